Context: an optimization exercise on an open-source flow, tuned for small area, a short achievable clock period and few clock cycles per item. The choices shown serve that exercise and are no tape-out recipe. At most, simulation tests tie the RTL to the original design; equivalence was not proved. Order is by start time. A run may have started before the one above it ended, and the first run may already hold edits. Some runs may be left out. An edit can pass the tests and still lose a function that they never use. For runs 2 to 10, 12, 22 to 24, 29 to 31, 35 and 44, only the layout was checked, not whether the RTL still works.

==> design.v <==
`timescale 1ns / 1ps
module ASCON_SBOX(input [63:0]Xark0,Xark1,Xark2,Xark3,Xark4,
output [63:0] Xsb0,Xsb1,Xsb2,Xsb3,Xsb4
 );
wire [63:0] Xa0,Xa1,Xa2,Xa3,Xa4,Xb0,Xb1,Xb2,Xb3,Xb4,Xc0,Xc1,Xc2,Xc3,Xc4;
assign Xa0 = Xark0 ^ Xark4;
assign Xa1 = Xark1;
assign Xa2 = Xark2 ^ Xark1;
assign Xa3 = Xark3;
assign Xa4 = Xark4 ^ Xark3;
assign Xb0 = ~Xa0 & Xa1;
assign Xb1 = ~Xa1 & Xa2;
assign Xb2 = ~Xa2 & Xa3;
assign Xb3 = ~Xa3 & Xa4;
assign Xb4 = ~Xa4 & Xa0;
assign Xc0 = Xa0 ^ Xb1;
assign Xc1 = Xa1 ^ Xb2;
assign Xc2 = Xa2 ^ Xb3;
assign Xc3 = Xa3 ^ Xb4;
assign Xc4 = Xa4 ^ Xb0; 
assign Xsb0 = Xc0 ^ Xc4;
assign Xsb1 = Xc1 ^ Xc0;
assign Xsb2 = ~ Xc2;
assign Xsb3 = Xc3 ^ Xc2;
assign Xsb4 = Xc4;
endmodule
`timescale 1ns / 1ps
module ASCON_ROUND_FUNCTION(input [63:0] Xi0,Xi1,Xi2,Xi3,Xi4, input [7:0] Roundconstant, output [63:0] Xo0,Xo1,Xo2,Xo3,Xo4 );
wire [63:0] Xark0,Xark1,Xark2,Xark3,Xark4,Xsb0,Xsb1,Xsb2,Xsb3,Xsb4;
assign Xark0 = Xi0;
assign Xark1 = Xi1;
assign Xark2 = Xi2 ^ {56'b0,Roundconstant};
assign Xark3 = Xi3;
assign Xark4 = Xi4;
ASCON_SBOX  asconsbox1(
Xark0,Xark1,Xark2,Xark3,Xark4,
Xsb0,Xsb1,Xsb2,Xsb3,Xsb4
            );
assign Xo0 = Xsb0 ^  { Xsb0[18:0],Xsb0[63:19] } ^ { Xsb0[27:0],Xsb0[63:28] };
assign Xo1 = Xsb1 ^  { Xsb1[60:0],Xsb1[63:61] } ^ { Xsb1[38:0],Xsb1[63:39] };
assign Xo2 = Xsb2 ^  { Xsb2[ 0:0],Xsb2[63: 1] } ^ { Xsb2[ 5:0],Xsb2[63: 6] };
assign Xo3 = Xsb3 ^  { Xsb3[ 9:0],Xsb3[63:10] } ^ { Xsb3[16:0],Xsb3[63:17] };
assign Xo4 = Xsb4 ^  { Xsb4[ 6:0],Xsb4[63: 7] } ^ { Xsb4[40:0],Xsb4[63:41] };
endmodule
`timescale 1ns / 1ps
module ASCON_ROUND_CONSTANT (
input clk,rst,ce,intial,inc,
input [3:0] constti,
output [7:0] constt
);
reg  [3:0] consttd;
reg [3:0] consttq;
always @(*) begin
case ({intial,inc})
2'b00: consttd = consttq ;
2'b01: consttd = consttq +1;
2'b10: consttd = constti;
2'b11: consttd = constti;
endcase
end
always @(posedge clk , posedge rst) begin
if (rst)
consttq <= 4'b0000;
else if (ce)
consttq <= consttd;
end
assign constt = {~consttq,consttq};
endmodule
`timescale 1ns / 1ps
module ASCON_DATAPATH(
   input clk,rst,ce,intial,inc,
   input [3:0]  constti,
   input[63:0] Xi0,Xi1,Xi2,Xi3,Xi4,
    output [63:0]Xo0,Xo1,Xo2,Xo3,Xo4
    );
    wire [7:0] constt;
    reg [63:0] Xreg0,Xreg1,Xreg2,Xreg3,Xreg4;
    ASCON_ROUND_CONSTANT asconRC1(
        .clk(clk),.rst(rst),.ce(ce),.intial(intial),.inc(inc),
        .constti(constti),
        .constt(constt)
    );
    ASCON_ROUND_FUNCTION asconRF1(
        Xreg0,Xreg1,Xreg2,Xreg3,Xreg4, 
        constt, 
        Xo0,Xo1,Xo2,Xo3,Xo4 
    );
    always @ (posedge clk , posedge rst) begin
    if (rst) begin
    Xreg0 <= 0;
    Xreg1 <= 0;
    Xreg2 <= 0;
    Xreg3 <= 0;
    Xreg4 <= 0; 
    end
    else if (ce) begin
    Xreg0 <= Xi0;
    Xreg1 <= Xi1;
    Xreg2 <= Xi2;
    Xreg3 <= Xi3;
    Xreg4 <= Xi4;
    end
    end
endmodule
`timescale 1ns / 1ps
module ASCONpadding(input [63:0]Ti,input [3:0]Tlen, output reg [63:0]To, output paddone );
always@(*) begin
case (Tlen)
4'd0: begin
To={1'b1,63'b0};
end
4'd1:begin
To={Ti[63:56],1'b1,55'b0};
end
4'd2:begin
To={Ti[63:48],1'b1,47'b0};
end
4'd3:begin
To={Ti[63:40],1'b1,39'b0};
end
4'd4:begin
To={Ti[63:32],1'b1,31'b0};
end
4'd5:begin
To={Ti[63:24],1'b1,23'b0};
end
4'd6:begin
To={Ti[63:16],1'b1,15'b0};
end
4'd7:begin
To={Ti[63:8],1'b1,7'b0};
end
4'd8: begin
To={Ti[63:0]};
end
default:begin
To={Ti[63:0]};
end
endcase
end
assign paddone = !Tlen[3];
endmodule
`timescale 1ns / 1ps
module ASCON_CONTROLER(
input              clk,rst,ce,start,startAD,startT,enc,
input      [127:0] key,nonce,
input        [3:0] PTlen,ADlen,
input       [63:0] ADblock,PTblock,
output     [127:0] T,
output      [63:0] CTblock,
output reg         CTv,
output reg         Tv,
output reg         read,
output             cons,isidle,
output reg        intial,inc,
output reg  [3:0] consti,
output reg [63:0] Xi0,Xi1,Xi2,Xi3,Xi4,
input      [63:0] Xo0,Xo1,Xo2,Xo3,Xo4
);
     reg  [5:0] cstate;
    reg [5:0] nstate;
    reg [63:0]datablock;
    reg [3:0]datalen;
    reg [127:0] keyreg;
    wire [63:0]pado,pado2;
    wire padv,padv2;
    reg lastassoq;
    wire startCT;
    wire startPT;
    parameter idle =              6'b000000,
              intialize1  =       6'b000001,
              intialize2  =       6'b000010,
              intialize3  =       6'b000011,
              intialize4  =       6'b000100,
              intialize5  =       6'b000101,
              intialize6 =        6'b000110,
              intialize7  =       6'b000111,
              intialize8  =       6'b001000,
              intialize9  =       6'b001001,
              intialize10 =       6'b001010,
              intialize11 =       6'b001011,
              intialize12 =       6'b001100, 
              Associateddata1  =  6'b001101,
              Associateddata2  =  6'b001110,
              Associateddata3  =  6'b001111,
              Associateddata4  =  6'b010000,
              Associateddata5  =  6'b010001,
              Associateddata6  =  6'b010010,
              Plaintext1  =       6'b010011,
              Plaintext2  =       6'b010100,
              Plaintext3  =       6'b010101,
              Plaintext4  =       6'b010110,
              Plaintext5  =       6'b010111,
              Plaintext6  =       6'b011000, 
              ciphertext1  =      6'b011001,
              ciphertext2  =      6'b011010,
              ciphertext3  =      6'b011011,
              ciphertext4  =      6'b011100,
              ciphertext5  =      6'b011101,
              ciphertext6  =      6'b011110,
              Finlization1  =     6'b011111, 
              Finlization2  =     6'b100000, 
              Finlization3  =     6'b100001, 
              Finlization4  =     6'b100010, 
              Finlization5  =     6'b100011, 
              Finlization6  =     6'b100100, 
              Finlization7  =     6'b100101, 
              Finlization8  =     6'b100110, 
              Finlization9  =     6'b100111, 
              Finlization10 =     6'b101000,
              Finlization11 =     6'b101001, 
              Finlization12 =     6'b101010, 
              intializereg =      6'b101011;
    always@(*) 
    begin
    case (cstate)
    6'b000000:begin
        intial = 0; inc = 0;
        consti = 4'b0000;
        Xi0 = 64'b0;
        Xi1 = 64'b0;
        Xi2 = 64'b0;
        Xi3 = 64'b0;
        Xi4 = 64'b0;
        CTv = 0;
        Tv = 0;
        read = 0;
        datablock = 64'b0;
        datalen = 0;
        if (start)
            nstate = intializereg;
        else
            nstate = idle;
    end
    6'b101011:begin
        intial = 1; inc = 0;
        consti = 4'b0000;
        Xi0 = 64'h80400c0600000000;
        Xi1 = key[127:64];
        Xi2 = key[63:0];
        Xi3 = nonce[127:64];
        Xi4 = nonce[63:0];
        CTv = 0;
        Tv = 0;
        read = 0;
        if (startAD) begin
            datablock = ADblock;
            datalen = ADlen;
        end
        else begin
            datablock = PTblock;
            datalen = PTlen;
        end
        nstate = intialize1;
    end
    6'b000001:begin
        intial = 0; inc = 1;
        consti = 4'b0000;
        Xi0 = Xo0;
        Xi1 = Xo1;
        Xi2 = Xo2;
        Xi3 = Xo3;
        Xi4 = Xo4;
        CTv = 0;
        Tv = 0;
        read = 0;
        if (startAD) begin
             datablock = ADblock;
             datalen = ADlen;
        end
        else begin
            datablock = PTblock;
            datalen = PTlen;
        end
        nstate = intialize2;
    end
    6'b000010:begin
        intial = 0; inc = 1;
        consti = 4'b0000;
        Xi0 = Xo0;
        Xi1 = Xo1;
        Xi2 = Xo2;
        Xi3 = Xo3;
        Xi4 = Xo4;
        CTv = 0;
        Tv = 0;
        read = 0;
        if (startAD) begin
             datablock = ADblock;
             datalen = ADlen;
        end
        else begin
             datablock = PTblock;
             datalen = PTlen;
        end
        nstate = intialize3;
    end
    6'b000011:begin
        intial = 0; inc = 1;
        consti = 4'b0000;
        Xi0 = Xo0;
        Xi1 = Xo1;
        Xi2 = Xo2;
        Xi3 = Xo3;
        Xi4 = Xo4;
        CTv = 0;
        Tv = 0;
        read = 0;
        if (startAD) begin
             datablock = ADblock;
             datalen = ADlen;
        end
        else begin
             datablock = PTblock;
             datalen = PTlen;
        end
        nstate = intialize4;
    end
    6'b000100:begin
        intial = 0; inc = 1;
        consti = 4'b0000;
        Xi0 = Xo0;
        Xi1 = Xo1;
        Xi2 = Xo2;
        Xi3 = Xo3;
        Xi4 = Xo4;
        CTv = 0;
        Tv = 0;
        read = 0;
        if (startAD) begin
             datablock = ADblock;
             datalen = ADlen;
        end
        else begin
             datablock = PTblock;
             datalen = PTlen;
        end
        nstate = intialize5;
    end
     6'b000101:begin
         intial = 0; inc = 1;
         consti = 4'b0000;
         Xi0 = Xo0;
         Xi1 = Xo1;
         Xi2 = Xo2;
         Xi3 = Xo3;
         Xi4 = Xo4;
         CTv = 0;
         Tv = 0;
         read = 0;
         if (startAD) begin
             datablock = ADblock;
             datalen = ADlen;
         end
         else begin
             datablock = PTblock;
             datalen = PTlen;
         end
         nstate = intialize6;
    end
    6'b000110:begin
        intial = 0; inc = 1;
        consti = 4'b0000;
        Xi0 = Xo0;
        Xi1 = Xo1;
        Xi2 = Xo2;
        Xi3 = Xo3;
        Xi4 = Xo4;
        CTv = 0;
        Tv = 0;
        read = 0;
        if (startAD) begin
             datablock = ADblock;
             datalen = ADlen;
        end
        else begin
             datablock = PTblock;
             datalen = PTlen;
        end
        nstate = intialize7;
    end
    6'b000111:begin
        intial = 0; inc = 1;
        consti = 4'b0000;
        Xi0 = Xo0;
        Xi1 = Xo1;
        Xi2 = Xo2;
        Xi3 = Xo3;
        Xi4 = Xo4;
        CTv = 0;
        Tv = 0;
        read = 0;
        if (startAD) begin
             datablock = ADblock;
             datalen = ADlen;
        end
        else begin
             datablock = PTblock;
             datalen = PTlen;
        end
        nstate = intialize8;
    end
    6'b001000:begin
        intial = 0; inc = 1;
        consti = 4'b0000;
        Xi0 = Xo0;
        Xi1 = Xo1;
        Xi2 = Xo2;
        Xi3 = Xo3;
        Xi4 = Xo4;
        CTv = 0;
        Tv = 0;
        read = 0;
        if (startAD) begin
             datablock = ADblock;
             datalen = ADlen;
        end
        else begin
             datablock = PTblock;
             datalen = PTlen;
        end
        nstate = intialize9;
    end
    6'b001001:begin
        intial = 0; inc = 1;
        consti = 4'b0000;
        Xi0 = Xo0;
        Xi1 = Xo1;
        Xi2 = Xo2;
        Xi3 = Xo3;
        Xi4 = Xo4;
        CTv = 0;
        Tv = 0;
        read = 0;
        if (startAD) begin
             datablock = ADblock;
             datalen = ADlen;
        end
        else begin
             datablock = PTblock;
             datalen = PTlen;
        end
        nstate = intialize10;
    end
    6'b001010:begin
        intial = 0; inc = 1;
        consti = 4'b0000;
        Xi0 = Xo0;
        Xi1 = Xo1;
        Xi2 = Xo2;
        Xi3 = Xo3;
        Xi4 = Xo4;
        CTv = 0;
        Tv = 0;
        read = 0;
        if (startAD) begin
             datablock = ADblock;
             datalen = ADlen;
        end
        else begin
             datablock = PTblock;
             datalen = PTlen;
        end
        nstate = intialize11;
    end
    6'b001011:begin
        intial = 0; inc = 1;
        consti = 4'b0000;
        Xi0 = Xo0;
        Xi1 = Xo1;
        Xi2 = Xo2;
        Xi3 = Xo3;
        Xi4 = Xo4;
        CTv = 0;
        Tv = 0;
        read = 0;
        if (startAD) begin
            datablock = ADblock;
            datalen = ADlen;
        end
        else begin
            datablock = PTblock;
            datalen = PTlen;
        end
        nstate = intialize12;
    end
    6'b001100:begin
        intial = 1; inc = 0;
        Xi3 = Xo3 ^ keyreg [127:64];
        Tv = 0;
        read = 0;
        if (startAD)begin
            CTv = 0;
            nstate = Associateddata1;
            consti = 4'b0110;
            Xi0 = pado ^ Xo0;  
            Xi1 = Xo1;
            Xi2 = Xo2;
            Xi4 = Xo4 ^ keyreg [63:0];
            datablock = ADblock;
            datalen = ADlen;
        end
        else if (startPT && PTlen == 4'd8)begin
            CTv = 1;
            nstate = Plaintext1;
            consti = 4'b0110;
            Xi0 = CTblock;
            Xi1 = Xo1;
            Xi2 = Xo2;
            Xi4 = Xo4 ^ keyreg [63:0]^1;
            datablock = PTblock;
            datalen = PTlen;
        end
        else if (startPT && PTlen != 4'd8)begin
            CTv = 1;
            nstate = Finlization1;
            consti = 4'b0000;
            Xi0 = CTblock;
            Xi1 = Xo1 ^ keyreg [127:64];
            Xi2 = Xo2 ^ keyreg [63:0] ;
            Xi4 = Xo4 ^ keyreg [63:0]^1;
            datablock = PTblock;
            datalen = PTlen;
        end
        else if (startCT && PTlen == 4'd8)begin
            CTv = 1;
            nstate = ciphertext1;
            consti = 4'b0110;
            Xi0 = PTblock;
            Xi1 = Xo1 ;
            Xi2 = Xo2 ;
            Xi4 = Xo4 ^ keyreg [63:0]^1;
            datablock = PTblock;
            datalen = PTlen;
        end
        else if (startCT && PTlen != 4'd8)begin
            CTv = 1;
            nstate = Finlization1;
            consti = 4'b0000;
            Xi0 = pado2 ^ Xo0;
            Xi1 = Xo1 ^ keyreg [127:64] ;
            Xi2 = Xo2 ^ keyreg [63:0] ;
            Xi4 = Xo4 ^ keyreg [63:0]^1;
            datablock = PTblock;
            datalen = PTlen;
        end
        else begin  
            CTv = 0;
            read = 0;
            nstate = Finlization1;
            consti = 4'b0000;
            Xi0 = CTblock;
            Xi1 = Xo1 ^ keyreg [127:64];
            Xi2 = Xo2 ^ keyreg [63:0] ;
            Xi4 = Xo4 ^ keyreg [63:0]^1;
            datablock = PTblock;
            datalen = PTlen;
        end
    end 
    6'b001101:begin
        intial = 0; inc = 1;
        consti = 4'b0110;
        Xi0 = Xo0;
        Xi1 = Xo1;
        Xi2 = Xo2;
        Xi3 = Xo3;
        Xi4 = Xo4;
        CTv = 0;
        Tv = 0;
        datalen = ADlen; 
        datablock = ADblock;
        read=0;
        nstate = Associateddata2;
    end
    6'b001110:begin
        intial = 0; inc = 1;
        consti = 4'b0110;
        Xi0 = Xo0;
        Xi1 = Xo1;
        Xi2 = Xo2;
        Xi3 = Xo3;
        Xi4 = Xo4;
        CTv = 0;
        Tv = 0;
        read = 0; 
        datalen = ADlen; 
        datablock = ADblock; 
        nstate = Associateddata3;
    end
    6'b001111:begin
        intial = 0; inc = 1;
        consti = 4'b0110;
        Xi0 = Xo0;
        Xi1 = Xo1;
        Xi2 = Xo2;
        Xi3 = Xo3;
        Xi4 = Xo4;
        CTv = 0;
        Tv = 0;
        read = startAD;
        datalen = ADlen; 
        datablock = ADblock; 
        nstate = Associateddata4;
    end
    6'b010000:begin
        intial = 0; inc = 1;
        consti = 4'b0110;
        Xi0 = Xo0;
        Xi1 = Xo1;
        Xi2 = Xo2;
        Xi3 = Xo3;
        Xi4 = Xo4;
        CTv = 0;
        Tv = 0;
        read = 0;
        nstate = Associateddata5;
        datalen = ADlen; 
        datablock = ADblock; 
    end
    6'b010001:begin
        intial = 0; inc = 1;
        consti = 4'b0110;
        Xi0 = Xo0;
        Xi1 = Xo1;
        Xi2 = Xo2;
        Xi3 = Xo3;
        Xi4 = Xo4;
        CTv = 0;
        Tv = 0;
        read = 0;
        nstate = Associateddata6;
        datalen = ADlen; 
        datablock = ADblock; 
    end
    6'b010010:begin
        intial = 1; inc = 0;   
        Xi3 = Xo3;
        Tv = 0;
        read = 0;
       if (lastassoq) begin 
            if (startPT && PTlen == 4'd8) begin    
                CTv = 1;
                datablock = PTblock;
                datalen = PTlen;
                nstate = Plaintext1;
                consti = 4'b0110;
                Xi0 = CTblock;
                Xi1 = Xo1;
                Xi2 = Xo2;
                Xi4 = Xo4 ^1;
            end
            else if (startPT && PTlen != 4'd8) begin   
                CTv = 1;
                datablock = PTblock;
                datalen = PTlen;
                nstate = Finlization1;
                consti = 4'b0000;
                Xi0 = CTblock;
                Xi1 = Xo1 ^ keyreg [127:64];
                Xi2 = Xo2 ^ keyreg [63:0] ;
                Xi4 = Xo4 ^1;
            end 
            else if (startCT && PTlen == 4'd8) begin
                CTv = 1;
                datablock = PTblock;
                datalen = PTlen;
                nstate = ciphertext1;
                Xi0 = PTblock;
                Xi1 = Xo1;
                Xi2 = Xo2;
                Xi4 = Xo4 ^ 1;
                consti = 4'b0110;
            end
            else if (startCT && PTlen != 4'd8) begin
                CTv = 1;
                datablock = PTblock;
                datalen = PTlen;
                nstate = Finlization1;
                Xi0 = pado2 ^ Xo0;
                Xi1 = Xo1 ^ keyreg [127:64];
                Xi2 = Xo2 ^ keyreg [63:0] ;
                Xi4 = Xo4 ^ 1;
                consti = 4'b0000;
            end
            else begin  
                 CTv = 0;
                 read = 0;
                datablock = PTblock;
                datalen = PTlen;
                nstate = Finlization1;
                consti = 4'b0000;
                Xi0 = CTblock;
                Xi1 = Xo1 ^ keyreg [127:64];
                Xi2 = Xo2 ^ keyreg [63:0] ;
                Xi4 = Xo4 ^ 1; 
            end
      end
      else begin
            CTv = 0;      
            nstate = Associateddata1;
            consti = 4'b0110;
            Xi0 = pado ^ Xo0;   
            Xi1 = Xo1;          
            Xi2 = Xo2;
            Xi4 = Xo4;
            datalen = ADlen; 
            datablock = ADblock; 
       end
    end
    6'b010011:begin
        intial = 0; inc = 1;
        consti = 4'b0110;
        Xi0 = Xo0;
        Xi1 = Xo1;
        Xi2 = Xo2;
        Xi3 = Xo3;
        Xi4 = Xo4;
        CTv = 0;
        Tv = 0;
        read = 1;
        datalen = PTlen; 
        datablock = PTblock; 
        nstate = Plaintext2;
    end
    6'b010100:begin
        intial = 0; inc = 1;
        consti = 4'b0110;
        Xi0 = Xo0;
        Xi1 = Xo1;
        Xi2 = Xo2;
        Xi3 = Xo3;
        Xi4 = Xo4;
        CTv = 0;
        Tv = 0;
        read = 0;
        datalen = PTlen; 
        datablock = PTblock; 
        nstate = Plaintext3;
    end
    6'b010101:begin
        intial = 0; inc = 1;
        consti = 4'b0110;
        Xi0 = Xo0;
        Xi1 = Xo1;
        Xi2 = Xo2;
        Xi3 = Xo3;
        Xi4 = Xo4;
        CTv = 0;
        Tv = 0;
        read = 0;
        datalen = PTlen; 
        datablock = PTblock;
        nstate = Plaintext4;
    end
    6'b010110:begin
        intial = 0; inc = 1;
        consti = 4'b0110;
        Xi0 = Xo0;
        Xi1 = Xo1;
        Xi2 = Xo2;
        Xi3 = Xo3;
        Xi4 = Xo4;
        CTv = 0;
        Tv = 0;
        read = 0;
        datalen = PTlen; 
        datablock = PTblock;
        nstate = Plaintext5;
    end
    6'b010111:begin
        intial = 0; inc = 1;
        consti = 4'b0110;
        Xi0 = Xo0;
        Xi1 = Xo1;
        Xi2 = Xo2;
        Xi3 = Xo3;
        Xi4 = Xo4;
        CTv = 0;
        Tv = 0;
        read = 0;
        datalen = PTlen; 
        datablock = PTblock;
        nstate = Plaintext6;
    end
    6'b011000:begin
        intial = 1; inc = 0;
        Xi3 = Xo3;
        Xi4 = Xo4;
        Tv = 0;
        read = 0;
        datablock = PTblock;
        datalen = PTlen;
        if (padv) begin
            Xi0 = pado  ^ Xo0;
            nstate = Finlization1;
            CTv =  startPT;
            consti = 4'b0000;
            Xi1 = Xo1 ^ keyreg [127:64];
            Xi2 = Xo2 ^ keyreg [63:0] ;
        end
        else begin 
            if (startPT) begin
                Xi0 = CTblock;
                nstate = Plaintext1;
                CTv = 1; 
                consti = 4'b0110;
                Xi1 = Xo1;
                Xi2 = Xo2;
            end
            else begin   
                Xi0 = pado  ^ Xo0;
                nstate = Finlization1;
                CTv = 0;
                consti = 4'b0000;
                Xi1 = Xo1 ^ keyreg [127:64];
                Xi2 = Xo2 ^ keyreg [63:0] ;
            end
        end
    end          
    6'b011001:begin
        intial = 0; inc = 1;
        consti = 4'b0110;
        Xi0 = Xo0; 
        Xi1 = Xo1;
        Xi2 = Xo2;
        Xi3 = Xo3;
        Xi4 = Xo4;
        CTv = 0;
        Tv = 0;
        read = 1;
        datablock = PTblock;
        datalen = PTlen;
        nstate = ciphertext2;
    end
    6'b011010:begin
        intial = 0; inc = 1;
        consti = 4'b0110;
        Xi0 = Xo0; 
        Xi1 = Xo1;
        Xi2 = Xo2;
        Xi3 = Xo3;
        Xi4 = Xo4;
        CTv = 0;
        Tv = 0;
        read = 0;
        datablock = PTblock;
        datalen = PTlen;
        nstate = ciphertext3;
    end
    6'b011011:begin
        intial = 0; inc = 1;
        consti = 4'b0110;
        Xi0 = Xo0; 
        Xi1 = Xo1;
        Xi2 = Xo2;
        Xi3 = Xo3;
        Xi4 = Xo4;
        CTv = 0;
        Tv = 0;
        read = 0;
        datablock = PTblock;
        datalen = PTlen;
        nstate = ciphertext4; 
    end
    6'b011100:begin
        intial = 0; inc = 1;
        consti = 4'b0110;
        Xi0 = Xo0; 
        Xi1 = Xo1;
        Xi2 = Xo2;
        Xi3 = Xo3;
        Xi4 = Xo4;
        CTv = 0;
        Tv = 0;
        read = 0;
        datablock = PTblock;
        datalen = PTlen;
        nstate = ciphertext5; 
    end
    6'b011101:begin
        intial = 0; inc = 1;
        consti = 4'b0110;
        Xi0 = Xo0; 
        Xi1 = Xo1;
        Xi2 = Xo2;
        Xi3 = Xo3;
        Xi4 = Xo4;
        CTv = 0;
        Tv = 0;
        read = 0;
        datablock = PTblock;
        datalen = PTlen;
        nstate = ciphertext6;
    end
    6'b011110:begin
        intial = 1; inc = 0;
        Xi3 = Xo3;
        Xi4 = Xo4;
        Tv = 0;
        read = 0;
        datablock = PTblock;
        datalen = PTlen;
        if (padv) begin
            Xi0 = pado2 ^ Xo0;
            nstate = Finlization1;
            CTv = startCT;
            consti = 4'b0000;
            Xi1 = Xo1 ^ keyreg [127:64];
            Xi2 = Xo2 ^ keyreg [63:0] ;
            end
        else begin 
            if (startCT) begin
                Xi0 = pado;
                nstate = ciphertext1;
                CTv = 1; 
                consti = 4'b0110;
                Xi1 = Xo1;
                Xi2 = Xo2;
            end
            else begin  
                Xi0 = pado ^ Xo0;
                nstate = Finlization1;
                CTv = 0;
                consti = 4'b0000;
                Xi1 = Xo1 ^ keyreg [127:64];
                Xi2 = Xo2 ^ keyreg [63:0] ;
            end
        end  
    end
    6'b011111:begin
        intial = 0; inc = 1;
        consti = 4'b0000;
        Xi0 = Xo0;
        Xi1 = Xo1;
        Xi2 = Xo2 ;
        Xi3 = Xo3;
        Xi4 = Xo4;
        Tv = 0;
        datablock = PTblock;
        datalen = PTlen;
        if (startPT ||startCT) read = 1;
        else read = 0;
        CTv = 0;
        nstate = Finlization2;
    end 
    6'b100000:begin
        intial = 0; inc = 1;
        consti = 4'b0000;
        Xi0 = Xo0;
        Xi1 = Xo1;
        Xi2 = Xo2;
        Xi3 = Xo3;
        Xi4 = Xo4;
        CTv = 0;
        Tv = 0;
        read = 0;  
        datablock = PTblock;
        datalen = PTlen;
        nstate = Finlization3;
    end 
    6'b100001:begin
        intial = 0; inc = 1;
        consti = 4'b0000;
        Xi0 = Xo0;
        Xi1 = Xo1;
        Xi2 = Xo2;
        Xi3 = Xo3;
        Xi4 = Xo4;
        CTv = 0;
        Tv = 0;
        read = 0;
        datablock = PTblock;
        datalen = PTlen;
        nstate = Finlization4;
    end 
    6'b100010:begin
        intial = 0; inc = 1;
        consti = 4'b0000;
        Xi0 = Xo0;
        Xi1 = Xo1;
        Xi2 = Xo2;
        Xi3 = Xo3;
        Xi4 = Xo4;
        CTv = 0;
        Tv = 0;
        read = 0;
        datablock = PTblock;
        datalen = PTlen;
        nstate = Finlization5;
    end 
    6'b100011:begin
        intial = 0; inc = 1;
        consti = 4'b0000;
        Xi0 = Xo0;
        Xi1 = Xo1;
        Xi2 = Xo2;
        Xi3 = Xo3;
        Xi4 = Xo4;
        CTv = 0;
        Tv = 0;
        read = 0;
        datablock = PTblock;
        datalen = PTlen;
        nstate = Finlization6;
    end 
    6'b100100:begin
        intial = 0; inc = 1;
        consti = 4'b0000;
        Xi0 = Xo0;
        Xi1 = Xo1;
        Xi2 = Xo2;
        Xi3 = Xo3;
        Xi4 = Xo4;
        CTv = 0;
        Tv = 0;
        read = 0;
        datablock = PTblock;
        datalen = PTlen;
        nstate = Finlization7;
    end 
    6'b100101:begin
        intial = 0; inc = 1;
        consti = 4'b0000;
        Xi0 = Xo0;
        Xi1 = Xo1;
        Xi2 = Xo2;
        Xi3 = Xo3;
        Xi4 = Xo4;
        CTv = 0;
        Tv = 0;
        read = 0;
        datablock = PTblock;
        datalen = PTlen;
        nstate = Finlization8;
    end 
    6'b100110:begin
        intial = 0; inc = 1;
        consti = 4'b0000;
        Xi0 = Xo0;
        Xi1 = Xo1;
        Xi2 = Xo2;
        Xi3 = Xo3;
        Xi4 = Xo4;
        CTv = 0;
        Tv = 0;
        read = 0;
        datablock = PTblock;
        datalen = PTlen;
        nstate = Finlization9;
    end 
    6'b100111:begin
        intial = 0; inc = 1;
        consti = 4'b0000;
        Xi0 = Xo0;
        Xi1 = Xo1;
        Xi2 = Xo2;
        Xi3 = Xo3;
        Xi4 = Xo4;
        CTv = 0;
        Tv = 0;
        read = 0;
        datablock = PTblock;
        datalen = PTlen;
        nstate = Finlization10;
    end
    6'b101000:begin
        intial = 0; inc = 1;
        consti = 4'b0000;
        Xi0 = Xo0;
        Xi1 = Xo1;
        Xi2 = Xo2;
        Xi3 = Xo3;
        Xi4 = Xo4;
        CTv = 0;
        Tv = 0;
        read = 0;
        datablock = PTblock;
        datalen = PTlen;
        nstate = Finlization11;
    end
    6'b101001:begin
        intial = 0; inc = 1;
        consti = 4'b0000;
        Xi0 = Xo0;
        Xi1 = Xo1;
        Xi2 = Xo2;
        Xi3 = Xo3;
        Xi4 = Xo4;
        CTv = 0;
        Tv = 0;
        read = 0;
        datablock = PTblock;
        datalen = PTlen;
        nstate = Finlization12;
    end 
    6'b101010:begin
        intial = 1; inc = 0;
        consti = 4'b0000;
        Xi0 = Xo0;
        Xi1 = Xo1;
        Xi2 = Xo2;
        Xi3 = Xo3;
        Xi4 = Xo4;
        CTv = 0;
        Tv = 1;
        read = 0;
        datablock = PTblock;
        datalen = PTlen;
        nstate = idle;
    end 
    default:begin
            intial = 1; inc = 0;
            consti = 4'b0000;
            Xi0 = Xo0;
            Xi1 = Xo1;
            Xi2 = Xo2;
            Xi3 = Xo3;
            Xi4 = Xo4;
            CTv = 0;
            Tv = 1;
            read = 0;
            datablock = PTblock;
            datalen = PTlen;
            nstate = idle;
    end
    endcase
    end
     always @(posedge clk, posedge rst)
    begin
    if (rst)
    cstate <= 6'b000000;
    else if (ce)
    cstate <= nstate;    
    end
    assign cons = (cstate == intialize12) || (cstate == Associateddata6) ||
                  (cstate == Plaintext6) || (cstate == ciphertext6);
    assign isidle = (cstate == idle);
    assign startCT = startT & ~enc;
    assign startPT = startT & enc;
    assign T = {Xo3,Xo4} ^ keyreg;
    assign CTblock = Xo0 ^ pado; 
    ASCONpadding asconpad1 ( datablock,datalen, pado,padv );
    ASCONpadding asconpad2 ( CTblock,datalen, pado2,padv2 );
    always @(posedge clk, posedge rst)
    begin
    if (rst) begin
        lastassoq <=0;
        keyreg <= 0;
    end
    else if (ce) begin
        if (cstate == Associateddata1) lastassoq <= padv;
        if (cstate == intializereg) keyreg <= key;
    end    
    end
endmodule
`timescale 1ns / 1ps
module ASCON_AEAD(
input          clk,rst,ce,start,startAD,startT,enc, 
input  [127:0] key,nonce,
input   [63:0] ADblock,PTblock,
input    [3:0] PTlen,ADlen,
output [127:0] T,
output  [63:0] CTblock,
output         CTv,Tv,read,
output         cons,isidle
);
wire intial,inc;
wire [3:0] consti;
wire [63:0] Xi0,Xi1,Xi2,Xi3,Xi4,Xo0,Xo1,Xo2,Xo3,Xo4;
ASCON_CONTROLER  asconcont1(
 clk,rst,ce,start,startAD,startT,enc,
 key,nonce,
 PTlen,ADlen,
ADblock,PTblock,
 T,
CTblock,
CTv,
Tv,
read,
cons,isidle,
intial,inc,
consti,
 Xi0,Xi1,Xi2,Xi3,Xi4,
Xo0,Xo1,Xo2,Xo3,Xo4
    );
ASCON_DATAPATH ascondatapath1(
 clk,rst,ce,intial,inc,
 consti,
 Xi0,Xi1,Xi2,Xi3,Xi4,
 Xo0,Xo1,Xo2,Xo3,Xo4
        );    
endmodule
`timescale 1ns / 1ps
module ascon128_stream(
input          clk, rst,
input          start, enc,
input  [127:0] key, nonce,
input          in_valid,
output         in_ready,
input   [63:0] in_data,
input    [3:0] in_bytes,
input          in_ad,
output         out_valid,
output  [63:0] out_data,
output         tag_valid,
output [127:0] tag
);
reg        blk_valid, blk_ad;
reg [63:0] blk_data;
reg  [3:0] blk_len;
wire cons, isidle, read;
wire ce = !(cons && !blk_valid);
assign in_ready = !blk_valid;
always @(posedge clk, posedge rst) begin
    if (rst)
        blk_valid <= 1'b0;
    else if (in_valid && in_ready)
        blk_valid <= 1'b1;
    else if (cons && blk_valid)
        blk_valid <= 1'b0;
end
always @(posedge clk) begin
    if (in_valid && in_ready) begin
        blk_data <= in_data;
        blk_len  <= in_bytes;
        blk_ad   <= in_ad;
    end
end
ASCON_AEAD core (
    .clk(clk), .rst(rst), .ce(ce),
    .start(start),
    .startAD(blk_valid & blk_ad),
    .startT(blk_valid & ~blk_ad),
    .enc(enc),
    .key(key), .nonce(nonce),
    .ADblock(blk_data), .PTblock(blk_data),
    .PTlen(blk_len), .ADlen(blk_len),
    .T(tag),
    .CTblock(out_data),
    .CTv(out_valid),
    .Tv(tag_valid),
    .read(read),
    .cons(cons), .isidle(isidle)
);
endmodule
==> run.sh <==
#!/bin/bash
# synth_recipe.tcl (not shown) runs the flow's synth.tcl, then flattens the netlist and writes it again
# the make line also repeats each setting of config.mk as NAME=value (left out here)
make -C /OpenROAD-flow-scripts/flow DESIGN_CONFIG=/design/flow/config.mk WORK_HOME=/design/flow/orfs CLKGATE_MAP_FILE= SYNTH_SCRIPT=/design/flow/synth_recipe.tcl finish
==> config.mk <==
export PLATFORM = sky130hd
export DESIGN_NAME = ascon128_stream
export DESIGN_NICKNAME = ascon128_stream
export VERILOG_FILES = /design/flow/design.v
export SDC_FILE = /design/flow/constraint.sdc
export NUM_CORES = 8
export LEC_CHECK = 0
export CAP_MARGIN = 20
export CORE_MARGIN = 2
export CORE_UTILIZATION = 40
export SLEW_MARGIN = 20
==> constraint.sdc <==
create_clock -name core_clock -period 10.0 [get_ports {clk}]
set_input_delay 2.0000 -clock core_clock [delete_from_list [all_inputs] [get_ports {clk}]]
set_output_delay 2.0000 -clock core_clock [all_outputs]
set_load 0.01 [all_outputs]
==> run summary, run 1 <==
synthesis-to-finish area growth 20.2%; Synth area leader dfrtp_1; Critical Path RT 8000 ps; die height 347 microns; WP data arrival 4560 ps; final setup TNS 0 ps; r2r setup slk 5010 ps; initial antenna violation count 5; vias 47300; final WL 262 mm; drt wl/cell 34.4 microns; Die W 347 microns; status complete, no violations; register bit total from synthesis 529; # Max-Cap Violations 0; layout cell share with drive strength beyond 1 0.0634; Hold Crit Class flop to flop; FP Rows 125; worst-case reg-to-reg path depth 10; area of the die 120000 sq um; Syn Std Cell Area 47000 sq um; Setup Fix Bufs, Post-CTS 0; Worst Skew 28.7 ps; Synth area leaders dfrtp_1, xnor2_1, xor2_1, nand2_1, edfxtp_1; total track usage 0.423; number of I/O pins 525; Max transition margin 0.124; critical path peak fanout 5; Worst Setup SP core.ascondatapath1.Xreg3[24]; post-synth top area share 0.245; CTS tree done; Placeable Area 116000 sq um; clk slew on worst S/H paths 60 ps; critical path startpoint category flop; number of DRC markers in iteration 0 6299; Synthesis Warnings 5; Placer Congestion 1.07; FFs w/ async S/R, synth 0.870; crit path kind flop to primary output; clk root buf clkbuf_16; Seq/Total Area, Yosys 0.289; vias in the first global route 44200; hpwl dp 202 mm; fmax 152 MHz; cts hold-fix bufs 0; minimum clock period 6560 ps; number of synthesized flops with an enable pin 69; Mapped Avg Cell Area 8.37 sq um; CTS resizes 0; count of cell types in the netlist 103; largest net degree at the start of global routing 150; Initial Util 0.404; first-pass GRT wire length 359 mm; RSZ-0062 raised after global routing false; Skew-Pair Late Insertion Delay 680 ps; reg2reg end core.ascondatapath1.Xreg2[31]; Cells after Synth 5615; post-route antenna net violation count 0; DRC viols 0; top_reg_cell synth dfrtp_1; CTS Buffer Depth 3; final hold viol count 0; DRT Pass-1 Iters 6; clk sink count 529; Port Buf Inserts 524; number of H-tree levels 3; Max Slew Vio Count 0; NumNets Final 6498; fin crit share 0.656; CP Capture Point tag[78]; Post-Syn Nets 6074; worst-margin pin slew 1300 ps; TritonCTS Buffers 71; number of fill cells 11300; worst r2r src core.asconcont1.cstate[0]; CP Capture Type primary output; Vias/cell 6.21; Setup violations, final 0; Congestion Overflow GR 0
flip-flops by register name (all words and copies together), names as in the netlist:
signal and flops:
blk_data 64, core.asconcont1.keyreg 128, core.asconcont1.lastassoq 1, core.ascondatapath1.Xreg4 64, core.ascondatapath1.Xreg1 64, core.ascondatapath1.Xreg3 64
blk_ad 1, core.asconcont1.cstate 6, core.ascondatapath1.Xreg2 64, blk_valid 1, blk_len 4, core.ascondatapath1.asconRC1.consttq 4
core.ascondatapath1.Xreg0 64
worst min-delay path by stage:
| stage | start | to | slack, ps | depth (start not counted) |
|---|---|---|---|---|
| finish | core.ascondatapath1.Xreg2[4] | core.ascondatapath1.Xreg2[4] | 520 | 1 |
| global route | core.ascondatapath1.Xreg2[1] | core.ascondatapath1.Xreg2[1] | 520 | 1 |
| CTS | core.ascondatapath1.Xreg2[1] | core.ascondatapath1.Xreg2[1] | 520 | 1 |
| detailed placement | core.ascondatapath1.Xreg2[1] | core.ascondatapath1.Xreg2[1] | 500 | 1 |
| global placement | core.ascondatapath1.Xreg2[1] | core.ascondatapath1.Xreg2[1] | 500 | 1 |
| floorplan | core.ascondatapath1.Xreg2[1] | core.ascondatapath1.Xreg2[1] | 480 | 1 |
cells by family (layout without fill, tap and decap cells):
group                    count (synthesis)  in the layout  synth area share
adder cells (fa/ha/maj)                193            193            0.0480
AO/OA/AOI/OAI                         1467           1467             0.203
AND/OR/NAND/NOR                       1541           1541             0.143
other                                    0              2                 0
flip-flops                             529            529             0.289
multiplexers                            34             34           0.00729
XOR/XNOR                              1316           1316             0.265
buffers and inverters                  535           1013            0.0454
layout make-up:
cell class,instances,area (sq um),area share
multi-input combinational,4551,31500,0.558
sequential,529,13600,0.240
timing repair buffer,671,6410,0.113
clock buffer,99,2010,0.0356
tap,1524,1910,0.0337
inverter,215,811,0.0143
clock inverter,28,231,0.00410
antenna,2,5.00,0.0000886
metrics by stage:
| step | util | setup WS (ps) | area (sq um) | hold WS, ps | std cells |
|---|---|---|---|---|---|
| floorplan | - | 1780 | 47000 | 483 | 5615 |
| global placement | 0.465 | 4080 | 54100 | 497 | 7488 |
| detailed placement | 0.466 | 4190 | 54200 | 504 | 7488 |
| CTS | 0.485 | 3470 | 56500 | 517 | 7615 |
| global route | 0.486 | 3390 | 56500 | 522 | 7617 |
| finish | 0.486 | 3440 | 56500 | 519 | 7619 |
cells in the final DEF, fill, tap and decap left out, types with 131 or more instances in the layout:
cell type | netlist | layout
xnor2_1 | 924 | 906
nand2_1 | 698 | 696
clkdlybuf4s50_1 | 0 | 524
nor2_1 | 510 | 505
dfrtp_1 | 460 | 459
a21oi_1 | 352 | 349
xor2_1 | 316 | 316
o21ai_0 | 290 | 290
inv_1 | 215 | 214
a221oi_1 | 147 | 147
buf_4 | 6 | 141
a31oi_1 | 131 | 131
cell usage after synthesis, types with 45 or more instances:
library cell / n
nor2_1: 510
o21bai_1: 45
xnor2_1: 924
o21ai_0: 290
a31oi_1: 131
dfrtp_1: 460
o22ai_1: 56
buf_2: 51
clkbuf_1: 243
nor2b_1: 70
inv_1: 215
a21o_1: 46
nor4_1: 69
xor2_1: 316
nand2_1: 698
a21oi_1: 352
maj3_1: 64
a221oi_1: 147
o21ai_1: 65
edfxtp_1: 69
ha_1: 129
per-layer routing:
| metal | up-vias | share of wire | track usage |
|---|---|---|---|
| met3 | 668 | 0.11 | 0.112 |
| met1 | 23200 | 0.39 | 0.547 |
| li1 | 20400 | - | - |
| met5 | - | 0.00023 | 0 |
| met4 | 6 | 0.076 | 0.260 |
| met2 | 3052 | 0.42 | 0.628 |
worst max-delay path, stage by stage, from the launching register on:
cell and delay, ps:
dfrtp_1 470, inv_1 70, ha_1 210, xnor2_1 790, xnor2_1 550, xnor2_1 520
xnor2_1 210, xnor2_1 430, clkdlybuf4s50_1 630
Testbench counts, summed over its fixed seeds: cycles 23,122, bytes 19,747.
Power of run 1 is not shown: default switching activity piles up to over one toggle a cycle in this logic, so the estimate is an artifact.
==> run 2, diff against run 1 <==
==> design.v (replaced) <==
`timescale 1ns / 1ps
module ASCON_SBOX(
input  [63:0] Xark0, Xark1, Xark2, Xark3, Xark4,
output [63:0] Xsb0, Xsb1, Xsb2, Xsb3, Xsb4
);
wire [63:0] a0 = Xark0 ^ Xark4;
wire [63:0] a1 = Xark1;
wire [63:0] a2 = Xark2 ^ Xark1;
wire [63:0] a3 = Xark3;
wire [63:0] a4 = Xark4 ^ Xark3;
wire [63:0] c0 = a0 ^ (~a1 & a2);
wire [63:0] c1 = a1 ^ (~a2 & a3);
wire [63:0] c2 = a2 ^ (~a3 & a4);
wire [63:0] c3 = a3 ^ (~a4 & a0);
wire [63:0] c4 = a4 ^ (~a0 & a1);
assign Xsb0 = c0 ^ c4;
assign Xsb1 = c1 ^ c0;
assign Xsb2 = ~c2;
assign Xsb3 = c3 ^ c2;
assign Xsb4 = c4;
endmodule
`timescale 1ns / 1ps
module ASCON_ROUND_FUNCTION(
input  [63:0] Xi0, Xi1, Xi2, Xi3, Xi4,
input   [3:0] rnd,
output [63:0] Xo0, Xo1, Xo2, Xo3, Xo4
);
wire [63:0] s0, s1, s2, s3, s4;
ASCON_SBOX sbox (
    .Xark0(Xi0), .Xark1(Xi1), .Xark2(Xi2 ^ {56'b0, ~rnd, rnd}), .Xark3(Xi3), .Xark4(Xi4),
    .Xsb0(s0), .Xsb1(s1), .Xsb2(s2), .Xsb3(s3), .Xsb4(s4)
);
assign Xo0 = s0 ^ {s0[18:0], s0[63:19]} ^ {s0[27:0], s0[63:28]};
assign Xo1 = s1 ^ {s1[60:0], s1[63:61]} ^ {s1[38:0], s1[63:39]};
assign Xo2 = s2 ^ {s2[ 0:0], s2[63: 1]} ^ {s2[ 5:0], s2[63: 6]};
assign Xo3 = s3 ^ {s3[ 9:0], s3[63:10]} ^ {s3[16:0], s3[63:17]};
assign Xo4 = s4 ^ {s4[ 6:0], s4[63: 7]} ^ {s4[40:0], s4[63:41]};
endmodule
`timescale 1ns / 1ps
module ascon128_stream #(
    parameter R    = 1,
    parameter OREG = 1
)(
input          clk, rst,
input          start, enc,
input  [127:0] key, nonce,
input          in_valid,
output         in_ready,
input   [63:0] in_data,
input    [3:0] in_bytes,
input          in_ad,
output         out_valid,
output  [63:0] out_data,
output         tag_valid,
output [127:0] tag
);
localparam [3:0] LAST = 12 - R;
reg  [63:0] S0, S1, S2, S3, S4;
reg  [63:0] O;
reg        rnd_q, init_q, fin_q, wait_q, fix_q, tag_q, txt_q, ov_q, rdy_q;
reg  [3:0] cnt;
wire [63:0] x0 [0:R];
wire [63:0] x1 [0:R];
wire [63:0] x2 [0:R];
wire [63:0] x3 [0:R];
wire [63:0] x4 [0:R];
assign x0[0] = S0;
assign x1[0] = S1;
assign x2[0] = S2;
assign x3[0] = S3;
assign x4[0] = S4;
genvar g;
generate
for (g = 0; g < R; g = g + 1) begin : rounds
    ASCON_ROUND_FUNCTION rf (
        .Xi0(x0[g]), .Xi1(x1[g]), .Xi2(x2[g]), .Xi3(x3[g]), .Xi4(x4[g]),
        .rnd(cnt + g[3:0]),
        .Xo0(x0[g+1]), .Xo1(x1[g+1]), .Xo2(x2[g+1]), .Xo3(x3[g+1]), .Xo4(x4[g+1])
    );
end
endgenerate
wire idle     = !(rnd_q | wait_q | fix_q | tag_q);
wire load     = idle & start;
wire last_rnd = rnd_q & (cnt == LAST);
wire can_use  = (OREG != 0) ? rdy_q : ((last_rnd & !fin_q) | wait_q);
wire absorb      = can_use & in_valid;
wire blk_last = !in_bytes[3];
wire absorb_ad   = absorb & in_ad;
wire absorb_txt  = absorb & !in_ad;
wire absorb_fin  = absorb_txt & blk_last;
wire dec_fix  = (OREG == 0) && absorb_txt && !enc;
reg [63:0] m, pad;
integer i;
always @(*) begin
    for (i = 0; i < 8; i = i + 1) begin
        m[63-8*i -: 8]   = (i < in_bytes) ? 8'hff : 8'h00;
        pad[63-8*i -: 8] = (i == in_bytes) ? 8'h80 : 8'h00;
    end
end
wire hold = wait_q | fix_q;
wire [63:0] b0 = hold ? S0 : x0[R];
wire [63:0] b1 = hold ? S1 : x1[R];
wire [63:0] b2 = hold ? S2 : x2[R];
wire [63:0] b3 = hold ? S3 : x3[R];
wire [63:0] b4 = hold ? S4 : x4[R];
wire key_fin = last_rnd & (init_q | fin_q);
wire [63:0] kin_hi = key[127:64] & {64{absorb_fin}};
wire [63:0] kin_lo = key[63:0]   & {64{absorb_fin}};
wire [63:0] kst_hi = key[127:64] & {64{key_fin}};
wire [63:0] kst_lo = key[63:0]   & {64{key_fin}};
wire [63:0] dm   = in_data & m;
wire [63:0] keep = (OREG != 0) ? ~(m & {64{absorb_txt & !enc}}) : ~(m & {64{fix_q}});
wire [63:0] inj0 = (absorb ? (dm ^ pad) : 64'b0) ^ (fix_q ? dm : 64'b0);
always @(posedge clk) begin
    if (load) begin
        S0 <= 64'h80400c0600000000;
        S1 <= key[127:64];
        S2 <= key[63:0];
        S3 <= nonce[127:64];
        S4 <= nonce[63:0];
    end else begin
        S0 <= (b0 & keep) ^ inj0;
        S1 <= b1 ^ kin_hi;
        S2 <= b2 ^ kin_lo;
        S3 <= b3 ^ kst_hi;
        S4 <= b4 ^ kst_lo ^ {63'b0, absorb_txt & !txt_q};
    end
    O <= b0 ^ in_data;
end
reg        rnd_d, init_d, fin_d, wait_d, fix_d, tag_d, txt_d;
reg  [3:0] cnt_d;
always @(*) begin
    rnd_d  = rnd_q;
    init_d = init_q;
    fin_d  = fin_q;
    wait_d = wait_q;
    fix_d  = 1'b0;
    tag_d  = 1'b0;
    txt_d  = txt_q | absorb_txt;
    cnt_d  = cnt + R[3:0];
    if (load) begin
        rnd_d  = 1'b1;
        init_d = 1'b1;
        fin_d  = 1'b0;
        txt_d  = 1'b0;
        cnt_d  = 4'd0;
    end
    if (last_rnd) begin
        init_d = 1'b0;
        if (fin_q) begin
            rnd_d = 1'b0;
            tag_d = 1'b1;
        end else if (!in_valid) begin
            rnd_d  = 1'b0;
            wait_d = 1'b1;
        end
    end
    if (absorb) begin
        wait_d = 1'b0;
        if (dec_fix) begin
            rnd_d = 1'b0;
            fix_d = 1'b1;
        end else begin
            rnd_d = 1'b1;
            fin_d = absorb_fin;
            cnt_d = absorb_fin ? 4'd0 : 4'd6;
        end
    end
    if (fix_q) begin
        rnd_d = 1'b1;
        fin_d = blk_last;
        cnt_d = blk_last ? 4'd0 : 4'd6;
    end
end
wire rdy_d = (OREG != 0) ? (wait_d | (rnd_d & !fin_d & (cnt_d == LAST))) : absorb;
always @(posedge clk, posedge rst) begin
    if (rst) begin
        rnd_q  <= 1'b0;
        init_q <= 1'b0;
        fin_q  <= 1'b0;
        wait_q <= 1'b0;
        fix_q  <= 1'b0;
        tag_q  <= 1'b0;
        txt_q  <= 1'b0;
        ov_q   <= 1'b0;
        rdy_q  <= 1'b0;
        cnt    <= 4'd0;
    end else begin
        rnd_q  <= rnd_d;
        init_q <= init_d;
        fin_q  <= fin_d;
        wait_q <= wait_d;
        fix_q  <= fix_d;
        tag_q  <= tag_d;
        txt_q  <= txt_d;
        ov_q   <= absorb_txt;
        rdy_q  <= rdy_d;
        cnt    <= cnt_d;
    end
end
assign in_ready  = rdy_q;
assign out_valid = ov_q;
assign out_data  = (OREG != 0) ? O : S0;
assign tag_valid = tag_q;
assign tag       = {S3, S4};
endmodule
==> run 2 against run 1 <==
  * Cell count shrank 20%
  * Setup slack gained 1800 ps
  * Wire length shrank 35%
  * Core utilization grew 0.68 points
  * Final area shrank 18%
  * Via count shrank 29%
  * Fmax grew 39%
  * Die area shrank 19%
  * Global-route usage shrank 8.4 points
  * Critical endpoint is now S1[16]
==> run summary, run 2 <==
status complete, no violations; number of fill cells 9011; r2r setup slk 6610 ps; Post-Synth Adder-Cell Area 0.0594; Syn Std Cell Area 38000 sq um; Placer Congestion 1.06; CTS tree done; number of DRC markers in iteration 0 3400; dominant cell by count in the synthesized netlist xnor2_1; Worst path slowest cell clkdlybuf4s50_1; first-pass GRT wire length 235 mm; post-synth top area share 0.250; # Max-Cap Violations 0; clk slew on worst S/H paths 60 ps; FFs w/ async S/R, synth 0.0303; Placeable Area 94600 sq um; fmax 212 MHz; NumNets Final 5236; drt wl/cell 28.1 microns; Seq/Total Area, Yosys 0.210; multiplexer share of the synthesized area 0.0787; worst-margin pin slew 1350 ps; TritonCTS Buffers 54; final WL 171 mm; FP Rows 113; Most common cell on crit path buf_4; DRT Pass-1 Iters 6; DRC viols 0; die height 312 microns; crit path kind input port to flop; synthesis-to-finish area growth 22.6%; worst r2r src wait_q; post-route antenna net violation count 0; critical path peak fanout 59; Post-Syn Nets 4785; clk sink count 396; register bit total from synthesis 396; worst path bufs/invs 3; CP Capture Type flop; Top delay family on crit path buffers and inverters; Synth area leaders xnor2_1, dfxtp_1, mux2i_1, xor2_1, xnor3_1; count of cell types in the netlist 63; cts hold-fix bufs 0; reg2reg end S0[28]; most common cell after layout, fill and taps aside xnor2_1; Port Buf Inserts 524; Max transition margin 0.0995; final critical-path setup slack 5290 ps; Initial Util 0.402; clk root buf clkbuf_16; xor/xnor cell area share of the yosys netlist 0.408; pre-CTS WS 4790 ps; number of I/O pins 525; top_reg_cell synth dfxtp_1; vias in the first global route 31000; Congestion Overflow GR 0; Worst path depth 8; largest family of logic cells by synthesized area XOR/XNOR gates; Synth top cells by count xnor2_1, nand2_1, dfxtp_1; crit path cell chain clkdlybuf4s50_1 -> nor3_2 -> buf_4 -> buf_4 -> nand2_1 -> mux2i_1 -> a211oi_1 -> a21o_1; minimum clock period 4710 ps; CTS Buffer Depth 3; total track usage 0.339; Synthesis Warnings 1; critical path startpoint category input port; CTS resizes 0; Worst Skew 28.0 ps; RSZ-0062 raised after global routing false; Cells after Synth 4326; Vias/cell 5.49; number of synthesized flops with an enable pin 0; worst-case reg-to-reg path depth 5; vias 33500; Die W 312 microns; worst hold slack 495 ps; Setup violations, final 0; Skew-Pair Late Insertion Delay 670 ps; final hold viol count 0; hpwl dp 139 mm; Critical Path RT 10550 ps; Setup Fix Bufs, Post-CTS 0; layout cell share with drive strength beyond 1 0.0485; Max Slew Vio Count 0; fin crit share 0.471; area of the die 97400 sq um; Mapped Avg Cell Area 8.78 sq um; Hold Crit Class flop to flop; WP data arrival 5260 ps; commonest non-fill, non-tap cells in the layout xnor2_1, nand2_1, clkdlybuf4s50_1; Worst Setup SP in_bytes[3]; Post-Synth Simple-Gate Area 0.0846; initial antenna violation count 25; CP Capture Point S1[16]; max incr delay on CP 920 ps; largest net degree at the start of global routing 206; number of H-tree levels 2; Compound-Gate Fraction of Synth Area 0.119; final setup TNS 0 ps; Synth area leader xnor2_1
==> run 2: cell families after synthesis <==
family | Yosys count
AO/OA/AOI/OAI | 717
XOR/XNOR | 1530
adder cells (fa/ha/maj) | 193
buffers and inverters | 390
flip-flops | 396
multiplexers | 295
AND/OR/NAND/NOR | 805
==> run 2: worst register-to-register path, cell delays in order (launching register included) <==
cell	delay, ps
dfrtp_4	730
buf_4	790
nor2b_1	1160
a22oi_1	220
xnor2_1	260
nor2_1	50
==> run 2: layout make-up <==
class / count / area, sq um / area share
multi-input cells: 3540 / 28600 / 0.614
clock inverters: 29 / 382 / 0.00819
clock buffers: 71 / 1530 / 0.0327
inverters: 205 / 769 / 0.0165
diodes: 11 / 27.5 / 0.000591
repair buffers: 580 / 5720 / 0.123
flip-flops and latches: 396 / 7990 / 0.172
well taps: 1265 / 1580 / 0.0340
==> run 2: worst min-delay path by stage <==
| stage | from | to | slack [ps] | depth (start not counted) |
|---|---|---|---|---|
| finish | init_q | init_q | 490 | 1 |
| global route | init_q | init_q | 500 | 1 |
| CTS | init_q | init_q | 490 | 1 |
| detailed placement | init_q | init_q | 480 | 1 |
| global placement | init_q | init_q | 480 | 1 |
| floorplan | init_q | init_q | 460 | 1 |
==> run 2: stage by stage <==
stage / area (sq um) / utilization / instances
after floorplan: 38000 / - / 4326
after CTS: 46500 / 0.492 / 6086
after global routing: 46600 / 0.492 / 6093
final: 46600 / 0.492 / 6097
after global placement: 44600 / 0.471 / 5986
after detailed placement: 44600 / 0.471 / 5986
==> run 2: layer usage <==
| layer | vias to the layer above | share of wire | track usage |
|---|---|---|---|
| met2 | 1631 | 0.44 | 0.529 |
| met4 | 30 | 0.066 | 0.196 |
| met5 | - | 0.0017 | 0 |
| met3 | 365 | 0.097 | 0.0875 |
| met1 | 16100 | 0.39 | 0.423 |
| li1 | 15400 | - | - |
Power of run 2 is left out for the same reason.
==> run 3, diff against run 2 <==
--- a/design.v
+++ b/design.v
@@ -39,7 +39,7 @@
 `timescale 1ns / 1ps
 module ascon128_stream #(
     parameter R    = 1,
-    parameter OREG = 1
+    parameter OREG = 0
 )(
 input          clk, rst,
 input          start, enc,
==> run 3 against run 2 <==
  * Register-to-register slack worse by 670 ps
  * Synthesized cell count is 5.8% lower
  * Non-clock buffer count is 30 higher
  * Cell count is 5.7% lower
  * Core utilization is 1.1 points higher
  * Synthesized area is 11% lower
  * Sequential share of layout area is 1.2 points lower
  * Sequential cell count is 63 lower
  * First-iteration DRC count is 9.8% higher
  * Critical endpoint is now S1[40]
  * Still clean on timing, DRC and antenna
  * Via count is 3.7% lower
  * Worst hold slack better by 56 ps
==> run summary, run 3 <==
Synth area leader xnor2_1; CTS resizes 0; register bit total from synthesis 333; CTS tree done; Placer Congestion 1.07; Initial Util 0.404; final hold viol count 0; NumNets Final 5031; Mapped Avg Cell Area 8.29 sq um; Worst Skew 34.8 ps; crit path kind input port to flop; number of I/O pins 525; TritonCTS Buffers 47; DRT Pass-1 Iters 6; worst-margin pin slew 1300 ps; fin cells 5747; Seq/Total Area, Yosys 0.199; number of fill cells 8093; critical path peak fanout 58; fin crit share 0.523; Cells after Synth 4077; Congestion Overflow GR 0; vias 32200; Max transition margin 0.124; CTS Buffer Depth 3; DRC viols 0; count of cell types in the netlist 60; fmax 191 MHz; Max Slew Vio Count 0; commonest non-fill, non-tap cells in the layout xnor2_1, nand2_1, clkdlybuf4s50_1; critical path startpoint category input port; RSZ-0062 raised after global routing false; Setup violations, final 0; drt wl/cell 29.7 microns; final WL 171 mm; area of the die 86900 sq um; number of H-tree levels 2; top_reg_cell synth dfxtp_1; post-route antenna net violation count 0; Synth top cells by count xnor2_1, nand2_1, dfxtp_1; placed cells 5656; Placeable Area 83700 sq um; Synth area leaders xnor2_1, dfxtp_1, xor2_1, nand2_1, mux2i_1; initial antenna violation count 13; dominant cell by count in the synthesized netlist xnor2_1; total track usage 0.380; clk sink count 333; # Max-Cap Violations 0; Syn Std Cell Area 33800 sq um; cts hold-fix bufs 0; minimum clock period 5230 ps; FFs w/ async S/R, synth 0.0390; Critical Path RT 10530 ps; number of DRC markers in iteration 0 3734; clk slew on worst S/H paths 60 ps; FP Rows 106; hpwl dp 139 mm; die height 295 microns; Setup Fix Bufs, Post-CTS 0; largest net degree at the start of global routing 90; number of synthesized flops with an enable pin 0; layout cell share with drive strength beyond 1 0.0423; WP data arrival 5750 ps; most common cell after layout, fill and taps aside xnor2_1; synthesis-to-finish area growth 24.6%; Skew-Pair Late Insertion Delay 620 ps; Post-Syn Nets 4536; vias in the first global route 29800; final setup TNS 0 ps; CP Capture Type flop; Hold Crit Class flop to flop; Vias/cell 5.61; Synthesis Warnings 1; Port Buf Inserts 524; post-synth top area share 0.274; Die W 295 microns; r2r setup slk 5940 ps; first-pass GRT wire length 231 mm; clk root buf clkbuf_16; status complete, no violations
[run 3: kinds of logic after synthesis]
group	Yosys count	share of synthesized area
adders and majority gates	193	0.0667
DFF	333	0.199
AOI/OAI and AO/OA	596	0.114
xor gates and xnor gates	1450	0.408
buffers and inverters	363	0.0419
and+or+nand+nor	954	0.115
muxes	188	0.0558
[run 3: worst max-delay path: stages]
cell and delay [ps]:
clkdlybuf4s50_1 640, nand2b_1 230, o41ai_4 250, buf_4 490, or2_4 840, buf_4 590, nand2_1 130, xnor2_1 160
o22ai_1 100, a211oi_1 240
[run 3: final cells by class]
type | instances | area (sq um) | share of cell area
inverters | 199 | 747 | 0.0177
diodes | 5 | 12.5 | 0.000297
well taps | 1134 | 1420 | 0.0337
clock buffers | 74 | 1410 | 0.0334
repair buffers | 610 | 5890 | 0.140
clock inverters | 11 | 141 | 0.00336
flip-flops and latches | 333 | 6730 | 0.160
multi-input cells | 3381 | 25800 | 0.612
[run 3: metal layers]
metal  track usage  vias to the layer above  part of all wire
li1              -                    14500                 -
met1         0.485                    15500              0.40
met2         0.575                     1819              0.43
met3        0.0850                      405              0.10
met4         0.250                       14             0.078
met5             0                        -           0.00054
[run 3: per-stage QoR]
step	area [sq um]	setup WS, ps	utilization	hold WS (ps)
floorplan	33800	6230	-	490
global placement	40500	4270	0.484	527
detailed placement	40500	4240	0.484	547
CTS	42100	4880	0.503	556
global route	42100	4600	0.503	619
finish	42100	4770	0.503	551
[run 3: worst paths after layout]
check	cells past startpoint	endpoint	start
min in group asynchronous	2	fix_q	rst
max in group asynchronous	2	cnt[1]	rst
worst max-delay path	10	S1[40]	in_valid
worst min register to register	2	txt_q	txt_q
worst max register to register	8	S0[18]	fix_q
worst min-delay path	2	txt_q	txt_q
Power of run 3 is left out for the same reason.
==> run 4, diff against run 3 <==
--- a/design.v
+++ b/design.v
@@ -38,8 +38,8 @@
 endmodule
 `timescale 1ns / 1ps
 module ascon128_stream #(
-    parameter R    = 1,
-    parameter OREG = 0
+    parameter R    = 2,
+    parameter OREG = 1
 )(
 input          clk, rst,
 input          start, enc,
==> run 4 against run 3 <==
  * Setup slack worse by 780 ps
  * Via count grew 51%
  * Still clean
  * Clock skew is 3.9 ps lower
  * Fmax down 13%
  * Critical endpoint is now S3[54]
  * Cell count grew 40%
==> run summary, run 4 <==
status complete, no violations; NumNets Final 6832; Post-Syn Nets 6190; max incr delay on CP 950 ps; dominant cell by count in the synthesized netlist xnor2_1; Max Slew Vio Count 0; first-pass GRT wire length 421 mm; clk sink count 396; Synth area leader xnor2_1; fmax 166 MHz; DRC viols 0; CTS tree done; total track usage 0.483; crit path cell chain xnor2_1 -> ha_1 -> xnor2_1 -> xnor2_1 -> xnor3_1 -> inv_1 -> ha_1 -> xnor2_1 -> xnor2_1 -> xor2_1 -> xnor2_1 -> a221oi_1; final setup TNS 0 ps; vias in the first global route 44900; top_reg_cell synth dfxtp_1; Worst Skew 31.0 ps; post-route antenna net violation count 0; FF+latch area 7990 sq um; Max transition margin 0.112; critical path startpoint category flop; number of fill cells 12000; CP Capture Type flop; multi-input combinational cell area 43300 sq um; FFs w/ async S/R, synth 0.0303; Post-Layout Inst Area 63500 sq um; number of DRC markers in iteration 0 6808; Worst path slowest cell xnor2_1; Most common cell on crit path xnor2_1; worst path bufs/invs 1; Vias/cell 6.06; Hold Crit Class flop to flop; FP Rows 132; Syn Std Cell Area 52100 sq um; Top delay family on crit path XOR/XNOR gates; post-synth top area share 0.234; Placeable Area 129000 sq um; fin cells 8050; initial antenna violation count 32; crit path kind flop to flop; Port Buf Inserts 524; drt wl/cell 41.0 microns; fin crit share 0.601; Placer Congestion 1.14; Setup violations, final 0; Synth top cells by count xnor2_1, nand2_1, xor2_1; clk root buf clkbuf_16; worst-margin pin slew 1320 ps; Seq/Total Area, Yosys 0.153; Synthesis Warnings 1; Setup Fix Bufs, Post-CTS 0; Skew-Pair Late Insertion Delay 690 ps; layout cell share with drive strength beyond 1 0.103; CTS Buffer Depth 3; Initial Util 0.403; register bit total from synthesis 396; Congestion Overflow GR 0; number of synthesized flops with an enable pin 0; count of cell types in the netlist 60; die height 365 microns; commonest non-fill, non-tap cells in the layout xnor2_1, nand2_1, clkdlybuf4s50_1; DRT Pass-1 Iters 9; placed cells 7931; most common cell after layout, fill and taps aside xnor2_1; final WL 330 mm; area of the die 133000 sq um; vias 48800; minimum clock period 6010 ps; WP data arrival 6580 ps; Synth area leaders xnor2_1, dfxtp_1, xnor3_1, xor2_1, ha_1; synthesis-to-finish area growth 22.1%; Critical Path RT 10570 ps; cts hold-fix bufs 0; CTS resizes 0; final hold viol count 0; hpwl dp 281 mm; critical path peak fanout 5; number of H-tree levels 2; Cells after Synth 5601; number of I/O pins 525; RSZ-0062 raised after global routing false; clk slew on worst S/H paths 80 ps; Placed Area 61500 sq um; Die W 365 microns; largest net degree at the start of global routing 131; TritonCTS Buffers 51; Mapped Avg Cell Area 9.29 sq um; # Max-Cap Violations 0
[run 4: changes by cell type after synthesis, moves of 71 or more]
cell,change
nand2_1,-133
xnor3_1,+252
a21oi_1,+88
mux2_2,+71
a311oi_1,+83
xnor2_1,+337
nor2_1,+218
xnor2_2,+78
ha_1,+130
xor2_1,+179
[run 4: area by class of cell]
class                   instances  share of cell area
well taps                    1742              0.0343
inverters                     267              0.0159
clock inverters                29             0.00691
clock buffers                  66              0.0227
repair buffers                761               0.111
diodes                         23            0.000906
multi-input cells            4766               0.682
flip-flops and latches        396               0.126
[run 4: final timing paths]
| path | from | endpoint | slack, ps | cells after the start |
|---|---|---|---|---|
| worst max-delay path | cnt[3] | S3[54] | 3990 | 12 |
| worst min-delay path | S1[48] | S1[48] | 480 | 1 |
| worst max register to register | cnt[3] | S3[54] | 3990 | 12 |
| worst min register to register | S1[48] | S1[48] | 480 | 1 |
| max in group asynchronous | rst | wait_q | 7980 | 2 |
| min in group asynchronous | rst | rdy_q | 1650 | 2 |
[run 4: cell families (layout without fill, tap and decap cells)]
| family | count (synthesis) | after routing | synth area share |
|---|---|---|---|
| simple gates | 1041 | 1041 | 0.0807 |
| xor+xnor | 2358 | 2358 | 0.511 |
| buf+inv | 439 | 1123 | 0.0318 |
| flops | 396 | 396 | 0.153 |
| compound gates | 810 | 810 | 0.100 |
| other cells | 0 | 23 | 0 |
| mux | 244 | 244 | 0.0502 |
| fa+ha+maj | 313 | 313 | 0.0726 |
[run 4: metal layers]
layer / up-vias / global-route usage / routed length (microns)
li1: 20200 / - / -
met1: 24200 / 0.601 / 125000
met2: 3512 / 0.683 / 132000
met3: 853 / 0.152 / 40100
met4: 18 / 0.387 / 32200
met5: - / 0 / 269
[run 4: worst register-to-register path, stage by stage (launching register included)]
cell and delay (ps):
dfrtp_1 470, xnor2_1 270, ha_1 280, xnor2_1 810, xnor2_1 570, xnor3_1 600
inv_1 90, ha_1 190, xnor2_1 950, xnor2_1 540, xor2_1 710, xnor2_1 160
a221oi_1 250
[run 4: metrics by stage]
stage	util	setup slack, ps	hold WS [ps]
2_1_floorplan	-	5990	447
3_3_place_gp	0.474	4180	458
3_5_place_dp	0.476	4040	466
4_1_cts	0.490	4400	479
5_1_grt	0.491	4250	505
6_report	0.491	3990	479
Power of run 4 is left out for the same reason.
==> run 5, diff against run 4 <==
--- a/design.v
+++ b/design.v
@@ -38,7 +38,7 @@
 endmodule
 `timescale 1ns / 1ps
 module ascon128_stream #(
-    parameter R    = 2,
+    parameter R    = 3,
     parameter OREG = 1
 )(
 input          clk, rst,
==> run 5 against run 4 <==
  * Now fails the layout checks on capacitance limit, slew limit
  * Final area is 30% higher
  * Core utilization is 0.81 points lower
  * Setup slack got worse by 2800 ps
  * Synthesized cell count is 29% higher
  * Clock skew increased by 9.2 ps
==> run summary, run 5 <==
status complete, but fails checks; Failing Checks capacitance limit, slew limit; crit path kind flop to flop; Die W 418 microns; Synth top cells by count xnor2_1, xor2_1, nand2_1; number of synthesized flops with an enable pin 0; worst hold slack 499 ps; worst-margin pin slew 1530 ps; clk slew on worst S/H paths 70 ps; Setup Fix Bufs, Post-CTS 0; dominant cell by count in the synthesized netlist xnor2_1; post-synth top area share 0.240; vias in the first global route 59900; synthesis-to-finish area growth 20.4%; Mapped Avg Cell Area 9.46 sq um; critical path peak fanout 7; Synthesis Warnings 1; commonest non-fill, non-tap cells in the layout xnor2_1, xor2_1, nand2_1; largest net degree at the start of global routing 99; CTS tree done; Max Slew Vio Count 5; CTS Buffer Depth 3; number of H-tree levels 2; post-route antenna net violation count 0; Initial Util 0.401; Critical Path RT 10530 ps; FFs w/ async S/R, synth 0.0303; critical path startpoint category flop; Port Buf Inserts 524; Hold Crit Class flop to flop; register bit total from synthesis 396; number of fill cells 16100; number of DRC markers in iteration 0 11400; pre-CTS WS 1890 ps; Worst Skew 40.2 ps; minimum clock period 8760 ps; # Max-Cap Violations 1; most common cell after layout, fill and taps aside xnor2_1; clk sink count 396; Cells after Synth 7253; Vias/cell 6.37; WP data arrival 9290 ps; final WL 521 mm; initial antenna violation count 54; FP Rows 152; cts hold-fix bufs 0; count of cell types in the netlist 82; Skew-Pair Late Insertion Delay 740 ps; CP Capture Type flop; fin crit share 0.876; Setup violations, final 0; total track usage 0.576; final critical-path setup slack 1240 ps; top_reg_cell synth dfxtp_1; NumNets Final 8757; Synth area leader xnor2_1; RSZ-0062 raised after global routing false; Synth area leaders xnor2_1, xnor3_1, dfxtp_1, xor2_1, ha_1; number of I/O pins 525; DRC viols 0; Placer Congestion 1.28; DRT Pass-1 Iters 11; TritonCTS Buffers 54; area of the die 175000 sq um; Max transition margin -0.0249; Congestion Overflow GR 0; Syn Std Cell Area 68600 sq um; final hold viol count 0; vias 66100; layout cell share with drive strength beyond 1 0.129; drt wl/cell 50.2 microns; hpwl dp 454 mm; clk root buf clkbuf_16; Seq/Total Area, Yosys 0.116; first-pass GRT wire length 641 mm; final setup TNS 0 ps; fmax 114 MHz; CTS resizes 0; Placeable Area 171000 sq um; Post-Syn Nets 7972; die height 418 microns
run 5: cell types whose count changed after synthesis, moves of 130 or more:
cell,delta
xor2_1,+310
xnor2_1,+489
xnor2_2,+166
ha_1,+130
nand2_1,+169
xnor3_1,+135
inv_1,+155
run 5: cell families (layout without fill, tap and decap cells):
family	count (synthesis)	count (layout)	share of synthesized area
flops	396	396	0.116
other cells	0	57	0
mux	252	252	0.0376
simple gates	1219	1219	0.0731
fa+ha+maj	529	529	0.0916
compound gates	789	789	0.0707
xor+xnor	3472	3472	0.577
buf+inv	596	1427	0.0339
run 5: worst paths after layout:
check	from	to	slack [ps]	cells after the start
worst max register to register	cnt[2]	S1[18]	1240	15
worst min-delay path	init_q	init_q	500	1
min in group asynchronous	rst	init_q	1620	2
worst min register to register	init_q	init_q	500	1
worst max-delay path	cnt[2]	S1[18]	1240	15
max in group asynchronous	rst	wait_q	8000	2
run 5: final cells by class:
| class | count | area [sq um] | area share |
|---|---|---|---|
| Multi-Input combinational cell | 6261 | 60000 | 0.726 |
| Timing Repair Buffer | 898 | 8140 | 0.0985 |
| Clock inverter | 28 | 397 | 0.00480 |
| Inverter | 427 | 1610 | 0.0195 |
| Antenna cell | 57 | 143 | 0.00173 |
| Clock buffer | 74 | 1560 | 0.0188 |
| Tap cell | 2233 | 2790 | 0.0338 |
| Sequential cell | 396 | 7990 | 0.0967 |
run 5: through the flow:
stage	utilization	instance area [sq um]	instances
global route	0.483	82500	10300
finish	0.483	82600	10400
floorplan	-	68600	7253
CTS	0.480	82100	10300
detailed placement	0.469	80200	10200
global placement	0.467	79800	10200
run 5: worst max-delay path: stages (launching register included):
cell and delay, ps:
dfrtp_1 580, xor2_1 550, ha_1 360, xnor2_1 940, xor2_1 850, xnor3_1 510, inv_1 90, ha_1 330
xnor2_1 1070, xnor3_1 750, xor2_1 330, xnor3_2 530, xnor2_1 220, xnor2_1 470, a21oi_1 140, a221oi_1 800
run 5: metal layers:
metal,vias to the layer above,global-route usage,part of all wire
met5,-,0.0192,0.00076
met4,24,0.574,0.13
met3,1856,0.333,0.16
met2,6179,0.744,0.37
met1,32600,0.638,0.34
li1,25400,-,-
Power of run 5 is left out for the same reason.
==> run 6, diff against run 5 <==
==> design.v (replaced) <==
`timescale 1ns / 1ps
module ASCON_SBOX(
input  [63:0] Xark0, Xark1, Xark2, Xark3, Xark4,
output [63:0] Xsb0, Xsb1, Xsb2, Xsb3, Xsb4
);
wire [63:0] a0 = Xark0 ^ Xark4;
wire [63:0] a1 = Xark1;
wire [63:0] a2 = Xark2 ^ Xark1;
wire [63:0] a3 = Xark3;
wire [63:0] a4 = Xark4 ^ Xark3;
wire [63:0] c0 = a0 ^ (~a1 & a2);
wire [63:0] c1 = a1 ^ (~a2 & a3);
wire [63:0] c2 = a2 ^ (~a3 & a4);
wire [63:0] c3 = a3 ^ (~a4 & a0);
wire [63:0] c4 = a4 ^ (~a0 & a1);
assign Xsb0 = c0 ^ c4;
assign Xsb1 = c1 ^ c0;
assign Xsb2 = ~c2;
assign Xsb3 = c3 ^ c2;
assign Xsb4 = c4;
endmodule
`timescale 1ns / 1ps
module ASCON_ROUND_FUNCTION(
input  [63:0] Xi0, Xi1, Xi2, Xi3, Xi4,
input   [3:0] rnd,
output [63:0] Xo0, Xo1, Xo2, Xo3, Xo4
);
wire [63:0] s0, s1, s2, s3, s4;
ASCON_SBOX sbox (
    .Xark0(Xi0), .Xark1(Xi1), .Xark2(Xi2 ^ {56'b0, ~rnd, rnd}), .Xark3(Xi3), .Xark4(Xi4),
    .Xsb0(s0), .Xsb1(s1), .Xsb2(s2), .Xsb3(s3), .Xsb4(s4)
);
assign Xo0 = s0 ^ {s0[18:0], s0[63:19]} ^ {s0[27:0], s0[63:28]};
assign Xo1 = s1 ^ {s1[60:0], s1[63:61]} ^ {s1[38:0], s1[63:39]};
assign Xo2 = s2 ^ {s2[ 0:0], s2[63: 1]} ^ {s2[ 5:0], s2[63: 6]};
assign Xo3 = s3 ^ {s3[ 9:0], s3[63:10]} ^ {s3[16:0], s3[63:17]};
assign Xo4 = s4 ^ {s4[ 6:0], s4[63: 7]} ^ {s4[40:0], s4[63:41]};
endmodule
`timescale 1ns / 1ps
module ascon128_stream #(
    parameter R = 1
)(
input          clk, rst,
input          start, enc,
input  [127:0] key, nonce,
input          in_valid,
output         in_ready,
input   [63:0] in_data,
input    [3:0] in_bytes,
input          in_ad,
output         out_valid,
output  [63:0] out_data,
output         tag_valid,
output [127:0] tag
);
localparam [3:0] LAST = 12 - R;
reg  [63:0] S0, S1, S2, S3, S4;
reg  [63:0] O;
reg        idle_q, rnd_q, init_q, fin_q, wait_q, tag_q, txt_q, enc_q;
reg  [3:0] cnt;
reg        rdy_q;      
reg        take_q;     
reg        ov_q;
reg        pend_q, ad_q, last_q;
reg  [7:0] m_q, pad_q;
wire [63:0] x0 [0:R];
wire [63:0] x1 [0:R];
wire [63:0] x2 [0:R];
wire [63:0] x3 [0:R];
wire [63:0] x4 [0:R];
assign x0[0] = S0;
assign x1[0] = S1;
assign x2[0] = S2;
assign x3[0] = S3;
assign x4[0] = S4;
genvar g;
generate
for (g = 0; g < R; g = g + 1) begin : rounds
    ASCON_ROUND_FUNCTION rf (
        .Xi0(x0[g]), .Xi1(x1[g]), .Xi2(x2[g]), .Xi3(x3[g]), .Xi4(x4[g]),
        .rnd(cnt + g[3:0]),
        .Xo0(x0[g+1]), .Xo1(x1[g+1]), .Xo2(x2[g+1]), .Xo3(x3[g+1]), .Xo4(x4[g+1])
    );
end
endgenerate
wire last_rnd = rnd_q & (cnt == LAST);
wire absorb   = take_q;
wire a_txt    = absorb & !ad_q;
wire a_fin    = a_txt & last_q;
wire a_dec    = a_txt & !enc_q;
wire key_st   = last_rnd & (init_q | fin_q);
wire [63:0] m, pad;
genvar b;
generate
for (b = 0; b < 8; b = b + 1) begin : bytes
    assign m[63-8*b -: 8]   = {8{m_q[b]}};
    assign pad[63-8*b -: 8] = {pad_q[b], 7'b0};
end
endgenerate
wire [63:0] b0 = wait_q ? S0 : x0[R];
wire [63:0] b1 = wait_q ? S1 : x1[R];
wire [63:0] b2 = wait_q ? S2 : x2[R];
wire [63:0] b3 = wait_q ? S3 : x3[R];
wire [63:0] b4 = wait_q ? S4 : x4[R];
wire [63:0] keep = ~(m & {64{a_dec}});
wire [63:0] inj0 = ((in_data & m) ^ pad) & {64{absorb}};
always @(posedge clk) begin
    if (idle_q) begin
        S0 <= 64'h80400c0600000000;
        S1 <= key[127:64];
        S2 <= key[63:0];
        S3 <= nonce[127:64];
        S4 <= nonce[63:0];
    end else begin
        S0 <= (b0 & keep) ^ inj0;
        S1 <= b1 ^ (key[127:64] & {64{a_fin}});
        S2 <= b2 ^ (key[63:0]   & {64{a_fin}});
        S3 <= b3 ^ (key[127:64] & {64{key_st}});
        S4 <= b4 ^ (key[63:0]   & {64{key_st}}) ^ {63'b0, a_txt & !txt_q};
    end
    O <= b0 ^ in_data;
end
reg        idle_d, rnd_d, init_d, fin_d, wait_d, tag_d, txt_d, enc_d;
reg  [3:0] cnt_d;
always @(*) begin
    idle_d = idle_q;
    rnd_d  = rnd_q;
    init_d = init_q;
    fin_d  = fin_q;
    wait_d = wait_q;
    tag_d  = 1'b0;
    txt_d  = txt_q | a_txt;
    enc_d  = enc_q;
    cnt_d  = cnt + R[3:0];
    if (idle_q && start) begin
        idle_d = 1'b0;
        rnd_d  = 1'b1;
        init_d = 1'b1;
        fin_d  = 1'b0;
        txt_d  = 1'b0;
        enc_d  = enc;
        cnt_d  = 4'd0;
    end
    if (tag_q)
        idle_d = 1'b1;
    if (last_rnd) begin
        init_d = 1'b0;
        if (fin_q) begin
            rnd_d = 1'b0;
            tag_d = 1'b1;
        end else if (!absorb) begin
            rnd_d  = 1'b0;
            wait_d = 1'b1;
        end
    end
    if (absorb) begin
        wait_d = 1'b0;
        rnd_d  = 1'b1;
        fin_d  = a_fin;
        cnt_d  = a_fin ? 4'd0 : 4'd6;
    end
end
wire rdy_d  = wait_d | (rnd_d & !fin_d & (cnt_d == LAST));
wire pend_d = in_valid & !(in_valid & take_q);
always @(posedge clk, posedge rst) begin
    if (rst) begin
        idle_q <= 1'b1;
        rnd_q  <= 1'b0;
        init_q <= 1'b0;
        fin_q  <= 1'b0;
        wait_q <= 1'b0;
        tag_q  <= 1'b0;
        txt_q  <= 1'b0;
        enc_q  <= 1'b0;
        cnt    <= 4'd0;
        rdy_q  <= 1'b0;
        take_q <= 1'b0;
        ov_q   <= 1'b0;
        pend_q <= 1'b0;
    end else begin
        idle_q <= idle_d;
        rnd_q  <= rnd_d;
        init_q <= init_d;
        fin_q  <= fin_d;
        wait_q <= wait_d;
        tag_q  <= tag_d;
        txt_q  <= txt_d;
        enc_q  <= enc_d;
        cnt    <= cnt_d;
        rdy_q  <= rdy_d;
        take_q <= rdy_d & pend_d;
        ov_q   <= a_txt;
        pend_q <= pend_d;
    end
end
integer i;
always @(posedge clk) begin
    ad_q   <= in_ad;
    last_q <= !in_bytes[3];
    for (i = 0; i < 8; i = i + 1) begin
        m_q[i]   <= (i < in_bytes);
        pad_q[i] <= (i == in_bytes);
    end
end
assign in_ready  = take_q;
assign out_valid = ov_q;
assign out_data  = O;
assign tag_valid = tag_q;
assign tag       = {S3, S4};
endmodule
==> run 6 against run 5 <==
  * The run now finishes clean
  * Clock skew shrank 12 ps
  * Worst hold slack gained 7.7 ps
  * Via count shrank 54%
==> run summary, run 6 <==
Top delay family on crit path buffers and inverters; Placeable Area 88100 sq um; number of synthesized flops with an enable pin 0; total track usage 0.341; CTS tree done; worst r2r src cnt[0]; fmax 256 MHz; critical path peak fanout 6; Hold Crit Class flop to flop; initial antenna violation count 16; CTS resizes 0; fin crit share 0.391; r2r setup slk 6190 ps; commonest non-fill, non-tap cells in the layout xnor2_1, nand2_1, clkdlybuf4s50_1; Mapped Avg Cell Area 9.07 sq um; multi-input combinational cell area 25700 sq um; clk slew on worst S/H paths 70 ps; top_reg_cell synth dfxtp_1; Congestion Overflow GR 0; layout cell share with drive strength beyond 1 0.0539; dominant cell by count in the synthesized netlist xnor2_1; worst-margin pin slew 1250 ps; cts hold-fix bufs 0; RSZ-0062 raised after global routing false; Synth top cells by count xnor2_1, nand2_1, dfxtp_1; CP Capture Point tag[127]; crit path kind flop to primary output; Worst Skew 28.3 ps; Worst path slowest cell clkdlybuf4s50_1; Cells after Synth 3911; crit path cell chain clkdlybuf4s50_1; Setup Fix Bufs, Post-CTS 0; first-pass GRT wire length 218 mm; minimum clock period 3910 ps; Critical Path RT 8000 ps; vias in the first global route 28900; Post-Syn Nets 4370; fin cells 5562; DRT Pass-1 Iters 5; die height 302 microns; Synth area leaders dfxtp_1, xnor2_1, xnor3_1, nand2_1, xor2_1; Initial Util 0.403; Synth area leader dfxtp_1; Setup violations, final 0; number of fill cells 8521; worst path bufs/invs 1; worst-case reg-to-reg path depth 9; final WL 159 mm; largest net degree at the start of global routing 129; vias 30200; Synthesis Warnings 1; max incr delay on CP 760 ps; Die W 302 microns; number of DRC markers in iteration 0 2980; count of cell types in the netlist 50; Max Slew Vio Count 0; drt wl/cell 28.6 microns; post-synth top area share 0.227; Syn Std Cell Area 35500 sq um; CTS Buffer Depth 3; Vias/cell 5.43; post-route antenna net violation count 0; Max transition margin 0.159; FF+latch area 8410 sq um; placed cells 5466; Seq/Total Area, Yosys 0.237; Worst path depth 1; most common cell after layout, fill and taps aside xnor2_1; FFs w/ async S/R, synth 0.0337; # Max-Cap Violations 0; reg2reg end S3[35]; TritonCTS Buffers 52; clk root buf clkbuf_16; status complete, no violations; synthesis-to-finish area growth 23.2%; final setup TNS 0 ps; register bit total from synthesis 416; DRC viols 0; FP Rows 109; number of I/O pins 525; area of the die 91100 sq um; Skew-Pair Late Insertion Delay 640 ps; clk sink count 416; WP data arrival 1910 ps; NumNets Final 4815; number of H-tree levels 2; Port Buf Inserts 524; critical path startpoint category flop; final hold viol count 0; CP Capture Type primary output; hpwl dp 131 mm; Placer Congestion 1.06; Worst Setup SP S3[63]
## run 6: cell count changes in the layout (fill, tap and decap cells not counted), sizes merged, moves of 143 or more
cell | before | now
buf | 374 | 31
ha | 389 | 129
inv | 429 | 205
nor2 | 340 | 197
xnor2 | 2132 | 795
xnor3 | 481 | 181
xor2 | 838 | 233
## run 6: per-stage QoR
| step | cell area [sq um] | setup slack, ps | hold slack (ps) | utilization |
|---|---|---|---|---|
| 2_1_floorplan | 35500 | 7310 | 459 | - |
| 3_3_place_gp | 41800 | 6260 | 485 | 0.475 |
| 3_5_place_dp | 41800 | 6190 | 495 | 0.475 |
| 4_1_cts | 43700 | 6110 | 508 | 0.496 |
| 5_1_grt | 43700 | 5890 | 541 | 0.496 |
| 6_report | 43700 | 6090 | 507 | 0.496 |
## run 6: worst reg2reg max path, stage by stage, from the launching register on
cell     delay [ps]
dfrtp_1         450
ha_1            220
nor2b_1         160
nor2b_1         330
o21a_4          530
buf_4           610
buf_4           660
nand2_1         270
xor2_1          190
mux2_2          270
## run 6: final cells by class
type,count,area share
Antenna cell,3,0.000172
Clock buffer,67,0.0334
Clock inverter,25,0.00885
Inverter,203,0.0176
Multi-Input combinational cell,3128,0.588
Sequential cell,416,0.192
Tap cell,1165,0.0334
Timing Repair Buffer,555,0.126
## run 6: worst min path at each step
| stage | start | to | slack, ps | cells after the start |
|---|---|---|---|---|
| 3_5_place_dp | txt_q | txt_q | 490 | 1 |
| 5_1_grt | txt_q | txt_q | 540 | 1 |
| 3_3_place_gp | txt_q | txt_q | 480 | 1 |
| 2_1_floorplan | last_q | fin_q | 460 | 2 |
| 6_report | txt_q | txt_q | 510 | 1 |
| 4_1_cts | txt_q | txt_q | 510 | 1 |
## run 6: metal layers
layer | GRT usage | up-vias | part of all wire
met5 | 0 | - | 0.00068
met4 | 0.161 | 16 | 0.056
met3 | 0.0579 | 304 | 0.087
met2 | 0.546 | 1454 | 0.45
met1 | 0.447 | 14700 | 0.41
li1 | - | 13800 | -
## run 6: kinds of logic (layout without fill, tap and decap cells)
family,after synthesis,in the layout,synth area share
adders and majority gates,193,193,0.0637
AOI/OAI and AO/OA,508,508,0.0879
other,0,3,0
buffers and inverters,367,850,0.0391
xor gates and xnor gates,1242,1242,0.399
and+or+nand+nor,970,970,0.110
DFF,416,416,0.237
muxes,215,215,0.0629
Power of run 6 is left out for the same reason.
==> run 7, diff against run 6 <==
--- a/design.v
+++ b/design.v
@@ -38,7 +38,7 @@
 endmodule
 `timescale 1ns / 1ps
 module ascon128_stream #(
-    parameter R = 1
+    parameter R = 2
 )(
 input          clk, rst,
 input          start, enc,
==> run 7 against run 6 <==
  * Global-route usage is 13 points higher
  * Sequential cell count stayed put
  * First-iteration DRC count rose by 120%
  * Via count is 55% higher
  * Still clean
  * Register-to-register slack worse by 2300 ps
  * Fmax shrank 36%
  * Final area increased by 46%
  * Die area grew 47%
  * Critical path depth rose by 12
  * Critical path type is now flop to flop
  * Highest routed layer unchanged
==> run summary, run 7 <==
number of I/O pins 525; Seq/Total Area, Yosys 0.160; fmax 163 MHz; final setup TNS 0 ps; fin crit share 0.613; largest net degree at the start of global routing 135; clk root buf clkbuf_16; CTS tree done; grt met2 use 0.690; Post-Syn Nets 6119; number of H-tree levels 2; Syn Std Cell Area 52500 sq um; NumNets Final 6720; CTS resizes 0; Post-Synth Adder-Cell Area 0.0758; minimum clock period 6130 ps; RSZ-0062 raised after global routing false; TritonCTS Buffers 52; multi-input combinational cell area 43300 sq um; most common cell after layout, fill and taps aside xnor2_1; Placeable Area 130000 sq um; xor/xnor cell area share of the yosys netlist 0.496; Cells after Synth 5530; Max Slew Vio Count 0; synthesis-to-finish area growth 21.3%; count of cell types in the netlist 65; number of DRC markers in iteration 0 6508; FP Rows 132; layout cell share with drive strength beyond 1 0.106; post-route antenna net violation count 0; hpwl dp 281 mm; register bit total from synthesis 416; Post-Synth Simple-Gate Area 0.0913; Worst Skew 61.9 ps; initial antenna violation count 35; CTS Buffer Depth 3; vias 46800; crit path kind flop to flop; Mapped Avg Cell Area 9.49 sq um; vias in the first global route 44300; met3 Usage GRT 0.132; top_reg_cell synth dfxtp_1; Port Buf Inserts 524; total track usage 0.473; Placer Congestion 1.19; final hold viol count 0; Die W 366 microns; Synth area leaders xnor2_1, xnor3_1, dfxtp_1, ha_1, mux2i_1; FF+latch area 8410 sq um; CP Capture Type flop; Synth top cells by count xnor2_1, nand2_1, xnor3_1; DRT Pass-1 Iters 6; number of fill cells 12000; WP data arrival 6690 ps; Max transition margin 0.0801; Initial Util 0.404; clk slew on worst S/H paths 60 ps; multiplexer share of the synthesized area 0.0749; Setup Fix Bufs, Post-CTS 0; final WL 326 mm; Setup violations, final 0; Vias/cell 5.91; # Max-Cap Violations 0; Compound-Gate Fraction of Synth Area 0.0681; area of the die 134000 sq um; FFs w/ async S/R, synth 0.0337; critical path peak fanout 4; clk sink count 416; Hold Crit Class flop to flop; largest family of logic cells by synthesized area XOR/XNOR gates; Synth area leader xnor2_1; critical path startpoint category flop; number of synthesized flops with an enable pin 0; dominant cell by count in the synthesized netlist xnor2_1; GRT busiest layer met2; post-synth top area share 0.208; die height 366 microns; first-pass GRT wire length 420 mm; drt wl/cell 41.2 microns; commonest non-fill, non-tap cells in the layout xnor2_1, nand2_1, clkdlybuf4s50_1; Critical Path RT 10550 ps; Skew-Pair Late Insertion Delay 730 ps; worst-margin pin slew 1370 ps; Synthesis Warnings 1; GRT met1 Usage 0.583; cts hold-fix bufs 0; status complete, no violations; Congestion Overflow GR 0; DRC viols 0
run 7: cell types whose count changed in the layout (fill, tap and decap cells not counted), sizes merged, moves of 127 or more:
cell / before / now
nor2: 197 / 324
mux2i: 151 / 319
xnor2: 795 / 1381
ha: 129 / 259
buf: 31 / 198
o21ai: 141 / 291
xnor3: 181 / 417
run 7: area by class of cell:
class	instances	area share
multi-input cells	4648	0.681
flip-flops and latches	416	0.132
repair buffers	722	0.106
well taps	1742	0.0342
clock buffers	65	0.0230
inverters	291	0.0173
clock inverters	32	0.00594
diodes	8	0.000315
run 7: cells by family (layout without fill, tap and decap cells):
group                      count (synthesis)  count (layout)
muxes                                    381             381
buffers and inverters                    466            1110
other                                      0               8
and+or+nand+nor                         1176            1176
xor gates and xnor gates                2166            2166
DFF                                      416             416
adders and majority gates                331             331
AOI/OAI and AO/OA                        594             594
run 7: worst paths after layout:
path / from / end / cells past startpoint / slack [ps]
max: S0[39] / S3[0] / 13 / 3870
min: tag_q / idle_q / 1 / 490
max reg2reg: S0[39] / S3[0] / 13 / 3870
min reg2reg: tag_q / idle_q / 1 / 490
max in group asynchronous: rst / wait_q / 2 / 7860
min in group asynchronous: rst / cnt[0] / 2 / 1680
run 7: stage by stage:
| step | cell area (sq um) | setup slack (ps) | cells | hold WS (ps) | utilization |
|---|---|---|---|---|---|
| floorplan | 52500 | 6120 | 5530 | 465 | - |
| global placement | 61300 | 3290 | 7812 | 458 | 0.472 |
| detailed placement | 61700 | 4210 | 7816 | 479 | 0.475 |
| CTS | 63500 | 4160 | 7913 | 495 | 0.489 |
| global route | 63600 | 3990 | 7916 | 512 | 0.490 |
| finish | 63600 | 3870 | 7924 | 488 | 0.490 |
run 7: critical path, cell delays in order, from the launching register on:
cell and delay (ps):
dfxtp_1 900, xnor2_2 170, xnor2_1 200, xnor2_2 770
xnor3_1 470, ha_1 350, xnor2_1 770, xor2_1 290
buf_4 370, xor2_1 810, xnor2_1 320, o21ai_0 270
xor2_1 150, o21ai_0 80
run 7: per-layer routing:
metal | wire (microns) | part of all wire
met4 | 32000 | 0.098
met5 | 148 | 0.00045
met1 | 125000 | 0.38
met2 | 134000 | 0.41
met3 | 34900 | 0.11
Power of run 7 is left out for the same reason.
==> run 8, diff against run 7 <==
--- a/design.v
+++ b/design.v
@@ -38,7 +38,7 @@
 endmodule
 `timescale 1ns / 1ps
 module ascon128_stream #(
-    parameter R = 2
+    parameter R = 3
 )(
 input          clk, rst,
 input          start, enc,
--- a/config.mk
+++ b/config.mk
@@ -8,4 +8,5 @@
 export CAP_MARGIN = 20
 export CORE_MARGIN = 2
 export CORE_UTILIZATION = 40
+export SETUP_SLACK_MARGIN = 5
 export SLEW_MARGIN = 20
==> run 8 against run 7 <==
  * Synthesized cell count up 28%
  * Synthesized area up 31%
  * The run now fails in global routing (5_1_grt)
==> run summary, run 8 <==
CTS Buffer Depth 3; Synthesis Warnings 1; Post-Syn Nets 7805; Placer Congestion 1.29; Port Buf Inserts 524; top_reg_cell synth dfxtp_1; GRT worst endpoint S1[54]$_DFF_P_/D; placed cells 9953; FFs w/ async S/R, synth 0.0337; Exit stage global routing (5_1_grt); clk sink count 416; Seq/Total Area, Yosys 0.123; Cells after Synth 7086; Mapped Avg Cell Area 9.67 sq um; Log Error [ERROR GRT-0232] Routing congestion too high. Check the congestion heatmap in the GUI.; pre-CTS WS 1540 ps; count of cell types in the netlist 73; TritonCTS Buffers 46; Synth area leader xnor2_1; Initial Util 0.404; status stopped before the end; clk root buf clkbuf_16; Syn Std Cell Area 68500 sq um; Synth top cells by count xnor2_1, nand2_1, xnor3_1; hpwl dp 435 mm; Die W 418 microns; largest net degree at the start of global routing 101; register bit total from synthesis 416; Congestion Overflow GR 729; post-synth top area share 0.229; number of H-tree levels 2; type of pin the worst path ends at register data pin; FP Rows 151; total track usage 0.801; Synth area leaders xnor2_1, xnor3_1, dfxtp_1, ha_1, xor2_1; die height 418 microns; dominant cell by count in the synthesized netlist xnor2_1; number of I/O pins 525; number of synthesized flops with an enable pin 0
## run 8: layer usage
layer,GRT overflow,GRT usage
met1,11,0.789
met2,404,0.927
met3,15,0.697
met4,298,0.795
met5,1,0.517
## run 8: cell families after synthesis
group,share of synthesized area
adders and majority gates,0.0911
muxes,0.0570
buffers and inverters,0.0332
DFF,0.123
and+or+nand+nor,0.0801
xor gates and xnor gates,0.562
AOI/OAI and AO/OA,0.0543
## run 8: worst max path at each step
stage,start,endpoint,slack (ps),cells past startpoint
4_1_cts,cnt[3],S1[36],4480,21
2_1_floorplan,cnt[3],S0[61],4940,20
3_5_place_dp,cnt[0],S3[37],1540,20
3_3_place_gp,S0[38],S3[53],810,18
## run 8: what timing repair did
item,CTS
endpoints found under the setup margin,384
setup buffers,1715
hold buffers,0
pin swaps,1592
hold endpoints to repair,0
cloned,0
resized for setup,4511
## run 8: stage by stage
stage,util,hold WS [ps],cell area (sq um)
CTS,0.748,495,127000
global placement,0.468,476,79300
floorplan,-,463,69000
detailed placement,0.470,480,79700
==> run 9, diff against run 8 <==
--- a/design.v
+++ b/design.v
@@ -38,7 +38,7 @@
 endmodule
 `timescale 1ns / 1ps
 module ascon128_stream #(
-    parameter R = 3
+    parameter R = 2
 )(
 input          clk, rst,
 input          start, enc,
==> run 9 against run 8 <==
  * The run now finishes clean
  * Synthesized area fell by 23%
  * Synthesized cell count is 22% lower
==> run summary, run 9 <==
r2r setup slk 4820 ps; TritonCTS Buffers 52; Synth top cells by count xnor2_1, nand2_1, xnor3_1; number of I/O pins 525; top_reg_cell synth dfxtp_1; Placeable Area 130000 sq um; Hold Crit Class flop to flop; count of cell types in the netlist 65; Synth area leader xnor2_1; CTS tree done; Die W 366 microns; Critical Path RT 10570 ps; clk sink count 416; post-route antenna net violation count 0; crit path cell chain xnor2_2 -> nand2_1 -> xnor2_1 -> xnor3_1 -> xor2_1 -> nor2b_1 -> xnor2_2 -> buf_4 -> xnor3_1 -> mux2i_1 -> xnor2_1 -> o21ai_1; Port Buf Inserts 524; dominant cell by count in the synthesized netlist xnor2_1; FFs w/ async S/R, synth 0.0337; fmax 193 MHz; Vias/cell 5.91; # Max-Cap Violations 0; worst-margin pin slew 1330 ps; initial antenna violation count 31; critical path peak fanout 5; final setup TNS 0 ps; max incr delay on CP 940 ps; synthesis-to-finish area growth 25.5%; DRT Pass-1 Iters 5; Max Slew Vio Count 0; pre-CTS WS 4210 ps; Synth area leaders xnor2_1, xnor3_1, dfxtp_1, ha_1, mux2i_1; CTS Buffer Depth 3; vias 46900; die height 366 microns; reg2reg end S4[7]; first-pass GRT wire length 421 mm; CP Capture Type flop; clk slew on worst S/H paths 70 ps; Synthesis Warnings 1; multi-input combinational cell area 45500 sq um; DRC viols 0; register bit total from synthesis 416; worst path bufs/invs 1; commonest non-fill, non-tap cells in the layout xnor2_1, nand2_1, clkdlybuf4s50_1; layout cell share with drive strength beyond 1 0.133; number of H-tree levels 2; final WL 327 mm; total track usage 0.474; final design utilization 0.507; NumNets Final 6724; Placer Congestion 1.19; Worst path depth 12; FP Rows 132; Congestion Overflow GR 0; worst-case reg-to-reg path depth 12; cts hold-fix bufs 0; FF+latch area 8410 sq um; area of the die 134000 sq um; Cells after Synth 5530; Initial Util 0.404; Setup violations, final 0; final hold viol count 0; Syn Std Cell Area 52500 sq um; Seq/Total Area, Yosys 0.160; largest net degree at the start of global routing 135; Worst path slowest cell xnor2_1; crit path kind flop to flop; Top delay family on crit path XOR/XNOR gates; Worst Setup SP S0[42]; number of DRC markers in iteration 0 6426; Skew-Pair Late Insertion Delay 720 ps; final critical-path setup slack 4820 ps; vias in the first global route 44700; minimum clock period 5180 ps; RSZ-0062 raised after global routing false; CP Capture Point S4[7]; clk root buf clkbuf_16; number of synthesized flops with an enable pin 0; WP data arrival 5750 ps; Max transition margin 0.105; fin crit share 0.518; post-synth top area share 0.208; number of fill cells 11800; Post-Syn Nets 6119; critical path startpoint category flop; status complete, no violations; hpwl dp 281 mm; drt wl/cell 41.2 microns; Worst Skew 56.9 ps; worst hold slack 490 ps; Mapped Avg Cell Area 9.49 sq um; most common cell after layout, fill and taps aside xnor2_1; worst r2r src S0[42]
## run 9: cell count changes after synthesis, moves of 56 or more
cell     change
ha_1       -130
inv_1      -130
maj3_1      -56
nand2_1     -72
xnor2_1    -545
xnor2_2    -105
xnor3_1    -148
xor2_1     -194
## run 9: worst register-to-register path, cell delays in order, from the launching register on
cell	delay [ps]
dfxtp_1	850
xnor2_2	210
nand2_1	100
xnor2_1	940
xnor3_1	470
xor2_1	230
nor2b_1	200
xnor2_2	780
buf_4	300
xnor3_1	500
mux2i_1	240
xnor2_1	150
o21ai_1	70
## run 9: stage by stage
step | instances | instance area (sq um)
floorplan | 5530 | 52500
global placement | 7812 | 61300
detailed placement | 7816 | 61700
CTS | 7916 | 64900
global route | 7925 | 65800
finish | 7934 | 65800
## run 9: cell type report
class / count / area share
diodes: 14 / 0.000532
multi-input cells: 4648 / 0.690
repair buffers: 726 / 0.103
well taps: 1742 / 0.0331
clock buffers: 65 / 0.0222
clock inverters: 32 / 0.00574
inverters: 291 / 0.0167
flip-flops and latches: 416 / 0.128
## run 9: kinds of logic (layout without fill, tap and decap cells)
family	Yosys count	in the layout	synth area share
fa+ha+maj	331	331	0.0758
other cells	0	14	0
buf+inv	466	1114	0.0334
flops	416	416	0.160
xor+xnor	2166	2166	0.496
compound gates	594	594	0.0681
mux	381	381	0.0749
simple gates	1176	1176	0.0913
## run 9: repair_timing
action / 4_1_cts / 5_1_grt
endpoints found under the setup margin: 223 / 133
buffers inserted: 3 / 4
pin swaps: 4 / 3
resized for setup: 157 / 95
cloned: 0 / 0
## run 9: worst min path at each step
stage,cells past startpoint,start,slack (ps),end
2_1_floorplan,1,init_q,460,init_q
3_3_place_gp,1,tag_q,460,idle_q
3_5_place_dp,1,tag_q,480,idle_q
4_1_cts,1,tag_q,500,idle_q
5_1_grt,1,init_q,510,init_q
6_report,1,tag_q,490,idle_q
## run 9: layer usage
layer / GRT usage / share of wire
met5: 0 / 0.00037
met4: 0.374 / 0.097
met3: 0.145 / 0.12
met2: 0.695 / 0.41
met1: 0.577 / 0.37
Power of run 9 is left out for the same reason.
==> run 10, diff against run 9 <==
==> design.v (replaced) <==
`timescale 1ns / 1ps
module ASCON_XOR2(input a, b, output y);
assign y = a ^ b;
endmodule
module ASCON_XNOR2(input a, b, output y);
assign y = ~(a ^ b);
endmodule
module ASCON_ORN(input a, b, output y);    
assign y = a | ~b;
endmodule
module ASCON_SBOX_COL(
input  [4:0] x,
output [4:0] y
);
wire a0, a2, a4;
wire n0, n1, n2, n3, n4;
wire c0, c1, c3;
ASCON_XOR2 ua0 (.a(x[0]), .b(x[4]), .y(a0));
ASCON_XOR2 ua2 (.a(x[2]), .b(x[1]), .y(a2));
ASCON_XOR2 ua4 (.a(x[4]), .b(x[3]), .y(a4));
ASCON_ORN  un0 (.a(x[1]), .b(a2),   .y(n0));
ASCON_ORN  un1 (.a(a2),   .b(x[3]), .y(n1));
ASCON_ORN  un2 (.a(x[3]), .b(a4),   .y(n2));
ASCON_ORN  un3 (.a(a4),   .b(a0),   .y(n3));
ASCON_ORN  un4 (.a(a0),   .b(x[1]), .y(n4));
ASCON_XNOR2 uc0 (.a(a0),   .b(n0), .y(c0));
ASCON_XNOR2 uc1 (.a(x[1]), .b(n1), .y(c1));
ASCON_XOR2  uc2 (.a(a2),   .b(n2), .y(y[2]));    
ASCON_XNOR2 uc3 (.a(x[3]), .b(n3), .y(c3));
ASCON_XNOR2 uc4 (.a(a4),   .b(n4), .y(y[4]));    
ASCON_XOR2  uy0 (.a(c0), .b(y[4]), .y(y[0]));
ASCON_XOR2  uy1 (.a(c1), .b(c0),   .y(y[1]));
ASCON_XNOR2 uy3 (.a(c3), .b(y[2]), .y(y[3]));    
endmodule
module ASCON_SBOX(
input  [63:0] Xark0, Xark1, Xark2, Xark3, Xark4,
output [63:0] Xsb0, Xsb1, Xsb2, Xsb3, Xsb4
);
genvar i;
generate
for (i = 0; i < 64; i = i + 1) begin : col
    ASCON_SBOX_COL s (
        .x({Xark4[i], Xark3[i], Xark2[i], Xark1[i], Xark0[i]}),
        .y({Xsb4[i], Xsb3[i], Xsb2[i], Xsb1[i], Xsb0[i]})
    );
end
endgenerate
endmodule
`timescale 1ns / 1ps
module ASCON_LIN(input [63:0] x, output [63:0] y);
parameter N1 = 0;
parameter N2 = 0;
wire [63:0] r1 = (x >> N1) | (x << (64 - N1));
wire [63:0] r2 = (x >> N2) | (x << (64 - N2));
wire [63:0] t;
genvar i;
generate
for (i = 0; i < 64; i = i + 1) begin : b
    ASCON_XOR2 x1 (.a(x[i]), .b(r1[i]), .y(t[i]));
    ASCON_XOR2 x2 (.a(t[i]), .b(r2[i]), .y(y[i]));
end
endgenerate
endmodule
module ASCON_ROUND_FUNCTION(
input  [63:0] Xi0, Xi1, Xi2, Xi3, Xi4,
input   [3:0] rnd,
output [63:0] Xo0, Xo1, Xo2, Xo3, Xo4
);
wire [63:0] s0, s1, s2, s3, s4;
ASCON_SBOX sbox (
    .Xark0(Xi0), .Xark1(Xi1), .Xark2(Xi2 ^ {56'b0, ~rnd, rnd}), .Xark3(Xi3), .Xark4(Xi4),
    .Xsb0(s0), .Xsb1(s1), .Xsb2(s2), .Xsb3(s3), .Xsb4(s4)
);
ASCON_LIN #(19, 28) l0 (.x(s0), .y(Xo0));
ASCON_LIN #(61, 39) l1 (.x(s1), .y(Xo1));
ASCON_LIN #( 1,  6) l2 (.x(s2), .y(Xo2));
ASCON_LIN #(10, 17) l3 (.x(s3), .y(Xo3));
ASCON_LIN #( 7, 41) l4 (.x(s4), .y(Xo4));
endmodule
`timescale 1ns / 1ps
module ASCON_NEXT(input w, s, r, z, i, output d);
assign d = ((w ? s : r) & ~z) ^ i;
endmodule
module ASCON_NEXT_K(input w, s, r, z, k, e, output d);
assign d = ((w ? s : r) & ~z) ^ (k & e);
endmodule
module ASCON_AO22(input a, b, c, e, output y);
assign y = (a & b) | (c & e);
endmodule
module ASCON_NEXT_0(input w, s, r, z, x, e, output d, o);
wire b = w ? s : r;
assign d = (b & ~z) ^ (x & e);
assign o = b ^ x;
endmodule
module ASCON_NEXT_0C(input w, s, r, z, x, e, c, output d, o);
wire b = w ? s : r;
assign d = (b & ~z) ^ ((x & e) | c);
assign o = b ^ x;
endmodule
`timescale 1ns / 1ps
module ascon128_stream #(
    parameter R = 1
)(
input          clk, rst,
input          start, enc,
input  [127:0] key, nonce,
input          in_valid,
output         in_ready,
input   [63:0] in_data,
input    [3:0] in_bytes,
input          in_ad,
output         out_valid,
output  [63:0] out_data,
output         tag_valid,
output [127:0] tag
);
localparam [3:0]  LAST = 12 - R;
localparam [63:0] IV   = 64'h80400c0600000000;
reg  [63:0] S0, S1, S2, S3, S4;
reg  [63:0] O;
reg        idle_q, rnd_q, init_q, fin_q, wait_q, tag_q, txt_q, enc_q;
reg        kst_q;      
reg  [3:0] cnt;
reg        rdy_q;      
reg        take_q;     
reg        ov_q;
reg        pend_q, ad_q, last_q;
reg  [7:0] m_q, pad_q;
wire [63:0] x0 [0:R];
wire [63:0] x1 [0:R];
wire [63:0] x2 [0:R];
wire [63:0] x3 [0:R];
wire [63:0] x4 [0:R];
assign x0[0] = S0;
assign x1[0] = S1;
assign x2[0] = S2;
assign x3[0] = S3;
assign x4[0] = S4;
genvar g;
generate
for (g = 0; g < R; g = g + 1) begin : rounds
    ASCON_ROUND_FUNCTION rf (
        .Xi0(x0[g]), .Xi1(x1[g]), .Xi2(x2[g]), .Xi3(x3[g]), .Xi4(x4[g]),
        .rnd(cnt + g[3:0]),
        .Xo0(x0[g+1]), .Xo1(x1[g+1]), .Xo2(x2[g+1]), .Xo3(x3[g+1]), .Xo4(x4[g+1])
    );
end
endgenerate
wire last_rnd = rnd_q & (cnt == LAST);
wire absorb   = take_q;
wire a_txt    = absorb & !ad_q;
wire a_fin    = a_txt & last_q;
wire a_dec    = a_txt & !enc_q;
wire e_key12  = a_fin | idle_q;                   
wire ds       = a_txt & !txt_q;                   
wire [7:0] e_byte    = m_q & {8{absorb}};         
wire [7:0] kill_byte = {8{idle_q}} | (m_q & {8{a_dec}});   
wire [7:0] pad_byte  = pad_q & {8{absorb}};       
wire [63:0] d0, d1, d2, d3, d4, o_d;
wire [63:0] inj3, inj4;
genvar i;
generate
for (i = 0; i < 64; i = i + 1) begin : bits
    localparam integer J = 7 - i / 8;             
    if ((i % 8 == 7) || IV[i]) begin : w0c
        wire c = ((i % 8 == 7) ? pad_byte[J] : 1'b0) | (IV[i] ? idle_q : 1'b0);
        ASCON_NEXT_0C n0 (.w(wait_q), .s(S0[i]), .r(x0[R][i]), .z(kill_byte[J]),
                          .x(in_data[i]), .e(e_byte[J]), .c(c), .d(d0[i]), .o(o_d[i]));
    end else begin : w0
        ASCON_NEXT_0  n0 (.w(wait_q), .s(S0[i]), .r(x0[R][i]), .z(kill_byte[J]),
                          .x(in_data[i]), .e(e_byte[J]), .d(d0[i]), .o(o_d[i]));
    end
    ASCON_NEXT_K n1 (.w(wait_q), .s(S1[i]), .r(x1[R][i]), .z(idle_q),
                     .k(key[64+i]), .e(e_key12), .d(d1[i]));
    ASCON_NEXT_K n2 (.w(wait_q), .s(S2[i]), .r(x2[R][i]), .z(idle_q),
                     .k(key[i]), .e(e_key12), .d(d2[i]));
    ASCON_AO22 k3 (.a(key[64+i]), .b(kst_q), .c(nonce[64+i]), .e(idle_q), .y(inj3[i]));
    ASCON_NEXT n3 (.w(wait_q), .s(S3[i]), .r(x3[R][i]), .z(idle_q), .i(inj3[i]), .d(d3[i]));
    ASCON_AO22 k4 (.a(key[i]), .b(kst_q), .c(nonce[i]), .e(idle_q), .y(inj4[i]));
    if (i == 0) begin : w4ds
        ASCON_NEXT n4 (.w(wait_q), .s(S4[i]), .r(x4[R][i]), .z(idle_q), .i(inj4[i] ^ ds), .d(d4[i]));
    end else begin : w4
        ASCON_NEXT n4 (.w(wait_q), .s(S4[i]), .r(x4[R][i]), .z(idle_q), .i(inj4[i]), .d(d4[i]));
    end
end
endgenerate
always @(posedge clk) begin
    S0 <= d0;
    S1 <= d1;
    S2 <= d2;
    S3 <= d3;
    S4 <= d4;
    O  <= o_d;
end
reg        idle_d, rnd_d, init_d, fin_d, wait_d, tag_d, txt_d, enc_d;
reg  [3:0] cnt_d;
always @(*) begin
    idle_d = idle_q;
    rnd_d  = rnd_q;
    init_d = init_q;
    fin_d  = fin_q;
    wait_d = wait_q;
    tag_d  = 1'b0;
    txt_d  = txt_q | a_txt;
    enc_d  = enc_q;
    cnt_d  = cnt + R[3:0];
    if (idle_q && start) begin
        idle_d = 1'b0;
        rnd_d  = 1'b1;
        init_d = 1'b1;
        fin_d  = 1'b0;
        txt_d  = 1'b0;
        enc_d  = enc;
        cnt_d  = 4'd0;
    end
    if (tag_q)
        idle_d = 1'b1;
    if (last_rnd) begin
        init_d = 1'b0;
        if (fin_q) begin
            rnd_d = 1'b0;
            tag_d = 1'b1;
        end else if (!absorb) begin
            rnd_d  = 1'b0;
            wait_d = 1'b1;
        end
    end
    if (absorb) begin
        wait_d = 1'b0;
        rnd_d  = 1'b1;
        fin_d  = a_fin;
        cnt_d  = a_fin ? 4'd0 : 4'd6;
    end
end
wire rdy_d  = wait_d | (rnd_d & !fin_d & (cnt_d == LAST));
wire kst_d  = rnd_d & (init_d | fin_d) & (cnt_d == LAST);
wire pend_d = in_valid & !(in_valid & take_q);
always @(posedge clk, posedge rst) begin
    if (rst) begin
        idle_q <= 1'b1;
        rnd_q  <= 1'b0;
        init_q <= 1'b0;
        fin_q  <= 1'b0;
        wait_q <= 1'b0;
        tag_q  <= 1'b0;
        txt_q  <= 1'b0;
        enc_q  <= 1'b0;
        kst_q  <= 1'b0;
        cnt    <= 4'd0;
        rdy_q  <= 1'b0;
        take_q <= 1'b0;
        ov_q   <= 1'b0;
        pend_q <= 1'b0;
    end else begin
        idle_q <= idle_d;
        rnd_q  <= rnd_d;
        init_q <= init_d;
        fin_q  <= fin_d;
        wait_q <= wait_d;
        tag_q  <= tag_d;
        txt_q  <= txt_d;
        enc_q  <= enc_d;
        kst_q  <= kst_d;
        cnt    <= cnt_d;
        rdy_q  <= rdy_d;
        take_q <= rdy_d & pend_d;
        ov_q   <= a_txt;
        pend_q <= pend_d;
    end
end
integer k;
always @(posedge clk) begin
    ad_q   <= in_ad;
    last_q <= !in_bytes[3];
    for (k = 0; k < 8; k = k + 1) begin
        m_q[k]   <= (k < in_bytes);
        pad_q[k] <= (k == in_bytes);
    end
end
assign in_ready  = take_q;
assign out_valid = ov_q;
assign out_data  = O;
assign tag_valid = tag_q;
assign tag       = {S3, S4};
endmodule
--- a/config.mk
+++ b/config.mk
@@ -8,5 +8,5 @@
 export CAP_MARGIN = 20
 export CORE_MARGIN = 2
 export CORE_UTILIZATION = 40
-export SETUP_SLACK_MARGIN = 5
 export SLEW_MARGIN = 20
+export SYNTH_HIERARCHICAL = 1
==> run 10 against run 9 <==
  * Synthesized area down 38%
  * First-iteration DRC count decreased by 61%
  * Sequential share of layout area is 7.8 points higher
  * Clock-buffer cell count up 11
  * Fmax rose by 26%
  * Via count down 42%
  * Register-to-register slack improved by 1100 ps
  * Cell count decreased by 34%
  * Final area down 38%
  * Wire length decreased by 56%
  * Largest cell class unchanged
==> run summary, run 10 <==
Vias/cell 5.18; WP data arrival 2100 ps; vias 27200; hpwl dp 119 mm; CTS resizes 0; clk root buf clkbuf_16; number of synthesized flops with an enable pin 0; count of cell types in the netlist 30; final WL 144 mm; TritonCTS Buffers 51; worst-margin pin slew 1320 ps; largest net degree at the start of global routing 92; Critical Path RT 8000 ps; vias in the first global route 26900; layout cell share with drive strength beyond 1 0.0337; multiplexer share of the synthesized area 0.0991; Setup violations, final 0; Setup Fix Bufs, Post-CTS 0; NumNets Final 4476; Placeable Area 80400 sq um; CTS tree done; number of I/O pins 525; Synth area leader xor2_1; cts hold-fix bufs 0; FFs w/ async S/R, synth 0.0360; post-route antenna net violation count 0; status complete, no violations; fmax 244 MHz; CP Capture Type primary output; DRT Pass-1 Iters 5; final setup TNS 0 ps; max incr delay on CP 810 ps; Worst Skew 19.3 ps; area of the die 83400 sq um; Post-Synth Adder-Cell Area 0.000386; die height 289 microns; Syn Std Cell Area 32400 sq um; wire length on met3 11.3 mm; dominant cell by count in the synthesized netlist xor2_1; max layer used met5; fin crit share 0.410; critical path peak fanout 23; clk sink count 417; Worst path slowest cell dfrtp_1; initial antenna violation count 8; Synthesis Warnings 7; Cells after Synth 3528; Die W 289 microns; Max transition margin 0.115; Hold Crit Class flop to flop; Post-Syn Nets 3859; synthesis-to-finish area growth 26.7%; Max Slew Vio Count 0; number of H-tree levels 2; # Max-Cap Violations 0; crit path kind flop to primary output; Top delay family on crit path flip-flops; Mapped Avg Cell Area 9.19 sq um; Post-Synth Simple-Gate Area 0.128; Seq/Total Area, Yosys 0.260; top_reg_cell synth dfxtp_1; Synth area leaders xor2_1, dfxtp_1, xnor2_1, mux2i_1, nand2b_1; crit path cell chain clkdlybuf4s50_1; Port Buf Inserts 524; xor/xnor cell area share of the yosys netlist 0.470; critical path startpoint category flop; worst path bufs/invs 1; DRC viols 0; minimum clock period 4100 ps; number of DRC markers in iteration 0 2479; most common cell after layout, fill and taps aside xor2_1; commonest non-fill, non-tap cells in the layout xor2_1, xnor2_1, clkdlybuf4s50_1; Compound-Gate Fraction of Synth Area 0.0411; final hold viol count 0; CTS Buffer Depth 3; Skew-Pair Late Insertion Delay 630 ps; Synth top cells by count xor2_1, xnor2_1, dfxtp_1; post-synth top area share 0.313; Congestion Overflow GR 0; drt wl/cell 27.5 microns; RSZ-0062 raised after global routing false; clk slew on worst S/H paths 50 ps; first-pass GRT wire length 201 mm; Initial Util 0.403; wl on met1 60.3 mm; Placer Congestion 1.04; FP Rows 104; routed wl met2 66.8 mm; total track usage 0.338; largest family of logic cells by synthesized area XOR/XNOR gates; register bit total from synthesis 417
run 10: cell types whose count changed after synthesis, moves of 128 or more:
cell,before,now
a22o_1,0,128
clkbuf_1,145,3
ha_1,259,1
inv_1,289,10
nand2_1,699,191
nand2b_1,33,324
o21ai_0,226,4
xnor2_1,1247,581
xnor2_2,133,0
xnor3_1,408,0
xor2_1,342,1158
run 10: layout make-up:
cell class,count,area (sq um)
Tap cell,1060,1330
Sequential cell,417,8440
Fill cell,7846,39300
Clock inverter,17,191
Inverter,11,41.3
Clock buffer,76,1520
Multi-Input combinational cell,3097,24000
Timing Repair Buffer,567,5570
Antenna cell,1,2.50
run 10: per-module statistics from Yosys (local to each module, per instance), excerpt:
module                flip-flops and latches  copies in the design
ASCON_ROUND_FUNCTION                       0                     1
ASCON_NEXT_0C                              0                    13
ASCON_NEXT                                 0                   128
ASCON_ORN                                  0                   320
ASCON_XNOR2                                0                   320
ASCON_XOR2                                 0                  1024
ASCON_NEXT_K                               0                   128
ASCON_AO22                                 0                   128
ascon128_stream                          417                     1
ASCON_NEXT_0                               0                    51
run 10: final timing paths:
| path | start | end | slack, ps | cells after the start |
|---|---|---|---|---|
| min in group asynchronous | rst | kst_q | 1730 | 2 |
| setup reg to reg | idle_q | S4[35] | 5910 | 5 |
| setup / recovery | take_q | in_ready | 5900 | 1 |
| max in group asynchronous | rst | wait_q | 7850 | 2 |
| hold reg to reg | tag_q | idle_q | 470 | 1 |
| hold / removal | tag_q | idle_q | 470 | 1 |
run 10: cells by family after synthesis:
logic type	Yosys count
XOR/XNOR	1739
AND/OR/NAND/NOR	874
flip-flops	417
multiplexers	321
AO/OA/AOI/OAI	162
buffers and inverters	14
adder cells (fa/ha/maj)	1
run 10: per-layer routing:
metal	track usage	vias to the layer above
li1	-	12600
met1	0.440	13200
met2	0.559	1092
met3	0.0585	257
met4	0.124	14
met5	0	-
run 10: per-stage QoR:
stage	std cells	hold WS (ps)	utilization	area, sq um	worst slack (ps)
2_1_floorplan	3528	464	-	32400	3340
3_3_place_gp	5151	461	0.489	39300	6050
3_5_place_dp	5152	458	0.489	39300	6000
4_1_cts	5245	472	0.511	41100	5890
5_1_grt	5245	500	0.511	41100	5740
6_report	5246	470	0.511	41100	5900
Power of run 10 is left out for the same reason.
==> run 11, diff against run 10 <==
--- a/design.v
+++ b/design.v
@@ -98,6 +98,20 @@
 assign o = b ^ x;
 endmodule
 `timescale 1ns / 1ps
+module ASCON_CREG #(
+    parameter RV = 1'b0
+)(
+input      clk, rst, d,
+output reg q
+);
+always @(posedge clk, posedge rst) begin
+    if (rst)
+        q <= RV;
+    else
+        q <= d;
+end
+endmodule
+`timescale 1ns / 1ps
 module ascon128_stream #(
     parameter R = 1
 )(
@@ -119,7 +133,6 @@
 reg  [63:0] S0, S1, S2, S3, S4;
 reg  [63:0] O;
 reg        idle_q, rnd_q, init_q, fin_q, wait_q, tag_q, txt_q, enc_q;
-reg        kst_q;      
 reg  [3:0] cnt;
 reg        rdy_q;      
 reg        take_q;     
@@ -151,36 +164,56 @@
 wire a_txt    = absorb & !ad_q;
 wire a_fin    = a_txt & last_q;
 wire a_dec    = a_txt & !enc_q;
-wire e_key12  = a_fin | idle_q;                   
 wire ds       = a_txt & !txt_q;                   
 wire [7:0] e_byte    = m_q & {8{absorb}};         
-wire [7:0] kill_byte = {8{idle_q}} | (m_q & {8{a_dec}});   
+wire [7:0] kill_byte;                            
 wire [7:0] pad_byte  = pad_q & {8{absorb}};       
+localparam NC = 8;
+localparam NK = 4;
+wire [NC-1:0] z_c, w_c;
+wire [NK-1:0] kst_c, k12_c;
+wire idle_d, wait_d, kst_d, k12_d;
+genvar c;
+generate
+for (c = 0; c < NC; c = c + 1) begin : cz
+    ASCON_CREG #(.RV(1'b1)) rz (.clk(clk), .rst(rst), .d(idle_d), .q(z_c[c]));
+    ASCON_CREG #(.RV(1'b0)) rw (.clk(clk), .rst(rst), .d(wait_d), .q(w_c[c]));
+end
+for (c = 0; c < NK; c = c + 1) begin : ck
+    ASCON_CREG #(.RV(1'b0)) rk  (.clk(clk), .rst(rst), .d(kst_d), .q(kst_c[c]));
+    ASCON_CREG #(.RV(1'b1)) r12 (.clk(clk), .rst(rst), .d(k12_d), .q(k12_c[c]));
+end
+endgenerate
 wire [63:0] d0, d1, d2, d3, d4, o_d;
 wire [63:0] inj3, inj4;
 genvar i;
 generate
 for (i = 0; i < 64; i = i + 1) begin : bits
     localparam integer J = 7 - i / 8;             
+    localparam integer C = i / (64 / NC);         
+    localparam integer K = i / (64 / NK);         
+    if (i % 8 == 0) begin : kb
+        assign kill_byte[J] = z_c[C] | (m_q[J] & a_dec);
+    end
     if ((i % 8 == 7) || IV[i]) begin : w0c
-        wire c = ((i % 8 == 7) ? pad_byte[J] : 1'b0) | (IV[i] ? idle_q : 1'b0);
-        ASCON_NEXT_0C n0 (.w(wait_q), .s(S0[i]), .r(x0[R][i]), .z(kill_byte[J]),
+        wire c = ((i % 8 == 7) ? pad_byte[J] : 1'b0) | (IV[i] ? z_c[C] : 1'b0);
+        ASCON_NEXT_0C n0 (.w(w_c[C]), .s(S0[i]), .r(x0[R][i]), .z(kill_byte[J]),
                           .x(in_data[i]), .e(e_byte[J]), .c(c), .d(d0[i]), .o(o_d[i]));
     end else begin : w0
-        ASCON_NEXT_0  n0 (.w(wait_q), .s(S0[i]), .r(x0[R][i]), .z(kill_byte[J]),
+        ASCON_NEXT_0  n0 (.w(w_c[C]), .s(S0[i]), .r(x0[R][i]), .z(kill_byte[J]),
                           .x(in_data[i]), .e(e_byte[J]), .d(d0[i]), .o(o_d[i]));
     end
-    ASCON_NEXT_K n1 (.w(wait_q), .s(S1[i]), .r(x1[R][i]), .z(idle_q),
-                     .k(key[64+i]), .e(e_key12), .d(d1[i]));
-    ASCON_NEXT_K n2 (.w(wait_q), .s(S2[i]), .r(x2[R][i]), .z(idle_q),
-                     .k(key[i]), .e(e_key12), .d(d2[i]));
-    ASCON_AO22 k3 (.a(key[64+i]), .b(kst_q), .c(nonce[64+i]), .e(idle_q), .y(inj3[i]));
-    ASCON_NEXT n3 (.w(wait_q), .s(S3[i]), .r(x3[R][i]), .z(idle_q), .i(inj3[i]), .d(d3[i]));
-    ASCON_AO22 k4 (.a(key[i]), .b(kst_q), .c(nonce[i]), .e(idle_q), .y(inj4[i]));
+    ASCON_NEXT_K n1 (.w(w_c[C]), .s(S1[i]), .r(x1[R][i]), .z(z_c[C]),
+                     .k(key[64+i]), .e(k12_c[K]), .d(d1[i]));
+    ASCON_NEXT_K n2 (.w(w_c[C]), .s(S2[i]), .r(x2[R][i]), .z(z_c[C]),
+                     .k(key[i]), .e(k12_c[K]), .d(d2[i]));
+    ASCON_AO22 k3 (.a(key[64+i]), .b(kst_c[K]), .c(nonce[64+i]), .e(z_c[C]), .y(inj3[i]));
+    ASCON_NEXT n3 (.w(w_c[C]), .s(S3[i]), .r(x3[R][i]), .z(z_c[C]), .i(inj3[i]), .d(d3[i]));
+    ASCON_AO22 k4 (.a(key[i]), .b(kst_c[K]), .c(nonce[i]), .e(z_c[C]), .y(inj4[i]));
     if (i == 0) begin : w4ds
-        ASCON_NEXT n4 (.w(wait_q), .s(S4[i]), .r(x4[R][i]), .z(idle_q), .i(inj4[i] ^ ds), .d(d4[i]));
+        ASCON_NEXT n4 (.w(w_c[C]), .s(S4[i]), .r(x4[R][i]), .z(z_c[C]), .i(inj4[i] ^ ds), .d(d4[i]));
     end else begin : w4
-        ASCON_NEXT n4 (.w(wait_q), .s(S4[i]), .r(x4[R][i]), .z(idle_q), .i(inj4[i]), .d(d4[i]));
+        ASCON_NEXT n4 (.w(w_c[C]), .s(S4[i]), .r(x4[R][i]), .z(z_c[C]), .i(inj4[i]), .d(d4[i]));
     end
 end
 endgenerate
@@ -192,20 +225,20 @@
     S4 <= d4;
     O  <= o_d;
 end
-reg        idle_d, rnd_d, init_d, fin_d, wait_d, tag_d, txt_d, enc_d;
+reg        idle_n, rnd_d, init_d, fin_d, wait_n, tag_d, txt_d, enc_d;
 reg  [3:0] cnt_d;
 always @(*) begin
-    idle_d = idle_q;
+    idle_n = idle_q;
     rnd_d  = rnd_q;
     init_d = init_q;
     fin_d  = fin_q;
-    wait_d = wait_q;
+    wait_n = wait_q;
     tag_d  = 1'b0;
     txt_d  = txt_q | a_txt;
     enc_d  = enc_q;
     cnt_d  = cnt + R[3:0];
     if (idle_q && start) begin
-        idle_d = 1'b0;
+        idle_n = 1'b0;
         rnd_d  = 1'b1;
         init_d = 1'b1;
         fin_d  = 1'b0;
@@ -214,7 +247,7 @@
         cnt_d  = 4'd0;
     end
     if (tag_q)
-        idle_d = 1'b1;
+        idle_n = 1'b1;
     if (last_rnd) begin
         init_d = 1'b0;
         if (fin_q) begin
@@ -222,19 +255,23 @@
             tag_d = 1'b1;
         end else if (!absorb) begin
             rnd_d  = 1'b0;
-            wait_d = 1'b1;
+            wait_n = 1'b1;
         end
     end
     if (absorb) begin
-        wait_d = 1'b0;
+        wait_n = 1'b0;
         rnd_d  = 1'b1;
         fin_d  = a_fin;
         cnt_d  = a_fin ? 4'd0 : 4'd6;
     end
 end
+assign idle_d = idle_n;
+assign wait_d = wait_n;
 wire rdy_d  = wait_d | (rnd_d & !fin_d & (cnt_d == LAST));
-wire kst_d  = rnd_d & (init_d | fin_d) & (cnt_d == LAST);
+assign kst_d = rnd_d & (init_d | fin_d) & (cnt_d == LAST);
 wire pend_d = in_valid & !(in_valid & take_q);
+wire take_d = rdy_d & pend_d;
+assign k12_d = idle_d | (take_d & !in_ad & !in_bytes[3]);
 always @(posedge clk, posedge rst) begin
     if (rst) begin
         idle_q <= 1'b1;
@@ -245,7 +282,6 @@
         tag_q  <= 1'b0;
         txt_q  <= 1'b0;
         enc_q  <= 1'b0;
-        kst_q  <= 1'b0;
         cnt    <= 4'd0;
         rdy_q  <= 1'b0;
         take_q <= 1'b0;
@@ -260,10 +296,9 @@
         tag_q  <= tag_d;
         txt_q  <= txt_d;
         enc_q  <= enc_d;
-        kst_q  <= kst_d;
         cnt    <= cnt_d;
         rdy_q  <= rdy_d;
-        take_q <= rdy_d & pend_d;
+        take_q <= take_d;
         ov_q   <= a_txt;
         pend_q <= pend_d;
     end
==> flow/run.sh (new file) <==
#!/bin/bash
# The standard layout (standard.sh), with plain buffers (buf_1) on the
# ports instead of the default delay-cell buffers. Every port still gets
# its own buffer. The make output goes to standard.log.
set -euo pipefail
export BUFFER_PORTS_ARGS="-buffer_cell sky130_fd_sc_hd__buf_1"
bash standard.sh > standard.log 2>&1
==> standard.sh (new file) <==
#!/bin/bash
# synth_recipe.tcl (not shown) runs the flow's synth.tcl, then flattens the netlist and writes it again
# the make line also repeats each setting of config.mk as NAME=value (left out here)
make -C /OpenROAD-flow-scripts/flow DESIGN_CONFIG=/design/flow/config.mk WORK_HOME=/design/flow/orfs CLKGATE_MAP_FILE= SYNTH_SCRIPT=/design/flow/synth_recipe.tcl "${@:-finish}"
removed: run.sh
==> run 11 against run 10 <==
  * Clock-buffer cell count fell by 7
  * Wire length rose by 2.8%
  * Clock skew fell by 1.2 ps
  * Via count rose by 2.0%
  * Synthesized area rose by 2.2%
  * Critical endpoint is now S1[27]
  * Sequential cell count rose by 23
  * Core utilization fell by 4.0 points
  * Worst hold slack improved by 30 ps
  * Setup slack improved by 210 ps
  * Critical path depth rose by 8
==> run summary, run 11 <==
Setup Fix Bufs, Post-CTS 0; Die W 292 microns; first-pass GRT wire length 203 mm; wire length on met3 10.4 mm; RSZ-0062 raised after global routing false; Mapped Avg Cell Area 9.26 sq um; Congestion Overflow GR 0; wl on met1 63.0 mm; post-route antenna net violation count 0; Synth area leaders xor2_1, dfxtp_1, xnor2_1, mux2i_1, nand2b_1; CP Capture Type flop; minimum clock period 3890 ps; Skew-Pair Late Insertion Delay 630 ps; worst r2r src S1[27]; Placer Congestion 1.09; number of H-tree levels 2; number of I/O pins 525; dominant cell by count in the synthesized netlist xor2_1; layout cell share with drive strength beyond 1 0.0417; final critical-path setup slack 6110 ps; worst-margin pin slew 1280 ps; largest net degree at the start of global routing 52; Port Buf Inserts 524; post-synth top area share 0.306; worst path bufs/invs 0; CTS resizes 0; final setup TNS 0 ps; FFs w/ async S/R, synth 0.0864; commonest non-fill, non-tap cells in the layout xor2_1, xnor2_1, buf_1; final WL 149 mm; pre-CTS WS 6270 ps; fin crit share 0.389; Initial Util 0.404; clk root buf clkbuf_16; count of cell types in the netlist 32; NumNets Final 4534; clk sink count 440; critical path startpoint category flop; total track usage 0.337; vias 27700; Top delay family on crit path XOR/XNOR gates; Post-Syn Nets 3909; routed wl met2 67.8 mm; Hold Path Sink txt_q; Placeable Area 82100 sq um; min-delay src txt_q; Synth area leader xor2_1; Max Slew Vio Count 0; Synthesis Warnings 9; # Max-Cap Violations 0; number of DRC markers in iteration 0 2649; number of synthesized flops with an enable pin 0; r2r setup slk 6110 ps; crit path kind flop to flop; initial antenna violation count 11; status complete, no violations; clk slew on worst S/H paths 60 ps; vias in the first global route 26700; Worst path slowest cell xor2_1; DRC viols 0; cts hold-fix bufs 0; critical path peak fanout 5; Critical Path RT 10550 ps; fmax 257 MHz; final hold viol count 0; synthesis-to-finish area growth 16.7%; max incr delay on CP 880 ps; Setup violations, final 0; TritonCTS Buffers 53; Syn Std Cell Area 33100 sq um; worst hold stages 2; Vias/cell 5.20; Synth top cells by count xor2_1, xnor2_1, dfxtp_1; top_reg_cell synth dfxtp_1; Hold Crit Class flop to flop; Seq/Total Area, Yosys 0.272; crit path cell chain xor2_1 -> nand2b_1 -> xnor2_1 -> xor2_1 -> xor2_1 -> xor2_1 -> mux2i_1 -> nor2_1 -> xnor2_1; register bit total from synthesis 440; most common cell after layout, fill and taps aside xor2_1; Worst Skew 18.1 ps; max layer used met5; hpwl dp 122 mm; FP Rows 105; reg2reg end S1[27]; CTS tree done; Max transition margin 0.141; WP data arrival 4430 ps; die height 292 microns; DRT Pass-1 Iters 6; worst-case reg-to-reg path depth 9; drt wl/cell 27.9 microns; CTS Buffer Depth 3; area of the die 85200 sq um; Cells after Synth 3578; Most common cell on crit path xor2_1
-- run 11: routing by layer --
metal / track usage / vias up
li1: - / 12700
met5: 0 / -
met4: 0.145 / 12
met3: 0.0575 / 246
met1: 0.441 / 13500
met2: 0.547 / 1170
-- run 11: worst max-delay path by stage --
stage / from / end / cells after the start
finish: S1[27] / S1[27] / 9
floorplan: start / ck[0].rk.q / 4
detailed placement: S1[27] / S1[27] / 9
CTS: S1[27] / S1[27] / 9
global route: S4[33] / S0[14] / 9
global placement: S4[46] / S0[46] / 9
-- run 11: worst min-delay path, stage by stage (launching register included) --
cell     delay (ps)
dfrtp_1         340
nor2_1           50
nor2_1           70
-- run 11: metrics by stage --
step | cells | area, sq um | util | hold slack (ps)
after floorplan | 3578 | 33100 | - | 463
after global placement | 5217 | 36800 | 0.448 | 473
after detailed placement | 5217 | 36900 | 0.449 | 492
after CTS | 5314 | 38600 | 0.470 | 505
after global routing | 5315 | 38700 | 0.471 | 526
final | 5320 | 38700 | 0.471 | 500
-- run 11: Yosys stat by module, one instance, submodules excluded, excerpt --
module,area [sq um],times used,cells inside
ASCON_NEXT_K,26.3,128,4
ascon128_stream,8970,1,514
ASCON_XOR2,8.76,1024,1
ASCON_NEXT_0,35.0,51,5
ASCON_NEXT_0C,36.3,13,5
ASCON_ORN,6.26,320,1
ASCON_AO22,8.76,128,1
ASCON_NEXT,22.5,128,3
ASCON_XNOR2,8.76,320,1
ASCON_ROUND_FUNCTION,70.1,1,8
-- run 11: layout make-up --
class	count	area (sq um)
Tap cell	1070	1340
Fill cell	8242	43400
Sequential cell	440	9030
Timing Repair Buffer	573	2350
Multi-Input combinational cell	3099	24100
Clock inverter	28	259
Clock buffer	69	1510
Antenna cell	5	12.5
Inverter	36	135
-- run 11: cell families (layout without fill, tap and decap cells) --
logic type / Yosys count / count (layout) / synth area share
xor gates and xnor gates: 1739 / 1739 / 0.460
and+or+nand+nor: 876 / 876 / 0.126
DFF: 440 / 440 / 0.272
muxes: 321 / 321 / 0.0970
AOI/OAI and AO/OA: 162 / 162 / 0.0404
buffers and inverters: 39 / 706 / 0.00442
adders and majority gates: 1 / 1 / 0.000377
other: 0 / 5 / 0
Testbench counts for the RTL of run 11, summed over its fixed seeds: cycles 23,122, bytes 19,747.
Power of run 11 is not shown: the default activity estimate is doubtful for this run.
==> run 12, diff against run 11 <==
--- a/design.v
+++ b/design.v
@@ -113,7 +113,7 @@
 endmodule
 `timescale 1ns / 1ps
 module ascon128_stream #(
-    parameter R = 1
+    parameter R = 2
 )(
 input          clk, rst,
 input          start, enc,
==> run 12 against run 11 <==
  * Still clean on timing, DRC and antenna
  * Clock skew increased by 17 ps
  * Die area increased by 41%
  * Wire length increased by 92%
  * Via count grew 50%
  * Cell count up 44%
  * Synthesized area up 42%
  * Non-clock buffer count grew 185
  * Core utilization up 0.86 points
==> run summary, run 12 <==
grt met2 use 0.680; clk root buf clkbuf_16; RSZ-0062 raised after global routing false; Initial Util 0.404; critical path startpoint category flop; worst r2r src S4[10]; Placer Congestion 1.16; minimum clock period 6980 ps; drt wl/cell 37.4 microns; WP data arrival 7550 ps; Synth area leaders xor2_1, dfxtp_1, xnor2_1, nand2b_1, mux2i_1; number of DRC markers in iteration 0 4780; worst hold slack 495 ps; top_reg_cell synth dfxtp_1; cts hold-fix bufs 0; final WL 286 mm; Port Buf Inserts 524; r2r setup slk 3020 ps; register bit total from synthesis 440; Most common cell on crit path xor2_1; most common cell after layout, fill and taps aside xor2_1; Hold Crit Class flop to flop; Worst path slowest cell xor2_1; Setup violations, final 0; worst path bufs/invs 1; TritonCTS Buffers 53; Congestion Overflow GR 0; final hold viol count 0; worst-case reg-to-reg path depth 16; Synthesis Warnings 9; first-pass GRT wire length 367 mm; layout cell share with drive strength beyond 1 0.0811; GRT busiest layer met2; Cells after Synth 5250; fmax 143 MHz; Skew-Pair Late Insertion Delay 670 ps; vias 41700; Post-Syn Nets 5583; area of the die 120000 sq um; clk slew on worst S/H paths 60 ps; CP Capture Point S0[36]; largest net degree at the start of global routing 52; Max Slew Vio Count 0; Critical Path RT 10580 ps; count of cell types in the netlist 34; Syn Std Cell Area 47000 sq um; Worst Setup SP S4[10]; Worst Skew 35.3 ps; CP Capture Type flop; Mapped Avg Cell Area 8.96 sq um; max incr delay on CP 960 ps; status complete, no violations; synthesis-to-finish area growth 18.7%; FP Rows 125; critical path peak fanout 4; number of I/O pins 525; post-route antenna net violation count 0; # Max-Cap Violations 0; Synth top cells by count xor2_1, xnor2_1, nand2b_1; Synth area leader xor2_1; Seq/Total Area, Yosys 0.192; Worst path depth 16; die height 347 microns; number of H-tree levels 2; reg2reg end S0[36]; vias in the first global route 39700; pre-CTS WS 3570 ps; Vias/cell 5.45; number of synthesized flops with an enable pin 0; clk sink count 440; CTS tree done; met3 Usage GRT 0.109; crit path kind flop to flop; Die W 347 microns; CTS resizes 0; DRC viols 0; post-synth top area share 0.407; commonest non-fill, non-tap cells in the layout xor2_1, xnor2_1, nand2b_1; final setup TNS 0 ps; crit path cell chain xor2_1 -> nand2b_1 -> xnor2_1 -> buf_4 -> xor2_1 -> xor2_1 -> xor2_1 -> xor2_1 -> nand2b_1 -> xnor2_1 -> xor2_1 -> xor2_1 -> xor2_1 -> mux2i_1 -> nor2_1 -> xnor2_1; CTS Buffer Depth 3; worst-margin pin slew 1340 ps; NumNets Final 6394; Top delay family on crit path XOR/XNOR gates; final critical-path setup slack 3020 ps; FFs w/ async S/R, synth 0.0864; Max transition margin 0.102; initial antenna violation count 27; hpwl dp 250 mm; DRT Pass-1 Iters 5; Placeable Area 116000 sq um; dominant cell by count in the synthesized netlist xor2_1; Setup Fix Bufs, Post-CTS 0; GRT met1 Usage 0.580; total track usage 0.460; fin crit share 0.698
==> run 12: kinds of logic after synthesis <==
| family | after synthesis | synth area share |
|---|---|---|
| flip-flops | 440 | 0.192 |
| XOR/XNOR | 3092 | 0.576 |
| adder cells (fa/ha/maj) | 3 | 0.000798 |
| AND/OR/NAND/NOR | 1193 | 0.131 |
| AO/OA/AOI/OAI | 162 | 0.0290 |
| multiplexers | 321 | 0.0683 |
| buffers and inverters | 39 | 0.00311 |
==> run 12: modules after synthesis (local to each module, per instance), a selection <==
module	cell area (sq um)	copies in the design	flip-flops and latches	cells
ASCON_AO22	8.76	128	0	1
ASCON_NEXT	22.5	128	0	3
ASCON_NEXT_0	35.0	51	0	5
ASCON_NEXT_0C	36.3	13	0	5
ASCON_NEXT_K	26.3	128	0	4
ASCON_ORN	6.26	640	0	1
ASCON_ROUND_FUNCTION	70.1	2	0	8
ASCON_XNOR2	8.76	640	0	1
ASCON_XOR2	8.76	2048	0	1
ascon128_stream	9020	1	416	514
==> run 12: worst min path at each step <==
stage	from	endpoint	depth (start not counted)
2_1_floorplan	init_q	init_q	1
4_1_cts	init_q	init_q	1
6_report	init_q	init_q	1
3_3_place_gp	init_q	init_q	1
5_1_grt	init_q	init_q	1
3_5_place_dp	init_q	init_q	1
==> run 12: worst reg2reg max path: cells and delay by family (launching register included) <==
kind	cells	cell delay, ps
muxes	1	270
xor gates and xnor gates	11	5370
and+or+nand+nor	3	570
buffers and inverters	1	230
DFF	1	460
==> run 12: cell type report <==
cell class                 count  area [sq um]
fill                       11300         60500
sequential                   440          9030
tap                         1524          1910
timing repair buffer         758          3740
antenna                       19          47.5
clock inverter                22           408
multi-input combinational   4771         39000
clock buffer                  76          1570
inverter                      37           139
==> run 12: per-stage QoR <==
stage          std cells   util  area [sq um]
4_1_cts             7627  0.479         55700
3_5_place_dp        7529  0.462         53700
2_1_floorplan       5250      -         47000
6_report            7647  0.480         55800
5_1_grt             7638  0.480         55800
3_3_place_gp        7523  0.459         53400
==> run 12: per-layer routing <==
metal | part of all wire | wire length, microns | vias to the layer above
met5 | 0.00061 | 174 | -
met4 | 0.085 | 24200 | 24
met3 | 0.090 | 25800 | 610
met2 | 0.42 | 120000 | 2363
met1 | 0.40 | 116000 | 20600
li1 | - | - | 18100
Power of run 12 is not shown: the default activity estimate is doubtful for this run.
==> run 13, diff against run 12 <==
--- a/design.v
+++ b/design.v
@@ -113,7 +113,7 @@
 endmodule
 `timescale 1ns / 1ps
 module ascon128_stream #(
-    parameter R = 2
+    parameter R = 1
 )(
 input          clk, rst,
 input          start, enc,
--- a/config.mk
+++ b/config.mk
@@ -7,6 +7,6 @@
 export LEC_CHECK = 0
 export CAP_MARGIN = 20
 export CORE_MARGIN = 2
-export CORE_UTILIZATION = 40
+export CORE_UTILIZATION = 60
 export SLEW_MARGIN = 20
 export SYNTH_HIERARCHICAL = 1
==> run 13 against run 12 <==
  * Still clean on timing, DRC and antenna
  * Core utilization up 21 points
  * Cell count down 35%
  * Non-clock buffer count down 196
  * Clock-buffer cell count down 3
  * Setup slack better by 3200 ps
  * Sequential share of layout area up 7.6 points
  * Sequential cell count unchanged
  * Fmax up 83%
  * Final area down 32%
  * Register-to-register slack better by 3200 ps
  * Critical path type unchanged
  * Highest routed layer unchanged
==> run summary, run 13 <==
status complete, no violations; Compound-Gate Fraction of Synth Area 0.0404; Critical Path RT 10550 ps; number of I/O pins 525; initial antenna violation count 9; minimum clock period 3820 ps; drt wl/cell 27.1 microns; DRC viols 0; Setup violations, final 0; Synth top cells by count xor2_1, xnor2_1, dfxtp_1; WP data arrival 4370 ps; post-route antenna net violation count 0; number of fill cells 4681; count of cell types in the netlist 32; clk slew on worst S/H paths 60 ps; top_reg_cell synth dfxtp_1; CTS Buffer Depth 3; crit path kind flop to flop; critical path peak fanout 5; dominant cell by count in the synthesized netlist xor2_1; met3 Usage GRT 0.108; GRT busiest layer met2; Cells after Synth 3578; fmax 262 MHz; Setup Fix Bufs, Post-CTS 0; total track usage 0.457; fin crit share 0.382; Max transition margin 0.0896; Placer Congestion 1.10; Congestion Overflow GR 0; grt met2 use 0.702; NumNets Final 4519; Post-Synth Adder-Cell Area 0.000377; layout cell share with drive strength beyond 1 0.0348; Mapped Avg Cell Area 9.26 sq um; CTS resizes 0; Synth area leader xor2_1; Die W 239 microns; first-pass GRT wire length 186 mm; RSZ-0062 raised after global routing false; hpwl dp 109 mm; clk sink count 440; commonest non-fill, non-tap cells in the layout xor2_1, xnor2_1, buf_1; Syn Std Cell Area 33100 sq um; Post-Syn Nets 3909; final setup TNS 0 ps; TritonCTS Buffers 49; # Max-Cap Violations 0; vias 28100; area of the die 57100 sq um; CP Capture Type flop; final WL 134 mm; xor/xnor cell area share of the yosys netlist 0.460; number of synthesized flops with an enable pin 0; synthesis-to-finish area growth 14.6%; FP Rows 86; Worst Skew 20.9 ps; worst-margin pin slew 1360 ps; most common cell after layout, fill and taps aside xor2_1; number of H-tree levels 2; post-synth top area share 0.306; final hold viol count 0; Hold Crit Class flop to flop; Port Buf Inserts 524; Seq/Total Area, Yosys 0.272; cts hold-fix bufs 0; die height 239 microns; Skew-Pair Late Insertion Delay 630 ps; Vias/cell 5.69; Max Slew Vio Count 0; vias in the first global route 26600; largest family of logic cells by synthesized area XOR/XNOR gates; register bit total from synthesis 440; Initial Util 0.604; DRT Pass-1 Iters 7; GRT met1 Usage 0.581; Post-Synth Simple-Gate Area 0.126; number of DRC markers in iteration 0 2808; multiplexer share of the synthesized area 0.0970; Placeable Area 54900 sq um; FFs w/ async S/R, synth 0.0864; Synth area leaders xor2_1, dfxtp_1, xnor2_1, mux2i_1, nand2b_1; clk root buf clkbuf_16; critical path startpoint category flop; CTS tree done; largest net degree at the start of global routing 52; Synthesis Warnings 9
[run 13: cell types whose count changed in the layout (fill, tap and decap cells not counted), moves of 16 or more]
cell,before,now
xor2_1,2132,1156
xnor2_2,82,3
diode_2,19,3
xor2_2,52,1
nand2b_1,644,322
buf_4,229,38
xnor2_1,821,579
[run 13: metal layers]
layer	wire length [microns]	vias to the layer above
met1	52800	13500
met3	13700	408
met2	57700	1507
met5	90	-
li1	-	12700
met4	9470	14
[run 13: final cells by class]
cell class              count  area [sq um]  area share
multi-input cells        3099         24000       0.632
inverters                  36           135     0.00356
diodes                      3          7.51    0.000198
repair buffers            562          2250      0.0593
clock buffers              73          1440      0.0378
flip-flops and latches    440          9030       0.238
clock inverters            17           240     0.00632
well taps                 704           881      0.0232
[run 13: worst paths after layout]
check,from,end,slack [ps],cells past startpoint
setup reg to reg,S1[24],S1[27],6180,9
setup / recovery,S1[24],S1[27],6180,9
min in group asynchronous,rst,ck[3].rk.q,1460,3
max in group asynchronous,rst,take_q,7920,3
hold reg to reg,txt_q,txt_q,500,2
hold / removal,txt_q,txt_q,500,2
[run 13: stage by stage]
stage / setup WS, ps / std cells / utilization / hold slack (ps) / cell area (sq um)
floorplan: 7140 / 3578 / - / 463 / 33100
global placement: 6370 / 4841 / 0.661 / 479 / 36300
detailed placement: 6360 / 4841 / 0.661 / 488 / 36300
CTS: 6030 / 4931 / 0.692 / 502 / 38000
global route: 6130 / 4932 / 0.692 / 544 / 38000
finish: 6180 / 4934 / 0.692 / 496 / 38000
[run 13: cell families after synthesis]
group / after synthesis
xor+xnor: 1739
simple gates: 876
flops: 440
mux: 321
compound gates: 162
buf+inv: 39
fa+ha+maj: 1
[run 13: critical path: stages, from the launching register on]
cell	delay, ps
dfxtp_1	410
xor2_1	300
nand2b_1	110
xnor2_1	630
xor2_1	790
xor2_1	490
xor2_1	590
mux2i_1	150
nor2_1	140
xnor2_1	120
[run 13: per-module statistics from Yosys, one instance, submodules excluded, a selection]
| module | cell area (sq um) | cells inside |
|---|---|---|
| ASCON_NEXT_K | 26.3 | 4 |
| ASCON_ROUND_FUNCTION | 70.1 | 8 |
| ASCON_NEXT_0 | 35.0 | 5 |
| ASCON_NEXT | 22.5 | 3 |
| ascon128_stream | 8970 | 514 |
| ASCON_XNOR2 | 8.76 | 1 |
Testbench counts for the RTL of run 13, summed over its fixed seeds: cycles 23,122, bytes 19,747.
Power of run 13 is not shown: the default activity estimate is doubtful for this run.
==> run 14, diff against run 13 <==
--- a/config.mk
+++ b/config.mk
@@ -7,6 +7,7 @@
 export LEC_CHECK = 0
 export CAP_MARGIN = 20
 export CORE_MARGIN = 2
-export CORE_UTILIZATION = 60
-export SLEW_MARGIN = 20
+export CORE_UTILIZATION = 40
+export GPL_TIMING_DRIVEN = 1
+export SLEW_MARGIN = 50
 export SYNTH_HIERARCHICAL = 1
==> run 14 against run 13 <==
  * Critical path depth stayed put
  * Final area is 6.1% higher
  * Sequential share of layout area is 1.3 points lower
  * Global-route usage is 12 points lower
  * Setup slack better by 220 ps
  * Sequential cell count stayed put
  * Critical endpoint is now S0[37]
  * Register-to-register slack better by 220 ps
  * Cell count is 7.9% higher
==> run summary, run 14 <==
final WL 149 mm; die height 292 microns; FP Rows 105; largest net degree at the start of global routing 52; number of synthesized flops with an enable pin 0; final hold viol count 0; CTS resizes 0; Critical Path RT 10540 ps; post-synth top area share 0.306; Cells after Synth 3578; register bit total from synthesis 440; number of H-tree levels 2; Post-Syn Nets 3909; Mapped Avg Cell Area 9.26 sq um; FF+latch area 9070 sq um; most common cell after layout, fill and taps aside xor2_1; fmax 277 MHz; first-pass GRT wire length 205 mm; TritonCTS Buffers 54; Post-Synth Simple-Gate Area 0.126; clk root buf clkbuf_16; Syn Std Cell Area 33100 sq um; CTS tree done; Port Buf Inserts 524; Placer Congestion 1.09; fin cells 5323; layout cell share with drive strength beyond 1 0.0868; RSZ-0062 raised after global routing false; number of DRC markers in iteration 0 2478; status complete, no violations; initial antenna violation count 8; worst-margin pin slew 821 ps; clk sink count 440; max incr delay on CP 640 ps; minimum clock period 3600 ps; Worst Skew 21.5 ps; clk slew on worst S/H paths 60 ps; post-route antenna net violation count 0; Max Slew Vio Count 0; worst r2r src S1[37]; Synth top cells by count xor2_1, xnor2_1, dfxtp_1; placed cells 5218; Synthesis Warnings 9; total track usage 0.340; Die W 292 microns; Max transition margin 0.450; Synth area leaders xor2_1, dfxtp_1, xnor2_1, mux2i_1, nand2b_1; NumNets Final 4535; hpwl dp 123 mm; count of cell types in the netlist 32; multi-input combinational cell area 25500 sq um; min-delay src txt_q; CP Capture Type flop; synthesis-to-finish area growth 21.6%; top_reg_cell synth dfxtp_1; multiplexer share of the synthesized area 0.0970; Setup violations, final 0; xor/xnor cell area share of the yosys netlist 0.460; Worst Setup SP S1[37]; drt wl/cell 28.0 microns; Seq/Total Area, Yosys 0.272; CTS Buffer Depth 3; number of fill cells 7982; Initial Util 0.404; cts hold-fix bufs 0; Congestion Overflow GR 0; commonest non-fill, non-tap cells in the layout xor2_1, buf_1, xnor2_1; Post-Synth Adder-Cell Area 0.000377; DRT Pass-1 Iters 5; number of I/O pins 525; Hold Crit Class flop to flop; Skew-Pair Late Insertion Delay 620 ps; fin crit share 0.360; worst hold slack 495 ps; vias 27600; critical path startpoint category flop; FFs w/ async S/R, synth 0.0864; Worst path slowest cell xor2_1; dominant cell by count in the synthesized netlist xor2_1; Most common cell on crit path xor2_1; crit path cell chain xor2_1 -> nand2b_1 -> xnor2_1 -> xor2_1 -> xor2_1 -> xor2_2 -> mux2i_1 -> nor2_1 -> xnor2_1; # Max-Cap Violations 0; Synth area leader xor2_1; critical path peak fanout 5; Vias/cell 5.19; WP data arrival 4150 ps; Setup Fix Bufs, Post-CTS 0; area of the die 85200 sq um; largest family of logic cells by synthesized area XOR/XNOR gates; crit path kind flop to flop; vias in the first global route 26900; Placeable Area 82100 sq um; DRC viols 0; Compound-Gate Fraction of Synth Area 0.0404; final setup TNS 0 ps
## run 14: kinds of logic after synthesis
kind of cell	Yosys count
AO/OA/AOI/OAI	162
adder cells (fa/ha/maj)	1
flip-flops	440
AND/OR/NAND/NOR	876
XOR/XNOR	1739
multiplexers	321
buffers and inverters	39
## run 14: Yosys stat by module (local to each module, per instance), a selection
module / flops+latches / area (sq um)
ASCON_ROUND_FUNCTION: 0 / 70.1
ASCON_ORN: 0 / 6.26
ASCON_NEXT_0C: 0 / 36.3
ASCON_AO22: 0 / 8.76
ASCON_NEXT_K: 0 / 26.3
ASCON_NEXT_0: 0 / 35.0
ASCON_XOR2: 0 / 8.76
ascon128_stream: 416 / 8970
ASCON_NEXT: 0 / 22.5
ASCON_XNOR2: 0 / 8.76
## run 14: final cells by class
class / instances / area share
Multi-Input combinational cell: 3099 / 0.632
Sequential cell: 440 / 0.225
Timing Repair Buffer: 573 / 0.0585
Clock buffer: 64 / 0.0367
Tap cell: 1070 / 0.0332
Clock inverter: 37 / 0.0107
Inverter: 36 / 0.00335
Antenna cell: 4 / 0.000248
## run 14: final timing paths
check / cells after the start / slack, ps / to
setup / recovery: 9 / 6400 / S0[37]
hold / removal: 2 / 500 / txt_q
setup reg to reg: 9 / 6400 / S0[37]
hold reg to reg: 2 / 500 / txt_q
max in group asynchronous: 3 / 7910 / idle_q
min in group asynchronous: 3 / 1490 / cz[7].rw.q
## run 14: per-layer routing
layer | vias up | global-route usage | share of wire
met5 | - | 0 | 0.00040
met3 | 233 | 0.0520 | 0.070
li1 | 12600 | - | -
met1 | 13700 | 0.450 | 0.42
met2 | 1117 | 0.552 | 0.46
met4 | 8 | 0.140 | 0.047
## run 14: worst max-delay path: cells and delay by family, from the launching register on
| kind | cells | cell delay (ps) |
|---|---|---|
| XOR/XNOR | 6 | 2610 |
| flip-flops | 1 | 430 |
| multiplexers | 1 | 200 |
| AND/OR/NAND/NOR | 2 | 280 |
## run 14: stage by stage
step | area, sq um | util | setup WS (ps)
global route | 40300 | 0.491 | 6320
floorplan | 33100 | - | 7140
detailed placement | 38200 | 0.465 | 6610
finish | 40300 | 0.491 | 6400
global placement | 36800 | 0.448 | 5800
CTS | 40100 | 0.489 | 6560
Power of run 14 is not shown: the default activity estimate is doubtful for this run.
==> run 15, diff against run 14 <==
--- a/config.mk
+++ b/config.mk
@@ -8,6 +8,7 @@
 export CAP_MARGIN = 20
 export CORE_MARGIN = 2
 export CORE_UTILIZATION = 40
-export GPL_TIMING_DRIVEN = 1
+export CTS_BUF_LIST = sky130_fd_sc_hd__clkbuf_8
+export CTS_CLUSTER_SIZE = 30
 export SLEW_MARGIN = 50
 export SYNTH_HIERARCHICAL = 1
==> run 15 against run 14 <==
  * Still clean
  * Global-route usage up 0.18 points
  * First-iteration DRC count up 6.3%
  * Final area about the same
  * Setup slack better by 38 ps
  * Fmax up 1.1%
  * Worst hold slack about the same
  * Die area unchanged
  * Clock skew up 20 ps
  * Non-clock buffer count up 1
  * Critical path type unchanged
  * Critical endpoint unchanged
==> run summary, run 15 <==
final WL 149 mm; worst-margin pin slew 837 ps; FF+latch area 9060 sq um; Syn Std Cell Area 33100 sq um; Synth area leader xor2_1; worst-case reg-to-reg path depth 9; crit path kind flop to flop; multiplexer share of the synthesized area 0.0970; Skew-Pair Late Insertion Delay 740 ps; CTS Buffer Depth 3; final hold viol count 0; FP Rows 105; Congestion Overflow GR 0; largest net degree at the start of global routing 52; Hold Crit Class flop to flop; Synth area leaders xor2_1, dfxtp_1, xnor2_1, mux2i_1, nand2b_1; most common cell after layout, fill and taps aside xor2_1; Post-Synth Simple-Gate Area 0.126; top_reg_cell synth dfxtp_1; reg2reg end S0[37]; worst hold stages 2; Cells after Synth 3578; Synthesis Warnings 9; number of H-tree levels 3; Post-Synth Adder-Cell Area 0.000377; clk slew on worst S/H paths 60 ps; Mapped Avg Cell Area 9.26 sq um; Compound-Gate Fraction of Synth Area 0.0404; # Max-Cap Violations 0; clk sink count 440; xor/xnor cell area share of the yosys netlist 0.460; cts hold-fix bufs 0; NumNets Final 4567; r2r setup slk 6430 ps; Critical Path RT 10660 ps; DRT Pass-1 Iters 5; RSZ-0062 raised after global routing false; number of I/O pins 525; fmax 280 MHz; dominant cell by count in the synthesized netlist xor2_1; commonest non-fill, non-tap cells in the layout xor2_1, buf_1, xnor2_1; number of synthesized flops with an enable pin 0; vias 27800; CTS resizes 0; Worst Skew 41.5 ps; Initial Util 0.404; Placeable Area 82100 sq um; number of DRC markers in iteration 0 2635; CP Capture Type flop; synthesis-to-finish area growth 21.7%; DRC viols 0; area of the die 85200 sq um; layout cell share with drive strength beyond 1 0.0951; hpwl dp 123 mm; Hold Path Sink txt_q; WP data arrival 4230 ps; count of cell types in the netlist 32; number of fill cells 8040; Setup Fix Bufs, Post-CTS 0; total track usage 0.341; Max transition margin 0.440; Max Slew Vio Count 0; post-synth top area share 0.306; post-route antenna net violation count 0; initial antenna violation count 13; Port Buf Inserts 524; Placer Congestion 1.09; FFs w/ async S/R, synth 0.0864; Die W 292 microns; Worst Setup SP S1[37]; critical path startpoint category flop; TritonCTS Buffers 85; Post-Syn Nets 3909; worst r2r src S1[37]; vias in the first global route 27200; Seq/Total Area, Yosys 0.272; Synth top cells by count xor2_1, xnor2_1, dfxtp_1; critical path peak fanout 5; largest family of logic cells by synthesized area XOR/XNOR gates; multi-input combinational cell area 25500 sq um; min-delay src txt_q; clk root buf clkbuf_8; status complete, no violations; first-pass GRT wire length 205 mm; final setup TNS 0 ps; Vias/cell 5.17; CTS tree done; minimum clock period 3570 ps; register bit total from synthesis 440; die height 292 microns; Setup violations, final 0; drt wl/cell 27.7 microns; fin crit share 0.357
-- run 15: changes by cell type in the layout (fill, tap and decap cells not counted), moves of 4 or more --
cell / before / now
diode_2: 4 / 9
clkinv_4: 4 / 0
clkinvlp_4: 7 / 2
clkbuf_16: 55 / 0
inv_1: 36 / 52
clkbuf_8: 7 / 114
-- run 15: area by class of cell --
class,instances,area share
Antenna cell,9,0.000558
Tap cell,1070,0.0332
Timing Repair Buffer,574,0.0591
Sequential cell,440,0.225
Inverter,36,0.00335
Multi-Input combinational cell,3099,0.632
Clock buffer,114,0.0389
Clock inverter,37,0.00788
-- run 15: through the flow --
step	hold WS, ps	instances	setup slack [ps]	util	instance area, sq um
CTS	502	5369	6470	0.488	40100
floorplan	463	3578	7140	-	33100
global placement	473	5217	5800	0.448	36800
global route	527	5373	6320	0.491	40300
finish	495	5379	6430	0.491	40300
detailed placement	490	5218	6610	0.465	38200
-- run 15: critical path, stage by stage, from the launching register on --
cell and delay, ps:
dfxtp_1 430, xor2_1 340, nand2b_1 120, xnor2_1 590, xor2_1 670, xor2_1 400, xor2_2 470, mux2i_1 200
nor2_1 150, xnor2_1 120
-- run 15: worst max path at each step --
stage                     slack [ps]          to
after global placement          5800      S0[46]
after floorplan                 7140  ck[0].rk.q
after detailed placement        6610      S0[37]
final                           6430      S0[37]
after global routing            6320      S0[37]
after CTS                       6470    tag[112]
-- run 15: cells by family (layout without fill, tap and decap cells) --
logic type                 after synthesis  after routing
xor gates and xnor gates              1739           1739
and+or+nand+nor                        876            876
DFF                                    440            440
adders and majority gates                1              1
other                                    0              9
muxes                                  321            321
AOI/OAI and AO/OA                      162            162
buffers and inverters                   39            761
-- run 15: modules after synthesis (local to each module, per instance), a selection --
module | cells | copies in the design | flops+latches
ASCON_ORN | 1 | 320 | 0
ASCON_XOR2 | 1 | 1024 | 0
ascon128_stream | 514 | 1 | 416
ASCON_XNOR2 | 1 | 320 | 0
ASCON_NEXT_0C | 5 | 13 | 0
ASCON_NEXT_0 | 5 | 51 | 0
ASCON_ROUND_FUNCTION | 8 | 1 | 0
ASCON_AO22 | 1 | 128 | 0
ASCON_NEXT_K | 4 | 128 | 0
ASCON_NEXT | 3 | 128 | 0
-- run 15: routing by layer --
layer / vias up / wire length (microns) / GRT usage
li1: 12700 / - / -
met1: 13600 / 62600 / 0.445
met2: 1207 / 67900 / 0.547
met3: 274 / 11100 / 0.0599
met4: 8 / 7580 / 0.163
met5: - / 46 / 0
Power of run 15 is not shown: the default activity estimate is doubtful for this run.
==> run 16, diff against run 15 <==
--- a/config.mk
+++ b/config.mk
@@ -8,7 +8,5 @@
 export CAP_MARGIN = 20
 export CORE_MARGIN = 2
 export CORE_UTILIZATION = 40
-export CTS_BUF_LIST = sky130_fd_sc_hd__clkbuf_8
-export CTS_CLUSTER_SIZE = 30
 export SLEW_MARGIN = 50
 export SYNTH_HIERARCHICAL = 1
==> run 16 against run 15 <==
  * Still clean on timing, DRC and antenna
  * Core utilization is essentially flat
  * Sequential share of layout area about the same
  * Clock skew shrank 20 ps
  * Worst hold slack is essentially flat
  * Wire length down 0.23%
  * Non-clock buffer count down 1
  * Critical endpoint unchanged
  * Largest cell class unchanged
==> run summary, run 16 <==
vias 27600; die height 292 microns; fin cells 5323; area of the die 85200 sq um; Synth area leaders xor2_1, dfxtp_1, xnor2_1, mux2i_1, nand2b_1; placed cells 5218; largest net degree at the start of global routing 52; number of DRC markers in iteration 0 2478; CTS Buffer Depth 3; Post-Layout Inst Area 40300 sq um; number of H-tree levels 2; Port Buf Inserts 524; final WL 149 mm; synthesis-to-finish area growth 21.6%; pre-CTS WS 6610 ps; Vias/cell 5.19; register bit total from synthesis 440; RSZ-0062 raised after global routing false; commonest non-fill, non-tap cells in the layout xor2_1, buf_1, xnor2_1; Synthesis Warnings 9; Seq/Total Area, Yosys 0.272; first-pass GRT wire length 205 mm; CTS resizes 0; dominant cell by count in the synthesized netlist xor2_1; vias in the first global route 26900; FFs w/ async S/R, synth 0.0864; NumNets Final 4535; fmax 277 MHz; number of I/O pins 525; Placeable Area 82100 sq um; FF+latch area 9070 sq um; total track usage 0.340; Initial Util 0.404; multi-input combinational cell area 25500 sq um; WP data arrival 4150 ps; Congestion Overflow GR 0; TritonCTS Buffers 54; Die W 292 microns; layout cell share with drive strength beyond 1 0.0868; top_reg_cell synth dfxtp_1; Critical Path RT 10540 ps; status complete, no violations; Setup Fix Bufs, Post-CTS 0; critical path peak fanout 5; Placed Area 38200 sq um; hpwl dp 123 mm; most common cell after layout, fill and taps aside xor2_1; Placer Congestion 1.09; DRC viols 0; Synth area leader xor2_1; crit path kind flop to flop; final setup TNS 0 ps; fin crit share 0.360; critical path startpoint category flop; final critical-path setup slack 6400 ps; clk sink count 440; Synth top cells by count xor2_1, xnor2_1, dfxtp_1; Cells after Synth 3578; Mapped Avg Cell Area 9.26 sq um; CTS tree done; Skew-Pair Late Insertion Delay 620 ps; initial antenna violation count 8; Setup violations, final 0; minimum clock period 3600 ps; post-route antenna net violation count 0; drt wl/cell 28.0 microns; number of fill cells 7982; Syn Std Cell Area 33100 sq um; Max transition margin 0.450; Worst Skew 21.5 ps; post-synth top area share 0.306; clk slew on worst S/H paths 60 ps; Max Slew Vio Count 0; worst-margin pin slew 821 ps; CP Capture Type flop; clk root buf clkbuf_16; Hold Crit Class flop to flop; cts hold-fix bufs 0; Post-Syn Nets 3909; DRT Pass-1 Iters 5; r2r setup slk 6400 ps; count of cell types in the netlist 32; FP Rows 105; number of synthesized flops with an enable pin 0; # Max-Cap Violations 0; final hold viol count 0
-- run 16: Yosys stat by module, one instance, submodules excluded, excerpt --
| module | area (sq um) | copies in the design |
|---|---|---|
| ASCON_NEXT | 22.5 | 128 |
| ASCON_XNOR2 | 8.76 | 320 |
| ASCON_XOR2 | 8.76 | 1024 |
| ASCON_NEXT_K | 26.3 | 128 |
| ascon128_stream | 8970 | 1 |
| ASCON_NEXT_0C | 36.3 | 13 |
| ASCON_AO22 | 8.76 | 128 |
| ASCON_NEXT_0 | 35.0 | 51 |
| ASCON_ORN | 6.26 | 320 |
| ASCON_ROUND_FUNCTION | 70.1 | 1 |
-- run 16: worst max-delay path, cell delays in order (launching register included) --
cell      delay (ps)
dfxtp_1          430
xor2_1           340
nand2b_1         130
xnor2_1          620
xor2_1           640
xor2_1           400
xor2_2           490
mux2i_1          200
nor2_1           150
xnor2_1          120
-- run 16: per-layer routing --
metal / share of wire / up-vias / track usage / routed length, microns
li1: - / 12600 / - / -
met1: 0.42 / 13700 / 0.450 / 62900
met2: 0.46 / 1117 / 0.552 / 68500
met3: 0.070 / 233 / 0.0520 / 10500
met4: 0.047 / 8 / 0.140 / 6950
met5: 0.00040 / - / 0 / 59
-- run 16: layout make-up --
cell class,count,share of cell area
Multi-Input combinational cell,3099,0.632
Sequential cell,440,0.225
Timing Repair Buffer,573,0.0585
Clock buffer,64,0.0367
Tap cell,1070,0.0332
Clock inverter,37,0.0107
Inverter,36,0.00335
Antenna cell,4,0.000248
-- run 16: path summary, 6_finish.rpt --
check	start	to	cells past startpoint
max reg2reg	S1[37]	S0[37]	9
max in group asynchronous	rst	idle_q	3
min in group asynchronous	rst	cz[7].rw.q	3
max	S1[37]	S0[37]	9
min	txt_q	txt_q	2
min reg2reg	txt_q	txt_q	2
-- run 16: logic make-up (layout without fill, tap and decap cells) --
logic type,after synthesis,after routing,share of synthesized area
simple gates,876,876,0.126
other cells,0,4,0
fa+ha+maj,1,1,0.000377
buf+inv,39,710,0.00442
mux,321,321,0.0970
flops,440,440,0.272
compound gates,162,162,0.0404
xor+xnor,1739,1739,0.460
-- run 16: through the flow --
stage	hold slack, ps	utilization
after detailed placement	490	0.465
after CTS	503	0.489
after floorplan	463	-
after global routing	527	0.491
final	495	0.491
after global placement	473	0.448
Power of run 16 is not shown: the default activity estimate is doubtful for this run.
==> run 17, diff against run 16 <==
--- a/config.mk
+++ b/config.mk
@@ -8,5 +8,5 @@
 export CAP_MARGIN = 20
 export CORE_MARGIN = 2
 export CORE_UTILIZATION = 40
-export SLEW_MARGIN = 50
+export SLEW_MARGIN = 70
 export SYNTH_HIERARCHICAL = 1
==> run 17 against run 16 <==
  * Still clean on timing, DRC and antenna
  * Setup slack better by 190 ps
  * Die area unchanged
  * Register-to-register slack better by 330 ps
  * Core utilization up 6.4 points
  * Worst hold slack better by 7.3 ps
  * Final area up 13%
  * Sequential share of layout area down 2.6 points
==> run summary, run 17 <==
status complete, no violations; vias in the first global route 28300; Synth area leaders xor2_1, dfxtp_1, xnor2_1, mux2i_1, nand2b_1; number of I/O pins 525; Seq/Total Area, Yosys 0.272; DRC viols 0; Worst Skew 24.9 ps; RSZ-0062 raised after global routing false; number of DRC markers in iteration 0 2655; Synth top cells by count xor2_1, xnor2_1, dfxtp_1; Mapped Avg Cell Area 9.26 sq um; die height 292 microns; Syn Std Cell Area 33100 sq um; vias 28700; Synth area leader xor2_1; Skew-Pair Late Insertion Delay 640 ps; GRT busiest layer met2; fin cells 5511; CTS tree done; FFs w/ async S/R, synth 0.0864; crit path kind flop to primary output; Setup violations, final 0; Max transition margin 0.662; worst hold stages 2; Max Slew Vio Count 0; Setup Fix Bufs, Post-CTS 0; layout cell share with drive strength beyond 1 0.193; Placeable Area 82100 sq um; Placed Area 43000 sq um; Congestion Overflow GR 0; cts hold-fix bufs 0; # Max-Cap Violations 0; dominant cell by count in the synthesized netlist xor2_1; clk slew on worst S/H paths 60 ps; first-pass GRT wire length 211 mm; Vias/cell 5.21; initial antenna violation count 11; Hold Path Sink txt_q; min-delay src txt_q; total track usage 0.349; post-synth top area share 0.306; commonest non-fill, non-tap cells in the layout xor2_1, buf_1, xnor2_1; clk root buf clkbuf_16; Worst path slowest cell dfxtp_1; crit path cell chain buf_1; CP Capture Type primary output; drt wl/cell 27.7 microns; count of cell types in the netlist 32; Post-Syn Nets 3909; worst-case reg-to-reg path depth 10; Cells after Synth 3578; FP Rows 105; CTS Buffer Depth 3; met3 Usage GRT 0.0608; Port Buf Inserts 524; worst path bufs/invs 1; clk sink count 440; placed cells 5399; Placer Congestion 1.09; hpwl dp 127 mm; fin crit share 0.342; Critical Path RT 8000 ps; critical path peak fanout 6; Initial Util 0.404; grt met2 use 0.557; WP data arrival 1420 ps; most common cell after layout, fill and taps aside xor2_1; Die W 292 microns; number of synthesized flops with an enable pin 0; CTS resizes 0; Top delay family on crit path flip-flops; worst r2r src cnt[3]; r2r setup slk 6730 ps; post-route antenna net violation count 0; register bit total from synthesis 440; reg2reg end S0[3]; fmax 293 MHz; worst-margin pin slew 506 ps; Hold Crit Class flop to flop; critical path startpoint category flop; GRT met1 Usage 0.455; largest net degree at the start of global routing 52; final WL 153 mm; TritonCTS Buffers 55; final setup TNS 0 ps; number of H-tree levels 2; minimum clock period 3420 ps; Post-Layout Inst Area 45600 sq um; area of the die 85200 sq um; synthesis-to-finish area growth 37.5%; max incr delay on CP 490 ps; DRT Pass-1 Iters 5; NumNets Final 4722; Synthesis Warnings 9; final hold viol count 0; top_reg_cell synth dfxtp_1
run 17: area by class of cell:
| cell class | instances | area (sq um) |
|---|---|---|
| tap | 1070 | 1340 |
| multi-input combinational | 3099 | 29300 |
| sequential | 440 | 9070 |
| timing repair buffer | 759 | 3810 |
| fill | 7482 | 36500 |
| clock inverter | 36 | 423 |
| inverter | 36 | 135 |
| clock buffer | 65 | 1440 |
| antenna | 6 | 15.0 |
run 17: modules after synthesis, one instance, submodules excluded, a selection:
module                area [sq um]  copies in the design
ASCON_AO22                    8.76                   128
ASCON_NEXT                    22.5                   128
ASCON_NEXT_0                  35.0                    51
ASCON_NEXT_0C                 36.3                    13
ASCON_NEXT_K                  26.3                   128
ASCON_ORN                     6.26                   320
ASCON_ROUND_FUNCTION          70.1                     1
ASCON_XNOR2                   8.76                   320
ASCON_XOR2                    8.76                  1024
ascon128_stream               8970                     1
run 17: metal layers:
metal | wire length [microns] | up-vias
li1 | - | 12900
met1 | 62600 | 14300
met2 | 69300 | 1281
met3 | 11900 | 308
met4 | 8780 | 6
met5 | 40 | -
run 17: worst max path at each step:
stage / startpoint / endpoint / cells after the start
after floorplan: start / ck[0].rk.q / 4
after global placement: S4[46] / S0[46] / 9
after detailed placement: cnt[3] / S1[6] / 10
after CTS: S3[42] / tag[106] / 1
after global routing: S4[31] / tag[31] / 1
final: S3[48] / tag[112] / 1
run 17: kinds of logic after synthesis:
group	synth area share
compound gates	0.0404
mux	0.0970
flops	0.272
xor+xnor	0.460
buf+inv	0.00442
fa+ha+maj	0.000377
simple gates	0.126
run 17: through the flow:
step | hold WS (ps) | util | setup WS, ps
final | 502 | 0.555 | 6580
after global routing | 529 | 0.555 | 6520
after CTS | 507 | 0.546 | 6580
after detailed placement | 493 | 0.523 | 6840
after global placement | 473 | 0.448 | 5800
after floorplan | 463 | - | 7140
Power of run 17 is not shown: the default activity estimate is doubtful for this run.
==> run 18, diff against run 17 <==
--- a/config.mk
+++ b/config.mk
@@ -5,8 +5,8 @@
 export SDC_FILE = /design/flow/constraint.sdc
 export NUM_CORES = 8
 export LEC_CHECK = 0
-export CAP_MARGIN = 20
+export CAP_MARGIN = 50
 export CORE_MARGIN = 2
 export CORE_UTILIZATION = 40
-export SLEW_MARGIN = 70
+export SLEW_MARGIN = 50
 export SYNTH_HIERARCHICAL = 1
==> run 18 against run 17 <==
  * Cell count is 3.4% lower
  * Non-clock buffer count shrank 185
  * Setup slack worse by 180 ps
  * Sequential share of layout area increased by 2.6 points
  * Worst hold slack got worse by 9.6 ps
==> run summary, run 18 <==
commonest non-fill, non-tap cells in the layout xor2_1, buf_1, xnor2_1; CTS resizes 0; clk sink count 440; Hold Path Sink txt_q; worst hold stages 2; Setup Fix Bufs, Post-CTS 0; synthesis-to-finish area growth 21.4%; final WL 149 mm; Worst Skew 23.5 ps; critical path startpoint category flop; post-route antenna net violation count 0; drt wl/cell 28.0 microns; Max transition margin 0.462; first-pass GRT wire length 204 mm; register bit total from synthesis 440; clk slew on worst S/H paths 60 ps; layout cell share with drive strength beyond 1 0.0843; clk root buf clkbuf_16; post-synth top area share 0.306; CP Capture Type flop; fmax 278 MHz; Cells after Synth 3578; vias in the first global route 27000; FP Rows 105; die height 292 microns; initial antenna violation count 12; Syn Std Cell Area 33100 sq um; worst-case reg-to-reg path depth 9; number of I/O pins 525; crit path kind flop to flop; worst r2r src S1[37]; number of DRC markers in iteration 0 2276; Setup violations, final 0; Congestion Overflow GR 0; DRT Pass-1 Iters 5; RSZ-0062 raised after global routing false; dominant cell by count in the synthesized netlist xor2_1; min-delay src txt_q; minimum clock period 3590 ps; Synth top cells by count xor2_1, xnor2_1, dfxtp_1; r2r setup slk 6410 ps; Max Slew Vio Count 0; total track usage 0.339; Placer Congestion 1.09; Hold Crit Class flop to flop; reg2reg end S0[37]; count of cell types in the netlist 32; top_reg_cell synth dfxtp_1; vias 27700; Synthesis Warnings 9; Skew-Pair Late Insertion Delay 640 ps; Placeable Area 82100 sq um; Seq/Total Area, Yosys 0.272; status complete, no violations; area of the die 85200 sq um; Die W 292 microns; DRC viols 0; Critical Path RT 10550 ps; Vias/cell 5.21; Initial Util 0.404; WP data arrival 4150 ps; worst-margin pin slew 804 ps; final hold viol count 0; CTS Buffer Depth 3; hpwl dp 123 mm; FFs w/ async S/R, synth 0.0864; Post-Syn Nets 3909; fin crit share 0.359; largest net degree at the start of global routing 52; CTS tree done; # Max-Cap Violations 0; Mapped Avg Cell Area 9.26 sq um; critical path peak fanout 5; Synth area leaders xor2_1, dfxtp_1, xnor2_1, mux2i_1, nand2b_1; Synth area leader xor2_1; final setup TNS 0 ps; Port Buf Inserts 524; number of H-tree levels 2; TritonCTS Buffers 53; most common cell after layout, fill and taps aside xor2_1; number of synthesized flops with an enable pin 0; NumNets Final 4535; cts hold-fix bufs 0
[run 18: cell counts after synthesis]
Identical to the previous run, type by type.
[run 18: how the worst max path moves through the flow]
stage               slack [ps]          to    from
finish                    6410      S0[37]  S1[37]
global placement          5800      S0[46]  S4[46]
global route              6340      S0[37]  S1[37]
floorplan                 7140  ck[0].rk.q   start
detailed placement        6610      S0[37]  S1[37]
CTS                       6560      S0[37]  S1[37]
[run 18: cell families after synthesis]
| family | count (synthesis) | synth area share |
|---|---|---|
| muxes | 321 | 0.0970 |
| xor gates and xnor gates | 1739 | 0.460 |
| adders and majority gates | 1 | 0.000377 |
| buffers and inverters | 39 | 0.00442 |
| DFF | 440 | 0.272 |
| and+or+nand+nor | 876 | 0.126 |
| AOI/OAI and AO/OA | 162 | 0.0404 |
[run 18: cell type report]
class	count	area, sq um
clock buffers	77	1540
flip-flops and latches	440	9060
multi-input cells	3099	25500
clock inverters	21	269
repair buffers	574	2380
inverters	36	135
well taps	1070	1340
diodes	7	17.5
fillers	8087	41900
[run 18: per-stage QoR]
step | cells | setup slack, ps | util | hold slack [ps] | cell area, sq um
global placement | 5217 | 5800 | 0.448 | 473 | 36800
floorplan | 3578 | 7140 | - | 463 | 33100
finish | 5324 | 6410 | 0.490 | 493 | 40200
CTS | 5317 | 6560 | 0.488 | 501 | 40000
detailed placement | 5219 | 6610 | 0.466 | 490 | 38200
global route | 5319 | 6340 | 0.490 | 525 | 40200
[run 18: worst max-delay path, cell delays in order (launching register included)]
cell	delay [ps]
dfxtp_1	430
xor2_1	340
nand2b_1	120
xnor2_1	580
xor2_1	680
xor2_1	410
xor2_2	490
mux2i_1	200
nor2_1	160
xnor2_1	120
[run 18: per-layer routing]
| layer | up-vias | track usage | part of all wire |
|---|---|---|---|
| met3 | 282 | 0.0634 | 0.075 |
| met5 | - | 0 | 0.00036 |
| li1 | 12600 | - | - |
| met4 | 8 | 0.150 | 0.050 |
| met2 | 1157 | 0.548 | 0.46 |
| met1 | 13600 | 0.441 | 0.42 |
[run 18: modules after synthesis, one instance, submodules excluded, excerpt]
module | cells | area [sq um]
ASCON_NEXT_0C | 5 | 36.3
ASCON_ORN | 1 | 6.26
ASCON_ROUND_FUNCTION | 8 | 70.1
ASCON_NEXT_K | 4 | 26.3
ascon128_stream | 514 | 8970
ASCON_NEXT_0 | 5 | 35.0
ASCON_AO22 | 1 | 8.76
Power of run 18 is not shown: the default activity estimate is doubtful for this run.
==> run 19, diff against run 18 <==
--- a/config.mk
+++ b/config.mk
@@ -5,8 +5,9 @@
 export SDC_FILE = /design/flow/constraint.sdc
 export NUM_CORES = 8
 export LEC_CHECK = 0
-export CAP_MARGIN = 50
+export CAP_MARGIN = 20
 export CORE_MARGIN = 2
 export CORE_UTILIZATION = 40
+export CTS_BUF_LIST = sky130_fd_sc_hd__clkbuf_4 sky130_fd_sc_hd__clkbuf_8 sky130_fd_sc_hd__clkbuf_16
 export SLEW_MARGIN = 50
 export SYNTH_HIERARCHICAL = 1
==> run 19 against run 18 <==
  * Still clean
  * Worst hold slack improved by 1.7 ps
  * Register-to-register slack got worse by 30 ps
  * First-iteration DRC count grew 19%
  * Via count shrank 0.32%
  * Global-route usage about the same
  * Cell count is the same
  * Synthesized cell count unchanged
  * Critical path depth is the same
  * Highest routed layer unchanged
==> run summary, run 19 <==
status complete, no violations; Setup violations, final 0; area of the die 85200 sq um; final hold viol count 0; Max Slew Vio Count 0; CTS resizes 0; Synth top cells by count xor2_1, xnor2_1, dfxtp_1; Max transition margin 0.416; multiplexer share of the synthesized area 0.0970; NumNets Final 4535; Post-Layout Inst Area 40300 sq um; largest net degree at the start of global routing 52; Congestion Overflow GR 0; Port Buf Inserts 524; hpwl dp 123 mm; number of I/O pins 525; Initial Util 0.404; Seq/Total Area, Yosys 0.272; largest family of logic cells by synthesized area XOR/XNOR gates; Critical Path RT 10540 ps; clk slew on worst S/H paths 60 ps; Synth area leaders xor2_1, dfxtp_1, xnor2_1, mux2i_1, nand2b_1; top_reg_cell synth dfxtp_1; minimum clock period 3620 ps; layout cell share with drive strength beyond 1 0.0873; final design utilization 0.491; number of fill cells 7986; number of DRC markers in iteration 0 2715; number of synthesized flops with an enable pin 0; synthesis-to-finish area growth 21.7%; final setup TNS 0 ps; WP data arrival 4160 ps; clk root buf clkbuf_16; Placed Area 38200 sq um; Syn Std Cell Area 33100 sq um; Worst Skew 21.6 ps; final WL 149 mm; Synthesis Warnings 9; worst hold slack 495 ps; TritonCTS Buffers 54; r2r setup slk 6380 ps; Mapped Avg Cell Area 9.26 sq um; DRC viols 0; Synth area leader xor2_1; FP Rows 105; fin crit share 0.362; post-synth top area share 0.306; Die W 292 microns; worst-margin pin slew 872 ps; Compound-Gate Fraction of Synth Area 0.0404; count of cell types in the netlist 32; initial antenna violation count 8; CP Capture Type flop; total track usage 0.340; CTS Buffer Depth 3; Placer Congestion 1.09; Vias/cell 5.19; die height 292 microns; post-route antenna net violation count 0; CTS tree done; Hold Crit Class flop to flop; number of H-tree levels 2; drt wl/cell 28.0 microns; xor/xnor cell area share of the yosys netlist 0.460; cts hold-fix bufs 0; Post-Synth Simple-Gate Area 0.126; # Max-Cap Violations 0; register bit total from synthesis 440; clk sink count 440; Post-Synth Adder-Cell Area 0.000377; Skew-Pair Late Insertion Delay 620 ps; Setup Fix Bufs, Post-CTS 0; DRT Pass-1 Iters 5; critical path peak fanout 5; first-pass GRT wire length 205 mm; Post-Syn Nets 3909; fmax 276 MHz; commonest non-fill, non-tap cells in the layout xor2_1, buf_1, xnor2_1; dominant cell by count in the synthesized netlist xor2_1; crit path kind flop to flop; most common cell after layout, fill and taps aside xor2_1; vias in the first global route 26900; vias 27600; critical path startpoint category flop; Cells after Synth 3578; FFs w/ async S/R, synth 0.0864; Placeable Area 82100 sq um; RSZ-0062 raised after global routing false
[run 19: final cells by class]
type                    instances  area [sq um]  share of cell area
multi-input cells            3099         25500               0.632
clock inverters                37           433              0.0107
inverters                      36           135             0.00335
repair buffers                573          2360              0.0585
flip-flops and latches        440          9060               0.225
well taps                    1070          1340              0.0332
diodes                          5          12.5            0.000310
clock buffers                  64          1490              0.0369
[run 19: final timing paths]
check                              to    from  cells after the start
setup / recovery               S0[37]  S1[37]                      9
setup reg to reg               S0[37]  S1[37]                      9
hold reg to reg                 txt_q   txt_q                      2
min in group asynchronous  cz[0].rw.q     rst                      3
hold / removal                  txt_q   txt_q                      2
max in group asynchronous      idle_q     rst                      3
[run 19: cells by family (layout without fill, tap and decap cells)]
logic type / after synthesis / after routing
DFF: 440 / 440
adders and majority gates: 1 / 1
muxes: 321 / 321
buffers and inverters: 39 / 710
other: 0 / 5
xor gates and xnor gates: 1739 / 1739
and+or+nand+nor: 876 / 876
AOI/OAI and AO/OA: 162 / 162
[run 19: through the flow]
stage | std cells | setup WS, ps
final | 5324 | 6380
after global routing | 5321 | 6320
after CTS | 5319 | 6560
after detailed placement | 5218 | 6610
after global placement | 5217 | 5800
after floorplan | 3578 | 7140
[run 19: Yosys stat by module (local to each module, per instance), a selection]
module | area, sq um | times used
ascon128_stream | 8970 | 1
ASCON_ROUND_FUNCTION | 70.1 | 1
ASCON_NEXT_0C | 36.3 | 13
ASCON_NEXT_0 | 35.0 | 51
ASCON_NEXT_K | 26.3 | 128
ASCON_NEXT | 22.5 | 128
ASCON_ORN | 6.26 | 320
[run 19: metal layers]
metal	wire length (microns)	GRT usage	vias to the layer above
met2	68100	0.550	1109
li1	-	-	12600
met5	46	0	-
met4	7110	0.143	8
met3	9920	0.0511	241
met1	63700	0.451	13700
[run 19: critical path, stage by stage (launching register included)]
cell,delay (ps)
dfxtp_1,430
xor2_1,350
nand2b_1,120
xnor2_1,600
xor2_1,650
xor2_1,400
xor2_2,500
mux2i_1,200
nor2_1,160
xnor2_1,130
Power of run 19 is not shown: the default activity estimate is doubtful for this run.
==> run 20, diff against run 19 <==
--- a/config.mk
+++ b/config.mk
@@ -8,6 +8,7 @@
 export CAP_MARGIN = 20
 export CORE_MARGIN = 2
 export CORE_UTILIZATION = 40
-export CTS_BUF_LIST = sky130_fd_sc_hd__clkbuf_4 sky130_fd_sc_hd__clkbuf_8 sky130_fd_sc_hd__clkbuf_16
+export CTS_CLUSTER_DIAMETER = 100
+export CTS_CLUSTER_SIZE = 24
 export SLEW_MARGIN = 50
 export SYNTH_HIERARCHICAL = 1
==> run 20 against run 19 <==
  * First-iteration DRC count is 5.7% lower
  * Critical path type unchanged
  * Synthesized cell count stayed put
  * Still clean on timing, DRC and antenna
  * Sequential cell count stayed put
  * Global-route usage is 0.30 points lower
==> run summary, run 20 <==
Placer Congestion 1.09; die height 292 microns; status complete, no violations; Critical Path RT 10560 ps; worst-margin pin slew 866 ps; Skew-Pair Late Insertion Delay 640 ps; worst r2r src S1[37]; Most common cell on crit path xor2_1; Post-Syn Nets 3909; area of the die 85200 sq um; critical path peak fanout 5; NumNets Final 4508; Max transition margin 0.421; largest net degree at the start of global routing 52; Top delay family on crit path XOR/XNOR gates; DRT Pass-1 Iters 5; final WL 148 mm; Synthesis Warnings 9; Initial Util 0.404; vias 27400; layout cell share with drive strength beyond 1 0.0751; clk slew on worst S/H paths 100 ps; final hold viol count 0; Worst path slowest cell xor2_1; synthesis-to-finish area growth 18.7%; dominant cell by count in the synthesized netlist xor2_1; Vias/cell 5.20; Placeable Area 82100 sq um; post-route antenna net violation count 0; number of synthesized flops with an enable pin 0; CTS resizes 0; initial antenna violation count 10; total track usage 0.337; first-pass GRT wire length 203 mm; Mapped Avg Cell Area 9.26 sq um; top_reg_cell synth dfxtp_1; register bit total from synthesis 440; Synth area leader xor2_1; worst path bufs/invs 0; fmax 278 MHz; commonest non-fill, non-tap cells in the layout xor2_1, buf_1, xnor2_1; clk root buf clkbuf_16; final setup TNS 0 ps; clk sink count 440; min-delay src txt_q; FFs w/ async S/R, synth 0.0864; Hold Crit Class flop to flop; fin crit share 0.360; number of DRC markers in iteration 0 2561; Die W 292 microns; Synth area leaders xor2_1, dfxtp_1, xnor2_1, mux2i_1, nand2b_1; number of H-tree levels 1; Syn Std Cell Area 33100 sq um; CTS tree done; Worst Setup SP S1[37]; Synth top cells by count xor2_1, xnor2_1, dfxtp_1; critical path startpoint category flop; most common cell after layout, fill and taps aside xor2_1; RSZ-0062 raised after global routing false; post-synth top area share 0.306; # Max-Cap Violations 0; Setup Fix Bufs, Post-CTS 0; hpwl dp 123 mm; number of I/O pins 525; vias in the first global route 26600; Seq/Total Area, Yosys 0.272; crit path kind flop to flop; WP data arrival 4160 ps; Cells after Synth 3578; cts hold-fix bufs 0; Setup violations, final 0; CP Capture Type flop; max incr delay on CP 650 ps; drt wl/cell 28.1 microns; Congestion Overflow GR 0; DRC viols 0; Port Buf Inserts 524; minimum clock period 3600 ps; TritonCTS Buffers 27; Max Slew Vio Count 0; count of cell types in the netlist 32; CTS Buffer Depth 3; FP Rows 105; Worst Skew 33.9 ps; crit path cell chain xor2_1 -> nand2b_1 -> xnor2_1 -> xor2_1 -> xor2_1 -> xor2_2 -> mux2i_1 -> nor2_1 -> xnor2_1
## run 20: cell types whose count changed in the layout (fill, tap and decap cells not counted), sizes merged
| cell | previous run | this run |
|---|---|---|
| bufinv | 8 | 2 |
| clkbuf | 64 | 34 |
| clkinv | 17 | 4 |
| clkinvlp | 7 | 1 |
| inv | 41 | 42 |
## run 20: worst reg2reg max path, stage by stage (launching register included)
cell and delay [ps]:
dfxtp_1 440, xor2_1 360, nand2b_1 120, xnor2_1 570, xor2_1 660, xor2_1 430, xor2_2 470, mux2i_1 200
nor2_1 150, xnor2_1 130
## run 20: per-stage QoR
step	hold WS, ps	cells	setup WS, ps	utilization	cell area, sq um
final	505	5270	6400	0.479	39300
after floorplan	463	3578	7140	-	33100
after CTS	513	5265	6550	0.477	39100
after global placement	473	5217	5800	0.448	36800
after detailed placement	490	5218	6610	0.465	38200
after global routing	538	5267	6380	0.479	39300
## run 20: cell families after synthesis
| kind of cell | count (synthesis) | share of synthesized area |
|---|---|---|
| compound gates | 162 | 0.0404 |
| xor+xnor | 1739 | 0.460 |
| fa+ha+maj | 1 | 0.000377 |
| buf+inv | 39 | 0.00442 |
| flops | 440 | 0.272 |
| mux | 321 | 0.0970 |
| simple gates | 876 | 0.126 |
## run 20: final cells by class
class | instances | area (sq um)
fill | 8078 | 42800
sequential | 440 | 9070
tap | 1070 | 1340
multi-input combinational | 3099 | 25500
antenna | 5 | 12.5
timing repair buffer | 573 | 2360
inverter | 36 | 135
clock inverter | 13 | 206
clock buffer | 34 | 732
## run 20: routing by layer
metal / up-vias / GRT usage / wire length, microns
met5: - / 0 / 136
met4: 12 / 0.138 / 7030
met3: 232 / 0.0476 / 9890
met2: 1082 / 0.548 / 67900
met1: 13600 / 0.448 / 62900
li1: 12500 / - / -
## run 20: path summary, 6_finish.rpt
check | to | depth (start not counted) | slack (ps)
max reg2reg | S0[37] | 9 | 6400
min in group asynchronous | cz[6].rw.q | 3 | 1450
max | S0[37] | 9 | 6400
min reg2reg | txt_q | 2 | 510
max in group asynchronous | idle_q | 3 | 7940
min | txt_q | 2 | 510
## run 20: per-module statistics from Yosys (local to each module, per instance), a selection
module | cells | copies in the design | area [sq um] | flip-flops and latches
ASCON_NEXT_0C | 5 | 13 | 36.3 | 0
ASCON_ROUND_FUNCTION | 8 | 1 | 70.1 | 0
ASCON_XOR2 | 1 | 1024 | 8.76 | 0
ascon128_stream | 514 | 1 | 8970 | 416
ASCON_NEXT_0 | 5 | 51 | 35.0 | 0
ASCON_ORN | 1 | 320 | 6.26 | 0
ASCON_NEXT | 3 | 128 | 22.5 | 0
Power of run 20 is not shown: the default activity estimate is doubtful for this run.
==> run 21, diff against run 20 <==
--- a/config.mk
+++ b/config.mk
@@ -8,7 +8,7 @@
 export CAP_MARGIN = 20
 export CORE_MARGIN = 2
 export CORE_UTILIZATION = 40
-export CTS_CLUSTER_DIAMETER = 100
-export CTS_CLUSTER_SIZE = 24
+export CTS_CLUSTER_DIAMETER = 70
+export CTS_CLUSTER_SIZE = 30
 export SLEW_MARGIN = 50
 export SYNTH_HIERARCHICAL = 1
==> run 21 against run 20 <==
  * Critical path depth stayed put
  * First-iteration DRC count is 0.90% lower
  * Sequential share of layout area is 0.36 points lower
  * Cell count is 0.61% higher
  * Clock skew is 2.1 ps higher
  * Global-route usage is 0.18 points higher
  * Critical path type unchanged
  * Critical endpoint unchanged
==> run summary, run 21 <==
final setup TNS 0 ps; Setup Fix Bufs, Post-CTS 0; WP data arrival 4150 ps; Initial Util 0.404; number of DRC markers in iteration 0 2538; post-route antenna net violation count 0; initial antenna violation count 7; number of I/O pins 525; Die W 292 microns; Max Slew Vio Count 0; FFs w/ async S/R, synth 0.0864; register bit total from synthesis 440; Max transition margin 0.463; worst r2r src S1[37]; Port Buf Inserts 524; Hold Crit Class flop to flop; RSZ-0062 raised after global routing false; cts hold-fix bufs 0; Skew-Pair Late Insertion Delay 620 ps; fmax 277 MHz; final hold viol count 0; status complete, no violations; r2r setup slk 6390 ps; critical path peak fanout 5; final critical-path setup slack 6390 ps; CTS tree done; crit path kind flop to flop; final WL 148 mm; Vias/cell 5.19; TritonCTS Buffers 42; top_reg_cell synth dfxtp_1; Synth top cells by count xor2_1, xnor2_1, dfxtp_1; DRC viols 0; Worst Skew 36.0 ps; clk sink count 440; DRT Pass-1 Iters 6; Placer Congestion 1.09; Syn Std Cell Area 33100 sq um; CP Capture Type flop; vias 27500; area of the die 85200 sq um; minimum clock period 3610 ps; largest net degree at the start of global routing 52; worst-margin pin slew 803 ps; Synth area leaders xor2_1, dfxtp_1, xnor2_1, mux2i_1, nand2b_1; dominant cell by count in the synthesized netlist xor2_1; most common cell after layout, fill and taps aside xor2_1; count of cell types in the netlist 32; worst hold slack 499 ps; die height 292 microns; Seq/Total Area, Yosys 0.272; post-synth top area share 0.306; drt wl/cell 28.0 microns; reg2reg end S0[37]; fin crit share 0.361; first-pass GRT wire length 204 mm; clk slew on worst S/H paths 90 ps; Mapped Avg Cell Area 9.26 sq um; commonest non-fill, non-tap cells in the layout xor2_1, buf_1, xnor2_1; Cells after Synth 3578; Congestion Overflow GR 0; Critical Path RT 10540 ps; CTS Buffer Depth 3; vias in the first global route 26800; Synthesis Warnings 9; clk root buf clkbuf_16; number of H-tree levels 2; synthesis-to-finish area growth 20.5%; # Max-Cap Violations 0; hpwl dp 123 mm; min-delay src txt_q; Post-Syn Nets 3909; Placeable Area 82100 sq um; total track usage 0.338; CTS resizes 0; FP Rows 105; worst-case reg-to-reg path depth 9; critical path startpoint category flop; Synth area leader xor2_1; number of synthesized flops with an enable pin 0; Setup violations, final 0; Worst Setup SP S1[37]; CP Capture Point S0[37]; layout cell share with drive strength beyond 1 0.0828; worst hold stages 2; NumNets Final 4523; pre-CTS WS 6610 ps
[run 21: per-stage QoR]
step,util,cells,cell area (sq um)
floorplan,-,3578,33100
global placement,0.448,5217,36800
detailed placement,0.465,5218,38200
CTS,0.484,5296,39800
global route,0.486,5298,39900
finish,0.486,5302,39900
[run 21: how the worst min path moves through the flow]
| stage | endpoint |
|---|---|
| 2_1_floorplan | init_q |
| 3_3_place_gp | init_q |
| 3_5_place_dp | txt_q |
| 4_1_cts | txt_q |
| 5_1_grt | txt_q |
| 6_report | txt_q |
[run 21: area by class of cell]
cell class / instances / area, sq um
Inverter: 36 / 135
Tap cell: 1070 / 1340
Fill cell: 8024 / 42200
Timing Repair Buffer: 573 / 2360
Multi-Input combinational cell: 3099 / 25500
Clock inverter: 34 / 473
Antenna cell: 6 / 15.0
Sequential cell: 440 / 9060
Clock buffer: 44 / 1070
[run 21: metal layers]
| layer | vias to the layer above | wire length, microns | global-route usage |
|---|---|---|---|
| li1 | 12600 | - | - |
| met1 | 13600 | 62800 | 0.449 |
| met2 | 1137 | 68900 | 0.556 |
| met3 | 199 | 10500 | 0.0505 |
| met4 | 4 | 6060 | 0.127 |
| met5 | - | 23 | 0 |
[run 21: worst max-delay path, stage by stage (launching register included)]
cell and delay [ps]:
dfxtp_1 440, xor2_1 340, nand2b_1 120, xnor2_1 620, xor2_1 640, xor2_1 430
xor2_2 460, mux2i_1 190, nor2_1 150, xnor2_1 130
[run 21: kinds of logic after synthesis]
logic type                 count (synthesis)  share of synthesized area
DFF                                      440                      0.272
muxes                                    321                     0.0970
xor gates and xnor gates                1739                      0.460
adders and majority gates                  1                   0.000377
and+or+nand+nor                          876                      0.126
buffers and inverters                     39                    0.00442
AOI/OAI and AO/OA                        162                     0.0404
[run 21: per-module statistics from Yosys, one instance, submodules excluded, excerpt]
| module | area, sq um | flip-flops and latches | cells |
|---|---|---|---|
| ascon128_stream | 8970 | 416 | 514 |
| ASCON_ROUND_FUNCTION | 70.1 | 0 | 8 |
| ASCON_NEXT_0C | 36.3 | 0 | 5 |
| ASCON_NEXT_0 | 35.0 | 0 | 5 |
| ASCON_NEXT_K | 26.3 | 0 | 4 |
| ASCON_NEXT | 22.5 | 0 | 3 |
| ASCON_AO22 | 8.76 | 0 | 1 |
| ASCON_XNOR2 | 8.76 | 0 | 1 |
| ASCON_XOR2 | 8.76 | 0 | 1 |
| ASCON_ORN | 6.26 | 0 | 1 |
Power of run 21 is not shown: the default activity estimate is doubtful for this run.
==> run 22, diff against run 21 <==
--- a/design.v
+++ b/design.v
@@ -113,7 +113,7 @@
 endmodule
 `timescale 1ns / 1ps
 module ascon128_stream #(
-    parameter R = 1
+    parameter R = 2
 )(
 input          clk, rst,
 input          start, enc,
--- a/config.mk
+++ b/config.mk
@@ -8,7 +8,6 @@
 export CAP_MARGIN = 20
 export CORE_MARGIN = 2
 export CORE_UTILIZATION = 40
-export CTS_CLUSTER_DIAMETER = 70
-export CTS_CLUSTER_SIZE = 30
+export SETUP_SLACK_MARGIN = 5
 export SLEW_MARGIN = 50
 export SYNTH_HIERARCHICAL = 1
==> run 22 against run 21 <==
  * Critical path depth is 7 higher
  * Still clean on timing, DRC and antenna
  * Final area is 67% higher
  * Critical endpoint is now S3[25]
  * First-iteration DRC count is 82% higher
  * Sequential share of layout area is 9.1 points lower
  * Sequential cell count stayed put
  * Fmax is 30% lower
  * Cell count is 48% higher
  * Global-route usage is 13 points higher
  * Setup slack worse by 1600 ps
  * Clock-buffer cell count is 35 higher
  * Synthesized cell count is 47% higher
  * Worst hold slack better by 0.78 ps
==> run summary, run 22 <==
clk slew on worst S/H paths 60 ps; fin crit share 0.516; synthesis-to-finish area growth 41.4%; final design utilization 0.572; layout cell share with drive strength beyond 1 0.222; top_reg_cell synth dfxtp_1; commonest non-fill, non-tap cells in the layout xor2_1, nand2b_1, xnor2_1; final WL 292 mm; WP data arrival 5750 ps; CP Capture Type flop; Synthesis Warnings 9; NumNets Final 6578; number of synthesized flops with an enable pin 0; Cells after Synth 5250; critical path peak fanout 6; first-pass GRT wire length 373 mm; CTS Buffer Depth 3; final hold viol count 0; Max Slew Vio Count 0; post-route antenna net violation count 0; number of H-tree levels 2; count of cell types in the netlist 34; number of DRC markers in iteration 0 4618; FFs w/ async S/R, synth 0.0864; Synth top cells by count xor2_1, xnor2_1, nand2b_1; Seq/Total Area, Yosys 0.192; initial antenna violation count 24; post-synth top area share 0.407; Initial Util 0.404; DRC viols 0; Synth area leader xor2_1; total track usage 0.469; Post-Syn Nets 5583; vias in the first global route 41000; Die W 347 microns; DRT Pass-1 Iters 6; Post-Layout Inst Area 66500 sq um; worst path bufs/invs 1; vias 42500; Vias/cell 5.44; most common cell after layout, fill and taps aside xor2_1; largest net degree at the start of global routing 52; FP Rows 125; # Max-Cap Violations 0; number of I/O pins 525; Hold Crit Class flop to flop; max incr delay on CP 530 ps; Worst Skew 24.9 ps; Placer Congestion 1.16; crit path kind flop to flop; Max transition margin 0.395; critical path startpoint category flop; Most common cell on crit path xor2_1; Placeable Area 116000 sq um; TritonCTS Buffers 52; dominant cell by count in the synthesized netlist xor2_1; RSZ-0062 raised after global routing true; Synth area leaders xor2_1, dfxtp_1, xnor2_1, nand2b_1, mux2i_1; Syn Std Cell Area 47000 sq um; Top delay family on crit path XOR/XNOR gates; final setup TNS 0 ps; Critical Path RT 10590 ps; Mapped Avg Cell Area 8.96 sq um; area of the die 120000 sq um; clk root buf clkbuf_16; Skew-Pair Late Insertion Delay 670 ps; crit path cell chain xor2_1 -> nand2b_1 -> xor2_2 -> xnor2_1 -> buf_4 -> xor2_1 -> xor2_2 -> xor2_1 -> nand2b_1 -> xor2_4 -> xnor2_2 -> xor2_1 -> xor2_2 -> mux2i_1 -> nor2_1 -> xor2_1; hpwl dp 252 mm; status complete, no violations; Worst path slowest cell xor2_2; Setup violations, final 0; die height 347 microns; drt wl/cell 37.3 microns; Placed Area 56900 sq um; worst-margin pin slew 905 ps; fmax 194 MHz; Congestion Overflow GR 0; register bit total from synthesis 440; minimum clock period 5160 ps; CTS tree done; Port Buf Inserts 524; cts hold-fix bufs 0; clk sink count 440; worst hold slack 500 ps
==> run 22: kinds of logic (layout without fill, tap and decap cells) <==
| group | count (synthesis) | after routing | share of synthesized area |
|---|---|---|---|
| multiplexers | 321 | 321 | 0.0683 |
| AND/OR/NAND/NOR | 1193 | 1193 | 0.131 |
| other | 0 | 14 | 0 |
| XOR/XNOR | 3092 | 3092 | 0.576 |
| AO/OA/AOI/OAI | 162 | 162 | 0.0290 |
| flip-flops | 440 | 440 | 0.192 |
| adder cells (fa/ha/maj) | 3 | 3 | 0.000798 |
| buffers and inverters | 39 | 1076 | 0.00311 |
==> run 22: path summary, 6_finish.rpt <==
kind                              from          to  slack, ps  cells after the start
worst max-delay path            S3[25]      S3[25]       4840                     16
worst min-delay path             txt_q       txt_q        500                      2
worst max register to register  S3[25]      S3[25]       4840                     16
worst min register to register   txt_q       txt_q        500                      2
max in group asynchronous          rst      cnt[1]       7790                      3
min in group asynchronous          rst  cz[3].rw.q       1490                      3
==> run 22: layout make-up <==
type	instances	area [sq um]
antenna	14	35.0
clock inverter	17	288
inverter	37	139
clock buffer	79	1560
timing repair buffer	943	5730
fill	10200	49800
multi-input combinational	4771	47800
sequential	440	9070
tap	1524	1910
==> run 22: routing by layer <==
layer,vias to the layer above,share of wire,track usage
met2,2393,0.42,0.692
met5,-,0.00055,0
met4,24,0.095,0.348
met3,691,0.10,0.111
li1,18100,-,-
met1,21400,0.38,0.594
==> run 22: worst min-delay path, stage by stage, from the launching register on <==
cell and delay, ps:
dfrtp_1 340, nor2_1 50, nor2_1 70
==> run 22: per-stage QoR <==
stage                     std cells  setup WS, ps
after floorplan                5250          6200
after global placement         7523          3020
after detailed placement       7550          4200
after CTS                      7714          4850
after global routing           7819          4780
final                          7825          4840
==> run 22: per-module statistics from Yosys (local to each module, per instance), a selection <==
module / area, sq um / flip-flops and latches / cells inside
ascon128_stream: 9020 / 416 / 514
ASCON_ROUND_FUNCTION: 70.1 / 0 / 8
ASCON_NEXT_0C: 36.3 / 0 / 5
ASCON_NEXT: 22.5 / 0 / 3
ASCON_XNOR2: 8.76 / 0 / 1
ASCON_XOR2: 8.76 / 0 / 1
ASCON_AO22: 8.76 / 0 / 1
==> run 22: repair_timing <==
action / CTS / global route
hold endpoints to repair: 0 / 0
cloned: 0 / 0
gates resized for setup: 317 / 358
pin swaps: 59 / 73
setup endpoints to repair: 232 / 255
buffers inserted: 68 / 96
Power of run 22 is not shown: the default activity estimate is doubtful for this run.
==> run 23, diff against run 22 <==
--- a/design.v
+++ b/design.v
@@ -113,7 +113,7 @@
 endmodule
 `timescale 1ns / 1ps
 module ascon128_stream #(
-    parameter R = 2
+    parameter R = 3
 )(
 input          clk, rst,
 input          start, enc,
==> run 23 against run 22 <==
  * The run now fails in global routing (5_1_grt)
  * Synthesized area increased by 29%
  * Synthesized cell count increased by 32%
==> run summary, run 23 <==
FFs w/ async S/R, synth 0.0864; die height 394 microns; dominant cell by count in the synthesized netlist xor2_1; number of H-tree levels 2; Post-Syn Nets 7259; Cells after Synth 6924; top_reg_cell synth dfxtp_1; FP Rows 143; post-synth top area share 0.462; Syn Std Cell Area 60900 sq um; Congestion Overflow GR 1538; cts hold-fix bufs 0; Seq/Total Area, Yosys 0.148; Port Buf Inserts 524; first-pass GRT wire length 896 mm; vias in the first global route 93400; hpwl dp 394 mm; Synth area leaders xor2_1, xnor2_1, dfxtp_1, nand2b_1, mux2i_1; status stopped before the end; clk root buf clkbuf_16; Exit stage global routing (5_1_grt); TritonCTS Buffers 53; register bit total from synthesis 440; Synth area leader xor2_1; largest net degree at the start of global routing 52; Log Error [ERROR GRT-0116] Global routing finished with congestion. Check the congestion regions in the DRC Viewer.; number of synthesized flops with an enable pin 0; count of cell types in the netlist 35; Placer Congestion 1.31; Initial Util 0.402; clk sink count 440; total track usage 0.816; Die W 394 microns; number of I/O pins 525; Synth top cells by count xor2_1, xnor2_1, nand2b_1; Mapped Avg Cell Area 8.80 sq um; Synthesis Warnings 9; CTS Buffer Depth 3
## run 23: cell count changes after synthesis, sizes merged, moves of 2 or more
| cell | previous run | this run |
|---|---|---|
| a21oi | 15 | 18 |
| ha | 3 | 5 |
| nand2b | 644 | 962 |
| nor2 | 338 | 334 |
| o21ai | 4 | 1 |
| o21bai | 0 | 2 |
| o31ai | 2 | 0 |
| xnor2 | 906 | 1231 |
| xor2 | 2186 | 3215 |
## run 23: metal layers
metal  global-route usage  GRT overflow
met1                0.809            28
met2                0.963           896
met3                0.708            47
met4                0.771           563
met5                0.461             4
## run 23: how the worst min path moves through the flow
stage | cells past startpoint | endpoint | slack, ps | start
floorplan | 1 | cnt[1] | 420 | last_q
global placement | 1 | init_q | 470 | init_q
detailed placement | 1 | cnt[1] | 470 | last_q
CTS | 1 | cnt[1] | 480 | last_q
## run 23: Yosys stat by module (local to each module, per instance), a selection
module                cell area [sq um]  copies in the design  cells
ASCON_NEXT_0C                      36.3                    13      5
ASCON_ROUND_FUNCTION               70.1                     3      8
ASCON_NEXT_0                       35.0                    51      5
ASCON_NEXT_K                       26.3                   128      4
ASCON_XOR2                         8.76                  3072      1
ASCON_ORN                          6.26                   960      1
ascon128_stream                    9040                     1    516
ASCON_AO22                         8.76                   128      1
ASCON_NEXT                         22.5                   128      3
ASCON_XNOR2                        8.76                   960      1
## run 23: kinds of logic after synthesis
group | synth area share
XOR/XNOR | 0.639
flip-flops | 0.148
adder cells (fa/ha/maj) | 0.00103
multiplexers | 0.0528
AND/OR/NAND/NOR | 0.134
buffers and inverters | 0.00234
AO/OA/AOI/OAI | 0.0225
## run 23: per-stage QoR
stage	utilization	area, sq um	setup WS [ps]	instances
floorplan	-	64300	4830	6924
global placement	0.484	73400	381	9967
detailed placement	0.510	77300	1900	9988
CTS	0.906	137000	4160	12300
## run 23: timing repair
action / 4_1_cts
endpoints found under the setup margin: 384
resized for setup: 4719
hold endpoints to repair: 0
buffers inserted: 2229
pin swaps: 2116
==> run 24, diff against run 23 <==
--- a/design.v
+++ b/design.v
@@ -47,17 +47,18 @@
 endgenerate
 endmodule
 `timescale 1ns / 1ps
+module ASCON_XOR3(input a, b, c, output y);
+assign y = a ^ b ^ c;
+endmodule
 module ASCON_LIN(input [63:0] x, output [63:0] y);
 parameter N1 = 0;
 parameter N2 = 0;
 wire [63:0] r1 = (x >> N1) | (x << (64 - N1));
 wire [63:0] r2 = (x >> N2) | (x << (64 - N2));
-wire [63:0] t;
 genvar i;
 generate
 for (i = 0; i < 64; i = i + 1) begin : b
-    ASCON_XOR2 x1 (.a(x[i]), .b(r1[i]), .y(t[i]));
-    ASCON_XOR2 x2 (.a(t[i]), .b(r2[i]), .y(y[i]));
+    ASCON_XOR3 x3 (.a(x[i]), .b(r1[i]), .c(r2[i]), .y(y[i]));
 end
 endgenerate
 endmodule
@@ -113,7 +114,7 @@
 endmodule
 `timescale 1ns / 1ps
 module ascon128_stream #(
-    parameter R = 3
+    parameter R = 1
 )(
 input          clk, rst,
 input          start, enc,
--- a/config.mk
+++ b/config.mk
@@ -8,6 +8,7 @@
 export CAP_MARGIN = 20
 export CORE_MARGIN = 2
 export CORE_UTILIZATION = 40
-export SETUP_SLACK_MARGIN = 5
+export CTS_CLUSTER_DIAMETER = 100
+export CTS_CLUSTER_SIZE = 24
 export SLEW_MARGIN = 50
 export SYNTH_HIERARCHICAL = 1
==> run 24 against run 23 <==
  * Now clean on timing, DRC and antenna
  * Synthesized area down 42%
  * Synthesized cell count fell by 53%
==> run summary, run 24 <==
status complete, no violations; worst-margin pin slew 835 ps; Post-Syn Nets 3589; Seq/Total Area, Yosys 0.256; Worst Skew 29.7 ps; vias 26600; FFs w/ async S/R, synth 0.0864; Max Slew Vio Count 0; crit path kind flop to flop; Skew-Pair Late Insertion Delay 650 ps; Max transition margin 0.441; worst path bufs/invs 0; clk sink count 440; # Max-Cap Violations 0; CTS resizes 0; FP Rows 108; post-route antenna net violation count 0; WP data arrival 4040 ps; Synthesis Warnings 9; most common cell after layout, fill and taps aside buf_1; Most common cell on crit path xnor2_1; largest net degree at the start of global routing 52; max incr delay on CP 550 ps; RSZ-0062 raised after global routing false; final hold viol count 0; critical path startpoint category flop; Worst path slowest cell xor3_1; CTS tree done; commonest non-fill, non-tap cells in the layout buf_1, xnor2_1, xor2_1; die height 300 microns; final WL 149 mm; Worst Setup SP cnt[1]; first-pass GRT wire length 202 mm; Mapped Avg Cell Area 10.8 sq um; fin crit share 0.350; NumNets Final 4196; register bit total from synthesis 440; clk slew on worst S/H paths 100 ps; initial antenna violation count 11; number of I/O pins 525; synthesis-to-finish area growth 17.5%; cts hold-fix bufs 0; number of fill cells 8297; min-delay src init_q; Port Buf Inserts 524; dominant cell by count in the synthesized netlist xnor2_1; Synth top cells by count xnor2_1, xor2_1, dfxtp_1; number of DRC markers in iteration 0 2559; DRC viols 0; pre-CTS WS 6620 ps; DRT Pass-1 Iters 5; Synth area leader dfxtp_1; layout cell share with drive strength beyond 1 0.0759; Vias/cell 5.28; CP Capture Type flop; Placer Congestion 1.07; minimum clock period 3500 ps; Top delay family on crit path XOR/XNOR gates; TritonCTS Buffers 28; Die W 300 microns; top_reg_cell synth dfxtp_1; Syn Std Cell Area 35100 sq um; Synth area leaders dfxtp_1, xor3_1, xnor2_1, xor2_1, mux2i_1; clk root buf clkbuf_16; Placeable Area 86900 sq um; hpwl dp 124 mm; Critical Path RT 10540 ps; vias in the first global route 25800; Hold Crit Class flop to flop; Setup violations, final 0; crit path cell chain xnor2_1 -> xor2_1 -> nand2b_1 -> xnor2_1 -> xor2_1 -> xor3_1 -> mux2i_1 -> nor2_1 -> xnor2_1; fmax 286 MHz; Setup Fix Bufs, Post-CTS 0; count of cell types in the netlist 33; Cells after Synth 3258; area of the die 90300 sq um; total track usage 0.322; Initial Util 0.405; final critical-path setup slack 6500 ps; drt wl/cell 29.6 microns; critical path peak fanout 4; worst r2r src cnt[1]; number of synthesized flops with an enable pin 0; worst hold slack 502 ps; number of H-tree levels 1; final setup TNS 0 ps; post-synth top area share 0.229; CTS Buffer Depth 3; Congestion Overflow GR 0
-- run 24: changes by cell type after synthesis, moves of 3 or more --
| cell | delta |
|---|---|
| xor2_1 | -2698 |
| nor2_1 | +3 |
| xnor2_1 | -649 |
| ha_1 | -4 |
| xor3_1 | +320 |
| a21oi_1 | -4 |
| nand2b_1 | -639 |
-- run 24: kinds of logic after synthesis --
kind of cell	Yosys count	synth area share
XOR/XNOR	1419	0.490
AND/OR/NAND/NOR	876	0.119
flip-flops	440	0.256
multiplexers	321	0.0915
AO/OA/AOI/OAI	162	0.0381
buffers and inverters	39	0.00417
adder cells (fa/ha/maj)	1	0.000356
-- run 24: modules after synthesis (local to each module, per instance), excerpt --
module	cells inside	area (sq um)	flops+latches
ASCON_XNOR2	1	8.76	0
ASCON_XOR3	1	23.8	0
ASCON_NEXT_K	4	26.3	0
ASCON_NEXT_0	5	35.0	0
ASCON_NEXT_0C	5	36.3	0
ASCON_ROUND_FUNCTION	8	70.1	0
ascon128_stream	514	8970	416
ASCON_NEXT	3	22.5	0
ASCON_XOR2	1	8.76	0
ASCON_AO22	1	8.76	0
ASCON_ORN	1	6.26	0
-- run 24: path summary, 6_finish.rpt --
| kind | endpoint | slack (ps) | cells past startpoint |
|---|---|---|---|
| worst min-delay path | init_q | 500 | 1 |
| worst min register to register | init_q | 500 | 1 |
| min in group asynchronous | cz[7].rw.q | 1480 | 2 |
| worst max-delay path | S0[5] | 6500 | 9 |
| max in group asynchronous | wait_q | 7870 | 2 |
| worst max register to register | S0[5] | 6500 | 9 |
-- run 24: layout make-up --
| type | count | area, sq um | share of cell area |
|---|---|---|---|
| Multi-Input combinational cell | 2779 | 27300 | 0.660 |
| Antenna cell | 3 | 7.51 | 0.000182 |
| Clock inverter | 13 | 186 | 0.00451 |
| Sequential cell | 440 | 9050 | 0.219 |
| Clock buffer | 37 | 797 | 0.0193 |
| Inverter | 36 | 135 | 0.00327 |
| Tap cell | 1155 | 1450 | 0.0350 |
| Timing Repair Buffer | 580 | 2410 | 0.0583 |
-- run 24: metrics by stage --
| step | util | cell area [sq um] | instances |
|---|---|---|---|
| 3_3_place_gp | 0.448 | 39000 | 4987 |
| 2_1_floorplan | - | 35100 | 3258 |
| 4_1_cts | 0.474 | 41100 | 5040 |
| 5_1_grt | 0.475 | 41300 | 5041 |
| 6_report | 0.475 | 41300 | 5043 |
| 3_5_place_dp | 0.462 | 40200 | 4990 |
-- run 24: routing by layer --
layer / share of wire / routed length (microns) / GRT usage
met2: 0.46 / 69400 / 0.528
met4: 0.045 / 6680 / 0.124
met5: 0.00051 / 76 / 0
met3: 0.081 / 12100 / 0.0558
met1: 0.41 / 61200 / 0.424
-- run 24: worst reg2reg max path, stage by stage (launching register included) --
cell and delay (ps):
dfrtp_1 460, xnor2_1 360, xor2_1 340, nand2b_1 120, xnor2_1 380, xor2_1 540, xor3_1 560, mux2i_1 410
nor2_1 100, xnor2_1 140
Power of run 24 is not shown: the default activity estimate is doubtful for this run.
==> run 25, diff against run 24 <==
--- a/design.v
+++ b/design.v
@@ -47,18 +47,17 @@
 endgenerate
 endmodule
 `timescale 1ns / 1ps
-module ASCON_XOR3(input a, b, c, output y);
-assign y = a ^ b ^ c;
-endmodule
 module ASCON_LIN(input [63:0] x, output [63:0] y);
 parameter N1 = 0;
 parameter N2 = 0;
 wire [63:0] r1 = (x >> N1) | (x << (64 - N1));
 wire [63:0] r2 = (x >> N2) | (x << (64 - N2));
+wire [63:0] t;
 genvar i;
 generate
 for (i = 0; i < 64; i = i + 1) begin : b
-    ASCON_XOR3 x3 (.a(x[i]), .b(r1[i]), .c(r2[i]), .y(y[i]));
+    ASCON_XOR2 x1 (.a(x[i]), .b(r1[i]), .y(t[i]));
+    ASCON_XOR2 x2 (.a(t[i]), .b(r2[i]), .y(y[i]));
 end
 endgenerate
 endmodule
--- a/config.mk
+++ b/config.mk
@@ -10,5 +10,6 @@
 export CORE_UTILIZATION = 40
 export CTS_CLUSTER_DIAMETER = 100
 export CTS_CLUSTER_SIZE = 24
+export PLACE_DENSITY = 0.85
 export SLEW_MARGIN = 50
 export SYNTH_HIERARCHICAL = 1
==> run 25 against run 24 <==
  * Sequential cell count unchanged
  * Non-clock buffer count down 9
  * Cell count up 4.3%
  * Via count up 5.1%
  * First-iteration DRC count up 6.8%
  * Critical path type is now flop to primary output
  * Clock-buffer cell count down 8
  * Final area down 5.2%
  * Core utilization up 0.13 points
==> run summary, run 25 <==
status complete, no violations; clk sink count 440; Die W 292 microns; Mapped Avg Cell Area 9.26 sq um; Port Buf Inserts 524; DRT Pass-1 Iters 6; r2r setup slk 6400 ps; Max transition margin 0.455; crit path cell chain buf_1; FFs w/ async S/R, synth 0.0864; Setup violations, final 0; wire length on met3 10.1 mm; fin crit share 0.361; Hold Crit Class flop to flop; Synth area leaders xor2_1, dfxtp_1, xnor2_1, mux2i_1, nand2b_1; layout cell share with drive strength beyond 1 0.0726; count of cell types in the netlist 32; TritonCTS Buffers 25; final hold viol count 0; fmax 277 MHz; CTS tree done; critical path startpoint category flop; number of I/O pins 525; initial antenna violation count 5; Worst Skew 19.3 ps; Skew-Pair Late Insertion Delay 620 ps; final setup TNS 0 ps; Worst Setup SP take_q; placed cells 5216; clk slew on worst S/H paths 90 ps; # Max-Cap Violations 0; worst-case reg-to-reg path depth 10; pre-CTS WS 6610 ps; CP Capture Point in_ready; Vias/cell 5.33; largest net degree at the start of global routing 52; first-pass GRT wire length 202 mm; Synth top cells by count xor2_1, xnor2_1, dfxtp_1; post-synth top area share 0.306; final WL 147 mm; Setup Fix Bufs, Post-CTS 0; clk root buf clkbuf_16; cts hold-fix bufs 0; CTS resizes 0; number of DRC markers in iteration 0 2732; Initial Util 0.404; synthesis-to-finish area growth 18.1%; max incr delay on CP 770 ps; minimum clock period 3610 ps; critical path peak fanout 25; area of the die 85200 sq um; number of H-tree levels 1; commonest non-fill, non-tap cells in the layout xor2_1, buf_1, xnor2_1; Syn Std Cell Area 33100 sq um; fin cells 5258; Worst path depth 1; crit path kind flop to primary output; Congestion Overflow GR 0; drt wl/cell 27.9 microns; number of synthesized flops with an enable pin 0; wl on met1 60.3 mm; worst r2r src cnt[0]; vias 28000; FP Rows 105; Max Slew Vio Count 0; top_reg_cell synth dfxtp_1; reg2reg end S0[45]; vias in the first global route 27300; post-route antenna net violation count 0; Cells after Synth 3578; Top delay family on crit path flip-flops; routed wl met2 67.5 mm; register bit total from synthesis 440; Synthesis Warnings 9; DRC viols 0; Worst path slowest cell dfrtp_2; hpwl dp 122 mm; max layer used met5; RSZ-0062 raised after global routing false; Placer Congestion 1.09; final critical-path setup slack 6390 ps; Critical Path RT 8000 ps; CP Capture Type primary output; CTS Buffer Depth 3; total track usage 0.332; WP data arrival 1610 ps; Seq/Total Area, Yosys 0.272; number of fill cells 7800; NumNets Final 4504; Placeable Area 82100 sq um; most common cell after layout, fill and taps aside xor2_1; worst-margin pin slew 815 ps; dominant cell by count in the synthesized netlist xor2_1; Synth area leader xor2_1; die height 292 microns; Post-Syn Nets 3909; worst path bufs/invs 1
run 25: layout make-up:
type	instances	area, sq um	share of cell area
diodes	2	5.00	0.000128
clock buffers	29	682	0.0174
clock inverters	11	139	0.00355
inverters	36	135	0.00345
multi-input cells	3099	25400	0.650
flip-flops and latches	440	9060	0.232
well taps	1070	1340	0.0342
repair buffers	571	2350	0.0600
run 25: worst reg2reg max path: stages, from the launching register on:
cell and delay [ps]:
dfrtp_1 520, xor2_1 260, xor2_1 360, nand2b_1 120
xnor2_1 440, xor2_2 500, xor2_1 290, xor2_1 520
mux2i_1 250, nor2_1 170, xnor2_1 130
run 25: worst min path at each step:
stage | from | to | slack, ps | cells past startpoint
3_5_place_dp | init_q | init_q | 480 | 1
5_1_grt | init_q | init_q | 520 | 1
6_report | init_q | init_q | 500 | 1
3_3_place_gp | init_q | init_q | 480 | 1
2_1_floorplan | init_q | init_q | 460 | 1
4_1_cts | init_q | init_q | 510 | 1
run 25: layer usage:
layer  GRT usage  up-vias
met1       0.428    13900
met5           0        -
li1            -    12500
met4       0.168        8
met3      0.0444      283
met2       0.544     1313
run 25: modules after synthesis, one instance, submodules excluded, a selection:
module           times used  cells
ASCON_XOR2             1024      1
ascon128_stream           1    514
ASCON_NEXT_0             51      5
ASCON_NEXT_0C            13      5
ASCON_ORN               320      1
ASCON_NEXT_K            128      4
ASCON_XNOR2             320      1
run 25: cells by family (layout without fill, tap and decap cells):
group                      Yosys count  in the layout  synth area share
buffers and inverters               39            647           0.00442
AOI/OAI and AO/OA                  162            162            0.0404
muxes                              321            321            0.0970
and+or+nand+nor                    876            876             0.126
other                                0              2                 0
DFF                                440            440             0.272
adders and majority gates            1              1          0.000377
xor gates and xnor gates          1739           1739             0.460
run 25: through the flow:
step / utilization / hold slack, ps / cell area [sq um]
after global placement: 0.448 / 479 / 36800
after floorplan: - / 463 / 33100
after CTS: 0.475 / 508 / 39000
after global routing: 0.477 / 520 / 39100
after detailed placement: 0.465 / 484 / 38200
final: 0.477 / 502 / 39100
Testbench counts for the RTL of run 25, summed over its fixed seeds: cycles 23,122, bytes 19,747.
Power of run 25 is not shown: the default activity estimate is doubtful for this run.
==> run 26, diff against run 25 <==
--- a/config.mk
+++ b/config.mk
@@ -7,7 +7,7 @@
 export LEC_CHECK = 0
 export CAP_MARGIN = 20
 export CORE_MARGIN = 2
-export CORE_UTILIZATION = 40
+export CORE_UTILIZATION = 65
 export CTS_CLUSTER_DIAMETER = 100
 export CTS_CLUSTER_SIZE = 24
 export PLACE_DENSITY = 0.85
==> run 26 against run 25 <==
  * Still clean
  * Setup slack gained 23 ps
  * Clock skew grew 6.3 ps
  * Wire length shrank 2.8%
  * Synthesized cell count is the same
  * Final area shrank 1.7%
  * Sequential share of layout area grew 0.38 points
  * Non-clock buffer count is the same
  * Worst hold slack lost 1.5 ps
  * Clock-buffer cell count grew 2
  * Cell count shrank 7.6%
  * Register-to-register slack is essentially flat
  * Largest cell class unchanged
==> run summary, run 26 <==
WP data arrival 4140 ps; Post-Syn Nets 3909; clk sink count 440; fin crit share 0.359; post-route antenna net violation count 0; Setup violations, final 0; Placeable Area 50300 sq um; number of DRC markers in iteration 0 4009; Hold Crit Class flop to flop; CTS tree done; Critical Path RT 10550 ps; Skew-Pair Late Insertion Delay 630 ps; Syn Std Cell Area 33100 sq um; vias in the first global route 28500; max incr delay on CP 670 ps; fmax 279 MHz; Seq/Total Area, Yosys 0.272; CTS Buffer Depth 3; number of I/O pins 525; post-synth top area share 0.306; NumNets Final 4503; Setup Fix Bufs, Post-CTS 0; drt wl/cell 29.3 microns; clk slew on worst S/H paths 110 ps; count of cell types in the netlist 32; layout cell share with drive strength beyond 1 0.0677; Worst path slowest cell xor2_1; DRT Pass-1 Iters 7; commonest non-fill, non-tap cells in the layout xor2_1, buf_1, xnor2_1; hpwl dp 114 mm; Synth area leaders xor2_1, dfxtp_1, xnor2_1, mux2i_1, nand2b_1; Max transition margin 0.421; Top delay family on crit path XOR/XNOR gates; DRC viols 0; status complete, no violations; final critical-path setup slack 6410 ps; Initial Util 0.659; die height 230 microns; largest family of logic cells by synthesized area XOR/XNOR gates; number of H-tree levels 1; critical path startpoint category flop; Max Slew Vio Count 0; total track usage 0.514; dominant cell by count in the synthesized netlist xor2_1; Congestion Overflow GR 0; CTS resizes 0; largest net degree at the start of global routing 52; multiplexer share of the synthesized area 0.0970; synthesis-to-finish area growth 16.1%; cts hold-fix bufs 0; area of the die 52800 sq um; Synth top cells by count xor2_1, xnor2_1, dfxtp_1; CP Capture Type flop; final setup TNS 0 ps; FP Rows 82; Post-Synth Adder-Cell Area 0.000377; Die W 230 microns; register bit total from synthesis 440; critical path peak fanout 5; crit path cell chain xor2_1 -> nand2b_1 -> xnor2_1 -> xor2_2 -> xor2_1 -> xor2_1 -> mux2i_1 -> nor2_1 -> xnor2_1; Port Buf Inserts 524; FFs w/ async S/R, synth 0.0864; RSZ-0062 raised after global routing false; TritonCTS Buffers 24; minimum clock period 3590 ps; crit path kind flop to flop; initial antenna violation count 5; Synth area leader xor2_1; Synthesis Warnings 9; Worst Skew 25.6 ps; final WL 142 mm; vias 29600; Vias/cell 6.10; first-pass GRT wire length 196 mm; final hold viol count 0; worst path bufs/invs 0; clk root buf clkbuf_16; Cells after Synth 3578; Placer Congestion 1.11; top_reg_cell synth dfxtp_1; # Max-Cap Violations 0; pre-CTS WS 6550 ps; worst-margin pin slew 865 ps; Most common cell on crit path xor2_1; Post-Synth Simple-Gate Area 0.126; Mapped Avg Cell Area 9.26 sq um; number of synthesized flops with an enable pin 0; Compound-Gate Fraction of Synth Area 0.0404; xor/xnor cell area share of the yosys netlist 0.460; most common cell after layout, fill and taps aside xor2_1
-- run 26: cell types whose count changed in the layout (fill, tap and decap cells not counted), moves of 2 or more --
cell,change
clkbuf_1,+6
clkbuf_16,-2
clkbuf_8,-2
dfstp_2,+2
dfstp_4,-2
inv_8,-2
xor2_1,+12
xor2_2,-13
-- run 26: worst paths after layout --
check | from | to | slack [ps] | depth (start not counted)
setup reg to reg | S1[27] | S1[27] | 6410 | 9
setup / recovery | S1[27] | S1[27] | 6410 | 9
hold / removal | init_q | init_q | 500 | 1
min in group asynchronous | rst | ck[3].rk.q | 1430 | 2
hold reg to reg | init_q | init_q | 500 | 1
max in group asynchronous | rst | idle_q | 8000 | 2
-- run 26: area by class of cell --
cell class	instances	area, sq um
diodes	1	2.50
clock buffers	31	627
clock inverters	6	118
fillers	3314	11800
inverters	36	135
multi-input cells	3099	25300
flip-flops and latches	440	9060
well taps	672	841
repair buffers	571	2360
-- run 26: modules after synthesis (local to each module, per instance), a selection --
module | times used | area [sq um] | cells inside
ASCON_XOR2 | 1024 | 8.76 | 1
ASCON_NEXT_0 | 51 | 35.0 | 5
ASCON_ROUND_FUNCTION | 1 | 70.1 | 8
ASCON_AO22 | 128 | 8.76 | 1
ASCON_NEXT_K | 128 | 26.3 | 4
ASCON_NEXT_0C | 13 | 36.3 | 5
ASCON_NEXT | 128 | 22.5 | 3
ASCON_ORN | 320 | 6.26 | 1
ascon128_stream | 1 | 8970 | 514
-- run 26: cell families after synthesis --
| kind of cell | Yosys count |
|---|---|
| AND/OR/NAND/NOR | 876 |
| adder cells (fa/ha/maj) | 1 |
| buffers and inverters | 39 |
| multiplexers | 321 |
| flip-flops | 440 |
| AO/OA/AOI/OAI | 162 |
| XOR/XNOR | 1739 |
-- run 26: routing by layer --
| layer | wire length (microns) | up-vias | global-route usage |
|---|---|---|---|
| met3 | 15600 | 590 | 0.121 |
| met2 | 61100 | 2085 | 0.798 |
| met5 | 50 | - | 0 |
| met1 | 52900 | 14400 | 0.635 |
| li1 | - | 12500 | - |
| met4 | 12800 | 8 | 0.350 |
-- run 26: worst reg2reg max path, cell delays in order, from the launching register on --
cell and delay [ps]:
dfxtp_1 430, xor2_1 350, nand2b_1 140, xnor2_1 590
xor2_2 640, xor2_1 250, xor2_1 670, mux2i_1 170
nor2_1 160, xnor2_1 130
-- run 26: per-stage QoR --
stage	util	std cells	area (sq um)	hold slack (ps)
floorplan	-	3578	33100	463
global placement	0.722	4816	36300	475
detailed placement	0.746	4817	37500	480
CTS	0.761	4854	38200	500
global route	0.766	4855	38500	509
finish	0.766	4856	38500	501
Power of run 26 is not shown: the default activity estimate is doubtful for this run.
==> run 27, diff against run 26 <==
--- a/config.mk
+++ b/config.mk
@@ -7,9 +7,9 @@
 export LEC_CHECK = 0
 export CAP_MARGIN = 20
 export CORE_MARGIN = 2
-export CORE_UTILIZATION = 65
+export CORE_UTILIZATION = 55
 export CTS_CLUSTER_DIAMETER = 100
 export CTS_CLUSTER_SIZE = 24
-export PLACE_DENSITY = 0.85
-export SLEW_MARGIN = 50
+export PLACE_DENSITY = 0.75
+export SLEW_MARGIN = 60
 export SYNTH_HIERARCHICAL = 1
==> run 27 against run 26 <==
  * Cell count is 2.9% higher
  * First-iteration DRC count is 26% lower
  * Via count is 5.1% lower
  * Sequential cell count stayed put
  * Clock-buffer cell count is 1 higher
  * Critical path depth is 8 lower
  * Core utilization is 9.2 points lower
  * Fmax is 5.1% higher
  * Clock skew is 14 ps higher
  * Worst hold slack better by 10 ps
  * Critical endpoint is now tag[69]
  * Highest routed layer unchanged
==> run summary, run 27 <==
Worst Skew 40.1 ps; Initial Util 0.558; number of I/O pins 525; Synth top cells by count xor2_1, xnor2_1, dfxtp_1; Setup Fix Bufs, Post-CTS 0; top_reg_cell synth dfxtp_1; fin crit share 0.341; Max transition margin 0.544; DRC viols 0; vias 28100; clk slew on worst S/H paths 100 ps; Placer Congestion 1.09; Seq/Total Area, Yosys 0.272; worst path bufs/invs 1; Port Buf Inserts 524; Syn Std Cell Area 33100 sq um; crit path kind flop to primary output; Top delay family on crit path flip-flops; Die W 249 microns; number of fill cells 4938; count of cell types in the netlist 32; worst hold stages 1; Congestion Overflow GR 0; critical path peak fanout 6; number of synthesized flops with an enable pin 0; total track usage 0.427; WP data arrival 1410 ps; TritonCTS Buffers 26; FFs w/ async S/R, synth 0.0864; Setup violations, final 0; fmax 293 MHz; RSZ-0062 raised after global routing false; worst-case reg-to-reg path depth 10; Max Slew Vio Count 0; Worst path slowest cell dfxtp_1; largest net degree at the start of global routing 52; final setup TNS 0 ps; Post-Layout Inst Area 40000 sq um; crit path cell chain buf_1; area of the die 62200 sq um; dominant cell by count in the synthesized netlist xor2_1; Cells after Synth 3578; initial antenna violation count 12; DRT Pass-1 Iters 6; Synth area leader xor2_1; register bit total from synthesis 440; layout cell share with drive strength beyond 1 0.101; critical path startpoint category flop; Vias/cell 5.62; # Max-Cap Violations 0; Hold Path Sink init_q; Mapped Avg Cell Area 9.26 sq um; Skew-Pair Late Insertion Delay 640 ps; vias in the first global route 27100; FP Rows 89; clk sink count 440; first-pass GRT wire length 192 mm; Critical Path RT 8000 ps; max incr delay on CP 530 ps; most common cell after layout, fill and taps aside xor2_1; worst hold slack 511 ps; die height 249 microns; Synth area leaders xor2_1, dfxtp_1, xnor2_1, mux2i_1, nand2b_1; status complete, no violations; commonest non-fill, non-tap cells in the layout xor2_1, buf_1, xnor2_1; Synthesis Warnings 9; drt wl/cell 27.4 microns; final WL 137 mm; CTS resizes 0; hpwl dp 113 mm; CTS tree done; CP Capture Type primary output; min-delay src init_q; minimum clock period 3410 ps; CTS Buffer Depth 3; post-synth top area share 0.306; worst-margin pin slew 682 ps; Placed Area 38800 sq um; final hold viol count 0; r2r setup slk 6600 ps; number of H-tree levels 1; Post-Syn Nets 3909; synthesis-to-finish area growth 20.6%; post-route antenna net violation count 0; NumNets Final 4536; worst r2r src cnt[3]; reg2reg end S0[48]; Hold Crit Class flop to flop; Placeable Area 59400 sq um; clk root buf clkbuf_16; number of DRC markers in iteration 0 2984; cts hold-fix bufs 0
## run 27: cell counts after synthesis
Identical to the previous run, type by type.
## run 27: cells by family after synthesis
| logic type | Yosys count | synth area share |
|---|---|---|
| xor gates and xnor gates | 1739 | 0.460 |
| and+or+nand+nor | 876 | 0.126 |
| DFF | 440 | 0.272 |
| muxes | 321 | 0.0970 |
| AOI/OAI and AO/OA | 162 | 0.0404 |
| buffers and inverters | 39 | 0.00442 |
| adders and majority gates | 1 | 0.000377 |
## run 27: how the worst max path moves through the flow
stage          slack, ps    endpoint  cells after the start    from
3_3_place_gp        6430      S0[14]                      9  S4[14]
2_1_floorplan       7140  ck[0].rk.q                      4   start
5_1_grt             6400      S0[48]                     10  cnt[3]
3_5_place_dp        6590      S0[48]                     10  cnt[3]
6_report            6590     tag[69]                      1   S3[5]
4_1_cts             6550      S0[48]                     10  cnt[3]
## run 27: cell type report
type                       count  area, sq um  area share
multi-input combinational   3099        26400       0.660
antenna                        5         12.5    0.000313
timing repair buffer         602         2610      0.0652
sequential                   440         9070       0.227
clock buffer                  32          673      0.0168
tap                          773          967      0.0242
clock inverter                11          146     0.00366
inverter                      36          135     0.00338
## run 27: through the flow
step	cells	worst slack [ps]	util
floorplan	3578	7140	-
global placement	4927	6430	0.615
detailed placement	4948	6590	0.654
CTS	4991	6550	0.668
global route	4993	6400	0.673
finish	4998	6590	0.674
## run 27: per-module statistics from Yosys (local to each module, per instance), excerpt
module                area (sq um)  times used  flip-flops and latches  cells
ASCON_XOR2                    8.76        1024                       0      1
ASCON_AO22                    8.76         128                       0      1
ASCON_NEXT_0C                 36.3          13                       0      5
ascon128_stream               8970           1                     416    514
ASCON_NEXT_K                  26.3         128                       0      4
ASCON_NEXT_0                  35.0          51                       0      5
ASCON_ORN                     6.26         320                       0      1
ASCON_XNOR2                   8.76         320                       0      1
ASCON_ROUND_FUNCTION          70.1           1                       0      8
ASCON_NEXT                    22.5         128                       0      3
## run 27: layer usage
layer  GRT usage  up-vias  part of all wire
li1            -    12600                 -
met1       0.557    13800              0.40
met2       0.670     1432              0.44
met3      0.0853      332             0.092
met4       0.220       14             0.061
met5           0        -           0.00067
Power of run 27 is not shown: the default activity estimate is doubtful for this run.
==> run 28, diff against run 27 <==
--- a/config.mk
+++ b/config.mk
@@ -11,5 +11,5 @@
 export CTS_CLUSTER_DIAMETER = 100
 export CTS_CLUSTER_SIZE = 24
 export PLACE_DENSITY = 0.75
-export SLEW_MARGIN = 60
+export SLEW_MARGIN = 50
 export SYNTH_HIERARCHICAL = 1
==> run 28 against run 27 <==
  * Clock skew fell by 12 ps
  * Die area stayed put
  * Sequential share of layout area rose by 0.83 points
  * Synthesized area is the same
  * Sequential cell count unchanged
  * Final area shrank 3.6%
  * Critical endpoint is now S0[7]
  * Largest cell class unchanged
==> run summary, run 28 <==
CTS tree done; CTS Buffer Depth 3; hpwl dp 113 mm; commonest non-fill, non-tap cells in the layout xor2_1, buf_1, xnor2_1; clk slew on worst S/H paths 110 ps; Synthesis Warnings 9; worst-case reg-to-reg path depth 10; fmax 286 MHz; fin crit share 0.350; clk sink count 440; GRT met1 Usage 0.561; vias 28000; number of H-tree levels 1; final hold viol count 0; Synth area leader xor2_1; worst-margin pin slew 836 ps; vias in the first global route 26900; NumNets Final 4512; register bit total from synthesis 440; cts hold-fix bufs 0; r2r setup slk 6500 ps; post-synth top area share 0.306; area of the die 62200 sq um; RSZ-0062 raised after global routing false; worst hold stages 1; Die W 249 microns; final WL 137 mm; Max transition margin 0.441; Syn Std Cell Area 33100 sq um; number of synthesized flops with an enable pin 0; Congestion Overflow GR 0; crit path kind flop to flop; number of DRC markers in iteration 0 3236; final setup TNS 0 ps; Skew-Pair Late Insertion Delay 630 ps; Post-Syn Nets 3909; Worst path slowest cell xnor2_1; count of cell types in the netlist 32; Synth top cells by count xor2_1, xnor2_1, dfxtp_1; Top delay family on crit path XOR/XNOR gates; Most common cell on crit path xor2_1; DRT Pass-1 Iters 5; Port Buf Inserts 524; CP Capture Type flop; drt wl/cell 27.5 microns; Seq/Total Area, Yosys 0.272; most common cell after layout, fill and taps aside xor2_1; Cells after Synth 3578; initial antenna violation count 6; Initial Util 0.558; TritonCTS Buffers 24; met3 Usage GRT 0.0773; Max Slew Vio Count 0; WP data arrival 4070 ps; Synth area leaders xor2_1, dfxtp_1, xnor2_1, mux2i_1, nand2b_1; grt met2 use 0.666; critical path startpoint category flop; layout cell share with drive strength beyond 1 0.0659; worst r2r src cnt[3]; min-delay src init_q; FFs w/ async S/R, synth 0.0864; Hold Path Sink init_q; critical path peak fanout 5; Worst Skew 28.5 ps; first-pass GRT wire length 191 mm; Hold Crit Class flop to flop; dominant cell by count in the synthesized netlist xor2_1; synthesis-to-finish area growth 16.2%; Placer Congestion 1.09; minimum clock period 3500 ps; reg2reg end S0[7]; max incr delay on CP 580 ps; largest net degree at the start of global routing 52; post-route antenna net violation count 0; CTS resizes 0; die height 249 microns; total track usage 0.426; Setup violations, final 0; GRT busiest layer met2; Critical Path RT 10570 ps; # Max-Cap Violations 0; Setup Fix Bufs, Post-CTS 0; crit path cell chain xnor2_1 -> xor2_1 -> nand2b_1 -> xnor2_1 -> xor2_1 -> xor2_1 -> xor2_1 -> mux2i_1 -> nor2_1 -> xnor2_1; Placeable Area 59400 sq um; DRC viols 0; FP Rows 89; clk root buf clkbuf_16; status complete, no violations; Mapped Avg Cell Area 9.26 sq um; number of I/O pins 525; worst path bufs/invs 0; top_reg_cell synth dfxtp_1; Vias/cell 5.64
## run 28: cell count changes in the layout (fill, tap and decap cells not counted), sizes merged
cell	delta
diode	-3
buf	-22
clkbuf	-4
clkinvlp	+1
inv	-5
## run 28: modules after synthesis, one instance, submodules excluded, a selection
module                cells inside  flops+latches  times used  area [sq um]
ASCON_ROUND_FUNCTION             8              0           1          70.1
ASCON_AO22                       1              0         128          8.76
ASCON_ORN                        1              0         320          6.26
ASCON_NEXT_K                     4              0         128          26.3
ASCON_XNOR2                      1              0         320          8.76
ASCON_NEXT                       3              0         128          22.5
ASCON_NEXT_0                     5              0          51          35.0
ascon128_stream                514            416           1          8970
ASCON_NEXT_0C                    5              0          13          36.3
ASCON_XOR2                       1              0        1024          8.76
## run 28: logic make-up after synthesis
group	count (synthesis)	share of synthesized area
adders and majority gates	1	0.000377
buffers and inverters	39	0.00442
muxes	321	0.0970
DFF	440	0.272
and+or+nand+nor	876	0.126
AOI/OAI and AO/OA	162	0.0404
xor gates and xnor gates	1739	0.460
## run 28: how the worst max path moves through the flow
stage / from / endpoint / slack (ps) / cells after the start
after floorplan: start / ck[0].rk.q / 7140 / 4
after global placement: S4[14] / S0[14] / 6430 / 9
after detailed placement: cnt[1] / S0[46] / 6690 / 10
after CTS: S3[5] / tag[69] / 6580 / 1
after global routing: cnt[3] / S0[48] / 6420 / 10
final: cnt[3] / S0[7] / 6500 / 10
## run 28: cell type report
type | count | area, sq um
Inverter | 36 | 135
Timing Repair Buffer | 580 | 2420
Clock buffer | 28 | 616
Tap cell | 773 | 967
Antenna cell | 2 | 5.00
Fill cell | 5170 | 20800
Multi-Input combinational cell | 3099 | 25200
Sequential cell | 440 | 9060
Clock inverter | 7 | 101
## run 28: layer usage
metal | routed length [microns] | up-vias
li1 | - | 12500
met1 | 55200 | 13600
met2 | 59800 | 1523
met3 | 12600 | 318
met4 | 8900 | 8
met5 | 47 | -
## run 28: metrics by stage
step	setup slack (ps)	hold slack, ps	std cells	utilization	cell area (sq um)
global placement	6430	480	4927	0.615	36500
finish	6500	508	4965	0.649	38500
floorplan	7140	463	3578	-	33100
CTS	6580	514	4963	0.647	38400
global route	6420	540	4963	0.649	38500
detailed placement	6690	492	4928	0.635	37700
Power of run 28 is not shown: the default activity estimate is doubtful for this run.
==> run 29, diff against run 28 <==
--- a/design.v
+++ b/design.v
@@ -90,12 +90,12 @@
 module ASCON_NEXT_0(input w, s, r, z, x, e, output d, o);
 wire b = w ? s : r;
 assign d = (b & ~z) ^ (x & e);
-assign o = b ^ x;
+assign o = r ^ x;
 endmodule
 module ASCON_NEXT_0C(input w, s, r, z, x, e, c, output d, o);
 wire b = w ? s : r;
 assign d = (b & ~z) ^ ((x & e) | c);
-assign o = b ^ x;
+assign o = r ^ x;
 endmodule
 `timescale 1ns / 1ps
 module ASCON_CREG #(
@@ -134,7 +134,6 @@
 reg  [63:0] O;
 reg        idle_q, rnd_q, init_q, fin_q, wait_q, tag_q, txt_q, enc_q;
 reg  [3:0] cnt;
-reg        rdy_q;      
 reg        take_q;     
 reg        ov_q;
 reg        pend_q, ad_q, last_q;
@@ -225,18 +224,17 @@
     S4 <= d4;
     O  <= o_d;
 end
-reg        idle_n, rnd_d, init_d, fin_d, wait_n, tag_d, txt_d, enc_d;
+reg        idle_n, rnd_d, init_d, fin_d, tag_d, txt_d, enc_d;
 reg  [3:0] cnt_d;
 always @(*) begin
     idle_n = idle_q;
     rnd_d  = rnd_q;
     init_d = init_q;
     fin_d  = fin_q;
-    wait_n = wait_q;
     tag_d  = 1'b0;
     txt_d  = txt_q | a_txt;
     enc_d  = enc_q;
-    cnt_d  = cnt + R[3:0];
+    cnt_d  = wait_q ? cnt : cnt + R[3:0];
     if (idle_q && start) begin
         idle_n = 1'b0;
         rnd_d  = 1'b1;
@@ -248,29 +246,22 @@
     end
     if (tag_q)
         idle_n = 1'b1;
-    if (last_rnd) begin
-        init_d = 1'b0;
-        if (fin_q) begin
-            rnd_d = 1'b0;
-            tag_d = 1'b1;
-        end else if (!absorb) begin
-            rnd_d  = 1'b0;
-            wait_n = 1'b1;
-        end
+    if (last_rnd && fin_q) begin
+        rnd_d = 1'b0;
+        tag_d = 1'b1;
     end
     if (absorb) begin
-        wait_n = 1'b0;
-        rnd_d  = 1'b1;
+        init_d = 1'b0;
         fin_d  = a_fin;
         cnt_d  = a_fin ? 4'd0 : 4'd6;
     end
 end
-assign idle_d = idle_n;
-assign wait_d = wait_n;
-wire rdy_d  = wait_d | (rnd_d & !fin_d & (cnt_d == LAST));
-assign kst_d = rnd_d & (init_d | fin_d) & (cnt_d == LAST);
+wire nl_d   = rnd_d & !fin_d & (cnt_d == LAST);
 wire pend_d = in_valid & !(in_valid & take_q);
-wire take_d = rdy_d & pend_d;
+wire take_d = nl_d & pend_d;
+assign idle_d = idle_n;
+assign wait_d = nl_d & !pend_d;
+assign kst_d  = rnd_d & (cnt_d == LAST) & (fin_d | (init_d & take_d));
 assign k12_d = idle_d | (take_d & !in_ad & !in_bytes[3]);
 always @(posedge clk, posedge rst) begin
     if (rst) begin
@@ -283,7 +274,6 @@
         txt_q  <= 1'b0;
         enc_q  <= 1'b0;
         cnt    <= 4'd0;
-        rdy_q  <= 1'b0;
         take_q <= 1'b0;
         ov_q   <= 1'b0;
         pend_q <= 1'b0;
@@ -297,7 +287,6 @@
         txt_q  <= txt_d;
         enc_q  <= enc_d;
         cnt    <= cnt_d;
-        rdy_q  <= rdy_d;
         take_q <= take_d;
         ov_q   <= a_txt;
         pend_q <= pend_d;
==> run 29 against run 28 <==
  * Highest routed layer unchanged
  * Fmax down 0.17%
  * Clock skew increased by 0.84 ps
  * Critical path type unchanged
  * Sequential cell count stayed put
  * Critical path depth decreased by 1
  * Wire length up 1.0%
  * Largest cell class unchanged
  * Sequential share of layout area fell by 0.12 points
  * Synthesized cell count is the same
  * Still clean on timing, DRC and antenna
  * Synthesized area about the same
  * Die area is essentially flat
==> run summary, run 29 <==
status complete, no violations; DRC viols 0; number of synthesized flops with an enable pin 0; Synth area leader xor2_1; worst-margin pin slew 823 ps; Max Slew Vio Count 0; most common cell after layout, fill and taps aside xor2_1; cts hold-fix bufs 0; post-route antenna net violation count 0; Seq/Total Area, Yosys 0.272; Syn Std Cell Area 33200 sq um; Post-Layout Inst Area 38800 sq um; Die W 250 microns; Synthesis Warnings 9; top_reg_cell synth dfxtp_1; RSZ-0062 raised after global routing false; synthesis-to-finish area growth 16.8%; vias 27900; total track usage 0.429; WP data arrival 4060 ps; TritonCTS Buffers 24; clk root buf clkbuf_16; count of cell types in the netlist 36; drt wl/cell 27.8 microns; Placer Congestion 1.09; clk slew on worst S/H paths 100 ps; final WL 138 mm; Placeable Area 60000 sq um; FFs w/ async S/R, synth 0.0864; minimum clock period 3510 ps; fin crit share 0.351; die height 250 microns; dominant cell by count in the synthesized netlist xor2_1; number of fill cells 5265; Port Buf Inserts 524; final setup TNS 0 ps; first-pass GRT wire length 191 mm; Setup violations, final 0; area of the die 62300 sq um; Worst Setup SP S1[24]; Max transition margin 0.449; layout cell share with drive strength beyond 1 0.0714; Hold Path Sink init_q; CTS resizes 0; Worst Skew 29.3 ps; number of I/O pins 525; commonest non-fill, non-tap cells in the layout xor2_1, buf_1, xnor2_1; number of DRC markers in iteration 0 3057; critical path peak fanout 5; final hold viol count 0; min-delay src init_q; NumNets Final 4506; CTS tree done; worst r2r src S1[24]; worst hold stages 2; FP Rows 90; register bit total from synthesis 440; Vias/cell 5.61; vias in the first global route 26900; Synth area leaders xor2_1, dfxtp_1, xnor2_1, mux2i_1, nand2b_1; # Max-Cap Violations 0; Synth top cells by count xor2_1, xnor2_1, dfxtp_1; reg2reg end S1[24]; fmax 285 MHz; worst-case reg-to-reg path depth 9; Critical Path RT 10560 ps; placed cells 4931; Post-Syn Nets 3909; Congestion Overflow GR 0; Skew-Pair Late Insertion Delay 620 ps; largest net degree at the start of global routing 52; Hold Crit Class flop to flop; Mapped Avg Cell Area 9.27 sq um; fin cells 4972; critical path startpoint category flop; Placed Area 37800 sq um; Setup Fix Bufs, Post-CTS 0; clk sink count 440; Initial Util 0.553; CTS Buffer Depth 3; initial antenna violation count 6; number of H-tree levels 1; crit path kind flop to flop; Cells after Synth 3578; post-synth top area share 0.323; hpwl dp 114 mm; r2r setup slk 6490 ps; CP Capture Type flop; DRT Pass-1 Iters 6
[run 29: layer usage]
layer	vias up	routed length (microns)	track usage
met4	8	8270	0.208
met1	13600	55700	0.559
li1	12500	-	-
met5	-	46	0
met3	301	11900	0.0734
met2	1442	62100	0.691
[run 29: layout make-up]
type	count	area (sq um)	area share
multi-input combinational	3103	25500	0.657
antenna	1	2.50	0.0000646
sequential	440	9070	0.234
clock buffer	34	679	0.0175
inverter	33	124	0.00320
timing repair buffer	573	2360	0.0608
tap	782	978	0.0252
clock inverter	6	76.3	0.00197
[run 29: worst max path at each step]
stage                      end  cells past startpoint
floorplan           cz[0].rw.q                      4
global route             S0[4]                     10
global placement    cz[1].rw.q                      5
detailed placement  cz[0].rw.q                      5
CTS                     S1[32]                      9
finish                  S1[24]                      9
[run 29: per-stage QoR]
| stage | hold slack (ps) | worst slack [ps] | util |
|---|---|---|---|
| finish | 518 | 6490 | 0.646 |
| global route | 552 | 6390 | 0.646 |
| CTS | 527 | 6630 | 0.643 |
| detailed placement | 502 | 6590 | 0.631 |
| global placement | 504 | 6320 | 0.608 |
| floorplan | 452 | 6790 | - |
[run 29: modules after synthesis, one instance, submodules excluded, excerpt]
module | cells inside | times used | cell area (sq um) | flops+latches
ASCON_NEXT_0 | 5 | 51 | 35.0 | 0
ASCON_XOR2 | 1 | 1024 | 8.76 | 0
ascon128_stream | 514 | 1 | 8990 | 416
ASCON_ROUND_FUNCTION | 8 | 1 | 70.1 | 0
ASCON_NEXT | 3 | 128 | 22.5 | 0
ASCON_ORN | 1 | 320 | 6.26 | 0
ASCON_XNOR2 | 1 | 320 | 8.76 | 0
ASCON_AO22 | 1 | 128 | 8.76 | 0
ASCON_NEXT_K | 4 | 128 | 26.3 | 0
[run 29: kinds of logic after synthesis]
group	count (synthesis)	share of synthesized area
compound gates	161	0.0404
xor+xnor	1740	0.460
fa+ha+maj	1	0.000377
buf+inv	35	0.00396
flops	440	0.272
mux	322	0.0972
simple gates	879	0.127
[run 29: worst max-delay path, cell delays in order, from the launching register on]
cell and delay (ps):
dfxtp_1 440, xor2_1 270, nand2b_1 110, xnor2_1 600
xor2_2 590, xor2_1 490, xor2_1 530, mux2i_1 140
nor2_1 140, xnor2_1 120
Power of run 29 is not shown: the default activity estimate is doubtful for this run.
==> run 30, diff against run 29 <==
--- a/design.v
+++ b/design.v
@@ -78,24 +78,37 @@
 ASCON_LIN #( 7, 41) l4 (.x(s4), .y(Xo4));
 endmodule
 `timescale 1ns / 1ps
-module ASCON_NEXT(input w, s, r, z, i, output d);
-assign d = ((w ? s : r) & ~z) ^ i;
+module ASCON_AO22(input a, b, c, e, output y);    
+assign y = (a & b) | (c & e);
 endmodule
-module ASCON_NEXT_K(input w, s, r, z, k, e, output d);
-assign d = ((w ? s : r) & ~z) ^ (k & e);
+module ASCON_AO21(input a, b, c, output y);       
+assign y = (a & b) | c;
 endmodule
-module ASCON_AO22(input a, b, c, e, output y);
-assign y = (a & b) | (c & e);
+module ASCON_XAND(input a, b, c, output y);       
+assign y = a ^ (b & c);
 endmodule
-module ASCON_NEXT_0(input w, s, r, z, x, e, output d, o);
-wire b = w ? s : r;
-assign d = (b & ~z) ^ (x & e);
-assign o = r ^ x;
-endmodule
-module ASCON_NEXT_0C(input w, s, r, z, x, e, c, output d, o);
-wire b = w ? s : r;
-assign d = (b & ~z) ^ ((x & e) | c);
-assign o = r ^ x;
+module ASCON_NEXT(input s, r, ws, rs, i, output d);
+wire b;
+ASCON_AO22 ub (.a(s), .b(ws), .c(r), .e(rs), .y(b));
+ASCON_XOR2 ud (.a(b), .b(i), .y(d));
+endmodule
+module ASCON_NEXT_K(input s, r, ws, rs, k, e, output d);
+wire b;
+ASCON_AO22 ub (.a(s), .b(ws), .c(r), .e(rs), .y(b));
+ASCON_XAND ud (.a(b), .b(k), .c(e), .y(d));
+endmodule
+module ASCON_NEXT_0(input s, r, ws, rs, x, e, output d, o);
+wire b;
+ASCON_AO22 ub (.a(s), .b(ws), .c(r), .e(rs), .y(b));
+ASCON_XAND ud (.a(b), .b(x), .c(e), .y(d));
+ASCON_XOR2 uo (.a(r), .b(x), .y(o));
+endmodule
+module ASCON_NEXT_0C(input s, r, ws, rs, x, e, c, output d, o);
+wire b, i;
+ASCON_AO22 ub (.a(s), .b(ws), .c(r), .e(rs), .y(b));
+ASCON_AO21 ui (.a(x), .b(e), .c(c), .y(i));
+ASCON_XOR2 ud (.a(b), .b(i), .y(d));
+ASCON_XOR2 uo (.a(r), .b(x), .y(o));
 endmodule
 `timescale 1ns / 1ps
 module ASCON_CREG #(
@@ -165,18 +178,19 @@
 wire a_dec    = a_txt & !enc_q;
 wire ds       = a_txt & !txt_q;                   
 wire [7:0] e_byte    = m_q & {8{absorb}};         
-wire [7:0] kill_byte;                            
+wire [7:0] rs_byte;                              
 wire [7:0] pad_byte  = pad_q & {8{absorb}};       
 localparam NC = 8;
 localparam NK = 4;
-wire [NC-1:0] z_c, w_c;
+wire [NC-1:0] z_c, ws_c, rs_c;
 wire [NK-1:0] kst_c, k12_c;
 wire idle_d, wait_d, kst_d, k12_d;
 genvar c;
 generate
 for (c = 0; c < NC; c = c + 1) begin : cz
     ASCON_CREG #(.RV(1'b1)) rz (.clk(clk), .rst(rst), .d(idle_d), .q(z_c[c]));
-    ASCON_CREG #(.RV(1'b0)) rw (.clk(clk), .rst(rst), .d(wait_d), .q(w_c[c]));
+    ASCON_CREG #(.RV(1'b0)) rw (.clk(clk), .rst(rst), .d(wait_d & !idle_d), .q(ws_c[c]));
+    ASCON_CREG #(.RV(1'b0)) rr (.clk(clk), .rst(rst), .d(!wait_d & !idle_d), .q(rs_c[c]));
 end
 for (c = 0; c < NK; c = c + 1) begin : ck
     ASCON_CREG #(.RV(1'b0)) rk  (.clk(clk), .rst(rst), .d(kst_d), .q(kst_c[c]));
@@ -192,27 +206,27 @@
     localparam integer C = i / (64 / NC);         
     localparam integer K = i / (64 / NK);         
     if (i % 8 == 0) begin : kb
-        assign kill_byte[J] = z_c[C] | (m_q[J] & a_dec);
+        assign rs_byte[J] = rs_c[C] & !(m_q[J] & a_dec);
     end
     if ((i % 8 == 7) || IV[i]) begin : w0c
         wire c = ((i % 8 == 7) ? pad_byte[J] : 1'b0) | (IV[i] ? z_c[C] : 1'b0);
-        ASCON_NEXT_0C n0 (.w(w_c[C]), .s(S0[i]), .r(x0[R][i]), .z(kill_byte[J]),
+        ASCON_NEXT_0C n0 (.s(S0[i]), .r(x0[R][i]), .ws(ws_c[C]), .rs(rs_byte[J]),
                           .x(in_data[i]), .e(e_byte[J]), .c(c), .d(d0[i]), .o(o_d[i]));
     end else begin : w0
-        ASCON_NEXT_0  n0 (.w(w_c[C]), .s(S0[i]), .r(x0[R][i]), .z(kill_byte[J]),
+        ASCON_NEXT_0  n0 (.s(S0[i]), .r(x0[R][i]), .ws(ws_c[C]), .rs(rs_byte[J]),
                           .x(in_data[i]), .e(e_byte[J]), .d(d0[i]), .o(o_d[i]));
     end
-    ASCON_NEXT_K n1 (.w(w_c[C]), .s(S1[i]), .r(x1[R][i]), .z(z_c[C]),
+    ASCON_NEXT_K n1 (.s(S1[i]), .r(x1[R][i]), .ws(ws_c[C]), .rs(rs_c[C]),
                      .k(key[64+i]), .e(k12_c[K]), .d(d1[i]));
-    ASCON_NEXT_K n2 (.w(w_c[C]), .s(S2[i]), .r(x2[R][i]), .z(z_c[C]),
+    ASCON_NEXT_K n2 (.s(S2[i]), .r(x2[R][i]), .ws(ws_c[C]), .rs(rs_c[C]),
                      .k(key[i]), .e(k12_c[K]), .d(d2[i]));
     ASCON_AO22 k3 (.a(key[64+i]), .b(kst_c[K]), .c(nonce[64+i]), .e(z_c[C]), .y(inj3[i]));
-    ASCON_NEXT n3 (.w(w_c[C]), .s(S3[i]), .r(x3[R][i]), .z(z_c[C]), .i(inj3[i]), .d(d3[i]));
+    ASCON_NEXT n3 (.s(S3[i]), .r(x3[R][i]), .ws(ws_c[C]), .rs(rs_c[C]), .i(inj3[i]), .d(d3[i]));
     ASCON_AO22 k4 (.a(key[i]), .b(kst_c[K]), .c(nonce[i]), .e(z_c[C]), .y(inj4[i]));
     if (i == 0) begin : w4ds
-        ASCON_NEXT n4 (.w(w_c[C]), .s(S4[i]), .r(x4[R][i]), .z(z_c[C]), .i(inj4[i] ^ ds), .d(d4[i]));
+        ASCON_NEXT n4 (.s(S4[i]), .r(x4[R][i]), .ws(ws_c[C]), .rs(rs_c[C]), .i(inj4[i] ^ ds), .d(d4[i]));
     end else begin : w4
-        ASCON_NEXT n4 (.w(w_c[C]), .s(S4[i]), .r(x4[R][i]), .z(z_c[C]), .i(inj4[i]), .d(d4[i]));
+        ASCON_NEXT n4 (.s(S4[i]), .r(x4[R][i]), .ws(ws_c[C]), .rs(rs_c[C]), .i(inj4[i]), .d(d4[i]));
     end
 end
 endgenerate
==> run 30 against run 29 <==
  * Still clean
  * Critical path depth did not move
  * Non-clock buffer count is 7 lower
  * Sequential cell count grew 8
  * Core utilization increased by 0.055 points
  * Die area decreased by 3.8%
  * Global-route usage increased by 0.75 points
  * Via count shrank 2.1%
  * Synthesized cell count fell by 8.5%
  * Wire length is 1.5% lower
  * First-iteration DRC count rose by 0.20%
  * Clock-buffer cell count down 6
  * Worst hold slack better by 3.3 ps
  * Largest cell class unchanged
==> run summary, run 30 <==
status complete, no violations; Die W 245 microns; Most common cell on crit path xor2_1; Seq/Total Area, Yosys 0.289; commonest non-fill, non-tap cells in the layout xor2_1, buf_1, a22o_1; fin crit share 0.352; final setup TNS 0 ps; Synth area leaders xor2_1, dfxtp_1, xnor2_1, a22o_1, nand2b_1; worst-margin pin slew 797 ps; area of the die 59900 sq um; post-route antenna net violation count 0; Max Slew Vio Count 0; Syn Std Cell Area 31900 sq um; most common cell after layout, fill and taps aside xor2_1; drt wl/cell 29.3 microns; vias 27300; number of H-tree levels 1; worst hold slack 522 ps; crit path kind flop to flop; top_reg_cell synth dfxtp_1; largest net degree at the start of global routing 41; layout cell share with drive strength beyond 1 0.0741; fmax 284 MHz; dominant cell by count in the synthesized netlist xor2_1; Max transition margin 0.466; total track usage 0.437; Post-Syn Nets 3606; cts hold-fix bufs 0; synthesis-to-finish area growth 16.5%; Placed Area 36400 sq um; Critical Path RT 10550 ps; hpwl dp 112 mm; CP Capture Type flop; DRC viols 0; FP Rows 88; die height 245 microns; Skew-Pair Late Insertion Delay 620 ps; clk slew on worst S/H paths 100 ps; final hold viol count 0; Synth top cells by count xor2_1, xnor2_1, a22o_1; vias in the first global route 25500; # Max-Cap Violations 0; Vias/cell 5.89; Hold Crit Class flop to flop; first-pass GRT wire length 187 mm; Top delay family on crit path XOR/XNOR gates; Placer Congestion 1.15; worst path bufs/invs 0; critical path startpoint category flop; max incr delay on CP 620 ps; Placeable Area 57500 sq um; number of synthesized flops with an enable pin 0; CTS Buffer Depth 3; post-synth top area share 0.339; number of I/O pins 525; RSZ-0062 raised after global routing false; Synth area leader xor2_1; Mapped Avg Cell Area 9.73 sq um; final critical-path setup slack 6480 ps; Worst Skew 26.1 ps; Post-Layout Inst Area 37100 sq um; initial antenna violation count 9; Synthesis Warnings 9; number of DRC markers in iteration 0 3063; Worst path slowest cell xor2_1; Setup violations, final 0; final WL 136 mm; WP data arrival 4070 ps; Setup Fix Bufs, Post-CTS 0; count of cell types in the netlist 39; Port Buf Inserts 524; crit path cell chain xnor2_1 -> xor2_1 -> nand2b_1 -> xnor2_1 -> xor2_1 -> xor2_1 -> xor2_1 -> a22o_1 -> xnor2_1; clk sink count 448; DRT Pass-1 Iters 5; FFs w/ async S/R, synth 0.103; Cells after Synth 3275; register bit total from synthesis 448; CTS tree done; critical path peak fanout 8; CTS resizes 0; NumNets Final 4195; clk root buf clkbuf_16; Initial Util 0.554; TritonCTS Buffers 23; minimum clock period 3520 ps; Congestion Overflow GR 0; pre-CTS WS 6550 ps
==> run 30: cell types whose count changed after synthesis, moves of 13 or more <==
cell	before	now
mux2i_1	321	1
a22o_1	128	448
a21oi_1	14	0
xor2_1	1222	1235
xnor2_1	518	505
nor2_1	336	15
==> run 30: routing by layer <==
layer,GRT usage,share of wire,vias to the layer above
met5,0,0.00057,-
met2,0.666,0.43,1606
li1,-,-,11900
met1,0.566,0.39,13400
met4,0.250,0.070,12
met3,0.104,0.11,387
==> run 30: worst min-delay path, delay by kind of cell (launching register included) <==
kind / cells / cell delay, ps
flops: 1 / 350
simple gates: 2 / 130
==> run 30: final timing paths <==
check | start | endpoint | slack (ps) | depth (start not counted)
max | cnt[0] | S0[49] | 6480 | 9
min | txt_q | txt_q | 520 | 2
max reg2reg | cnt[0] | S0[49] | 6480 | 9
min reg2reg | txt_q | txt_q | 520 | 2
max in group asynchronous | rst | idle_q | 7910 | 2
min in group asynchronous | rst | cz[1].rr.q | 1480 | 2
==> run 30: modules after synthesis (local to each module, per instance), excerpt <==
module                cells inside  cell area (sq um)  flops+latches
ASCON_AO22                       1               8.76              0
ASCON_XNOR2                      1               8.76              0
ASCON_ROUND_FUNCTION             8               70.1              0
ASCON_ORN                        1               6.26              0
ascon128_stream                515               9030            416
ASCON_XOR2                       1               8.76              0
ASCON_XAND                       2               12.5              0
==> run 30: through the flow <==
step                      instances   util
after global routing           4637  0.646
final                          4640  0.646
after global placement         4604  0.611
after detailed placement       4604  0.633
after CTS                      4637  0.644
after floorplan                3275      -
==> run 30: cell families (layout without fill, tap and decap cells) <==
| logic type | count (synthesis) | after routing | share of synthesized area |
|---|---|---|---|
| xor+xnor | 1740 | 1740 | 0.478 |
| simple gates | 559 | 559 | 0.0945 |
| compound gates | 482 | 482 | 0.132 |
| flops | 448 | 448 | 0.289 |
| buf+inv | 43 | 640 | 0.00506 |
| mux | 2 | 2 | 0.000667 |
| fa+ha+maj | 1 | 1 | 0.000393 |
| other cells | 0 | 3 | 0 |
==> run 30: area by class of cell <==
cell class	count	area, sq um
flip-flops and latches	448	9230
multi-input cells	2784	23900
fillers	4972	20300
repair buffers	566	2290
clock buffers	28	594
diodes	3	7.51
clock inverters	5	47.5
inverters	41	154
well taps	765	957
Power of run 30 is not shown: the default activity estimate is doubtful for this run.
==> run 31, diff against run 30 <==
--- a/design.v
+++ b/design.v
@@ -87,10 +87,22 @@
 module ASCON_XAND(input a, b, c, output y);       
 assign y = a ^ (b & c);
 endmodule
-module ASCON_NEXT(input s, r, ws, rs, i, output d);
-wire b;
-ASCON_AO22 ub (.a(s), .b(ws), .c(r), .e(rs), .y(b));
-ASCON_XOR2 ud (.a(b), .b(i), .y(d));
+module ASCON_A222OI(input a, b, c, e, f, g, output y);    
+assign y = ~((a & b) | (c & e) | (f & g));
+endmodule
+module ASCON_XNAND(input a, b, c, output y);      
+assign y = ~a ^ (b & c);
+endmodule
+module ASCON_NEXT_N(input s, r, ws, rs, n, z, k, e, output d);
+wire bn;
+ASCON_A222OI ub (.a(s), .b(ws), .c(r), .e(rs), .f(n), .g(z), .y(bn));
+ASCON_XNAND  ud (.a(bn), .b(k), .c(e), .y(d));
+endmodule
+module ASCON_NEXT_NT(input s, r, ws, rs, n, z, k, e, t, output d);
+wire bn, i;
+ASCON_A222OI ub (.a(s), .b(ws), .c(r), .e(rs), .f(n), .g(z), .y(bn));
+ASCON_XAND   ui (.a(t), .b(k), .c(e), .y(i));
+ASCON_XNOR2  ud (.a(bn), .b(i), .y(d));
 endmodule
 module ASCON_NEXT_K(input s, r, ws, rs, k, e, output d);
 wire b;
@@ -198,7 +210,6 @@
 end
 endgenerate
 wire [63:0] d0, d1, d2, d3, d4, o_d;
-wire [63:0] inj3, inj4;
 genvar i;
 generate
 for (i = 0; i < 64; i = i + 1) begin : bits
@@ -220,13 +231,14 @@
                      .k(key[64+i]), .e(k12_c[K]), .d(d1[i]));
     ASCON_NEXT_K n2 (.s(S2[i]), .r(x2[R][i]), .ws(ws_c[C]), .rs(rs_c[C]),
                      .k(key[i]), .e(k12_c[K]), .d(d2[i]));
-    ASCON_AO22 k3 (.a(key[64+i]), .b(kst_c[K]), .c(nonce[64+i]), .e(z_c[C]), .y(inj3[i]));
-    ASCON_NEXT n3 (.s(S3[i]), .r(x3[R][i]), .ws(ws_c[C]), .rs(rs_c[C]), .i(inj3[i]), .d(d3[i]));
-    ASCON_AO22 k4 (.a(key[i]), .b(kst_c[K]), .c(nonce[i]), .e(z_c[C]), .y(inj4[i]));
+    ASCON_NEXT_N n3 (.s(S3[i]), .r(x3[R][i]), .ws(ws_c[C]), .rs(rs_c[C]),
+                     .n(nonce[64+i]), .z(z_c[C]), .k(key[64+i]), .e(kst_c[K]), .d(d3[i]));
     if (i == 0) begin : w4ds
-        ASCON_NEXT n4 (.s(S4[i]), .r(x4[R][i]), .ws(ws_c[C]), .rs(rs_c[C]), .i(inj4[i] ^ ds), .d(d4[i]));
+        ASCON_NEXT_NT n4 (.s(S4[i]), .r(x4[R][i]), .ws(ws_c[C]), .rs(rs_c[C]),
+                          .n(nonce[i]), .z(z_c[C]), .k(key[i]), .e(kst_c[K]), .t(ds), .d(d4[i]));
     end else begin : w4
-        ASCON_NEXT n4 (.s(S4[i]), .r(x4[R][i]), .ws(ws_c[C]), .rs(rs_c[C]), .i(inj4[i]), .d(d4[i]));
+        ASCON_NEXT_N n4 (.s(S4[i]), .r(x4[R][i]), .ws(ws_c[C]), .rs(rs_c[C]),
+                         .n(nonce[i]), .z(z_c[C]), .k(key[i]), .e(kst_c[K]), .d(d4[i]));
     end
 end
 endgenerate
==> run 31 against run 30 <==
  * Critical path depth is 7 lower
  * Non-clock buffer count is 10 higher
  * Synthesized area is 1.5% lower
  * Critical path type is now flop to primary output
  * Critical endpoint is now in_ready
  * Fmax is 11% lower
  * Cell count hardly changed
  * Register-to-register slack better by 20 ps
  * Core utilization is 0.89 points higher
  * Wire length is 3.6% higher
  * Clock-buffer cell count is 3 higher
  * Final area is 0.55% lower
==> run summary, run 31 <==
die height 243 microns; most common cell after layout, fill and taps aside xor2_1; RSZ-0062 raised after global routing false; Hold Crit Class flop to flop; largest net degree at the start of global routing 41; Port Buf Inserts 524; count of cell types in the netlist 38; Skew-Pair Late Insertion Delay 620 ps; met3 Usage GRT 0.0864; drt wl/cell 30.3 microns; top_reg_cell synth dfxtp_1; layout cell share with drive strength beyond 1 0.0798; total track usage 0.460; Setup violations, final 0; number of synthesized flops with an enable pin 0; WP data arrival 1970 ps; first-pass GRT wire length 193 mm; Synth top cells by count xor2_1, xnor2_1, dfxtp_1; DRC viols 0; synthesis-to-finish area growth 17.7%; final WL 141 mm; final design utilization 0.655; Initial Util 0.556; NumNets Final 4206; fin crit share 0.397; status complete, no violations; Congestion Overflow GR 0; Cells after Synth 3275; CP Capture Type primary output; number of DRC markers in iteration 0 3623; dominant cell by count in the synthesized netlist xor2_1; max incr delay on CP 800 ps; Placer Congestion 1.11; critical path startpoint category flop; initial antenna violation count 6; Die W 243 microns; Seq/Total Area, Yosys 0.294; Syn Std Cell Area 31400 sq um; Synth area leader xor2_1; area of the die 59000 sq um; clk root buf clkbuf_16; CTS tree done; final hold viol count 0; number of H-tree levels 1; clk slew on worst S/H paths 90 ps; GRT met1 Usage 0.609; Max Slew Vio Count 0; Worst path slowest cell dfrtp_1; number of I/O pins 525; # Max-Cap Violations 0; placed cells 4605; number of fill cells 4909; register bit total from synthesis 448; FP Rows 87; vias in the first global route 26200; Post-Layout Inst Area 36900 sq um; CTS resizes 0; Setup Fix Bufs, Post-CTS 0; vias 27700; worst-margin pin slew 830 ps; grt met2 use 0.711; clk sink count 448; Placeable Area 56400 sq um; Synthesis Warnings 9; GRT busiest layer met2; DRT Pass-1 Iters 15; crit path cell chain buf_4 -> buf_1; Synth area leaders xor2_1, dfxtp_1, xnor2_1, nand2b_1, a22o_1; minimum clock period 3970 ps; Mapped Avg Cell Area 9.58 sq um; critical path peak fanout 14; commonest non-fill, non-tap cells in the layout xor2_1, buf_1, xnor2_1; hpwl dp 116 mm; Vias/cell 5.96; Max transition margin 0.445; Worst Skew 33.4 ps; Critical Path RT 8000 ps; fin cells 4644; post-synth top area share 0.344; crit path kind flop to primary output; post-route antenna net violation count 0; TritonCTS Buffers 24; CTS Buffer Depth 3; final setup TNS 0 ps; cts hold-fix bufs 0; fmax 252 MHz; Placed Area 36100 sq um; FFs w/ async S/R, synth 0.103; Post-Syn Nets 3606
[run 31: final timing paths]
kind,depth (start not counted),slack (ps),startpoint,to
worst min register to register,2,510,init_q,init_q
min in group asynchronous,3,1460,rst,cz[6].rr.q
worst max register to register,9,6500,cnt[0],S0[4]
worst min-delay path,2,510,init_q,init_q
worst max-delay path,2,6030,take_q,in_ready
max in group asynchronous,3,7930,rst,idle_q
[run 31: Yosys stat by module (local to each module, per instance), excerpt]
module                cells inside  flops+latches  copies in the design  area (sq um)
ascon128_stream                514            416                     1          9010
ASCON_ROUND_FUNCTION             8              0                     1          70.1
ASCON_XNOR2                      1              0                   321          8.76
ASCON_XAND                       2              0                   180          12.5
ASCON_ORN                        1              0                   320          6.26
ASCON_XOR2                       1              0                  1101          8.76
ASCON_XNAND                      2              0                   127          12.5
ASCON_A222OI                     1              0                   128          10.0
ASCON_AO22                       1              0                   192          8.76
ASCON_AO21                       1              0                    13          7.51
[run 31: metal layers]
| layer | share of wire | up-vias |
|---|---|---|
| met5 | 0.00035 | - |
| met4 | 0.063 | 8 |
| li1 | - | 11900 |
| met1 | 0.40 | 13700 |
| met2 | 0.44 | 1741 |
| met3 | 0.10 | 323 |
[run 31: area by class of cell]
class | count | area [sq um] | area share
Antenna cell | 2 | 5.00 | 0.000135
Clock buffer | 31 | 658 | 0.0178
Clock inverter | 6 | 90.1 | 0.00244
Inverter | 41 | 154 | 0.00417
Multi-Input combinational cell | 2784 | 23500 | 0.636
Sequential cell | 448 | 9240 | 0.250
Tap cell | 756 | 946 | 0.0256
Timing Repair Buffer | 576 | 2360 | 0.0640
[run 31: worst max-delay path: cells and delay by family, from the launching register on]
family,cells,cell delay (ps)
buffers and inverters,2,550
flip-flops,1,800
[run 31: logic make-up after synthesis]
kind of cell               after synthesis  share of synthesized area
xor gates and xnor gates              1740                      0.486
AOI/OAI and AO/OA                      354                      0.103
adders and majority gates                1                   0.000399
muxes                                    2                   0.000678
DFF                                    448                      0.294
buffers and inverters                   43                    0.00514
and+or+nand+nor                        687                      0.111
[run 31: through the flow]
stage	hold slack, ps	setup slack, ps
6_report	508	6030
2_1_floorplan	452	6810
4_1_cts	516	6060
5_1_grt	564	6060
3_5_place_dp	494	6400
3_3_place_gp	481	6230
Power of run 31 is not shown: the default activity estimate is doubtful for this run.
==> run 32, diff against run 31 <==
--- a/design.v
+++ b/design.v
@@ -161,8 +161,17 @@
 reg  [3:0] cnt;
 reg        take_q;     
 reg        ov_q;
-reg        pend_q, ad_q, last_q;
-reg  [7:0] m_q, pad_q;
+reg        pend_q, ad_q;
+reg  [3:0] len_q;
+wire [7:0] m_q, pad_q;
+wire       last_q = !len_q[3];
+genvar q;
+generate
+for (q = 0; q < 8; q = q + 1) begin : lens
+    assign m_q[q]   = (q < len_q);
+    assign pad_q[q] = (q == len_q);
+end
+endgenerate
 wire [63:0] x0 [0:R];
 wire [63:0] x1 [0:R];
 wire [63:0] x2 [0:R];
@@ -196,7 +205,7 @@
 localparam NK = 4;
 wire [NC-1:0] z_c, ws_c, rs_c;
 wire [NK-1:0] kst_c, k12_c;
-wire idle_d, wait_d, kst_d, k12_d;
+wire idle_d, wait_d, kst_d, k12_d, take_d;
 genvar c;
 generate
 for (c = 0; c < NC; c = c + 1) begin : cz
@@ -204,6 +213,7 @@
     ASCON_CREG #(.RV(1'b0)) rw (.clk(clk), .rst(rst), .d(wait_d & !idle_d), .q(ws_c[c]));
     ASCON_CREG #(.RV(1'b0)) rr (.clk(clk), .rst(rst), .d(!wait_d & !idle_d), .q(rs_c[c]));
 end
+ASCON_CREG #(.RV(1'b0)) rin (.clk(clk), .rst(rst), .d(take_d), .q(in_ready));
 for (c = 0; c < NK; c = c + 1) begin : ck
     ASCON_CREG #(.RV(1'b0)) rk  (.clk(clk), .rst(rst), .d(kst_d), .q(kst_c[c]));
     ASCON_CREG #(.RV(1'b1)) r12 (.clk(clk), .rst(rst), .d(k12_d), .q(k12_c[c]));
@@ -284,7 +294,7 @@
 end
 wire nl_d   = rnd_d & !fin_d & (cnt_d == LAST);
 wire pend_d = in_valid & !(in_valid & take_q);
-wire take_d = nl_d & pend_d;
+assign take_d = nl_d & pend_d;
 assign idle_d = idle_n;
 assign wait_d = nl_d & !pend_d;
 assign kst_d  = rnd_d & (cnt_d == LAST) & (fin_d | (init_d & take_d));
@@ -318,16 +328,10 @@
         pend_q <= pend_d;
     end
 end
-integer k;
 always @(posedge clk) begin
     ad_q   <= in_ad;
-    last_q <= !in_bytes[3];
-    for (k = 0; k < 8; k = k + 1) begin
-        m_q[k]   <= (k < in_bytes);
-        pad_q[k] <= (k == in_bytes);
-    end
+    len_q  <= in_bytes;
 end
-assign in_ready  = take_q;
 assign out_valid = ov_q;
 assign out_data  = O;
 assign tag_valid = tag_q;
==> flow/run.sh (replaced) <==
#!/bin/bash
# The standard layout (standard.sh) with two changes to the port
# buffers (every port still gets its own buffer):
#  - plain buf_1 buffers instead of the default delay-cell buffers,
#  - after global placement, the output port buffers become buf_2.
# The make output goes to standard.log.
set -euo pipefail
here=$(cd "$(dirname "$0")" && pwd)
export BUFFER_PORTS_ARGS="-buffer_cell sky130_fd_sc_hd__buf_1"
export POST_GLOBAL_PLACE_TCL="$here/outbuf.tcl"
bash standard.sh > standard.log 2>&1
==> flow/outbuf.tcl (new file) <==
# Output port buffers: buf_2 instead of buf_1 (every port keeps its own buffer).
set db [ord::get_db]
set block [ord::get_db_block]
set m2 [$db findMaster sky130_fd_sc_hd__buf_2]
set n 0
foreach bterm [$block getBTerms] {
  if {[$bterm getIoType] ne "OUTPUT"} continue
  set net [$bterm getNet]
  if {$net eq "NULL"} continue
  foreach it [$net getITerms] {
    if {[$it isOutputSignal]} {
      set inst [$it getInst]
      if {[[$inst getMaster] getName] eq "sky130_fd_sc_hd__buf_1"} {
        $inst swapMaster $m2
        incr n
      }
    }
  }
}
puts "outbuf.tcl: $n output buffers now buf_2"
==> run 32 against run 31 <==
  * Clock skew is 14 ps higher
  * Global-route usage decreased by 0.73 points
  * Wire length is 2.1% lower
  * Critical path depth rose by 6
  * Still clean
  * Critical path type is now flop to flop
==> run summary, run 32 <==
final hold viol count 0; initial antenna violation count 5; Vias/cell 5.92; cts hold-fix bufs 0; first-pass GRT wire length 190 mm; Initial Util 0.554; DRC viols 0; number of synthesized flops with an enable pin 0; top_reg_cell synth dfxtp_1; min-delay src init_q; worst r2r src S1[29]; FP Rows 87; WP data arrival 4170 ps; critical path startpoint category flop; # Max-Cap Violations 0; Post-Syn Nets 3587; Synthesis Warnings 9; number of I/O pins 525; Mapped Avg Cell Area 9.56 sq um; Hold Crit Class flop to flop; Seq/Total Area, Yosys 0.288; Critical Path RT 10550 ps; minimum clock period 3620 ps; vias in the first global route 26000; Congestion Overflow GR 0; CTS tree done; Setup Fix Bufs, Post-CTS 0; post-synth top area share 0.347; worst-case reg-to-reg path depth 8; total track usage 0.452; final WL 138 mm; CP Capture Type flop; Die W 242 microns; dominant cell by count in the synthesized netlist xor2_1; clk slew on worst S/H paths 100 ps; Max transition margin 0.416; critical path peak fanout 5; Syn Std Cell Area 31100 sq um; TritonCTS Buffers 24; number of DRC markers in iteration 0 3721; Setup violations, final 0; vias 27400; RSZ-0062 raised after global routing false; most common cell after layout, fill and taps aside xor2_1; die height 242 microns; synthesis-to-finish area growth 18.1%; number of H-tree levels 1; layout cell share with drive strength beyond 1 0.127; Cells after Synth 3256; CTS Buffer Depth 3; Synth area leaders xor2_1, dfxtp_1, xnor2_1, nand2b_1, a22o_1; Max Slew Vio Count 0; Worst Skew 47.6 ps; commonest non-fill, non-tap cells in the layout xor2_1, xnor2_1, dfxtp_1; count of cell types in the netlist 43; NumNets Final 4185; fin crit share 0.362; DRT Pass-1 Iters 10; crit path kind flop to flop; register bit total from synthesis 436; hpwl dp 113 mm; status complete, no violations; area of the die 58500 sq um; FFs w/ async S/R, synth 0.108; drt wl/cell 29.8 microns; clk root buf clkbuf_16; Synth area leader xor2_1; CTS resizes 0; number of fill cells 4782; Synth top cells by count xor2_1, xnor2_1, dfxtp_1; worst hold stages 2; largest net degree at the start of global routing 41; Placeable Area 56200 sq um; fmax 276 MHz; post-route antenna net violation count 0; Worst Setup SP S1[29]; final setup TNS 0 ps; Port Buf Inserts 524; clk sink count 436; Skew-Pair Late Insertion Delay 640 ps; worst-margin pin slew 872 ps
==> run 32: cell types whose count changed in the layout (fill, tap and decap cells not counted), sizes merged, moves of 2 or more <==
cell	before	now
dfxtp	402	389
and2	17	5
nor2b	0	7
a21boi	8	3
o21a	0	5
nand2	316	312
a21oi	3	6
buf	576	573
clkbuf	31	28
and2b	2	0
nand2b	323	325
nor2	15	17
==> run 32: kinds of logic (layout without fill, tap and decap cells) <==
kind of cell,Yosys count,count (layout),share of synthesized area
compound gates,358,358,0.105
fa+ha+maj,1,1,0.000402
mux,2,2,0.000683
xor+xnor,1740,1740,0.490
other cells,0,2,0
flops,436,436,0.288
buf+inv,40,648,0.00482
simple gates,679,679,0.111
==> run 32: worst max-delay path, cell delays in order, from the launching register on <==
cell and delay (ps):
dfxtp_1 440, xor2_1 320, nand2b_1 110, xnor2_1 490
xor2_2 540, xor2_1 670, xor2_2 630, a22o_1 240
xnor2_1 110
==> run 32: cell type report <==
type | count | area [sq um] | share of cell area
tap | 756 | 946 | 0.0257
multi-input combinational | 2780 | 23300 | 0.635
antenna | 2 | 5.00 | 0.000136
clock inverter | 9 | 121 | 0.00330
timing repair buffer | 574 | 2590 | 0.0704
clock buffer | 27 | 612 | 0.0166
sequential | 436 | 9010 | 0.245
inverter | 38 | 143 | 0.00388
==> run 32: worst paths after layout <==
check	endpoint	slack [ps]
setup / recovery	S1[29]	6380
hold / removal	init_q	520
setup reg to reg	S1[29]	6380
hold reg to reg	init_q	520
max in group asynchronous	idle_q	7780
min in group asynchronous	cz[3].rr.q	1570
==> run 32: modules after synthesis (local to each module, per instance), a selection <==
module / flops+latches / cell area [sq um] / cells inside
ASCON_AO22: 0 / 8.76 / 1
ASCON_XAND: 0 / 12.5 / 2
ASCON_XNAND: 0 / 12.5 / 2
ASCON_ORN: 0 / 6.26 / 1
ASCON_AO21: 0 / 7.51 / 1
ASCON_A222OI: 0 / 10.0 / 1
ascon128_stream: 403 / 8740 / 493
ASCON_XOR2: 0 / 8.76 / 1
==> run 32: metrics by stage <==
step / hold slack, ps / instance area, sq um / cells / setup slack (ps) / util
final: 519 / 36700 / 4622 / 6380 / 0.654
after global routing: 566 / 36700 / 4620 / 6400 / 0.654
after CTS: 529 / 36600 / 4620 / 6550 / 0.651
after detailed placement: 508 / 35800 / 4584 / 6380 / 0.638
after global placement: 472 / 34400 / 4584 / 6330 / 0.613
after floorplan: 452 / 31100 / 3256 / 6870 / -
==> run 32: layer usage <==
| layer | vias to the layer above | global-route usage | part of all wire |
|---|---|---|---|
| li1 | 11900 | - | - |
| met1 | 13400 | 0.585 | 0.39 |
| met2 | 1746 | 0.698 | 0.44 |
| met3 | 337 | 0.101 | 0.10 |
| met4 | 6 | 0.256 | 0.068 |
| met5 | - | 0 | 0.00020 |
Testbench counts for the RTL of run 32, summed over its fixed seeds: cycles 23,122, bytes 19,747.
Power of run 32 is not shown: the default activity estimate is doubtful for this run.
==> run 33, diff against run 32 <==
==> flow/run.sh (replaced) <==
#!/bin/bash
# The standard layout (standard.sh), with plain buffers (buf_1) on the
# ports instead of the default delay-cell buffers. Every port still gets
# its own buffer. The make output goes to standard.log.
set -euo pipefail
export BUFFER_PORTS_ARGS="-buffer_cell sky130_fd_sc_hd__buf_1"
bash standard.sh > standard.log 2>&1
removed: flow/outbuf.tcl
==> run 33 against run 32 <==
  * Highest routed layer unchanged
  * Largest cell class unchanged
  * First-iteration DRC count up 4.5%
  * Sequential cell count is the same
  * Worst hold slack got worse by 3.3 ps
  * Synthesized cell count stayed put
  * Setup slack better by 44 ps
==> run summary, run 33 <==
Max Slew Vio Count 0; critical path startpoint category flop; clk slew on worst S/H paths 90 ps; CTS tree done; WP data arrival 4110 ps; register bit total from synthesis 436; worst path bufs/invs 0; top_reg_cell synth dfxtp_1; Max transition margin 0.444; worst-margin pin slew 828 ps; Synthesis Warnings 9; DRT Pass-1 Iters 13; # Max-Cap Violations 0; Synth area leaders xor2_1, dfxtp_1, xnor2_1, nand2b_1, a22o_1; Worst path slowest cell xor2_1; minimum clock period 3580 ps; most common cell after layout, fill and taps aside xor2_1; count of cell types in the netlist 43; Die W 242 microns; Setup Fix Bufs, Post-CTS 0; Vias/cell 5.94; Synth top cells by count xor2_1, xnor2_1, dfxtp_1; Post-Syn Nets 3587; fin crit share 0.358; critical path peak fanout 5; vias in the first global route 25600; number of I/O pins 525; total track usage 0.452; Mapped Avg Cell Area 9.56 sq um; CP Capture Type flop; initial antenna violation count 2; crit path cell chain xor2_1 -> nand2b_1 -> xnor2_1 -> xor2_2 -> xor2_1 -> xor2_2 -> a22o_1 -> xnor2_1; Critical Path RT 10530 ps; cts hold-fix bufs 0; number of H-tree levels 1; Syn Std Cell Area 31100 sq um; Hold Crit Class flop to flop; Post-Layout Inst Area 36400 sq um; clk sink count 436; Congestion Overflow GR 0; clk root buf clkbuf_16; crit path kind flop to flop; number of fill cells 4923; commonest non-fill, non-tap cells in the layout xor2_1, buf_1, xnor2_1; post-synth top area share 0.347; RSZ-0062 raised after global routing false; Placed Area 35600 sq um; Skew-Pair Late Insertion Delay 610 ps; CTS resizes 0; FP Rows 87; layout cell share with drive strength beyond 1 0.0736; final WL 138 mm; Synth area leader xor2_1; final setup TNS 0 ps; die height 242 microns; TritonCTS Buffers 22; Setup violations, final 0; DRC viols 0; number of synthesized flops with an enable pin 0; Seq/Total Area, Yosys 0.288; vias 27400; status complete, no violations; fmax 279 MHz; Initial Util 0.554; CTS Buffer Depth 3; largest net degree at the start of global routing 41; synthesis-to-finish area growth 16.9%; FFs w/ async S/R, synth 0.108; Placer Congestion 1.10; Placeable Area 56200 sq um; NumNets Final 4183; max incr delay on CP 650 ps; final hold viol count 0; Port Buf Inserts 524; area of the die 58500 sq um; first-pass GRT wire length 189 mm; post-route antenna net violation count 0; number of DRC markers in iteration 0 3890; Cells after Synth 3256; hpwl dp 113 mm; drt wl/cell 29.8 microns; dominant cell by count in the synthesized netlist xor2_1; Top delay family on crit path XOR/XNOR gates; Worst Skew 20.3 ps
## run 33: cell counts after synthesis
Identical to the previous run, type by type.
## run 33: tightest hold or removal path, cell delays in order (launching register included)
cell	delay, ps
dfrtp_1	340
nor2_1	60
nor2_1	80
## run 33: layout make-up
class | instances | area [sq um] | area share
multi-input cells | 2780 | 23300 | 0.641
clock buffers | 28 | 616 | 0.0169
well taps | 756 | 946 | 0.0260
inverters | 38 | 143 | 0.00392
flip-flops and latches | 436 | 9010 | 0.248
clock inverters | 2 | 18.8 | 0.000516
diodes | 1 | 2.50 | 0.0000688
repair buffers | 574 | 2340 | 0.0644
## run 33: logic make-up (layout without fill, tap and decap cells)
| logic type | count (synthesis) | after routing | synth area share |
|---|---|---|---|
| xor gates and xnor gates | 1740 | 1740 | 0.490 |
| other | 0 | 1 | 0 |
| and+or+nand+nor | 679 | 679 | 0.111 |
| buffers and inverters | 40 | 642 | 0.00482 |
| AOI/OAI and AO/OA | 358 | 358 | 0.105 |
| adders and majority gates | 1 | 1 | 0.000402 |
| muxes | 2 | 2 | 0.000683 |
| DFF | 436 | 436 | 0.288 |
## run 33: through the flow
step	util	hold WS, ps	setup slack [ps]	std cells
finish	0.648	516	6420	4615
global route	0.648	545	6340	4614
CTS	0.645	525	6540	4614
detailed placement	0.634	503	6390	4584
global placement	0.613	472	6330	4584
floorplan	-	452	6870	3256
## run 33: per-layer routing
layer	up-vias	routed length, microns	GRT usage	share of wire
met4	2	8690	0.235	0.063
met3	306	14700	0.0989	0.11
li1	11900	-	-	-
met5	-	13	0	0.000094
met1	13500	53300	0.588	0.39
met2	1689	60900	0.705	0.44
## run 33: final timing paths
path | end | cells after the start | slack, ps | from
max | S1[29] | 8 | 6420 | S1[29]
min | init_q | 2 | 520 | init_q
max reg2reg | S1[29] | 8 | 6420 | S1[29]
min reg2reg | init_q | 2 | 520 | init_q
max in group asynchronous | idle_q | 2 | 7750 | rst
min in group asynchronous | ck[2].rk.q | 2 | 1610 | rst
## run 33: per-module statistics from Yosys, one instance, submodules excluded, a selection
| module | copies in the design | flops+latches |
|---|---|---|
| ASCON_ROUND_FUNCTION | 1 | 0 |
| ASCON_XNAND | 127 | 0 |
| ASCON_AO22 | 192 | 0 |
| ASCON_XNOR2 | 321 | 0 |
| ASCON_XAND | 180 | 0 |
| ASCON_A222OI | 128 | 0 |
| ASCON_AO21 | 13 | 0 |
| ASCON_XOR2 | 1101 | 0 |
| ascon128_stream | 1 | 403 |
| ASCON_ORN | 320 | 0 |
Power of run 33 is not shown: the default activity estimate is doubtful for this run.
==> run 34, diff against run 33 <==
--- a/config.mk
+++ b/config.mk
@@ -11,5 +11,5 @@
 export CTS_CLUSTER_DIAMETER = 100
 export CTS_CLUSTER_SIZE = 24
 export PLACE_DENSITY = 0.75
-export SLEW_MARGIN = 50
+export SLEW_MARGIN = 40
 export SYNTH_HIERARCHICAL = 1
==> run 34 against run 33 <==
  * First-iteration DRC count fell by 6.6%
  * Setup slack got worse by 7.9 ps
  * Cell count is 0.13% higher
  * Still clean on timing, DRC and antenna
  * Core utilization is 1.3 points lower
  * Critical path depth stayed put
  * Global-route usage decreased by 0.27 points
  * Largest cell class unchanged
  * Via count increased by 0.29%
==> run summary, run 34 <==
crit path kind flop to flop; largest net degree at the start of global routing 41; number of synthesized flops with an enable pin 0; Setup violations, final 0; first-pass GRT wire length 189 mm; Syn Std Cell Area 31100 sq um; crit path cell chain xor2_1 -> nand2b_1 -> xnor2_1 -> xor2_1 -> xor2_1 -> xor2_1 -> a22o_1 -> xnor2_1; vias 27500; layout cell share with drive strength beyond 1 0.0471; final hold viol count 0; r2r setup slk 6410 ps; cts hold-fix bufs 0; count of cell types in the netlist 43; Die W 242 microns; CTS tree done; Synth area leader xor2_1; FP Rows 87; drt wl/cell 29.7 microns; post-route antenna net violation count 0; most common cell after layout, fill and taps aside xor2_1; Worst Skew 27.9 ps; CTS Buffer Depth 3; Most common cell on crit path xor2_1; FFs w/ async S/R, synth 0.108; die height 242 microns; initial antenna violation count 2; CTS resizes 0; clk sink count 436; worst-margin pin slew 1020 ps; hpwl dp 113 mm; Hold Crit Class flop to flop; vias in the first global route 25600; Synthesis Warnings 9; DRT Pass-1 Iters 11; top_reg_cell synth dfxtp_1; Max transition margin 0.320; worst hold stages 2; fin crit share 0.359; number of DRC markers in iteration 0 3635; Placeable Area 56200 sq um; Placer Congestion 1.10; critical path startpoint category flop; Mapped Avg Cell Area 9.56 sq um; clk slew on worst S/H paths 100 ps; Skew-Pair Late Insertion Delay 610 ps; Setup Fix Bufs, Post-CTS 0; commonest non-fill, non-tap cells in the layout xor2_1, buf_1, xnor2_1; final setup TNS 0 ps; # Max-Cap Violations 0; number of fill cells 5021; Initial Util 0.554; synthesis-to-finish area growth 14.5%; max incr delay on CP 810 ps; worst hold slack 513 ps; Port Buf Inserts 524; NumNets Final 4184; RSZ-0062 raised after global routing false; post-synth top area share 0.347; fmax 279 MHz; Worst path slowest cell xor2_1; DRC viols 0; final WL 137 mm; Vias/cell 5.94; WP data arrival 4110 ps; Congestion Overflow GR 0; Cells after Synth 3256; number of I/O pins 525; Critical Path RT 10530 ps; clk root buf clkbuf_16; Synth area leaders xor2_1, dfxtp_1, xnor2_1, nand2b_1, a22o_1; worst-case reg-to-reg path depth 8; TritonCTS Buffers 23; minimum clock period 3590 ps; dominant cell by count in the synthesized netlist xor2_1; critical path peak fanout 5; Max Slew Vio Count 0; total track usage 0.449; Seq/Total Area, Yosys 0.288; status complete, no violations; register bit total from synthesis 436; Synth top cells by count xor2_1, xnor2_1, dfxtp_1; number of H-tree levels 1; CP Capture Type flop; Post-Syn Nets 3587; area of the die 58500 sq um
-- run 34: logic make-up (layout without fill, tap and decap cells) --
group / count (synthesis) / in the layout / share of synthesized area
buffers and inverters: 40 / 648 / 0.00482
multiplexers: 2 / 2 / 0.000683
AND/OR/NAND/NOR: 679 / 679 / 0.111
other: 0 / 1 / 0
flip-flops: 436 / 436 / 0.288
AO/OA/AOI/OAI: 358 / 358 / 0.105
XOR/XNOR: 1740 / 1740 / 0.490
adder cells (fa/ha/maj): 1 / 1 / 0.000402
-- run 34: final cells by class --
type | count | area, sq um | area share
sequential | 436 | 9000 | 0.253
multi-input combinational | 2780 | 22500 | 0.631
clock inverter | 7 | 86.3 | 0.00242
tap | 756 | 946 | 0.0265
clock buffer | 29 | 608 | 0.0171
timing repair buffer | 574 | 2340 | 0.0658
antenna | 1 | 2.50 | 0.0000702
inverter | 38 | 143 | 0.00400
-- run 34: worst paths after layout --
kind	to	start
max	S1[27]	S1[27]
min	init_q	init_q
max reg2reg	S1[27]	S1[27]
min reg2reg	init_q	init_q
max in group asynchronous	idle_q	rst
min in group asynchronous	cz[1].rw.q	rst
-- run 34: per-layer routing --
metal	up-vias	global-route usage	wire (microns)
met1	13500	0.589	53700
li1	11900	-	-
met4	2	0.249	9230
met3	313	0.0916	14400
met2	1747	0.693	59900
met5	-	0	13
-- run 34: worst max-delay path: cells and delay by family, from the launching register on --
family                    cells  cell delay (ps)
AOI/OAI and AO/OA             1              250
xor gates and xnor gates      6             2710
DFF                           1              440
and+or+nand+nor               1              120
-- run 34: per-module statistics from Yosys (local to each module, per instance), a selection --
module	flip-flops and latches	cell area [sq um]	cells inside
ASCON_A222OI	0	10.0	1
ASCON_AO21	0	7.51	1
ASCON_AO22	0	8.76	1
ASCON_ROUND_FUNCTION	0	70.1	8
ASCON_XAND	0	12.5	2
ASCON_XNAND	0	12.5	2
ASCON_XNOR2	0	8.76	1
ASCON_XOR2	0	8.76	1
ascon128_stream	403	8740	493
-- run 34: through the flow --
step                      setup slack (ps)  utilization  cells  cell area (sq um)
after floorplan                       6870            -   3256              31100
after global placement                6330        0.613   4584              34400
after detailed placement              6400        0.620   4584              34900
after CTS                             6570        0.633   4620              35500
after global routing                  6440        0.634   4620              35600
final                                 6410        0.634   4621              35600
Power of run 34 is not shown: the default activity estimate is doubtful for this run.
==> run 35, diff against run 34 <==
--- a/design.v
+++ b/design.v
@@ -201,15 +201,19 @@
 wire [7:0] e_byte    = m_q & {8{absorb}};         
 wire [7:0] rs_byte;                              
 wire [7:0] pad_byte  = pad_q & {8{absorb}};       
-localparam NC = 8;
-localparam NK = 4;
-wire [NC-1:0] z_c, ws_c, rs_c;
+localparam NC = 4;
+localparam NZ = 2;
+localparam NK = 2;
+wire [NC-1:0] ws_c, rs_c;
+wire [NZ-1:0] z_c;
 wire [NK-1:0] kst_c, k12_c;
 wire idle_d, wait_d, kst_d, k12_d, take_d;
 genvar c;
 generate
-for (c = 0; c < NC; c = c + 1) begin : cz
+for (c = 0; c < NZ; c = c + 1) begin : cz
     ASCON_CREG #(.RV(1'b1)) rz (.clk(clk), .rst(rst), .d(idle_d), .q(z_c[c]));
+end
+for (c = 0; c < NC; c = c + 1) begin : cw
     ASCON_CREG #(.RV(1'b0)) rw (.clk(clk), .rst(rst), .d(wait_d & !idle_d), .q(ws_c[c]));
     ASCON_CREG #(.RV(1'b0)) rr (.clk(clk), .rst(rst), .d(!wait_d & !idle_d), .q(rs_c[c]));
 end
@@ -225,14 +229,15 @@
 for (i = 0; i < 64; i = i + 1) begin : bits
     localparam integer J = 7 - i / 8;             
     localparam integer C = i / (64 / NC);         
+    localparam integer Z = i / (64 / NZ);         
     localparam integer K = i / (64 / NK);         
     if (i % 8 == 0) begin : kb
         assign rs_byte[J] = rs_c[C] & !(m_q[J] & a_dec);
     end
     if ((i % 8 == 7) || IV[i]) begin : w0c
-        wire c = ((i % 8 == 7) ? pad_byte[J] : 1'b0) | (IV[i] ? z_c[C] : 1'b0);
+        wire cb = ((i % 8 == 7) ? pad_byte[J] : 1'b0) | (IV[i] ? z_c[Z] : 1'b0);
         ASCON_NEXT_0C n0 (.s(S0[i]), .r(x0[R][i]), .ws(ws_c[C]), .rs(rs_byte[J]),
-                          .x(in_data[i]), .e(e_byte[J]), .c(c), .d(d0[i]), .o(o_d[i]));
+                          .x(in_data[i]), .e(e_byte[J]), .c(cb), .d(d0[i]), .o(o_d[i]));
     end else begin : w0
         ASCON_NEXT_0  n0 (.s(S0[i]), .r(x0[R][i]), .ws(ws_c[C]), .rs(rs_byte[J]),
                           .x(in_data[i]), .e(e_byte[J]), .d(d0[i]), .o(o_d[i]));
@@ -242,13 +247,13 @@
     ASCON_NEXT_K n2 (.s(S2[i]), .r(x2[R][i]), .ws(ws_c[C]), .rs(rs_c[C]),
                      .k(key[i]), .e(k12_c[K]), .d(d2[i]));
     ASCON_NEXT_N n3 (.s(S3[i]), .r(x3[R][i]), .ws(ws_c[C]), .rs(rs_c[C]),
-                     .n(nonce[64+i]), .z(z_c[C]), .k(key[64+i]), .e(kst_c[K]), .d(d3[i]));
+                     .n(nonce[64+i]), .z(z_c[Z]), .k(key[64+i]), .e(kst_c[K]), .d(d3[i]));
     if (i == 0) begin : w4ds
         ASCON_NEXT_NT n4 (.s(S4[i]), .r(x4[R][i]), .ws(ws_c[C]), .rs(rs_c[C]),
-                          .n(nonce[i]), .z(z_c[C]), .k(key[i]), .e(kst_c[K]), .t(ds), .d(d4[i]));
+                          .n(nonce[i]), .z(z_c[Z]), .k(key[i]), .e(kst_c[K]), .t(ds), .d(d4[i]));
     end else begin : w4
         ASCON_NEXT_N n4 (.s(S4[i]), .r(x4[R][i]), .ws(ws_c[C]), .rs(rs_c[C]),
-                         .n(nonce[i]), .z(z_c[C]), .k(key[i]), .e(kst_c[K]), .d(d4[i]));
+                         .n(nonce[i]), .z(z_c[Z]), .k(key[i]), .e(kst_c[K]), .d(d4[i]));
     end
 end
 endgenerate
--- a/config.mk
+++ b/config.mk
@@ -11,5 +11,5 @@
 export CTS_CLUSTER_DIAMETER = 100
 export CTS_CLUSTER_SIZE = 24
 export PLACE_DENSITY = 0.75
-export SLEW_MARGIN = 40
+export SLEW_MARGIN = 50
 export SYNTH_HIERARCHICAL = 1
==> run 35 against run 34 <==
  * Clock-buffer cell count decreased by 2
  * Worst hold slack improved by 1.4 ps
  * Non-clock buffer count decreased by 11
  * Synthesized cell count decreased by 1.1%
  * Critical endpoint is now S0[2]
==> run summary, run 35 <==
status complete, no violations; final WL 130 mm; initial antenna violation count 10; WP data arrival 4010 ps; Compound-Gate Fraction of Synth Area 0.107; Hold Crit Class flop to flop; Critical Path RT 10540 ps; number of fill cells 4795; Post-Synth Adder-Cell Area 0.000409; Cells after Synth 3220; clk root buf clkbuf_16; clk sink count 418; minimum clock period 3470 ps; number of DRC markers in iteration 0 3957; Mapped Avg Cell Area 9.50 sq um; Vias/cell 5.98; Initial Util 0.555; FP Rows 86; critical path peak fanout 8; Port Buf Inserts 524; critical path startpoint category flop; NumNets Final 4136; Placed Area 35000 sq um; DRC viols 0; Seq/Total Area, Yosys 0.278; number of synthesized flops with an enable pin 0; most common cell after layout, fill and taps aside xor2_1; DRT Pass-1 Iters 9; synthesis-to-finish area growth 16.9%; commonest non-fill, non-tap cells in the layout xor2_1, buf_1, xnor2_1; drt wl/cell 28.5 microns; number of H-tree levels 1; CTS tree done; FFs w/ async S/R, synth 0.0694; Synth area leader xor2_1; RSZ-0062 raised after global routing false; crit path kind flop to flop; number of I/O pins 525; # Max-Cap Violations 0; Synth area leaders xor2_1, dfxtp_1, xnor2_1, nand2b_1, a22o_1; TritonCTS Buffers 22; Post-Synth Simple-Gate Area 0.113; CTS Buffer Depth 3; Setup Fix Bufs, Post-CTS 0; fin crit share 0.347; Setup violations, final 0; hpwl dp 106 mm; worst-margin pin slew 850 ps; largest family of logic cells by synthesized area XOR/XNOR gates; die height 240 microns; Max Slew Vio Count 0; layout cell share with drive strength beyond 1 0.0679; post-route antenna net violation count 0; vias in the first global route 25600; post-synth top area share 0.353; clk slew on worst S/H paths 100 ps; vias 27300; Synthesis Warnings 9; final design utilization 0.649; Worst Skew 33.4 ps; worst hold slack 514 ps; Post-Syn Nets 3551; Placer Congestion 1.10; dominant cell by count in the synthesized netlist xor2_1; Skew-Pair Late Insertion Delay 620 ps; largest net degree at the start of global routing 81; final setup TNS 0 ps; register bit total from synthesis 418; Placeable Area 55100 sq um; fmax 288 MHz; Post-Layout Inst Area 35800 sq um; CP Capture Type flop; count of cell types in the netlist 43; area of the die 57500 sq um; Die W 240 microns; CTS resizes 0; Congestion Overflow GR 0; final hold viol count 0; xor/xnor cell area share of the yosys netlist 0.499; Synth top cells by count xor2_1, xnor2_1, dfxtp_1; cts hold-fix bufs 0; total track usage 0.437; Syn Std Cell Area 30600 sq um; multiplexer share of the synthesized area 0.000695; first-pass GRT wire length 180 mm; Max transition margin 0.432; top_reg_cell synth dfxtp_1
==> run 35: final cells by class <==
cell class	instances	area, sq um	share of cell area
flip-flops and latches	418	8530	0.239
clock inverters	6	46.3	0.00129
clock buffers	27	601	0.0168
inverters	20	75.1	0.00210
multi-input cells	2780	23200	0.649
repair buffers	563	2340	0.0654
diodes	4	10.0	0.000280
well taps	748	936	0.0262
==> run 35: cells by family (layout without fill, tap and decap cells) <==
family / after synthesis / after routing
xor+xnor: 1740 / 1740
simple gates: 679 / 679
flops: 418 / 418
compound gates: 358 / 358
buf+inv: 22 / 616
mux: 2 / 2
fa+ha+maj: 1 / 1
other cells: 0 / 4
==> run 35: worst max-delay path, stage by stage, from the launching register on <==
cell      delay [ps]
dfrtp_1          580
xor2_1           310
xor2_1           360
nand2b_1         120
xnor2_1          360
xor2_1           670
xor2_1           220
xor2_1           430
a22o_1           220
xnor2_1          110
==> run 35: path summary, 6_finish.rpt <==
path | endpoint | depth (start not counted) | slack [ps] | from
min | init_q | 2 | 510 | init_q
min in group asynchronous | cw[3].rr.q | 2 | 1450 | rst
max reg2reg | S0[2] | 9 | 6530 | cnt[2]
max | S0[2] | 9 | 6530 | cnt[2]
min reg2reg | init_q | 2 | 510 | init_q
max in group asynchronous | idle_q | 2 | 7910 | rst
==> run 35: routing by layer <==
| layer | up-vias | global-route usage | part of all wire |
|---|---|---|---|
| met4 | 12 | 0.259 | 0.072 |
| met1 | 13300 | 0.563 | 0.38 |
| met5 | - | 0 | 0.00061 |
| met3 | 404 | 0.0865 | 0.11 |
| li1 | 11800 | - | - |
| met2 | 1807 | 0.681 | 0.44 |
==> run 35: stage by stage <==
stage / cells / setup WS, ps
global placement: 4527 / 6470
global route: 4563 / 6480
detailed placement: 4529 / 6590
floorplan: 3220 / 7030
finish: 4566 / 6530
CTS: 4562 / 6560
==> run 35: per-module statistics from Yosys (local to each module, per instance), excerpt <==
| module | copies in the design | area, sq um | flops+latches | cells inside |
|---|---|---|---|---|
| ASCON_XAND | 180 | 12.5 | 0 | 2 |
| ASCON_AO22 | 192 | 8.76 | 0 | 1 |
| ascon128_stream | 1 | 8740 | 403 | 493 |
| ASCON_XOR2 | 1101 | 8.76 | 0 | 1 |
| ASCON_ORN | 320 | 6.26 | 0 | 1 |
| ASCON_XNOR2 | 321 | 8.76 | 0 | 1 |
| ASCON_A222OI | 128 | 10.0 | 0 | 1 |
| ASCON_XNAND | 127 | 12.5 | 0 | 2 |
| ASCON_ROUND_FUNCTION | 1 | 70.1 | 0 | 8 |
| ASCON_AO21 | 13 | 7.51 | 0 | 1 |
Power of run 35 is not shown: the default activity estimate is doubtful for this run.
==> run 36, diff against run 35 <==
==> design.v: back to that of run 32 <==
--- a/config.mk
+++ b/config.mk
@@ -11,5 +11,5 @@
 export CTS_CLUSTER_DIAMETER = 100
 export CTS_CLUSTER_SIZE = 24
 export PLACE_DENSITY = 0.75
-export SLEW_MARGIN = 50
+export SLEW_MARGIN = 60
 export SYNTH_HIERARCHICAL = 1
==> run 36 against run 35 <==
  * Still clean on timing, DRC and antenna
  * Core utilization up 2.5 points
  * Wire length grew 6.6%
  * Worst hold slack got worse by 12 ps
  * Synthesized area grew 1.7%
  * Synthesized cell count is 1.1% higher
  * Critical path depth fell by 8
  * Register-to-register slack improved by 210 ps
  * Non-clock buffer count up 34
  * Die area grew 1.7%
  * Sequential cell count increased by 18
  * Via count is 2.0% higher
  * Global-route usage increased by 2.0 points
  * Critical path type is now flop to primary output
  * Highest routed layer unchanged
==> run summary, run 36 <==
status complete, no violations; worst r2r src cnt[3]; Synthesis Warnings 9; max incr delay on CP 520 ps; Worst Setup SP S4[39]; DRC viols 0; Syn Std Cell Area 31100 sq um; vias 27900; Synth area leaders xor2_1, dfxtp_1, xnor2_1, nand2b_1, a22o_1; Die W 242 microns; die height 242 microns; number of synthesized flops with an enable pin 0; Seq/Total Area, Yosys 0.288; final WL 139 mm; area of the die 58500 sq um; Setup violations, final 0; final hold viol count 0; drt wl/cell 29.9 microns; # Max-Cap Violations 0; r2r setup slk 6740 ps; Synth top cells by count xor2_1, xnor2_1, dfxtp_1; TritonCTS Buffers 23; CTS tree done; clk slew on worst S/H paths 110 ps; Cells after Synth 3256; RSZ-0062 raised after global routing false; WP data arrival 1410 ps; most common cell after layout, fill and taps aside xor2_1; number of DRC markers in iteration 0 3668; number of H-tree levels 1; Post-Syn Nets 3587; layout cell share with drive strength beyond 1 0.117; Worst path depth 1; CTS resizes 0; CP Capture Type primary output; Placer Congestion 1.10; crit path cell chain buf_1; Port Buf Inserts 524; synthesis-to-finish area growth 21.6%; Max transition margin 0.541; fin crit share 0.341; Congestion Overflow GR 0; Worst Skew 32.1 ps; post-synth top area share 0.347; worst path bufs/invs 1; critical path peak fanout 4; worst-case reg-to-reg path depth 9; number of I/O pins 525; post-route antenna net violation count 0; DRT Pass-1 Iters 13; Placeable Area 56200 sq um; Worst path slowest cell dfxtp_1; number of fill cells 4641; first-pass GRT wire length 192 mm; commonest non-fill, non-tap cells in the layout xor2_1, buf_1, dfxtp_1, xnor2_1, nand2b_1; largest net degree at the start of global routing 41; CP Capture Point tag[39]; crit path kind flop to primary output; top_reg_cell synth dfxtp_1; Mapped Avg Cell Area 9.56 sq um; Max Slew Vio Count 0; worst-margin pin slew 689 ps; final setup TNS 0 ps; count of cell types in the netlist 43; Synth area leader xor2_1; vias in the first global route 26400; clk root buf clkbuf_16; FFs w/ async S/R, synth 0.108; Setup Fix Bufs, Post-CTS 0; CTS Buffer Depth 3; initial antenna violation count 6; reg2reg end S0[3]; hpwl dp 114 mm; Skew-Pair Late Insertion Delay 620 ps; Initial Util 0.554; total track usage 0.457; fmax 294 MHz; NumNets Final 4207; minimum clock period 3410 ps; min-delay src init_q; Top delay family on crit path flip-flops; cts hold-fix bufs 0; Hold Crit Class flop to flop; clk sink count 436; critical path startpoint category flop; FP Rows 87; Vias/cell 6.00; register bit total from synthesis 436; Critical Path RT 8000 ps; dominant cell by count in the synthesized netlist xor2_1
run 36: cell types whose count changed in the layout (fill, tap and decap cells not counted), sizes merged:
cell | before | now
buf | 563 | 596
inv | 23 | 41
dfrtp | 24 | 34
dfstp | 5 | 13
clkbuf | 27 | 28
clkinvlp | 1 | 2
diode | 4 | 3
run 36: final cells by class:
cell class	count	area (sq um)	area share
antenna	3	7.51	0.000198
sequential	436	9030	0.238
clock inverter	7	63.8	0.00169
tap	756	946	0.0250
timing repair buffer	597	2500	0.0661
inverter	38	143	0.00377
multi-input combinational	2780	24600	0.649
clock buffer	27	601	0.0159
run 36: metrics by stage:
stage | setup slack (ps) | area, sq um | instances | util | hold WS (ps)
3_5_place_dp | 6550 | 36800 | 4606 | 0.656 | 497
6_report | 6590 | 37900 | 4644 | 0.674 | 502
2_1_floorplan | 6870 | 31100 | 3256 | - | 452
3_3_place_gp | 6330 | 34400 | 4584 | 0.613 | 472
4_1_cts | 6600 | 37500 | 4640 | 0.668 | 519
5_1_grt | 6590 | 37900 | 4642 | 0.674 | 532
run 36: cells by family after synthesis:
kind of cell               after synthesis  synth area share
adders and majority gates                1          0.000402
DFF                                    436             0.288
AOI/OAI and AO/OA                      358             0.105
muxes                                    2          0.000683
buffers and inverters                   40           0.00482
xor gates and xnor gates              1740             0.490
and+or+nand+nor                        679             0.111
run 36: layer usage:
metal | global-route usage | share of wire | wire (microns)
met5 | 0 | 0.00029 | 41
met3 | 0.0918 | 0.11 | 15200
met4 | 0.263 | 0.069 | 9590
met1 | 0.596 | 0.38 | 52700
met2 | 0.708 | 0.44 | 61400
run 36: how the worst min path moves through the flow:
stage | depth (start not counted) | to
after CTS | 2 | init_q
after global placement | 2 | init_q
final | 2 | init_q
after global routing | 2 | init_q
after floorplan | 2 | init_q
after detailed placement | 2 | init_q
run 36: modules after synthesis (local to each module, per instance), excerpt:
| module | times used | cells | area, sq um |
|---|---|---|---|
| ASCON_XOR2 | 1101 | 1 | 8.76 |
| ASCON_A222OI | 128 | 1 | 10.0 |
| ASCON_XNOR2 | 321 | 1 | 8.76 |
| ASCON_XAND | 180 | 2 | 12.5 |
| ascon128_stream | 1 | 493 | 8740 |
| ASCON_AO21 | 13 | 1 | 7.51 |
| ASCON_ORN | 320 | 1 | 6.26 |
| ASCON_ROUND_FUNCTION | 1 | 8 | 70.1 |
| ASCON_XNAND | 127 | 2 | 12.5 |
| ASCON_AO22 | 192 | 1 | 8.76 |
run 36: tightest hold or removal path: cells and delay by family (launching register included):
family | cells | cell delay [ps]
and+or+nand+nor | 2 | 140
DFF | 1 | 330
Testbench counts for the RTL of run 36, summed over its fixed seeds: cycles 23,122, bytes 19,747.
Power of run 36 is not shown: the default activity estimate is doubtful for this run.
==> run 37, diff against run 36 <==
--- a/design.v
+++ b/design.v
@@ -61,14 +61,17 @@
 end
 endgenerate
 endmodule
-module ASCON_ROUND_FUNCTION(
+module ASCON_ROUND_FUNCTION #(
+    parameter ADD_RC = 1
+)(
 input  [63:0] Xi0, Xi1, Xi2, Xi3, Xi4,
 input   [3:0] rnd,
 output [63:0] Xo0, Xo1, Xo2, Xo3, Xo4
 );
 wire [63:0] s0, s1, s2, s3, s4;
+wire [63:0] Xc2 = ADD_RC ? (Xi2 ^ {56'b0, ~rnd, rnd}) : Xi2;
 ASCON_SBOX sbox (
-    .Xark0(Xi0), .Xark1(Xi1), .Xark2(Xi2 ^ {56'b0, ~rnd, rnd}), .Xark3(Xi3), .Xark4(Xi4),
+    .Xark0(Xi0), .Xark1(Xi1), .Xark2(Xc2), .Xark3(Xi3), .Xark4(Xi4),
     .Xsb0(s0), .Xsb1(s1), .Xsb2(s2), .Xsb3(s3), .Xsb4(s4)
 );
 ASCON_LIN #(19, 28) l0 (.x(s0), .y(Xo0));
@@ -109,6 +112,12 @@
 ASCON_AO22 ub (.a(s), .b(ws), .c(r), .e(rs), .y(b));
 ASCON_XAND ud (.a(b), .b(k), .c(e), .y(d));
 endmodule
+module ASCON_NEXT_KT(input s, r, ws, rs, k, e, t, output d);
+wire b, i;
+ASCON_AO22 ub (.a(s), .b(ws), .c(r), .e(rs), .y(b));
+ASCON_XAND ui (.a(t), .b(k), .c(e), .y(i));
+ASCON_XOR2 ud (.a(b), .b(i), .y(d));
+endmodule
 module ASCON_NEXT_0(input s, r, ws, rs, x, e, output d, o);
 wire b;
 ASCON_AO22 ub (.a(s), .b(ws), .c(r), .e(rs), .y(b));
@@ -185,7 +194,7 @@
 genvar g;
 generate
 for (g = 0; g < R; g = g + 1) begin : rounds
-    ASCON_ROUND_FUNCTION rf (
+    ASCON_ROUND_FUNCTION #(.ADD_RC(g != 0)) rf (
         .Xi0(x0[g]), .Xi1(x1[g]), .Xi2(x2[g]), .Xi3(x3[g]), .Xi4(x4[g]),
         .rnd(cnt + g[3:0]),
         .Xo0(x0[g+1]), .Xo1(x1[g+1]), .Xo2(x2[g+1]), .Xo3(x3[g+1]), .Xo4(x4[g+1])
@@ -201,15 +210,20 @@
 wire [7:0] e_byte    = m_q & {8{absorb}};         
 wire [7:0] rs_byte;                              
 wire [7:0] pad_byte  = pad_q & {8{absorb}};       
-localparam NC = 8;
-localparam NK = 4;
-wire [NC-1:0] z_c, ws_c, rs_c;
+localparam NC = 4;
+localparam NZ = 2;
+localparam NK = 2;
+wire [NC-1:0] ws_c, rs_c;
+wire [NZ-1:0] z_c;
 wire [NK-1:0] kst_c, k12_c;
 wire idle_d, wait_d, kst_d, k12_d, take_d;
+wire [7:0] rc_inj;
 genvar c;
 generate
-for (c = 0; c < NC; c = c + 1) begin : cz
+for (c = 0; c < NZ; c = c + 1) begin : cz
     ASCON_CREG #(.RV(1'b1)) rz (.clk(clk), .rst(rst), .d(idle_d), .q(z_c[c]));
+end
+for (c = 0; c < NC; c = c + 1) begin : cw
     ASCON_CREG #(.RV(1'b0)) rw (.clk(clk), .rst(rst), .d(wait_d & !idle_d), .q(ws_c[c]));
     ASCON_CREG #(.RV(1'b0)) rr (.clk(clk), .rst(rst), .d(!wait_d & !idle_d), .q(rs_c[c]));
 end
@@ -225,30 +239,36 @@
 for (i = 0; i < 64; i = i + 1) begin : bits
     localparam integer J = 7 - i / 8;             
     localparam integer C = i / (64 / NC);         
+    localparam integer Z = i / (64 / NZ);         
     localparam integer K = i / (64 / NK);         
     if (i % 8 == 0) begin : kb
         assign rs_byte[J] = rs_c[C] & !(m_q[J] & a_dec);
     end
     if ((i % 8 == 7) || IV[i]) begin : w0c
-        wire c = ((i % 8 == 7) ? pad_byte[J] : 1'b0) | (IV[i] ? z_c[C] : 1'b0);
+        wire cb = ((i % 8 == 7) ? pad_byte[J] : 1'b0) | (IV[i] ? z_c[Z] : 1'b0);
         ASCON_NEXT_0C n0 (.s(S0[i]), .r(x0[R][i]), .ws(ws_c[C]), .rs(rs_byte[J]),
-                          .x(in_data[i]), .e(e_byte[J]), .c(c), .d(d0[i]), .o(o_d[i]));
+                          .x(in_data[i]), .e(e_byte[J]), .c(cb), .d(d0[i]), .o(o_d[i]));
     end else begin : w0
         ASCON_NEXT_0  n0 (.s(S0[i]), .r(x0[R][i]), .ws(ws_c[C]), .rs(rs_byte[J]),
                           .x(in_data[i]), .e(e_byte[J]), .d(d0[i]), .o(o_d[i]));
     end
     ASCON_NEXT_K n1 (.s(S1[i]), .r(x1[R][i]), .ws(ws_c[C]), .rs(rs_c[C]),
                      .k(key[64+i]), .e(k12_c[K]), .d(d1[i]));
-    ASCON_NEXT_K n2 (.s(S2[i]), .r(x2[R][i]), .ws(ws_c[C]), .rs(rs_c[C]),
-                     .k(key[i]), .e(k12_c[K]), .d(d2[i]));
+    if (i < 8) begin : w2rc
+        ASCON_NEXT_KT n2 (.s(S2[i]), .r(x2[R][i]), .ws(ws_c[C]), .rs(rs_c[C]),
+                          .k(key[i]), .e(k12_c[K]), .t(rc_inj[i]), .d(d2[i]));
+    end else begin : w2
+        ASCON_NEXT_K n2 (.s(S2[i]), .r(x2[R][i]), .ws(ws_c[C]), .rs(rs_c[C]),
+                         .k(key[i]), .e(k12_c[K]), .d(d2[i]));
+    end
     ASCON_NEXT_N n3 (.s(S3[i]), .r(x3[R][i]), .ws(ws_c[C]), .rs(rs_c[C]),
-                     .n(nonce[64+i]), .z(z_c[C]), .k(key[64+i]), .e(kst_c[K]), .d(d3[i]));
+                     .n(nonce[64+i]), .z(z_c[Z]), .k(key[64+i]), .e(kst_c[K]), .d(d3[i]));
     if (i == 0) begin : w4ds
         ASCON_NEXT_NT n4 (.s(S4[i]), .r(x4[R][i]), .ws(ws_c[C]), .rs(rs_c[C]),
-                          .n(nonce[i]), .z(z_c[C]), .k(key[i]), .e(kst_c[K]), .t(ds), .d(d4[i]));
+                          .n(nonce[i]), .z(z_c[Z]), .k(key[i]), .e(kst_c[K]), .t(ds), .d(d4[i]));
     end else begin : w4
         ASCON_NEXT_N n4 (.s(S4[i]), .r(x4[R][i]), .ws(ws_c[C]), .rs(rs_c[C]),
-                         .n(nonce[i]), .z(z_c[C]), .k(key[i]), .e(kst_c[K]), .d(d4[i]));
+                         .n(nonce[i]), .z(z_c[Z]), .k(key[i]), .e(kst_c[K]), .d(d4[i]));
     end
 end
 endgenerate
@@ -292,6 +312,8 @@
         cnt_d  = a_fin ? 4'd0 : 4'd6;
     end
 end
+wire [3:0] rc_n   = idle_q ? 4'd0 : cnt_d;
+assign rc_inj     = wait_q ? 8'd0 : {~rc_n, rc_n};
 wire nl_d   = rnd_d & !fin_d & (cnt_d == LAST);
 wire pend_d = in_valid & !(in_valid & take_q);
 assign take_d = nl_d & pend_d;
--- a/config.mk
+++ b/config.mk
@@ -11,5 +11,5 @@
 export CTS_CLUSTER_DIAMETER = 100
 export CTS_CLUSTER_SIZE = 24
 export PLACE_DENSITY = 0.75
-export SLEW_MARGIN = 60
+export SLEW_MARGIN = 50
 export SYNTH_HIERARCHICAL = 1
==> run 37 against run 36 <==
  * Still clean on timing, DRC and antenna
  * First-iteration DRC count up 13%
  * Core utilization down 1.9 points
  * Global-route usage up 2.3 points
  * Die area down 1.6%
  * Non-clock buffer count down 14
  * Critical path depth unchanged
  * Fmax down 1.4%
  * Critical endpoint is now tag[80]
  * Largest cell class unchanged
  * Highest routed layer unchanged
==> run summary, run 37 <==
cts hold-fix bufs 0; NumNets Final 4175; count of cell types in the netlist 37; worst hold slack 498 ps; worst-case reg-to-reg path depth 9; clk root buf clkbuf_16; WP data arrival 1450 ps; TritonCTS Buffers 24; Placed Area 35300 sq um; register bit total from synthesis 418; clk slew on worst S/H paths 90 ps; fmax 289 MHz; Skew-Pair Late Insertion Delay 640 ps; most common cell after layout, fill and taps aside xor2_1; Critical Path RT 8000 ps; critical path startpoint category flop; vias in the first global route 25700; worst-margin pin slew 837 ps; CP Capture Type primary output; layout cell share with drive strength beyond 1 0.0714; vias 27800; initial antenna violation count 8; Port Buf Inserts 524; worst path bufs/invs 1; synthesis-to-finish area growth 17.9%; Post-Syn Nets 3572; Initial Util 0.556; number of H-tree levels 1; number of synthesized flops with an enable pin 0; Cells after Synth 3241; Worst Setup SP S3[16]; minimum clock period 3450 ps; final hold viol count 0; Synthesis Warnings 9; Hold Crit Class flop to flop; hpwl dp 115 mm; Worst path depth 1; Worst path slowest cell dfxtp_1; first-pass GRT wire length 193 mm; number of I/O pins 525; Synth top cells by count xor2_1, xnor2_1, dfxtp_1; reg2reg end S0[15]; r2r setup slk 6620 ps; # Max-Cap Violations 0; CTS resizes 0; status complete, no violations; largest net degree at the start of global routing 81; Setup violations, final 0; CTS tree done; FP Rows 86; Setup Fix Bufs, Post-CTS 0; Synth area leaders xor2_1, dfxtp_1, xnor2_1, nand2b_1, a22o_1; clk sink count 418; RSZ-0062 raised after global routing false; post-synth top area share 0.354; CP Capture Point tag[80]; dominant cell by count in the synthesized netlist xor2_1; critical path peak fanout 6; final setup TNS 0 ps; Placeable Area 55100 sq um; Max transition margin 0.439; CTS Buffer Depth 3; DRT Pass-1 Iters 13; Seq/Total Area, Yosys 0.278; FFs w/ async S/R, synth 0.0694; area of the die 57600 sq um; Post-Layout Inst Area 36100 sq um; Worst Skew 41.6 ps; die height 240 microns; worst r2r src S0[15]; final WL 142 mm; crit path cell chain buf_1; Die W 240 microns; total track usage 0.480; crit path kind flop to primary output; commonest non-fill, non-tap cells in the layout xor2_1, buf_1, xnor2_1; drt wl/cell 30.8 microns; post-route antenna net violation count 0; Vias/cell 6.04; number of DRC markers in iteration 0 4147; fin crit share 0.345; Syn Std Cell Area 30600 sq um; DRC viols 0; Placer Congestion 1.07; Congestion Overflow GR 0; Max Slew Vio Count 0; max incr delay on CP 450 ps; Mapped Avg Cell Area 9.45 sq um; Top delay family on crit path flip-flops; Synth area leader xor2_1; top_reg_cell synth dfxtp_1
[run 37: how the worst min path moves through the flow]
stage / start / end / slack (ps) / cells after the start
final: init_q / init_q / 500 / 2
after global routing: init_q / init_q / 520 / 2
after CTS: init_q / init_q / 500 / 2
after detailed placement: init_q / init_q / 480 / 2
after global placement: init_q / init_q / 480 / 2
after floorplan: init_q / init_q / 450 / 2
[run 37: cell type report]
cell class,count,area [sq um]
inverter,24,90.1
antenna,4,10.0
fill,4771,19000
sequential,418,8550
clock inverter,7,110
clock buffer,27,622
timing repair buffer,583,2570
tap,748,936
multi-input combinational,2793,23200
[run 37: worst reg2reg max path, cell delays in order, from the launching register on]
cell	delay [ps]
dfxtp_1	630
xor2_1	290
nand2b_1	170
xnor2_1	120
buf_4	240
xor2_1	650
xor2_1	220
xor2_1	600
a22o_1	240
xor2_1	150
[run 37: stage by stage]
| step | cells | utilization | setup WS (ps) |
|---|---|---|---|
| after global routing | 4602 | 0.655 | 6530 |
| after floorplan | 3241 | - | 6670 |
| after detailed placement | 4566 | 0.640 | 6410 |
| after CTS | 4600 | 0.653 | 6540 |
| after global placement | 4555 | 0.616 | 6470 |
| final | 4604 | 0.655 | 6550 |
[run 37: metal layers]
metal,wire length [microns],GRT usage,up-vias
met4,10200,0.289,10
li1,-,-,11900
met5,73,0,-
met3,16000,0.0964,391
met1,55400,0.640,13600
met2,60100,0.716,1889
[run 37: Yosys stat by module (local to each module, per instance), a selection]
module	cell area, sq um	flops+latches
ascon128_stream	8750	403
ASCON_XAND	12.5	0
ASCON_XNAND	12.5	0
ASCON_A222OI	10.0	0
ASCON_AO22	8.76	0
ASCON_XNOR2	8.76	0
ASCON_XOR2	8.76	0
ASCON_AO21	7.51	0
ASCON_ORN	6.26	0
[run 37: logic make-up (layout without fill, tap and decap cells)]
kind of cell             Yosys count  count (layout)  synth area share
adder cells (fa/ha/maj)            1               1          0.000409
AO/OA/AOI/OAI                    360             360             0.106
XOR/XNOR                        1739            1739             0.497
multiplexers                       4               4           0.00143
buffers and inverters             30             641           0.00372
AND/OR/NAND/NOR                  689             689             0.113
other                              0               4                 0
flip-flops                       418             418             0.278
Testbench counts for the RTL of run 37, summed over its fixed seeds: cycles 23,122, bytes 19,747.
Power of run 37 is not shown: the default activity estimate is doubtful for this run.
==> run 38, diff against run 37 <==
==> flow/run.sh (replaced) <==
#!/bin/bash
# The standard layout (standard.sh) with two changes to the port
# buffers (every port still gets its own buffer):
#  - plain buf_1 buffers instead of the default delay-cell buffers,
#  - after global placement, the output port buffers become buf_2.
# The make output goes to standard.log.
set -euo pipefail
here=$(cd "$(dirname "$0")" && pwd)
export BUFFER_PORTS_ARGS="-buffer_cell sky130_fd_sc_hd__buf_1"
export POST_GLOBAL_PLACE_TCL="$here/outbuf.tcl"
bash standard.sh > standard.log 2>&1
==> flow/outbuf.tcl (new file) <==
# Output port buffers: buf_2 instead of buf_1 (every port keeps its own buffer).
set db [ord::get_db]
set block [ord::get_db_block]
set m2 [$db findMaster sky130_fd_sc_hd__buf_2]
set n 0
foreach bterm [$block getBTerms] {
  if {[$bterm getIoType] ne "OUTPUT"} continue
  set net [$bterm getNet]
  if {$net eq "NULL"} continue
  foreach it [$net getITerms] {
    if {[$it isOutputSignal]} {
      set inst [$it getInst]
      if {[[$inst getMaster] getName] eq "sky130_fd_sc_hd__buf_1"} {
        $inst swapMaster $m2
        incr n
      }
    }
  }
}
puts "outbuf.tcl: $n output buffers now buf_2"
--- a/config.mk
+++ b/config.mk
@@ -11,5 +11,5 @@
 export CTS_CLUSTER_DIAMETER = 100
 export CTS_CLUSTER_SIZE = 24
 export PLACE_DENSITY = 0.75
-export SLEW_MARGIN = 50
+export SLEW_MARGIN = 60
 export SYNTH_HIERARCHICAL = 1
==> run 38 against run 37 <==
  * Still clean on timing, DRC and antenna
  * Sequential cell count unchanged
  * Sequential share of layout area decreased by 1.1 points
  * Die area unchanged
  * First-iteration DRC count decreased by 3.9%
  * Via count increased by 1.1%
  * Largest cell class unchanged
  * Wire length increased by 1.5%
  * Final area increased by 5.0%
  * Setup slack improved by 86 ps
  * Global-route usage increased by 0.69 points
  * Worst hold slack improved by 5.3 ps
  * Core utilization increased by 3.3 points
==> run summary, run 38 <==
Mapped Avg Cell Area 9.45 sq um; DRT Pass-1 Iters 10; Seq/Total Area, Yosys 0.278; area of the die 57600 sq um; Synthesis Warnings 9; vias in the first global route 26200; multi-input combinational cell area 24400 sq um; number of I/O pins 525; Placeable Area 55100 sq um; NumNets Final 4214; number of synthesized flops with an enable pin 0; Initial Util 0.556; # Max-Cap Violations 0; Worst Skew 24.2 ps; Congestion Overflow GR 0; Max transition margin 0.527; fin crit share 0.337; Vias/cell 6.04; Critical Path RT 8000 ps; clk sink count 418; Max Slew Vio Count 0; TritonCTS Buffers 25; Synth area leader xor2_1; fin cells 4647; Cells after Synth 3241; crit path kind flop to primary output; die height 240 microns; FP Rows 86; crit path cell chain buf_2; first-pass GRT wire length 196 mm; number of fill cells 4524; Synth area leaders xor2_1, dfxtp_1, xnor2_1, nand2b_1, a22o_1; final design utilization 0.688; GRT busiest layer met2; Port Buf Inserts 524; register bit total from synthesis 418; Hold Crit Class flop to flop; FFs w/ async S/R, synth 0.0694; post-route antenna net violation count 0; met3 Usage GRT 0.0963; worst path bufs/invs 1; CP Capture Type primary output; final setup TNS 0 ps; WP data arrival 1370 ps; CTS tree done; drt wl/cell 31.0 microns; largest net degree at the start of global routing 81; Synth top cells by count xor2_1, xnor2_1, dfxtp_1; number of H-tree levels 1; GRT met1 Usage 0.650; status complete, no violations; final critical-path setup slack 6630 ps; Die W 240 microns; worst-margin pin slew 708 ps; critical path startpoint category flop; cts hold-fix bufs 0; total track usage 0.487; DRC viols 0; synthesis-to-finish area growth 23.8%; RSZ-0062 raised after global routing false; clk root buf clkbuf_16; CTS resizes 0; Worst path slowest cell dfxtp_1; initial antenna violation count 4; dominant cell by count in the synthesized netlist xor2_1; post-synth top area share 0.354; commonest non-fill, non-tap cells in the layout xor2_1, xnor2_1, dfxtp_1; number of DRC markers in iteration 0 3986; minimum clock period 3370 ps; pre-CTS WS 6420 ps; grt met2 use 0.725; CTS Buffer Depth 3; clk slew on worst S/H paths 100 ps; vias 28100; most common cell after layout, fill and taps aside xor2_1; Setup Fix Bufs, Post-CTS 0; fmax 297 MHz; Post-Syn Nets 3572; final hold viol count 0; Top delay family on crit path flip-flops; FF+latch area 8550 sq um; layout cell share with drive strength beyond 1 0.163; Skew-Pair Late Insertion Delay 620 ps; final WL 144 mm; Syn Std Cell Area 30600 sq um; hpwl dp 118 mm; top_reg_cell synth dfxtp_1; count of cell types in the netlist 37; critical path peak fanout 6; placed cells 4604; max incr delay on CP 550 ps; Setup violations, final 0
## run 38: Yosys stat by module, one instance, submodules excluded, excerpt
module	cells inside	copies in the design	flip-flops and latches	area (sq um)
ASCON_AO22	1	192	0	8.76
ASCON_XOR2	1	1109	0	8.76
ASCON_AO21	1	13	0	7.51
ASCON_XNAND	2	127	0	12.5
ASCON_ORN	1	320	0	6.26
ASCON_A222OI	1	128	0	10.0
ASCON_XNOR2	1	321	0	8.76
## run 38: area by class of cell
class / count / share of cell area
multi-input cells: 2793 / 0.643
flip-flops and latches: 418 / 0.226
repair buffers: 621 / 0.0840
well taps: 748 / 0.0247
clock buffers: 29 / 0.0172
clock inverters: 9 / 0.00320
inverters: 24 / 0.00241
diodes: 5 / 0.000330
## run 38: final timing paths
check / start / end / slack, ps / cells past startpoint
max reg2reg: S1[49] / S0[49] / 6740 / 8
min reg2reg: init_q / init_q / 500 / 2
max in group asynchronous: rst / idle_q / 8250 / 2
min in group asynchronous: rst / cw[0].rw.q / 1340 / 2
min: init_q / init_q / 500 / 2
max: S3[37] / tag[101] / 6630 / 1
## run 38: logic make-up after synthesis
family,after synthesis,share of synthesized area
xor+xnor,1739,0.497
buf+inv,30,0.00372
mux,4,0.00143
flops,418,0.278
compound gates,360,0.106
simple gates,689,0.113
fa+ha+maj,1,0.000409
## run 38: worst reg2reg max path, delay by kind of cell (launching register included)
| kind | cells | cell delay [ps] |
|---|---|---|
| AOI/OAI and AO/OA | 1 | 250 |
| xor gates and xnor gates | 6 | 2310 |
| DFF | 1 | 430 |
| and+or+nand+nor | 1 | 190 |
## run 38: through the flow
stage          hold slack [ps]  instance area [sq um]
4_1_cts                    499                  37600
6_report                   504                  37900
3_5_place_dp               475                  36900
3_3_place_gp               480                  33900
5_1_grt                    521                  37900
2_1_floorplan              452                  30600
## run 38: metal layers
layer  part of all wire  wire, microns
met1               0.39          55600
met2               0.43          61200
met3               0.11          16400
met4              0.074          10600
met5           0.000090             13
Power of run 38 is not shown: the default activity estimate is doubtful for this run.
==> run 39, diff against run 38 <==
==> flow/run.sh (replaced) <==
#!/bin/bash
# The standard layout (standard.sh), with plain buffers (buf_1) on the
# ports instead of the default delay-cell buffers. Every port still gets
# its own buffer. The make output goes to standard.log.
set -euo pipefail
export BUFFER_PORTS_ARGS="-buffer_cell sky130_fd_sc_hd__buf_1"
bash standard.sh > standard.log 2>&1
--- a/config.mk
+++ b/config.mk
@@ -11,5 +11,5 @@
 export CTS_CLUSTER_DIAMETER = 100
 export CTS_CLUSTER_SIZE = 24
 export PLACE_DENSITY = 0.75
-export SLEW_MARGIN = 60
+export SLEW_MARGIN = 55
 export SYNTH_HIERARCHICAL = 1
removed: flow/outbuf.tcl
==> run 39 against run 38 <==
  * Clock skew is 13 ps higher
  * Sequential cell count stayed put
  * Clock-buffer cell count is 2 lower
  * Via count is 0.66% lower
  * Die area stayed put
  * Non-clock buffer count is 30 lower
  * Final area is 3.2% lower
  * Cell count is 0.77% lower
  * Sequential share of layout area is 0.75 points higher
  * Synthesized area stayed put
  * Largest cell class unchanged
==> run summary, run 39 <==
Synthesis Warnings 9; CTS tree done; number of synthesized flops with an enable pin 0; # Max-Cap Violations 0; total track usage 0.482; post-route antenna net violation count 0; final setup TNS 0 ps; Hold Crit Class flop to flop; FP Rows 86; die height 240 microns; FFs w/ async S/R, synth 0.0694; CTS Buffer Depth 3; Worst path slowest cell dfxtp_1; Setup violations, final 0; critical path startpoint category flop; final design utilization 0.666; Syn Std Cell Area 30600 sq um; dominant cell by count in the synthesized netlist xor2_1; vias 27900; Port Buf Inserts 524; Congestion Overflow GR 0; vias in the first global route 25900; fmax 287 MHz; synthesis-to-finish area growth 19.8%; Post-Synth Adder-Cell Area 0.000409; Synth area leaders xor2_1, dfxtp_1, xnor2_1, nand2b_1, a22o_1; number of DRC markers in iteration 0 4270; Setup Fix Bufs, Post-CTS 0; first-pass GRT wire length 194 mm; largest net degree at the start of global routing 81; CTS resizes 0; Placeable Area 55100 sq um; max incr delay on CP 460 ps; post-synth top area share 0.354; TritonCTS Buffers 23; xor/xnor cell area share of the yosys netlist 0.497; layout cell share with drive strength beyond 1 0.0889; Max transition margin 0.488; Vias/cell 6.05; RSZ-0062 raised after global routing false; initial antenna violation count 4; number of I/O pins 525; DRT Pass-1 Iters 11; number of H-tree levels 1; most common cell after layout, fill and taps aside xor2_1; Initial Util 0.556; Max Slew Vio Count 0; Compound-Gate Fraction of Synth Area 0.106; Seq/Total Area, Yosys 0.278; drt wl/cell 31.0 microns; clk slew on worst S/H paths 110 ps; WP data arrival 1480 ps; largest family of logic cells by synthesized area XOR/XNOR gates; Die W 240 microns; cts hold-fix bufs 0; commonest non-fill, non-tap cells in the layout xor2_1, buf_1, xnor2_1; Worst Skew 36.8 ps; final hold viol count 0; hpwl dp 116 mm; final WL 143 mm; Post-Synth Simple-Gate Area 0.113; status complete, no violations; Top delay family on crit path flip-flops; clk sink count 418; critical path peak fanout 6; clk root buf clkbuf_16; crit path kind flop to primary output; DRC viols 0; Mapped Avg Cell Area 9.45 sq um; Synth top cells by count xor2_1, xnor2_1, dfxtp_1; Cells after Synth 3241; Skew-Pair Late Insertion Delay 630 ps; Critical Path RT 8000 ps; multiplexer share of the synthesized area 0.00143; area of the die 57600 sq um; top_reg_cell synth dfxtp_1; worst path bufs/invs 1; crit path cell chain buf_1; Post-Syn Nets 3572; CP Capture Type primary output; register bit total from synthesis 418; worst-margin pin slew 766 ps; Placer Congestion 1.07; Synth area leader xor2_1; fin crit share 0.348; NumNets Final 4182; count of cell types in the netlist 37; minimum clock period 3480 ps
run 39: worst paths after layout:
path	startpoint	end	slack, ps	depth (start not counted)
worst max-delay path	S3[16]	tag[80]	6520	1
worst min-delay path	init_q	init_q	500	2
worst max register to register	S0[14]	S0[59]	6680	8
worst min register to register	init_q	init_q	500	2
max in group asynchronous	rst	idle_q	8200	2
min in group asynchronous	rst	cw[2].rw.q	1370	2
run 39: cell families after synthesis:
group,count (synthesis)
and+or+nand+nor,689
muxes,4
adders and majority gates,1
AOI/OAI and AO/OA,360
xor gates and xnor gates,1739
buffers and inverters,30
DFF,418
run 39: final cells by class:
type	instances	area, sq um
clock buffer	27	622
multi-input combinational	2793	23700
sequential	418	8550
clock inverter	7	105
tap	748	936
inverter	24	90.1
timing repair buffer	591	2660
antenna	3	7.51
fill	4728	18400
run 39: modules after synthesis (local to each module, per instance), a selection:
module           times used  cell area [sq um]  flops+latches
ASCON_A222OI            128               10.0              0
ASCON_ORN               320               6.26              0
ASCON_XOR2             1109               8.76              0
ASCON_AO22              192               8.76              0
ascon128_stream           1               8750            403
ASCON_XAND              180               12.5              0
ASCON_XNOR2             321               8.76              0
ASCON_AO21               13               7.51              0
ASCON_XNAND             127               12.5              0
run 39: layer usage:
| metal | GRT usage | routed length, microns | up-vias |
|---|---|---|---|
| met1 | 0.637 | 54600 | 13700 |
| met2 | 0.718 | 60100 | 1941 |
| met5 | 0 | 0 | - |
| li1 | - | - | 11900 |
| met4 | 0.300 | 10900 | 0 |
| met3 | 0.104 | 17200 | 409 |
run 39: through the flow:
stage	hold WS, ps	instance area (sq um)	worst slack (ps)	cells
6_report	497	36700	6520	4611
5_1_grt	518	36700	6510	4609
4_1_cts	497	36500	6540	4607
3_5_place_dp	475	35800	6400	4573
3_3_place_gp	480	33900	6470	4555
2_1_floorplan	452	30600	6670	3241
run 39: tightest hold or removal path: stages, from the launching register on:
cell,delay (ps)
dfrtp_1,330
nor2_1,60
nor2_1,80
Power of run 39 is not shown: the default activity estimate is doubtful for this run.
==> run 40, diff against run 39 <==
--- a/config.mk
+++ b/config.mk
@@ -7,9 +7,9 @@
 export LEC_CHECK = 0
 export CAP_MARGIN = 20
 export CORE_MARGIN = 2
-export CORE_UTILIZATION = 55
+export CORE_UTILIZATION = 50
 export CTS_CLUSTER_DIAMETER = 100
 export CTS_CLUSTER_SIZE = 24
 export PLACE_DENSITY = 0.75
-export SLEW_MARGIN = 55
+export SLEW_MARGIN = 50
 export SYNTH_HIERARCHICAL = 1
==> run 40 against run 39 <==
  * Critical path depth stayed put
  * Setup slack better by 99 ps
  * Sequential share of layout area grew 0.34 points
  * Worst hold slack better by 5.6 ps
  * Highest routed layer is now met5
==> run summary, run 40 <==
worst-margin pin slew 816 ps; Worst path slowest cell dfxtp_1; vias in the first global route 25900; Synth area leader xor2_1; Congestion Overflow GR 0; synthesis-to-finish area growth 17.8%; critical path peak fanout 6; CTS Buffer Depth 3; worst hold stages 2; worst hold slack 503 ps; largest net degree at the start of global routing 79; post-route antenna net violation count 0; CP Capture Type primary output; number of DRC markers in iteration 0 3567; Placeable Area 60500 sq um; clk root buf clkbuf_16; Placer Congestion 1.08; worst path bufs/invs 1; worst-case reg-to-reg path depth 8; Vias/cell 5.87; Cells after Synth 3241; dominant cell by count in the synthesized netlist xor2_1; Synthesis Warnings 9; clk sink count 418; commonest non-fill, non-tap cells in the layout xor2_1, buf_1, xnor2_1; CTS resizes 0; cts hold-fix bufs 0; Setup violations, final 0; count of cell types in the netlist 37; Syn Std Cell Area 30600 sq um; final setup TNS 0 ps; RSZ-0062 raised after global routing false; number of synthesized flops with an enable pin 0; Post-Syn Nets 3572; register bit total from synthesis 418; Die W 251 microns; NumNets Final 4163; final hold viol count 0; FFs w/ async S/R, synth 0.0694; total track usage 0.418; Mapped Avg Cell Area 9.45 sq um; Hold Crit Class flop to flop; layout cell share with drive strength beyond 1 0.0731; first-pass GRT wire length 188 mm; die height 251 microns; crit path cell chain buf_1; final WL 137 mm; Initial Util 0.506; WP data arrival 1380 ps; top_reg_cell synth dfxtp_1; Setup Fix Bufs, Post-CTS 0; FP Rows 90; Seq/Total Area, Yosys 0.278; vias 27200; Max transition margin 0.454; critical path startpoint category flop; Synth area leaders xor2_1, dfxtp_1, xnor2_1, nand2b_1, a22o_1; Max Slew Vio Count 0; area of the die 63200 sq um; # Max-Cap Violations 0; Top delay family on crit path flip-flops; hpwl dp 112 mm; Critical Path RT 8000 ps; DRC viols 0; minimum clock period 3380 ps; drt wl/cell 29.6 microns; clk slew on worst S/H paths 100 ps; number of I/O pins 525; initial antenna violation count 8; Worst Skew 34.7 ps; CTS tree done; fmax 295 MHz; most common cell after layout, fill and taps aside xor2_1; post-synth top area share 0.354; TritonCTS Buffers 25; Port Buf Inserts 524; Synth top cells by count xor2_1, xnor2_1, dfxtp_1; DRT Pass-1 Iters 14; status complete, no violations; Skew-Pair Late Insertion Delay 620 ps; max incr delay on CP 540 ps; Worst path depth 1; crit path kind flop to primary output; fin crit share 0.338; number of H-tree levels 1
## run 40: cell families (layout without fill, tap and decap cells)
| logic type | count (synthesis) | count (layout) | synth area share |
|---|---|---|---|
| adders and majority gates | 1 | 1 | 0.000409 |
| DFF | 418 | 418 | 0.278 |
| and+or+nand+nor | 689 | 689 | 0.113 |
| muxes | 4 | 4 | 0.00143 |
| buffers and inverters | 30 | 634 | 0.00372 |
| xor gates and xnor gates | 1739 | 1739 | 0.497 |
| other | 0 | 6 | 0 |
| AOI/OAI and AO/OA | 360 | 360 | 0.106 |
## run 40: final cells by class
type / count / area [sq um]
Sequential cell: 418 / 8540
Antenna cell: 6 / 15.0
Fill cell: 5383 / 24400
Clock buffer: 30 / 654
Multi-Input combinational cell: 2793 / 23300
Clock inverter: 10 / 128
Tap cell: 782 / 978
Timing Repair Buffer: 570 / 2360
Inverter: 24 / 90.1
## run 40: per-stage QoR
stage / cell area, sq um / setup slack, ps / cells / util
final: 36100 / 6620 / 4633 / 0.597
after global routing: 36100 / 6550 / 4629 / 0.597
after CTS: 35900 / 6590 / 4627 / 0.594
after detailed placement: 35100 / 6460 / 4587 / 0.581
after global placement: 33900 / 6460 / 4586 / 0.561
after floorplan: 30600 / 6670 / 3241 / -
## run 40: path summary, 6_finish.rpt
kind                             start         end  slack [ps]
worst max-delay path            S3[12]     tag[76]        6620
worst max register to register   S1[1]       S1[4]        6720
worst min-delay path             txt_q       txt_q         500
min in group asynchronous          rst  cw[0].rr.q        1470
max in group asynchronous          rst      init_q        7910
worst min register to register   txt_q       txt_q         500
## run 40: per-module statistics from Yosys (local to each module, per instance), a selection
module / cells inside / times used
ASCON_A222OI: 1 / 128
ASCON_AO21: 1 / 13
ASCON_AO22: 1 / 192
ASCON_ORN: 1 / 320
ASCON_XAND: 2 / 180
ASCON_XNOR2: 1 / 321
ascon128_stream: 514 / 1
## run 40: per-layer routing
metal / global-route usage / up-vias / wire, microns / share of wire
li1: - / 11900 / - / -
met1: 0.545 / 13300 / 53900 / 0.39
met2: 0.660 / 1670 / 60700 / 0.44
met3: 0.0750 / 298 / 13600 / 0.099
met4: 0.218 / 6 / 8680 / 0.063
met5: 0 / - / 39 / 0.00028
Power of run 40 is not shown: the default activity estimate is doubtful for this run.
==> run 41, diff against run 40 <==
--- a/config.mk
+++ b/config.mk
@@ -5,7 +5,7 @@
 export SDC_FILE = /design/flow/constraint.sdc
 export NUM_CORES = 8
 export LEC_CHECK = 0
-export CAP_MARGIN = 20
+export CAP_MARGIN = 0
 export CORE_MARGIN = 2
 export CORE_UTILIZATION = 50
 export CTS_CLUSTER_DIAMETER = 100
==> run 41 against run 40 <==
  * Final area stayed put
  * Largest cell class unchanged
  * Still clean
  * First-iteration DRC count unchanged
  * Fmax did not move
  * Cell count is the same
  * Via count is the same
  * Wire length stayed put
  * Core utilization is the same
  * Die area unchanged
  * Highest routed layer unchanged
  * Clock-buffer cell count unchanged
  * Critical path depth unchanged
==> run summary, run 41 <==
Congestion Overflow GR 0; most common cell after layout, fill and taps aside xor2_1; worst r2r src S1[1]; post-route antenna net violation count 0; clk slew on worst S/H paths 100 ps; drt wl/cell 29.6 microns; layout cell share with drive strength beyond 1 0.0731; Setup violations, final 0; final hold viol count 0; hpwl dp 112 mm; CTS Buffer Depth 3; worst-margin pin slew 816 ps; critical path startpoint category flop; Initial Util 0.506; number of fill cells 5383; Mapped Avg Cell Area 9.45 sq um; minimum clock period 3380 ps; Worst path depth 1; worst hold slack 503 ps; FFs w/ async S/R, synth 0.0694; FP Rows 90; die height 251 microns; CP Capture Type primary output; first-pass GRT wire length 188 mm; worst path bufs/invs 1; Worst Skew 34.7 ps; top_reg_cell synth dfxtp_1; pre-CTS WS 6460 ps; crit path cell chain buf_1; Synth area leaders xor2_1, dfxtp_1, xnor2_1, nand2b_1, a22o_1; clk sink count 418; total track usage 0.418; number of I/O pins 525; CTS resizes 0; largest family of logic cells by synthesized area XOR/XNOR gates; WP data arrival 1380 ps; Top delay family on crit path flip-flops; NumNets Final 4163; vias in the first global route 25900; number of H-tree levels 1; commonest non-fill, non-tap cells in the layout xor2_1, buf_1, xnor2_1; multiplexer share of the synthesized area 0.00143; Worst path slowest cell dfxtp_1; initial antenna violation count 8; Post-Synth Simple-Gate Area 0.113; final setup TNS 0 ps; DRC viols 0; status complete, no violations; Placeable Area 60500 sq um; Hold Crit Class flop to flop; final critical-path setup slack 6620 ps; Vias/cell 5.87; final WL 137 mm; cts hold-fix bufs 0; dominant cell by count in the synthesized netlist xor2_1; Seq/Total Area, Yosys 0.278; Max Slew Vio Count 0; fin crit share 0.338; vias 27200; clk root buf clkbuf_16; Cells after Synth 3241; Syn Std Cell Area 30600 sq um; Skew-Pair Late Insertion Delay 620 ps; CTS tree done; xor/xnor cell area share of the yosys netlist 0.497; RSZ-0062 raised after global routing false; number of DRC markers in iteration 0 3567; Worst Setup SP S3[12]; count of cell types in the netlist 37; CP Capture Point tag[76]; Critical Path RT 8000 ps; DRT Pass-1 Iters 14; largest net degree at the start of global routing 79; # Max-Cap Violations 0; TritonCTS Buffers 25; r2r setup slk 6720 ps; Placer Congestion 1.08; post-synth top area share 0.354; Port Buf Inserts 524; Die W 251 microns; Setup Fix Bufs, Post-CTS 0; synthesis-to-finish area growth 17.8%; area of the die 63200 sq um; Synth area leader xor2_1; Compound-Gate Fraction of Synth Area 0.106; Synthesis Warnings 9; register bit total from synthesis 418; worst-case reg-to-reg path depth 8; number of synthesized flops with an enable pin 0; crit path kind flop to primary output; critical path peak fanout 6; max incr delay on CP 540 ps; fmax 295 MHz; Post-Synth Adder-Cell Area 0.000409; reg2reg end S1[4]; Post-Syn Nets 3572; Max transition margin 0.454; Synth top cells by count xor2_1, xnor2_1, dfxtp_1
## run 41: routing by layer
layer	vias to the layer above	GRT usage	share of wire
li1	11900	-	-
met1	13300	0.545	0.39
met2	1670	0.660	0.44
met3	298	0.0750	0.099
met4	6	0.218	0.063
met5	-	0	0.00028
## run 41: how the worst min path moves through the flow
stage | startpoint | endpoint | slack, ps | cells after the start
6_report | txt_q | txt_q | 500 | 2
5_1_grt | init_q | init_q | 550 | 2
4_1_cts | txt_q | txt_q | 510 | 2
3_5_place_dp | txt_q | txt_q | 490 | 2
3_3_place_gp | init_q | init_q | 480 | 2
2_1_floorplan | init_q | init_q | 450 | 2
## run 41: worst min-delay path: stages (launching register included)
cell     delay [ps]
dfrtp_1         350
nor2_1           50
nor2_1           70
## run 41: layout make-up
type                    count  area, sq um  share of cell area
multi-input cells        2793        23300               0.646
well taps                 782          978              0.0271
diodes                      6         15.0            0.000416
inverters                  24         90.1             0.00250
repair buffers            570         2360              0.0654
flip-flops and latches    418         8540               0.237
clock buffers              30          654              0.0181
clock inverters            10          128             0.00354
## run 41: cell families after synthesis
family          count (synthesis)
xor+xnor                     1739
simple gates                  689
flops                         418
compound gates                360
buf+inv                        30
mux                             4
fa+ha+maj                       1
## run 41: through the flow
| step | cells | util | cell area [sq um] |
|---|---|---|---|
| global placement | 4586 | 0.561 | 33900 |
| CTS | 4627 | 0.594 | 35900 |
| floorplan | 3241 | - | 30600 |
| global route | 4629 | 0.597 | 36100 |
| finish | 4633 | 0.597 | 36100 |
| detailed placement | 4587 | 0.581 | 35100 |
## run 41: Yosys stat by module, one instance, submodules excluded, excerpt
module | cell area [sq um] | times used | cells inside
ASCON_AO22 | 8.76 | 192 | 1
ASCON_XOR2 | 8.76 | 1109 | 1
ASCON_A222OI | 10.0 | 128 | 1
ASCON_XNAND | 12.5 | 127 | 2
ASCON_XAND | 12.5 | 180 | 2
ascon128_stream | 8750 | 1 | 514
ASCON_ORN | 6.26 | 320 | 1
ASCON_XNOR2 | 8.76 | 321 | 1
ASCON_AO21 | 7.51 | 13 | 1
Power of run 41 is not shown: the default activity estimate is doubtful for this run.
==> run 42, diff against run 41 <==
--- a/config.mk
+++ b/config.mk
@@ -5,9 +5,9 @@
 export SDC_FILE = /design/flow/constraint.sdc
 export NUM_CORES = 8
 export LEC_CHECK = 0
-export CAP_MARGIN = 0
+export CAP_MARGIN = 20
 export CORE_MARGIN = 2
-export CORE_UTILIZATION = 50
+export CORE_UTILIZATION = 45
 export CTS_CLUSTER_DIAMETER = 100
 export CTS_CLUSTER_SIZE = 24
 export PLACE_DENSITY = 0.75
==> run 42 against run 41 <==
  * Die area grew 11%
  * Clock skew shrank 0.94 ps
  * Cell count grew 1.9%
  * Setup slack lost 48 ps
  * Wire length grew 1.0%
  * Sequential cell count is the same
  * Via count grew 0.88%
  * Worst hold slack gained 22 ps
  * Core utilization shrank 6.0 points
  * First-iteration DRC count grew 15%
  * Still clean
  * Global-route usage shrank 3.9 points
  * Non-clock buffer count shrank 4
==> run summary, run 42 <==
status complete, no violations; max incr delay on CP 560 ps; pre-CTS WS 6420 ps; Vias/cell 5.81; minimum clock period 3430 ps; clk sink count 418; number of synthesized flops with an enable pin 0; initial antenna violation count 8; largest net degree at the start of global routing 81; Critical Path RT 8000 ps; worst path bufs/invs 1; hpwl dp 113 mm; Synthesis Warnings 9; area of the die 70100 sq um; Die W 265 microns; final hold viol count 0; vias 27400; Synth area leader xor2_1; Setup Fix Bufs, Post-CTS 0; WP data arrival 1430 ps; Top delay family on crit path flip-flops; Max transition margin 0.434; TritonCTS Buffers 25; Synth area leaders xor2_1, dfxtp_1, xnor2_1, nand2b_1, a22o_1; RSZ-0062 raised after global routing false; Congestion Overflow GR 0; final WL 138 mm; Max Slew Vio Count 0; number of DRC markers in iteration 0 4091; critical path startpoint category flop; fmax 291 MHz; critical path peak fanout 6; layout cell share with drive strength beyond 1 0.0695; Initial Util 0.455; Skew-Pair Late Insertion Delay 620 ps; NumNets Final 4159; Placeable Area 67300 sq um; r2r setup slk 6720 ps; Seq/Total Area, Yosys 0.278; Placed Area 35200 sq um; Port Buf Inserts 524; crit path cell chain buf_1; FFs w/ async S/R, synth 0.0694; fin crit share 0.343; final setup TNS 0 ps; die height 265 microns; most common cell after layout, fill and taps aside xor2_1; commonest non-fill, non-tap cells in the layout xor2_1, buf_1, xnor2_1; clk slew on worst S/H paths 110 ps; Worst Skew 33.8 ps; Mapped Avg Cell Area 9.45 sq um; count of cell types in the netlist 37; top_reg_cell synth dfxtp_1; drt wl/cell 29.3 microns; Setup violations, final 0; Post-Syn Nets 3572; clk root buf clkbuf_16; Syn Std Cell Area 30600 sq um; final critical-path setup slack 6570 ps; total track usage 0.379; CTS tree done; CTS Buffer Depth 3; Placer Congestion 1.12; DRT Pass-1 Iters 10; CTS resizes 0; worst-margin pin slew 846 ps; # Max-Cap Violations 0; Cells after Synth 3241; Post-Layout Inst Area 36100 sq um; number of H-tree levels 1; number of I/O pins 525; Synth top cells by count xor2_1, xnor2_1, dfxtp_1; number of fill cells 6215; CP Capture Type primary output; DRC viols 0; crit path kind flop to primary output; register bit total from synthesis 418; vias in the first global route 25900; worst hold slack 525 ps; Worst path slowest cell dfxtp_1; post-synth top area share 0.354; FP Rows 95; synthesis-to-finish area growth 18.0%; Hold Crit Class flop to flop; cts hold-fix bufs 0; dominant cell by count in the synthesized netlist xor2_1; post-route antenna net violation count 0; first-pass GRT wire length 190 mm
-- run 42: cell types whose count changed in the layout (fill, tap and decap cells not counted), moves of 2 or more --
cell,before,now
bufinv_16,0,2
clkinv_2,2,0
xor2_2,84,68
xor2_1,1153,1169
buf_6,9,12
buf_4,36,28
inv_8,1,4
inv_12,3,0
xnor2_2,87,92
xnor2_1,415,410
-- run 42: per-stage QoR --
stage                     instances   util
after detailed placement       4674  0.523
after CTS                      4715  0.535
after global routing           4717  0.537
after floorplan                3241      -
final                          4721  0.537
after global placement         4673  0.505
-- run 42: metal layers --
| metal | GRT usage | part of all wire | vias to the layer above | routed length, microns |
|---|---|---|---|---|
| li1 | - | - | 11900 | - |
| met1 | 0.489 | 0.39 | 13400 | 53800 |
| met2 | 0.600 | 0.44 | 1748 | 61400 |
| met3 | 0.0646 | 0.10 | 371 | 14000 |
| met4 | 0.211 | 0.066 | 6 | 9160 |
| met5 | 0 | 0.00023 | - | 32 |
-- run 42: modules after synthesis (local to each module, per instance), a selection --
module | flops+latches | cells | area [sq um] | copies in the design
ascon128_stream | 403 | 514 | 8750 | 1
ASCON_XNAND | 0 | 2 | 12.5 | 127
ASCON_XOR2 | 0 | 1 | 8.76 | 1109
ASCON_ORN | 0 | 1 | 6.26 | 320
ASCON_AO22 | 0 | 1 | 8.76 | 192
ASCON_A222OI | 0 | 1 | 10.0 | 128
-- run 42: kinds of logic after synthesis --
family | count (synthesis) | synth area share
AOI/OAI and AO/OA | 360 | 0.106
xor gates and xnor gates | 1739 | 0.497
adders and majority gates | 1 | 0.000409
buffers and inverters | 30 | 0.00372
DFF | 418 | 0.278
muxes | 4 | 0.00143
and+or+nand+nor | 689 | 0.113
-- run 42: path summary, 6_finish.rpt --
check / start / end / cells after the start
worst max-delay path: S3[15] / tag[79] / 1
worst min-delay path: txt_q / txt_q / 2
worst max register to register: S1[16] / S0[61] / 8
worst min register to register: txt_q / txt_q / 2
max in group asynchronous: rst / tag_q / 2
min in group asynchronous: rst / cw[3].rr.q / 2
-- run 42: layout make-up --
class / count / area (sq um) / share of cell area
Antenna cell: 6 / 15.0 / 0.000415
Multi-Input combinational cell: 2793 / 23200 / 0.643
Timing Repair Buffer: 566 / 2350 / 0.0649
Clock inverter: 11 / 181 / 0.00502
Clock buffer: 30 / 644 / 0.0178
Tap cell: 873 / 1090 / 0.0302
Inverter: 24 / 90.1 / 0.00249
Sequential cell: 418 / 8540 / 0.236
Power of run 42 is not shown: the default activity estimate is doubtful for this run.
==> run 43, diff against run 42 <==
==> flow/run.sh (replaced) <==
#!/bin/bash
# The standard layout (standard.sh) with two changes to the port
# buffers (every port still gets its own buffer):
#  - plain buf_1 buffers instead of the default delay-cell buffers,
#  - after global placement, the output port buffers become buf_2.
# The make output goes to standard.log.
set -euo pipefail
here=$(cd "$(dirname "$0")" && pwd)
export BUFFER_PORTS_ARGS="-buffer_cell sky130_fd_sc_hd__buf_1"
export POST_GLOBAL_PLACE_TCL="$here/outbuf.tcl"
bash standard.sh > standard.log 2>&1
==> flow/outbuf.tcl (new file) <==
# Output port buffers: buf_2 instead of buf_1 (every port keeps its own buffer).
set db [ord::get_db]
set block [ord::get_db_block]
set m2 [$db findMaster sky130_fd_sc_hd__buf_2]
set n 0
foreach bterm [$block getBTerms] {
  if {[$bterm getIoType] ne "OUTPUT"} continue
  set net [$bterm getNet]
  if {$net eq "NULL"} continue
  foreach it [$net getITerms] {
    if {[$it isOutputSignal]} {
      set inst [$it getInst]
      if {[[$inst getMaster] getName] eq "sky130_fd_sc_hd__buf_1"} {
        $inst swapMaster $m2
        incr n
      }
    }
  }
}
puts "outbuf.tcl: $n output buffers now buf_2"
--- a/config.mk
+++ b/config.mk
@@ -7,7 +7,7 @@
 export LEC_CHECK = 0
 export CAP_MARGIN = 20
 export CORE_MARGIN = 2
-export CORE_UTILIZATION = 45
+export CORE_UTILIZATION = 50
 export CTS_CLUSTER_DIAMETER = 100
 export CTS_CLUSTER_SIZE = 24
 export PLACE_DENSITY = 0.75
==> run 43 against run 42 <==
  * Global-route usage is 3.9 points higher
  * Final area is 0.57% higher
  * Cell count down 1.9%
  * Via count fell by 1.0%
  * Critical endpoint is now tag[78]
==> run summary, run 43 <==
status complete, no violations; Setup violations, final 0; vias in the first global route 26000; Worst path slowest cell dfxtp_1; Synth area leader xor2_1; Setup Fix Bufs, Post-CTS 0; Post-Syn Nets 3572; fin crit share 0.338; top_reg_cell synth dfxtp_1; dominant cell by count in the synthesized netlist xor2_1; worst-margin pin slew 819 ps; Synth area leaders xor2_1, dfxtp_1, xnor2_1, nand2b_1, a22o_1; number of DRC markers in iteration 0 3710; Hold Crit Class flop to flop; clk slew on worst S/H paths 100 ps; FP Rows 90; Vias/cell 5.86; CP Capture Type primary output; Top delay family on crit path flip-flops; final WL 137 mm; r2r setup slk 6740 ps; FFs w/ async S/R, synth 0.0694; CTS resizes 0; layout cell share with drive strength beyond 1 0.125; post-synth top area share 0.354; Synth top cells by count xor2_1, xnor2_1, dfxtp_1; TritonCTS Buffers 24; number of H-tree levels 1; initial antenna violation count 8; NumNets Final 4162; CTS Buffer Depth 3; Congestion Overflow GR 0; WP data arrival 1380 ps; fmax 296 MHz; number of fill cells 5354; DRT Pass-1 Iters 13; Cells after Synth 3241; die height 251 microns; cts hold-fix bufs 0; number of I/O pins 525; synthesis-to-finish area growth 18.7%; number of synthesized flops with an enable pin 0; Placeable Area 60500 sq um; total track usage 0.417; Synthesis Warnings 9; RSZ-0062 raised after global routing false; vias 27100; Critical Path RT 8000 ps; Seq/Total Area, Yosys 0.278; critical path startpoint category flop; hpwl dp 112 mm; Die W 251 microns; Initial Util 0.506; max incr delay on CP 540 ps; Max Slew Vio Count 0; crit path cell chain buf_2; first-pass GRT wire length 188 mm; crit path kind flop to primary output; area of the die 63200 sq um; register bit total from synthesis 418; final setup TNS 0 ps; # Max-Cap Violations 0; final hold viol count 0; commonest non-fill, non-tap cells in the layout xor2_1, xnor2_1, dfxtp_1; worst r2r src S1[31]; most common cell after layout, fill and taps aside xor2_1; worst path bufs/invs 1; minimum clock period 3380 ps; worst hold stages 2; clk root buf clkbuf_16; post-route antenna net violation count 0; Syn Std Cell Area 30600 sq um; Max transition margin 0.452; Port Buf Inserts 524; drt wl/cell 29.5 microns; reg2reg end S0[31]; DRC viols 0; CTS tree done; clk sink count 418; largest net degree at the start of global routing 79; count of cell types in the netlist 37; worst-case reg-to-reg path depth 8; Mapped Avg Cell Area 9.45 sq um; Skew-Pair Late Insertion Delay 620 ps; Hold Path Sink init_q; min-delay src init_q; critical path peak fanout 6; Worst Skew 32.6 ps
[run 43: how the worst max path moves through the flow]
stage,startpoint,to,cells past startpoint
detailed placement,start,S2[5],7
floorplan,start,S2[5],7
finish,S3[14],tag[78],1
global placement,start,S2[5],7
CTS,S3[12],tag[76],1
global route,S3[12],tag[76],1
[run 43: layout make-up]
| type | instances | area [sq um] | area share |
|---|---|---|---|
| Tap cell | 782 | 978 | 0.0269 |
| Inverter | 24 | 90.1 | 0.00248 |
| Clock inverter | 11 | 133 | 0.00365 |
| Multi-Input combinational cell | 2793 | 23300 | 0.642 |
| Clock buffer | 29 | 651 | 0.0179 |
| Sequential cell | 418 | 8540 | 0.235 |
| Timing Repair Buffer | 570 | 2600 | 0.0716 |
| Antenna cell | 6 | 15.0 | 0.000413 |
[run 43: modules after synthesis (local to each module, per instance), a selection]
module | copies in the design | flip-flops and latches | area, sq um | cells inside
ascon128_stream | 1 | 403 | 8750 | 514
ASCON_XNAND | 127 | 0 | 12.5 | 2
ASCON_XAND | 180 | 0 | 12.5 | 2
ASCON_ORN | 320 | 0 | 6.26 | 1
ASCON_XNOR2 | 321 | 0 | 8.76 | 1
ASCON_AO22 | 192 | 0 | 8.76 | 1
ASCON_XOR2 | 1109 | 0 | 8.76 | 1
ASCON_AO21 | 13 | 0 | 7.51 | 1
[run 43: cells by family after synthesis]
group           share of synthesized area
compound gates                      0.106
xor+xnor                            0.497
fa+ha+maj                        0.000409
buf+inv                           0.00372
flops                               0.278
mux                               0.00143
simple gates                        0.113
[run 43: through the flow]
stage	instance area, sq um	instances	setup WS (ps)	hold slack [ps]	util
3_3_place_gp	33900	4586	6460	485	0.561
5_1_grt	36300	4630	6600	559	0.601
3_5_place_dp	35400	4587	6440	491	0.585
2_1_floorplan	30600	3241	6670	452	-
4_1_cts	36200	4627	6610	516	0.598
6_report	36300	4633	6620	515	0.601
[run 43: layer usage]
metal / global-route usage / wire (microns)
met3: 0.0713 / 13200
met5: 0 / 13
met4: 0.224 / 8930
met2: 0.656 / 60400
met1: 0.548 / 54300
Power of run 43 is not shown: the default activity estimate is doubtful for this run.
==> run 44, diff against run 43 <==
--- a/design.v
+++ b/design.v
@@ -118,18 +118,11 @@
 ASCON_XAND ui (.a(t), .b(k), .c(e), .y(i));
 ASCON_XOR2 ud (.a(b), .b(i), .y(d));
 endmodule
-module ASCON_NEXT_0(input s, r, ws, rs, x, e, output d, o);
-wire b;
-ASCON_AO22 ub (.a(s), .b(ws), .c(r), .e(rs), .y(b));
-ASCON_XAND ud (.a(b), .b(x), .c(e), .y(d));
-ASCON_XOR2 uo (.a(r), .b(x), .y(o));
-endmodule
-module ASCON_NEXT_0C(input s, r, ws, rs, x, e, c, output d, o);
+module ASCON_NEXT_0C(input s, r, ws, rs, x, e, c, output d);
 wire b, i;
 ASCON_AO22 ub (.a(s), .b(ws), .c(r), .e(rs), .y(b));
 ASCON_AO21 ui (.a(x), .b(e), .c(c), .y(i));
 ASCON_XOR2 ud (.a(b), .b(i), .y(d));
-ASCON_XOR2 uo (.a(r), .b(x), .y(o));
 endmodule
 `timescale 1ns / 1ps
 module ASCON_CREG #(
@@ -165,8 +158,7 @@
 localparam [3:0]  LAST = 12 - R;
 localparam [63:0] IV   = 64'h80400c0600000000;
 reg  [63:0] S0, S1, S2, S3, S4;
-reg  [63:0] O;
-reg        idle_q, rnd_q, init_q, fin_q, wait_q, tag_q, txt_q, enc_q;
+reg        idle_q, rnd_q, init_q, fin_q, wait_q, tag_q, txt_q, enc_q, fix_q;
 reg  [3:0] cnt;
 reg        take_q;     
 reg        ov_q;
@@ -207,8 +199,8 @@
 wire a_fin    = a_txt & last_q;
 wire a_dec    = a_txt & !enc_q;
 wire ds       = a_txt & !txt_q;                   
-wire [7:0] e_byte    = m_q & {8{absorb}};         
-wire [7:0] rs_byte;                              
+wire [7:0] e_byte    = m_q & {8{absorb | fix_q}};  
+wire [7:0] ws_byte;                              
 wire [7:0] pad_byte  = pad_q & {8{absorb}};       
 localparam NC = 4;
 localparam NZ = 2;
@@ -216,7 +208,7 @@
 wire [NC-1:0] ws_c, rs_c;
 wire [NZ-1:0] z_c;
 wire [NK-1:0] kst_c, k12_c;
-wire idle_d, wait_d, kst_d, k12_d, take_d;
+wire idle_d, wait_d, kst_d, k12_d, take_d, fix_d;
 wire [7:0] rc_inj;
 genvar c;
 generate
@@ -227,13 +219,14 @@
     ASCON_CREG #(.RV(1'b0)) rw (.clk(clk), .rst(rst), .d(wait_d & !idle_d), .q(ws_c[c]));
     ASCON_CREG #(.RV(1'b0)) rr (.clk(clk), .rst(rst), .d(!wait_d & !idle_d), .q(rs_c[c]));
 end
-ASCON_CREG #(.RV(1'b0)) rin (.clk(clk), .rst(rst), .d(take_d), .q(in_ready));
+wire dtxt_d = !in_ad & !enc_q;
+ASCON_CREG #(.RV(1'b0)) rin (.clk(clk), .rst(rst), .d((take_d & !dtxt_d) | fix_d), .q(in_ready));
 for (c = 0; c < NK; c = c + 1) begin : ck
     ASCON_CREG #(.RV(1'b0)) rk  (.clk(clk), .rst(rst), .d(kst_d), .q(kst_c[c]));
     ASCON_CREG #(.RV(1'b1)) r12 (.clk(clk), .rst(rst), .d(k12_d), .q(k12_c[c]));
 end
 endgenerate
-wire [63:0] d0, d1, d2, d3, d4, o_d;
+wire [63:0] d0, d1, d2, d3, d4;
 genvar i;
 generate
 for (i = 0; i < 64; i = i + 1) begin : bits
@@ -242,15 +235,15 @@
     localparam integer Z = i / (64 / NZ);         
     localparam integer K = i / (64 / NK);         
     if (i % 8 == 0) begin : kb
-        assign rs_byte[J] = rs_c[C] & !(m_q[J] & a_dec);
+        assign ws_byte[J] = ws_c[C] & !(m_q[J] & fix_q);
     end
     if ((i % 8 == 7) || IV[i]) begin : w0c
         wire cb = ((i % 8 == 7) ? pad_byte[J] : 1'b0) | (IV[i] ? z_c[Z] : 1'b0);
-        ASCON_NEXT_0C n0 (.s(S0[i]), .r(x0[R][i]), .ws(ws_c[C]), .rs(rs_byte[J]),
-                          .x(in_data[i]), .e(e_byte[J]), .c(cb), .d(d0[i]), .o(o_d[i]));
+        ASCON_NEXT_0C n0 (.s(S0[i]), .r(x0[R][i]), .ws(ws_byte[J]), .rs(rs_c[C]),
+                          .x(in_data[i]), .e(e_byte[J]), .c(cb), .d(d0[i]));
     end else begin : w0
-        ASCON_NEXT_0  n0 (.s(S0[i]), .r(x0[R][i]), .ws(ws_c[C]), .rs(rs_byte[J]),
-                          .x(in_data[i]), .e(e_byte[J]), .d(d0[i]), .o(o_d[i]));
+        ASCON_NEXT_K  n0 (.s(S0[i]), .r(x0[R][i]), .ws(ws_byte[J]), .rs(rs_c[C]),
+                          .k(in_data[i]), .e(e_byte[J]), .d(d0[i]));
     end
     ASCON_NEXT_K n1 (.s(S1[i]), .r(x1[R][i]), .ws(ws_c[C]), .rs(rs_c[C]),
                      .k(key[64+i]), .e(k12_c[K]), .d(d1[i]));
@@ -278,7 +271,6 @@
     S2 <= d2;
     S3 <= d3;
     S4 <= d4;
-    O  <= o_d;
 end
 reg        idle_n, rnd_d, init_d, fin_d, tag_d, txt_d, enc_d;
 reg  [3:0] cnt_d;
@@ -290,7 +282,7 @@
     tag_d  = 1'b0;
     txt_d  = txt_q | a_txt;
     enc_d  = enc_q;
-    cnt_d  = wait_q ? cnt : cnt + R[3:0];
+    cnt_d  = (wait_q | fix_q) ? cnt : cnt + R[3:0];
     if (idle_q && start) begin
         idle_n = 1'b0;
         rnd_d  = 1'b1;
@@ -315,10 +307,11 @@
 wire [3:0] rc_n   = idle_q ? 4'd0 : cnt_d;
 assign rc_inj     = wait_q ? 8'd0 : {~rc_n, rc_n};
 wire nl_d   = rnd_d & !fin_d & (cnt_d == LAST);
-wire pend_d = in_valid & !(in_valid & take_q);
+wire pend_d = in_valid & !(in_valid & in_ready);
 assign take_d = nl_d & pend_d;
 assign idle_d = idle_n;
-assign wait_d = nl_d & !pend_d;
+assign fix_d  = a_dec;
+assign wait_d = (nl_d & !pend_d) | fix_d;
 assign kst_d  = rnd_d & (cnt_d == LAST) & (fin_d | (init_d & take_d));
 assign k12_d = idle_d | (take_d & !in_ad & !in_bytes[3]);
 always @(posedge clk, posedge rst) begin
@@ -335,6 +328,7 @@
         take_q <= 1'b0;
         ov_q   <= 1'b0;
         pend_q <= 1'b0;
+        fix_q  <= 1'b0;
     end else begin
         idle_q <= idle_d;
         rnd_q  <= rnd_d;
@@ -348,6 +342,7 @@
         take_q <= take_d;
         ov_q   <= a_txt;
         pend_q <= pend_d;
+        fix_q  <= fix_d;
     end
 end
 always @(posedge clk) begin
@@ -355,7 +350,7 @@
     len_q  <= in_bytes;
 end
 assign out_valid = ov_q;
-assign out_data  = O;
+assign out_data  = S0;
 assign tag_valid = tag_q;
 assign tag       = {S3, S4};
 endmodule
==> flow/run.sh (replaced) <==
#!/bin/bash
# The standard layout (standard.sh), with plain buffers (buf_1) on the
# ports instead of the default delay-cell buffers. Every port still gets
# its own buffer. The make output goes to standard.log.
set -euo pipefail
export BUFFER_PORTS_ARGS="-buffer_cell sky130_fd_sc_hd__buf_1"
bash standard.sh > standard.log 2>&1
removed: flow/outbuf.tcl
==> run 44 against run 43 <==
  * Die area is 5.5% lower
  * Fmax decreased by 5.0%
  * Critical path depth grew 7
  * Wire length is 0.83% lower
  * Register-to-register slack worse by 290 ps
  * Synthesized area down 5.6%
==> run summary, run 44 <==
status complete, no violations; initial antenna violation count 4; Worst Skew 25.9 ps; largest net degree at the start of global routing 81; crit path kind flop to flop; final hold viol count 0; area of the die 59700 sq um; first-pass GRT wire length 187 mm; crit path cell chain xor2_1 -> nand2b_1 -> xnor2_1 -> xor2_1 -> xor2_1 -> xor2_1 -> a22o_1 -> xnor2_1; TritonCTS Buffers 22; vias 27100; Die W 244 microns; synthesis-to-finish area growth 18.8%; critical path startpoint category flop; clk root buf clkbuf_16; number of synthesized flops with an enable pin 0; Vias/cell 6.03; number of H-tree levels 1; Synth area leader xor2_1; WP data arrival 4090 ps; final setup TNS 0 ps; DRC viols 0; FFs w/ async S/R, synth 0.0845; commonest non-fill, non-tap cells in the layout xor2_1, buf_1, xnor2_1; Max transition margin 0.462; hpwl dp 110 mm; cts hold-fix bufs 0; critical path peak fanout 5; Max Slew Vio Count 0; post-route antenna net violation count 0; fin crit share 0.355; Hold Crit Class flop to flop; Synthesis Warnings 9; number of fill cells 5139; NumNets Final 4047; Most common cell on crit path xor2_1; worst-margin pin slew 804 ps; final WL 136 mm; worst-case reg-to-reg path depth 8; post-synth top area share 0.355; number of DRC markers in iteration 0 3781; Setup violations, final 0; drt wl/cell 30.2 microns; r2r setup slk 6450 ps; layout cell share with drive strength beyond 1 0.0770; Mapped Avg Cell Area 9.26 sq um; total track usage 0.440; FF+latch area 7280 sq um; Placeable Area 57500 sq um; Port Buf Inserts 524; RSZ-0062 raised after global routing false; Critical Path RT 10540 ps; Congestion Overflow GR 0; count of cell types in the netlist 43; Synth area leaders xor2_1, dfxtp_1, xnor2_1, nand2b_1, a22o_1; minimum clock period 3550 ps; reg2reg end S0[37]; multi-input combinational cell area 22900 sq um; Setup Fix Bufs, Post-CTS 0; top_reg_cell synth dfxtp_1; clk slew on worst S/H paths 110 ps; Worst Setup SP S1[37]; CP Capture Type flop; Placed Area 33400 sq um; Synth top cells by count xor2_1, xnor2_1, dfxtp_1, nand2b_1, nand2_1; die height 244 microns; CTS resizes 0; Post-Syn Nets 3454; max incr delay on CP 640 ps; most common cell after layout, fill and taps aside xor2_1; Post-Layout Inst Area 34300 sq um; Seq/Total Area, Yosys 0.251; register bit total from synthesis 355; FP Rows 88; dominant cell by count in the synthesized netlist xor2_1; number of I/O pins 525; Top delay family on crit path XOR/XNOR gates; Worst path slowest cell xor2_1; worst r2r src S1[37]; Skew-Pair Late Insertion Delay 610 ps; Worst path depth 8; Placer Congestion 1.10; DRT Pass-1 Iters 13; Cells after Synth 3123; Initial Util 0.503; CP Capture Point S0[37]; Syn Std Cell Area 28900 sq um; # Max-Cap Violations 0; CTS Buffer Depth 3; worst path bufs/invs 0; clk sink count 355; fmax 281 MHz; vias in the first global route 25100; CTS tree done
-- run 44: changes by cell type after synthesis, moves of 3 or more --
cell	change
dfxtp_1	-64
o31ai_1	+3
xor2_1	-65
o21ai_0	+3
-- run 44: how the worst min path moves through the flow --
stage / start / endpoint / slack (ps) / cells after the start
6_report: txt_q / txt_q / 520 / 1
5_1_grt: txt_q / txt_q / 540 / 1
4_1_cts: txt_q / txt_q / 510 / 1
3_5_place_dp: txt_q / txt_q / 490 / 1
3_3_place_gp: txt_q / txt_q / 490 / 1
2_1_floorplan: txt_q / txt_q / 460 / 1
-- run 44: through the flow --
step           setup slack (ps)   util  cells  hold slack [ps]
6_report                   6450  0.597   4496              521
3_3_place_gp               6430  0.560   4456              489
3_5_place_dp               6370  0.581   4456              487
2_1_floorplan              6820      -   3123              465
5_1_grt                    6420  0.597   4494              545
4_1_cts                    6600  0.593   4493              512
-- run 44: kinds of logic (layout without fill, tap and decap cells) --
logic type                 Yosys count  in the layout  synth area share
xor gates and xnor gates          1673           1673             0.507
and+or+nand+nor                    684            684             0.119
AOI/OAI and AO/OA                  377            377             0.117
DFF                                355            355             0.251
buffers and inverters               31            637           0.00433
muxes                                2              2          0.000779
adders and majority gates            1              1          0.000433
other                                0              2                 0
-- run 44: metal layers --
layer | vias up | part of all wire | global-route usage | wire (microns)
met3 | 358 | 0.12 | 0.0984 | 16200
li1 | 11500 | - | - | -
met4 | 6 | 0.067 | 0.242 | 9150
met2 | 1967 | 0.43 | 0.670 | 58400
met5 | - | 0.00028 | 0 | 38
met1 | 13200 | 0.38 | 0.577 | 51800
-- run 44: final cells by class --
type | count | share of cell area
diodes | 2 | 0.000146
inverters | 25 | 0.00273
clock buffers | 26 | 0.0171
multi-input cells | 2737 | 0.666
clock inverters | 11 | 0.00419
repair buffers | 575 | 0.0702
flip-flops and latches | 355 | 0.212
well taps | 765 | 0.0279
-- run 44: Yosys stat by module, one instance, submodules excluded, a selection --
module / times used / cells inside / flops+latches
ASCON_XAND: 180 / 2 / 0
ASCON_XNAND: 127 / 2 / 0
ASCON_A222OI: 128 / 1 / 0
ASCON_XOR2: 1045 / 1 / 0
ASCON_XNOR2: 321 / 1 / 0
ASCON_AO21: 13 / 1 / 0
ASCON_ORN: 320 / 1 / 0
Power of run 44 is left out: the tool's default activity adds up to more than one toggle a clock period on the data nets, which glitch-free logic cannot reach.

## re-timing with driven ports
In the flow no input, the clock included, has a driving cell. The finished layouts below were timed again as built, in two steps. Step 1 assumes that a clkbuf_16 drives the clock port and a buf_2 every other input. Step 2 also shifts input and output timing later by t, the mid clock arrival at the registers, as if the neighbouring blocks saw the same clock. Slacks: ideal ports / drivers / drivers and shift; pairs: ideal ports / drivers.
run | shift t [ns] | setup slack, ns | clock arrival spread, ns | worst register clock-pin slew, ns
run 1 | 0.746 | 3.440 / 3.361 / 4.107 | 0.030 / 0.030 | 0.07 / 0.07
run 2 | 0.731 | 5.287 / 5.332 / 4.601 | 0.029 / 0.028 | 0.07 / 0.07
run 3 | 0.680 | 4.774 / 4.805 / 4.125 | 0.035 / 0.035 | 0.07 / 0.07
run 4 | 0.762 | 3.990 / 3.990 / 3.888 | 0.031 / 0.031 | 0.08 / 0.08
run 5 | 0.824 | 1.236 / 1.236 / 1.236 | 0.040 / 0.041 | 0.08 / 0.08
run 6 | 0.696 | 6.092 / 6.027 / 6.195 | 0.028 / 0.028 | 0.07 / 0.07
run 7 | 0.782 | 3.866 / 3.866 / 3.866 | 0.062 / 0.062 | 0.08 / 0.08
run 9 | 0.776 | 4.820 / 4.820 / 4.820 | 0.056 / 0.057 | 0.07 / 0.07
run 10 | 0.684 | 5.903 / 5.839 / 5.911 | 0.019 / 0.019 | 0.07 / 0.07
run 11 | 0.694 | 6.114 / 6.114 / 6.114 | 0.020 / 0.020 | 0.07 / 0.07
run 12 | 0.736 | 3.024 / 3.024 / 3.024 | 0.035 / 0.035 | 0.07 / 0.07
run 13 | 0.690 | 6.180 / 6.180 / 6.180 | 0.021 / 0.021 | 0.08 / 0.08
run 14 | 0.686 | 6.396 / 6.396 / 6.396 | 0.022 / 0.022 | 0.07 / 0.07
run 15 | 0.782 | 6.433 / 6.399 / 6.433 | 0.042 / 0.042 | 0.07 / 0.07
run 16 | 0.686 | 6.396 / 6.396 / 6.396 | 0.022 / 0.022 | 0.07 / 0.07
run 17 | 0.700 | 6.583 / 6.509 / 6.730 | 0.026 / 0.026 | 0.07 / 0.07
run 18 | 0.697 | 6.406 / 6.406 / 6.406 | 0.024 / 0.024 | 0.07 / 0.07
run 19 | 0.684 | 6.379 / 6.379 / 6.379 | 0.023 / 0.023 | 0.07 / 0.07
run 20 | 0.691 | 6.405 / 6.405 / 6.405 | 0.034 / 0.034 | 0.11 / 0.11
run 21 | 0.679 | 6.395 / 6.395 / 6.395 | 0.037 / 0.036 | 0.10 / 0.10
run 22 | 0.742 | 4.837 / 4.837 / 4.837 | 0.024 / 0.025 | 0.07 / 0.07
run 24 | 0.704 | 6.503 / 6.490 / 6.503 | 0.031 / 0.031 | 0.11 / 0.11
run 25 | 0.684 | 6.390 / 6.317 / 6.401 | 0.019 / 0.019 | 0.11 / 0.11
run 26 | 0.682 | 6.413 / 6.413 / 6.413 | 0.027 / 0.027 | 0.11 / 0.11
run 27 | 0.690 | 6.586 / 6.518 / 6.596 | 0.040 / 0.040 | 0.11 / 0.11
run 28 | 0.685 | 6.501 / 6.501 / 6.501 | 0.029 / 0.028 | 0.11 / 0.11
run 29 | 0.671 | 6.495 / 6.495 / 6.495 | 0.030 / 0.031 | 0.11 / 0.11
run 30 | 0.679 | 6.480 / 6.480 / 6.480 | 0.027 / 0.027 | 0.11 / 0.11
run 31 | 0.672 | 6.032 / 5.965 / 6.502 | 0.034 / 0.033 | 0.11 / 0.11
run 32 | 0.684 | 6.376 / 6.376 / 6.376 | 0.049 / 0.050 | 0.11 / 0.11
run 33 | 0.663 | 6.420 / 6.420 / 6.394 | 0.021 / 0.021 | 0.11 / 0.11
run 34 | 0.665 | 6.412 / 6.412 / 6.373 | 0.029 / 0.030 | 0.11 / 0.11
run 35 | 0.669 | 6.531 / 6.519 / 6.531 | 0.035 / 0.035 | 0.11 / 0.11
run 36 | 0.671 | 6.594 / 6.526 / 6.561 | 0.032 / 0.032 | 0.11 / 0.11
run 37 | 0.674 | 6.546 / 6.488 / 6.364 | 0.043 / 0.043 | 0.11 / 0.11
run 38 | 0.669 | 6.632 / 6.566 / 6.376 | 0.024 / 0.024 | 0.11 / 0.11
run 39 | 0.665 | 6.516 / 6.459 / 6.369 | 0.037 / 0.037 | 0.11 / 0.11
run 40 | 0.664 | 6.616 / 6.552 / 6.436 | 0.036 / 0.036 | 0.11 / 0.11
run 41 | 0.664 | 6.616 / 6.552 / 6.436 | 0.036 / 0.036 | 0.11 / 0.11
run 42 | 0.674 | 6.567 / 6.500 / 6.365 | 0.034 / 0.035 | 0.11 / 0.11
run 43 | 0.671 | 6.625 / 6.556 / 6.438 | 0.034 / 0.034 | 0.11 / 0.11
run 44 | 0.655 | 6.446 / 6.446 / 6.329 | 0.026 / 0.026 | 0.11 / 0.11
The setup slack of run 2, which loses most, moves by +0.045 ns with the drivers and by -0.686 ns with both steps.
